Context: an optimization exercise on an open-source flow, tuned for small area and a short achievable clock period. The choices shown serve that exercise and are no tape-out recipe. At most, simulation tests tie the RTL to the original design; equivalence was not proved. The runs stand in the order in which they began. Some may have run side by side, so a run need not build on the results above it, and the first need not be the original design. Not every run is shown, and edits may drop behaviour that the tests do not exercise. The RTL of run 1 was laid out without a check of its function. Power figures rest on the tool's default switching activity, not on a simulated workload.

[design/flow/flow/run.sh]
#!/bin/bash
# The standard ORFS layout (standard.sh), with timing repair aimed past the
# required slack, plain buffers on the ports and resizing not held to the
# cell footprint. Each tool's log is under orfs/logs/; make's output is in
# flow_make.log.
set -euo pipefail
bash standard.sh MATCH_CELL_FOOTPRINT=0 SETUP_SLACK_MARGIN=12 \
  "BUFFER_PORTS_ARGS=-buffer_cell sky130_fd_sc_hd__buf_2" finish > flow_make.log 2>&1
[design/flow/design.v]
module Vr_HW2_aoi222(A, S, Y);
  input [2:0] A;
  input [2:0] S;
  output Y;
  assign Y = ~((A[0] & S[0]) | (A[1] & S[1]) | (A[2] & S[2]));
endmodule
module Vr_HW2_aoi22(A, S, Y);
  input [1:0] A;
  input [1:0] S;
  output Y;
  assign Y = ~((A[0] & S[0]) | (A[1] & S[1]));
endmodule
module Vr_HW2_aoi21(A1, A2, B1, Y);
  input A1, A2, B1;
  output Y;
  assign Y = ~((A1 & A2) | B1);
endmodule
module Vr_HW2_oai21(A1, A2, B1, Y);
  input A1, A2, B1;
  output Y;
  assign Y = ~((A1 | A2) & B1);
endmodule
module Vr_HW2_nand2(A, B, Y);
  input A, B;
  output Y;
  assign Y = ~(A & B);
endmodule
module Vr_HW2_nor2(A, B, Y);
  input A, B;
  output Y;
  assign Y = ~(A | B);
endmodule
module Vr_HW2_xor2(A, B, Y);
  input A, B;
  output Y;
  assign Y = A ^ B;
endmodule
module Vr_HW2_xnor2(A, B, Y);
  input A, B;
  output Y;
  assign Y = ~(A ^ B);
endmodule
module Vr_HW2_inv(A, Y);
  input A;
  output Y;
  assign Y = ~A;
endmodule
module Vr_HW2_ripple_adder_M_bits(A, B, S);
  input [31:0] A, B;
  output [31:0] S;
  wire w1, w2, w3, w4, w5, w6, w7, w8, w9, w10, w11, w12, w13, w14, w15, w16, w17, w18, w19, w20, w21, w22, w23, w24, w25, w26, w27, w28, w29, w30, w31, w32, w33, w34, w35, w36, w37, w38, w39, w40, w41, w42, w43, w44, w45, w46, w47, w48, w49, w50, w51, w52, w53, w54, w55, w56, w57, w58, w59, w60, w61, w62, w63, w64, w65, w66, w67, w68, w69, w70, w71, w72, w73, w74, w75, w76, w77, w78, w79, w80, w81, w82, w83, w84, w85, w86, w87, w88, w89, w90, w91, w92, w93, w94, w95, w96, w97, w98, w99, w100, w101, w102, w103, w104, w105, w106, w107, w108, w109, w110, w111, w112, w113, w114, w115, w116, w117, w118, w119, w120, w121, w122, w123, w124, w125, w126, w127, w128, w129, w130, w131, w132, w133, w134, w135, w136, w137, w138, w139, w140, w141, w142, w143, w144, w145, w146, w147, w148, w149, w150, w151, w152, w153, w154, w155, w156, w157, w158, w159, w160, w161, w162, w163, w164, w165, w166, w167, w168, w169, w170, w171, w172, w173, w174, w175, w176, w177, w178, w179, w180, w181, w182, w183, w184, w185, w186, w187, w188, w189, w190, w191, w192, w193, w194, w195, w196, w197, w198, w199, w200, w201, w202, w203, w204, w205, w206, w207, w208, w209, w210, w211, w212, w213, w214, w215, w216, w217, w218, w219, w220, w221, w222, w223, w224, w225, w226, w227, w228, w229, w230, w231, w232, w233, w234, w235, w236, w237, w238, w239, w240, w241, w242, w243, w244, w245, w246, w247, w248, w249, w250, w251, w252, w253, w254, w255, w256, w257, w258, w259, w260, w261, w262, w263, w264, w265, w266, w267, w268, w269, w270, w271, w272, w273, w274, w275, w276, w277, w278, w279, w280, w281, w282, w283, w284, w285, w286, w287, w288, w289, w290, w291, w292, w293, w294, w295, w296, w297, w298, w299, w300, w301, w302, w303, w304, w305, w306, w307, w308, w309, w310, w311, w312, w313, w314, w315, w316, w317, w318, w319, w320, w321, w322, w323, w324, w325, w326, w327, w328, w329, w330;
  Vr_HW2_xor2 u0 (.A(A[0]), .B(B[0]), .Y(w1));
  Vr_HW2_xor2 u1 (.A(A[1]), .B(B[1]), .Y(w2));
  Vr_HW2_xor2 u2 (.A(A[2]), .B(B[2]), .Y(w3));
  Vr_HW2_xor2 u3 (.A(A[3]), .B(B[3]), .Y(w4));
  Vr_HW2_xor2 u4 (.A(A[4]), .B(B[4]), .Y(w5));
  Vr_HW2_xor2 u5 (.A(A[5]), .B(B[5]), .Y(w6));
  Vr_HW2_xor2 u6 (.A(A[6]), .B(B[6]), .Y(w7));
  Vr_HW2_xor2 u7 (.A(A[7]), .B(B[7]), .Y(w8));
  Vr_HW2_xor2 u8 (.A(A[8]), .B(B[8]), .Y(w9));
  Vr_HW2_xor2 u9 (.A(A[9]), .B(B[9]), .Y(w10));
  Vr_HW2_xor2 u10 (.A(A[10]), .B(B[10]), .Y(w11));
  Vr_HW2_xor2 u11 (.A(A[11]), .B(B[11]), .Y(w12));
  Vr_HW2_xor2 u12 (.A(A[12]), .B(B[12]), .Y(w13));
  Vr_HW2_xor2 u13 (.A(A[13]), .B(B[13]), .Y(w14));
  Vr_HW2_xor2 u14 (.A(A[14]), .B(B[14]), .Y(w15));
  Vr_HW2_xor2 u15 (.A(A[15]), .B(B[15]), .Y(w16));
  Vr_HW2_xor2 u16 (.A(A[16]), .B(B[16]), .Y(w17));
  Vr_HW2_xor2 u17 (.A(A[17]), .B(B[17]), .Y(w18));
  Vr_HW2_xor2 u18 (.A(A[18]), .B(B[18]), .Y(w19));
  Vr_HW2_xor2 u19 (.A(A[19]), .B(B[19]), .Y(w20));
  Vr_HW2_xor2 u20 (.A(A[20]), .B(B[20]), .Y(w21));
  Vr_HW2_xor2 u21 (.A(A[21]), .B(B[21]), .Y(w22));
  Vr_HW2_xor2 u22 (.A(A[22]), .B(B[22]), .Y(w23));
  Vr_HW2_xor2 u23 (.A(A[23]), .B(B[23]), .Y(w24));
  Vr_HW2_xor2 u24 (.A(A[24]), .B(B[24]), .Y(w25));
  Vr_HW2_xor2 u25 (.A(A[25]), .B(B[25]), .Y(w26));
  Vr_HW2_xor2 u26 (.A(A[26]), .B(B[26]), .Y(w27));
  Vr_HW2_xor2 u27 (.A(A[27]), .B(B[27]), .Y(w28));
  Vr_HW2_xor2 u28 (.A(A[28]), .B(B[28]), .Y(w29));
  Vr_HW2_xor2 u29 (.A(A[29]), .B(B[29]), .Y(w30));
  Vr_HW2_xor2 u30 (.A(A[30]), .B(B[30]), .Y(w31));
  Vr_HW2_xor2 u31 (.A(A[31]), .B(B[31]), .Y(w32));
  Vr_HW2_nand2 u32 (.A(A[0]), .B(B[0]), .Y(w33));
  Vr_HW2_nand2 u33 (.A(A[1]), .B(B[1]), .Y(w34));
  Vr_HW2_nor2 u34 (.A(A[1]), .B(B[1]), .Y(w35));
  Vr_HW2_nand2 u35 (.A(A[2]), .B(B[2]), .Y(w36));
  Vr_HW2_nor2 u36 (.A(A[2]), .B(B[2]), .Y(w37));
  Vr_HW2_nand2 u37 (.A(A[3]), .B(B[3]), .Y(w38));
  Vr_HW2_nor2 u38 (.A(A[3]), .B(B[3]), .Y(w39));
  Vr_HW2_nand2 u39 (.A(A[4]), .B(B[4]), .Y(w40));
  Vr_HW2_nor2 u40 (.A(A[4]), .B(B[4]), .Y(w41));
  Vr_HW2_nand2 u41 (.A(A[5]), .B(B[5]), .Y(w42));
  Vr_HW2_nor2 u42 (.A(A[5]), .B(B[5]), .Y(w43));
  Vr_HW2_nand2 u43 (.A(A[6]), .B(B[6]), .Y(w44));
  Vr_HW2_nor2 u44 (.A(A[6]), .B(B[6]), .Y(w45));
  Vr_HW2_nand2 u45 (.A(A[7]), .B(B[7]), .Y(w46));
  Vr_HW2_nor2 u46 (.A(A[7]), .B(B[7]), .Y(w47));
  Vr_HW2_nand2 u47 (.A(A[8]), .B(B[8]), .Y(w48));
  Vr_HW2_nor2 u48 (.A(A[8]), .B(B[8]), .Y(w49));
  Vr_HW2_nand2 u49 (.A(A[9]), .B(B[9]), .Y(w50));
  Vr_HW2_nor2 u50 (.A(A[9]), .B(B[9]), .Y(w51));
  Vr_HW2_nand2 u51 (.A(A[10]), .B(B[10]), .Y(w52));
  Vr_HW2_nor2 u52 (.A(A[10]), .B(B[10]), .Y(w53));
  Vr_HW2_nand2 u53 (.A(A[11]), .B(B[11]), .Y(w54));
  Vr_HW2_nor2 u54 (.A(A[11]), .B(B[11]), .Y(w55));
  Vr_HW2_nand2 u55 (.A(A[12]), .B(B[12]), .Y(w56));
  Vr_HW2_nor2 u56 (.A(A[12]), .B(B[12]), .Y(w57));
  Vr_HW2_nand2 u57 (.A(A[13]), .B(B[13]), .Y(w58));
  Vr_HW2_nor2 u58 (.A(A[13]), .B(B[13]), .Y(w59));
  Vr_HW2_nand2 u59 (.A(A[14]), .B(B[14]), .Y(w60));
  Vr_HW2_nor2 u60 (.A(A[14]), .B(B[14]), .Y(w61));
  Vr_HW2_nand2 u61 (.A(A[15]), .B(B[15]), .Y(w62));
  Vr_HW2_nor2 u62 (.A(A[15]), .B(B[15]), .Y(w63));
  Vr_HW2_nand2 u63 (.A(A[16]), .B(B[16]), .Y(w64));
  Vr_HW2_nor2 u64 (.A(A[16]), .B(B[16]), .Y(w65));
  Vr_HW2_nand2 u65 (.A(A[17]), .B(B[17]), .Y(w66));
  Vr_HW2_nor2 u66 (.A(A[17]), .B(B[17]), .Y(w67));
  Vr_HW2_nand2 u67 (.A(A[18]), .B(B[18]), .Y(w68));
  Vr_HW2_nor2 u68 (.A(A[18]), .B(B[18]), .Y(w69));
  Vr_HW2_nand2 u69 (.A(A[19]), .B(B[19]), .Y(w70));
  Vr_HW2_nor2 u70 (.A(A[19]), .B(B[19]), .Y(w71));
  Vr_HW2_nand2 u71 (.A(A[20]), .B(B[20]), .Y(w72));
  Vr_HW2_nor2 u72 (.A(A[20]), .B(B[20]), .Y(w73));
  Vr_HW2_nand2 u73 (.A(A[21]), .B(B[21]), .Y(w74));
  Vr_HW2_nor2 u74 (.A(A[21]), .B(B[21]), .Y(w75));
  Vr_HW2_nand2 u75 (.A(A[22]), .B(B[22]), .Y(w76));
  Vr_HW2_nor2 u76 (.A(A[22]), .B(B[22]), .Y(w77));
  Vr_HW2_nand2 u77 (.A(A[23]), .B(B[23]), .Y(w78));
  Vr_HW2_nor2 u78 (.A(A[23]), .B(B[23]), .Y(w79));
  Vr_HW2_nand2 u79 (.A(A[24]), .B(B[24]), .Y(w80));
  Vr_HW2_nor2 u80 (.A(A[24]), .B(B[24]), .Y(w81));
  Vr_HW2_nand2 u81 (.A(A[25]), .B(B[25]), .Y(w82));
  Vr_HW2_nor2 u82 (.A(A[25]), .B(B[25]), .Y(w83));
  Vr_HW2_nand2 u83 (.A(A[26]), .B(B[26]), .Y(w84));
  Vr_HW2_nor2 u84 (.A(A[26]), .B(B[26]), .Y(w85));
  Vr_HW2_nand2 u85 (.A(A[27]), .B(B[27]), .Y(w86));
  Vr_HW2_nor2 u86 (.A(A[27]), .B(B[27]), .Y(w87));
  Vr_HW2_nand2 u87 (.A(A[28]), .B(B[28]), .Y(w88));
  Vr_HW2_nor2 u88 (.A(A[28]), .B(B[28]), .Y(w89));
  Vr_HW2_nand2 u89 (.A(A[29]), .B(B[29]), .Y(w90));
  Vr_HW2_nor2 u90 (.A(A[29]), .B(B[29]), .Y(w91));
  Vr_HW2_nand2 u91 (.A(A[30]), .B(B[30]), .Y(w92));
  Vr_HW2_nor2 u92 (.A(A[30]), .B(B[30]), .Y(w93));
  Vr_HW2_nand2 u93 (.A(A[31]), .B(B[31]), .Y(w94));
  Vr_HW2_nor2 u94 (.A(A[31]), .B(B[31]), .Y(w95));
  Vr_HW2_oai21 u95 (.A1(w35), .A2(w33), .B1(w34), .Y(w96));
  Vr_HW2_oai21 u96 (.A1(w37), .A2(w34), .B1(w36), .Y(w97));
  Vr_HW2_nor2 u97 (.A(w37), .B(w35), .Y(w98));
  Vr_HW2_oai21 u98 (.A1(w39), .A2(w36), .B1(w38), .Y(w99));
  Vr_HW2_nor2 u99 (.A(w39), .B(w37), .Y(w100));
  Vr_HW2_oai21 u100 (.A1(w41), .A2(w38), .B1(w40), .Y(w101));
  Vr_HW2_nor2 u101 (.A(w41), .B(w39), .Y(w102));
  Vr_HW2_oai21 u102 (.A1(w43), .A2(w40), .B1(w42), .Y(w103));
  Vr_HW2_nor2 u103 (.A(w43), .B(w41), .Y(w104));
  Vr_HW2_oai21 u104 (.A1(w45), .A2(w42), .B1(w44), .Y(w105));
  Vr_HW2_nor2 u105 (.A(w45), .B(w43), .Y(w106));
  Vr_HW2_oai21 u106 (.A1(w47), .A2(w44), .B1(w46), .Y(w107));
  Vr_HW2_nor2 u107 (.A(w47), .B(w45), .Y(w108));
  Vr_HW2_oai21 u108 (.A1(w49), .A2(w46), .B1(w48), .Y(w109));
  Vr_HW2_nor2 u109 (.A(w49), .B(w47), .Y(w110));
  Vr_HW2_oai21 u110 (.A1(w51), .A2(w48), .B1(w50), .Y(w111));
  Vr_HW2_nor2 u111 (.A(w51), .B(w49), .Y(w112));
  Vr_HW2_oai21 u112 (.A1(w53), .A2(w50), .B1(w52), .Y(w113));
  Vr_HW2_nor2 u113 (.A(w53), .B(w51), .Y(w114));
  Vr_HW2_oai21 u114 (.A1(w55), .A2(w52), .B1(w54), .Y(w115));
  Vr_HW2_nor2 u115 (.A(w55), .B(w53), .Y(w116));
  Vr_HW2_oai21 u116 (.A1(w57), .A2(w54), .B1(w56), .Y(w117));
  Vr_HW2_nor2 u117 (.A(w57), .B(w55), .Y(w118));
  Vr_HW2_oai21 u118 (.A1(w59), .A2(w56), .B1(w58), .Y(w119));
  Vr_HW2_nor2 u119 (.A(w59), .B(w57), .Y(w120));
  Vr_HW2_oai21 u120 (.A1(w61), .A2(w58), .B1(w60), .Y(w121));
  Vr_HW2_nor2 u121 (.A(w61), .B(w59), .Y(w122));
  Vr_HW2_oai21 u122 (.A1(w63), .A2(w60), .B1(w62), .Y(w123));
  Vr_HW2_nor2 u123 (.A(w63), .B(w61), .Y(w124));
  Vr_HW2_oai21 u124 (.A1(w65), .A2(w62), .B1(w64), .Y(w125));
  Vr_HW2_nor2 u125 (.A(w65), .B(w63), .Y(w126));
  Vr_HW2_oai21 u126 (.A1(w67), .A2(w64), .B1(w66), .Y(w127));
  Vr_HW2_nor2 u127 (.A(w67), .B(w65), .Y(w128));
  Vr_HW2_oai21 u128 (.A1(w69), .A2(w66), .B1(w68), .Y(w129));
  Vr_HW2_nor2 u129 (.A(w69), .B(w67), .Y(w130));
  Vr_HW2_oai21 u130 (.A1(w71), .A2(w68), .B1(w70), .Y(w131));
  Vr_HW2_nor2 u131 (.A(w71), .B(w69), .Y(w132));
  Vr_HW2_oai21 u132 (.A1(w73), .A2(w70), .B1(w72), .Y(w133));
  Vr_HW2_nor2 u133 (.A(w73), .B(w71), .Y(w134));
  Vr_HW2_oai21 u134 (.A1(w75), .A2(w72), .B1(w74), .Y(w135));
  Vr_HW2_nor2 u135 (.A(w75), .B(w73), .Y(w136));
  Vr_HW2_oai21 u136 (.A1(w77), .A2(w74), .B1(w76), .Y(w137));
  Vr_HW2_nor2 u137 (.A(w77), .B(w75), .Y(w138));
  Vr_HW2_oai21 u138 (.A1(w79), .A2(w76), .B1(w78), .Y(w139));
  Vr_HW2_nor2 u139 (.A(w79), .B(w77), .Y(w140));
  Vr_HW2_oai21 u140 (.A1(w81), .A2(w78), .B1(w80), .Y(w141));
  Vr_HW2_nor2 u141 (.A(w81), .B(w79), .Y(w142));
  Vr_HW2_oai21 u142 (.A1(w83), .A2(w80), .B1(w82), .Y(w143));
  Vr_HW2_nor2 u143 (.A(w83), .B(w81), .Y(w144));
  Vr_HW2_oai21 u144 (.A1(w85), .A2(w82), .B1(w84), .Y(w145));
  Vr_HW2_nor2 u145 (.A(w85), .B(w83), .Y(w146));
  Vr_HW2_oai21 u146 (.A1(w87), .A2(w84), .B1(w86), .Y(w147));
  Vr_HW2_nor2 u147 (.A(w87), .B(w85), .Y(w148));
  Vr_HW2_oai21 u148 (.A1(w89), .A2(w86), .B1(w88), .Y(w149));
  Vr_HW2_nor2 u149 (.A(w89), .B(w87), .Y(w150));
  Vr_HW2_oai21 u150 (.A1(w91), .A2(w88), .B1(w90), .Y(w151));
  Vr_HW2_nor2 u151 (.A(w91), .B(w89), .Y(w152));
  Vr_HW2_oai21 u152 (.A1(w93), .A2(w90), .B1(w92), .Y(w153));
  Vr_HW2_nor2 u153 (.A(w93), .B(w91), .Y(w154));
  Vr_HW2_oai21 u154 (.A1(w95), .A2(w92), .B1(w94), .Y(w155));
  Vr_HW2_nor2 u155 (.A(w95), .B(w93), .Y(w156));
  Vr_HW2_inv u156 (.A(w33), .Y(w157));
  Vr_HW2_aoi21 u157 (.A1(w98), .A2(w157), .B1(w97), .Y(w158));
  Vr_HW2_aoi21 u158 (.A1(w100), .A2(w96), .B1(w99), .Y(w159));
  Vr_HW2_aoi21 u159 (.A1(w102), .A2(w97), .B1(w101), .Y(w160));
  Vr_HW2_nand2 u160 (.A(w102), .B(w98), .Y(w161));
  Vr_HW2_aoi21 u161 (.A1(w104), .A2(w99), .B1(w103), .Y(w162));
  Vr_HW2_nand2 u162 (.A(w104), .B(w100), .Y(w163));
  Vr_HW2_aoi21 u163 (.A1(w106), .A2(w101), .B1(w105), .Y(w164));
  Vr_HW2_nand2 u164 (.A(w106), .B(w102), .Y(w165));
  Vr_HW2_aoi21 u165 (.A1(w108), .A2(w103), .B1(w107), .Y(w166));
  Vr_HW2_nand2 u166 (.A(w108), .B(w104), .Y(w167));
  Vr_HW2_aoi21 u167 (.A1(w110), .A2(w105), .B1(w109), .Y(w168));
  Vr_HW2_nand2 u168 (.A(w110), .B(w106), .Y(w169));
  Vr_HW2_aoi21 u169 (.A1(w112), .A2(w107), .B1(w111), .Y(w170));
  Vr_HW2_nand2 u170 (.A(w112), .B(w108), .Y(w171));
  Vr_HW2_aoi21 u171 (.A1(w114), .A2(w109), .B1(w113), .Y(w172));
  Vr_HW2_nand2 u172 (.A(w114), .B(w110), .Y(w173));
  Vr_HW2_aoi21 u173 (.A1(w116), .A2(w111), .B1(w115), .Y(w174));
  Vr_HW2_nand2 u174 (.A(w116), .B(w112), .Y(w175));
  Vr_HW2_aoi21 u175 (.A1(w118), .A2(w113), .B1(w117), .Y(w176));
  Vr_HW2_nand2 u176 (.A(w118), .B(w114), .Y(w177));
  Vr_HW2_aoi21 u177 (.A1(w120), .A2(w115), .B1(w119), .Y(w178));
  Vr_HW2_nand2 u178 (.A(w120), .B(w116), .Y(w179));
  Vr_HW2_aoi21 u179 (.A1(w122), .A2(w117), .B1(w121), .Y(w180));
  Vr_HW2_nand2 u180 (.A(w122), .B(w118), .Y(w181));
  Vr_HW2_aoi21 u181 (.A1(w124), .A2(w119), .B1(w123), .Y(w182));
  Vr_HW2_nand2 u182 (.A(w124), .B(w120), .Y(w183));
  Vr_HW2_aoi21 u183 (.A1(w126), .A2(w121), .B1(w125), .Y(w184));
  Vr_HW2_nand2 u184 (.A(w126), .B(w122), .Y(w185));
  Vr_HW2_aoi21 u185 (.A1(w128), .A2(w123), .B1(w127), .Y(w186));
  Vr_HW2_nand2 u186 (.A(w128), .B(w124), .Y(w187));
  Vr_HW2_aoi21 u187 (.A1(w130), .A2(w125), .B1(w129), .Y(w188));
  Vr_HW2_nand2 u188 (.A(w130), .B(w126), .Y(w189));
  Vr_HW2_aoi21 u189 (.A1(w132), .A2(w127), .B1(w131), .Y(w190));
  Vr_HW2_nand2 u190 (.A(w132), .B(w128), .Y(w191));
  Vr_HW2_aoi21 u191 (.A1(w134), .A2(w129), .B1(w133), .Y(w192));
  Vr_HW2_nand2 u192 (.A(w134), .B(w130), .Y(w193));
  Vr_HW2_aoi21 u193 (.A1(w136), .A2(w131), .B1(w135), .Y(w194));
  Vr_HW2_nand2 u194 (.A(w136), .B(w132), .Y(w195));
  Vr_HW2_aoi21 u195 (.A1(w138), .A2(w133), .B1(w137), .Y(w196));
  Vr_HW2_nand2 u196 (.A(w138), .B(w134), .Y(w197));
  Vr_HW2_aoi21 u197 (.A1(w140), .A2(w135), .B1(w139), .Y(w198));
  Vr_HW2_nand2 u198 (.A(w140), .B(w136), .Y(w199));
  Vr_HW2_aoi21 u199 (.A1(w142), .A2(w137), .B1(w141), .Y(w200));
  Vr_HW2_nand2 u200 (.A(w142), .B(w138), .Y(w201));
  Vr_HW2_aoi21 u201 (.A1(w144), .A2(w139), .B1(w143), .Y(w202));
  Vr_HW2_nand2 u202 (.A(w144), .B(w140), .Y(w203));
  Vr_HW2_aoi21 u203 (.A1(w146), .A2(w141), .B1(w145), .Y(w204));
  Vr_HW2_nand2 u204 (.A(w146), .B(w142), .Y(w205));
  Vr_HW2_aoi21 u205 (.A1(w148), .A2(w143), .B1(w147), .Y(w206));
  Vr_HW2_nand2 u206 (.A(w148), .B(w144), .Y(w207));
  Vr_HW2_aoi21 u207 (.A1(w150), .A2(w145), .B1(w149), .Y(w208));
  Vr_HW2_nand2 u208 (.A(w150), .B(w146), .Y(w209));
  Vr_HW2_aoi21 u209 (.A1(w152), .A2(w147), .B1(w151), .Y(w210));
  Vr_HW2_nand2 u210 (.A(w152), .B(w148), .Y(w211));
  Vr_HW2_aoi21 u211 (.A1(w154), .A2(w149), .B1(w153), .Y(w212));
  Vr_HW2_nand2 u212 (.A(w154), .B(w150), .Y(w213));
  Vr_HW2_aoi21 u213 (.A1(w156), .A2(w151), .B1(w155), .Y(w214));
  Vr_HW2_nand2 u214 (.A(w156), .B(w152), .Y(w215));
  Vr_HW2_oai21 u215 (.A1(w161), .A2(w33), .B1(w160), .Y(w216));
  Vr_HW2_inv u216 (.A(w96), .Y(w217));
  Vr_HW2_oai21 u217 (.A1(w163), .A2(w217), .B1(w162), .Y(w218));
  Vr_HW2_oai21 u218 (.A1(w165), .A2(w158), .B1(w164), .Y(w219));
  Vr_HW2_oai21 u219 (.A1(w167), .A2(w159), .B1(w166), .Y(w220));
  Vr_HW2_oai21 u220 (.A1(w169), .A2(w160), .B1(w168), .Y(w221));
  Vr_HW2_nor2 u221 (.A(w169), .B(w161), .Y(w222));
  Vr_HW2_oai21 u222 (.A1(w171), .A2(w162), .B1(w170), .Y(w223));
  Vr_HW2_nor2 u223 (.A(w171), .B(w163), .Y(w224));
  Vr_HW2_oai21 u224 (.A1(w173), .A2(w164), .B1(w172), .Y(w225));
  Vr_HW2_nor2 u225 (.A(w173), .B(w165), .Y(w226));
  Vr_HW2_oai21 u226 (.A1(w175), .A2(w166), .B1(w174), .Y(w227));
  Vr_HW2_nor2 u227 (.A(w175), .B(w167), .Y(w228));
  Vr_HW2_oai21 u228 (.A1(w177), .A2(w168), .B1(w176), .Y(w229));
  Vr_HW2_nor2 u229 (.A(w177), .B(w169), .Y(w230));
  Vr_HW2_oai21 u230 (.A1(w179), .A2(w170), .B1(w178), .Y(w231));
  Vr_HW2_nor2 u231 (.A(w179), .B(w171), .Y(w232));
  Vr_HW2_oai21 u232 (.A1(w181), .A2(w172), .B1(w180), .Y(w233));
  Vr_HW2_nor2 u233 (.A(w181), .B(w173), .Y(w234));
  Vr_HW2_oai21 u234 (.A1(w183), .A2(w174), .B1(w182), .Y(w235));
  Vr_HW2_nor2 u235 (.A(w183), .B(w175), .Y(w236));
  Vr_HW2_oai21 u236 (.A1(w185), .A2(w176), .B1(w184), .Y(w237));
  Vr_HW2_nor2 u237 (.A(w185), .B(w177), .Y(w238));
  Vr_HW2_oai21 u238 (.A1(w187), .A2(w178), .B1(w186), .Y(w239));
  Vr_HW2_nor2 u239 (.A(w187), .B(w179), .Y(w240));
  Vr_HW2_oai21 u240 (.A1(w189), .A2(w180), .B1(w188), .Y(w241));
  Vr_HW2_nor2 u241 (.A(w189), .B(w181), .Y(w242));
  Vr_HW2_oai21 u242 (.A1(w191), .A2(w182), .B1(w190), .Y(w243));
  Vr_HW2_nor2 u243 (.A(w191), .B(w183), .Y(w244));
  Vr_HW2_oai21 u244 (.A1(w193), .A2(w184), .B1(w192), .Y(w245));
  Vr_HW2_nor2 u245 (.A(w193), .B(w185), .Y(w246));
  Vr_HW2_oai21 u246 (.A1(w195), .A2(w186), .B1(w194), .Y(w247));
  Vr_HW2_nor2 u247 (.A(w195), .B(w187), .Y(w248));
  Vr_HW2_oai21 u248 (.A1(w197), .A2(w188), .B1(w196), .Y(w249));
  Vr_HW2_nor2 u249 (.A(w197), .B(w189), .Y(w250));
  Vr_HW2_oai21 u250 (.A1(w199), .A2(w190), .B1(w198), .Y(w251));
  Vr_HW2_nor2 u251 (.A(w199), .B(w191), .Y(w252));
  Vr_HW2_oai21 u252 (.A1(w201), .A2(w192), .B1(w200), .Y(w253));
  Vr_HW2_nor2 u253 (.A(w201), .B(w193), .Y(w254));
  Vr_HW2_oai21 u254 (.A1(w203), .A2(w194), .B1(w202), .Y(w255));
  Vr_HW2_nor2 u255 (.A(w203), .B(w195), .Y(w256));
  Vr_HW2_oai21 u256 (.A1(w205), .A2(w196), .B1(w204), .Y(w257));
  Vr_HW2_nor2 u257 (.A(w205), .B(w197), .Y(w258));
  Vr_HW2_oai21 u258 (.A1(w207), .A2(w198), .B1(w206), .Y(w259));
  Vr_HW2_nor2 u259 (.A(w207), .B(w199), .Y(w260));
  Vr_HW2_oai21 u260 (.A1(w209), .A2(w200), .B1(w208), .Y(w261));
  Vr_HW2_nor2 u261 (.A(w209), .B(w201), .Y(w262));
  Vr_HW2_oai21 u262 (.A1(w211), .A2(w202), .B1(w210), .Y(w263));
  Vr_HW2_nor2 u263 (.A(w211), .B(w203), .Y(w264));
  Vr_HW2_oai21 u264 (.A1(w213), .A2(w204), .B1(w212), .Y(w265));
  Vr_HW2_nor2 u265 (.A(w213), .B(w205), .Y(w266));
  Vr_HW2_oai21 u266 (.A1(w215), .A2(w206), .B1(w214), .Y(w267));
  Vr_HW2_nor2 u267 (.A(w215), .B(w207), .Y(w268));
  Vr_HW2_aoi21 u268 (.A1(w222), .A2(w157), .B1(w221), .Y(w269));
  Vr_HW2_aoi21 u269 (.A1(w224), .A2(w96), .B1(w223), .Y(w270));
  Vr_HW2_inv u270 (.A(w158), .Y(w271));
  Vr_HW2_aoi21 u271 (.A1(w226), .A2(w271), .B1(w225), .Y(w272));
  Vr_HW2_inv u272 (.A(w159), .Y(w273));
  Vr_HW2_aoi21 u273 (.A1(w228), .A2(w273), .B1(w227), .Y(w274));
  Vr_HW2_aoi21 u274 (.A1(w230), .A2(w216), .B1(w229), .Y(w275));
  Vr_HW2_aoi21 u275 (.A1(w232), .A2(w218), .B1(w231), .Y(w276));
  Vr_HW2_aoi21 u276 (.A1(w234), .A2(w219), .B1(w233), .Y(w277));
  Vr_HW2_aoi21 u277 (.A1(w236), .A2(w220), .B1(w235), .Y(w278));
  Vr_HW2_aoi21 u278 (.A1(w238), .A2(w221), .B1(w237), .Y(w279));
  Vr_HW2_nand2 u279 (.A(w238), .B(w222), .Y(w280));
  Vr_HW2_aoi21 u280 (.A1(w240), .A2(w223), .B1(w239), .Y(w281));
  Vr_HW2_nand2 u281 (.A(w240), .B(w224), .Y(w282));
  Vr_HW2_aoi21 u282 (.A1(w242), .A2(w225), .B1(w241), .Y(w283));
  Vr_HW2_nand2 u283 (.A(w242), .B(w226), .Y(w284));
  Vr_HW2_aoi21 u284 (.A1(w244), .A2(w227), .B1(w243), .Y(w285));
  Vr_HW2_nand2 u285 (.A(w244), .B(w228), .Y(w286));
  Vr_HW2_aoi21 u286 (.A1(w246), .A2(w229), .B1(w245), .Y(w287));
  Vr_HW2_nand2 u287 (.A(w246), .B(w230), .Y(w288));
  Vr_HW2_aoi21 u288 (.A1(w248), .A2(w231), .B1(w247), .Y(w289));
  Vr_HW2_nand2 u289 (.A(w248), .B(w232), .Y(w290));
  Vr_HW2_aoi21 u290 (.A1(w250), .A2(w233), .B1(w249), .Y(w291));
  Vr_HW2_nand2 u291 (.A(w250), .B(w234), .Y(w292));
  Vr_HW2_aoi21 u292 (.A1(w252), .A2(w235), .B1(w251), .Y(w293));
  Vr_HW2_nand2 u293 (.A(w252), .B(w236), .Y(w294));
  Vr_HW2_aoi21 u294 (.A1(w254), .A2(w237), .B1(w253), .Y(w295));
  Vr_HW2_nand2 u295 (.A(w254), .B(w238), .Y(w296));
  Vr_HW2_aoi21 u296 (.A1(w256), .A2(w239), .B1(w255), .Y(w297));
  Vr_HW2_nand2 u297 (.A(w256), .B(w240), .Y(w298));
  Vr_HW2_aoi21 u298 (.A1(w258), .A2(w241), .B1(w257), .Y(w299));
  Vr_HW2_nand2 u299 (.A(w258), .B(w242), .Y(w300));
  Vr_HW2_aoi21 u300 (.A1(w260), .A2(w243), .B1(w259), .Y(w301));
  Vr_HW2_nand2 u301 (.A(w260), .B(w244), .Y(w302));
  Vr_HW2_aoi21 u302 (.A1(w262), .A2(w245), .B1(w261), .Y(w303));
  Vr_HW2_nand2 u303 (.A(w262), .B(w246), .Y(w304));
  Vr_HW2_aoi21 u304 (.A1(w264), .A2(w247), .B1(w263), .Y(w305));
  Vr_HW2_nand2 u305 (.A(w264), .B(w248), .Y(w306));
  Vr_HW2_aoi21 u306 (.A1(w266), .A2(w249), .B1(w265), .Y(w307));
  Vr_HW2_nand2 u307 (.A(w266), .B(w250), .Y(w308));
  Vr_HW2_aoi21 u308 (.A1(w268), .A2(w251), .B1(w267), .Y(w309));
  Vr_HW2_nand2 u309 (.A(w268), .B(w252), .Y(w310));
  Vr_HW2_oai21 u310 (.A1(w280), .A2(w33), .B1(w279), .Y(w311));
  Vr_HW2_oai21 u311 (.A1(w282), .A2(w217), .B1(w281), .Y(w312));
  Vr_HW2_oai21 u312 (.A1(w284), .A2(w158), .B1(w283), .Y(w313));
  Vr_HW2_oai21 u313 (.A1(w286), .A2(w159), .B1(w285), .Y(w314));
  Vr_HW2_inv u314 (.A(w216), .Y(w315));
  Vr_HW2_oai21 u315 (.A1(w288), .A2(w315), .B1(w287), .Y(w316));
  Vr_HW2_inv u316 (.A(w218), .Y(w317));
  Vr_HW2_oai21 u317 (.A1(w290), .A2(w317), .B1(w289), .Y(w318));
  Vr_HW2_inv u318 (.A(w219), .Y(w319));
  Vr_HW2_oai21 u319 (.A1(w292), .A2(w319), .B1(w291), .Y(w320));
  Vr_HW2_inv u320 (.A(w220), .Y(w321));
  Vr_HW2_oai21 u321 (.A1(w294), .A2(w321), .B1(w293), .Y(w322));
  Vr_HW2_oai21 u322 (.A1(w296), .A2(w269), .B1(w295), .Y(w323));
  Vr_HW2_oai21 u323 (.A1(w298), .A2(w270), .B1(w297), .Y(w324));
  Vr_HW2_oai21 u324 (.A1(w300), .A2(w272), .B1(w299), .Y(w325));
  Vr_HW2_oai21 u325 (.A1(w302), .A2(w274), .B1(w301), .Y(w326));
  Vr_HW2_oai21 u326 (.A1(w304), .A2(w275), .B1(w303), .Y(w327));
  Vr_HW2_oai21 u327 (.A1(w306), .A2(w276), .B1(w305), .Y(w328));
  Vr_HW2_oai21 u328 (.A1(w308), .A2(w277), .B1(w307), .Y(w329));
  Vr_HW2_oai21 u329 (.A1(w310), .A2(w278), .B1(w309), .Y(w330));
  assign S[0] = w1;
  Vr_HW2_xnor2 u331 (.A(w2), .B(w33), .Y(S[1]));
  Vr_HW2_xor2 u332 (.A(w3), .B(w96), .Y(S[2]));
  Vr_HW2_xnor2 u333 (.A(w4), .B(w158), .Y(S[3]));
  Vr_HW2_xnor2 u334 (.A(w5), .B(w159), .Y(S[4]));
  Vr_HW2_xor2 u335 (.A(w6), .B(w216), .Y(S[5]));
  Vr_HW2_xor2 u336 (.A(w7), .B(w218), .Y(S[6]));
  Vr_HW2_xor2 u337 (.A(w8), .B(w219), .Y(S[7]));
  Vr_HW2_xor2 u338 (.A(w9), .B(w220), .Y(S[8]));
  Vr_HW2_xnor2 u339 (.A(w10), .B(w269), .Y(S[9]));
  Vr_HW2_xnor2 u340 (.A(w11), .B(w270), .Y(S[10]));
  Vr_HW2_xnor2 u341 (.A(w12), .B(w272), .Y(S[11]));
  Vr_HW2_xnor2 u342 (.A(w13), .B(w274), .Y(S[12]));
  Vr_HW2_xnor2 u343 (.A(w14), .B(w275), .Y(S[13]));
  Vr_HW2_xnor2 u344 (.A(w15), .B(w276), .Y(S[14]));
  Vr_HW2_xnor2 u345 (.A(w16), .B(w277), .Y(S[15]));
  Vr_HW2_xnor2 u346 (.A(w17), .B(w278), .Y(S[16]));
  Vr_HW2_xor2 u347 (.A(w18), .B(w311), .Y(S[17]));
  Vr_HW2_xor2 u348 (.A(w19), .B(w312), .Y(S[18]));
  Vr_HW2_xor2 u349 (.A(w20), .B(w313), .Y(S[19]));
  Vr_HW2_xor2 u350 (.A(w21), .B(w314), .Y(S[20]));
  Vr_HW2_xor2 u351 (.A(w22), .B(w316), .Y(S[21]));
  Vr_HW2_xor2 u352 (.A(w23), .B(w318), .Y(S[22]));
  Vr_HW2_xor2 u353 (.A(w24), .B(w320), .Y(S[23]));
  Vr_HW2_xor2 u354 (.A(w25), .B(w322), .Y(S[24]));
  Vr_HW2_xor2 u355 (.A(w26), .B(w323), .Y(S[25]));
  Vr_HW2_xor2 u356 (.A(w27), .B(w324), .Y(S[26]));
  Vr_HW2_xor2 u357 (.A(w28), .B(w325), .Y(S[27]));
  Vr_HW2_xor2 u358 (.A(w29), .B(w326), .Y(S[28]));
  Vr_HW2_xor2 u359 (.A(w30), .B(w327), .Y(S[29]));
  Vr_HW2_xor2 u360 (.A(w31), .B(w328), .Y(S[30]));
  Vr_HW2_xor2 u361 (.A(w32), .B(w329), .Y(S[31]));
endmodule
module Vr_HW2_MUX_S_sel_M_bits(SEL, A, Y);
  input [31:0] SEL;
  input [31:0] A;
  output Y;
  wire [10:0] n;
  genvar g;
  generate
    for (g = 0; g < 10; g = g + 1) begin : g_aoi
      Vr_HW2_aoi222 u_aoi (.A(A[3*g +: 3]), .S(SEL[3*g +: 3]), .Y(n[g]));
    end
  endgenerate
  Vr_HW2_aoi22 u_aoi_last (.A(A[31:30]), .S(SEL[31:30]), .Y(n[10]));
  assign Y = ~&n;
endmodule
module Vr_HW2_N_to_S_dec(A, EN, Y);
  input [4:0] A;
  input EN;
  output [31:0] Y;
  assign Y = EN ? (32'b1 << A) : 32'b0;
endmodule
module Vr_HW2_ALU(A, B, CI, S);
  input [31:0] A, B;
  input CI;
  output [31:0] S;
  wire w1, w2, w3, w4, w5, w6, w7, w8, w9, w10, w11, w12, w13, w14, w15, w16, w17, w18, w19, w20, w21, w22, w23, w24, w25, w26, w27, w28, w29, w30, w31, w32, w33, w34, w35, w36, w37, w38, w39, w40, w41, w42, w43, w44, w45, w46, w47, w48, w49, w50, w51, w52, w53, w54, w55, w56, w57, w58, w59, w60, w61, w62, w63, w64, w65, w66, w67, w68, w69, w70, w71, w72, w73, w74, w75, w76, w77, w78, w79, w80, w81, w82, w83, w84, w85, w86, w87, w88, w89, w90, w91, w92, w93, w94, w95, w96, w97, w98, w99, w100, w101, w102, w103, w104, w105, w106, w107, w108, w109, w110, w111, w112, w113, w114, w115, w116, w117, w118, w119, w120, w121, w122, w123, w124, w125, w126, w127, w128, w129, w130, w131, w132, w133, w134, w135, w136, w137, w138, w139, w140, w141, w142, w143, w144, w145, w146, w147, w148, w149, w150, w151, w152, w153, w154, w155, w156, w157, w158, w159, w160, w161, w162, w163, w164, w165, w166, w167, w168, w169, w170, w171, w172, w173, w174, w175, w176, w177, w178, w179, w180, w181, w182, w183, w184, w185, w186, w187, w188, w189, w190, w191, w192, w193, w194, w195, w196, w197, w198, w199, w200, w201, w202, w203, w204, w205, w206, w207, w208, w209, w210, w211, w212, w213, w214, w215, w216, w217, w218, w219, w220, w221, w222, w223, w224, w225, w226, w227, w228, w229, w230, w231, w232, w233, w234, w235, w236, w237, w238, w239, w240, w241, w242, w243, w244, w245, w246, w247, w248, w249, w250, w251, w252, w253;
  Vr_HW2_xor2 u0 (.A(A[0]), .B(B[0]), .Y(w1));
  Vr_HW2_xor2 u1 (.A(A[1]), .B(B[1]), .Y(w2));
  Vr_HW2_xor2 u2 (.A(A[2]), .B(B[2]), .Y(w3));
  Vr_HW2_xor2 u3 (.A(A[3]), .B(B[3]), .Y(w4));
  Vr_HW2_xor2 u4 (.A(A[4]), .B(B[4]), .Y(w5));
  Vr_HW2_xor2 u5 (.A(A[5]), .B(B[5]), .Y(w6));
  Vr_HW2_xor2 u6 (.A(A[6]), .B(B[6]), .Y(w7));
  Vr_HW2_xor2 u7 (.A(A[7]), .B(B[7]), .Y(w8));
  Vr_HW2_xor2 u8 (.A(A[8]), .B(B[8]), .Y(w9));
  Vr_HW2_xor2 u9 (.A(A[9]), .B(B[9]), .Y(w10));
  Vr_HW2_xor2 u10 (.A(A[10]), .B(B[10]), .Y(w11));
  Vr_HW2_xor2 u11 (.A(A[11]), .B(B[11]), .Y(w12));
  Vr_HW2_xor2 u12 (.A(A[12]), .B(B[12]), .Y(w13));
  Vr_HW2_xor2 u13 (.A(A[13]), .B(B[13]), .Y(w14));
  Vr_HW2_xor2 u14 (.A(A[14]), .B(B[14]), .Y(w15));
  Vr_HW2_xor2 u15 (.A(A[15]), .B(B[15]), .Y(w16));
  Vr_HW2_xor2 u16 (.A(A[16]), .B(B[16]), .Y(w17));
  Vr_HW2_xor2 u17 (.A(A[17]), .B(B[17]), .Y(w18));
  Vr_HW2_xor2 u18 (.A(A[18]), .B(B[18]), .Y(w19));
  Vr_HW2_xor2 u19 (.A(A[19]), .B(B[19]), .Y(w20));
  Vr_HW2_xor2 u20 (.A(A[20]), .B(B[20]), .Y(w21));
  Vr_HW2_xor2 u21 (.A(A[21]), .B(B[21]), .Y(w22));
  Vr_HW2_xor2 u22 (.A(A[22]), .B(B[22]), .Y(w23));
  Vr_HW2_xor2 u23 (.A(A[23]), .B(B[23]), .Y(w24));
  Vr_HW2_xor2 u24 (.A(A[24]), .B(B[24]), .Y(w25));
  Vr_HW2_xor2 u25 (.A(A[25]), .B(B[25]), .Y(w26));
  Vr_HW2_xor2 u26 (.A(A[26]), .B(B[26]), .Y(w27));
  Vr_HW2_xor2 u27 (.A(A[27]), .B(B[27]), .Y(w28));
  Vr_HW2_xor2 u28 (.A(A[28]), .B(B[28]), .Y(w29));
  Vr_HW2_xor2 u29 (.A(A[29]), .B(B[29]), .Y(w30));
  Vr_HW2_xor2 u30 (.A(A[30]), .B(B[30]), .Y(w31));
  Vr_HW2_xor2 u31 (.A(A[31]), .B(B[31]), .Y(w32));
  Vr_HW2_nand2 u32 (.A(A[0]), .B(B[0]), .Y(w33));
  Vr_HW2_nand2 u33 (.A(CI), .B(w1), .Y(w34));
  Vr_HW2_nand2 u34 (.A(w33), .B(w34), .Y(w35));
  Vr_HW2_nand2 u35 (.A(A[1]), .B(B[1]), .Y(w36));
  Vr_HW2_nor2 u36 (.A(A[1]), .B(B[1]), .Y(w37));
  Vr_HW2_nand2 u37 (.A(A[2]), .B(B[2]), .Y(w38));
  Vr_HW2_nor2 u38 (.A(A[2]), .B(B[2]), .Y(w39));
  Vr_HW2_nand2 u39 (.A(A[3]), .B(B[3]), .Y(w40));
  Vr_HW2_nor2 u40 (.A(A[3]), .B(B[3]), .Y(w41));
  Vr_HW2_nand2 u41 (.A(A[4]), .B(B[4]), .Y(w42));
  Vr_HW2_nor2 u42 (.A(A[4]), .B(B[4]), .Y(w43));
  Vr_HW2_nand2 u43 (.A(A[5]), .B(B[5]), .Y(w44));
  Vr_HW2_nor2 u44 (.A(A[5]), .B(B[5]), .Y(w45));
  Vr_HW2_nand2 u45 (.A(A[6]), .B(B[6]), .Y(w46));
  Vr_HW2_nor2 u46 (.A(A[6]), .B(B[6]), .Y(w47));
  Vr_HW2_nand2 u47 (.A(A[7]), .B(B[7]), .Y(w48));
  Vr_HW2_nor2 u48 (.A(A[7]), .B(B[7]), .Y(w49));
  Vr_HW2_nand2 u49 (.A(A[8]), .B(B[8]), .Y(w50));
  Vr_HW2_nor2 u50 (.A(A[8]), .B(B[8]), .Y(w51));
  Vr_HW2_nand2 u51 (.A(A[9]), .B(B[9]), .Y(w52));
  Vr_HW2_nor2 u52 (.A(A[9]), .B(B[9]), .Y(w53));
  Vr_HW2_nand2 u53 (.A(A[10]), .B(B[10]), .Y(w54));
  Vr_HW2_nor2 u54 (.A(A[10]), .B(B[10]), .Y(w55));
  Vr_HW2_nand2 u55 (.A(A[11]), .B(B[11]), .Y(w56));
  Vr_HW2_nor2 u56 (.A(A[11]), .B(B[11]), .Y(w57));
  Vr_HW2_nand2 u57 (.A(A[12]), .B(B[12]), .Y(w58));
  Vr_HW2_nor2 u58 (.A(A[12]), .B(B[12]), .Y(w59));
  Vr_HW2_nand2 u59 (.A(A[13]), .B(B[13]), .Y(w60));
  Vr_HW2_nor2 u60 (.A(A[13]), .B(B[13]), .Y(w61));
  Vr_HW2_nand2 u61 (.A(A[14]), .B(B[14]), .Y(w62));
  Vr_HW2_nor2 u62 (.A(A[14]), .B(B[14]), .Y(w63));
  Vr_HW2_nand2 u63 (.A(A[15]), .B(B[15]), .Y(w64));
  Vr_HW2_nor2 u64 (.A(A[15]), .B(B[15]), .Y(w65));
  Vr_HW2_nand2 u65 (.A(A[16]), .B(B[16]), .Y(w66));
  Vr_HW2_nor2 u66 (.A(A[16]), .B(B[16]), .Y(w67));
  Vr_HW2_nand2 u67 (.A(A[17]), .B(B[17]), .Y(w68));
  Vr_HW2_nor2 u68 (.A(A[17]), .B(B[17]), .Y(w69));
  Vr_HW2_nand2 u69 (.A(A[18]), .B(B[18]), .Y(w70));
  Vr_HW2_nor2 u70 (.A(A[18]), .B(B[18]), .Y(w71));
  Vr_HW2_nand2 u71 (.A(A[19]), .B(B[19]), .Y(w72));
  Vr_HW2_nor2 u72 (.A(A[19]), .B(B[19]), .Y(w73));
  Vr_HW2_nand2 u73 (.A(A[20]), .B(B[20]), .Y(w74));
  Vr_HW2_nor2 u74 (.A(A[20]), .B(B[20]), .Y(w75));
  Vr_HW2_nand2 u75 (.A(A[21]), .B(B[21]), .Y(w76));
  Vr_HW2_nor2 u76 (.A(A[21]), .B(B[21]), .Y(w77));
  Vr_HW2_nand2 u77 (.A(A[22]), .B(B[22]), .Y(w78));
  Vr_HW2_nor2 u78 (.A(A[22]), .B(B[22]), .Y(w79));
  Vr_HW2_nand2 u79 (.A(A[23]), .B(B[23]), .Y(w80));
  Vr_HW2_nor2 u80 (.A(A[23]), .B(B[23]), .Y(w81));
  Vr_HW2_nand2 u81 (.A(A[24]), .B(B[24]), .Y(w82));
  Vr_HW2_nor2 u82 (.A(A[24]), .B(B[24]), .Y(w83));
  Vr_HW2_nand2 u83 (.A(A[25]), .B(B[25]), .Y(w84));
  Vr_HW2_nor2 u84 (.A(A[25]), .B(B[25]), .Y(w85));
  Vr_HW2_nand2 u85 (.A(A[26]), .B(B[26]), .Y(w86));
  Vr_HW2_nor2 u86 (.A(A[26]), .B(B[26]), .Y(w87));
  Vr_HW2_nand2 u87 (.A(A[27]), .B(B[27]), .Y(w88));
  Vr_HW2_nor2 u88 (.A(A[27]), .B(B[27]), .Y(w89));
  Vr_HW2_nand2 u89 (.A(A[28]), .B(B[28]), .Y(w90));
  Vr_HW2_nor2 u90 (.A(A[28]), .B(B[28]), .Y(w91));
  Vr_HW2_nand2 u91 (.A(A[29]), .B(B[29]), .Y(w92));
  Vr_HW2_nor2 u92 (.A(A[29]), .B(B[29]), .Y(w93));
  Vr_HW2_nand2 u93 (.A(A[30]), .B(B[30]), .Y(w94));
  Vr_HW2_nor2 u94 (.A(A[30]), .B(B[30]), .Y(w95));
  Vr_HW2_nand2 u95 (.A(A[31]), .B(B[31]), .Y(w96));
  Vr_HW2_nor2 u96 (.A(A[31]), .B(B[31]), .Y(w97));
  Vr_HW2_inv u97 (.A(w35), .Y(w98));
  Vr_HW2_oai21 u98 (.A1(w37), .A2(w98), .B1(w36), .Y(w99));
  Vr_HW2_oai21 u99 (.A1(w41), .A2(w38), .B1(w40), .Y(w100));
  Vr_HW2_nor2 u100 (.A(w41), .B(w39), .Y(w101));
  Vr_HW2_oai21 u101 (.A1(w45), .A2(w42), .B1(w44), .Y(w102));
  Vr_HW2_nor2 u102 (.A(w45), .B(w43), .Y(w103));
  Vr_HW2_oai21 u103 (.A1(w49), .A2(w46), .B1(w48), .Y(w104));
  Vr_HW2_nor2 u104 (.A(w49), .B(w47), .Y(w105));
  Vr_HW2_oai21 u105 (.A1(w53), .A2(w50), .B1(w52), .Y(w106));
  Vr_HW2_nor2 u106 (.A(w53), .B(w51), .Y(w107));
  Vr_HW2_oai21 u107 (.A1(w57), .A2(w54), .B1(w56), .Y(w108));
  Vr_HW2_nor2 u108 (.A(w57), .B(w55), .Y(w109));
  Vr_HW2_oai21 u109 (.A1(w61), .A2(w58), .B1(w60), .Y(w110));
  Vr_HW2_nor2 u110 (.A(w61), .B(w59), .Y(w111));
  Vr_HW2_oai21 u111 (.A1(w65), .A2(w62), .B1(w64), .Y(w112));
  Vr_HW2_nor2 u112 (.A(w65), .B(w63), .Y(w113));
  Vr_HW2_oai21 u113 (.A1(w69), .A2(w66), .B1(w68), .Y(w114));
  Vr_HW2_nor2 u114 (.A(w69), .B(w67), .Y(w115));
  Vr_HW2_oai21 u115 (.A1(w73), .A2(w70), .B1(w72), .Y(w116));
  Vr_HW2_nor2 u116 (.A(w73), .B(w71), .Y(w117));
  Vr_HW2_oai21 u117 (.A1(w77), .A2(w74), .B1(w76), .Y(w118));
  Vr_HW2_nor2 u118 (.A(w77), .B(w75), .Y(w119));
  Vr_HW2_oai21 u119 (.A1(w81), .A2(w78), .B1(w80), .Y(w120));
  Vr_HW2_nor2 u120 (.A(w81), .B(w79), .Y(w121));
  Vr_HW2_oai21 u121 (.A1(w85), .A2(w82), .B1(w84), .Y(w122));
  Vr_HW2_nor2 u122 (.A(w85), .B(w83), .Y(w123));
  Vr_HW2_oai21 u123 (.A1(w89), .A2(w86), .B1(w88), .Y(w124));
  Vr_HW2_nor2 u124 (.A(w89), .B(w87), .Y(w125));
  Vr_HW2_oai21 u125 (.A1(w93), .A2(w90), .B1(w92), .Y(w126));
  Vr_HW2_nor2 u126 (.A(w93), .B(w91), .Y(w127));
  Vr_HW2_oai21 u127 (.A1(w97), .A2(w94), .B1(w96), .Y(w128));
  Vr_HW2_nor2 u128 (.A(w97), .B(w95), .Y(w129));
  Vr_HW2_inv u129 (.A(w99), .Y(w130));
  Vr_HW2_oai21 u130 (.A1(w39), .A2(w130), .B1(w38), .Y(w131));
  Vr_HW2_aoi21 u131 (.A1(w101), .A2(w99), .B1(w100), .Y(w132));
  Vr_HW2_inv u132 (.A(w102), .Y(w133));
  Vr_HW2_oai21 u133 (.A1(w47), .A2(w133), .B1(w46), .Y(w134));
  Vr_HW2_inv u134 (.A(w103), .Y(w135));
  Vr_HW2_nor2 u135 (.A(w47), .B(w135), .Y(w136));
  Vr_HW2_aoi21 u136 (.A1(w105), .A2(w102), .B1(w104), .Y(w137));
  Vr_HW2_nand2 u137 (.A(w105), .B(w103), .Y(w138));
  Vr_HW2_inv u138 (.A(w106), .Y(w139));
  Vr_HW2_oai21 u139 (.A1(w55), .A2(w139), .B1(w54), .Y(w140));
  Vr_HW2_inv u140 (.A(w107), .Y(w141));
  Vr_HW2_nor2 u141 (.A(w55), .B(w141), .Y(w142));
  Vr_HW2_aoi21 u142 (.A1(w109), .A2(w106), .B1(w108), .Y(w143));
  Vr_HW2_nand2 u143 (.A(w109), .B(w107), .Y(w144));
  Vr_HW2_inv u144 (.A(w110), .Y(w145));
  Vr_HW2_oai21 u145 (.A1(w63), .A2(w145), .B1(w62), .Y(w146));
  Vr_HW2_inv u146 (.A(w111), .Y(w147));
  Vr_HW2_nor2 u147 (.A(w63), .B(w147), .Y(w148));
  Vr_HW2_aoi21 u148 (.A1(w113), .A2(w110), .B1(w112), .Y(w149));
  Vr_HW2_nand2 u149 (.A(w113), .B(w111), .Y(w150));
  Vr_HW2_inv u150 (.A(w114), .Y(w151));
  Vr_HW2_oai21 u151 (.A1(w71), .A2(w151), .B1(w70), .Y(w152));
  Vr_HW2_inv u152 (.A(w115), .Y(w153));
  Vr_HW2_nor2 u153 (.A(w71), .B(w153), .Y(w154));
  Vr_HW2_aoi21 u154 (.A1(w117), .A2(w114), .B1(w116), .Y(w155));
  Vr_HW2_nand2 u155 (.A(w117), .B(w115), .Y(w156));
  Vr_HW2_inv u156 (.A(w118), .Y(w157));
  Vr_HW2_oai21 u157 (.A1(w79), .A2(w157), .B1(w78), .Y(w158));
  Vr_HW2_inv u158 (.A(w119), .Y(w159));
  Vr_HW2_nor2 u159 (.A(w79), .B(w159), .Y(w160));
  Vr_HW2_aoi21 u160 (.A1(w121), .A2(w118), .B1(w120), .Y(w161));
  Vr_HW2_nand2 u161 (.A(w121), .B(w119), .Y(w162));
  Vr_HW2_inv u162 (.A(w122), .Y(w163));
  Vr_HW2_oai21 u163 (.A1(w87), .A2(w163), .B1(w86), .Y(w164));
  Vr_HW2_inv u164 (.A(w123), .Y(w165));
  Vr_HW2_nor2 u165 (.A(w87), .B(w165), .Y(w166));
  Vr_HW2_aoi21 u166 (.A1(w125), .A2(w122), .B1(w124), .Y(w167));
  Vr_HW2_nand2 u167 (.A(w125), .B(w123), .Y(w168));
  Vr_HW2_inv u168 (.A(w126), .Y(w169));
  Vr_HW2_oai21 u169 (.A1(w95), .A2(w169), .B1(w94), .Y(w170));
  Vr_HW2_inv u170 (.A(w127), .Y(w171));
  Vr_HW2_nor2 u171 (.A(w95), .B(w171), .Y(w172));
  Vr_HW2_aoi21 u172 (.A1(w129), .A2(w126), .B1(w128), .Y(w173));
  Vr_HW2_nand2 u173 (.A(w129), .B(w127), .Y(w174));
  Vr_HW2_oai21 u174 (.A1(w43), .A2(w132), .B1(w42), .Y(w175));
  Vr_HW2_inv u175 (.A(w132), .Y(w176));
  Vr_HW2_aoi21 u176 (.A1(w103), .A2(w176), .B1(w102), .Y(w177));
  Vr_HW2_aoi21 u177 (.A1(w136), .A2(w176), .B1(w134), .Y(w178));
  Vr_HW2_oai21 u178 (.A1(w138), .A2(w132), .B1(w137), .Y(w179));
  Vr_HW2_oai21 u179 (.A1(w59), .A2(w143), .B1(w58), .Y(w180));
  Vr_HW2_nor2 u180 (.A(w59), .B(w144), .Y(w181));
  Vr_HW2_inv u181 (.A(w143), .Y(w182));
  Vr_HW2_aoi21 u182 (.A1(w111), .A2(w182), .B1(w110), .Y(w183));
  Vr_HW2_inv u183 (.A(w144), .Y(w184));
  Vr_HW2_nand2 u184 (.A(w111), .B(w184), .Y(w185));
  Vr_HW2_aoi21 u185 (.A1(w148), .A2(w182), .B1(w146), .Y(w186));
  Vr_HW2_nand2 u186 (.A(w148), .B(w184), .Y(w187));
  Vr_HW2_oai21 u187 (.A1(w150), .A2(w143), .B1(w149), .Y(w188));
  Vr_HW2_nor2 u188 (.A(w150), .B(w144), .Y(w189));
  Vr_HW2_oai21 u189 (.A1(w75), .A2(w155), .B1(w74), .Y(w190));
  Vr_HW2_nor2 u190 (.A(w75), .B(w156), .Y(w191));
  Vr_HW2_inv u191 (.A(w155), .Y(w192));
  Vr_HW2_aoi21 u192 (.A1(w119), .A2(w192), .B1(w118), .Y(w193));
  Vr_HW2_inv u193 (.A(w156), .Y(w194));
  Vr_HW2_nand2 u194 (.A(w119), .B(w194), .Y(w195));
  Vr_HW2_aoi21 u195 (.A1(w160), .A2(w192), .B1(w158), .Y(w196));
  Vr_HW2_nand2 u196 (.A(w160), .B(w194), .Y(w197));
  Vr_HW2_oai21 u197 (.A1(w162), .A2(w155), .B1(w161), .Y(w198));
  Vr_HW2_nor2 u198 (.A(w162), .B(w156), .Y(w199));
  Vr_HW2_oai21 u199 (.A1(w91), .A2(w167), .B1(w90), .Y(w200));
  Vr_HW2_nor2 u200 (.A(w91), .B(w168), .Y(w201));
  Vr_HW2_inv u201 (.A(w167), .Y(w202));
  Vr_HW2_aoi21 u202 (.A1(w127), .A2(w202), .B1(w126), .Y(w203));
  Vr_HW2_inv u203 (.A(w168), .Y(w204));
  Vr_HW2_nand2 u204 (.A(w127), .B(w204), .Y(w205));
  Vr_HW2_aoi21 u205 (.A1(w172), .A2(w202), .B1(w170), .Y(w206));
  Vr_HW2_nand2 u206 (.A(w172), .B(w204), .Y(w207));
  Vr_HW2_oai21 u207 (.A1(w174), .A2(w167), .B1(w173), .Y(w208));
  Vr_HW2_nor2 u208 (.A(w174), .B(w168), .Y(w209));
  Vr_HW2_inv u209 (.A(w179), .Y(w210));
  Vr_HW2_oai21 u210 (.A1(w51), .A2(w210), .B1(w50), .Y(w211));
  Vr_HW2_aoi21 u211 (.A1(w107), .A2(w179), .B1(w106), .Y(w212));
  Vr_HW2_aoi21 u212 (.A1(w142), .A2(w179), .B1(w140), .Y(w213));
  Vr_HW2_oai21 u213 (.A1(w144), .A2(w210), .B1(w143), .Y(w214));
  Vr_HW2_aoi21 u214 (.A1(w181), .A2(w179), .B1(w180), .Y(w215));
  Vr_HW2_oai21 u215 (.A1(w185), .A2(w210), .B1(w183), .Y(w216));
  Vr_HW2_oai21 u216 (.A1(w187), .A2(w210), .B1(w186), .Y(w217));
  Vr_HW2_aoi21 u217 (.A1(w189), .A2(w179), .B1(w188), .Y(w218));
  Vr_HW2_inv u218 (.A(w198), .Y(w219));
  Vr_HW2_oai21 u219 (.A1(w83), .A2(w219), .B1(w82), .Y(w220));
  Vr_HW2_inv u220 (.A(w199), .Y(w221));
  Vr_HW2_nor2 u221 (.A(w83), .B(w221), .Y(w222));
  Vr_HW2_aoi21 u222 (.A1(w123), .A2(w198), .B1(w122), .Y(w223));
  Vr_HW2_nand2 u223 (.A(w123), .B(w199), .Y(w224));
  Vr_HW2_aoi21 u224 (.A1(w166), .A2(w198), .B1(w164), .Y(w225));
  Vr_HW2_nand2 u225 (.A(w166), .B(w199), .Y(w226));
  Vr_HW2_oai21 u226 (.A1(w168), .A2(w219), .B1(w167), .Y(w227));
  Vr_HW2_nor2 u227 (.A(w168), .B(w221), .Y(w228));
  Vr_HW2_aoi21 u228 (.A1(w201), .A2(w198), .B1(w200), .Y(w229));
  Vr_HW2_nand2 u229 (.A(w201), .B(w199), .Y(w230));
  Vr_HW2_oai21 u230 (.A1(w205), .A2(w219), .B1(w203), .Y(w231));
  Vr_HW2_nor2 u231 (.A(w205), .B(w221), .Y(w232));
  Vr_HW2_oai21 u232 (.A1(w207), .A2(w219), .B1(w206), .Y(w233));
  Vr_HW2_nor2 u233 (.A(w207), .B(w221), .Y(w234));
  Vr_HW2_aoi21 u234 (.A1(w209), .A2(w198), .B1(w208), .Y(w235));
  Vr_HW2_nand2 u235 (.A(w209), .B(w199), .Y(w236));
  Vr_HW2_oai21 u236 (.A1(w67), .A2(w218), .B1(w66), .Y(w237));
  Vr_HW2_inv u237 (.A(w218), .Y(w238));
  Vr_HW2_aoi21 u238 (.A1(w115), .A2(w238), .B1(w114), .Y(w239));
  Vr_HW2_aoi21 u239 (.A1(w154), .A2(w238), .B1(w152), .Y(w240));
  Vr_HW2_oai21 u240 (.A1(w156), .A2(w218), .B1(w155), .Y(w241));
  Vr_HW2_aoi21 u241 (.A1(w191), .A2(w238), .B1(w190), .Y(w242));
  Vr_HW2_oai21 u242 (.A1(w195), .A2(w218), .B1(w193), .Y(w243));
  Vr_HW2_oai21 u243 (.A1(w197), .A2(w218), .B1(w196), .Y(w244));
  Vr_HW2_aoi21 u244 (.A1(w199), .A2(w238), .B1(w198), .Y(w245));
  Vr_HW2_aoi21 u245 (.A1(w222), .A2(w238), .B1(w220), .Y(w246));
  Vr_HW2_oai21 u246 (.A1(w224), .A2(w218), .B1(w223), .Y(w247));
  Vr_HW2_oai21 u247 (.A1(w226), .A2(w218), .B1(w225), .Y(w248));
  Vr_HW2_aoi21 u248 (.A1(w228), .A2(w238), .B1(w227), .Y(w249));
  Vr_HW2_oai21 u249 (.A1(w230), .A2(w218), .B1(w229), .Y(w250));
  Vr_HW2_aoi21 u250 (.A1(w232), .A2(w238), .B1(w231), .Y(w251));
  Vr_HW2_aoi21 u251 (.A1(w234), .A2(w238), .B1(w233), .Y(w252));
  Vr_HW2_oai21 u252 (.A1(w236), .A2(w218), .B1(w235), .Y(w253));
  Vr_HW2_xor2 u253 (.A(w1), .B(CI), .Y(S[0]));
  Vr_HW2_xor2 u254 (.A(w2), .B(w35), .Y(S[1]));
  Vr_HW2_xor2 u255 (.A(w3), .B(w99), .Y(S[2]));
  Vr_HW2_xor2 u256 (.A(w4), .B(w131), .Y(S[3]));
  Vr_HW2_xnor2 u257 (.A(w5), .B(w132), .Y(S[4]));
  Vr_HW2_xor2 u258 (.A(w6), .B(w175), .Y(S[5]));
  Vr_HW2_xnor2 u259 (.A(w7), .B(w177), .Y(S[6]));
  Vr_HW2_xnor2 u260 (.A(w8), .B(w178), .Y(S[7]));
  Vr_HW2_xor2 u261 (.A(w9), .B(w179), .Y(S[8]));
  Vr_HW2_xor2 u262 (.A(w10), .B(w211), .Y(S[9]));
  Vr_HW2_xnor2 u263 (.A(w11), .B(w212), .Y(S[10]));
  Vr_HW2_xnor2 u264 (.A(w12), .B(w213), .Y(S[11]));
  Vr_HW2_xor2 u265 (.A(w13), .B(w214), .Y(S[12]));
  Vr_HW2_xnor2 u266 (.A(w14), .B(w215), .Y(S[13]));
  Vr_HW2_xor2 u267 (.A(w15), .B(w216), .Y(S[14]));
  Vr_HW2_xor2 u268 (.A(w16), .B(w217), .Y(S[15]));
  Vr_HW2_xnor2 u269 (.A(w17), .B(w218), .Y(S[16]));
  Vr_HW2_xor2 u270 (.A(w18), .B(w237), .Y(S[17]));
  Vr_HW2_xnor2 u271 (.A(w19), .B(w239), .Y(S[18]));
  Vr_HW2_xnor2 u272 (.A(w20), .B(w240), .Y(S[19]));
  Vr_HW2_xor2 u273 (.A(w21), .B(w241), .Y(S[20]));
  Vr_HW2_xnor2 u274 (.A(w22), .B(w242), .Y(S[21]));
  Vr_HW2_xor2 u275 (.A(w23), .B(w243), .Y(S[22]));
  Vr_HW2_xor2 u276 (.A(w24), .B(w244), .Y(S[23]));
  Vr_HW2_xnor2 u277 (.A(w25), .B(w245), .Y(S[24]));
  Vr_HW2_xnor2 u278 (.A(w26), .B(w246), .Y(S[25]));
  Vr_HW2_xor2 u279 (.A(w27), .B(w247), .Y(S[26]));
  Vr_HW2_xor2 u280 (.A(w28), .B(w248), .Y(S[27]));
  Vr_HW2_xnor2 u281 (.A(w29), .B(w249), .Y(S[28]));
  Vr_HW2_xor2 u282 (.A(w30), .B(w250), .Y(S[29]));
  Vr_HW2_xnor2 u283 (.A(w31), .B(w251), .Y(S[30]));
  Vr_HW2_xnor2 u284 (.A(w32), .B(w252), .Y(S[31]));
endmodule
module Vr_HW2_branch_add(A, B, CI, S);
  input [29:0] A, B;
  input CI;
  output [29:0] S;
  wire w1, w2, w3, w4, w5, w6, w7, w8, w9, w10, w11, w12, w13, w14, w15, w16, w17, w18, w19, w20, w21, w22, w23, w24, w25, w26, w27, w28, w29, w30, w31, w32, w33, w34, w35, w36, w37, w38, w39, w40, w41, w42, w43, w44, w45, w46, w47, w48, w49, w50, w51, w52, w53, w54, w55, w56, w57, w58, w59, w60, w61, w62, w63, w64, w65, w66, w67, w68, w69, w70, w71, w72, w73, w74, w75, w76, w77, w78, w79, w80, w81, w82, w83, w84, w85, w86, w87, w88, w89, w90, w91, w92, w93, w94, w95, w96, w97, w98, w99, w100, w101, w102, w103, w104, w105, w106, w107, w108, w109, w110, w111, w112, w113, w114, w115, w116, w117, w118, w119, w120, w121, w122, w123, w124, w125, w126, w127, w128, w129, w130, w131, w132, w133, w134, w135, w136, w137, w138, w139, w140, w141, w142, w143, w144, w145, w146, w147, w148, w149, w150, w151, w152, w153, w154, w155, w156, w157, w158, w159, w160, w161, w162, w163, w164, w165, w166, w167, w168, w169, w170, w171, w172, w173, w174, w175, w176, w177, w178, w179, w180, w181, w182, w183, w184, w185, w186, w187, w188, w189, w190, w191, w192, w193, w194, w195, w196, w197, w198, w199, w200, w201, w202, w203, w204, w205, w206, w207, w208, w209, w210, w211, w212, w213, w214, w215, w216, w217, w218, w219, w220, w221, w222, w223, w224, w225, w226, w227, w228, w229;
  Vr_HW2_xor2 u0 (.A(A[0]), .B(B[0]), .Y(w1));
  Vr_HW2_xor2 u1 (.A(A[1]), .B(B[1]), .Y(w2));
  Vr_HW2_xor2 u2 (.A(A[2]), .B(B[2]), .Y(w3));
  Vr_HW2_xor2 u3 (.A(A[3]), .B(B[3]), .Y(w4));
  Vr_HW2_xor2 u4 (.A(A[4]), .B(B[4]), .Y(w5));
  Vr_HW2_xor2 u5 (.A(A[5]), .B(B[5]), .Y(w6));
  Vr_HW2_xor2 u6 (.A(A[6]), .B(B[6]), .Y(w7));
  Vr_HW2_xor2 u7 (.A(A[7]), .B(B[7]), .Y(w8));
  Vr_HW2_xor2 u8 (.A(A[8]), .B(B[8]), .Y(w9));
  Vr_HW2_xor2 u9 (.A(A[9]), .B(B[9]), .Y(w10));
  Vr_HW2_xor2 u10 (.A(A[10]), .B(B[10]), .Y(w11));
  Vr_HW2_xor2 u11 (.A(A[11]), .B(B[11]), .Y(w12));
  Vr_HW2_xor2 u12 (.A(A[12]), .B(B[12]), .Y(w13));
  Vr_HW2_xor2 u13 (.A(A[13]), .B(B[13]), .Y(w14));
  Vr_HW2_xor2 u14 (.A(A[14]), .B(B[14]), .Y(w15));
  Vr_HW2_xor2 u15 (.A(A[15]), .B(B[15]), .Y(w16));
  Vr_HW2_xor2 u16 (.A(A[16]), .B(B[16]), .Y(w17));
  Vr_HW2_xor2 u17 (.A(A[17]), .B(B[17]), .Y(w18));
  Vr_HW2_xor2 u18 (.A(A[18]), .B(B[18]), .Y(w19));
  Vr_HW2_xor2 u19 (.A(A[19]), .B(B[19]), .Y(w20));
  Vr_HW2_xor2 u20 (.A(A[20]), .B(B[20]), .Y(w21));
  Vr_HW2_xor2 u21 (.A(A[21]), .B(B[21]), .Y(w22));
  Vr_HW2_xor2 u22 (.A(A[22]), .B(B[22]), .Y(w23));
  Vr_HW2_xor2 u23 (.A(A[23]), .B(B[23]), .Y(w24));
  Vr_HW2_xor2 u24 (.A(A[24]), .B(B[24]), .Y(w25));
  Vr_HW2_xor2 u25 (.A(A[25]), .B(B[25]), .Y(w26));
  Vr_HW2_xor2 u26 (.A(A[26]), .B(B[26]), .Y(w27));
  Vr_HW2_xor2 u27 (.A(A[27]), .B(B[27]), .Y(w28));
  Vr_HW2_xor2 u28 (.A(A[28]), .B(B[28]), .Y(w29));
  Vr_HW2_xor2 u29 (.A(A[29]), .B(B[29]), .Y(w30));
  Vr_HW2_nand2 u30 (.A(A[0]), .B(B[0]), .Y(w31));
  Vr_HW2_nand2 u31 (.A(CI), .B(w1), .Y(w32));
  Vr_HW2_nand2 u32 (.A(w31), .B(w32), .Y(w33));
  Vr_HW2_nand2 u33 (.A(A[1]), .B(B[1]), .Y(w34));
  Vr_HW2_nor2 u34 (.A(A[1]), .B(B[1]), .Y(w35));
  Vr_HW2_nand2 u35 (.A(A[2]), .B(B[2]), .Y(w36));
  Vr_HW2_nor2 u36 (.A(A[2]), .B(B[2]), .Y(w37));
  Vr_HW2_nand2 u37 (.A(A[3]), .B(B[3]), .Y(w38));
  Vr_HW2_nor2 u38 (.A(A[3]), .B(B[3]), .Y(w39));
  Vr_HW2_nand2 u39 (.A(A[4]), .B(B[4]), .Y(w40));
  Vr_HW2_nor2 u40 (.A(A[4]), .B(B[4]), .Y(w41));
  Vr_HW2_nand2 u41 (.A(A[5]), .B(B[5]), .Y(w42));
  Vr_HW2_nor2 u42 (.A(A[5]), .B(B[5]), .Y(w43));
  Vr_HW2_nand2 u43 (.A(A[6]), .B(B[6]), .Y(w44));
  Vr_HW2_nor2 u44 (.A(A[6]), .B(B[6]), .Y(w45));
  Vr_HW2_nand2 u45 (.A(A[7]), .B(B[7]), .Y(w46));
  Vr_HW2_nor2 u46 (.A(A[7]), .B(B[7]), .Y(w47));
  Vr_HW2_nand2 u47 (.A(A[8]), .B(B[8]), .Y(w48));
  Vr_HW2_nor2 u48 (.A(A[8]), .B(B[8]), .Y(w49));
  Vr_HW2_nand2 u49 (.A(A[9]), .B(B[9]), .Y(w50));
  Vr_HW2_nor2 u50 (.A(A[9]), .B(B[9]), .Y(w51));
  Vr_HW2_nand2 u51 (.A(A[10]), .B(B[10]), .Y(w52));
  Vr_HW2_nor2 u52 (.A(A[10]), .B(B[10]), .Y(w53));
  Vr_HW2_nand2 u53 (.A(A[11]), .B(B[11]), .Y(w54));
  Vr_HW2_nor2 u54 (.A(A[11]), .B(B[11]), .Y(w55));
  Vr_HW2_nand2 u55 (.A(A[12]), .B(B[12]), .Y(w56));
  Vr_HW2_nor2 u56 (.A(A[12]), .B(B[12]), .Y(w57));
  Vr_HW2_nand2 u57 (.A(A[13]), .B(B[13]), .Y(w58));
  Vr_HW2_nor2 u58 (.A(A[13]), .B(B[13]), .Y(w59));
  Vr_HW2_nand2 u59 (.A(A[14]), .B(B[14]), .Y(w60));
  Vr_HW2_nor2 u60 (.A(A[14]), .B(B[14]), .Y(w61));
  Vr_HW2_nand2 u61 (.A(A[15]), .B(B[15]), .Y(w62));
  Vr_HW2_nor2 u62 (.A(A[15]), .B(B[15]), .Y(w63));
  Vr_HW2_nand2 u63 (.A(A[16]), .B(B[16]), .Y(w64));
  Vr_HW2_nor2 u64 (.A(A[16]), .B(B[16]), .Y(w65));
  Vr_HW2_nand2 u65 (.A(A[17]), .B(B[17]), .Y(w66));
  Vr_HW2_nor2 u66 (.A(A[17]), .B(B[17]), .Y(w67));
  Vr_HW2_nand2 u67 (.A(A[18]), .B(B[18]), .Y(w68));
  Vr_HW2_nor2 u68 (.A(A[18]), .B(B[18]), .Y(w69));
  Vr_HW2_nand2 u69 (.A(A[19]), .B(B[19]), .Y(w70));
  Vr_HW2_nor2 u70 (.A(A[19]), .B(B[19]), .Y(w71));
  Vr_HW2_nand2 u71 (.A(A[20]), .B(B[20]), .Y(w72));
  Vr_HW2_nor2 u72 (.A(A[20]), .B(B[20]), .Y(w73));
  Vr_HW2_nand2 u73 (.A(A[21]), .B(B[21]), .Y(w74));
  Vr_HW2_nor2 u74 (.A(A[21]), .B(B[21]), .Y(w75));
  Vr_HW2_nand2 u75 (.A(A[22]), .B(B[22]), .Y(w76));
  Vr_HW2_nor2 u76 (.A(A[22]), .B(B[22]), .Y(w77));
  Vr_HW2_nand2 u77 (.A(A[23]), .B(B[23]), .Y(w78));
  Vr_HW2_nor2 u78 (.A(A[23]), .B(B[23]), .Y(w79));
  Vr_HW2_nand2 u79 (.A(A[24]), .B(B[24]), .Y(w80));
  Vr_HW2_nor2 u80 (.A(A[24]), .B(B[24]), .Y(w81));
  Vr_HW2_nand2 u81 (.A(A[25]), .B(B[25]), .Y(w82));
  Vr_HW2_nor2 u82 (.A(A[25]), .B(B[25]), .Y(w83));
  Vr_HW2_nand2 u83 (.A(A[26]), .B(B[26]), .Y(w84));
  Vr_HW2_nor2 u84 (.A(A[26]), .B(B[26]), .Y(w85));
  Vr_HW2_nand2 u85 (.A(A[27]), .B(B[27]), .Y(w86));
  Vr_HW2_nor2 u86 (.A(A[27]), .B(B[27]), .Y(w87));
  Vr_HW2_nand2 u87 (.A(A[28]), .B(B[28]), .Y(w88));
  Vr_HW2_nor2 u88 (.A(A[28]), .B(B[28]), .Y(w89));
  Vr_HW2_nand2 u89 (.A(A[29]), .B(B[29]), .Y(w90));
  Vr_HW2_nor2 u90 (.A(A[29]), .B(B[29]), .Y(w91));
  Vr_HW2_inv u91 (.A(w33), .Y(w92));
  Vr_HW2_oai21 u92 (.A1(w35), .A2(w92), .B1(w34), .Y(w93));
  Vr_HW2_oai21 u93 (.A1(w39), .A2(w36), .B1(w38), .Y(w94));
  Vr_HW2_nor2 u94 (.A(w39), .B(w37), .Y(w95));
  Vr_HW2_oai21 u95 (.A1(w43), .A2(w40), .B1(w42), .Y(w96));
  Vr_HW2_nor2 u96 (.A(w43), .B(w41), .Y(w97));
  Vr_HW2_oai21 u97 (.A1(w47), .A2(w44), .B1(w46), .Y(w98));
  Vr_HW2_nor2 u98 (.A(w47), .B(w45), .Y(w99));
  Vr_HW2_oai21 u99 (.A1(w51), .A2(w48), .B1(w50), .Y(w100));
  Vr_HW2_nor2 u100 (.A(w51), .B(w49), .Y(w101));
  Vr_HW2_oai21 u101 (.A1(w55), .A2(w52), .B1(w54), .Y(w102));
  Vr_HW2_nor2 u102 (.A(w55), .B(w53), .Y(w103));
  Vr_HW2_oai21 u103 (.A1(w59), .A2(w56), .B1(w58), .Y(w104));
  Vr_HW2_nor2 u104 (.A(w59), .B(w57), .Y(w105));
  Vr_HW2_oai21 u105 (.A1(w63), .A2(w60), .B1(w62), .Y(w106));
  Vr_HW2_nor2 u106 (.A(w63), .B(w61), .Y(w107));
  Vr_HW2_oai21 u107 (.A1(w67), .A2(w64), .B1(w66), .Y(w108));
  Vr_HW2_nor2 u108 (.A(w67), .B(w65), .Y(w109));
  Vr_HW2_oai21 u109 (.A1(w71), .A2(w68), .B1(w70), .Y(w110));
  Vr_HW2_nor2 u110 (.A(w71), .B(w69), .Y(w111));
  Vr_HW2_oai21 u111 (.A1(w75), .A2(w72), .B1(w74), .Y(w112));
  Vr_HW2_nor2 u112 (.A(w75), .B(w73), .Y(w113));
  Vr_HW2_oai21 u113 (.A1(w79), .A2(w76), .B1(w78), .Y(w114));
  Vr_HW2_nor2 u114 (.A(w79), .B(w77), .Y(w115));
  Vr_HW2_oai21 u115 (.A1(w83), .A2(w80), .B1(w82), .Y(w116));
  Vr_HW2_nor2 u116 (.A(w83), .B(w81), .Y(w117));
  Vr_HW2_oai21 u117 (.A1(w87), .A2(w84), .B1(w86), .Y(w118));
  Vr_HW2_nor2 u118 (.A(w87), .B(w85), .Y(w119));
  Vr_HW2_oai21 u119 (.A1(w91), .A2(w88), .B1(w90), .Y(w120));
  Vr_HW2_nor2 u120 (.A(w91), .B(w89), .Y(w121));
  Vr_HW2_inv u121 (.A(w93), .Y(w122));
  Vr_HW2_oai21 u122 (.A1(w37), .A2(w122), .B1(w36), .Y(w123));
  Vr_HW2_aoi21 u123 (.A1(w95), .A2(w93), .B1(w94), .Y(w124));
  Vr_HW2_inv u124 (.A(w96), .Y(w125));
  Vr_HW2_oai21 u125 (.A1(w45), .A2(w125), .B1(w44), .Y(w126));
  Vr_HW2_inv u126 (.A(w97), .Y(w127));
  Vr_HW2_nor2 u127 (.A(w45), .B(w127), .Y(w128));
  Vr_HW2_aoi21 u128 (.A1(w99), .A2(w96), .B1(w98), .Y(w129));
  Vr_HW2_nand2 u129 (.A(w99), .B(w97), .Y(w130));
  Vr_HW2_inv u130 (.A(w100), .Y(w131));
  Vr_HW2_oai21 u131 (.A1(w53), .A2(w131), .B1(w52), .Y(w132));
  Vr_HW2_inv u132 (.A(w101), .Y(w133));
  Vr_HW2_nor2 u133 (.A(w53), .B(w133), .Y(w134));
  Vr_HW2_aoi21 u134 (.A1(w103), .A2(w100), .B1(w102), .Y(w135));
  Vr_HW2_nand2 u135 (.A(w103), .B(w101), .Y(w136));
  Vr_HW2_inv u136 (.A(w104), .Y(w137));
  Vr_HW2_oai21 u137 (.A1(w61), .A2(w137), .B1(w60), .Y(w138));
  Vr_HW2_inv u138 (.A(w105), .Y(w139));
  Vr_HW2_nor2 u139 (.A(w61), .B(w139), .Y(w140));
  Vr_HW2_aoi21 u140 (.A1(w107), .A2(w104), .B1(w106), .Y(w141));
  Vr_HW2_nand2 u141 (.A(w107), .B(w105), .Y(w142));
  Vr_HW2_inv u142 (.A(w108), .Y(w143));
  Vr_HW2_oai21 u143 (.A1(w69), .A2(w143), .B1(w68), .Y(w144));
  Vr_HW2_inv u144 (.A(w109), .Y(w145));
  Vr_HW2_nor2 u145 (.A(w69), .B(w145), .Y(w146));
  Vr_HW2_aoi21 u146 (.A1(w111), .A2(w108), .B1(w110), .Y(w147));
  Vr_HW2_nand2 u147 (.A(w111), .B(w109), .Y(w148));
  Vr_HW2_inv u148 (.A(w112), .Y(w149));
  Vr_HW2_oai21 u149 (.A1(w77), .A2(w149), .B1(w76), .Y(w150));
  Vr_HW2_inv u150 (.A(w113), .Y(w151));
  Vr_HW2_nor2 u151 (.A(w77), .B(w151), .Y(w152));
  Vr_HW2_aoi21 u152 (.A1(w115), .A2(w112), .B1(w114), .Y(w153));
  Vr_HW2_nand2 u153 (.A(w115), .B(w113), .Y(w154));
  Vr_HW2_inv u154 (.A(w116), .Y(w155));
  Vr_HW2_oai21 u155 (.A1(w85), .A2(w155), .B1(w84), .Y(w156));
  Vr_HW2_inv u156 (.A(w117), .Y(w157));
  Vr_HW2_nor2 u157 (.A(w85), .B(w157), .Y(w158));
  Vr_HW2_aoi21 u158 (.A1(w119), .A2(w116), .B1(w118), .Y(w159));
  Vr_HW2_nand2 u159 (.A(w119), .B(w117), .Y(w160));
  Vr_HW2_oai21 u160 (.A1(w41), .A2(w124), .B1(w40), .Y(w161));
  Vr_HW2_inv u161 (.A(w124), .Y(w162));
  Vr_HW2_aoi21 u162 (.A1(w97), .A2(w162), .B1(w96), .Y(w163));
  Vr_HW2_aoi21 u163 (.A1(w128), .A2(w162), .B1(w126), .Y(w164));
  Vr_HW2_oai21 u164 (.A1(w130), .A2(w124), .B1(w129), .Y(w165));
  Vr_HW2_oai21 u165 (.A1(w57), .A2(w135), .B1(w56), .Y(w166));
  Vr_HW2_nor2 u166 (.A(w57), .B(w136), .Y(w167));
  Vr_HW2_inv u167 (.A(w135), .Y(w168));
  Vr_HW2_aoi21 u168 (.A1(w105), .A2(w168), .B1(w104), .Y(w169));
  Vr_HW2_inv u169 (.A(w136), .Y(w170));
  Vr_HW2_nand2 u170 (.A(w105), .B(w170), .Y(w171));
  Vr_HW2_aoi21 u171 (.A1(w140), .A2(w168), .B1(w138), .Y(w172));
  Vr_HW2_nand2 u172 (.A(w140), .B(w170), .Y(w173));
  Vr_HW2_oai21 u173 (.A1(w142), .A2(w135), .B1(w141), .Y(w174));
  Vr_HW2_nor2 u174 (.A(w142), .B(w136), .Y(w175));
  Vr_HW2_oai21 u175 (.A1(w73), .A2(w147), .B1(w72), .Y(w176));
  Vr_HW2_nor2 u176 (.A(w73), .B(w148), .Y(w177));
  Vr_HW2_inv u177 (.A(w147), .Y(w178));
  Vr_HW2_aoi21 u178 (.A1(w113), .A2(w178), .B1(w112), .Y(w179));
  Vr_HW2_inv u179 (.A(w148), .Y(w180));
  Vr_HW2_nand2 u180 (.A(w113), .B(w180), .Y(w181));
  Vr_HW2_aoi21 u181 (.A1(w152), .A2(w178), .B1(w150), .Y(w182));
  Vr_HW2_nand2 u182 (.A(w152), .B(w180), .Y(w183));
  Vr_HW2_oai21 u183 (.A1(w154), .A2(w147), .B1(w153), .Y(w184));
  Vr_HW2_nor2 u184 (.A(w154), .B(w148), .Y(w185));
  Vr_HW2_oai21 u185 (.A1(w89), .A2(w159), .B1(w88), .Y(w186));
  Vr_HW2_nor2 u186 (.A(w89), .B(w160), .Y(w187));
  Vr_HW2_inv u187 (.A(w159), .Y(w188));
  Vr_HW2_aoi21 u188 (.A1(w121), .A2(w188), .B1(w120), .Y(w189));
  Vr_HW2_inv u189 (.A(w160), .Y(w190));
  Vr_HW2_nand2 u190 (.A(w121), .B(w190), .Y(w191));
  Vr_HW2_inv u191 (.A(w165), .Y(w192));
  Vr_HW2_oai21 u192 (.A1(w49), .A2(w192), .B1(w48), .Y(w193));
  Vr_HW2_aoi21 u193 (.A1(w101), .A2(w165), .B1(w100), .Y(w194));
  Vr_HW2_aoi21 u194 (.A1(w134), .A2(w165), .B1(w132), .Y(w195));
  Vr_HW2_oai21 u195 (.A1(w136), .A2(w192), .B1(w135), .Y(w196));
  Vr_HW2_aoi21 u196 (.A1(w167), .A2(w165), .B1(w166), .Y(w197));
  Vr_HW2_oai21 u197 (.A1(w171), .A2(w192), .B1(w169), .Y(w198));
  Vr_HW2_oai21 u198 (.A1(w173), .A2(w192), .B1(w172), .Y(w199));
  Vr_HW2_aoi21 u199 (.A1(w175), .A2(w165), .B1(w174), .Y(w200));
  Vr_HW2_inv u200 (.A(w184), .Y(w201));
  Vr_HW2_oai21 u201 (.A1(w81), .A2(w201), .B1(w80), .Y(w202));
  Vr_HW2_inv u202 (.A(w185), .Y(w203));
  Vr_HW2_nor2 u203 (.A(w81), .B(w203), .Y(w204));
  Vr_HW2_aoi21 u204 (.A1(w117), .A2(w184), .B1(w116), .Y(w205));
  Vr_HW2_nand2 u205 (.A(w117), .B(w185), .Y(w206));
  Vr_HW2_aoi21 u206 (.A1(w158), .A2(w184), .B1(w156), .Y(w207));
  Vr_HW2_nand2 u207 (.A(w158), .B(w185), .Y(w208));
  Vr_HW2_oai21 u208 (.A1(w160), .A2(w201), .B1(w159), .Y(w209));
  Vr_HW2_nor2 u209 (.A(w160), .B(w203), .Y(w210));
  Vr_HW2_aoi21 u210 (.A1(w187), .A2(w184), .B1(w186), .Y(w211));
  Vr_HW2_nand2 u211 (.A(w187), .B(w185), .Y(w212));
  Vr_HW2_oai21 u212 (.A1(w191), .A2(w201), .B1(w189), .Y(w213));
  Vr_HW2_nor2 u213 (.A(w191), .B(w203), .Y(w214));
  Vr_HW2_oai21 u214 (.A1(w65), .A2(w200), .B1(w64), .Y(w215));
  Vr_HW2_inv u215 (.A(w200), .Y(w216));
  Vr_HW2_aoi21 u216 (.A1(w109), .A2(w216), .B1(w108), .Y(w217));
  Vr_HW2_aoi21 u217 (.A1(w146), .A2(w216), .B1(w144), .Y(w218));
  Vr_HW2_oai21 u218 (.A1(w148), .A2(w200), .B1(w147), .Y(w219));
  Vr_HW2_aoi21 u219 (.A1(w177), .A2(w216), .B1(w176), .Y(w220));
  Vr_HW2_oai21 u220 (.A1(w181), .A2(w200), .B1(w179), .Y(w221));
  Vr_HW2_oai21 u221 (.A1(w183), .A2(w200), .B1(w182), .Y(w222));
  Vr_HW2_aoi21 u222 (.A1(w185), .A2(w216), .B1(w184), .Y(w223));
  Vr_HW2_aoi21 u223 (.A1(w204), .A2(w216), .B1(w202), .Y(w224));
  Vr_HW2_oai21 u224 (.A1(w206), .A2(w200), .B1(w205), .Y(w225));
  Vr_HW2_oai21 u225 (.A1(w208), .A2(w200), .B1(w207), .Y(w226));
  Vr_HW2_aoi21 u226 (.A1(w210), .A2(w216), .B1(w209), .Y(w227));
  Vr_HW2_oai21 u227 (.A1(w212), .A2(w200), .B1(w211), .Y(w228));
  Vr_HW2_aoi21 u228 (.A1(w214), .A2(w216), .B1(w213), .Y(w229));
  Vr_HW2_xor2 u229 (.A(w1), .B(CI), .Y(S[0]));
  Vr_HW2_xor2 u230 (.A(w2), .B(w33), .Y(S[1]));
  Vr_HW2_xor2 u231 (.A(w3), .B(w93), .Y(S[2]));
  Vr_HW2_xor2 u232 (.A(w4), .B(w123), .Y(S[3]));
  Vr_HW2_xnor2 u233 (.A(w5), .B(w124), .Y(S[4]));
  Vr_HW2_xor2 u234 (.A(w6), .B(w161), .Y(S[5]));
  Vr_HW2_xnor2 u235 (.A(w7), .B(w163), .Y(S[6]));
  Vr_HW2_xnor2 u236 (.A(w8), .B(w164), .Y(S[7]));
  Vr_HW2_xor2 u237 (.A(w9), .B(w165), .Y(S[8]));
  Vr_HW2_xor2 u238 (.A(w10), .B(w193), .Y(S[9]));
  Vr_HW2_xnor2 u239 (.A(w11), .B(w194), .Y(S[10]));
  Vr_HW2_xnor2 u240 (.A(w12), .B(w195), .Y(S[11]));
  Vr_HW2_xor2 u241 (.A(w13), .B(w196), .Y(S[12]));
  Vr_HW2_xnor2 u242 (.A(w14), .B(w197), .Y(S[13]));
  Vr_HW2_xor2 u243 (.A(w15), .B(w198), .Y(S[14]));
  Vr_HW2_xor2 u244 (.A(w16), .B(w199), .Y(S[15]));
  Vr_HW2_xnor2 u245 (.A(w17), .B(w200), .Y(S[16]));
  Vr_HW2_xor2 u246 (.A(w18), .B(w215), .Y(S[17]));
  Vr_HW2_xnor2 u247 (.A(w19), .B(w217), .Y(S[18]));
  Vr_HW2_xnor2 u248 (.A(w20), .B(w218), .Y(S[19]));
  Vr_HW2_xor2 u249 (.A(w21), .B(w219), .Y(S[20]));
  Vr_HW2_xnor2 u250 (.A(w22), .B(w220), .Y(S[21]));
  Vr_HW2_xor2 u251 (.A(w23), .B(w221), .Y(S[22]));
  Vr_HW2_xor2 u252 (.A(w24), .B(w222), .Y(S[23]));
  Vr_HW2_xnor2 u253 (.A(w25), .B(w223), .Y(S[24]));
  Vr_HW2_xnor2 u254 (.A(w26), .B(w224), .Y(S[25]));
  Vr_HW2_xor2 u255 (.A(w27), .B(w225), .Y(S[26]));
  Vr_HW2_xor2 u256 (.A(w28), .B(w226), .Y(S[27]));
  Vr_HW2_xnor2 u257 (.A(w29), .B(w227), .Y(S[28]));
  Vr_HW2_xor2 u258 (.A(w30), .B(w228), .Y(S[29]));
endmodule
module Vr_HW2(CLK, RST, IMEM_ADDR, IMEM_DATA, DMEM_ADDR, DMEM_RE, DMEM_WE, DMEM_WDATA, DMEM_RDATA);
  input CLK, RST;
  output [31:0] IMEM_ADDR;
  input  [31:0] IMEM_DATA;
  output [31:0] DMEM_ADDR;
  output DMEM_RE;
  output DMEM_WE;
  output [31:0] DMEM_WDATA;
  input  [31:0] DMEM_RDATA;
  wire [31:0] inst = IMEM_DATA;
  wire [5:0] op = inst[31:26];
  wire [4:0] rs = inst[25:21];
  wire [4:0] rt = inst[20:16];
  wire [4:0] rd = inst[15:11];
  wire [15:0] imm = inst[15:0];
  wire is_r   = (op == 6'b000000);
  wire is_lw  = (op == 6'b100011);
  wire is_sw  = (op == 6'b101011);
  wire is_beq = (op == 6'b000100);
  wire alu_sub = (is_r & (inst[5:0] == 6'b100010)) | is_beq;
  wire reg_write = is_r | is_lw;
  wire [4:0] wr = is_r ? rd : rt;
  reg [31:2] pc;
  assign IMEM_ADDR = {pc, 2'b00};
  reg [31:0] regs [0:31];
  wire [31:0] sel1, sel2, we_dec;
  wire [31:0] rd1, rd2;
  Vr_HW2_N_to_S_dec u_dec1 (.A(rs), .EN(1'b1), .Y(sel1));
  Vr_HW2_N_to_S_dec u_dec2 (.A(rt), .EN(1'b1), .Y(sel2));
  Vr_HW2_N_to_S_dec u_decw (.A(wr), .EN(reg_write), .Y(we_dec));
  genvar i, k;
  generate
    for (i = 0; i < 32; i = i + 1) begin : g_rd
      wire [31:0] col;
      for (k = 0; k < 32; k = k + 1) begin : g_col
        assign col[k] = regs[k][i];
      end
      Vr_HW2_MUX_S_sel_M_bits u_rd1 (.SEL(sel1), .A(col), .Y(rd1[i]));
      Vr_HW2_MUX_S_sel_M_bits u_rd2 (.SEL(sel2), .A(col), .Y(rd2[i]));
    end
  endgenerate
  Vr_HW2_ripple_adder_M_bits u_addr (.A(rd1), .B({{16{imm[15]}}, imm}), .S(DMEM_ADDR));
  assign DMEM_RE    = is_lw;
  assign DMEM_WE    = is_sw;
  assign DMEM_WDATA = rd2;
  wire [31:0] alu;
  Vr_HW2_ALU u_alu (.A(rd1), .B(rd2 ^ {32{alu_sub}}), .CI(alu_sub), .S(alu));
  wire take = is_beq & (alu == 32'b0);
  wire [31:2] pc_plus4 = pc + 30'd1;
  wire [31:2] pc_branch;
  Vr_HW2_branch_add u_badd (.A(pc), .B({{14{imm[15]}}, imm}), .CI(1'b1), .S(pc_branch));
  always @(posedge CLK)
    if (RST) pc <= 30'b0;
    else pc <= take ? pc_branch : pc_plus4;
  wire [31:0] wd = is_lw ? DMEM_RDATA : alu;
  wire [31:0] wd_r0 = wd & {32{~RST}};
  wire [4:0]  wd_r1 = wd[4:0] | {5{RST}};
  generate
    for (i = 0; i < 32; i = i + 1) begin : g_rf
      wire en = RST | we_dec[i];
      wire [31:0] d;
      for (k = 0; k < 5; k = k + 1) begin : g_low
        assign d[k] = ((i >> k) & 1) ? wd_r1[k] : wd_r0[k];
      end
      assign d[31:5] = wd_r0[31:5];
      always @(posedge CLK)
        if (en) regs[i] <= d;
    end
  endgenerate
endmodule
[design/flow/config.mk]
export PLATFORM = sky130hd
export DESIGN_NAME = Vr_HW2
export DESIGN_NICKNAME = Vr_HW2
export VERILOG_FILES = /design/flow/design.v
export SDC_FILE = /design/flow/constraint.sdc
export NUM_CORES = 4
export LEC_CHECK = 0
export CAP_MARGIN = 20
export CORE_MARGIN = 2
export CORE_UTILIZATION = 60
export CTS_CLUSTER_DIAMETER = 60
export CTS_CLUSTER_SIZE = 30
export SLEW_MARGIN = 20
export SYNTH_HIERARCHICAL = 1
[design/flow/standard.sh]
#!/bin/bash
# synth_recipe.tcl (not shown) runs the flow's synth.tcl, then flattens the netlist and writes it again
# the make line also repeats each setting of config.mk as NAME=value (left out here)
make -C /OpenROAD-flow-scripts/flow DESIGN_CONFIG=/design/flow/config.mk WORK_HOME=/design/flow/orfs CLKGATE_MAP_FILE= SYNTH_SCRIPT=/design/flow/synth_recipe.tcl "${@:-finish}"
[design/flow/constraint.sdc]
create_clock -name core_clock -period 25.0 [get_ports {CLK}]
set_input_delay 5.0000 -clock core_clock [delete_from_list [all_inputs] [get_ports {CLK}]]
set_output_delay 5.0000 -clock core_clock [all_outputs]
set_load 0.01 [all_outputs]
==> results of run 1 <==
==> how the worst min path moves through the flow <==
| stage | from | to | slack, ps | cells after the start |
|---|---|---|---|---|
| floorplan | pc[2] | pc[2] | 590 | 1 |
| global placement | pc[2] | pc[2] | 580 | 1 |
| detailed placement | pc[2] | pc[2] | 590 | 1 |
| CTS | pc[2] | pc[2] | 630 | 1 |
| global route | pc[2] | pc[2] | 650 | 1 |
| finish | pc[2] | pc[2] | 630 | 1 |
==> metal layers <==
metal  global-route usage  vias to the layer above  part of all wire  wire [µm]
met5             0.000581                        -           0.00039         75
met4                0.336                        6             0.088      17100
met3                0.179                      860              0.18      34700
met2                0.648                     4095              0.42      82000
met1                0.560                    19200              0.31      59600
li1                     -                    15700                 -          -
==> what timing repair did <==
action,4_1_cts,5_1_grt
setup endpoints to repair,30,28
hold buffers,0,0
pin swaps,86,98
buffers inserted,52,44
gates resized for setup,212,122
cloned,7,4
==> sequential cells by signal, summed over array words and instances (netlist names) <==
register / cells
regs: 1024
pc: 30
==> power by group through the flow <==
| stage | clock network [mW] | logic (mW) | registers, mW |
|---|---|---|---|
| floorplan | 0 | 0.336 | 2.46 |
| global placement | 0 | 0.615 | 2.47 |
| detailed placement | 0 | 0.631 | 2.50 |
| CTS | 1.36 | 0.675 | 2.46 |
| global route | 1.42 | 0.770 | 2.49 |
| finish | 1.36 | 0.750 | 2.47 |
==> cells in the final DEF, fill, tap and decap left out, drive strengths merged <==
| cell type | n |
|---|---|
| or2 | 35 |
| clkbuf | 87 |
| clkinvlp | 4 |
| clkinv | 19 |
| nor3 | 7 |
| conb | 20 |
| and3 | 5 |
| xnor2 | 47 |
| a21oi | 136 |
| o21ai | 159 |
| a22oi | 64 |
| nor2 | 334 |
| nand4b | 10 |
| nand2b | 12 |
| or3 | 66 |
| dfxtp | 30 |
| a211oi | 29 |
| or4 | 1 |
| mux2i | 5 |
| and2 | 2 |
| nand2 | 233 |
| edfxtp | 1024 |
| a222oi | 640 |
| nand3 | 73 |
| nor4 | 9 |
| nor4b | 4 |
| xor2 | 199 |
| diode | 6 |
| inv | 97 |
| or4b | 3 |
| mux2 | 5 |
| nand4 | 149 |
| a31oi | 1 |
| buf | 381 |
| ha | 1 |
| nand4bb | 9 |
==> cells by family (layout without fill, tap and decap cells) <==
kind of cell / Yosys count / count (layout) / synth area share
xor gates and xnor gates: 246 / 246 / 0.0448
and+or+nand+nor: 952 / 952 / 0.0956
adders and majority gates: 1 / 1 / 0.000260
other: 2 / 26 / 0.000156
buffers and inverters: 101 / 588 / 0.00913
DFF: 1054 / 1054 / 0.652
muxes: 10 / 10 / 0.00221
AOI/OAI and AO/OA: 1029 / 1029 / 0.196
==> per-module statistics from Yosys, one instance, submodules excluded, excerpt <==
module / copies in the design / cells / cell area (µm²)
Vr_HW2_xnor2: 39 / 1 / 8.76
Vr_HW2_MUX_S_sel_M_bits: 64 / 4 / 23.8
Vr_HW2_inv: 58 / 1 / 3.75
Vr_HW2_aoi21: 108 / 1 / 8.76
Vr_HW2_xor2: 148 / 1 / 8.76
Vr_HW2_aoi222: 640 / 1 / 10.0
Vr_HW2_nand2: 165 / 1 / 3.75
Vr_HW2_nor2: 196 / 1 / 3.75
Vr_HW2_aoi22: 64 / 1 / 12.5
Vr_HW2_ripple_adder_M_bits: 1 / 1 / 7.51
==> worst register-to-register path, cell delays in order, from the launching register on <==
cell and delay [ps]:
edfxtp_1 410, a222oi_1 410, nand4_1 210, or3_1 460, xor2_1 240, xor2_1 250
nand2_1 80, nand2_1 120, inv_1 50, o21ai_1 320, a21oi_2 170, o21ai_1 260
buf_4 220, a21oi_2 110, buf_4 200, inv_1 360, a21oi_2 120, xnor2_1 230
nor4_2 750, nand4b_1 240, or3_4 710, nor2_1 330, a211oi_2 70
==> final cells by class <==
type	count	area, µm²
Antenna cell	6	15.0
Sequential cell	1054	31400
Multi-Input combinational cell	2258	17700
Timing Repair Buffer	391	3160
Fill cell	5283	22600
Clock inverter	60	832
Inverter	60	225
Clock buffer	77	1910
Tap cell	1050	1310
==> synthesized netlist by cell type, types with 10 or more instances <==
cell / number / area (µm²)
edfxtp_1: 1024 / 30700
a222oi_1: 640 / 6410
nor2_1: 334 / 1250
nand2_1: 233 / 875
xor2_1: 199 / 1740
o21ai_1: 158 / 791
nand4_1: 148 / 926
a21oi_2: 108 / 946
nand3_1: 73 / 365
or3_1: 66 / 413
a22oi_2: 64 / 801
inv_1: 59 / 221
xnor2_1: 47 / 412
or2_2: 35 / 219
dfxtp_1: 30 / 601
a21oi_1: 28 / 140
clkbuf_1: 26 / 97.6
a211oi_2: 22 / 275
nand2b_1: 12 / 75.1
nand4b_1: 10 / 87.6
==> results by group, run 1 <==
Setup path
  – Reg-to-Reg Start: regs[18][0]
  – Worst-path cell chain: buf_12 > nand4bb_4 > nor2_2 > buf_6 > a222oi_1 > nand4_1 > or3_4 > nor2_4 > o21ai_4 > a21oi_4 > o21ai_2 > a21oi_2 > buf_4 > xnor2_4 > buf_6
  – Setup crit end: DMEM_ADDR[15]
  – WS Path Type: in -> out
  – Critical Path Source Type: input pin
  – Most used cell, CP: buf_6
  – Endpoint kind of the worst setup timing path: primary output
  – R2r setup slk: about 19000 ps
  – Crit path depth: 15
  – Crit path required time: 20000 ps
  – Worst reg2reg path endpoint: pc[9]
  – Delay-heaviest family, CP: simple AND/OR/NAND/NOR gates
  – Number of buffers and inverters on the critical path: 4
  – Worst Setup SP: IMEM_DATA[21]
  – Slowest-stage cell, CP: or3_4
  – Crit Path Max Fanout: 32
  – Max incr delay on CP: ~670 ps
  – Worst r2r path cells: 22
  – WP data arrival: 8570 ps

Clock network
  – Clock latency (worst-skew pair): slightly below 700 ps
  – Total CTS buffers: 74
  – CTS root buffer: clkbuf_16
  – Clock-pin slew on the worst setup and hold paths: about 70 ps
  – CTS max path bufs: 3
  – CTS H-tree depth: 3
  – TritonCTS clock tree: yes
  – Clock sinks: between 1000 and 1500

STA
  – Fin crit share: 0.543
  – RSZ-0062 raised after global routing: true
  – Normalized max-slew margin: 0.177
  – Fin worst setup slack: approximately 11000 ps
  – Clock skew: between 50 and 60 ps
  – Finish-stage setup viols: 0
  – Setup_tns: 0 ps
  – Worst slew pin tran: around 1200 ps
  – Fmax: around 74 MHz
  – Final Max Tran Viols: 0
  – Final Hold Vio Count: 0
  – Hold Slack: around 630 ps
  – Fin crit period: roughly 14000 ps

Routing
  – Routed WL: between 150000 and 200000 µm
  – DRC: 0
  – Routed WL per cell: 39.0 µm
  – Vias: 39900
  – ANT nets after route: 0
  – First-pass iteration count of the detailed router: 14
  – Initial DRC count: roughly 10000
  – Via-per-instance ratio: between 8 and 9

Power
  – Total power: 4.57 mW
  – LEAKAGE: roughly 20 nW
  – Gate power share: 0.164
  – Max rail drop VDD: roughly 0.10 mV
  – P_int: between 3 and 4 mW
  – Net Switching: 1.43 mW
  – Cell Pwr Density: 80.9 mW/mm²
  – Sequential share of power: 0.539
  – Sw frac: 0.312
  – Clk pwr share: 0.297

Floorplanning
  – Standard-cell row count: ~100
  – Core box area: between 0.07 and 0.08 mm²
  – Num ports: ~160
  – Die width: about 290 µm
  – Starting Density: 0.608
  – Die height: ~290 µm
  – Die area: around 0.082 mm²

Final layout
  – Area grow syn2layout: 17.6%
  – Final instance area: 0.0565 mm²
  – Fraction of layout cells with a size suffix above 1: 0.263
  – Final #Nets: between 3000 and 4000
  – Post-layout util: 0.715
  – Fin cells: 4956

Yosys
  – Netlist cell types: 44
  – Number of flops mapped to enable cells by yosys: 1024
  – Mean Syn Cell Area: between 10 and 15 µm²
  – Sequential element share of the synthesized area: 0.652
  – Synth Register Bits: about 1100
  – Predominant post-synthesis flop cell: edfxtp_1
  – Cell area after synthesis: ~0.048 mm²
  – Mapped Cells: 3395
  – Synth async-reset ratio: 0
  – Ys Warns: 8

Placement
  – Dpl hpwl: around 110000 µm
  – Placed Area: between 0.05 and 0.06 mm²
  – Final RePlAce weighted congestion: approximately 1.0
  – Cell count after placement: 4706
  – Number of port buffers: between 150 and 200
  – Pre-CTS worst setup slack: about 11000 ps

Global route
  – Gr usage total: 0.454
  – Largest net degree at the start of global routing: 57
  – Vias in the first global route: around 38000
  – First-pass GRT wire length: roughly 270000 µm
  – Antenna violations before repair: 9
  – Remaining global-route overflow: 0

Hold path
  – Hold WC Path Type: reg -> reg

Run
  – Max_cap viols: 0

Outcome
  – Status: timing/DRC/antenna clean
==> run 2: changes to the inputs <==
--- a/design/flow/design.v
+++ b/design/flow/design.v
@@ -26,4 +26,19 @@
   assign Y = ~(A & B);
 endmodule
+module Vr_HW2_nand3(A, B, C, Y);
+  input A, B, C;
+  output Y;
+  assign Y = ~(A & B & C);
+endmodule
+module Vr_HW2_mux2i(A0, A1, S, Y);
+  input A0, A1, S;
+  output Y;
+  assign Y = ~(S ? A1 : A0);
+endmodule
+module Vr_HW2_and2(A, B, Y);
+  input A, B;
+  output Y;
+  assign Y = A & B;
+endmodule
 module Vr_HW2_nor2(A, B, Y);
   input A, B;
@@ -41,4 +56,21 @@
   assign Y = ~(A ^ B);
 endmodule
+module Vr_HW2_o31ai(A, B, Y);
+  input [2:0] A;
+  input B;
+  output Y;
+  assign Y = ~((A[0] | A[1] | A[2]) & B);
+endmodule
+module Vr_HW2_nor4(A, B, Y);
+  input [2:0] A;
+  input B;
+  output Y;
+  assign Y = ~(A[0] | A[1] | A[2] | B);
+endmodule
+module Vr_HW2_or3(A, Y);
+  input [2:0] A;
+  output Y;
+  assign Y = A[0] | A[1] | A[2];
+endmodule
 module Vr_HW2_inv(A, Y);
   input A;
@@ -46,6 +78,7 @@
   assign Y = ~A;
 endmodule
-module Vr_HW2_ripple_adder_M_bits(A, B, S);
+module Vr_HW2_ripple_adder_M_bits(A, AH, B, S);
   input [31:0] A, B;
+  input [95:0] AH;
   output [31:0] S;
   wire w1, w2, w3, w4, w5, w6, w7, w8, w9, w10, w11, w12, w13, w14, w15, w16, w17, w18, w19, w20, w21, w22, w23, w24, w25, w26, w27, w28, w29, w30, w31, w32, w33, w34, w35, w36, w37, w38, w39, w40, w41, w42, w43, w44, w45, w46, w47, w48, w49, w50, w51, w52, w53, w54, w55, w56, w57, w58, w59, w60, w61, w62, w63, w64, w65, w66, w67, w68, w69, w70, w71, w72, w73, w74, w75, w76, w77, w78, w79, w80, w81, w82, w83, w84, w85, w86, w87, w88, w89, w90, w91, w92, w93, w94, w95, w96, w97, w98, w99, w100, w101, w102, w103, w104, w105, w106, w107, w108, w109, w110, w111, w112, w113, w114, w115, w116, w117, w118, w119, w120, w121, w122, w123, w124, w125, w126, w127, w128, w129, w130, w131, w132, w133, w134, w135, w136, w137, w138, w139, w140, w141, w142, w143, w144, w145, w146, w147, w148, w149, w150, w151, w152, w153, w154, w155, w156, w157, w158, w159, w160, w161, w162, w163, w164, w165, w166, w167, w168, w169, w170, w171, w172, w173, w174, w175, w176, w177, w178, w179, w180, w181, w182, w183, w184, w185, w186, w187, w188, w189, w190, w191, w192, w193, w194, w195, w196, w197, w198, w199, w200, w201, w202, w203, w204, w205, w206, w207, w208, w209, w210, w211, w212, w213, w214, w215, w216, w217, w218, w219, w220, w221, w222, w223, w224, w225, w226, w227, w228, w229, w230, w231, w232, w233, w234, w235, w236, w237, w238, w239, w240, w241, w242, w243, w244, w245, w246, w247, w248, w249, w250, w251, w252, w253, w254, w255, w256, w257, w258, w259, w260, w261, w262, w263, w264, w265, w266, w267, w268, w269, w270, w271, w272, w273, w274, w275, w276, w277, w278, w279, w280, w281, w282, w283, w284, w285, w286, w287, w288, w289, w290, w291, w292, w293, w294, w295, w296, w297, w298, w299, w300, w301, w302, w303, w304, w305, w306, w307, w308, w309, w310, w311, w312, w313, w314, w315, w316, w317, w318, w319, w320, w321, w322, w323, w324, w325, w326, w327, w328, w329, w330;
@@ -82,67 +115,67 @@
   Vr_HW2_xor2 u30 (.A(A[30]), .B(B[30]), .Y(w31));
   Vr_HW2_xor2 u31 (.A(A[31]), .B(B[31]), .Y(w32));
-  Vr_HW2_nand2 u32 (.A(A[0]), .B(B[0]), .Y(w33));
-  Vr_HW2_nand2 u33 (.A(A[1]), .B(B[1]), .Y(w34));
-  Vr_HW2_nor2 u34 (.A(A[1]), .B(B[1]), .Y(w35));
-  Vr_HW2_nand2 u35 (.A(A[2]), .B(B[2]), .Y(w36));
-  Vr_HW2_nor2 u36 (.A(A[2]), .B(B[2]), .Y(w37));
-  Vr_HW2_nand2 u37 (.A(A[3]), .B(B[3]), .Y(w38));
-  Vr_HW2_nor2 u38 (.A(A[3]), .B(B[3]), .Y(w39));
-  Vr_HW2_nand2 u39 (.A(A[4]), .B(B[4]), .Y(w40));
-  Vr_HW2_nor2 u40 (.A(A[4]), .B(B[4]), .Y(w41));
-  Vr_HW2_nand2 u41 (.A(A[5]), .B(B[5]), .Y(w42));
-  Vr_HW2_nor2 u42 (.A(A[5]), .B(B[5]), .Y(w43));
-  Vr_HW2_nand2 u43 (.A(A[6]), .B(B[6]), .Y(w44));
-  Vr_HW2_nor2 u44 (.A(A[6]), .B(B[6]), .Y(w45));
-  Vr_HW2_nand2 u45 (.A(A[7]), .B(B[7]), .Y(w46));
-  Vr_HW2_nor2 u46 (.A(A[7]), .B(B[7]), .Y(w47));
-  Vr_HW2_nand2 u47 (.A(A[8]), .B(B[8]), .Y(w48));
-  Vr_HW2_nor2 u48 (.A(A[8]), .B(B[8]), .Y(w49));
-  Vr_HW2_nand2 u49 (.A(A[9]), .B(B[9]), .Y(w50));
-  Vr_HW2_nor2 u50 (.A(A[9]), .B(B[9]), .Y(w51));
-  Vr_HW2_nand2 u51 (.A(A[10]), .B(B[10]), .Y(w52));
-  Vr_HW2_nor2 u52 (.A(A[10]), .B(B[10]), .Y(w53));
-  Vr_HW2_nand2 u53 (.A(A[11]), .B(B[11]), .Y(w54));
-  Vr_HW2_nor2 u54 (.A(A[11]), .B(B[11]), .Y(w55));
-  Vr_HW2_nand2 u55 (.A(A[12]), .B(B[12]), .Y(w56));
-  Vr_HW2_nor2 u56 (.A(A[12]), .B(B[12]), .Y(w57));
-  Vr_HW2_nand2 u57 (.A(A[13]), .B(B[13]), .Y(w58));
-  Vr_HW2_nor2 u58 (.A(A[13]), .B(B[13]), .Y(w59));
-  Vr_HW2_nand2 u59 (.A(A[14]), .B(B[14]), .Y(w60));
-  Vr_HW2_nor2 u60 (.A(A[14]), .B(B[14]), .Y(w61));
-  Vr_HW2_nand2 u61 (.A(A[15]), .B(B[15]), .Y(w62));
-  Vr_HW2_nor2 u62 (.A(A[15]), .B(B[15]), .Y(w63));
-  Vr_HW2_nand2 u63 (.A(A[16]), .B(B[16]), .Y(w64));
-  Vr_HW2_nor2 u64 (.A(A[16]), .B(B[16]), .Y(w65));
-  Vr_HW2_nand2 u65 (.A(A[17]), .B(B[17]), .Y(w66));
-  Vr_HW2_nor2 u66 (.A(A[17]), .B(B[17]), .Y(w67));
-  Vr_HW2_nand2 u67 (.A(A[18]), .B(B[18]), .Y(w68));
-  Vr_HW2_nor2 u68 (.A(A[18]), .B(B[18]), .Y(w69));
-  Vr_HW2_nand2 u69 (.A(A[19]), .B(B[19]), .Y(w70));
-  Vr_HW2_nor2 u70 (.A(A[19]), .B(B[19]), .Y(w71));
-  Vr_HW2_nand2 u71 (.A(A[20]), .B(B[20]), .Y(w72));
-  Vr_HW2_nor2 u72 (.A(A[20]), .B(B[20]), .Y(w73));
-  Vr_HW2_nand2 u73 (.A(A[21]), .B(B[21]), .Y(w74));
-  Vr_HW2_nor2 u74 (.A(A[21]), .B(B[21]), .Y(w75));
-  Vr_HW2_nand2 u75 (.A(A[22]), .B(B[22]), .Y(w76));
-  Vr_HW2_nor2 u76 (.A(A[22]), .B(B[22]), .Y(w77));
-  Vr_HW2_nand2 u77 (.A(A[23]), .B(B[23]), .Y(w78));
-  Vr_HW2_nor2 u78 (.A(A[23]), .B(B[23]), .Y(w79));
-  Vr_HW2_nand2 u79 (.A(A[24]), .B(B[24]), .Y(w80));
-  Vr_HW2_nor2 u80 (.A(A[24]), .B(B[24]), .Y(w81));
-  Vr_HW2_nand2 u81 (.A(A[25]), .B(B[25]), .Y(w82));
-  Vr_HW2_nor2 u82 (.A(A[25]), .B(B[25]), .Y(w83));
-  Vr_HW2_nand2 u83 (.A(A[26]), .B(B[26]), .Y(w84));
-  Vr_HW2_nor2 u84 (.A(A[26]), .B(B[26]), .Y(w85));
-  Vr_HW2_nand2 u85 (.A(A[27]), .B(B[27]), .Y(w86));
-  Vr_HW2_nor2 u86 (.A(A[27]), .B(B[27]), .Y(w87));
-  Vr_HW2_nand2 u87 (.A(A[28]), .B(B[28]), .Y(w88));
-  Vr_HW2_nor2 u88 (.A(A[28]), .B(B[28]), .Y(w89));
-  Vr_HW2_nand2 u89 (.A(A[29]), .B(B[29]), .Y(w90));
-  Vr_HW2_nor2 u90 (.A(A[29]), .B(B[29]), .Y(w91));
-  Vr_HW2_nand2 u91 (.A(A[30]), .B(B[30]), .Y(w92));
-  Vr_HW2_nor2 u92 (.A(A[30]), .B(B[30]), .Y(w93));
-  Vr_HW2_nand2 u93 (.A(A[31]), .B(B[31]), .Y(w94));
-  Vr_HW2_nor2 u94 (.A(A[31]), .B(B[31]), .Y(w95));
+  Vr_HW2_o31ai u32 (.A(AH[2:0]), .B(B[0]), .Y(w33));
+  Vr_HW2_o31ai u33 (.A(AH[5:3]), .B(B[1]), .Y(w34));
+  Vr_HW2_nor4 u34 (.A(AH[5:3]), .B(B[1]), .Y(w35));
+  Vr_HW2_o31ai u35 (.A(AH[8:6]), .B(B[2]), .Y(w36));
+  Vr_HW2_nor4 u36 (.A(AH[8:6]), .B(B[2]), .Y(w37));
+  Vr_HW2_o31ai u37 (.A(AH[11:9]), .B(B[3]), .Y(w38));
+  Vr_HW2_nor4 u38 (.A(AH[11:9]), .B(B[3]), .Y(w39));
+  Vr_HW2_o31ai u39 (.A(AH[14:12]), .B(B[4]), .Y(w40));
+  Vr_HW2_nor4 u40 (.A(AH[14:12]), .B(B[4]), .Y(w41));
+  Vr_HW2_o31ai u41 (.A(AH[17:15]), .B(B[5]), .Y(w42));
+  Vr_HW2_nor4 u42 (.A(AH[17:15]), .B(B[5]), .Y(w43));
+  Vr_HW2_o31ai u43 (.A(AH[20:18]), .B(B[6]), .Y(w44));
+  Vr_HW2_nor4 u44 (.A(AH[20:18]), .B(B[6]), .Y(w45));
+  Vr_HW2_o31ai u45 (.A(AH[23:21]), .B(B[7]), .Y(w46));
+  Vr_HW2_nor4 u46 (.A(AH[23:21]), .B(B[7]), .Y(w47));
+  Vr_HW2_o31ai u47 (.A(AH[26:24]), .B(B[8]), .Y(w48));
+  Vr_HW2_nor4 u48 (.A(AH[26:24]), .B(B[8]), .Y(w49));
+  Vr_HW2_o31ai u49 (.A(AH[29:27]), .B(B[9]), .Y(w50));
+  Vr_HW2_nor4 u50 (.A(AH[29:27]), .B(B[9]), .Y(w51));
+  Vr_HW2_o31ai u51 (.A(AH[32:30]), .B(B[10]), .Y(w52));
+  Vr_HW2_nor4 u52 (.A(AH[32:30]), .B(B[10]), .Y(w53));
+  Vr_HW2_o31ai u53 (.A(AH[35:33]), .B(B[11]), .Y(w54));
+  Vr_HW2_nor4 u54 (.A(AH[35:33]), .B(B[11]), .Y(w55));
+  Vr_HW2_o31ai u55 (.A(AH[38:36]), .B(B[12]), .Y(w56));
+  Vr_HW2_nor4 u56 (.A(AH[38:36]), .B(B[12]), .Y(w57));
+  Vr_HW2_o31ai u57 (.A(AH[41:39]), .B(B[13]), .Y(w58));
+  Vr_HW2_nor4 u58 (.A(AH[41:39]), .B(B[13]), .Y(w59));
+  Vr_HW2_o31ai u59 (.A(AH[44:42]), .B(B[14]), .Y(w60));
+  Vr_HW2_nor4 u60 (.A(AH[44:42]), .B(B[14]), .Y(w61));
+  Vr_HW2_o31ai u61 (.A(AH[47:45]), .B(B[15]), .Y(w62));
+  Vr_HW2_nor4 u62 (.A(AH[47:45]), .B(B[15]), .Y(w63));
+  Vr_HW2_o31ai u63 (.A(AH[50:48]), .B(B[16]), .Y(w64));
+  Vr_HW2_nor4 u64 (.A(AH[50:48]), .B(B[16]), .Y(w65));
+  Vr_HW2_o31ai u65 (.A(AH[53:51]), .B(B[17]), .Y(w66));
+  Vr_HW2_nor4 u66 (.A(AH[53:51]), .B(B[17]), .Y(w67));
+  Vr_HW2_o31ai u67 (.A(AH[56:54]), .B(B[18]), .Y(w68));
+  Vr_HW2_nor4 u68 (.A(AH[56:54]), .B(B[18]), .Y(w69));
+  Vr_HW2_o31ai u69 (.A(AH[59:57]), .B(B[19]), .Y(w70));
+  Vr_HW2_nor4 u70 (.A(AH[59:57]), .B(B[19]), .Y(w71));
+  Vr_HW2_o31ai u71 (.A(AH[62:60]), .B(B[20]), .Y(w72));
+  Vr_HW2_nor4 u72 (.A(AH[62:60]), .B(B[20]), .Y(w73));
+  Vr_HW2_o31ai u73 (.A(AH[65:63]), .B(B[21]), .Y(w74));
+  Vr_HW2_nor4 u74 (.A(AH[65:63]), .B(B[21]), .Y(w75));
+  Vr_HW2_o31ai u75 (.A(AH[68:66]), .B(B[22]), .Y(w76));
+  Vr_HW2_nor4 u76 (.A(AH[68:66]), .B(B[22]), .Y(w77));
+  Vr_HW2_o31ai u77 (.A(AH[71:69]), .B(B[23]), .Y(w78));
+  Vr_HW2_nor4 u78 (.A(AH[71:69]), .B(B[23]), .Y(w79));
+  Vr_HW2_o31ai u79 (.A(AH[74:72]), .B(B[24]), .Y(w80));
+  Vr_HW2_nor4 u80 (.A(AH[74:72]), .B(B[24]), .Y(w81));
+  Vr_HW2_o31ai u81 (.A(AH[77:75]), .B(B[25]), .Y(w82));
+  Vr_HW2_nor4 u82 (.A(AH[77:75]), .B(B[25]), .Y(w83));
+  Vr_HW2_o31ai u83 (.A(AH[80:78]), .B(B[26]), .Y(w84));
+  Vr_HW2_nor4 u84 (.A(AH[80:78]), .B(B[26]), .Y(w85));
+  Vr_HW2_o31ai u85 (.A(AH[83:81]), .B(B[27]), .Y(w86));
+  Vr_HW2_nor4 u86 (.A(AH[83:81]), .B(B[27]), .Y(w87));
+  Vr_HW2_o31ai u87 (.A(AH[86:84]), .B(B[28]), .Y(w88));
+  Vr_HW2_nor4 u88 (.A(AH[86:84]), .B(B[28]), .Y(w89));
+  Vr_HW2_o31ai u89 (.A(AH[89:87]), .B(B[29]), .Y(w90));
+  Vr_HW2_nor4 u90 (.A(AH[89:87]), .B(B[29]), .Y(w91));
+  Vr_HW2_o31ai u91 (.A(AH[92:90]), .B(B[30]), .Y(w92));
+  Vr_HW2_nor4 u92 (.A(AH[92:90]), .B(B[30]), .Y(w93));
+  Vr_HW2_o31ai u93 (.A(AH[95:93]), .B(B[31]), .Y(w94));
+  Vr_HW2_nor4 u94 (.A(AH[95:93]), .B(B[31]), .Y(w95));
   Vr_HW2_oai21 u95 (.A1(w35), .A2(w33), .B1(w34), .Y(w96));
   Vr_HW2_oai21 u96 (.A1(w37), .A2(w34), .B1(w36), .Y(w97));
@@ -413,8 +446,8 @@
   Vr_HW2_xor2 u361 (.A(w32), .B(w329), .Y(S[31]));
 endmodule
-module Vr_HW2_MUX_S_sel_M_bits(SEL, A, Y);
+module Vr_HW2_MUX_S_sel_M_bits(SEL, A, H);
   input [31:0] SEL;
   input [31:0] A;
-  output Y;
+  output [2:0] H;  
   wire [10:0] n;
   genvar g;
@@ -425,17 +458,69 @@
   endgenerate
   Vr_HW2_aoi22 u_aoi_last (.A(A[31:30]), .S(SEL[31:30]), .Y(n[10]));
-  assign Y = ~&n;
+  assign H[0] = ~&n[3:0];
+  assign H[1] = ~&n[7:4];
+  assign H[2] = ~&n[10:8];
 endmodule
-module Vr_HW2_N_to_S_dec(A, EN, Y);
+module Vr_HW2_N_to_S_dec(A, Y);
+  input [4:0] A;
+  output [31:0] Y;
+  wire [4:0] an;
+  wire [3:0] pa_n;
+  wire [7:0] pb_n;
+  genvar k, m;
+  generate
+    for (k = 0; k < 5; k = k + 1) begin : g_inv
+      Vr_HW2_inv u_inv (.A(A[k]), .Y(an[k]));
+    end
+    for (k = 0; k < 4; k = k + 1) begin : g_pa
+      Vr_HW2_nand2 u_pa (.A(k[0] ? A[0] : an[0]), .B(k[1] ? A[1] : an[1]), .Y(pa_n[k]));
+    end
+    for (m = 0; m < 8; m = m + 1) begin : g_pb
+      Vr_HW2_nand3 u_pb (.A(m[0] ? A[2] : an[2]), .B(m[1] ? A[3] : an[3]), .C(m[2] ? A[4] : an[4]), .Y(pb_n[m]));
+    end
+    for (m = 0; m < 8; m = m + 1) begin : g_y
+      for (k = 0; k < 4; k = k + 1) begin : g_yk
+        Vr_HW2_nor2 u_y (.A(pa_n[k]), .B(pb_n[m]), .Y(Y[4*m + k]));
+      end
+    end
+  endgenerate
+endmodule
+module Vr_HW2_wdec(A, EN, RSTN, Y);
   input [4:0] A;
   input EN;
+  input RSTN;  
   output [31:0] Y;
-  assign Y = EN ? (32'b1 << A) : 32'b0;
+  wire [4:0] an;
+  wire [3:0] pa_n;
+  wire [7:0] pb_n;
+  genvar k, m;
+  generate
+    for (k = 0; k < 5; k = k + 1) begin : g_inv
+      Vr_HW2_inv u_inv (.A(A[k]), .Y(an[k]));
+    end
+    for (k = 0; k < 4; k = k + 1) begin : g_pa
+      Vr_HW2_nand3 u_pa (.A(k[0] ? A[0] : an[0]), .B(k[1] ? A[1] : an[1]), .C(EN), .Y(pa_n[k]));
+    end
+    for (m = 0; m < 8; m = m + 1) begin : g_pb
+      Vr_HW2_nand3 u_pb (.A(m[0] ? A[2] : an[2]), .B(m[1] ? A[3] : an[3]), .C(m[2] ? A[4] : an[4]), .Y(pb_n[m]));
+    end
+    for (m = 0; m < 8; m = m + 1) begin : g_y
+      for (k = 0; k < 4; k = k + 1) begin : g_yk
+        Vr_HW2_oai21 u_y (.A1(pa_n[k]), .A2(pb_n[m]), .B1(RSTN), .Y(Y[4*m + k]));
+      end
+    end
+  endgenerate
 endmodule
-module Vr_HW2_ALU(A, B, CI, S);
+module Vr_HW2_and32(A, Y);
+  input [31:0] A;
+  output Y;
+  assign Y = &A;
+endmodule
+module Vr_HW2_ALU(A, B, CI, S, X);
   input [31:0] A, B;
   input CI;
   output [31:0] S;
-  wire w1, w2, w3, w4, w5, w6, w7, w8, w9, w10, w11, w12, w13, w14, w15, w16, w17, w18, w19, w20, w21, w22, w23, w24, w25, w26, w27, w28, w29, w30, w31, w32, w33, w34, w35, w36, w37, w38, w39, w40, w41, w42, w43, w44, w45, w46, w47, w48, w49, w50, w51, w52, w53, w54, w55, w56, w57, w58, w59, w60, w61, w62, w63, w64, w65, w66, w67, w68, w69, w70, w71, w72, w73, w74, w75, w76, w77, w78, w79, w80, w81, w82, w83, w84, w85, w86, w87, w88, w89, w90, w91, w92, w93, w94, w95, w96, w97, w98, w99, w100, w101, w102, w103, w104, w105, w106, w107, w108, w109, w110, w111, w112, w113, w114, w115, w116, w117, w118, w119, w120, w121, w122, w123, w124, w125, w126, w127, w128, w129, w130, w131, w132, w133, w134, w135, w136, w137, w138, w139, w140, w141, w142, w143, w144, w145, w146, w147, w148, w149, w150, w151, w152, w153, w154, w155, w156, w157, w158, w159, w160, w161, w162, w163, w164, w165, w166, w167, w168, w169, w170, w171, w172, w173, w174, w175, w176, w177, w178, w179, w180, w181, w182, w183, w184, w185, w186, w187, w188, w189, w190, w191, w192, w193, w194, w195, w196, w197, w198, w199, w200, w201, w202, w203, w204, w205, w206, w207, w208, w209, w210, w211, w212, w213, w214, w215, w216, w217, w218, w219, w220, w221, w222, w223, w224, w225, w226, w227, w228, w229, w230, w231, w232, w233, w234, w235, w236, w237, w238, w239, w240, w241, w242, w243, w244, w245, w246, w247, w248, w249, w250, w251, w252, w253;
+  output [31:0] X;  
+  wire w1, w2, w3, w4, w5, w6, w7, w8, w9, w10, w11, w12, w13, w14, w15, w16, w17, w18, w19, w20, w21, w22, w23, w24, w25, w26, w27, w28, w29, w30, w31, w32, w33, w34, w35, w36, w37, w38, w39, w40, w41, w42, w43, w44, w45, w46, w47, w48, w49, w50, w51, w52, w53, w54, w55, w56, w57, w58, w59, w60, w61, w62, w63, w64, w65, w66, w67, w68, w69, w70, w71, w72, w73, w74, w75, w76, w77, w78, w79, w80, w81, w82, w83, w84, w85, w86, w87, w88, w89, w90, w91, w92, w93, w94, w95, w96, w97, w98, w99, w100, w101, w102, w103, w104, w105, w106, w107, w108, w109, w110, w111, w112, w113, w114, w115, w116, w117, w118, w119, w120, w121, w122, w123, w124, w125, w126, w127, w128, w129, w130, w131, w132, w133, w134, w135, w136, w137, w138, w139, w140, w141, w142, w143, w144, w145, w146, w147, w148, w149, w150, w151, w152, w153, w154, w155, w156, w157, w158, w159, w160, w161, w162, w163, w164, w165, w166, w167, w168, w169, w170, w171, w172, w173, w174, w175, w176, w177, w178, w179, w180, w181, w182, w183, w184, w185, w186, w187, w188, w189;
   Vr_HW2_xor2 u0 (.A(A[0]), .B(B[0]), .Y(w1));
   Vr_HW2_xor2 u1 (.A(A[1]), .B(B[1]), .Y(w2));
@@ -567,160 +652,97 @@
   Vr_HW2_oai21 u127 (.A1(w97), .A2(w94), .B1(w96), .Y(w128));
   Vr_HW2_nor2 u128 (.A(w97), .B(w95), .Y(w129));
-  Vr_HW2_inv u129 (.A(w99), .Y(w130));
-  Vr_HW2_oai21 u130 (.A1(w39), .A2(w130), .B1(w38), .Y(w131));
-  Vr_HW2_aoi21 u131 (.A1(w101), .A2(w99), .B1(w100), .Y(w132));
-  Vr_HW2_inv u132 (.A(w102), .Y(w133));
-  Vr_HW2_oai21 u133 (.A1(w47), .A2(w133), .B1(w46), .Y(w134));
-  Vr_HW2_inv u134 (.A(w103), .Y(w135));
-  Vr_HW2_nor2 u135 (.A(w47), .B(w135), .Y(w136));
-  Vr_HW2_aoi21 u136 (.A1(w105), .A2(w102), .B1(w104), .Y(w137));
-  Vr_HW2_nand2 u137 (.A(w105), .B(w103), .Y(w138));
-  Vr_HW2_inv u138 (.A(w106), .Y(w139));
-  Vr_HW2_oai21 u139 (.A1(w55), .A2(w139), .B1(w54), .Y(w140));
-  Vr_HW2_inv u140 (.A(w107), .Y(w141));
-  Vr_HW2_nor2 u141 (.A(w55), .B(w141), .Y(w142));
-  Vr_HW2_aoi21 u142 (.A1(w109), .A2(w106), .B1(w108), .Y(w143));
-  Vr_HW2_nand2 u143 (.A(w109), .B(w107), .Y(w144));
-  Vr_HW2_inv u144 (.A(w110), .Y(w145));
-  Vr_HW2_oai21 u145 (.A1(w63), .A2(w145), .B1(w62), .Y(w146));
-  Vr_HW2_inv u146 (.A(w111), .Y(w147));
-  Vr_HW2_nor2 u147 (.A(w63), .B(w147), .Y(w148));
-  Vr_HW2_aoi21 u148 (.A1(w113), .A2(w110), .B1(w112), .Y(w149));
-  Vr_HW2_nand2 u149 (.A(w113), .B(w111), .Y(w150));
-  Vr_HW2_inv u150 (.A(w114), .Y(w151));
-  Vr_HW2_oai21 u151 (.A1(w71), .A2(w151), .B1(w70), .Y(w152));
-  Vr_HW2_inv u152 (.A(w115), .Y(w153));
-  Vr_HW2_nor2 u153 (.A(w71), .B(w153), .Y(w154));
-  Vr_HW2_aoi21 u154 (.A1(w117), .A2(w114), .B1(w116), .Y(w155));
-  Vr_HW2_nand2 u155 (.A(w117), .B(w115), .Y(w156));
-  Vr_HW2_inv u156 (.A(w118), .Y(w157));
-  Vr_HW2_oai21 u157 (.A1(w79), .A2(w157), .B1(w78), .Y(w158));
-  Vr_HW2_inv u158 (.A(w119), .Y(w159));
-  Vr_HW2_nor2 u159 (.A(w79), .B(w159), .Y(w160));
-  Vr_HW2_aoi21 u160 (.A1(w121), .A2(w118), .B1(w120), .Y(w161));
-  Vr_HW2_nand2 u161 (.A(w121), .B(w119), .Y(w162));
-  Vr_HW2_inv u162 (.A(w122), .Y(w163));
-  Vr_HW2_oai21 u163 (.A1(w87), .A2(w163), .B1(w86), .Y(w164));
-  Vr_HW2_inv u164 (.A(w123), .Y(w165));
-  Vr_HW2_nor2 u165 (.A(w87), .B(w165), .Y(w166));
-  Vr_HW2_aoi21 u166 (.A1(w125), .A2(w122), .B1(w124), .Y(w167));
-  Vr_HW2_nand2 u167 (.A(w125), .B(w123), .Y(w168));
-  Vr_HW2_inv u168 (.A(w126), .Y(w169));
-  Vr_HW2_oai21 u169 (.A1(w95), .A2(w169), .B1(w94), .Y(w170));
-  Vr_HW2_inv u170 (.A(w127), .Y(w171));
-  Vr_HW2_nor2 u171 (.A(w95), .B(w171), .Y(w172));
-  Vr_HW2_aoi21 u172 (.A1(w129), .A2(w126), .B1(w128), .Y(w173));
-  Vr_HW2_nand2 u173 (.A(w129), .B(w127), .Y(w174));
-  Vr_HW2_oai21 u174 (.A1(w43), .A2(w132), .B1(w42), .Y(w175));
-  Vr_HW2_inv u175 (.A(w132), .Y(w176));
-  Vr_HW2_aoi21 u176 (.A1(w103), .A2(w176), .B1(w102), .Y(w177));
-  Vr_HW2_aoi21 u177 (.A1(w136), .A2(w176), .B1(w134), .Y(w178));
-  Vr_HW2_oai21 u178 (.A1(w138), .A2(w132), .B1(w137), .Y(w179));
-  Vr_HW2_oai21 u179 (.A1(w59), .A2(w143), .B1(w58), .Y(w180));
-  Vr_HW2_nor2 u180 (.A(w59), .B(w144), .Y(w181));
-  Vr_HW2_inv u181 (.A(w143), .Y(w182));
-  Vr_HW2_aoi21 u182 (.A1(w111), .A2(w182), .B1(w110), .Y(w183));
-  Vr_HW2_inv u183 (.A(w144), .Y(w184));
-  Vr_HW2_nand2 u184 (.A(w111), .B(w184), .Y(w185));
-  Vr_HW2_aoi21 u185 (.A1(w148), .A2(w182), .B1(w146), .Y(w186));
-  Vr_HW2_nand2 u186 (.A(w148), .B(w184), .Y(w187));
-  Vr_HW2_oai21 u187 (.A1(w150), .A2(w143), .B1(w149), .Y(w188));
-  Vr_HW2_nor2 u188 (.A(w150), .B(w144), .Y(w189));
-  Vr_HW2_oai21 u189 (.A1(w75), .A2(w155), .B1(w74), .Y(w190));
-  Vr_HW2_nor2 u190 (.A(w75), .B(w156), .Y(w191));
-  Vr_HW2_inv u191 (.A(w155), .Y(w192));
-  Vr_HW2_aoi21 u192 (.A1(w119), .A2(w192), .B1(w118), .Y(w193));
-  Vr_HW2_inv u193 (.A(w156), .Y(w194));
-  Vr_HW2_nand2 u194 (.A(w119), .B(w194), .Y(w195));
-  Vr_HW2_aoi21 u195 (.A1(w160), .A2(w192), .B1(w158), .Y(w196));
-  Vr_HW2_nand2 u196 (.A(w160), .B(w194), .Y(w197));
-  Vr_HW2_oai21 u197 (.A1(w162), .A2(w155), .B1(w161), .Y(w198));
-  Vr_HW2_nor2 u198 (.A(w162), .B(w156), .Y(w199));
-  Vr_HW2_oai21 u199 (.A1(w91), .A2(w167), .B1(w90), .Y(w200));
-  Vr_HW2_nor2 u200 (.A(w91), .B(w168), .Y(w201));
-  Vr_HW2_inv u201 (.A(w167), .Y(w202));
-  Vr_HW2_aoi21 u202 (.A1(w127), .A2(w202), .B1(w126), .Y(w203));
-  Vr_HW2_inv u203 (.A(w168), .Y(w204));
-  Vr_HW2_nand2 u204 (.A(w127), .B(w204), .Y(w205));
-  Vr_HW2_aoi21 u205 (.A1(w172), .A2(w202), .B1(w170), .Y(w206));
-  Vr_HW2_nand2 u206 (.A(w172), .B(w204), .Y(w207));
-  Vr_HW2_oai21 u207 (.A1(w174), .A2(w167), .B1(w173), .Y(w208));
-  Vr_HW2_nor2 u208 (.A(w174), .B(w168), .Y(w209));
-  Vr_HW2_inv u209 (.A(w179), .Y(w210));
-  Vr_HW2_oai21 u210 (.A1(w51), .A2(w210), .B1(w50), .Y(w211));
-  Vr_HW2_aoi21 u211 (.A1(w107), .A2(w179), .B1(w106), .Y(w212));
-  Vr_HW2_aoi21 u212 (.A1(w142), .A2(w179), .B1(w140), .Y(w213));
-  Vr_HW2_oai21 u213 (.A1(w144), .A2(w210), .B1(w143), .Y(w214));
-  Vr_HW2_aoi21 u214 (.A1(w181), .A2(w179), .B1(w180), .Y(w215));
-  Vr_HW2_oai21 u215 (.A1(w185), .A2(w210), .B1(w183), .Y(w216));
-  Vr_HW2_oai21 u216 (.A1(w187), .A2(w210), .B1(w186), .Y(w217));
-  Vr_HW2_aoi21 u217 (.A1(w189), .A2(w179), .B1(w188), .Y(w218));
-  Vr_HW2_inv u218 (.A(w198), .Y(w219));
-  Vr_HW2_oai21 u219 (.A1(w83), .A2(w219), .B1(w82), .Y(w220));
-  Vr_HW2_inv u220 (.A(w199), .Y(w221));
-  Vr_HW2_nor2 u221 (.A(w83), .B(w221), .Y(w222));
-  Vr_HW2_aoi21 u222 (.A1(w123), .A2(w198), .B1(w122), .Y(w223));
-  Vr_HW2_nand2 u223 (.A(w123), .B(w199), .Y(w224));
-  Vr_HW2_aoi21 u224 (.A1(w166), .A2(w198), .B1(w164), .Y(w225));
-  Vr_HW2_nand2 u225 (.A(w166), .B(w199), .Y(w226));
-  Vr_HW2_oai21 u226 (.A1(w168), .A2(w219), .B1(w167), .Y(w227));
-  Vr_HW2_nor2 u227 (.A(w168), .B(w221), .Y(w228));
-  Vr_HW2_aoi21 u228 (.A1(w201), .A2(w198), .B1(w200), .Y(w229));
-  Vr_HW2_nand2 u229 (.A(w201), .B(w199), .Y(w230));
-  Vr_HW2_oai21 u230 (.A1(w205), .A2(w219), .B1(w203), .Y(w231));
-  Vr_HW2_nor2 u231 (.A(w205), .B(w221), .Y(w232));
-  Vr_HW2_oai21 u232 (.A1(w207), .A2(w219), .B1(w206), .Y(w233));
-  Vr_HW2_nor2 u233 (.A(w207), .B(w221), .Y(w234));
-  Vr_HW2_aoi21 u234 (.A1(w209), .A2(w198), .B1(w208), .Y(w235));
-  Vr_HW2_nand2 u235 (.A(w209), .B(w199), .Y(w236));
-  Vr_HW2_oai21 u236 (.A1(w67), .A2(w218), .B1(w66), .Y(w237));
-  Vr_HW2_inv u237 (.A(w218), .Y(w238));
-  Vr_HW2_aoi21 u238 (.A1(w115), .A2(w238), .B1(w114), .Y(w239));
-  Vr_HW2_aoi21 u239 (.A1(w154), .A2(w238), .B1(w152), .Y(w240));
-  Vr_HW2_oai21 u240 (.A1(w156), .A2(w218), .B1(w155), .Y(w241));
-  Vr_HW2_aoi21 u241 (.A1(w191), .A2(w238), .B1(w190), .Y(w242));
-  Vr_HW2_oai21 u242 (.A1(w195), .A2(w218), .B1(w193), .Y(w243));
-  Vr_HW2_oai21 u243 (.A1(w197), .A2(w218), .B1(w196), .Y(w244));
-  Vr_HW2_aoi21 u244 (.A1(w199), .A2(w238), .B1(w198), .Y(w245));
-  Vr_HW2_aoi21 u245 (.A1(w222), .A2(w238), .B1(w220), .Y(w246));
-  Vr_HW2_oai21 u246 (.A1(w224), .A2(w218), .B1(w223), .Y(w247));
-  Vr_HW2_oai21 u247 (.A1(w226), .A2(w218), .B1(w225), .Y(w248));
-  Vr_HW2_aoi21 u248 (.A1(w228), .A2(w238), .B1(w227), .Y(w249));
-  Vr_HW2_oai21 u249 (.A1(w230), .A2(w218), .B1(w229), .Y(w250));
-  Vr_HW2_aoi21 u250 (.A1(w232), .A2(w238), .B1(w231), .Y(w251));
-  Vr_HW2_aoi21 u251 (.A1(w234), .A2(w238), .B1(w233), .Y(w252));
-  Vr_HW2_oai21 u252 (.A1(w236), .A2(w218), .B1(w235), .Y(w253));
-  Vr_HW2_xor2 u253 (.A(w1), .B(CI), .Y(S[0]));
-  Vr_HW2_xor2 u254 (.A(w2), .B(w35), .Y(S[1]));
-  Vr_HW2_xor2 u255 (.A(w3), .B(w99), .Y(S[2]));
-  Vr_HW2_xor2 u256 (.A(w4), .B(w131), .Y(S[3]));
-  Vr_HW2_xnor2 u257 (.A(w5), .B(w132), .Y(S[4]));
-  Vr_HW2_xor2 u258 (.A(w6), .B(w175), .Y(S[5]));
-  Vr_HW2_xnor2 u259 (.A(w7), .B(w177), .Y(S[6]));
-  Vr_HW2_xnor2 u260 (.A(w8), .B(w178), .Y(S[7]));
-  Vr_HW2_xor2 u261 (.A(w9), .B(w179), .Y(S[8]));
-  Vr_HW2_xor2 u262 (.A(w10), .B(w211), .Y(S[9]));
-  Vr_HW2_xnor2 u263 (.A(w11), .B(w212), .Y(S[10]));
-  Vr_HW2_xnor2 u264 (.A(w12), .B(w213), .Y(S[11]));
-  Vr_HW2_xor2 u265 (.A(w13), .B(w214), .Y(S[12]));
-  Vr_HW2_xnor2 u266 (.A(w14), .B(w215), .Y(S[13]));
-  Vr_HW2_xor2 u267 (.A(w15), .B(w216), .Y(S[14]));
-  Vr_HW2_xor2 u268 (.A(w16), .B(w217), .Y(S[15]));
-  Vr_HW2_xnor2 u269 (.A(w17), .B(w218), .Y(S[16]));
-  Vr_HW2_xor2 u270 (.A(w18), .B(w237), .Y(S[17]));
-  Vr_HW2_xnor2 u271 (.A(w19), .B(w239), .Y(S[18]));
-  Vr_HW2_xnor2 u272 (.A(w20), .B(w240), .Y(S[19]));
-  Vr_HW2_xor2 u273 (.A(w21), .B(w241), .Y(S[20]));
-  Vr_HW2_xnor2 u274 (.A(w22), .B(w242), .Y(S[21]));
-  Vr_HW2_xor2 u275 (.A(w23), .B(w243), .Y(S[22]));
-  Vr_HW2_xor2 u276 (.A(w24), .B(w244), .Y(S[23]));
-  Vr_HW2_xnor2 u277 (.A(w25), .B(w245), .Y(S[24]));
-  Vr_HW2_xnor2 u278 (.A(w26), .B(w246), .Y(S[25]));
-  Vr_HW2_xor2 u279 (.A(w27), .B(w247), .Y(S[26]));
-  Vr_HW2_xor2 u280 (.A(w28), .B(w248), .Y(S[27]));
-  Vr_HW2_xnor2 u281 (.A(w29), .B(w249), .Y(S[28]));
-  Vr_HW2_xor2 u282 (.A(w30), .B(w250), .Y(S[29]));
-  Vr_HW2_xnor2 u283 (.A(w31), .B(w251), .Y(S[30]));
-  Vr_HW2_xnor2 u284 (.A(w32), .B(w252), .Y(S[31]));
+  Vr_HW2_aoi21 u129 (.A1(w101), .A2(w99), .B1(w100), .Y(w130));
+  Vr_HW2_aoi21 u130 (.A1(w105), .A2(w102), .B1(w104), .Y(w131));
+  Vr_HW2_nand2 u131 (.A(w105), .B(w103), .Y(w132));
+  Vr_HW2_aoi21 u132 (.A1(w109), .A2(w106), .B1(w108), .Y(w133));
+  Vr_HW2_nand2 u133 (.A(w109), .B(w107), .Y(w134));
+  Vr_HW2_aoi21 u134 (.A1(w113), .A2(w110), .B1(w112), .Y(w135));
+  Vr_HW2_nand2 u135 (.A(w113), .B(w111), .Y(w136));
+  Vr_HW2_aoi21 u136 (.A1(w117), .A2(w114), .B1(w116), .Y(w137));
+  Vr_HW2_nand2 u137 (.A(w117), .B(w115), .Y(w138));
+  Vr_HW2_aoi21 u138 (.A1(w121), .A2(w118), .B1(w120), .Y(w139));
+  Vr_HW2_nand2 u139 (.A(w121), .B(w119), .Y(w140));
+  Vr_HW2_aoi21 u140 (.A1(w125), .A2(w122), .B1(w124), .Y(w141));
+  Vr_HW2_nand2 u141 (.A(w125), .B(w123), .Y(w142));
+  Vr_HW2_aoi21 u142 (.A1(w129), .A2(w126), .B1(w128), .Y(w143));
+  Vr_HW2_nand2 u143 (.A(w129), .B(w127), .Y(w144));
+  Vr_HW2_oai21 u144 (.A1(w132), .A2(w130), .B1(w131), .Y(w145));
+  Vr_HW2_oai21 u145 (.A1(w136), .A2(w133), .B1(w135), .Y(w146));
+  Vr_HW2_nor2 u146 (.A(w136), .B(w134), .Y(w147));
+  Vr_HW2_oai21 u147 (.A1(w140), .A2(w137), .B1(w139), .Y(w148));
+  Vr_HW2_nor2 u148 (.A(w140), .B(w138), .Y(w149));
+  Vr_HW2_oai21 u149 (.A1(w144), .A2(w141), .B1(w143), .Y(w150));
+  Vr_HW2_nor2 u150 (.A(w144), .B(w142), .Y(w151));
+  Vr_HW2_aoi21 u151 (.A1(w147), .A2(w145), .B1(w146), .Y(w152));
+  Vr_HW2_aoi21 u152 (.A1(w151), .A2(w148), .B1(w150), .Y(w153));
+  Vr_HW2_nand2 u153 (.A(w151), .B(w149), .Y(w154));
+  Vr_HW2_oai21 u154 (.A1(w154), .A2(w152), .B1(w153), .Y(w155));
+  Vr_HW2_inv u155 (.A(w152), .Y(w156));
+  Vr_HW2_aoi21 u156 (.A1(w149), .A2(w156), .B1(w148), .Y(w157));
+  Vr_HW2_inv u157 (.A(w145), .Y(w158));
+  Vr_HW2_oai21 u158 (.A1(w134), .A2(w158), .B1(w133), .Y(w159));
+  Vr_HW2_oai21 u159 (.A1(w138), .A2(w152), .B1(w137), .Y(w160));
+  Vr_HW2_oai21 u160 (.A1(w142), .A2(w157), .B1(w141), .Y(w161));
+  Vr_HW2_inv u161 (.A(w130), .Y(w162));
+  Vr_HW2_aoi21 u162 (.A1(w103), .A2(w162), .B1(w102), .Y(w163));
+  Vr_HW2_aoi21 u163 (.A1(w107), .A2(w145), .B1(w106), .Y(w164));
+  Vr_HW2_aoi21 u164 (.A1(w111), .A2(w159), .B1(w110), .Y(w165));
+  Vr_HW2_aoi21 u165 (.A1(w115), .A2(w156), .B1(w114), .Y(w166));
+  Vr_HW2_aoi21 u166 (.A1(w119), .A2(w160), .B1(w118), .Y(w167));
+  Vr_HW2_inv u167 (.A(w157), .Y(w168));
+  Vr_HW2_aoi21 u168 (.A1(w123), .A2(w168), .B1(w122), .Y(w169));
+  Vr_HW2_aoi21 u169 (.A1(w127), .A2(w161), .B1(w126), .Y(w170));
+  Vr_HW2_inv u170 (.A(w99), .Y(w171));
+  Vr_HW2_oai21 u171 (.A1(w39), .A2(w171), .B1(w38), .Y(w172));
+  Vr_HW2_oai21 u172 (.A1(w43), .A2(w130), .B1(w42), .Y(w173));
+  Vr_HW2_oai21 u173 (.A1(w47), .A2(w163), .B1(w46), .Y(w174));
+  Vr_HW2_oai21 u174 (.A1(w51), .A2(w158), .B1(w50), .Y(w175));
+  Vr_HW2_oai21 u175 (.A1(w55), .A2(w164), .B1(w54), .Y(w176));
+  Vr_HW2_inv u176 (.A(w159), .Y(w177));
+  Vr_HW2_oai21 u177 (.A1(w59), .A2(w177), .B1(w58), .Y(w178));
+  Vr_HW2_oai21 u178 (.A1(w63), .A2(w165), .B1(w62), .Y(w179));
+  Vr_HW2_oai21 u179 (.A1(w67), .A2(w152), .B1(w66), .Y(w180));
+  Vr_HW2_oai21 u180 (.A1(w71), .A2(w166), .B1(w70), .Y(w181));
+  Vr_HW2_inv u181 (.A(w160), .Y(w182));
+  Vr_HW2_oai21 u182 (.A1(w75), .A2(w182), .B1(w74), .Y(w183));
+  Vr_HW2_oai21 u183 (.A1(w79), .A2(w167), .B1(w78), .Y(w184));
+  Vr_HW2_oai21 u184 (.A1(w83), .A2(w157), .B1(w82), .Y(w185));
+  Vr_HW2_oai21 u185 (.A1(w87), .A2(w169), .B1(w86), .Y(w186));
+  Vr_HW2_inv u186 (.A(w161), .Y(w187));
+  Vr_HW2_oai21 u187 (.A1(w91), .A2(w187), .B1(w90), .Y(w188));
+  Vr_HW2_oai21 u188 (.A1(w95), .A2(w170), .B1(w94), .Y(w189));
+  Vr_HW2_xor2 u189 (.A(w1), .B(CI), .Y(S[0]));
+  Vr_HW2_xor2 u190 (.A(w2), .B(w35), .Y(S[1]));
+  Vr_HW2_xor2 u191 (.A(w3), .B(w99), .Y(S[2]));
+  Vr_HW2_xor2 u192 (.A(w4), .B(w172), .Y(S[3]));
+  Vr_HW2_xnor2 u193 (.A(w5), .B(w130), .Y(S[4]));
+  Vr_HW2_xor2 u194 (.A(w6), .B(w173), .Y(S[5]));
+  Vr_HW2_xnor2 u195 (.A(w7), .B(w163), .Y(S[6]));
+  Vr_HW2_xor2 u196 (.A(w8), .B(w174), .Y(S[7]));
+  Vr_HW2_xor2 u197 (.A(w9), .B(w145), .Y(S[8]));
+  Vr_HW2_xor2 u198 (.A(w10), .B(w175), .Y(S[9]));
+  Vr_HW2_xnor2 u199 (.A(w11), .B(w164), .Y(S[10]));
+  Vr_HW2_xor2 u200 (.A(w12), .B(w176), .Y(S[11]));
+  Vr_HW2_xor2 u201 (.A(w13), .B(w159), .Y(S[12]));
+  Vr_HW2_xor2 u202 (.A(w14), .B(w178), .Y(S[13]));
+  Vr_HW2_xnor2 u203 (.A(w15), .B(w165), .Y(S[14]));
+  Vr_HW2_xor2 u204 (.A(w16), .B(w179), .Y(S[15]));
+  Vr_HW2_xnor2 u205 (.A(w17), .B(w152), .Y(S[16]));
+  Vr_HW2_xor2 u206 (.A(w18), .B(w180), .Y(S[17]));
+  Vr_HW2_xnor2 u207 (.A(w19), .B(w166), .Y(S[18]));
+  Vr_HW2_xor2 u208 (.A(w20), .B(w181), .Y(S[19]));
+  Vr_HW2_xor2 u209 (.A(w21), .B(w160), .Y(S[20]));
+  Vr_HW2_xor2 u210 (.A(w22), .B(w183), .Y(S[21]));
+  Vr_HW2_xnor2 u211 (.A(w23), .B(w167), .Y(S[22]));
+  Vr_HW2_xor2 u212 (.A(w24), .B(w184), .Y(S[23]));
+  Vr_HW2_xnor2 u213 (.A(w25), .B(w157), .Y(S[24]));
+  Vr_HW2_xor2 u214 (.A(w26), .B(w185), .Y(S[25]));
+  Vr_HW2_xnor2 u215 (.A(w27), .B(w169), .Y(S[26]));
+  Vr_HW2_xor2 u216 (.A(w28), .B(w186), .Y(S[27]));
+  Vr_HW2_xor2 u217 (.A(w29), .B(w161), .Y(S[28]));
+  Vr_HW2_xor2 u218 (.A(w30), .B(w188), .Y(S[29]));
+  Vr_HW2_xnor2 u219 (.A(w31), .B(w170), .Y(S[30]));
+  Vr_HW2_xor2 u220 (.A(w32), .B(w189), .Y(S[31]));
+  assign X = {w32, w31, w30, w29, w28, w27, w26, w25, w24, w23, w22, w21, w20, w19, w18, w17, w16, w15, w14, w13, w12, w11, w10, w9, w8, w7, w6, w5, w4, w3, w2, w1};
 endmodule
 module Vr_HW2_branch_add(A, B, CI, S);
@@ -728,5 +750,5 @@
   input CI;
   output [29:0] S;
-  wire w1, w2, w3, w4, w5, w6, w7, w8, w9, w10, w11, w12, w13, w14, w15, w16, w17, w18, w19, w20, w21, w22, w23, w24, w25, w26, w27, w28, w29, w30, w31, w32, w33, w34, w35, w36, w37, w38, w39, w40, w41, w42, w43, w44, w45, w46, w47, w48, w49, w50, w51, w52, w53, w54, w55, w56, w57, w58, w59, w60, w61, w62, w63, w64, w65, w66, w67, w68, w69, w70, w71, w72, w73, w74, w75, w76, w77, w78, w79, w80, w81, w82, w83, w84, w85, w86, w87, w88, w89, w90, w91, w92, w93, w94, w95, w96, w97, w98, w99, w100, w101, w102, w103, w104, w105, w106, w107, w108, w109, w110, w111, w112, w113, w114, w115, w116, w117, w118, w119, w120, w121, w122, w123, w124, w125, w126, w127, w128, w129, w130, w131, w132, w133, w134, w135, w136, w137, w138, w139, w140, w141, w142, w143, w144, w145, w146, w147, w148, w149, w150, w151, w152, w153, w154, w155, w156, w157, w158, w159, w160, w161, w162, w163, w164, w165, w166, w167, w168, w169, w170, w171, w172, w173, w174, w175, w176, w177, w178, w179, w180, w181, w182, w183, w184, w185, w186, w187, w188, w189, w190, w191, w192, w193, w194, w195, w196, w197, w198, w199, w200, w201, w202, w203, w204, w205, w206, w207, w208, w209, w210, w211, w212, w213, w214, w215, w216, w217, w218, w219, w220, w221, w222, w223, w224, w225, w226, w227, w228, w229;
+  wire w1, w2, w3, w4, w5, w6, w7, w8, w9, w10, w11, w12, w13, w14, w15, w16, w17, w18, w19, w20, w21, w22, w23, w24, w25, w26, w27, w28, w29, w30, w31, w32, w33, w34, w35, w36, w37, w38, w39, w40, w41, w42, w43, w44, w45, w46, w47, w48, w49, w50, w51, w52, w53, w54, w55, w56, w57, w58, w59, w60, w61, w62, w63, w64, w65, w66, w67, w68, w69, w70, w71, w72, w73, w74, w75, w76, w77, w78, w79, w80, w81, w82, w83, w84, w85, w86, w87, w88, w89, w90, w91, w92, w93, w94, w95, w96, w97, w98, w99, w100, w101, w102, w103, w104, w105, w106, w107, w108, w109, w110, w111, w112, w113, w114, w115, w116, w117, w118, w119, w120, w121, w122, w123, w124, w125, w126, w127, w128, w129, w130, w131, w132, w133, w134, w135, w136, w137, w138, w139, w140, w141, w142, w143, w144, w145, w146, w147, w148, w149, w150, w151, w152, w153, w154, w155, w156, w157, w158, w159, w160, w161, w162, w163, w164, w165, w166, w167, w168, w169, w170, w171, w172, w173;
   Vr_HW2_xor2 u0 (.A(A[0]), .B(B[0]), .Y(w1));
   Vr_HW2_xor2 u1 (.A(A[1]), .B(B[1]), .Y(w2));
@@ -850,142 +872,86 @@
   Vr_HW2_oai21 u119 (.A1(w91), .A2(w88), .B1(w90), .Y(w120));
   Vr_HW2_nor2 u120 (.A(w91), .B(w89), .Y(w121));
-  Vr_HW2_inv u121 (.A(w93), .Y(w122));
-  Vr_HW2_oai21 u122 (.A1(w37), .A2(w122), .B1(w36), .Y(w123));
-  Vr_HW2_aoi21 u123 (.A1(w95), .A2(w93), .B1(w94), .Y(w124));
-  Vr_HW2_inv u124 (.A(w96), .Y(w125));
-  Vr_HW2_oai21 u125 (.A1(w45), .A2(w125), .B1(w44), .Y(w126));
-  Vr_HW2_inv u126 (.A(w97), .Y(w127));
-  Vr_HW2_nor2 u127 (.A(w45), .B(w127), .Y(w128));
-  Vr_HW2_aoi21 u128 (.A1(w99), .A2(w96), .B1(w98), .Y(w129));
-  Vr_HW2_nand2 u129 (.A(w99), .B(w97), .Y(w130));
-  Vr_HW2_inv u130 (.A(w100), .Y(w131));
-  Vr_HW2_oai21 u131 (.A1(w53), .A2(w131), .B1(w52), .Y(w132));
-  Vr_HW2_inv u132 (.A(w101), .Y(w133));
-  Vr_HW2_nor2 u133 (.A(w53), .B(w133), .Y(w134));
-  Vr_HW2_aoi21 u134 (.A1(w103), .A2(w100), .B1(w102), .Y(w135));
-  Vr_HW2_nand2 u135 (.A(w103), .B(w101), .Y(w136));
-  Vr_HW2_inv u136 (.A(w104), .Y(w137));
-  Vr_HW2_oai21 u137 (.A1(w61), .A2(w137), .B1(w60), .Y(w138));
-  Vr_HW2_inv u138 (.A(w105), .Y(w139));
-  Vr_HW2_nor2 u139 (.A(w61), .B(w139), .Y(w140));
-  Vr_HW2_aoi21 u140 (.A1(w107), .A2(w104), .B1(w106), .Y(w141));
-  Vr_HW2_nand2 u141 (.A(w107), .B(w105), .Y(w142));
-  Vr_HW2_inv u142 (.A(w108), .Y(w143));
-  Vr_HW2_oai21 u143 (.A1(w69), .A2(w143), .B1(w68), .Y(w144));
-  Vr_HW2_inv u144 (.A(w109), .Y(w145));
-  Vr_HW2_nor2 u145 (.A(w69), .B(w145), .Y(w146));
-  Vr_HW2_aoi21 u146 (.A1(w111), .A2(w108), .B1(w110), .Y(w147));
-  Vr_HW2_nand2 u147 (.A(w111), .B(w109), .Y(w148));
-  Vr_HW2_inv u148 (.A(w112), .Y(w149));
-  Vr_HW2_oai21 u149 (.A1(w77), .A2(w149), .B1(w76), .Y(w150));
-  Vr_HW2_inv u150 (.A(w113), .Y(w151));
-  Vr_HW2_nor2 u151 (.A(w77), .B(w151), .Y(w152));
-  Vr_HW2_aoi21 u152 (.A1(w115), .A2(w112), .B1(w114), .Y(w153));
-  Vr_HW2_nand2 u153 (.A(w115), .B(w113), .Y(w154));
-  Vr_HW2_inv u154 (.A(w116), .Y(w155));
-  Vr_HW2_oai21 u155 (.A1(w85), .A2(w155), .B1(w84), .Y(w156));
-  Vr_HW2_inv u156 (.A(w117), .Y(w157));
-  Vr_HW2_nor2 u157 (.A(w85), .B(w157), .Y(w158));
-  Vr_HW2_aoi21 u158 (.A1(w119), .A2(w116), .B1(w118), .Y(w159));
-  Vr_HW2_nand2 u159 (.A(w119), .B(w117), .Y(w160));
-  Vr_HW2_oai21 u160 (.A1(w41), .A2(w124), .B1(w40), .Y(w161));
-  Vr_HW2_inv u161 (.A(w124), .Y(w162));
-  Vr_HW2_aoi21 u162 (.A1(w97), .A2(w162), .B1(w96), .Y(w163));
-  Vr_HW2_aoi21 u163 (.A1(w128), .A2(w162), .B1(w126), .Y(w164));
-  Vr_HW2_oai21 u164 (.A1(w130), .A2(w124), .B1(w129), .Y(w165));
-  Vr_HW2_oai21 u165 (.A1(w57), .A2(w135), .B1(w56), .Y(w166));
-  Vr_HW2_nor2 u166 (.A(w57), .B(w136), .Y(w167));
-  Vr_HW2_inv u167 (.A(w135), .Y(w168));
-  Vr_HW2_aoi21 u168 (.A1(w105), .A2(w168), .B1(w104), .Y(w169));
-  Vr_HW2_inv u169 (.A(w136), .Y(w170));
-  Vr_HW2_nand2 u170 (.A(w105), .B(w170), .Y(w171));
-  Vr_HW2_aoi21 u171 (.A1(w140), .A2(w168), .B1(w138), .Y(w172));
-  Vr_HW2_nand2 u172 (.A(w140), .B(w170), .Y(w173));
-  Vr_HW2_oai21 u173 (.A1(w142), .A2(w135), .B1(w141), .Y(w174));
-  Vr_HW2_nor2 u174 (.A(w142), .B(w136), .Y(w175));
-  Vr_HW2_oai21 u175 (.A1(w73), .A2(w147), .B1(w72), .Y(w176));
-  Vr_HW2_nor2 u176 (.A(w73), .B(w148), .Y(w177));
-  Vr_HW2_inv u177 (.A(w147), .Y(w178));
-  Vr_HW2_aoi21 u178 (.A1(w113), .A2(w178), .B1(w112), .Y(w179));
-  Vr_HW2_inv u179 (.A(w148), .Y(w180));
-  Vr_HW2_nand2 u180 (.A(w113), .B(w180), .Y(w181));
-  Vr_HW2_aoi21 u181 (.A1(w152), .A2(w178), .B1(w150), .Y(w182));
-  Vr_HW2_nand2 u182 (.A(w152), .B(w180), .Y(w183));
-  Vr_HW2_oai21 u183 (.A1(w154), .A2(w147), .B1(w153), .Y(w184));
-  Vr_HW2_nor2 u184 (.A(w154), .B(w148), .Y(w185));
-  Vr_HW2_oai21 u185 (.A1(w89), .A2(w159), .B1(w88), .Y(w186));
-  Vr_HW2_nor2 u186 (.A(w89), .B(w160), .Y(w187));
-  Vr_HW2_inv u187 (.A(w159), .Y(w188));
-  Vr_HW2_aoi21 u188 (.A1(w121), .A2(w188), .B1(w120), .Y(w189));
-  Vr_HW2_inv u189 (.A(w160), .Y(w190));
-  Vr_HW2_nand2 u190 (.A(w121), .B(w190), .Y(w191));
-  Vr_HW2_inv u191 (.A(w165), .Y(w192));
-  Vr_HW2_oai21 u192 (.A1(w49), .A2(w192), .B1(w48), .Y(w193));
-  Vr_HW2_aoi21 u193 (.A1(w101), .A2(w165), .B1(w100), .Y(w194));
-  Vr_HW2_aoi21 u194 (.A1(w134), .A2(w165), .B1(w132), .Y(w195));
-  Vr_HW2_oai21 u195 (.A1(w136), .A2(w192), .B1(w135), .Y(w196));
-  Vr_HW2_aoi21 u196 (.A1(w167), .A2(w165), .B1(w166), .Y(w197));
-  Vr_HW2_oai21 u197 (.A1(w171), .A2(w192), .B1(w169), .Y(w198));
-  Vr_HW2_oai21 u198 (.A1(w173), .A2(w192), .B1(w172), .Y(w199));
-  Vr_HW2_aoi21 u199 (.A1(w175), .A2(w165), .B1(w174), .Y(w200));
-  Vr_HW2_inv u200 (.A(w184), .Y(w201));
-  Vr_HW2_oai21 u201 (.A1(w81), .A2(w201), .B1(w80), .Y(w202));
-  Vr_HW2_inv u202 (.A(w185), .Y(w203));
-  Vr_HW2_nor2 u203 (.A(w81), .B(w203), .Y(w204));
-  Vr_HW2_aoi21 u204 (.A1(w117), .A2(w184), .B1(w116), .Y(w205));
-  Vr_HW2_nand2 u205 (.A(w117), .B(w185), .Y(w206));
-  Vr_HW2_aoi21 u206 (.A1(w158), .A2(w184), .B1(w156), .Y(w207));
-  Vr_HW2_nand2 u207 (.A(w158), .B(w185), .Y(w208));
-  Vr_HW2_oai21 u208 (.A1(w160), .A2(w201), .B1(w159), .Y(w209));
-  Vr_HW2_nor2 u209 (.A(w160), .B(w203), .Y(w210));
-  Vr_HW2_aoi21 u210 (.A1(w187), .A2(w184), .B1(w186), .Y(w211));
-  Vr_HW2_nand2 u211 (.A(w187), .B(w185), .Y(w212));
-  Vr_HW2_oai21 u212 (.A1(w191), .A2(w201), .B1(w189), .Y(w213));
-  Vr_HW2_nor2 u213 (.A(w191), .B(w203), .Y(w214));
-  Vr_HW2_oai21 u214 (.A1(w65), .A2(w200), .B1(w64), .Y(w215));
-  Vr_HW2_inv u215 (.A(w200), .Y(w216));
-  Vr_HW2_aoi21 u216 (.A1(w109), .A2(w216), .B1(w108), .Y(w217));
-  Vr_HW2_aoi21 u217 (.A1(w146), .A2(w216), .B1(w144), .Y(w218));
-  Vr_HW2_oai21 u218 (.A1(w148), .A2(w200), .B1(w147), .Y(w219));
-  Vr_HW2_aoi21 u219 (.A1(w177), .A2(w216), .B1(w176), .Y(w220));
-  Vr_HW2_oai21 u220 (.A1(w181), .A2(w200), .B1(w179), .Y(w221));
-  Vr_HW2_oai21 u221 (.A1(w183), .A2(w200), .B1(w182), .Y(w222));
-  Vr_HW2_aoi21 u222 (.A1(w185), .A2(w216), .B1(w184), .Y(w223));
-  Vr_HW2_aoi21 u223 (.A1(w204), .A2(w216), .B1(w202), .Y(w224));
-  Vr_HW2_oai21 u224 (.A1(w206), .A2(w200), .B1(w205), .Y(w225));
-  Vr_HW2_oai21 u225 (.A1(w208), .A2(w200), .B1(w207), .Y(w226));
-  Vr_HW2_aoi21 u226 (.A1(w210), .A2(w216), .B1(w209), .Y(w227));
-  Vr_HW2_oai21 u227 (.A1(w212), .A2(w200), .B1(w211), .Y(w228));
-  Vr_HW2_aoi21 u228 (.A1(w214), .A2(w216), .B1(w213), .Y(w229));
-  Vr_HW2_xor2 u229 (.A(w1), .B(CI), .Y(S[0]));
-  Vr_HW2_xor2 u230 (.A(w2), .B(w33), .Y(S[1]));
-  Vr_HW2_xor2 u231 (.A(w3), .B(w93), .Y(S[2]));
-  Vr_HW2_xor2 u232 (.A(w4), .B(w123), .Y(S[3]));
-  Vr_HW2_xnor2 u233 (.A(w5), .B(w124), .Y(S[4]));
-  Vr_HW2_xor2 u234 (.A(w6), .B(w161), .Y(S[5]));
-  Vr_HW2_xnor2 u235 (.A(w7), .B(w163), .Y(S[6]));
-  Vr_HW2_xnor2 u236 (.A(w8), .B(w164), .Y(S[7]));
-  Vr_HW2_xor2 u237 (.A(w9), .B(w165), .Y(S[8]));
-  Vr_HW2_xor2 u238 (.A(w10), .B(w193), .Y(S[9]));
-  Vr_HW2_xnor2 u239 (.A(w11), .B(w194), .Y(S[10]));
-  Vr_HW2_xnor2 u240 (.A(w12), .B(w195), .Y(S[11]));
-  Vr_HW2_xor2 u241 (.A(w13), .B(w196), .Y(S[12]));
-  Vr_HW2_xnor2 u242 (.A(w14), .B(w197), .Y(S[13]));
-  Vr_HW2_xor2 u243 (.A(w15), .B(w198), .Y(S[14]));
-  Vr_HW2_xor2 u244 (.A(w16), .B(w199), .Y(S[15]));
-  Vr_HW2_xnor2 u245 (.A(w17), .B(w200), .Y(S[16]));
-  Vr_HW2_xor2 u246 (.A(w18), .B(w215), .Y(S[17]));
-  Vr_HW2_xnor2 u247 (.A(w19), .B(w217), .Y(S[18]));
-  Vr_HW2_xnor2 u248 (.A(w20), .B(w218), .Y(S[19]));
-  Vr_HW2_xor2 u249 (.A(w21), .B(w219), .Y(S[20]));
-  Vr_HW2_xnor2 u250 (.A(w22), .B(w220), .Y(S[21]));
-  Vr_HW2_xor2 u251 (.A(w23), .B(w221), .Y(S[22]));
-  Vr_HW2_xor2 u252 (.A(w24), .B(w222), .Y(S[23]));
-  Vr_HW2_xnor2 u253 (.A(w25), .B(w223), .Y(S[24]));
-  Vr_HW2_xnor2 u254 (.A(w26), .B(w224), .Y(S[25]));
-  Vr_HW2_xor2 u255 (.A(w27), .B(w225), .Y(S[26]));
-  Vr_HW2_xor2 u256 (.A(w28), .B(w226), .Y(S[27]));
-  Vr_HW2_xnor2 u257 (.A(w29), .B(w227), .Y(S[28]));
-  Vr_HW2_xor2 u258 (.A(w30), .B(w228), .Y(S[29]));
+  Vr_HW2_aoi21 u121 (.A1(w95), .A2(w93), .B1(w94), .Y(w122));
+  Vr_HW2_aoi21 u122 (.A1(w99), .A2(w96), .B1(w98), .Y(w123));
+  Vr_HW2_nand2 u123 (.A(w99), .B(w97), .Y(w124));
+  Vr_HW2_aoi21 u124 (.A1(w103), .A2(w100), .B1(w102), .Y(w125));
+  Vr_HW2_nand2 u125 (.A(w103), .B(w101), .Y(w126));
+  Vr_HW2_aoi21 u126 (.A1(w107), .A2(w104), .B1(w106), .Y(w127));
+  Vr_HW2_nand2 u127 (.A(w107), .B(w105), .Y(w128));
+  Vr_HW2_aoi21 u128 (.A1(w111), .A2(w108), .B1(w110), .Y(w129));
+  Vr_HW2_nand2 u129 (.A(w111), .B(w109), .Y(w130));
+  Vr_HW2_aoi21 u130 (.A1(w115), .A2(w112), .B1(w114), .Y(w131));
+  Vr_HW2_nand2 u131 (.A(w115), .B(w113), .Y(w132));
+  Vr_HW2_aoi21 u132 (.A1(w119), .A2(w116), .B1(w118), .Y(w133));
+  Vr_HW2_nand2 u133 (.A(w119), .B(w117), .Y(w134));
+  Vr_HW2_oai21 u134 (.A1(w124), .A2(w122), .B1(w123), .Y(w135));
+  Vr_HW2_oai21 u135 (.A1(w128), .A2(w125), .B1(w127), .Y(w136));
+  Vr_HW2_nor2 u136 (.A(w128), .B(w126), .Y(w137));
+  Vr_HW2_oai21 u137 (.A1(w132), .A2(w129), .B1(w131), .Y(w138));
+  Vr_HW2_nor2 u138 (.A(w132), .B(w130), .Y(w139));
+  Vr_HW2_aoi21 u139 (.A1(w137), .A2(w135), .B1(w136), .Y(w140));
+  Vr_HW2_inv u140 (.A(w140), .Y(w141));
+  Vr_HW2_aoi21 u141 (.A1(w139), .A2(w141), .B1(w138), .Y(w142));
+  Vr_HW2_inv u142 (.A(w135), .Y(w143));
+  Vr_HW2_oai21 u143 (.A1(w126), .A2(w143), .B1(w125), .Y(w144));
+  Vr_HW2_oai21 u144 (.A1(w130), .A2(w140), .B1(w129), .Y(w145));
+  Vr_HW2_oai21 u145 (.A1(w134), .A2(w142), .B1(w133), .Y(w146));
+  Vr_HW2_inv u146 (.A(w122), .Y(w147));
+  Vr_HW2_aoi21 u147 (.A1(w97), .A2(w147), .B1(w96), .Y(w148));
+  Vr_HW2_aoi21 u148 (.A1(w101), .A2(w135), .B1(w100), .Y(w149));
+  Vr_HW2_aoi21 u149 (.A1(w105), .A2(w144), .B1(w104), .Y(w150));
+  Vr_HW2_aoi21 u150 (.A1(w109), .A2(w141), .B1(w108), .Y(w151));
+  Vr_HW2_aoi21 u151 (.A1(w113), .A2(w145), .B1(w112), .Y(w152));
+  Vr_HW2_inv u152 (.A(w142), .Y(w153));
+  Vr_HW2_aoi21 u153 (.A1(w117), .A2(w153), .B1(w116), .Y(w154));
+  Vr_HW2_aoi21 u154 (.A1(w121), .A2(w146), .B1(w120), .Y(w155));
+  Vr_HW2_inv u155 (.A(w93), .Y(w156));
+  Vr_HW2_oai21 u156 (.A1(w37), .A2(w156), .B1(w36), .Y(w157));
+  Vr_HW2_oai21 u157 (.A1(w41), .A2(w122), .B1(w40), .Y(w158));
+  Vr_HW2_oai21 u158 (.A1(w45), .A2(w148), .B1(w44), .Y(w159));
+  Vr_HW2_oai21 u159 (.A1(w49), .A2(w143), .B1(w48), .Y(w160));
+  Vr_HW2_oai21 u160 (.A1(w53), .A2(w149), .B1(w52), .Y(w161));
+  Vr_HW2_inv u161 (.A(w144), .Y(w162));
+  Vr_HW2_oai21 u162 (.A1(w57), .A2(w162), .B1(w56), .Y(w163));
+  Vr_HW2_oai21 u163 (.A1(w61), .A2(w150), .B1(w60), .Y(w164));
+  Vr_HW2_oai21 u164 (.A1(w65), .A2(w140), .B1(w64), .Y(w165));
+  Vr_HW2_oai21 u165 (.A1(w69), .A2(w151), .B1(w68), .Y(w166));
+  Vr_HW2_inv u166 (.A(w145), .Y(w167));
+  Vr_HW2_oai21 u167 (.A1(w73), .A2(w167), .B1(w72), .Y(w168));
+  Vr_HW2_oai21 u168 (.A1(w77), .A2(w152), .B1(w76), .Y(w169));
+  Vr_HW2_oai21 u169 (.A1(w81), .A2(w142), .B1(w80), .Y(w170));
+  Vr_HW2_oai21 u170 (.A1(w85), .A2(w154), .B1(w84), .Y(w171));
+  Vr_HW2_inv u171 (.A(w146), .Y(w172));
+  Vr_HW2_oai21 u172 (.A1(w89), .A2(w172), .B1(w88), .Y(w173));
+  Vr_HW2_xor2 u173 (.A(w1), .B(CI), .Y(S[0]));
+  Vr_HW2_xor2 u174 (.A(w2), .B(w33), .Y(S[1]));
+  Vr_HW2_xor2 u175 (.A(w3), .B(w93), .Y(S[2]));
+  Vr_HW2_xor2 u176 (.A(w4), .B(w157), .Y(S[3]));
+  Vr_HW2_xnor2 u177 (.A(w5), .B(w122), .Y(S[4]));
+  Vr_HW2_xor2 u178 (.A(w6), .B(w158), .Y(S[5]));
+  Vr_HW2_xnor2 u179 (.A(w7), .B(w148), .Y(S[6]));
+  Vr_HW2_xor2 u180 (.A(w8), .B(w159), .Y(S[7]));
+  Vr_HW2_xor2 u181 (.A(w9), .B(w135), .Y(S[8]));
+  Vr_HW2_xor2 u182 (.A(w10), .B(w160), .Y(S[9]));
+  Vr_HW2_xnor2 u183 (.A(w11), .B(w149), .Y(S[10]));
+  Vr_HW2_xor2 u184 (.A(w12), .B(w161), .Y(S[11]));
+  Vr_HW2_xor2 u185 (.A(w13), .B(w144), .Y(S[12]));
+  Vr_HW2_xor2 u186 (.A(w14), .B(w163), .Y(S[13]));
+  Vr_HW2_xnor2 u187 (.A(w15), .B(w150), .Y(S[14]));
+  Vr_HW2_xor2 u188 (.A(w16), .B(w164), .Y(S[15]));
+  Vr_HW2_xnor2 u189 (.A(w17), .B(w140), .Y(S[16]));
+  Vr_HW2_xor2 u190 (.A(w18), .B(w165), .Y(S[17]));
+  Vr_HW2_xnor2 u191 (.A(w19), .B(w151), .Y(S[18]));
+  Vr_HW2_xor2 u192 (.A(w20), .B(w166), .Y(S[19]));
+  Vr_HW2_xor2 u193 (.A(w21), .B(w145), .Y(S[20]));
+  Vr_HW2_xor2 u194 (.A(w22), .B(w168), .Y(S[21]));
+  Vr_HW2_xnor2 u195 (.A(w23), .B(w152), .Y(S[22]));
+  Vr_HW2_xor2 u196 (.A(w24), .B(w169), .Y(S[23]));
+  Vr_HW2_xnor2 u197 (.A(w25), .B(w142), .Y(S[24]));
+  Vr_HW2_xor2 u198 (.A(w26), .B(w170), .Y(S[25]));
+  Vr_HW2_xnor2 u199 (.A(w27), .B(w154), .Y(S[26]));
+  Vr_HW2_xor2 u200 (.A(w28), .B(w171), .Y(S[27]));
+  Vr_HW2_xor2 u201 (.A(w29), .B(w146), .Y(S[28]));
+  Vr_HW2_xor2 u202 (.A(w30), .B(w173), .Y(S[29]));
 endmodule
 module Vr_HW2(CLK, RST, IMEM_ADDR, IMEM_DATA, DMEM_ADDR, DMEM_RE, DMEM_WE, DMEM_WDATA, DMEM_RDATA);
@@ -1016,7 +982,10 @@
   wire [31:0] sel1, sel2, we_dec;
   wire [31:0] rd1, rd2;
-  Vr_HW2_N_to_S_dec u_dec1 (.A(rs), .EN(1'b1), .Y(sel1));
-  Vr_HW2_N_to_S_dec u_dec2 (.A(rt), .EN(1'b1), .Y(sel2));
-  Vr_HW2_N_to_S_dec u_decw (.A(wr), .EN(reg_write), .Y(we_dec));
+  wire [95:0] rd1_h, rd2_h;  
+  Vr_HW2_N_to_S_dec u_dec1 (.A(rs), .Y(sel1));
+  Vr_HW2_N_to_S_dec u_dec2 (.A(rt), .Y(sel2));
+  wire rst_n;
+  Vr_HW2_inv u_rstn (.A(RST), .Y(rst_n));
+  Vr_HW2_wdec u_decw (.A(wr), .EN(reg_write), .RSTN(rst_n), .Y(we_dec));  
   genvar i, k;
   generate
@@ -1026,27 +995,48 @@
         assign col[k] = regs[k][i];
       end
-      Vr_HW2_MUX_S_sel_M_bits u_rd1 (.SEL(sel1), .A(col), .Y(rd1[i]));
-      Vr_HW2_MUX_S_sel_M_bits u_rd2 (.SEL(sel2), .A(col), .Y(rd2[i]));
+      Vr_HW2_MUX_S_sel_M_bits u_rd1 (.SEL(sel1), .A(col), .H(rd1_h[3*i +: 3]));
+      Vr_HW2_MUX_S_sel_M_bits u_rd2 (.SEL(sel2), .A(col), .H(rd2_h[3*i +: 3]));
+      Vr_HW2_or3 u_or1 (.A(rd1_h[3*i +: 3]), .Y(rd1[i]));
+      Vr_HW2_or3 u_or2 (.A(rd2_h[3*i +: 3]), .Y(rd2[i]));
     end
   endgenerate
-  Vr_HW2_ripple_adder_M_bits u_addr (.A(rd1), .B({{16{imm[15]}}, imm}), .S(DMEM_ADDR));
+  Vr_HW2_ripple_adder_M_bits u_addr (.A(rd1), .AH(rd1_h), .B({{16{imm[15]}}, imm}), .S(DMEM_ADDR));
   assign DMEM_RE    = is_lw;
   assign DMEM_WE    = is_sw;
   assign DMEM_WDATA = rd2;
-  wire [31:0] alu;
-  Vr_HW2_ALU u_alu (.A(rd1), .B(rd2 ^ {32{alu_sub}}), .CI(alu_sub), .S(alu));
-  wire take = is_beq & (alu == 32'b0);
-  wire [31:2] pc_plus4 = pc + 30'd1;
-  wire [31:2] pc_branch;
-  Vr_HW2_branch_add u_badd (.A(pc), .B({{14{imm[15]}}, imm}), .CI(1'b1), .S(pc_branch));
+  wire [31:0] alu, alu_x, alu_b;
+  generate
+    for (i = 0; i < 32; i = i + 1) begin : g_alub
+      Vr_HW2_xor2 u_bx (.A(rd2[i]), .B(alu_sub), .Y(alu_b[i]));
+    end
+  endgenerate
+  Vr_HW2_ALU u_alu (.A(rd1), .B(alu_b), .CI(alu_sub), .S(alu), .X(alu_x));
+  wire eq, take;
+  Vr_HW2_and32 u_eq (.A(alu_x), .Y(eq));
+  Vr_HW2_and2 u_take (.A(is_beq), .B(eq), .Y(take));
+  wire [31:2] pc_next;
+  wire [15:0] off;
+  generate
+    for (i = 0; i < 16; i = i + 1) begin : g_off
+      Vr_HW2_and2 u_off (.A(imm[i]), .B(take), .Y(off[i]));
+    end
+  endgenerate
+  Vr_HW2_branch_add u_badd (.A(pc), .B({{14{off[15]}}, off}), .CI(1'b1), .S(pc_next));
   always @(posedge CLK)
     if (RST) pc <= 30'b0;
-    else pc <= take ? pc_branch : pc_plus4;
-  wire [31:0] wd = is_lw ? DMEM_RDATA : alu;
-  wire [31:0] wd_r0 = wd & {32{~RST}};
-  wire [4:0]  wd_r1 = wd[4:0] | {5{RST}};
+    else pc <= pc_next;
+  wire [31:0] wd_n, wd_r0;
+  wire [4:0] wd_r1;
+  generate
+    for (i = 0; i < 32; i = i + 1) begin : g_wd
+      Vr_HW2_mux2i u_wd (.A0(alu[i]), .A1(DMEM_RDATA[i]), .S(is_lw), .Y(wd_n[i]));
+      Vr_HW2_nor2 u_r0 (.A(RST), .B(wd_n[i]), .Y(wd_r0[i]));    
+      if (i < 5) begin : g_r1
+        Vr_HW2_nand2 u_r1 (.A(rst_n), .B(wd_n[i]), .Y(wd_r1[i]));  
+      end
+    end
+  endgenerate
   generate
     for (i = 0; i < 32; i = i + 1) begin : g_rf
-      wire en = RST | we_dec[i];
       wire [31:0] d;
       for (k = 0; k < 5; k = k + 1) begin : g_low
@@ -1055,5 +1045,5 @@
       assign d[31:5] = wd_r0[31:5];
       always @(posedge CLK)
-        if (en) regs[i] <= d;
+        if (we_dec[i]) regs[i] <= d;
     end
   endgenerate
==> design/flow/flow/run.sh (replaced) <==
#!/bin/bash
# The standard ORFS layout (standard.sh) with these changes:
#  - before floorplanning, flow/downsize.tcl sets combinational cells to
#    drive strength 1 (synthesis sizes each small module on its own);
#  - timing repair aims past the required slack (SETUP_SLACK_MARGIN) and may
#    change a cell's footprint;
#  - plain buffers (buf_2) on the ports.
# Each tool's log is under orfs/logs/; make's output is in flow_make.log.
set -euo pipefail
bash standard.sh MATCH_CELL_FOOTPRINT=0 SETUP_SLACK_MARGIN=12 TNS_END_PERCENT=0 \
  "PRE_FLOORPLAN_TCL=$PWD/flow/downsize.tcl" \
  "BUFFER_PORTS_ARGS=-buffer_cell sky130_fd_sc_hd__buf_2" finish > flow_make.log 2>&1
==> design/flow/flow/downsize.tcl (new file) <==
# Before floorplanning: set every combinational cell to its smallest drive
# strength (_1) of the same function; timing repair upsizes where needed.
set db [ord::get_db]
set n 0
foreach inst [[ord::get_db_block] getInsts] {
  set m [[$inst getMaster] getName]
  if { [regexp {^(sky130_fd_sc_hd__([a-z0-9]+))_([0-9]+)$} $m -> base fn sz] } {
    if { $sz > 1 && ![string match "*df*" $fn] && ![string match "*dl*" $fn] && ![string match "conb" $fn] } {
      set small [$db findMaster ${base}_1]
      if { $small != "NULL" } {
        $inst swapMaster $small
        incr n
      }
    }
  }
}
puts "downsize.tcl: set $n cells to drive strength 1"
--- a/design/flow/config.mk
+++ b/design/flow/config.mk
@@ -8,7 +8,8 @@
 export CAP_MARGIN = 20
 export CORE_MARGIN = 2
-export CORE_UTILIZATION = 60
-export CTS_CLUSTER_DIAMETER = 60
-export CTS_CLUSTER_SIZE = 30
+export CORE_UTILIZATION = 55
+export CTS_BUF_LIST = sky130_fd_sc_hd__clkbuf_8
+export CTS_CLUSTER_DIAMETER = 50
+export CTS_CLUSTER_SIZE = 20
 export SLEW_MARGIN = 20
 export SYNTH_HIERARCHICAL = 1
==> results by group, run 2 <==
Clock network
  – Hold_buf cts: 0 (unchanged)
  – Clock sinks: 1054 (unchanged)
  – Total CTS buffers: 99 (+34%)
  – CTS H-tree depth: 3 (unchanged)
  – CTS root buffer: clkbuf_8
  – TritonCTS clock tree: yes
  – Clock-pin slew on the worst setup and hold paths: 90 ps (+20 ps)
  – CTS max path bufs: 3 (unchanged)
  – Clock latency (worst-skew pair): 810 ps (+130 ps)

Global route
  – Vias in the first global route: 34600 (-9.6%)
  – Largest net degree at the start of global routing: 64 (+12%)
  – Antenna violations before repair: 2 (-7)
  – Gr usage total: 0.398 (-0.0558)
  – Remaining global-route overflow: 0 (unchanged)
  – First-pass GRT wire length: 245000 µm (-7.6%)

Yosys
  – Ys Warns: 8 (unchanged)
  – Mapped Cells: 3138 (-7.6%)

Setup path
  – Endpoint kind of the worst setup timing path: primary output
  – Crit Path Max Fanout: 32 (unchanged)
  – Delay-heaviest family, CP: buffers and inverters
  – Slowest-stage cell, CP: a222oi_1
  – WP data arrival: 8440 ps (-130 ps)
  – Critical Path Source Type: input pin
  – Crit path required time: 20000 ps (about the same)
  – WS Path Type: in -> out
  – Number of buffers and inverters on the critical path: 7 (+3)
  – Worst-path cell chain: buf_6 > clkinvlp_4 > nand3_4 > buf_4 > nor2_4 > buf_6 > a222oi_1 > nand4_1 > buf_6 > nor4_4 > buf_4 > o21ai_2 > a21oi_2 > o21ai_2 > a21oi_2 > o21ai_2 > xor2_2 > buf_2
  – Max incr delay on CP: 380 ps (-290 ps)

Floorplanning
  – Standard-cell row count: 106 (+2.9%)
  – Starting Density: 0.553 (-0.0550)
  – Core box area: 0.0833 mm² (+5.3%)
  – Die width: 293 µm (+2.2%)
  – Num ports: 164 (unchanged)
  – Die height: 293 µm (+2.2%)
  – Die area: 0.0860 mm² (+4.4%)

STA
  – Setup_tns: 0 ps (unchanged)
  – Finish-stage setup viols: 0 (unchanged)
  – Worst slew pin tran: 1240 ps (+7.34 ps)
  – Clock skew: 72.6 ps (+13.8 ps)
  – Fin crit period: 13440 ps (-135 ps)
  – Final Max Tran Viols: 0 (unchanged)
  – Fmax: 74.4 MHz (+1.0%)
  – Normalized max-slew margin: 0.173 (-0.00382)
  – Fin crit share: 0.537 (-0.00541)
  – Final Hold Vio Count: 0 (unchanged)
  – RSZ-0062 raised after global routing: true

Final layout
  – Most flops, register: regs
  – Final #Nets: 3633 (-7.0%)
  – Fillcell total: 5991 (+13%)
  – Largest register FFs: 1024 (unchanged)
  – Final instance area: 0.0543 mm² (-3.9%)
  – Fraction of layout cells with a size suffix above 1: 0.229 (-0.0338)
  – Seq. cell area: 0.0314 mm² (unchanged)
  – Area of the multi-input gates: 0.0164 mm² (-7.4%)
  – Top Registers: regs: 1024 flops, pc: 30 flops
  – Commonest cells after routing, fill and taps aside: edfxtp_1, a222oi_1, xor2_1
  – Commonest non-fill, non-tap cell in the layout: edfxtp_1

Run
  – Max_cap viols: 0 (unchanged)

Power
  – Max rail drop VDD: 0.169 mV (+67%)
  – LEAKAGE: 18.9 nW (-4.5%)
  – Cell Pwr Density: 123 mW/mm² (+51%)

Routing
  – Top sig layer: met5
  – Met2 WL: 72900 µm (-11%)
  – Met3 wire length: 28800 µm (-17%)
  – Routed WL: 175000 µm (-9.5%)
  – Routed WL per cell: 37.0 µm (-5.2%)
  – DRC: 0 (unchanged)
  – Initial DRC count: 9214 (-7.9%)
  – ANT nets after route: 0 (unchanged)
  – Vias: 36900 (-7.6%)
  – First-pass iteration count of the detailed router: 17 (+3)
  – Via-per-instance ratio: 7.80 (-3.2%)
  – WL met1: 62500 µm (+4.9%)

Placement
  – Final RePlAce weighted congestion: 1.05 (+3.2%)
  – Dpl hpwl: 108000 µm (+0.40%)
  – Number of port buffers: 161 (unchanged)
  – Placed Area: 0.0497 mm² (-3.4%)

Outcome
  – Status: timing/DRC/antenna clean

Hold path
  – Hold WC Path Type: reg -> reg
run 2: cell types whose count changed in the layout (fill, tap and decap cells not counted), sizes merged, moves of 27 or more:
cell    previous run  this run
nand2            233       131
a211oi            29         0
nor2b              0        31
nor2             334       239
mux2i              5        32
or2               35         1
a21oi            136        83
o31ai              0        31
run 2: layout make-up:
cell class / count / area share
Clock inverter: 82 / 0.0164
Antenna cell: 3 / 0.000138
Tap cell: 1080 / 0.0249
Timing Repair Buffer: 365 / 0.0501
Multi-Input combinational cell: 2004 / 0.303
Inverter: 43 / 0.00318
Sequential cell: 1054 / 0.577
Clock buffer: 102 / 0.0258
run 2: worst paths after layout:
kind            startpoint             to  slack, ps  depth (start not counted)
max          IMEM_DATA[25]  DMEM_ADDR[20]      11560                         18
min                 pc[31]         pc[31]        700                          3
max reg2reg    regs[18][3]         pc[29]      17870                         25
min reg2reg         pc[31]         pc[31]        700                          3
run 2: layer usage:
layer / GRT usage / up-vias
li1: - / 14900
met2: 0.575 / 3537
met4: 0.196 / 2
met1: 0.561 / 17900
met5: 0 / -
met3: 0.108 / 505
run 2: power breakdown:
part	switching, mW	internal [mW]	total [mW]
logic	1.39	0.500	1.89
registers	0.429	3.16	3.59
clock network	0.683	0.496	1.18
run 2: tightest hold or removal path, stage by stage (launching register included):
cell	delay, ps
dfxtp_1	350
xor2_1	80
xor2_1	120
nor2b_1	120
run 2: timing repair:
item | 4_1_cts | 5_1_grt
setup buffers | 78 | 7
gates cloned | 4 | 0
resized for setup | 301 | 14
endpoints found under the setup margin | 31 | 29
hold endpoints to repair | 0 | 0
pin swaps | 132 | 21
run 2: metrics by stage:
stage | util | std cells | total power [mW] | hold WS [ps] | setup slack (ps)
after floorplan | - | 3140 | 4.36 | 710 | 12110
after global placement | 0.596 | 4453 | 5.15 | 663 | 10580
after detailed placement | 0.596 | 4454 | 5.25 | 677 | 10500
after CTS | 0.649 | 4720 | 6.56 | 702 | 11850
after global routing | 0.652 | 4731 | 6.89 | 760 | 11540
final | 0.652 | 4733 | 6.66 | 703 | 11560
==> run 3: changes to the inputs <==
==> design/flow/config.mk (replaced) <==
export PLATFORM = sky130hd
export DESIGN_NAME = Vr_HW2
export DESIGN_NICKNAME = Vr_HW2
export VERILOG_FILES = /design/flow/design.v
export SDC_FILE = /design/flow/constraint.sdc
export NUM_CORES = 4
export LEC_CHECK = 0
export CAP_MARGIN = 20
export CORE_MARGIN = 2
export CORE_UTILIZATION = 45
export CTS_CLUSTER_DIAMETER = 60
export CTS_CLUSTER_SIZE = 30
export SLEW_MARGIN = 20
export SYNTH_HIERARCHICAL = 1
==> results by group, run 3 <==
Power
  – Net Switching: 2.61 mW (+4.4%)
  – Gate power share: 0.281 (-0.002)
  – LEAKAGE: 19.2 nW (+1.7%)
  – Sw frac: 0.373 (-0.00224)
  – P_int: 4.39 mW (+5.4%)
  – Clk pwr share: 0.206 (+0.029)
  – Max rail drop VDD: 0.139 mV (-18%)
  – Sequential share of power: 0.512 (-0.028)
  – Cell Pwr Density: 126 mW/mm² (+2.9%)

Setup path
  – Worst Setup SP: IMEM_DATA[24]
  – Max incr delay on CP: 600 ps (+220 ps)
  – Reg-to-Reg Start: regs[21][3]
  – WP data arrival: 8520 ps (+80 ps)
  – Critical Path Source Type: input pin
  – Delay-heaviest family, CP: buffers and inverters
  – Endpoint kind of the worst setup timing path: primary output
  – Slowest-stage cell, CP: xnor2_1
  – Worst r2r path cells: 25 (unchanged)
  – Worst-path cell chain: buf_4 > clkinvlp_4 > nand3_4 > buf_4 > nor2_4 > buf_12 > a222oi_1 > nand4_1 > buf_4 > nor4_4 > buf_4 > nor2_1 > nand2_1 > nor2_1 > a21oi_4 > xnor2_1 > buf_2
  – R2r setup slk: 17230 ps (-640 ps)
  – Crit Path Max Fanout: 16 (-50%)
  – Most used cell, CP: buf_4
  – WS Path Type: in -> out
  – Crit path required time: 20000 ps (about the same)
  – Number of buffers and inverters on the critical path: 7 (unchanged)
  – Worst reg2reg path endpoint: pc[29]

Placement
  – Final RePlAce weighted congestion: 1.07 (+1.7%)
  – Dpl hpwl: 116000 µm (+7.2%)
  – Number of port buffers: 161 (unchanged)
  – Placed Area: 0.0501 mm² (+0.96%)

STA
  – Worst slew pin tran: 1280 ps (+37.8 ps)
  – Fin crit share: 0.541 (+0.00340)
  – Fmax: 74.0 MHz (-0.63%)
  – Fin crit period: 13520 ps (+85.1 ps)
  – Setup_tns: 0 ps (unchanged)
  – RSZ-0062 raised after global routing: true
  – Normalized max-slew margin: 0.150 (-0.0233)
  – Clock skew: 51.0 ps (-21.6 ps)
  – Final Hold Vio Count: 0 (unchanged)
  – Finish-stage setup viols: 0 (unchanged)
  – Final Max Tran Viols: 0 (unchanged)

Global route
  – Largest net degree at the start of global routing: 52 (-19%)
  – Antenna violations before repair: 10 (+8)
  – First-pass GRT wire length: 257000 µm (+4.9%)
  – Vias in the first global route: 34500 (-0.36%)
  – Gr usage total: 0.346 (-0.0520)
  – Remaining global-route overflow: 0 (unchanged)

Routing
  – First-pass iteration count of the detailed router: 15 (-2)
  – Met3 wire length: 26000 µm (-9.7%)
  – Routed WL: 187000 µm (+7.0%)
  – Vias: 37200 (+0.69%)
  – Initial DRC count: 9047 (-1.8%)
  – Routed WL per cell: 37.5 µm (+1.3%)
  – DRC: 0 (unchanged)
  – ANT nets after route: 0 (unchanged)
  – WL met1: 68500 µm (+9.6%)
  – Met2 WL: 81500 µm (+12%)
  – Top sig layer: met5
  – Via-per-instance ratio: 7.44 (-4.6%)

Final layout
  – Fraction of layout cells with a size suffix above 1: 0.224 (-0.00520)
  – Commonest cells after routing, fill and taps aside: edfxtp_1, a222oi_1, xor2_1
  – Final #Nets: 3621 (-0.33%)
  – Commonest non-fill, non-tap cell in the layout: edfxtp_1
  – Post-layout util: 0.546 (-0.106)
  – Final instance area: 0.0555 mm² (+2.1%)
  – Top Registers: regs: 1024 flops, pc: 30 flops
  – Largest register FFs: 1024 (unchanged)
  – Most flops, register: regs

Floorplanning
  – Starting Density: 0.453 (-0.0996)
  – Die height: 324 µm (+10%)
  – Core box area: 0.102 mm² (+22%)
  – Die width: 324 µm (+10%)
  – Num ports: 164 (unchanged)
  – Die area: 0.105 mm² (+22%)
  – Standard-cell row count: 117 (+10%)

Clock network
  – Hold_buf cts: 0 (unchanged)
  – Clock-pin slew on the worst setup and hold paths: 70 ps (-20 ps)
  – CTS max path bufs: 3 (unchanged)
  – Clock latency (worst-skew pair): 710 ps (-100 ps)
  – Clock sinks: 1054 (unchanged)
  – CTS H-tree depth: 3 (unchanged)
  – Total CTS buffers: 82 (-17%)
  – CTS root buffer: clkbuf_16
  – TritonCTS clock tree: yes

Yosys
  – Ys Warns: 8 (unchanged)
  – Mapped Cells: 3138 (unchanged)

Hold path
  – Hold EP: pc[31]
  – Hold WC Path Type: reg -> reg
  – Worst Hold Depth: 3 (unchanged)
  – Hold_sp: pc[31]

Outcome
  – Status: timing/DRC/antenna clean

Run
  – Max_cap viols: 0 (unchanged)
run 3: worst max-delay path by stage:
stage | to | slack, ps | cells past startpoint
2_1_floorplan | DMEM_ADDR[24] | 12110 | 12
3_3_place_gp | DMEM_ADDR[16] | 10290 | 14
3_5_place_dp | DMEM_ADDR[15] | 10360 | 14
4_1_cts | DMEM_ADDR[24] | 11580 | 16
5_1_grt | DMEM_ADDR[21] | 11500 | 18
6_report | DMEM_ADDR[11] | 11480 | 17
run 3: worst reg2reg max path, stage by stage, from the launching register on:
cell and delay, ps:
edfxtp_1 390, a222oi_1 420, nand4_1 250, or3_1 560, xor2_1 330, xor2_1 870
nand4_1 180, or4_1 740, nor2_1 340, and2_1 510, and2_1 270, xor2_1 110
nand2_1 70, nand2_1 80, inv_1 60, o21ai_1 120, a21oi_1 400, o21ai_1 300
a21oi_1 420, inv_1 120, a21oi_1 360, inv_1 80, a21oi_1 210, o21ai_1 120
xor2_1 160, nor2b_1 130
run 3: layer usage:
metal	vias to the layer above	GRT usage
li1	14900	-
met1	18500	0.477
met2	3280	0.519
met3	488	0.0737
met4	8	0.176
met5	-	0
run 3: repair_timing:
item | CTS | global route
cloned | 0 | 2
pin swaps | 54 | 76
gates resized for setup | 176 | 146
endpoints found under the setup margin | 31 | 36
buffers inserted | 50 | 36
run 3: power groups by stage:
stage                     registers, mW  logic, mW  clock network [mW]
final                              3.58       1.97                1.44
after global routing               3.67       2.05                1.53
after CTS                          3.57       1.82                1.46
after detailed placement           3.60       1.73                   0
after global placement             3.56       1.68                   0
after floorplan                    3.47      0.886                   0
run 3: layout make-up:
cell class / count / area, µm²
fill: 8203 / 46100
timing repair buffer: 370 / 2750
sequential: 1054 / 31400
tap: 1368 / 1710
antenna: 6 / 15.0
inverter: 43 / 173
clock buffer: 84 / 2080
clock inverter: 68 / 937
multi-input combinational: 2004 / 16400
run 3: through the flow:
step	worst slack, ps	std cells	hold slack, ps	total power [mW]
5_1_grt	11500	4992	753	7.25
3_5_place_dp	10360	4749	678	5.33
4_1_cts	11580	4951	708	6.84
3_3_place_gp	10290	4747	682	5.24
6_report	11480	4997	709	6.99
2_1_floorplan	12110	3140	710	4.36
==> run 4: changes to the inputs <==
--- a/design/flow/config.mk
+++ b/design/flow/config.mk
@@ -8,7 +8,7 @@
 export CAP_MARGIN = 20
 export CORE_MARGIN = 2
-export CORE_UTILIZATION = 45
-export CTS_CLUSTER_DIAMETER = 60
-export CTS_CLUSTER_SIZE = 30
+export CORE_UTILIZATION = 55
+export CTS_CLUSTER_DIAMETER = 100
+export CTS_CLUSTER_SIZE = 20
 export SLEW_MARGIN = 20
 export SYNTH_HIERARCHICAL = 1
==> results by group, run 4 <==
Placement
  – Number of port buffers: 161 (unchanged)
  – Dpl hpwl: 108000 µm (-6.7%)
  – Cell count after placement: 4454 (-6.2%)
  – Pre-CTS worst setup slack: 10500 ps (+140 ps)
  – Final RePlAce weighted congestion: 1.05 (-1.6%)

Floorplanning
  – Core box area: 0.0833 mm² (-18%)
  – Die area: 0.0860 mm² (-18%)
  – Standard-cell row count: 106 (-9.4%)
  – Die height: 293 µm (-9.4%)
  – Starting Density: 0.553 (+0.0996)
  – Die width: 293 µm (-9.4%)
  – Num ports: 164 (unchanged)

Power
  – Total power: 6.51 mW (-7.0%)
  – Sequential share of power: 0.553 (+0.041)
  – Clk pwr share: 0.152 (-0.054)
  – Sw frac: 0.368 (-0.00531)
  – LEAKAGE: 18.6 nW (-2.8%)
  – P_int: 4.11 mW (-6.2%)
  – Net Switching: 2.39 mW (-8.3%)
  – Cell Pwr Density: 120 mW/mm² (-4.7%)
  – Max rail drop VDD: 0.147 mV (+6.4%)
  – Gate power share: 0.295 (+0.014)

Clock network
  – Clock sinks: 1054 (unchanged)
  – CTS H-tree depth: 2 (-1)
  – Total CTS buffers: 59 (-28%)
  – Clock latency (worst-skew pair): 710 ps (about the same)
  – CTS max path bufs: 3 (unchanged)
  – TritonCTS clock tree: yes
  – CTS root buffer: clkbuf_16
  – Clock-pin slew on the worst setup and hold paths: 80 ps (about the same)

Hold path
  – Hold WC Path Type: reg -> reg
  – Hold_sp: pc[31]
  – Worst Hold Depth: 3 (unchanged)
  – Hold EP: pc[31]

Setup path
  – Reg-to-Reg Start: regs[0][3]
  – Worst r2r path cells: 25 (unchanged)
  – Worst reg2reg path endpoint: pc[29]
  – Crit Path Max Fanout: 8 (-8)
  – Critical Path Source Type: input pin
  – R2r setup slk: 17850 ps (+620 ps)
  – WS Path Type: in -> out
  – WP data arrival: 8400 ps (-120 ps)
  – Crit path required time: 20000 ps (about the same)
  – Worst Setup SP: IMEM_DATA[25]
  – Endpoint kind of the worst setup timing path: primary output

Routing
  – DRC: 0 (unchanged)
  – Via-per-instance ratio: 7.91 (+6.4%)
  – WL met1: 62400 µm (-8.9%)
  – Initial DRC count: 8887 (-1.8%)
  – Top sig layer: met5
  – First-pass iteration count of the detailed router: 19 (+4)
  – Routed WL per cell: 37.8 µm (+0.75%)
  – Met2 WL: 74100 µm (-9.1%)
  – Vias: 36700 (-1.3%)
  – Routed WL: 175000 µm (-6.5%)
  – ANT nets after route: 0 (unchanged)
  – Met3 wire length: 28400 µm (+9.2%)

Final layout
  – Seq. cell area: 0.0314 mm² (unchanged)
  – Largest register FFs: 1024 (unchanged)
  – Fraction of layout cells with a size suffix above 1: 0.219 (-0.00472)
  – Fin cells: 4639 (-7.2%)
  – Commonest non-fill, non-tap cell in the layout: edfxtp_1
  – Final #Nets: 3609 (-0.33%)
  – Most flops, register: regs
  – Area of the multi-input gates: 0.0167 mm² (+1.3%)
  – Post-layout util: 0.650 (+0.104)
  – Top Registers: regs: 1024 flops, pc: 30 flops
  – Fillcell total: 5978 (-27%)
  – Commonest cells after routing, fill and taps aside: edfxtp_1, a222oi_1, xor2_1

Yosys
  – Mapped Cells: 3138 (unchanged)
  – Ys Warns: 8 (unchanged)

STA
  – Setup_tns: 0 ps (unchanged)
  – Fin worst setup slack: 11600 ps (+125 ps)
  – Fin crit period: 13400 ps (-125 ps)
  – Finish-stage setup viols: 0 (unchanged)
  – Fin crit share: 0.536 (-0.00501)
  – Normalized max-slew margin: 0.169 (+0.0199)
  – RSZ-0062 raised after global routing: true
  – Final Max Tran Viols: 0 (unchanged)
  – Clock skew: 52.5 ps (+1.50 ps)
  – Final Hold Vio Count: 0 (unchanged)
  – Worst slew pin tran: 1240 ps (-32.8 ps)
  – Fmax: 74.6 MHz (+0.94%)

Run
  – Max_cap viols: 0 (unchanged)

Global route
  – Largest net degree at the start of global routing: 64 (+23%)
  – Antenna violations before repair: 4 (-6)
  – Remaining global-route overflow: 0 (unchanged)
  – Vias in the first global route: 34200 (-0.78%)
  – Gr usage total: 0.397 (+0.0509)
  – First-pass GRT wire length: 244000 µm (-4.8%)

Outcome
  – Status: timing/DRC/antenna clean
-- run 4: stage by stage --
stage / hold slack, ps / area, µm²
floorplan: 710 / 46000
finish: 703 / 54100
global route: 759 / 54100
detailed placement: 677 / 49700
global placement: 663 / 49600
CTS: 701 / 53600
-- run 4: worst max-delay path by stage --
stage | depth (start not counted) | slack (ps) | endpoint
2_1_floorplan | 12 | 12110 | DMEM_ADDR[24]
3_3_place_gp | 15 | 10580 | DMEM_ADDR[31]
3_5_place_dp | 15 | 10500 | DMEM_ADDR[31]
4_1_cts | 16 | 11880 | DMEM_ADDR[22]
5_1_grt | 16 | 11620 | DMEM_ADDR[22]
6_report | 16 | 11600 | DMEM_ADDR[7]
-- run 4: critical path: stages --
cell and delay (ps):
buf_12 80, clkinvlp_4 190, nand3_4 200, buf_12 130
nor2_4 70, clkbuf_16 200, a222oi_1 440, nand4_1 170
buf_6 180, nor4_4 370, o21ai_2 150, a21oi_4 240
o21ai_4 110, buf_4 150, xor2_1 460, buf_2 230
-- run 4: final cells by class --
class,count,area share
clock buffer,68,0.0281
timing repair buffer,381,0.0546
tap,1080,0.0250
clock inverter,5,0.00187
sequential,1054,0.579
inverter,43,0.00324
multi-input combinational,2004,0.308
antenna,4,0.000185
-- run 4: power by group through the flow --
stage	sequential [mW]	clock (mW)	combinational, mW
final	3.60	0.990	1.92
after global routing	3.67	1.06	2.00
after detailed placement	3.61	0	1.64
after CTS	3.57	1.00	1.80
after floorplan	3.47	0	0.886
after global placement	3.55	0	1.60
-- run 4: metal layers --
metal	vias up	global-route usage
met3	461	0.102
met2	3457	0.579
li1	14800	-
met4	2	0.190
met5	-	0
met1	18000	0.561
-- run 4: timing repair --
item,in CTS,in global routing
hold buffers,0,0
resized for setup,321,55
pin swaps,138,45
endpoints found under the setup margin,31,26
cloned,5,0
setup buffers,86,14
==> run 5: changes to the inputs <==
--- a/design/flow/flow/run.sh
+++ b/design/flow/flow/run.sh
@@ -5,8 +5,8 @@
 #  - timing repair aims past the required slack (SETUP_SLACK_MARGIN) and may
 #    change a cell's footprint;
-#  - plain buffers (buf_2) on the ports.
+#  - plain buffers (buf_1) on the ports.
 # Each tool's log is under orfs/logs/; make's output is in flow_make.log.
 set -euo pipefail
 bash standard.sh MATCH_CELL_FOOTPRINT=0 SETUP_SLACK_MARGIN=12 TNS_END_PERCENT=0 \
   "PRE_FLOORPLAN_TCL=$PWD/flow/downsize.tcl" \
-  "BUFFER_PORTS_ARGS=-buffer_cell sky130_fd_sc_hd__buf_2" finish > flow_make.log 2>&1
+  "BUFFER_PORTS_ARGS=-buffer_cell sky130_fd_sc_hd__buf_1" finish > flow_make.log 2>&1
--- a/design/flow/config.mk
+++ b/design/flow/config.mk
@@ -8,5 +8,5 @@
 export CAP_MARGIN = 20
 export CORE_MARGIN = 2
-export CORE_UTILIZATION = 55
+export CORE_UTILIZATION = 60
 export CTS_CLUSTER_DIAMETER = 100
 export CTS_CLUSTER_SIZE = 20
==> results by group, run 5 <==
Outcome
  – Status: timing/DRC/antenna clean

Placement
  – Number of port buffers: 161 (unchanged)
  – Pre-CTS worst setup slack: 10680 ps (+178 ps)
  – Cell count after placement: 4413 (-0.92%)
  – Final RePlAce weighted congestion: 1.04 (-1.1%)
  – Placed Area: 0.0494 mm² (-0.54%)
  – Dpl hpwl: 107000 µm (-1.1%)

Setup path
  – Slowest-stage cell, CP: a222oi_1
  – Number of buffers and inverters on the critical path: 5 (-2)
  – Worst r2r path cells: 25 (unchanged)
  – Crit Path Max Fanout: 22 (+14)
  – R2r setup slk: 17470 ps (-380 ps)
  – Worst reg2reg path endpoint: pc[29]
  – Critical Path Source Type: input pin
  – WS Path Type: in -> out
  – Max incr delay on CP: 640 ps (+180 ps)
  – WP data arrival: 8410 ps (about the same)
  – Delay-heaviest family, CP: compound AO/OA/AOI/OAI gates
  – Crit path required time: 20000 ps (about the same)
  – Endpoint kind of the worst setup timing path: primary output
  – Reg-to-Reg Start: regs[0][2]
  – Worst-path cell chain: buf_12 > clkinvlp_4 > nand3_4 > nor2_4 > buf_4 > a222oi_1 > nand3_2 > nor4_4 > buf_4 > nor2_2 > a21oi_2 > o21ai_1 > a21oi_2 > o21ai_2 > xor2_2 > clkbuf_2

Hold path
  – Hold EP: pc[31]
  – Worst Hold Depth: 3 (unchanged)
  – Hold_sp: pc[31]
  – Hold WC Path Type: reg -> reg

Clock network
  – Clock-pin slew on the worst setup and hold paths: 80 ps (about the same)
  – Hold_buf cts: 0 (unchanged)
  – Total CTS buffers: 59 (unchanged)
  – Clock latency (worst-skew pair): 710 ps (about the same)
  – Clock sinks: 1054 (unchanged)
  – CTS H-tree depth: 2 (unchanged)
  – CTS max path bufs: 3 (unchanged)
  – TritonCTS clock tree: yes
  – CTS root buffer: clkbuf_16

Floorplanning
  – Starting Density: 0.606 (+0.0534)
  – Standard-cell row count: 101 (-4.7%)
  – Num ports: 164 (unchanged)
  – Die area: 0.0790 mm² (-8.2%)
  – Die height: 281 µm (-4.2%)
  – Core box area: 0.0759 mm² (-8.8%)
  – Die width: 281 µm (-4.2%)

Global route
  – Largest net degree at the start of global routing: 52 (-19%)
  – GRT busiest layer: met2
  – Met2 Usage GRT: 0.614 (+0.0351)
  – First-pass GRT wire length: 242000 µm (-1.1%)
  – Gr usage total: 0.428 (+0.0312)
  – Met1 Resource Use GR: 0.589 (+0.0280)
  – Antenna violations before repair: 8 (+4)
  – Remaining global-route overflow: 0 (unchanged)
  – GR Layer Usage met3: 0.124 (+0.0223)
  – Vias in the first global route: 34700 (+1.5%)

STA
  – Hold Slack: 697 ps (-6.73 ps)
  – Worst slew pin tran: 1270 ps (+28.0 ps)
  – Normalized max-slew margin: 0.151 (-0.0187)
  – Fin crit period: 13410 ps (+15.9 ps)
  – RSZ-0062 raised after global routing: true
  – Final Hold Vio Count: 0 (unchanged)
  – Fin crit share: 0.536 (+0.000636)
  – Fin worst setup slack: 11590 ps (-15.9 ps)
  – Clock skew: 46.3 ps (-6.17 ps)
  – Fmax: 74.6 MHz (-0.12%)
  – Setup_tns: 0 ps (unchanged)
  – Finish-stage setup viols: 0 (unchanged)
  – Final Max Tran Viols: 0 (unchanged)

Power
  – Clk pwr share: 0.153 (about the same)
  – Total power: 6.54 mW (+0.47%)
  – P_int: 4.10 mW (-0.24%)
  – Max rail drop VDD: 0.130 mV (-12%)
  – Gate power share: 0.294 (about the same)
  – Sequential share of power: 0.553 (about the same)
  – Net Switching: 2.43 mW (+1.7%)
  – Cell Pwr Density: 122 mW/mm² (+1.4%)
  – Sw frac: 0.372 (+0.00445)
  – LEAKAGE: 18.2 nW (-2.6%)

Final layout
  – Fraction of layout cells with a size suffix above 1: 0.173 (-0.0459)
  – Final instance area: 0.0536 mm² (-0.96%)
  – Commonest cells after routing, fill and taps aside: edfxtp_1, a222oi_1, xor2_1
  – Seq. cell area: 0.0314 mm² (unchanged)
  – Post-layout util: 0.706 (+0.0559)
  – Largest register FFs: 1024 (unchanged)
  – Most flops, register: regs
  – Area of the multi-input gates: 0.0164 mm² (-1.3%)
  – Fillcell total: 4960 (-17%)
  – Top Registers: regs: 1024 flops, pc: 30 flops
  – Final #Nets: 3609 (unchanged)
  – Fin cells: 4589 (-1.1%)
  – Commonest non-fill, non-tap cell in the layout: edfxtp_1

Routing
  – Initial DRC count: 9961 (+12%)
  – Vias: 37700 (+2.7%)
  – DRC: 0 (unchanged)
  – ANT nets after route: 0 (unchanged)
  – Via-per-instance ratio: 8.21 (+3.8%)
  – Routed WL: 175000 µm (about the same)
  – Routed WL per cell: 38.2 µm (+1.1%)
  – First-pass iteration count of the detailed router: 19 (unchanged)

Run
  – Max_cap viols: 0 (unchanged)

Yosys
  – Ys Warns: 8 (unchanged)
  – Mapped Cells: 3138 (unchanged)
## run 5: worst min-delay path, delay by kind of cell (launching register included)
kind	cells	cell delay [ps]
flip-flops	1	350
XOR/XNOR	2	200
AND/OR/NAND/NOR	1	120
## run 5: routing by layer
layer  vias to the layer above  part of all wire
met2                      4072              0.42
met4                         6             0.077
met5                         -           0.00022
li1                      14800                 -
met1                     18100              0.33
met3                       698              0.17
## run 5: cell type report
class	instances	area share
tap	1030	0.0240
sequential	1054	0.585
clock inverter	7	0.00243
antenna	2	0.0000934
inverter	43	0.00308
timing repair buffer	381	0.0503
clock buffer	68	0.0284
multi-input combinational	2004	0.307
## run 5: what timing repair did
item,4_1_cts,5_1_grt
pin swaps,78,89
endpoints found under the setup margin,32,42
cloned,0,5
hold endpoints to repair,0,0
buffers inserted,65,29
gates resized for setup,159,208
## run 5: worst max-delay path by stage
stage,startpoint,cells past startpoint,slack (ps),endpoint
after floorplan,IMEM_DATA[25],12,12110,DMEM_ADDR[24]
after global placement,IMEM_DATA[22],15,10840,DMEM_ADDR[28]
after detailed placement,IMEM_DATA[21],15,10680,DMEM_ADDR[28]
after CTS,IMEM_DATA[23],16,11720,DMEM_ADDR[22]
after global routing,IMEM_DATA[23],16,11530,DMEM_ADDR[22]
final,IMEM_DATA[23],16,11590,DMEM_ADDR[22]
## run 5: power by group through the flow
stage          Sequential [mW]  Clock [mW]  Combinational, mW
2_1_floorplan             3.47           0              0.886
5_1_grt                   3.68        1.06               1.98
4_1_cts                   3.59        1.00               1.73
3_5_place_dp              3.61           0               1.64
3_3_place_gp              3.56           0               1.59
6_report                  3.61        1.00               1.92
==> run 6: changes to the inputs <==
--- a/design/flow/design.v
+++ b/design/flow/design.v
@@ -82,5 +82,5 @@
   input [95:0] AH;
   output [31:0] S;
-  wire w1, w2, w3, w4, w5, w6, w7, w8, w9, w10, w11, w12, w13, w14, w15, w16, w17, w18, w19, w20, w21, w22, w23, w24, w25, w26, w27, w28, w29, w30, w31, w32, w33, w34, w35, w36, w37, w38, w39, w40, w41, w42, w43, w44, w45, w46, w47, w48, w49, w50, w51, w52, w53, w54, w55, w56, w57, w58, w59, w60, w61, w62, w63, w64, w65, w66, w67, w68, w69, w70, w71, w72, w73, w74, w75, w76, w77, w78, w79, w80, w81, w82, w83, w84, w85, w86, w87, w88, w89, w90, w91, w92, w93, w94, w95, w96, w97, w98, w99, w100, w101, w102, w103, w104, w105, w106, w107, w108, w109, w110, w111, w112, w113, w114, w115, w116, w117, w118, w119, w120, w121, w122, w123, w124, w125, w126, w127, w128, w129, w130, w131, w132, w133, w134, w135, w136, w137, w138, w139, w140, w141, w142, w143, w144, w145, w146, w147, w148, w149, w150, w151, w152, w153, w154, w155, w156, w157, w158, w159, w160, w161, w162, w163, w164, w165, w166, w167, w168, w169, w170, w171, w172, w173, w174, w175, w176, w177, w178, w179, w180, w181, w182, w183, w184, w185, w186, w187, w188, w189, w190, w191, w192, w193, w194, w195, w196, w197, w198, w199, w200, w201, w202, w203, w204, w205, w206, w207, w208, w209, w210, w211, w212, w213, w214, w215, w216, w217, w218, w219, w220, w221, w222, w223, w224, w225, w226, w227, w228, w229, w230, w231, w232, w233, w234, w235, w236, w237, w238, w239, w240, w241, w242, w243, w244, w245, w246, w247, w248, w249, w250, w251, w252, w253, w254, w255, w256, w257, w258, w259, w260, w261, w262, w263, w264, w265, w266, w267, w268, w269, w270, w271, w272, w273, w274, w275, w276, w277, w278, w279, w280, w281, w282, w283, w284, w285, w286, w287, w288, w289, w290, w291, w292, w293, w294, w295, w296, w297, w298, w299, w300, w301, w302, w303, w304, w305, w306, w307, w308, w309, w310, w311, w312, w313, w314, w315, w316, w317, w318, w319, w320, w321, w322, w323, w324, w325, w326, w327, w328, w329, w330;
+  wire w1, w2, w3, w4, w5, w6, w7, w8, w9, w10, w11, w12, w13, w14, w15, w16, w17, w18, w19, w20, w21, w22, w23, w24, w25, w26, w27, w28, w29, w30, w31, w32, w33, w34, w35, w36, w37, w38, w39, w40, w41, w42, w43, w44, w45, w46, w47, w48, w49, w50, w51, w52, w53, w54, w55, w56, w57, w58, w59, w60, w61, w62, w63, w64, w65, w66, w67, w68, w69, w70, w71, w72, w73, w74, w75, w76, w77, w78, w79, w80, w81, w82, w83, w84, w85, w86, w87, w88, w89, w90, w91, w92, w93, w94, w95, w96, w97, w98, w99, w100, w101, w102, w103, w104, w105, w106, w107, w108, w109, w110, w111, w112, w113, w114, w115, w116, w117, w118, w119, w120, w121, w122, w123, w124, w125, w126, w127, w128, w129, w130, w131, w132, w133, w134, w135, w136, w137, w138, w139, w140, w141, w142, w143, w144, w145, w146, w147, w148, w149, w150, w151, w152, w153, w154, w155, w156, w157, w158, w159, w160, w161, w162, w163, w164, w165, w166, w167, w168, w169, w170, w171, w172, w173, w174, w175, w176, w177, w178, w179, w180, w181, w182, w183, w184, w185, w186, w187, w188, w189, w190, w191, w192, w193, w194, w195, w196, w197, w198, w199, w200, w201, w202, w203, w204, w205, w206, w207, w208, w209, w210, w211, w212, w213, w214, w215, w216, w217, w218, w219, w220, w221, w222, w223, w224, w225, w226, w227, w228, w229, w230, w231, w232, w233, w234, w235, w236, w237, w238, w239, w240, w241, w242, w243, w244, w245, w246, w247, w248, w249, w250, w251, w252, w253, w254, w255, w256, w257, w258, w259, w260, w261, w262, w263, w264, w265, w266, w267, w268, w269, w270, w271, w272, w273, w274, w275, w276, w277, w278, w279, w280, w281, w282, w283, w284, w285, w286, w287, w288, w289, w290, w291, w292, w293, w294, w295, w296, w297, w298, w299, w300, w301, w302, w303, w304, w305, w306, w307, w308, w309, w310, w311, w312, w313, w314, w315, w316, w317, w318, w319, w320, w321, w322, w323, w324, w325, w326, w327, w328, w329, w330, w331, w332, w333, w334, w335, w336, w337, w338, w339, w340, w341, w342, w343, w344, w345, w346, w347, w348, w349, w350, w351, w352, w353, w354, w355, w356, w357, w358, w359, w360, w361, w362, w363, w364, w365, w366, w367, w368, w369, w370, w371, w372, w373, w374, w375, w376, w377, w378, w379, w380, w381, w382;
   Vr_HW2_xor2 u0 (.A(A[0]), .B(B[0]), .Y(w1));
   Vr_HW2_xor2 u1 (.A(A[1]), .B(B[1]), .Y(w2));
@@ -116,333 +116,385 @@
   Vr_HW2_xor2 u31 (.A(A[31]), .B(B[31]), .Y(w32));
   Vr_HW2_o31ai u32 (.A(AH[2:0]), .B(B[0]), .Y(w33));
-  Vr_HW2_o31ai u33 (.A(AH[5:3]), .B(B[1]), .Y(w34));
-  Vr_HW2_nor4 u34 (.A(AH[5:3]), .B(B[1]), .Y(w35));
-  Vr_HW2_o31ai u35 (.A(AH[8:6]), .B(B[2]), .Y(w36));
-  Vr_HW2_nor4 u36 (.A(AH[8:6]), .B(B[2]), .Y(w37));
-  Vr_HW2_o31ai u37 (.A(AH[11:9]), .B(B[3]), .Y(w38));
-  Vr_HW2_nor4 u38 (.A(AH[11:9]), .B(B[3]), .Y(w39));
-  Vr_HW2_o31ai u39 (.A(AH[14:12]), .B(B[4]), .Y(w40));
-  Vr_HW2_nor4 u40 (.A(AH[14:12]), .B(B[4]), .Y(w41));
-  Vr_HW2_o31ai u41 (.A(AH[17:15]), .B(B[5]), .Y(w42));
-  Vr_HW2_nor4 u42 (.A(AH[17:15]), .B(B[5]), .Y(w43));
-  Vr_HW2_o31ai u43 (.A(AH[20:18]), .B(B[6]), .Y(w44));
-  Vr_HW2_nor4 u44 (.A(AH[20:18]), .B(B[6]), .Y(w45));
-  Vr_HW2_o31ai u45 (.A(AH[23:21]), .B(B[7]), .Y(w46));
-  Vr_HW2_nor4 u46 (.A(AH[23:21]), .B(B[7]), .Y(w47));
-  Vr_HW2_o31ai u47 (.A(AH[26:24]), .B(B[8]), .Y(w48));
-  Vr_HW2_nor4 u48 (.A(AH[26:24]), .B(B[8]), .Y(w49));
-  Vr_HW2_o31ai u49 (.A(AH[29:27]), .B(B[9]), .Y(w50));
-  Vr_HW2_nor4 u50 (.A(AH[29:27]), .B(B[9]), .Y(w51));
-  Vr_HW2_o31ai u51 (.A(AH[32:30]), .B(B[10]), .Y(w52));
-  Vr_HW2_nor4 u52 (.A(AH[32:30]), .B(B[10]), .Y(w53));
-  Vr_HW2_o31ai u53 (.A(AH[35:33]), .B(B[11]), .Y(w54));
-  Vr_HW2_nor4 u54 (.A(AH[35:33]), .B(B[11]), .Y(w55));
-  Vr_HW2_o31ai u55 (.A(AH[38:36]), .B(B[12]), .Y(w56));
-  Vr_HW2_nor4 u56 (.A(AH[38:36]), .B(B[12]), .Y(w57));
-  Vr_HW2_o31ai u57 (.A(AH[41:39]), .B(B[13]), .Y(w58));
-  Vr_HW2_nor4 u58 (.A(AH[41:39]), .B(B[13]), .Y(w59));
-  Vr_HW2_o31ai u59 (.A(AH[44:42]), .B(B[14]), .Y(w60));
-  Vr_HW2_nor4 u60 (.A(AH[44:42]), .B(B[14]), .Y(w61));
-  Vr_HW2_o31ai u61 (.A(AH[47:45]), .B(B[15]), .Y(w62));
-  Vr_HW2_nor4 u62 (.A(AH[47:45]), .B(B[15]), .Y(w63));
-  Vr_HW2_o31ai u63 (.A(AH[50:48]), .B(B[16]), .Y(w64));
-  Vr_HW2_nor4 u64 (.A(AH[50:48]), .B(B[16]), .Y(w65));
-  Vr_HW2_o31ai u65 (.A(AH[53:51]), .B(B[17]), .Y(w66));
-  Vr_HW2_nor4 u66 (.A(AH[53:51]), .B(B[17]), .Y(w67));
-  Vr_HW2_o31ai u67 (.A(AH[56:54]), .B(B[18]), .Y(w68));
-  Vr_HW2_nor4 u68 (.A(AH[56:54]), .B(B[18]), .Y(w69));
-  Vr_HW2_o31ai u69 (.A(AH[59:57]), .B(B[19]), .Y(w70));
-  Vr_HW2_nor4 u70 (.A(AH[59:57]), .B(B[19]), .Y(w71));
-  Vr_HW2_o31ai u71 (.A(AH[62:60]), .B(B[20]), .Y(w72));
-  Vr_HW2_nor4 u72 (.A(AH[62:60]), .B(B[20]), .Y(w73));
-  Vr_HW2_o31ai u73 (.A(AH[65:63]), .B(B[21]), .Y(w74));
-  Vr_HW2_nor4 u74 (.A(AH[65:63]), .B(B[21]), .Y(w75));
-  Vr_HW2_o31ai u75 (.A(AH[68:66]), .B(B[22]), .Y(w76));
-  Vr_HW2_nor4 u76 (.A(AH[68:66]), .B(B[22]), .Y(w77));
-  Vr_HW2_o31ai u77 (.A(AH[71:69]), .B(B[23]), .Y(w78));
-  Vr_HW2_nor4 u78 (.A(AH[71:69]), .B(B[23]), .Y(w79));
-  Vr_HW2_o31ai u79 (.A(AH[74:72]), .B(B[24]), .Y(w80));
-  Vr_HW2_nor4 u80 (.A(AH[74:72]), .B(B[24]), .Y(w81));
-  Vr_HW2_o31ai u81 (.A(AH[77:75]), .B(B[25]), .Y(w82));
-  Vr_HW2_nor4 u82 (.A(AH[77:75]), .B(B[25]), .Y(w83));
-  Vr_HW2_o31ai u83 (.A(AH[80:78]), .B(B[26]), .Y(w84));
-  Vr_HW2_nor4 u84 (.A(AH[80:78]), .B(B[26]), .Y(w85));
-  Vr_HW2_o31ai u85 (.A(AH[83:81]), .B(B[27]), .Y(w86));
-  Vr_HW2_nor4 u86 (.A(AH[83:81]), .B(B[27]), .Y(w87));
-  Vr_HW2_o31ai u87 (.A(AH[86:84]), .B(B[28]), .Y(w88));
-  Vr_HW2_nor4 u88 (.A(AH[86:84]), .B(B[28]), .Y(w89));
-  Vr_HW2_o31ai u89 (.A(AH[89:87]), .B(B[29]), .Y(w90));
-  Vr_HW2_nor4 u90 (.A(AH[89:87]), .B(B[29]), .Y(w91));
-  Vr_HW2_o31ai u91 (.A(AH[92:90]), .B(B[30]), .Y(w92));
-  Vr_HW2_nor4 u92 (.A(AH[92:90]), .B(B[30]), .Y(w93));
-  Vr_HW2_o31ai u93 (.A(AH[95:93]), .B(B[31]), .Y(w94));
-  Vr_HW2_nor4 u94 (.A(AH[95:93]), .B(B[31]), .Y(w95));
-  Vr_HW2_oai21 u95 (.A1(w35), .A2(w33), .B1(w34), .Y(w96));
-  Vr_HW2_oai21 u96 (.A1(w37), .A2(w34), .B1(w36), .Y(w97));
-  Vr_HW2_nor2 u97 (.A(w37), .B(w35), .Y(w98));
-  Vr_HW2_oai21 u98 (.A1(w39), .A2(w36), .B1(w38), .Y(w99));
-  Vr_HW2_nor2 u99 (.A(w39), .B(w37), .Y(w100));
-  Vr_HW2_oai21 u100 (.A1(w41), .A2(w38), .B1(w40), .Y(w101));
-  Vr_HW2_nor2 u101 (.A(w41), .B(w39), .Y(w102));
-  Vr_HW2_oai21 u102 (.A1(w43), .A2(w40), .B1(w42), .Y(w103));
-  Vr_HW2_nor2 u103 (.A(w43), .B(w41), .Y(w104));
-  Vr_HW2_oai21 u104 (.A1(w45), .A2(w42), .B1(w44), .Y(w105));
-  Vr_HW2_nor2 u105 (.A(w45), .B(w43), .Y(w106));
-  Vr_HW2_oai21 u106 (.A1(w47), .A2(w44), .B1(w46), .Y(w107));
-  Vr_HW2_nor2 u107 (.A(w47), .B(w45), .Y(w108));
-  Vr_HW2_oai21 u108 (.A1(w49), .A2(w46), .B1(w48), .Y(w109));
-  Vr_HW2_nor2 u109 (.A(w49), .B(w47), .Y(w110));
-  Vr_HW2_oai21 u110 (.A1(w51), .A2(w48), .B1(w50), .Y(w111));
-  Vr_HW2_nor2 u111 (.A(w51), .B(w49), .Y(w112));
-  Vr_HW2_oai21 u112 (.A1(w53), .A2(w50), .B1(w52), .Y(w113));
-  Vr_HW2_nor2 u113 (.A(w53), .B(w51), .Y(w114));
-  Vr_HW2_oai21 u114 (.A1(w55), .A2(w52), .B1(w54), .Y(w115));
-  Vr_HW2_nor2 u115 (.A(w55), .B(w53), .Y(w116));
-  Vr_HW2_oai21 u116 (.A1(w57), .A2(w54), .B1(w56), .Y(w117));
-  Vr_HW2_nor2 u117 (.A(w57), .B(w55), .Y(w118));
-  Vr_HW2_oai21 u118 (.A1(w59), .A2(w56), .B1(w58), .Y(w119));
-  Vr_HW2_nor2 u119 (.A(w59), .B(w57), .Y(w120));
-  Vr_HW2_oai21 u120 (.A1(w61), .A2(w58), .B1(w60), .Y(w121));
-  Vr_HW2_nor2 u121 (.A(w61), .B(w59), .Y(w122));
-  Vr_HW2_oai21 u122 (.A1(w63), .A2(w60), .B1(w62), .Y(w123));
-  Vr_HW2_nor2 u123 (.A(w63), .B(w61), .Y(w124));
-  Vr_HW2_oai21 u124 (.A1(w65), .A2(w62), .B1(w64), .Y(w125));
-  Vr_HW2_nor2 u125 (.A(w65), .B(w63), .Y(w126));
-  Vr_HW2_oai21 u126 (.A1(w67), .A2(w64), .B1(w66), .Y(w127));
-  Vr_HW2_nor2 u127 (.A(w67), .B(w65), .Y(w128));
-  Vr_HW2_oai21 u128 (.A1(w69), .A2(w66), .B1(w68), .Y(w129));
-  Vr_HW2_nor2 u129 (.A(w69), .B(w67), .Y(w130));
-  Vr_HW2_oai21 u130 (.A1(w71), .A2(w68), .B1(w70), .Y(w131));
-  Vr_HW2_nor2 u131 (.A(w71), .B(w69), .Y(w132));
-  Vr_HW2_oai21 u132 (.A1(w73), .A2(w70), .B1(w72), .Y(w133));
-  Vr_HW2_nor2 u133 (.A(w73), .B(w71), .Y(w134));
-  Vr_HW2_oai21 u134 (.A1(w75), .A2(w72), .B1(w74), .Y(w135));
-  Vr_HW2_nor2 u135 (.A(w75), .B(w73), .Y(w136));
-  Vr_HW2_oai21 u136 (.A1(w77), .A2(w74), .B1(w76), .Y(w137));
-  Vr_HW2_nor2 u137 (.A(w77), .B(w75), .Y(w138));
-  Vr_HW2_oai21 u138 (.A1(w79), .A2(w76), .B1(w78), .Y(w139));
-  Vr_HW2_nor2 u139 (.A(w79), .B(w77), .Y(w140));
-  Vr_HW2_oai21 u140 (.A1(w81), .A2(w78), .B1(w80), .Y(w141));
-  Vr_HW2_nor2 u141 (.A(w81), .B(w79), .Y(w142));
-  Vr_HW2_oai21 u142 (.A1(w83), .A2(w80), .B1(w82), .Y(w143));
-  Vr_HW2_nor2 u143 (.A(w83), .B(w81), .Y(w144));
-  Vr_HW2_oai21 u144 (.A1(w85), .A2(w82), .B1(w84), .Y(w145));
-  Vr_HW2_nor2 u145 (.A(w85), .B(w83), .Y(w146));
-  Vr_HW2_oai21 u146 (.A1(w87), .A2(w84), .B1(w86), .Y(w147));
-  Vr_HW2_nor2 u147 (.A(w87), .B(w85), .Y(w148));
-  Vr_HW2_oai21 u148 (.A1(w89), .A2(w86), .B1(w88), .Y(w149));
-  Vr_HW2_nor2 u149 (.A(w89), .B(w87), .Y(w150));
-  Vr_HW2_oai21 u150 (.A1(w91), .A2(w88), .B1(w90), .Y(w151));
-  Vr_HW2_nor2 u151 (.A(w91), .B(w89), .Y(w152));
-  Vr_HW2_oai21 u152 (.A1(w93), .A2(w90), .B1(w92), .Y(w153));
-  Vr_HW2_nor2 u153 (.A(w93), .B(w91), .Y(w154));
-  Vr_HW2_oai21 u154 (.A1(w95), .A2(w92), .B1(w94), .Y(w155));
-  Vr_HW2_nor2 u155 (.A(w95), .B(w93), .Y(w156));
-  Vr_HW2_inv u156 (.A(w33), .Y(w157));
-  Vr_HW2_aoi21 u157 (.A1(w98), .A2(w157), .B1(w97), .Y(w158));
-  Vr_HW2_aoi21 u158 (.A1(w100), .A2(w96), .B1(w99), .Y(w159));
-  Vr_HW2_aoi21 u159 (.A1(w102), .A2(w97), .B1(w101), .Y(w160));
-  Vr_HW2_nand2 u160 (.A(w102), .B(w98), .Y(w161));
-  Vr_HW2_aoi21 u161 (.A1(w104), .A2(w99), .B1(w103), .Y(w162));
-  Vr_HW2_nand2 u162 (.A(w104), .B(w100), .Y(w163));
-  Vr_HW2_aoi21 u163 (.A1(w106), .A2(w101), .B1(w105), .Y(w164));
-  Vr_HW2_nand2 u164 (.A(w106), .B(w102), .Y(w165));
-  Vr_HW2_aoi21 u165 (.A1(w108), .A2(w103), .B1(w107), .Y(w166));
-  Vr_HW2_nand2 u166 (.A(w108), .B(w104), .Y(w167));
-  Vr_HW2_aoi21 u167 (.A1(w110), .A2(w105), .B1(w109), .Y(w168));
-  Vr_HW2_nand2 u168 (.A(w110), .B(w106), .Y(w169));
-  Vr_HW2_aoi21 u169 (.A1(w112), .A2(w107), .B1(w111), .Y(w170));
-  Vr_HW2_nand2 u170 (.A(w112), .B(w108), .Y(w171));
-  Vr_HW2_aoi21 u171 (.A1(w114), .A2(w109), .B1(w113), .Y(w172));
-  Vr_HW2_nand2 u172 (.A(w114), .B(w110), .Y(w173));
-  Vr_HW2_aoi21 u173 (.A1(w116), .A2(w111), .B1(w115), .Y(w174));
-  Vr_HW2_nand2 u174 (.A(w116), .B(w112), .Y(w175));
-  Vr_HW2_aoi21 u175 (.A1(w118), .A2(w113), .B1(w117), .Y(w176));
-  Vr_HW2_nand2 u176 (.A(w118), .B(w114), .Y(w177));
-  Vr_HW2_aoi21 u177 (.A1(w120), .A2(w115), .B1(w119), .Y(w178));
-  Vr_HW2_nand2 u178 (.A(w120), .B(w116), .Y(w179));
-  Vr_HW2_aoi21 u179 (.A1(w122), .A2(w117), .B1(w121), .Y(w180));
-  Vr_HW2_nand2 u180 (.A(w122), .B(w118), .Y(w181));
-  Vr_HW2_aoi21 u181 (.A1(w124), .A2(w119), .B1(w123), .Y(w182));
-  Vr_HW2_nand2 u182 (.A(w124), .B(w120), .Y(w183));
-  Vr_HW2_aoi21 u183 (.A1(w126), .A2(w121), .B1(w125), .Y(w184));
-  Vr_HW2_nand2 u184 (.A(w126), .B(w122), .Y(w185));
-  Vr_HW2_aoi21 u185 (.A1(w128), .A2(w123), .B1(w127), .Y(w186));
-  Vr_HW2_nand2 u186 (.A(w128), .B(w124), .Y(w187));
-  Vr_HW2_aoi21 u187 (.A1(w130), .A2(w125), .B1(w129), .Y(w188));
-  Vr_HW2_nand2 u188 (.A(w130), .B(w126), .Y(w189));
-  Vr_HW2_aoi21 u189 (.A1(w132), .A2(w127), .B1(w131), .Y(w190));
-  Vr_HW2_nand2 u190 (.A(w132), .B(w128), .Y(w191));
-  Vr_HW2_aoi21 u191 (.A1(w134), .A2(w129), .B1(w133), .Y(w192));
-  Vr_HW2_nand2 u192 (.A(w134), .B(w130), .Y(w193));
-  Vr_HW2_aoi21 u193 (.A1(w136), .A2(w131), .B1(w135), .Y(w194));
-  Vr_HW2_nand2 u194 (.A(w136), .B(w132), .Y(w195));
-  Vr_HW2_aoi21 u195 (.A1(w138), .A2(w133), .B1(w137), .Y(w196));
-  Vr_HW2_nand2 u196 (.A(w138), .B(w134), .Y(w197));
-  Vr_HW2_aoi21 u197 (.A1(w140), .A2(w135), .B1(w139), .Y(w198));
-  Vr_HW2_nand2 u198 (.A(w140), .B(w136), .Y(w199));
-  Vr_HW2_aoi21 u199 (.A1(w142), .A2(w137), .B1(w141), .Y(w200));
-  Vr_HW2_nand2 u200 (.A(w142), .B(w138), .Y(w201));
-  Vr_HW2_aoi21 u201 (.A1(w144), .A2(w139), .B1(w143), .Y(w202));
-  Vr_HW2_nand2 u202 (.A(w144), .B(w140), .Y(w203));
-  Vr_HW2_aoi21 u203 (.A1(w146), .A2(w141), .B1(w145), .Y(w204));
-  Vr_HW2_nand2 u204 (.A(w146), .B(w142), .Y(w205));
-  Vr_HW2_aoi21 u205 (.A1(w148), .A2(w143), .B1(w147), .Y(w206));
-  Vr_HW2_nand2 u206 (.A(w148), .B(w144), .Y(w207));
-  Vr_HW2_aoi21 u207 (.A1(w150), .A2(w145), .B1(w149), .Y(w208));
-  Vr_HW2_nand2 u208 (.A(w150), .B(w146), .Y(w209));
-  Vr_HW2_aoi21 u209 (.A1(w152), .A2(w147), .B1(w151), .Y(w210));
-  Vr_HW2_nand2 u210 (.A(w152), .B(w148), .Y(w211));
-  Vr_HW2_aoi21 u211 (.A1(w154), .A2(w149), .B1(w153), .Y(w212));
-  Vr_HW2_nand2 u212 (.A(w154), .B(w150), .Y(w213));
-  Vr_HW2_aoi21 u213 (.A1(w156), .A2(w151), .B1(w155), .Y(w214));
-  Vr_HW2_nand2 u214 (.A(w156), .B(w152), .Y(w215));
-  Vr_HW2_oai21 u215 (.A1(w161), .A2(w33), .B1(w160), .Y(w216));
-  Vr_HW2_inv u216 (.A(w96), .Y(w217));
-  Vr_HW2_oai21 u217 (.A1(w163), .A2(w217), .B1(w162), .Y(w218));
-  Vr_HW2_oai21 u218 (.A1(w165), .A2(w158), .B1(w164), .Y(w219));
-  Vr_HW2_oai21 u219 (.A1(w167), .A2(w159), .B1(w166), .Y(w220));
-  Vr_HW2_oai21 u220 (.A1(w169), .A2(w160), .B1(w168), .Y(w221));
-  Vr_HW2_nor2 u221 (.A(w169), .B(w161), .Y(w222));
-  Vr_HW2_oai21 u222 (.A1(w171), .A2(w162), .B1(w170), .Y(w223));
-  Vr_HW2_nor2 u223 (.A(w171), .B(w163), .Y(w224));
-  Vr_HW2_oai21 u224 (.A1(w173), .A2(w164), .B1(w172), .Y(w225));
-  Vr_HW2_nor2 u225 (.A(w173), .B(w165), .Y(w226));
-  Vr_HW2_oai21 u226 (.A1(w175), .A2(w166), .B1(w174), .Y(w227));
-  Vr_HW2_nor2 u227 (.A(w175), .B(w167), .Y(w228));
-  Vr_HW2_oai21 u228 (.A1(w177), .A2(w168), .B1(w176), .Y(w229));
-  Vr_HW2_nor2 u229 (.A(w177), .B(w169), .Y(w230));
-  Vr_HW2_oai21 u230 (.A1(w179), .A2(w170), .B1(w178), .Y(w231));
-  Vr_HW2_nor2 u231 (.A(w179), .B(w171), .Y(w232));
-  Vr_HW2_oai21 u232 (.A1(w181), .A2(w172), .B1(w180), .Y(w233));
-  Vr_HW2_nor2 u233 (.A(w181), .B(w173), .Y(w234));
-  Vr_HW2_oai21 u234 (.A1(w183), .A2(w174), .B1(w182), .Y(w235));
-  Vr_HW2_nor2 u235 (.A(w183), .B(w175), .Y(w236));
-  Vr_HW2_oai21 u236 (.A1(w185), .A2(w176), .B1(w184), .Y(w237));
-  Vr_HW2_nor2 u237 (.A(w185), .B(w177), .Y(w238));
-  Vr_HW2_oai21 u238 (.A1(w187), .A2(w178), .B1(w186), .Y(w239));
-  Vr_HW2_nor2 u239 (.A(w187), .B(w179), .Y(w240));
-  Vr_HW2_oai21 u240 (.A1(w189), .A2(w180), .B1(w188), .Y(w241));
-  Vr_HW2_nor2 u241 (.A(w189), .B(w181), .Y(w242));
-  Vr_HW2_oai21 u242 (.A1(w191), .A2(w182), .B1(w190), .Y(w243));
-  Vr_HW2_nor2 u243 (.A(w191), .B(w183), .Y(w244));
-  Vr_HW2_oai21 u244 (.A1(w193), .A2(w184), .B1(w192), .Y(w245));
-  Vr_HW2_nor2 u245 (.A(w193), .B(w185), .Y(w246));
-  Vr_HW2_oai21 u246 (.A1(w195), .A2(w186), .B1(w194), .Y(w247));
-  Vr_HW2_nor2 u247 (.A(w195), .B(w187), .Y(w248));
-  Vr_HW2_oai21 u248 (.A1(w197), .A2(w188), .B1(w196), .Y(w249));
-  Vr_HW2_nor2 u249 (.A(w197), .B(w189), .Y(w250));
-  Vr_HW2_oai21 u250 (.A1(w199), .A2(w190), .B1(w198), .Y(w251));
-  Vr_HW2_nor2 u251 (.A(w199), .B(w191), .Y(w252));
-  Vr_HW2_oai21 u252 (.A1(w201), .A2(w192), .B1(w200), .Y(w253));
-  Vr_HW2_nor2 u253 (.A(w201), .B(w193), .Y(w254));
-  Vr_HW2_oai21 u254 (.A1(w203), .A2(w194), .B1(w202), .Y(w255));
-  Vr_HW2_nor2 u255 (.A(w203), .B(w195), .Y(w256));
-  Vr_HW2_oai21 u256 (.A1(w205), .A2(w196), .B1(w204), .Y(w257));
-  Vr_HW2_nor2 u257 (.A(w205), .B(w197), .Y(w258));
-  Vr_HW2_oai21 u258 (.A1(w207), .A2(w198), .B1(w206), .Y(w259));
-  Vr_HW2_nor2 u259 (.A(w207), .B(w199), .Y(w260));
-  Vr_HW2_oai21 u260 (.A1(w209), .A2(w200), .B1(w208), .Y(w261));
-  Vr_HW2_nor2 u261 (.A(w209), .B(w201), .Y(w262));
-  Vr_HW2_oai21 u262 (.A1(w211), .A2(w202), .B1(w210), .Y(w263));
-  Vr_HW2_nor2 u263 (.A(w211), .B(w203), .Y(w264));
-  Vr_HW2_oai21 u264 (.A1(w213), .A2(w204), .B1(w212), .Y(w265));
-  Vr_HW2_nor2 u265 (.A(w213), .B(w205), .Y(w266));
-  Vr_HW2_oai21 u266 (.A1(w215), .A2(w206), .B1(w214), .Y(w267));
-  Vr_HW2_nor2 u267 (.A(w215), .B(w207), .Y(w268));
-  Vr_HW2_aoi21 u268 (.A1(w222), .A2(w157), .B1(w221), .Y(w269));
-  Vr_HW2_aoi21 u269 (.A1(w224), .A2(w96), .B1(w223), .Y(w270));
-  Vr_HW2_inv u270 (.A(w158), .Y(w271));
-  Vr_HW2_aoi21 u271 (.A1(w226), .A2(w271), .B1(w225), .Y(w272));
-  Vr_HW2_inv u272 (.A(w159), .Y(w273));
-  Vr_HW2_aoi21 u273 (.A1(w228), .A2(w273), .B1(w227), .Y(w274));
-  Vr_HW2_aoi21 u274 (.A1(w230), .A2(w216), .B1(w229), .Y(w275));
-  Vr_HW2_aoi21 u275 (.A1(w232), .A2(w218), .B1(w231), .Y(w276));
-  Vr_HW2_aoi21 u276 (.A1(w234), .A2(w219), .B1(w233), .Y(w277));
-  Vr_HW2_aoi21 u277 (.A1(w236), .A2(w220), .B1(w235), .Y(w278));
-  Vr_HW2_aoi21 u278 (.A1(w238), .A2(w221), .B1(w237), .Y(w279));
-  Vr_HW2_nand2 u279 (.A(w238), .B(w222), .Y(w280));
-  Vr_HW2_aoi21 u280 (.A1(w240), .A2(w223), .B1(w239), .Y(w281));
-  Vr_HW2_nand2 u281 (.A(w240), .B(w224), .Y(w282));
-  Vr_HW2_aoi21 u282 (.A1(w242), .A2(w225), .B1(w241), .Y(w283));
-  Vr_HW2_nand2 u283 (.A(w242), .B(w226), .Y(w284));
-  Vr_HW2_aoi21 u284 (.A1(w244), .A2(w227), .B1(w243), .Y(w285));
-  Vr_HW2_nand2 u285 (.A(w244), .B(w228), .Y(w286));
-  Vr_HW2_aoi21 u286 (.A1(w246), .A2(w229), .B1(w245), .Y(w287));
-  Vr_HW2_nand2 u287 (.A(w246), .B(w230), .Y(w288));
-  Vr_HW2_aoi21 u288 (.A1(w248), .A2(w231), .B1(w247), .Y(w289));
-  Vr_HW2_nand2 u289 (.A(w248), .B(w232), .Y(w290));
-  Vr_HW2_aoi21 u290 (.A1(w250), .A2(w233), .B1(w249), .Y(w291));
-  Vr_HW2_nand2 u291 (.A(w250), .B(w234), .Y(w292));
-  Vr_HW2_aoi21 u292 (.A1(w252), .A2(w235), .B1(w251), .Y(w293));
-  Vr_HW2_nand2 u293 (.A(w252), .B(w236), .Y(w294));
-  Vr_HW2_aoi21 u294 (.A1(w254), .A2(w237), .B1(w253), .Y(w295));
-  Vr_HW2_nand2 u295 (.A(w254), .B(w238), .Y(w296));
-  Vr_HW2_aoi21 u296 (.A1(w256), .A2(w239), .B1(w255), .Y(w297));
-  Vr_HW2_nand2 u297 (.A(w256), .B(w240), .Y(w298));
-  Vr_HW2_aoi21 u298 (.A1(w258), .A2(w241), .B1(w257), .Y(w299));
-  Vr_HW2_nand2 u299 (.A(w258), .B(w242), .Y(w300));
-  Vr_HW2_aoi21 u300 (.A1(w260), .A2(w243), .B1(w259), .Y(w301));
-  Vr_HW2_nand2 u301 (.A(w260), .B(w244), .Y(w302));
-  Vr_HW2_aoi21 u302 (.A1(w262), .A2(w245), .B1(w261), .Y(w303));
-  Vr_HW2_nand2 u303 (.A(w262), .B(w246), .Y(w304));
-  Vr_HW2_aoi21 u304 (.A1(w264), .A2(w247), .B1(w263), .Y(w305));
-  Vr_HW2_nand2 u305 (.A(w264), .B(w248), .Y(w306));
-  Vr_HW2_aoi21 u306 (.A1(w266), .A2(w249), .B1(w265), .Y(w307));
-  Vr_HW2_nand2 u307 (.A(w266), .B(w250), .Y(w308));
-  Vr_HW2_aoi21 u308 (.A1(w268), .A2(w251), .B1(w267), .Y(w309));
-  Vr_HW2_nand2 u309 (.A(w268), .B(w252), .Y(w310));
-  Vr_HW2_oai21 u310 (.A1(w280), .A2(w33), .B1(w279), .Y(w311));
-  Vr_HW2_oai21 u311 (.A1(w282), .A2(w217), .B1(w281), .Y(w312));
-  Vr_HW2_oai21 u312 (.A1(w284), .A2(w158), .B1(w283), .Y(w313));
-  Vr_HW2_oai21 u313 (.A1(w286), .A2(w159), .B1(w285), .Y(w314));
-  Vr_HW2_inv u314 (.A(w216), .Y(w315));
-  Vr_HW2_oai21 u315 (.A1(w288), .A2(w315), .B1(w287), .Y(w316));
-  Vr_HW2_inv u316 (.A(w218), .Y(w317));
-  Vr_HW2_oai21 u317 (.A1(w290), .A2(w317), .B1(w289), .Y(w318));
-  Vr_HW2_inv u318 (.A(w219), .Y(w319));
-  Vr_HW2_oai21 u319 (.A1(w292), .A2(w319), .B1(w291), .Y(w320));
-  Vr_HW2_inv u320 (.A(w220), .Y(w321));
-  Vr_HW2_oai21 u321 (.A1(w294), .A2(w321), .B1(w293), .Y(w322));
-  Vr_HW2_oai21 u322 (.A1(w296), .A2(w269), .B1(w295), .Y(w323));
-  Vr_HW2_oai21 u323 (.A1(w298), .A2(w270), .B1(w297), .Y(w324));
-  Vr_HW2_oai21 u324 (.A1(w300), .A2(w272), .B1(w299), .Y(w325));
-  Vr_HW2_oai21 u325 (.A1(w302), .A2(w274), .B1(w301), .Y(w326));
-  Vr_HW2_oai21 u326 (.A1(w304), .A2(w275), .B1(w303), .Y(w327));
-  Vr_HW2_oai21 u327 (.A1(w306), .A2(w276), .B1(w305), .Y(w328));
-  Vr_HW2_oai21 u328 (.A1(w308), .A2(w277), .B1(w307), .Y(w329));
-  Vr_HW2_oai21 u329 (.A1(w310), .A2(w278), .B1(w309), .Y(w330));
+  Vr_HW2_nor4 u33 (.A(AH[2:0]), .B(B[0]), .Y(w34));
+  Vr_HW2_o31ai u34 (.A(AH[5:3]), .B(B[1]), .Y(w35));
+  Vr_HW2_nor4 u35 (.A(AH[5:3]), .B(B[1]), .Y(w36));
+  Vr_HW2_o31ai u36 (.A(AH[8:6]), .B(B[2]), .Y(w37));
+  Vr_HW2_nor4 u37 (.A(AH[8:6]), .B(B[2]), .Y(w38));
+  Vr_HW2_o31ai u38 (.A(AH[11:9]), .B(B[3]), .Y(w39));
+  Vr_HW2_nor4 u39 (.A(AH[11:9]), .B(B[3]), .Y(w40));
+  Vr_HW2_o31ai u40 (.A(AH[14:12]), .B(B[4]), .Y(w41));
+  Vr_HW2_nor4 u41 (.A(AH[14:12]), .B(B[4]), .Y(w42));
+  Vr_HW2_o31ai u42 (.A(AH[17:15]), .B(B[5]), .Y(w43));
+  Vr_HW2_nor4 u43 (.A(AH[17:15]), .B(B[5]), .Y(w44));
+  Vr_HW2_o31ai u44 (.A(AH[20:18]), .B(B[6]), .Y(w45));
+  Vr_HW2_nor4 u45 (.A(AH[20:18]), .B(B[6]), .Y(w46));
+  Vr_HW2_o31ai u46 (.A(AH[23:21]), .B(B[7]), .Y(w47));
+  Vr_HW2_nor4 u47 (.A(AH[23:21]), .B(B[7]), .Y(w48));
+  Vr_HW2_o31ai u48 (.A(AH[26:24]), .B(B[8]), .Y(w49));
+  Vr_HW2_nor4 u49 (.A(AH[26:24]), .B(B[8]), .Y(w50));
+  Vr_HW2_o31ai u50 (.A(AH[29:27]), .B(B[9]), .Y(w51));
+  Vr_HW2_nor4 u51 (.A(AH[29:27]), .B(B[9]), .Y(w52));
+  Vr_HW2_o31ai u52 (.A(AH[32:30]), .B(B[10]), .Y(w53));
+  Vr_HW2_nor4 u53 (.A(AH[32:30]), .B(B[10]), .Y(w54));
+  Vr_HW2_o31ai u54 (.A(AH[35:33]), .B(B[11]), .Y(w55));
+  Vr_HW2_nor4 u55 (.A(AH[35:33]), .B(B[11]), .Y(w56));
+  Vr_HW2_o31ai u56 (.A(AH[38:36]), .B(B[12]), .Y(w57));
+  Vr_HW2_nor4 u57 (.A(AH[38:36]), .B(B[12]), .Y(w58));
+  Vr_HW2_o31ai u58 (.A(AH[41:39]), .B(B[13]), .Y(w59));
+  Vr_HW2_nor4 u59 (.A(AH[41:39]), .B(B[13]), .Y(w60));
+  Vr_HW2_o31ai u60 (.A(AH[44:42]), .B(B[14]), .Y(w61));
+  Vr_HW2_nor4 u61 (.A(AH[44:42]), .B(B[14]), .Y(w62));
+  Vr_HW2_o31ai u62 (.A(AH[47:45]), .B(B[15]), .Y(w63));
+  Vr_HW2_nor4 u63 (.A(AH[47:45]), .B(B[15]), .Y(w64));
+  Vr_HW2_o31ai u64 (.A(AH[50:48]), .B(B[16]), .Y(w65));
+  Vr_HW2_nor4 u65 (.A(AH[50:48]), .B(B[16]), .Y(w66));
+  Vr_HW2_o31ai u66 (.A(AH[53:51]), .B(B[17]), .Y(w67));
+  Vr_HW2_nor4 u67 (.A(AH[53:51]), .B(B[17]), .Y(w68));
+  Vr_HW2_o31ai u68 (.A(AH[56:54]), .B(B[18]), .Y(w69));
+  Vr_HW2_nor4 u69 (.A(AH[56:54]), .B(B[18]), .Y(w70));
+  Vr_HW2_o31ai u70 (.A(AH[59:57]), .B(B[19]), .Y(w71));
+  Vr_HW2_nor4 u71 (.A(AH[59:57]), .B(B[19]), .Y(w72));
+  Vr_HW2_o31ai u72 (.A(AH[62:60]), .B(B[20]), .Y(w73));
+  Vr_HW2_nor4 u73 (.A(AH[62:60]), .B(B[20]), .Y(w74));
+  Vr_HW2_o31ai u74 (.A(AH[65:63]), .B(B[21]), .Y(w75));
+  Vr_HW2_nor4 u75 (.A(AH[65:63]), .B(B[21]), .Y(w76));
+  Vr_HW2_o31ai u76 (.A(AH[68:66]), .B(B[22]), .Y(w77));
+  Vr_HW2_nor4 u77 (.A(AH[68:66]), .B(B[22]), .Y(w78));
+  Vr_HW2_o31ai u78 (.A(AH[71:69]), .B(B[23]), .Y(w79));
+  Vr_HW2_nor4 u79 (.A(AH[71:69]), .B(B[23]), .Y(w80));
+  Vr_HW2_o31ai u80 (.A(AH[74:72]), .B(B[24]), .Y(w81));
+  Vr_HW2_nor4 u81 (.A(AH[74:72]), .B(B[24]), .Y(w82));
+  Vr_HW2_o31ai u82 (.A(AH[77:75]), .B(B[25]), .Y(w83));
+  Vr_HW2_nor4 u83 (.A(AH[77:75]), .B(B[25]), .Y(w84));
+  Vr_HW2_o31ai u84 (.A(AH[80:78]), .B(B[26]), .Y(w85));
+  Vr_HW2_nor4 u85 (.A(AH[80:78]), .B(B[26]), .Y(w86));
+  Vr_HW2_o31ai u86 (.A(AH[83:81]), .B(B[27]), .Y(w87));
+  Vr_HW2_nor4 u87 (.A(AH[83:81]), .B(B[27]), .Y(w88));
+  Vr_HW2_o31ai u88 (.A(AH[86:84]), .B(B[28]), .Y(w89));
+  Vr_HW2_nor4 u89 (.A(AH[86:84]), .B(B[28]), .Y(w90));
+  Vr_HW2_o31ai u90 (.A(AH[89:87]), .B(B[29]), .Y(w91));
+  Vr_HW2_nor4 u91 (.A(AH[89:87]), .B(B[29]), .Y(w92));
+  Vr_HW2_o31ai u92 (.A(AH[92:90]), .B(B[30]), .Y(w93));
+  Vr_HW2_nor4 u93 (.A(AH[92:90]), .B(B[30]), .Y(w94));
+  Vr_HW2_o31ai u94 (.A(AH[95:93]), .B(B[31]), .Y(w95));
+  Vr_HW2_nor4 u95 (.A(AH[95:93]), .B(B[31]), .Y(w96));
+  Vr_HW2_nand2 u96 (.A(w35), .B(w33), .Y(w97));
+  Vr_HW2_nand2 u97 (.A(w37), .B(w35), .Y(w98));
+  Vr_HW2_nor2 u98 (.A(w36), .B(w34), .Y(w99));
+  Vr_HW2_nand2 u99 (.A(w39), .B(w37), .Y(w100));
+  Vr_HW2_nor2 u100 (.A(w38), .B(w36), .Y(w101));
+  Vr_HW2_nand2 u101 (.A(w41), .B(w39), .Y(w102));
+  Vr_HW2_nor2 u102 (.A(w40), .B(w38), .Y(w103));
+  Vr_HW2_nand2 u103 (.A(w43), .B(w41), .Y(w104));
+  Vr_HW2_nor2 u104 (.A(w42), .B(w40), .Y(w105));
+  Vr_HW2_nand2 u105 (.A(w45), .B(w43), .Y(w106));
+  Vr_HW2_nor2 u106 (.A(w44), .B(w42), .Y(w107));
+  Vr_HW2_nand2 u107 (.A(w47), .B(w45), .Y(w108));
+  Vr_HW2_nor2 u108 (.A(w46), .B(w44), .Y(w109));
+  Vr_HW2_nand2 u109 (.A(w49), .B(w47), .Y(w110));
+  Vr_HW2_nor2 u110 (.A(w48), .B(w46), .Y(w111));
+  Vr_HW2_nand2 u111 (.A(w51), .B(w49), .Y(w112));
+  Vr_HW2_nor2 u112 (.A(w50), .B(w48), .Y(w113));
+  Vr_HW2_nand2 u113 (.A(w53), .B(w51), .Y(w114));
+  Vr_HW2_nor2 u114 (.A(w52), .B(w50), .Y(w115));
+  Vr_HW2_nand2 u115 (.A(w55), .B(w53), .Y(w116));
+  Vr_HW2_nor2 u116 (.A(w54), .B(w52), .Y(w117));
+  Vr_HW2_nand2 u117 (.A(w57), .B(w55), .Y(w118));
+  Vr_HW2_nor2 u118 (.A(w56), .B(w54), .Y(w119));
+  Vr_HW2_nand2 u119 (.A(w59), .B(w57), .Y(w120));
+  Vr_HW2_nor2 u120 (.A(w58), .B(w56), .Y(w121));
+  Vr_HW2_nand2 u121 (.A(w61), .B(w59), .Y(w122));
+  Vr_HW2_nor2 u122 (.A(w60), .B(w58), .Y(w123));
+  Vr_HW2_nand2 u123 (.A(w63), .B(w61), .Y(w124));
+  Vr_HW2_nor2 u124 (.A(w62), .B(w60), .Y(w125));
+  Vr_HW2_nand2 u125 (.A(w65), .B(w63), .Y(w126));
+  Vr_HW2_nor2 u126 (.A(w64), .B(w62), .Y(w127));
+  Vr_HW2_nand2 u127 (.A(w67), .B(w65), .Y(w128));
+  Vr_HW2_nor2 u128 (.A(w66), .B(w64), .Y(w129));
+  Vr_HW2_nand2 u129 (.A(w69), .B(w67), .Y(w130));
+  Vr_HW2_nor2 u130 (.A(w68), .B(w66), .Y(w131));
+  Vr_HW2_nand2 u131 (.A(w71), .B(w69), .Y(w132));
+  Vr_HW2_nor2 u132 (.A(w70), .B(w68), .Y(w133));
+  Vr_HW2_nand2 u133 (.A(w73), .B(w71), .Y(w134));
+  Vr_HW2_nor2 u134 (.A(w72), .B(w70), .Y(w135));
+  Vr_HW2_nand2 u135 (.A(w75), .B(w73), .Y(w136));
+  Vr_HW2_nor2 u136 (.A(w74), .B(w72), .Y(w137));
+  Vr_HW2_nand2 u137 (.A(w77), .B(w75), .Y(w138));
+  Vr_HW2_nor2 u138 (.A(w76), .B(w74), .Y(w139));
+  Vr_HW2_nand2 u139 (.A(w79), .B(w77), .Y(w140));
+  Vr_HW2_nor2 u140 (.A(w78), .B(w76), .Y(w141));
+  Vr_HW2_nand2 u141 (.A(w81), .B(w79), .Y(w142));
+  Vr_HW2_nor2 u142 (.A(w80), .B(w78), .Y(w143));
+  Vr_HW2_nand2 u143 (.A(w83), .B(w81), .Y(w144));
+  Vr_HW2_nor2 u144 (.A(w82), .B(w80), .Y(w145));
+  Vr_HW2_nand2 u145 (.A(w85), .B(w83), .Y(w146));
+  Vr_HW2_nor2 u146 (.A(w84), .B(w82), .Y(w147));
+  Vr_HW2_nand2 u147 (.A(w87), .B(w85), .Y(w148));
+  Vr_HW2_nor2 u148 (.A(w86), .B(w84), .Y(w149));
+  Vr_HW2_nand2 u149 (.A(w89), .B(w87), .Y(w150));
+  Vr_HW2_nor2 u150 (.A(w88), .B(w86), .Y(w151));
+  Vr_HW2_nand2 u151 (.A(w91), .B(w89), .Y(w152));
+  Vr_HW2_nor2 u152 (.A(w90), .B(w88), .Y(w153));
+  Vr_HW2_nand2 u153 (.A(w93), .B(w91), .Y(w154));
+  Vr_HW2_nor2 u154 (.A(w92), .B(w90), .Y(w155));
+  Vr_HW2_nand2 u155 (.A(w95), .B(w93), .Y(w156));
+  Vr_HW2_nor2 u156 (.A(w94), .B(w92), .Y(w157));
+  Vr_HW2_inv u157 (.A(w33), .Y(w158));
+  Vr_HW2_aoi21 u158 (.A1(w99), .A2(w158), .B1(w98), .Y(w159));
+  Vr_HW2_aoi21 u159 (.A1(w101), .A2(w97), .B1(w100), .Y(w160));
+  Vr_HW2_aoi21 u160 (.A1(w103), .A2(w98), .B1(w102), .Y(w161));
+  Vr_HW2_nand2 u161 (.A(w103), .B(w99), .Y(w162));
+  Vr_HW2_aoi21 u162 (.A1(w105), .A2(w100), .B1(w104), .Y(w163));
+  Vr_HW2_nand2 u163 (.A(w105), .B(w101), .Y(w164));
+  Vr_HW2_aoi21 u164 (.A1(w107), .A2(w102), .B1(w106), .Y(w165));
+  Vr_HW2_nand2 u165 (.A(w107), .B(w103), .Y(w166));
+  Vr_HW2_aoi21 u166 (.A1(w109), .A2(w104), .B1(w108), .Y(w167));
+  Vr_HW2_nand2 u167 (.A(w109), .B(w105), .Y(w168));
+  Vr_HW2_aoi21 u168 (.A1(w111), .A2(w106), .B1(w110), .Y(w169));
+  Vr_HW2_nand2 u169 (.A(w111), .B(w107), .Y(w170));
+  Vr_HW2_aoi21 u170 (.A1(w113), .A2(w108), .B1(w112), .Y(w171));
+  Vr_HW2_nand2 u171 (.A(w113), .B(w109), .Y(w172));
+  Vr_HW2_aoi21 u172 (.A1(w115), .A2(w110), .B1(w114), .Y(w173));
+  Vr_HW2_nand2 u173 (.A(w115), .B(w111), .Y(w174));
+  Vr_HW2_aoi21 u174 (.A1(w117), .A2(w112), .B1(w116), .Y(w175));
+  Vr_HW2_nand2 u175 (.A(w117), .B(w113), .Y(w176));
+  Vr_HW2_aoi21 u176 (.A1(w119), .A2(w114), .B1(w118), .Y(w177));
+  Vr_HW2_nand2 u177 (.A(w119), .B(w115), .Y(w178));
+  Vr_HW2_aoi21 u178 (.A1(w121), .A2(w116), .B1(w120), .Y(w179));
+  Vr_HW2_nand2 u179 (.A(w121), .B(w117), .Y(w180));
+  Vr_HW2_aoi21 u180 (.A1(w123), .A2(w118), .B1(w122), .Y(w181));
+  Vr_HW2_nand2 u181 (.A(w123), .B(w119), .Y(w182));
+  Vr_HW2_aoi21 u182 (.A1(w125), .A2(w120), .B1(w124), .Y(w183));
+  Vr_HW2_nand2 u183 (.A(w125), .B(w121), .Y(w184));
+  Vr_HW2_aoi21 u184 (.A1(w127), .A2(w122), .B1(w126), .Y(w185));
+  Vr_HW2_nand2 u185 (.A(w127), .B(w123), .Y(w186));
+  Vr_HW2_aoi21 u186 (.A1(w129), .A2(w124), .B1(w128), .Y(w187));
+  Vr_HW2_nand2 u187 (.A(w129), .B(w125), .Y(w188));
+  Vr_HW2_aoi21 u188 (.A1(w131), .A2(w126), .B1(w130), .Y(w189));
+  Vr_HW2_nand2 u189 (.A(w131), .B(w127), .Y(w190));
+  Vr_HW2_aoi21 u190 (.A1(w133), .A2(w128), .B1(w132), .Y(w191));
+  Vr_HW2_nand2 u191 (.A(w133), .B(w129), .Y(w192));
+  Vr_HW2_aoi21 u192 (.A1(w135), .A2(w130), .B1(w134), .Y(w193));
+  Vr_HW2_nand2 u193 (.A(w135), .B(w131), .Y(w194));
+  Vr_HW2_aoi21 u194 (.A1(w137), .A2(w132), .B1(w136), .Y(w195));
+  Vr_HW2_nand2 u195 (.A(w137), .B(w133), .Y(w196));
+  Vr_HW2_aoi21 u196 (.A1(w139), .A2(w134), .B1(w138), .Y(w197));
+  Vr_HW2_nand2 u197 (.A(w139), .B(w135), .Y(w198));
+  Vr_HW2_aoi21 u198 (.A1(w141), .A2(w136), .B1(w140), .Y(w199));
+  Vr_HW2_nand2 u199 (.A(w141), .B(w137), .Y(w200));
+  Vr_HW2_aoi21 u200 (.A1(w143), .A2(w138), .B1(w142), .Y(w201));
+  Vr_HW2_nand2 u201 (.A(w143), .B(w139), .Y(w202));
+  Vr_HW2_aoi21 u202 (.A1(w145), .A2(w140), .B1(w144), .Y(w203));
+  Vr_HW2_nand2 u203 (.A(w145), .B(w141), .Y(w204));
+  Vr_HW2_aoi21 u204 (.A1(w147), .A2(w142), .B1(w146), .Y(w205));
+  Vr_HW2_nand2 u205 (.A(w147), .B(w143), .Y(w206));
+  Vr_HW2_aoi21 u206 (.A1(w149), .A2(w144), .B1(w148), .Y(w207));
+  Vr_HW2_nand2 u207 (.A(w149), .B(w145), .Y(w208));
+  Vr_HW2_aoi21 u208 (.A1(w151), .A2(w146), .B1(w150), .Y(w209));
+  Vr_HW2_nand2 u209 (.A(w151), .B(w147), .Y(w210));
+  Vr_HW2_aoi21 u210 (.A1(w153), .A2(w148), .B1(w152), .Y(w211));
+  Vr_HW2_nand2 u211 (.A(w153), .B(w149), .Y(w212));
+  Vr_HW2_aoi21 u212 (.A1(w155), .A2(w150), .B1(w154), .Y(w213));
+  Vr_HW2_nand2 u213 (.A(w155), .B(w151), .Y(w214));
+  Vr_HW2_aoi21 u214 (.A1(w157), .A2(w152), .B1(w156), .Y(w215));
+  Vr_HW2_nand2 u215 (.A(w157), .B(w153), .Y(w216));
+  Vr_HW2_oai21 u216 (.A1(w162), .A2(w33), .B1(w161), .Y(w217));
+  Vr_HW2_inv u217 (.A(w97), .Y(w218));
+  Vr_HW2_oai21 u218 (.A1(w164), .A2(w218), .B1(w163), .Y(w219));
+  Vr_HW2_oai21 u219 (.A1(w166), .A2(w159), .B1(w165), .Y(w220));
+  Vr_HW2_oai21 u220 (.A1(w168), .A2(w160), .B1(w167), .Y(w221));
+  Vr_HW2_oai21 u221 (.A1(w170), .A2(w161), .B1(w169), .Y(w222));
+  Vr_HW2_nor2 u222 (.A(w170), .B(w162), .Y(w223));
+  Vr_HW2_oai21 u223 (.A1(w172), .A2(w163), .B1(w171), .Y(w224));
+  Vr_HW2_nor2 u224 (.A(w172), .B(w164), .Y(w225));
+  Vr_HW2_oai21 u225 (.A1(w174), .A2(w165), .B1(w173), .Y(w226));
+  Vr_HW2_nor2 u226 (.A(w174), .B(w166), .Y(w227));
+  Vr_HW2_oai21 u227 (.A1(w176), .A2(w167), .B1(w175), .Y(w228));
+  Vr_HW2_nor2 u228 (.A(w176), .B(w168), .Y(w229));
+  Vr_HW2_oai21 u229 (.A1(w178), .A2(w169), .B1(w177), .Y(w230));
+  Vr_HW2_nor2 u230 (.A(w178), .B(w170), .Y(w231));
+  Vr_HW2_oai21 u231 (.A1(w180), .A2(w171), .B1(w179), .Y(w232));
+  Vr_HW2_nor2 u232 (.A(w180), .B(w172), .Y(w233));
+  Vr_HW2_oai21 u233 (.A1(w182), .A2(w173), .B1(w181), .Y(w234));
+  Vr_HW2_nor2 u234 (.A(w182), .B(w174), .Y(w235));
+  Vr_HW2_oai21 u235 (.A1(w184), .A2(w175), .B1(w183), .Y(w236));
+  Vr_HW2_nor2 u236 (.A(w184), .B(w176), .Y(w237));
+  Vr_HW2_oai21 u237 (.A1(w186), .A2(w177), .B1(w185), .Y(w238));
+  Vr_HW2_nor2 u238 (.A(w186), .B(w178), .Y(w239));
+  Vr_HW2_oai21 u239 (.A1(w188), .A2(w179), .B1(w187), .Y(w240));
+  Vr_HW2_nor2 u240 (.A(w188), .B(w180), .Y(w241));
+  Vr_HW2_oai21 u241 (.A1(w190), .A2(w181), .B1(w189), .Y(w242));
+  Vr_HW2_nor2 u242 (.A(w190), .B(w182), .Y(w243));
+  Vr_HW2_oai21 u243 (.A1(w192), .A2(w183), .B1(w191), .Y(w244));
+  Vr_HW2_nor2 u244 (.A(w192), .B(w184), .Y(w245));
+  Vr_HW2_oai21 u245 (.A1(w194), .A2(w185), .B1(w193), .Y(w246));
+  Vr_HW2_nor2 u246 (.A(w194), .B(w186), .Y(w247));
+  Vr_HW2_oai21 u247 (.A1(w196), .A2(w187), .B1(w195), .Y(w248));
+  Vr_HW2_nor2 u248 (.A(w196), .B(w188), .Y(w249));
+  Vr_HW2_oai21 u249 (.A1(w198), .A2(w189), .B1(w197), .Y(w250));
+  Vr_HW2_nor2 u250 (.A(w198), .B(w190), .Y(w251));
+  Vr_HW2_oai21 u251 (.A1(w200), .A2(w191), .B1(w199), .Y(w252));
+  Vr_HW2_nor2 u252 (.A(w200), .B(w192), .Y(w253));
+  Vr_HW2_oai21 u253 (.A1(w202), .A2(w193), .B1(w201), .Y(w254));
+  Vr_HW2_nor2 u254 (.A(w202), .B(w194), .Y(w255));
+  Vr_HW2_oai21 u255 (.A1(w204), .A2(w195), .B1(w203), .Y(w256));
+  Vr_HW2_nor2 u256 (.A(w204), .B(w196), .Y(w257));
+  Vr_HW2_oai21 u257 (.A1(w206), .A2(w197), .B1(w205), .Y(w258));
+  Vr_HW2_nor2 u258 (.A(w206), .B(w198), .Y(w259));
+  Vr_HW2_oai21 u259 (.A1(w208), .A2(w199), .B1(w207), .Y(w260));
+  Vr_HW2_nor2 u260 (.A(w208), .B(w200), .Y(w261));
+  Vr_HW2_oai21 u261 (.A1(w210), .A2(w201), .B1(w209), .Y(w262));
+  Vr_HW2_nor2 u262 (.A(w210), .B(w202), .Y(w263));
+  Vr_HW2_oai21 u263 (.A1(w212), .A2(w203), .B1(w211), .Y(w264));
+  Vr_HW2_nor2 u264 (.A(w212), .B(w204), .Y(w265));
+  Vr_HW2_oai21 u265 (.A1(w214), .A2(w205), .B1(w213), .Y(w266));
+  Vr_HW2_nor2 u266 (.A(w214), .B(w206), .Y(w267));
+  Vr_HW2_oai21 u267 (.A1(w216), .A2(w207), .B1(w215), .Y(w268));
+  Vr_HW2_nor2 u268 (.A(w216), .B(w208), .Y(w269));
+  Vr_HW2_aoi21 u269 (.A1(w223), .A2(w158), .B1(w222), .Y(w270));
+  Vr_HW2_aoi21 u270 (.A1(w225), .A2(w97), .B1(w224), .Y(w271));
+  Vr_HW2_inv u271 (.A(w159), .Y(w272));
+  Vr_HW2_aoi21 u272 (.A1(w227), .A2(w272), .B1(w226), .Y(w273));
+  Vr_HW2_inv u273 (.A(w160), .Y(w274));
+  Vr_HW2_aoi21 u274 (.A1(w229), .A2(w274), .B1(w228), .Y(w275));
+  Vr_HW2_aoi21 u275 (.A1(w231), .A2(w217), .B1(w230), .Y(w276));
+  Vr_HW2_aoi21 u276 (.A1(w233), .A2(w219), .B1(w232), .Y(w277));
+  Vr_HW2_aoi21 u277 (.A1(w235), .A2(w220), .B1(w234), .Y(w278));
+  Vr_HW2_aoi21 u278 (.A1(w237), .A2(w221), .B1(w236), .Y(w279));
+  Vr_HW2_aoi21 u279 (.A1(w239), .A2(w222), .B1(w238), .Y(w280));
+  Vr_HW2_nand2 u280 (.A(w239), .B(w223), .Y(w281));
+  Vr_HW2_aoi21 u281 (.A1(w241), .A2(w224), .B1(w240), .Y(w282));
+  Vr_HW2_nand2 u282 (.A(w241), .B(w225), .Y(w283));
+  Vr_HW2_aoi21 u283 (.A1(w243), .A2(w226), .B1(w242), .Y(w284));
+  Vr_HW2_nand2 u284 (.A(w243), .B(w227), .Y(w285));
+  Vr_HW2_aoi21 u285 (.A1(w245), .A2(w228), .B1(w244), .Y(w286));
+  Vr_HW2_nand2 u286 (.A(w245), .B(w229), .Y(w287));
+  Vr_HW2_aoi21 u287 (.A1(w247), .A2(w230), .B1(w246), .Y(w288));
+  Vr_HW2_nand2 u288 (.A(w247), .B(w231), .Y(w289));
+  Vr_HW2_aoi21 u289 (.A1(w249), .A2(w232), .B1(w248), .Y(w290));
+  Vr_HW2_nand2 u290 (.A(w249), .B(w233), .Y(w291));
+  Vr_HW2_aoi21 u291 (.A1(w251), .A2(w234), .B1(w250), .Y(w292));
+  Vr_HW2_nand2 u292 (.A(w251), .B(w235), .Y(w293));
+  Vr_HW2_aoi21 u293 (.A1(w253), .A2(w236), .B1(w252), .Y(w294));
+  Vr_HW2_nand2 u294 (.A(w253), .B(w237), .Y(w295));
+  Vr_HW2_aoi21 u295 (.A1(w255), .A2(w238), .B1(w254), .Y(w296));
+  Vr_HW2_nand2 u296 (.A(w255), .B(w239), .Y(w297));
+  Vr_HW2_aoi21 u297 (.A1(w257), .A2(w240), .B1(w256), .Y(w298));
+  Vr_HW2_nand2 u298 (.A(w257), .B(w241), .Y(w299));
+  Vr_HW2_aoi21 u299 (.A1(w259), .A2(w242), .B1(w258), .Y(w300));
+  Vr_HW2_nand2 u300 (.A(w259), .B(w243), .Y(w301));
+  Vr_HW2_aoi21 u301 (.A1(w261), .A2(w244), .B1(w260), .Y(w302));
+  Vr_HW2_nand2 u302 (.A(w261), .B(w245), .Y(w303));
+  Vr_HW2_aoi21 u303 (.A1(w263), .A2(w246), .B1(w262), .Y(w304));
+  Vr_HW2_nand2 u304 (.A(w263), .B(w247), .Y(w305));
+  Vr_HW2_aoi21 u305 (.A1(w265), .A2(w248), .B1(w264), .Y(w306));
+  Vr_HW2_nand2 u306 (.A(w265), .B(w249), .Y(w307));
+  Vr_HW2_aoi21 u307 (.A1(w267), .A2(w250), .B1(w266), .Y(w308));
+  Vr_HW2_nand2 u308 (.A(w267), .B(w251), .Y(w309));
+  Vr_HW2_aoi21 u309 (.A1(w269), .A2(w252), .B1(w268), .Y(w310));
+  Vr_HW2_nand2 u310 (.A(w269), .B(w253), .Y(w311));
+  Vr_HW2_oai21 u311 (.A1(w281), .A2(w33), .B1(w280), .Y(w312));
+  Vr_HW2_oai21 u312 (.A1(w283), .A2(w218), .B1(w282), .Y(w313));
+  Vr_HW2_oai21 u313 (.A1(w285), .A2(w159), .B1(w284), .Y(w314));
+  Vr_HW2_oai21 u314 (.A1(w287), .A2(w160), .B1(w286), .Y(w315));
+  Vr_HW2_inv u315 (.A(w217), .Y(w316));
+  Vr_HW2_oai21 u316 (.A1(w289), .A2(w316), .B1(w288), .Y(w317));
+  Vr_HW2_inv u317 (.A(w219), .Y(w318));
+  Vr_HW2_oai21 u318 (.A1(w291), .A2(w318), .B1(w290), .Y(w319));
+  Vr_HW2_inv u319 (.A(w220), .Y(w320));
+  Vr_HW2_oai21 u320 (.A1(w293), .A2(w320), .B1(w292), .Y(w321));
+  Vr_HW2_inv u321 (.A(w221), .Y(w322));
+  Vr_HW2_oai21 u322 (.A1(w295), .A2(w322), .B1(w294), .Y(w323));
+  Vr_HW2_oai21 u323 (.A1(w297), .A2(w270), .B1(w296), .Y(w324));
+  Vr_HW2_oai21 u324 (.A1(w299), .A2(w271), .B1(w298), .Y(w325));
+  Vr_HW2_oai21 u325 (.A1(w301), .A2(w273), .B1(w300), .Y(w326));
+  Vr_HW2_oai21 u326 (.A1(w303), .A2(w275), .B1(w302), .Y(w327));
+  Vr_HW2_oai21 u327 (.A1(w305), .A2(w276), .B1(w304), .Y(w328));
+  Vr_HW2_oai21 u328 (.A1(w307), .A2(w277), .B1(w306), .Y(w329));
+  Vr_HW2_oai21 u329 (.A1(w309), .A2(w278), .B1(w308), .Y(w330));
+  Vr_HW2_oai21 u330 (.A1(w311), .A2(w279), .B1(w310), .Y(w331));
   assign S[0] = w1;
-  Vr_HW2_xnor2 u331 (.A(w2), .B(w33), .Y(S[1]));
-  Vr_HW2_xor2 u332 (.A(w3), .B(w96), .Y(S[2]));
-  Vr_HW2_xnor2 u333 (.A(w4), .B(w158), .Y(S[3]));
-  Vr_HW2_xnor2 u334 (.A(w5), .B(w159), .Y(S[4]));
-  Vr_HW2_xor2 u335 (.A(w6), .B(w216), .Y(S[5]));
-  Vr_HW2_xor2 u336 (.A(w7), .B(w218), .Y(S[6]));
-  Vr_HW2_xor2 u337 (.A(w8), .B(w219), .Y(S[7]));
-  Vr_HW2_xor2 u338 (.A(w9), .B(w220), .Y(S[8]));
-  Vr_HW2_xnor2 u339 (.A(w10), .B(w269), .Y(S[9]));
-  Vr_HW2_xnor2 u340 (.A(w11), .B(w270), .Y(S[10]));
-  Vr_HW2_xnor2 u341 (.A(w12), .B(w272), .Y(S[11]));
-  Vr_HW2_xnor2 u342 (.A(w13), .B(w274), .Y(S[12]));
-  Vr_HW2_xnor2 u343 (.A(w14), .B(w275), .Y(S[13]));
-  Vr_HW2_xnor2 u344 (.A(w15), .B(w276), .Y(S[14]));
-  Vr_HW2_xnor2 u345 (.A(w16), .B(w277), .Y(S[15]));
-  Vr_HW2_xnor2 u346 (.A(w17), .B(w278), .Y(S[16]));
-  Vr_HW2_xor2 u347 (.A(w18), .B(w311), .Y(S[17]));
-  Vr_HW2_xor2 u348 (.A(w19), .B(w312), .Y(S[18]));
-  Vr_HW2_xor2 u349 (.A(w20), .B(w313), .Y(S[19]));
-  Vr_HW2_xor2 u350 (.A(w21), .B(w314), .Y(S[20]));
-  Vr_HW2_xor2 u351 (.A(w22), .B(w316), .Y(S[21]));
-  Vr_HW2_xor2 u352 (.A(w23), .B(w318), .Y(S[22]));
-  Vr_HW2_xor2 u353 (.A(w24), .B(w320), .Y(S[23]));
-  Vr_HW2_xor2 u354 (.A(w25), .B(w322), .Y(S[24]));
-  Vr_HW2_xor2 u355 (.A(w26), .B(w323), .Y(S[25]));
-  Vr_HW2_xor2 u356 (.A(w27), .B(w324), .Y(S[26]));
-  Vr_HW2_xor2 u357 (.A(w28), .B(w325), .Y(S[27]));
-  Vr_HW2_xor2 u358 (.A(w29), .B(w326), .Y(S[28]));
-  Vr_HW2_xor2 u359 (.A(w30), .B(w327), .Y(S[29]));
-  Vr_HW2_xor2 u360 (.A(w31), .B(w328), .Y(S[30]));
-  Vr_HW2_xor2 u361 (.A(w32), .B(w329), .Y(S[31]));
+  Vr_HW2_nor2 u332 (.A(w34), .B(w33), .Y(w332));
+  Vr_HW2_xor2 u333 (.A(w2), .B(w332), .Y(S[1]));
+  Vr_HW2_inv u334 (.A(w36), .Y(w333));
+  Vr_HW2_nand2 u335 (.A(w333), .B(w97), .Y(w334));
+  Vr_HW2_xnor2 u336 (.A(w3), .B(w334), .Y(S[2]));
+  Vr_HW2_nor2 u337 (.A(w38), .B(w159), .Y(w335));
+  Vr_HW2_xor2 u338 (.A(w4), .B(w335), .Y(S[3]));
+  Vr_HW2_nor2 u339 (.A(w40), .B(w160), .Y(w336));
+  Vr_HW2_xor2 u340 (.A(w5), .B(w336), .Y(S[4]));
+  Vr_HW2_inv u341 (.A(w42), .Y(w337));
+  Vr_HW2_nand2 u342 (.A(w337), .B(w217), .Y(w338));
+  Vr_HW2_xnor2 u343 (.A(w6), .B(w338), .Y(S[5]));
+  Vr_HW2_inv u344 (.A(w44), .Y(w339));
+  Vr_HW2_nand2 u345 (.A(w339), .B(w219), .Y(w340));
+  Vr_HW2_xnor2 u346 (.A(w7), .B(w340), .Y(S[6]));
+  Vr_HW2_inv u347 (.A(w46), .Y(w341));
+  Vr_HW2_nand2 u348 (.A(w341), .B(w220), .Y(w342));
+  Vr_HW2_xnor2 u349 (.A(w8), .B(w342), .Y(S[7]));
+  Vr_HW2_inv u350 (.A(w48), .Y(w343));
+  Vr_HW2_nand2 u351 (.A(w343), .B(w221), .Y(w344));
+  Vr_HW2_xnor2 u352 (.A(w9), .B(w344), .Y(S[8]));
+  Vr_HW2_nor2 u353 (.A(w50), .B(w270), .Y(w345));
+  Vr_HW2_xor2 u354 (.A(w10), .B(w345), .Y(S[9]));
+  Vr_HW2_nor2 u355 (.A(w52), .B(w271), .Y(w346));
+  Vr_HW2_xor2 u356 (.A(w11), .B(w346), .Y(S[10]));
+  Vr_HW2_nor2 u357 (.A(w54), .B(w273), .Y(w347));
+  Vr_HW2_xor2 u358 (.A(w12), .B(w347), .Y(S[11]));
+  Vr_HW2_nor2 u359 (.A(w56), .B(w275), .Y(w348));
+  Vr_HW2_xor2 u360 (.A(w13), .B(w348), .Y(S[12]));
+  Vr_HW2_nor2 u361 (.A(w58), .B(w276), .Y(w349));
+  Vr_HW2_xor2 u362 (.A(w14), .B(w349), .Y(S[13]));
+  Vr_HW2_nor2 u363 (.A(w60), .B(w277), .Y(w350));
+  Vr_HW2_xor2 u364 (.A(w15), .B(w350), .Y(S[14]));
+  Vr_HW2_nor2 u365 (.A(w62), .B(w278), .Y(w351));
+  Vr_HW2_xor2 u366 (.A(w16), .B(w351), .Y(S[15]));
+  Vr_HW2_nor2 u367 (.A(w64), .B(w279), .Y(w352));
+  Vr_HW2_xor2 u368 (.A(w17), .B(w352), .Y(S[16]));
+  Vr_HW2_inv u369 (.A(w66), .Y(w353));
+  Vr_HW2_nand2 u370 (.A(w353), .B(w312), .Y(w354));
+  Vr_HW2_xnor2 u371 (.A(w18), .B(w354), .Y(S[17]));
+  Vr_HW2_inv u372 (.A(w68), .Y(w355));
+  Vr_HW2_nand2 u373 (.A(w355), .B(w313), .Y(w356));
+  Vr_HW2_xnor2 u374 (.A(w19), .B(w356), .Y(S[18]));
+  Vr_HW2_inv u375 (.A(w70), .Y(w357));
+  Vr_HW2_nand2 u376 (.A(w357), .B(w314), .Y(w358));
+  Vr_HW2_xnor2 u377 (.A(w20), .B(w358), .Y(S[19]));
+  Vr_HW2_inv u378 (.A(w72), .Y(w359));
+  Vr_HW2_nand2 u379 (.A(w359), .B(w315), .Y(w360));
+  Vr_HW2_xnor2 u380 (.A(w21), .B(w360), .Y(S[20]));
+  Vr_HW2_inv u381 (.A(w74), .Y(w361));
+  Vr_HW2_nand2 u382 (.A(w361), .B(w317), .Y(w362));
+  Vr_HW2_xnor2 u383 (.A(w22), .B(w362), .Y(S[21]));
+  Vr_HW2_inv u384 (.A(w76), .Y(w363));
+  Vr_HW2_nand2 u385 (.A(w363), .B(w319), .Y(w364));
+  Vr_HW2_xnor2 u386 (.A(w23), .B(w364), .Y(S[22]));
+  Vr_HW2_inv u387 (.A(w78), .Y(w365));
+  Vr_HW2_nand2 u388 (.A(w365), .B(w321), .Y(w366));
+  Vr_HW2_xnor2 u389 (.A(w24), .B(w366), .Y(S[23]));
+  Vr_HW2_inv u390 (.A(w80), .Y(w367));
+  Vr_HW2_nand2 u391 (.A(w367), .B(w323), .Y(w368));
+  Vr_HW2_xnor2 u392 (.A(w25), .B(w368), .Y(S[24]));
+  Vr_HW2_inv u393 (.A(w82), .Y(w369));
+  Vr_HW2_nand2 u394 (.A(w369), .B(w324), .Y(w370));
+  Vr_HW2_xnor2 u395 (.A(w26), .B(w370), .Y(S[25]));
+  Vr_HW2_inv u396 (.A(w84), .Y(w371));
+  Vr_HW2_nand2 u397 (.A(w371), .B(w325), .Y(w372));
+  Vr_HW2_xnor2 u398 (.A(w27), .B(w372), .Y(S[26]));
+  Vr_HW2_inv u399 (.A(w86), .Y(w373));
+  Vr_HW2_nand2 u400 (.A(w373), .B(w326), .Y(w374));
+  Vr_HW2_xnor2 u401 (.A(w28), .B(w374), .Y(S[27]));
+  Vr_HW2_inv u402 (.A(w88), .Y(w375));
+  Vr_HW2_nand2 u403 (.A(w375), .B(w327), .Y(w376));
+  Vr_HW2_xnor2 u404 (.A(w29), .B(w376), .Y(S[28]));
+  Vr_HW2_inv u405 (.A(w90), .Y(w377));
+  Vr_HW2_nand2 u406 (.A(w377), .B(w328), .Y(w378));
+  Vr_HW2_xnor2 u407 (.A(w30), .B(w378), .Y(S[29]));
+  Vr_HW2_inv u408 (.A(w92), .Y(w379));
+  Vr_HW2_nand2 u409 (.A(w379), .B(w329), .Y(w380));
+  Vr_HW2_xnor2 u410 (.A(w31), .B(w380), .Y(S[30]));
+  Vr_HW2_inv u411 (.A(w94), .Y(w381));
+  Vr_HW2_nand2 u412 (.A(w381), .B(w330), .Y(w382));
+  Vr_HW2_xnor2 u413 (.A(w32), .B(w382), .Y(S[31]));
 endmodule
 module Vr_HW2_MUX_S_sel_M_bits(SEL, A, H);
--- a/design/flow/flow/run.sh
+++ b/design/flow/flow/run.sh
@@ -5,8 +5,8 @@
 #  - timing repair aims past the required slack (SETUP_SLACK_MARGIN) and may
 #    change a cell's footprint;
-#  - plain buffers (buf_1) on the ports.
+#  - plain buffers (buf_2) on the ports.
 # Each tool's log is under orfs/logs/; make's output is in flow_make.log.
 set -euo pipefail
 bash standard.sh MATCH_CELL_FOOTPRINT=0 SETUP_SLACK_MARGIN=12 TNS_END_PERCENT=0 \
   "PRE_FLOORPLAN_TCL=$PWD/flow/downsize.tcl" \
-  "BUFFER_PORTS_ARGS=-buffer_cell sky130_fd_sc_hd__buf_1" finish > flow_make.log 2>&1
+  "BUFFER_PORTS_ARGS=-buffer_cell sky130_fd_sc_hd__buf_2" finish > flow_make.log 2>&1
--- a/design/flow/config.mk
+++ b/design/flow/config.mk
@@ -8,5 +8,5 @@
 export CAP_MARGIN = 20
 export CORE_MARGIN = 2
-export CORE_UTILIZATION = 60
+export CORE_UTILIZATION = 55
 export CTS_CLUSTER_DIAMETER = 100
 export CTS_CLUSTER_SIZE = 20
==> results by group, run 6 <==
Outcome
  – Status: timing/DRC/antenna clean

Routing
  – Via-per-instance ratio: 7.82 (-4.9%)
  – Routed WL: 174000 µm (-0.48%)
  – ANT nets after route: 0 (unchanged)
  – Initial DRC count: 9030 (-9.3%)
  – DRC: 0 (unchanged)
  – Routed WL per cell: 37.1 µm (-2.8%)
  – First-pass iteration count of the detailed router: 14 (-5)
  – Vias: 36700 (-2.6%)

Placement
  – Number of port buffers: 161 (unchanged)
  – Final RePlAce weighted congestion: 1.03 (-0.30%)
  – Cell count after placement: 4508 (+2.2%)
  – Dpl hpwl: 108000 µm (+1.4%)

STA
  – Fin crit share: 0.535 (-0.00104)
  – Final Hold Vio Count: 0 (unchanged)
  – Fmax: 74.7 MHz (+0.19%)
  – Worst slew pin tran: 1260 ps (-7.52 ps)
  – Clock skew: 54.7 ps (+8.36 ps)
  – Setup_tns: 0 ps (unchanged)
  – Fin crit period: 13390 ps (-26.0 ps)
  – Final Max Tran Viols: 0 (unchanged)
  – Finish-stage setup viols: 0 (unchanged)
  – RSZ-0062 raised after global routing: true
  – Normalized max-slew margin: 0.156 (+0.00503)

Final layout
  – Commonest non-fill, non-tap cell in the layout: edfxtp_1
  – Post-layout util: 0.648 (-0.0579)
  – Most flops, register: regs
  – Final #Nets: 3651 (+1.2%)
  – Fraction of layout cells with a size suffix above 1: 0.205 (+0.0322)
  – Commonest cells after routing, fill and taps aside: edfxtp_1, a222oi_1, xor2_1
  – Top Registers: regs: 1024 flops, pc: 30 flops
  – Fin cells: 4699 (+2.4%)
  – Largest register FFs: 1024 (unchanged)

Global route
  – Vias in the first global route: 34300 (-1.1%)
  – Largest net degree at the start of global routing: 52 (unchanged)
  – Remaining global-route overflow: 0 (unchanged)
  – First-pass GRT wire length: 242000 µm (+0.25%)
  – Antenna violations before repair: 6 (-2)
  – Gr usage total: 0.393 (-0.0358)

Clock network
  – Clock-pin slew on the worst setup and hold paths: 80 ps (about the same)
  – Clock sinks: 1054 (unchanged)
  – Total CTS buffers: 60 (+1.7%)
  – CTS H-tree depth: 2 (unchanged)
  – Clock latency (worst-skew pair): 700 ps (about the same)
  – CTS root buffer: clkbuf_16
  – CTS max path bufs: 3 (unchanged)
  – TritonCTS clock tree: yes

Yosys
  – Ys Warns: 8 (unchanged)
  – Mapped Cells: 3190 (+1.7%)

Floorplanning
  – Die width: 294 µm (+4.6%)
  – Die area: 0.0863 mm² (+9.3%)
  – Starting Density: 0.554 (-0.0524)
  – Die height: 294 µm (+4.6%)
  – Core box area: 0.0834 mm² (+9.8%)
  – Standard-cell row count: 106 (+5.0%)
  – Num ports: 164 (unchanged)

Setup path
  – Worst-path cell chain: clkbuf_4 > inv_2 > nand2_4 > buf_12 > nor2_2 > buf_8 > a222oi_1 > nand4_1 > buf_4 > nor4_4 > buf_4 > nor2_2 > a21oi_2 > o21ai_2 > a21oi_4 > nor2_2 > xor2_2 > buf_2
  – Endpoint kind of the worst setup timing path: primary output
  – WP data arrival: 8390 ps (-20 ps)
  – Most used cell, CP: nor2_2
  – WS Path Type: in -> out
  – Delay-heaviest family, CP: buffers and inverters
  – Max incr delay on CP: 390 ps (-250 ps)
  – Slowest-stage cell, CP: a222oi_1
  – Crit Path Max Fanout: 32 (+45%)
  – Critical Path Source Type: input pin
  – Crit path required time: 20000 ps (about the same)
  – Number of buffers and inverters on the critical path: 7 (+2)

Power
  – Gate power share: 0.292 (-0.002)
  – Cell Pwr Density: 121 mW/mm² (-1.2%)
  – P_int: 4.14 mW (+0.80%)
  – Clk pwr share: 0.158 (+0.005)
  – Net Switching: 2.38 mW (-2.3%)
  – Max rail drop VDD: 0.158 mV (+22%)
  – Sw frac: 0.365 (-0.00719)
  – LEAKAGE: 18.9 nW (+3.8%)
  – Sequential share of power: 0.551 (-0.002)

Hold path
  – Hold WC Path Type: reg -> reg

Run
  – Max_cap viols: 0 (unchanged)
==> run 6: cell count changes in the layout (fill, tap and decap cells not counted), sizes merged <==
cell / before / now
clkbuf: 85 / 90
inv: 44 / 65
nor4: 32 / 33
clkinvlp: 1 / 2
nor2: 239 / 250
nand2: 131 / 181
xor2: 189 / 180
o21ai: 175 / 145
diode: 2 / 6
xnor2: 30 / 39
buf: 364 / 361
==> run 6: repair_timing <==
item,4_1_cts,5_1_grt
setup buffers,72,18
endpoints found under the setup margin,31,33
hold buffers,0,0
resized for setup,256,74
pin swaps,110,59
gates cloned,2,1
==> run 6: metrics by stage <==
step / hold slack, ps / power (mW) / setup slack, ps / cell area [µm²]
finish: 693 / 6.51 / 11610 / 54000
global route: 751 / 6.73 / 11610 / 54000
CTS: 704 / 6.39 / 11830 / 53500
detailed placement: 680 / 5.26 / 10440 / 49900
global placement: 653 / 5.15 / 10450 / 49800
floorplan: 710 / 4.37 / 12300 / 46200
==> run 6: cell type report <==
type,count,area (µm²)
clock buffers,81,1590
diodes,6,15.0
inverters,63,244
fillers,6097,29400
flip-flops and latches,1054,31400
multi-input cells,2036,16500
repair buffers,370,2810
clock inverters,9,145
well taps,1080,1350
==> run 6: routing by layer <==
metal  part of all wire  GRT usage
met2               0.43      0.577
met5            0.00012          0
met3               0.15     0.0862
met4              0.063      0.202
met1               0.36      0.553
==> run 6: worst paths after layout <==
check                 from            end  slack [ps]  depth (start not counted)
min reg2reg         pc[31]         pc[31]         690                          3
min                 pc[31]         pc[31]         690                          3
max reg2reg    regs[17][3]         pc[29]       17390                         25
max          IMEM_DATA[22]  DMEM_ADDR[15]       11610                         18
==> run 6: power by group through the flow <==
stage / logic [mW] / registers, mW / clock network [mW]
2_1_floorplan: 0.896 / 3.47 / 0
5_1_grt: 1.98 / 3.67 / 1.09
4_1_cts: 1.79 / 3.57 / 1.03
3_5_place_dp: 1.66 / 3.60 / 0
3_3_place_gp: 1.61 / 3.54 / 0
6_report: 1.90 / 3.59 / 1.03
==> run 6: worst reg2reg max path, cell delays in order, from the launching register on <==
cell and delay [ps]:
edfxtp_1 430, a222oi_1 340, nand4_1 390, or3_1 570, xor2_1 270, xor2_1 870, nand4_1 160, or4_1 690
nor2_1 350, and2_1 460, and2_1 250, xor2_1 110, nand2_1 80, nand2_1 90, inv_1 70, o21ai_1 120
a21oi_1 390, o21ai_1 240, a21oi_1 370, inv_1 110, a21oi_1 370, inv_1 90, a21oi_1 220, o21ai_1 130
xor2_1 170, nor2b_1 130
==> run 7: changes to the inputs <==
==> design/flow/design.v: back to that of run 2 <==
--- a/design/flow/config.mk
+++ b/design/flow/config.mk
@@ -9,6 +9,7 @@
 export CORE_MARGIN = 2
 export CORE_UTILIZATION = 55
+export CTS_BUF_LIST = sky130_fd_sc_hd__clkbuf_8
 export CTS_CLUSTER_DIAMETER = 100
-export CTS_CLUSTER_SIZE = 20
+export CTS_CLUSTER_SIZE = 14
 export SLEW_MARGIN = 20
 export SYNTH_HIERARCHICAL = 1
==> results by group, run 7 <==
Placement
  – Final RePlAce weighted congestion: 1.05 (+1.4%)
  – Dpl hpwl: 108000 µm (-0.31%)
  – Placed Area: 0.0497 mm² (-0.49%)
  – Number of port buffers: 161 (unchanged)

Final layout
  – Fillcell total: 6074 (-0.38%)
  – Most flops, register: regs
  – Top Registers: regs: 1024 flops, pc: 30 flops
  – Largest register FFs: 1024 (unchanged)
  – Final #Nets: 3623 (-0.77%)
  – Final instance area: 0.0535 mm² (-1.1%)
  – Commonest non-fill, non-tap cell in the layout: edfxtp_1
  – Commonest cells after routing, fill and taps aside: edfxtp_1, a222oi_1, xor2_1
  – Fraction of layout cells with a size suffix above 1: 0.217 (+0.0114)

Routing
  – Routed WL: 175000 µm (+0.21%)
  – DRC: 0 (unchanged)
  – Vias: 36800 (+0.23%)
  – ANT nets after route: 0 (unchanged)
  – Routed WL per cell: 37.6 µm (+1.2%)
  – Initial DRC count: 9116 (+0.95%)
  – Via-per-instance ratio: 7.91 (+1.3%)
  – First-pass iteration count of the detailed router: 14 (unchanged)

Clock network
  – Total CTS buffers: 85 (+42%)
  – CTS max path bufs: 3 (unchanged)
  – Clock-pin slew on the worst setup and hold paths: 90 ps (about the same)
  – CTS root buffer: clkbuf_8
  – TritonCTS clock tree: yes
  – CTS H-tree depth: 3 (+1)
  – Hold_buf cts: 0 (unchanged)
  – Clock latency (worst-skew pair): 770 ps (+70 ps)
  – Clock sinks: 1054 (unchanged)

Global route
  – Remaining global-route overflow: 0 (unchanged)
  – Antenna violations before repair: 2 (-4)
  – Largest net degree at the start of global routing: 64 (+23%)
  – Gr usage total: 0.396 (+0.00364)
  – GRT busiest layer: met2
  – Met2 Usage GRT: 0.576 (about the same)
  – Met1 Resource Use GR: 0.558 (+0.00459)
  – Vias in the first global route: 34600 (+0.75%)
  – GR Layer Usage met3: 0.104 (+0.0175)
  – First-pass GRT wire length: 243000 µm (+0.44%)

Setup path
  – WP data arrival: 8410 ps (+20 ps)
  – Crit path depth: 17 (-1)
  – WS Path Type: in -> out
  – Slowest-stage cell, CP: o21ai_2
  – Critical Path Source Type: input pin
  – Number of buffers and inverters on the critical path: 6 (-1)
  – Endpoint kind of the worst setup timing path: primary output
  – Worst r2r path cells: 25 (unchanged)
  – Worst-path cell chain: buf_12 > clkinvlp_4 > nand3_4 > buf_6 > nor2_4 > clkbuf_16 > a222oi_1 > nand4_1 > buf_4 > nor4_4 > nor2_1 > nand2_1 > nor2_1 > nand2_1 > o21ai_2 > xor2_2 > buf_2
  – Delay-heaviest family, CP: simple AND/OR/NAND/NOR gates
  – Crit path required time: 20000 ps (about the same)
  – Max incr delay on CP: 360 ps (-30 ps)
  – Crit Path Max Fanout: 16 (-50%)

Floorplanning
  – Die area: 0.0860 mm² (-0.34%)
  – Standard-cell row count: 106 (unchanged)
  – Die width: 293 µm (-0.17%)
  – Die height: 293 µm (-0.17%)
  – Num ports: 164 (unchanged)
  – Core box area: 0.0833 mm² (-0.16%)
  – Starting Density: 0.553 (-0.00104)

Power
  – Cell Pwr Density: 119 mW/mm² (-1.3%)
  – LEAKAGE: 18.4 nW (-2.2%)
  – Max rail drop VDD: 0.147 mV (-7.0%)

STA
  – Final Hold Vio Count: 0 (unchanged)
  – RSZ-0062 raised after global routing: true
  – Fin crit period: 13410 ps (+20.0 ps)
  – Final Max Tran Viols: 0 (unchanged)
  – Fmax: 74.6 MHz (-0.15%)
  – Worst slew pin tran: 1230 ps (-34.3 ps)
  – Fin crit share: 0.536 (+0.000800)
  – Finish-stage setup viols: 0 (unchanged)
  – Setup_tns: 0 ps (unchanged)
  – Normalized max-slew margin: 0.179 (+0.0229)
  – Clock skew: 58.3 ps (+3.62 ps)

Yosys
  – Mapped Cells: 3138 (-1.6%)
  – Ys Warns: 8 (unchanged)

Hold path
  – Worst Hold Depth: 3 (unchanged)
  – Hold WC Path Type: reg -> reg

Run
  – Max_cap viols: 0 (unchanged)

Outcome
  – Status: timing/DRC/antenna clean
==> run 7: changes by cell type in the layout (fill, tap and decap cells not counted), sizes merged <==
cell and delta:
nor2 -11, nand2 -50, clkinv -3, clkinvlp +3, nor4 -1, diode -5
xor2 +9, inv -14, xnor2 -9, buf +1, o21ai +30, clkbuf +2
==> run 7: where the power goes <==
group	internal, mW	switching (mW)	leakage, nW	total [mW]
combinational	0.501	1.39	7.16	1.89
sequential	3.17	0.428	10.6	3.59
clock	0.324	0.552	0.693	0.875
==> run 7: cell type report <==
cell class                 count  area [µm²]  area share
antenna                        1        2.50   0.0000468
clock buffer                  85        1170      0.0219
clock inverter                15         143     0.00267
inverter                      43         173     0.00323
multi-input combinational   2004       16500       0.308
sequential                  1054       31400       0.586
tap                         1080        1350      0.0253
timing repair buffer         369        2800      0.0524
==> run 7: final timing paths <==
path / slack, ps / from / to
min: 700 / pc[31] / pc[31]
max reg2reg: 17900 / regs[0][3] / pc[29]
min reg2reg: 700 / pc[31] / pc[31]
max: 11590 / IMEM_DATA[24] / DMEM_ADDR[20]
==> run 7: worst min-delay path, cell delays in order, from the launching register on <==
cell and delay [ps]:
dfxtp_1 350, xor2_1 80, xor2_1 120, nor2b_1 120
==> run 7: stage by stage <==
| step | cells | power, mW | util | worst slack (ps) | hold slack [ps] |
|---|---|---|---|---|---|
| 3_3_place_gp | 4453 | 5.15 | 0.596 | 10580 | 663 |
| 2_1_floorplan | 3140 | 4.36 | - | 12110 | 710 |
| 6_report | 4651 | 6.36 | 0.642 | 11590 | 704 |
| 3_5_place_dp | 4454 | 5.25 | 0.596 | 10500 | 677 |
| 5_1_grt | 4651 | 6.58 | 0.642 | 11550 | 761 |
| 4_1_cts | 4635 | 6.25 | 0.637 | 11850 | 704 |
==> run 7: what timing repair did <==
item	4_1_cts	5_1_grt
gates cloned	4	2
endpoints found under the setup margin	31	29
resized for setup	286	35
pin swaps	125	38
buffers inserted	77	10
==> run 7: routing by layer <==
| metal | vias to the layer above | part of all wire |
|---|---|---|
| li1 | 14800 | - |
| met1 | 17900 | 0.35 |
| met2 | 3589 | 0.42 |
| met3 | 507 | 0.16 |
| met4 | 0 | 0.062 |
| met5 | - | 0 |
==> run 8: changes to the inputs <==
--- a/design/flow/flow/run.sh
+++ b/design/flow/flow/run.sh
@@ -5,8 +5,8 @@
 #  - timing repair aims past the required slack (SETUP_SLACK_MARGIN) and may
 #    change a cell's footprint;
-#  - plain buffers (buf_2) on the ports.
+#  - plain buffers (buf_1) on the ports.
 # Each tool's log is under orfs/logs/; make's output is in flow_make.log.
 set -euo pipefail
 bash standard.sh MATCH_CELL_FOOTPRINT=0 SETUP_SLACK_MARGIN=12 TNS_END_PERCENT=0 \
   "PRE_FLOORPLAN_TCL=$PWD/flow/downsize.tcl" \
-  "BUFFER_PORTS_ARGS=-buffer_cell sky130_fd_sc_hd__buf_2" finish > flow_make.log 2>&1
+  "BUFFER_PORTS_ARGS=-buffer_cell sky130_fd_sc_hd__buf_1" finish > flow_make.log 2>&1
--- a/design/flow/config.mk
+++ b/design/flow/config.mk
@@ -9,7 +9,6 @@
 export CORE_MARGIN = 2
 export CORE_UTILIZATION = 55
-export CTS_BUF_LIST = sky130_fd_sc_hd__clkbuf_8
 export CTS_CLUSTER_DIAMETER = 100
-export CTS_CLUSTER_SIZE = 14
+export CTS_CLUSTER_SIZE = 20
 export SLEW_MARGIN = 20
 export SYNTH_HIERARCHICAL = 1
==> results by group, run 8 <==
Routing
  – Initial DRC count: 9101 (-0.16%)
  – ANT nets after route: 0 (unchanged)
  – Routed WL: 173000 µm (-0.81%)
  – Vias: 36600 (-0.64%)
  – Routed WL per cell: 37.7 µm (+0.18%)
  – First-pass iteration count of the detailed router: 14 (unchanged)
  – Via-per-instance ratio: 7.94 (+0.35%)
  – DRC: 0 (unchanged)

Placement
  – Final RePlAce weighted congestion: 1.05 (+0.47%)
  – Pre-CTS worst setup slack: 10550 ps (+47.7 ps)
  – Cell count after placement: 4455 (+0.022%)
  – Number of port buffers: 161 (unchanged)
  – Dpl hpwl: 109000 µm (+1.0%)

Setup path
  – Endpoint kind of the worst setup timing path: primary output
  – Setup crit end: DMEM_ADDR[23]
  – R2r setup slk: 17670 ps (-230 ps)
  – Number of buffers and inverters on the critical path: 6 (unchanged)
  – Worst Setup SP: IMEM_DATA[21]
  – Critical Path Source Type: input pin
  – WS Path Type: in -> out
  – Slowest-stage cell, CP: a222oi_1
  – Crit path required time: 20000 ps (about the same)
  – Delay-heaviest family, CP: compound AO/OA/AOI/OAI gates
  – Crit path depth: 17 (unchanged)
  – Max incr delay on CP: 750 ps (+390 ps)
  – Worst-path cell chain: clkbuf_2 > inv_1 > nand2_4 > buf_12 > nor2_4 > buf_6 > a222oi_1 > nand4_1 > buf_4 > nor4_4 > nor2_1 > a21oi_1 > o21ai_1 > a21oi_1 > o21ai_1 > xor2_1 > buf_1
  – Reg-to-Reg Start: regs[6][21]
  – Crit Path Max Fanout: 32 (+16)
  – Worst reg2reg path endpoint: pc[29]
  – WP data arrival: 8590 ps (+180 ps)
  – Worst r2r path cells: 25 (unchanged)

Final layout
  – Fin cells: 4605 (-0.99%)
  – Top Registers: regs: 1024 flops, pc: 30 flops
  – Fraction of layout cells with a size suffix above 1: 0.139 (-0.0774)
  – Commonest cells after routing, fill and taps aside: edfxtp_1, a222oi_1, xor2_1
  – Final #Nets: 3571 (-1.4%)
  – Commonest non-fill, non-tap cell in the layout: edfxtp_1
  – Post-layout util: 0.632 (-0.00940)
  – Largest register FFs: 1024 (unchanged)
  – Most flops, register: regs

STA
  – Final Hold Vio Count: 0 (unchanged)
  – Clock skew: 28.0 ps (-30.4 ps)
  – Fin worst setup slack: 11410 ps (-183 ps)
  – Normalized max-slew margin: 0.149 (-0.0302)
  – Worst slew pin tran: 1270 ps (+45.1 ps)
  – Final Max Tran Viols: 0 (unchanged)
  – Finish-stage setup viols: 0 (unchanged)
  – Fin crit share: 0.544 (+0.00734)
  – Fin crit period: 13590 ps (+183 ps)
  – Setup_tns: 0 ps (unchanged)
  – RSZ-0062 raised after global routing: true
  – Fmax: 73.6 MHz (-1.3%)

Clock network
  – CTS root buffer: clkbuf_16
  – Total CTS buffers: 60 (-29%)
  – Clock-pin slew on the worst setup and hold paths: 90 ps (about the same)
  – TritonCTS clock tree: yes
  – CTS H-tree depth: 2 (-1)
  – CTS max path bufs: 3 (unchanged)
  – Clock sinks: 1054 (unchanged)
  – Clock latency (worst-skew pair): 680 ps (-90 ps)

Yosys
  – Ys Warns: 8 (unchanged)
  – Mapped Cells: 3138 (unchanged)

Power
  – Cell Pwr Density: 122 mW/mm² (+2.4%)
  – Max rail drop VDD: 0.207 mV (+41%)
  – LEAKAGE: 17.8 nW (-3.6%)

Floorplanning
  – Num ports: 164 (unchanged)
  – Standard-cell row count: 106 (unchanged)
  – Core box area: 0.0833 mm² (unchanged)
  – Die width: 293 µm (unchanged)
  – Die area: 0.0860 mm² (unchanged)
  – Starting Density: 0.553 (unchanged)
  – Die height: 293 µm (unchanged)

Global route
  – Antenna violations before repair: 8 (+6)
  – First-pass GRT wire length: 242000 µm (-0.60%)
  – Remaining global-route overflow: 0 (unchanged)
  – Gr usage total: 0.392 (-0.00370)
  – Vias in the first global route: 34200 (-1.2%)
  – Largest net degree at the start of global routing: 53 (-17%)

Outcome
  – Status: timing/DRC/antenna clean

Run
  – Max_cap viols: 0 (unchanged)

Hold path
  – Hold WC Path Type: reg -> reg
## run 8: through the flow
step | power, mW | cell area, µm² | hold WS [ps]
after detailed placement | 5.25 | 49500 | 675
after CTS | 6.33 | 52500 | 699
after floorplan | 4.36 | 46000 | 710
final | 6.41 | 52700 | 700
after global routing | 6.63 | 52700 | 751
after global placement | 5.16 | 49500 | 665
## run 8: report_power, final
group	leakage (nW)	internal, mW	switching, mW	total [mW]
Sequential	10.6	3.17	0.428	3.59
Clock	0.804	0.444	0.562	1.01
Combinational	6.39	0.441	1.37	1.81
Total	17.8	4.05	2.36	6.41
## run 8: worst min path at each step
| stage | from | end | slack, ps | cells after the start |
|---|---|---|---|---|
| after floorplan | pc[31] | pc[31] | 710 | 3 |
| after global placement | pc[31] | pc[31] | 670 | 3 |
| after detailed placement | pc[31] | pc[31] | 670 | 3 |
| after CTS | pc[31] | pc[31] | 700 | 3 |
| after global routing | pc[31] | pc[31] | 750 | 3 |
| final | pc[31] | pc[31] | 700 | 3 |
## run 8: timing repair
action	CTS	global route
hold buffers	0	0
resized for setup	167	5
pin swaps	76	2
setup buffers	64	0
endpoints found under the setup margin	31	41
gates cloned	0	0
## run 8: layer usage
metal / track usage / up-vias / routed length [µm]
li1: - / 14800 / -
met1: 0.568 / 17900 / 64000
met2: 0.570 / 3412 / 73000
met3: 0.0821 / 486 / 26000
met4: 0.190 / 4 / 10400
met5: 0 / - / 27
## run 8: area by class of cell
cell class              instances  area [µm²]
flip-flops and latches       1054       31400
clock inverters                 8         105
repair buffers                342        2170
inverters                      43         161
clock buffers                  70        1560
diodes                          4        10.0
fillers                      6251       30600
multi-input cells            2004       16000
well taps                    1080        1350
## run 8: worst reg2reg max path, stage by stage, from the launching register on
cell      delay, ps
edfxtp_1        400
a222oi_1        730
nand4_1         370
or3_1           590
xor2_1          320
xor2_1          290
nand4_1         140
or4_1           780
nor2_1          200
and2_1          440
and2_1          240
xor2_1          110
nand2_1          80
nand2_1          70
inv_1            70
o21ai_1         130
a21oi_1         400
o21ai_1         240
a21oi_1         380
inv_1           110
a21oi_1         360
inv_1            80
a21oi_1         220
o21ai_1         120
xor2_1          160
nor2b_1         130

-- separate check: timing with driven ports --
Ports are ideal in the flow. The routed layouts listed here were re-timed in OpenROAD.
Step 1: set_driving_cell puts a clkbuf_16 on CLK and a buf_2 on each other input, an assumption about the parent block.
Step 2 times the ports against the registers' clock, not the clock port: input delays grow and output delays shrink by t, the midpoint of the rising clock arrivals with the driver on.
a / b / c = ideal ports / drivers / drivers and shift; a / b = the first two.
run | t, ns | setup WS [ns] | hold slack, ns | worst slew at a driven data input, ns | pins driven straight from the clock port
run 1 | 0.730 | 11.429 / 11.366 / 11.366 | 0.632 / 0.632 / 0.632 | 0.11 | 1
run 2 | 0.840 | 11.564 / 11.488 / 11.488 | 0.703 / 0.703 / 0.703 | 0.09 | 1
run 3 | 0.752 | 11.479 / 11.405 / 11.120 | 0.709 / 0.709 / 0.709 | 0.12 | 1
run 4 | 0.756 | 11.604 / 11.516 / 11.516 | 0.703 / 0.703 / 0.703 | 0.09 | 1
run 5 | 0.754 | 11.588 / 11.488 / 11.372 | 0.697 / 0.697 / 0.697 | 0.10 | 1
run 6 | 0.742 | 11.614 / 11.542 / 11.444 | 0.693 / 0.693 / 0.693 | 0.10 | 1
run 7 | 0.809 | 11.594 / 11.501 / 11.501 | 0.704 / 0.704 / 0.704 | 0.10 | 1
run 8 | 0.738 | 11.411 / 11.341 / 11.341 | 0.700 / 0.700 / 0.700 | 0.07 | 1
After both steps every run listed still meets setup and hold. The setup slack of run 3, which loses most, moves by -0.074 ns with the drivers and by -0.359 ns with both steps.
